What follows belongs to an exercise in optimizing a design on an open flow for small area and a short achievable clock period; a production flow would make more cautious choices. Where RTL was checked, it was by simulation tests only, not by an equivalence proof against the original. Runs are listed by start time; runs that overlapped did not see each other's results, and the first one shown may already differ from the original design. Some runs may be left out. An edit can pass the tests and still lose a function that they never use. No functional check of the RTL was part of runs 2, 4, 6, 7, 10 to 13, 15 to 19, 24 to 26, 32, 42, 43, 47, 48 and 50 to 52. No activity file was given, so power comes from the tool's default toggle rates.

--- flow/run.sh ---
#!/bin/bash
# synth_recipe.tcl (not shown) runs the flow's synth.tcl, then flattens the netlist and writes it again
# the make line also repeats each setting of config.mk as NAME=value (left out here)
make -C /OpenROAD-flow-scripts/flow DESIGN_CONFIG=/design/flow/config.mk WORK_HOME=/design/flow/orfs CLKGATE_MAP_FILE= SYNTH_SCRIPT=/design/flow/synth_recipe.tcl finish
--- flow/config.mk ---
export PLATFORM = sky130hd
export DESIGN_NAME = mac_16bit
export DESIGN_NICKNAME = mac_16bit
export VERILOG_FILES = /design/flow/design.v
export SDC_FILE = /design/flow/constraint.sdc
export NUM_CORES = 4
export LEC_CHECK = 0
export CAP_MARGIN = 20
export CORE_MARGIN = 2
export CORE_UTILIZATION = 40
export SLEW_MARGIN = 20
--- flow/constraint.sdc ---
create_clock -name core_clock -period 6.9 [get_ports {clk}]
set_input_delay 1.3800 -clock core_clock [delete_from_list [all_inputs] [get_ports {clk}]]
set_output_delay 1.3800 -clock core_clock [all_outputs]
set_load 0.01 [all_outputs]
--- flow/design.v ---
module fullAdder(sum,cout,a,b,cin);
output sum,cout;
input a,b,cin;
wire m,n,o;
xor(m,a,b);
and(n,a,b);
xor(sum,m,cin);
and(o,m,cin);
or(cout,o,n);
endmodule 
module mux2to1(out, sel, in1 ,in2);
output out;
input sel,in1,in2;
wire a,b,c;
not(a,sel);
nand(b,in1,a);
nand(c,sel,in2);
nand(out,b,c);
endmodule
module carryLookAheadAdder4bit(sum, cout, a, b, c0);
output [3:0] sum;
output cout;
input [3:0] a,b;
input c0;
wire p0,p1,p2,p3,p0not,p1not,p2not,p3not;
wire g0,g1,g2,g3,g0not,g1not,g2not,g3not;
wire c1,c2,c3,c0not;
not(c0not,c0);
nand(g0not,a[0],b[0]);
not(g0,g0not);
xnor(p0not,a[0],b[0]);
not(p0,p0not);
nand(g1not,a[1],b[1]);
not(g1,g1not);
xnor(p1not,a[1],b[1]);
not(p1,p1not);
nand(g2not,a[2],b[2]);
not(g2,g2not);
xnor(p2not,a[2],b[2]);
not(p2,p2not);
nand(g3not,a[3],b[3]);
not(g3,g3not);
xnor(p3not,a[3],b[3]);
not(p3,p3not);
cy1 carry1(.c1(c1),.p0(p0),.c0(c0),.g0not(g0not));
cy2 carry2(.c2(c2),.p0(p0),.p1(p1),.c0not(c0not),.g0(g0),.g1not(g1not));
cy3 carry3(.c3(c3),.p1(p1),.p2(p2),.p0not(p0not),.c0(c0),.g0not(g0not),.g1(g1),.g2not(g2not));
cy4 carry4(.c4(cout),.p2(p2),.p3(p3),.p1(p1),.p0(p0),.c0not(c0not),.g0(g0),.g1(g1),.g2(g2),.g3(g3));
xor(sum[0],p0,c0);
xor(sum[1],p1,c1);
xor(sum[2],p2,c2);
xor(sum[3],p3,c3);
endmodule 
module cy1(c1,p0,c0,g0not);
output c1;
input p0,c0,g0not;
wire a;
nand(a,p0,c0);
nand(c1,a,g0not);
endmodule
module cy2(c2,p0,p1,c0not,g0,g1not);
output c2;
input p0,p1,c0not,g0,g1not;
wire a,b,c,d;
nand(a,p0,p1);
nor(c,a,c0not);
nand(b,p1,g0);
nand(d,b,g1not);
or(c2,c,d);
endmodule
module cy3(c3,p1,p2,p0not,c0,g0not,g1,g2not);
output c3;
input p1,p2,p0not,c0,g0not,g1,g2not;
wire a,b,c,e,f,g,h;
nand(a,p1,p2);
or(g,a,g0not);
nand(b,p2,g1);
nor(c,a,p0not);
nand(e,b,g2not);
nand(f,c,c0);
nand(h,f,g);
or(c3,h,e);
endmodule 
module cy4(c4,p2,p3,p1,p0,c0not,g0,g1,g2,g3);
output c4;
input p2,p3,p1,p0,c0not,g0,g1,g2,g3;
wire a,b,c,d,e,f,g,h,i,j,k,l,m;
and(a,p3,g2);
and(b,p3,p2);
nand(c,p3,p2);
nand(d,p1,g0);
nand(e,p3,p2);
nand(f,p1,p0);
nor(g,g3,a);
nand(h,b,g1);
or(i,c,d);
or(j,e,f);
and(k,h,i);
or(l,j,c0not);
and(m,k,l);
nand(c4,g,m);
endmodule 
module carrySlelectAdder4bit (sum, cout, a, b, cin);
output [3:0] sum;
output cout;
input [3:0] a,b;
input cin;
wire [3:0] sum_0, sum_1;
wire cout_0, cout_1;
carryLookAheadAdder4bit cla0(sum_0[3:0], cout_0, a, b, 1'b0);
carryLookAheadAdder4bit cla1(sum_1[3:0], cout_1, a, b, 1'b1);
mux2to1 m0(sum[0], cin, sum_0[0], sum_1[0]);
mux2to1 m1(sum[1], cin, sum_0[1], sum_1[1]);
mux2to1 m2(sum[2], cin, sum_0[2], sum_1[2]);
mux2to1 m3(sum[3], cin, sum_0[3], sum_1[3]);
mux2to1 m4(cout, cin, cout_0, cout_1);
endmodule
module carrySelectAdder28bit(sum, in1, in2);
output [27:0] sum;
input wire [26:0] in1; 
input wire [27:0] in2;
wire [27:0] in1_padded;
assign in1_padded[26:0] = in1;
assign in1_padded[27] = in1[26];
wire c0,c1,c2,c3,c4,c5,c6,cout;
carrySlelectAdder4bit cla0(sum[3:0], c0, in1_padded[3:0], in2[3:0], 1'b0);
carrySlelectAdder4bit cla1(sum[7:4], c1, in1_padded[7:4], in2[7:4], c0);
carrySlelectAdder4bit cla2(sum[11:8], c2, in1_padded[11:8], in2[11:8], c1);
carrySlelectAdder4bit cla3(sum[15:12], c3, in1_padded[15:12], in2[15:12], c2);
carrySlelectAdder4bit cla4(sum[19:16], c4, in1_padded[19:16], in2[19:16], c3);
carrySlelectAdder4bit cla5(sum[23:20], c5, in1_padded[23:20], in2[23:20], c4);
carrySlelectAdder4bit cla6(sum[27:24], c6, in1_padded[27:24], in2[27:24], c5);
endmodule
module carrySelectAdder32bit(sum, in1, in2);
output [31:0] sum;
input [31:0] in1, in2;
wire c0,c1,c2,c3,c4,c5,c6,cout;
carrySlelectAdder4bit cla0(sum[3:0], c0, in1[3:0], in2[3:0], 1'b0);
carrySlelectAdder4bit cla1(sum[7:4], c1, in1[7:4], in2[7:4], c0);
carrySlelectAdder4bit cla2(sum[11:8], c2, in1[11:8], in2[11:8], c1);
carrySlelectAdder4bit cla3(sum[15:12], c3, in1[15:12], in2[15:12], c2);
carrySlelectAdder4bit cla4(sum[19:16], c4, in1[19:16], in2[19:16], c3);
carrySlelectAdder4bit cla5(sum[23:20], c5, in1[23:20], in2[23:20], c4);
carrySlelectAdder4bit cla6(sum[27:24], c6, in1[27:24], in2[27:24], c5);
carrySlelectAdder4bit cla7(sum[31:28], cout, in1[31:28], in2[31:28], c6);
endmodule
module carrySelectAdder40bit(sum, in1, in2);
output [39:0] sum;
input [39:0] in1, in2;
wire c0,c1,c2,c3,c4,c5,c6,c7,c8,cout;
carrySlelectAdder4bit cla0(sum[3:0], c0, in1[3:0], in2[3:0], 1'b0);
carrySlelectAdder4bit cla1(sum[7:4], c1, in1[7:4], in2[7:4], c0);
carrySlelectAdder4bit cla2(sum[11:8], c2, in1[11:8], in2[11:8], c1);
carrySlelectAdder4bit cla3(sum[15:12], c3, in1[15:12], in2[15:12], c2);
carrySlelectAdder4bit cla4(sum[19:16], c4, in1[19:16], in2[19:16], c3);
carrySlelectAdder4bit cla5(sum[23:20], c5, in1[23:20], in2[23:20], c4);
carrySlelectAdder4bit cla6(sum[27:24], c6, in1[27:24], in2[27:24], c5);
carrySlelectAdder4bit cla7(sum[31:28], c7, in1[31:28], in2[31:28], c6);
carrySlelectAdder4bit cla8(sum[35:32], c8, in1[35:32], in2[35:32], c7);
carrySlelectAdder4bit cla9(sum[39:36], cout, in1[39:36], in2[39:36], c8);
endmodule
module carrySaveAdder32bit(sum,carry,in1,in2,in3);
output [31:0] sum, carry;
input [31:0] in1, in2, in3;
wire garbage;
assign carry[0] = 1'b0;
fullAdder f0(.sum(sum[0]),.cout(carry[1]),.a(in1[0]),.b(in2[0]),.cin(in3[0]));
fullAdder f1(.sum(sum[1]),.cout(carry[2]),.a(in1[1]),.b(in2[1]),.cin(in3[1]));
fullAdder f2(.sum(sum[2]),.cout(carry[3]),.a(in1[2]),.b(in2[2]),.cin(in3[2]));
fullAdder f3(.sum(sum[3]),.cout(carry[4]),.a(in1[3]),.b(in2[3]),.cin(in3[3]));
fullAdder f4(.sum(sum[4]),.cout(carry[5]),.a(in1[4]),.b(in2[4]),.cin(in3[4]));
fullAdder f5(.sum(sum[5]),.cout(carry[6]),.a(in1[5]),.b(in2[5]),.cin(in3[5]));
fullAdder f6(.sum(sum[6]),.cout(carry[7]),.a(in1[6]),.b(in2[6]),.cin(in3[6]));
fullAdder f7(.sum(sum[7]),.cout(carry[8]),.a(in1[7]),.b(in2[7]),.cin(in3[7]));
fullAdder f8(.sum(sum[8]),.cout(carry[9]),.a(in1[8]),.b(in2[8]),.cin(in3[8]));
fullAdder f9(.sum(sum[9]),.cout(carry[10]),.a(in1[9]),.b(in2[9]),.cin(in3[9]));
fullAdder f10(.sum(sum[10]),.cout(carry[11]),.a(in1[10]),.b(in2[10]),.cin(in3[10]));
fullAdder f11(.sum(sum[11]),.cout(carry[12]),.a(in1[11]),.b(in2[11]),.cin(in3[11]));
fullAdder f12(.sum(sum[12]),.cout(carry[13]),.a(in1[12]),.b(in2[12]),.cin(in3[12]));
fullAdder f13(.sum(sum[13]),.cout(carry[14]),.a(in1[13]),.b(in2[13]),.cin(in3[13]));
fullAdder f14(.sum(sum[14]),.cout(carry[15]),.a(in1[14]),.b(in2[14]),.cin(in3[14]));
fullAdder f15(.sum(sum[15]),.cout(carry[16]),.a(in1[15]),.b(in2[15]),.cin(in3[15]));
fullAdder f16(.sum(sum[16]),.cout(carry[17]),.a(in1[16]),.b(in2[16]),.cin(in3[16]));
fullAdder f17(.sum(sum[17]),.cout(carry[18]),.a(in1[17]),.b(in2[17]),.cin(in3[17]));
fullAdder f18(.sum(sum[18]),.cout(carry[19]),.a(in1[18]),.b(in2[18]),.cin(in3[18]));
fullAdder f19(.sum(sum[19]),.cout(carry[20]),.a(in1[19]),.b(in2[19]),.cin(in3[19]));
fullAdder f20(.sum(sum[20]),.cout(carry[21]),.a(in1[20]),.b(in2[20]),.cin(in3[20]));
fullAdder f21(.sum(sum[21]),.cout(carry[22]),.a(in1[21]),.b(in2[21]),.cin(in3[21]));
fullAdder f22(.sum(sum[22]),.cout(carry[23]),.a(in1[22]),.b(in2[22]),.cin(in3[22]));
fullAdder f23(.sum(sum[23]),.cout(carry[24]),.a(in1[23]),.b(in2[23]),.cin(in3[23]));
fullAdder f24(.sum(sum[24]),.cout(carry[25]),.a(in1[24]),.b(in2[24]),.cin(in3[24]));
fullAdder f25(.sum(sum[25]),.cout(carry[26]),.a(in1[25]),.b(in2[25]),.cin(in3[25]));
fullAdder f26(.sum(sum[26]),.cout(carry[27]),.a(in1[26]),.b(in2[26]),.cin(in3[26]));
fullAdder f27(.sum(sum[27]),.cout(carry[28]),.a(in1[27]),.b(in2[27]),.cin(in3[27]));
fullAdder f28(.sum(sum[28]),.cout(carry[29]),.a(in1[28]),.b(in2[28]),.cin(in3[28]));
fullAdder f29(.sum(sum[29]),.cout(carry[30]),.a(in1[29]),.b(in2[29]),.cin(in3[29]));
fullAdder f30(.sum(sum[30]),.cout(carry[31]),.a(in1[30]),.b(in2[30]),.cin(in3[30]));
fullAdder f31(.sum(sum[31]),.cout(garbage),.a(in1[31]),.b(in2[31]),.cin(in3[31]));
endmodule 
module boothEncoderDecoder(PPIJ, BIP1, BI, BIM1, AJ, AJM1);
output PPIJ;
input BIP1, BI, BIM1, AJ, AJM1;
wire a,b,c,d,e,f,g,h,i;
xor(a,BI,BIM1);
xor(b,BIP1,BI);
xor(c,BIP1,AJM1);
xor(d,BI,BIM1);
xor(e,BIP1,AJ);
nand(f,b,c);
nand(g,d,e);
nor(h,a,f);
not(i,h);
nand(PPIJ,i,g);
endmodule  
module partialProductGenerator(PP, neg, MD, MRIP1, MRI, MRIM1);
output [17:0] PP;
output neg;
input [15:0] MD;
input MRIP1, MRI, MRIM1;
boothEncoderDecoder PP0(PP[0], MRIP1, MRI, MRIM1, MD[0], 1'b0);
boothEncoderDecoder PP1(PP[1], MRIP1, MRI, MRIM1, MD[1], MD[0]);
boothEncoderDecoder PP2(PP[2], MRIP1, MRI, MRIM1, MD[2], MD[1]);
boothEncoderDecoder PP3(PP[3], MRIP1, MRI, MRIM1, MD[3], MD[2]);
boothEncoderDecoder PP4(PP[4], MRIP1, MRI, MRIM1, MD[4], MD[3]);
boothEncoderDecoder PP5(PP[5], MRIP1, MRI, MRIM1, MD[5], MD[4]);
boothEncoderDecoder PP6(PP[6], MRIP1, MRI, MRIM1, MD[6], MD[5]);
boothEncoderDecoder PP7(PP[7], MRIP1, MRI, MRIM1, MD[7], MD[6]);
boothEncoderDecoder PP8(PP[8], MRIP1, MRI, MRIM1, MD[8], MD[7]);
boothEncoderDecoder PP9(PP[9], MRIP1, MRI, MRIM1, MD[9], MD[8]);
boothEncoderDecoder PP10(PP[10], MRIP1, MRI, MRIM1, MD[10], MD[9]);
boothEncoderDecoder PP11(PP[11], MRIP1, MRI, MRIM1, MD[11], MD[10]);
boothEncoderDecoder PP12(PP[12], MRIP1, MRI, MRIM1, MD[12], MD[11]);
boothEncoderDecoder PP13(PP[13], MRIP1, MRI, MRIM1, MD[13], MD[12]);
boothEncoderDecoder PP14(PP[14], MRIP1, MRI, MRIM1, MD[14], MD[13]);
boothEncoderDecoder PP15(PP[15], MRIP1, MRI, MRIM1, MD[15], MD[14]);
boothEncoderDecoder PP16(PP[16], MRIP1, MRI, MRIM1, MD[15], MD[15]);
boothEncoderDecoder PP17(PP[17], MRIP1, MRI, MRIM1, MD[15], MD[15]);
getNegBit n0(neg,MD[15],PP[17],MRIP1, MRI, MRIM1);
endmodule
module getNegBit(neg,MD_MSB, PP_MSB,MRIP1, MRI, MRIM1);
output neg;
input MRIP1, MRI, MRIM1, MD_MSB, PP_MSB;
wire all_1, all_0, a,b,c,d,e,f;
nand(a,MRIP1,MRI);
not(b,MRIM1);
nor(all_1,a,b);
nor(c,MRIP1,MRI);
not(d,MRIM1);
and(all_0,c,d);
nor(e,all_0,all_1);
xor(f,PP_MSB,MD_MSB);
and(neg,e,f);
endmodule
module generatePartialProducts(PP0,PP1,PP2,PP3,PP4,PP5,PP6,PP7,PP8,neg,MD,MR);
output [17:0] PP0,PP1,PP2,PP3,PP4,PP5,PP6,PP7,PP8;
output [7:0] neg;
input [15:0] MD, MR;
wire not_used;
partialProductGenerator P0(PP0, neg[0], MD, MR[1], MR[0], 1'b0);
partialProductGenerator P1(PP1, neg[1], MD, MR[3], MR[2], MR[1]);
partialProductGenerator P2(PP2, neg[2], MD, MR[5], MR[4], MR[3]);
partialProductGenerator P3(PP3, neg[3], MD, MR[7], MR[6], MR[5]);
partialProductGenerator P4(PP4, neg[4], MD, MR[9], MR[8], MR[7]);
partialProductGenerator P5(PP5, neg[5], MD, MR[11], MR[10], MR[9]);
partialProductGenerator P6(PP6, neg[6], MD, MR[13], MR[12], MR[11]);
partialProductGenerator P7(PP7, neg[7], MD, MR[15], MR[14], MR[13]);
partialProductGenerator P8(PP8, not_used, MD, MR[15] ,MR[15], MR[15]);
endmodule
module mac_16bit(out_rounded,md,mr,clk,rst);
output reg [26:0] out_rounded;
input [15:0] md,mr;               
input clk,rst;
reg [15:0] MD,MR;
reg [39:0] acc;
wire [39:0] mult_out;
wire [17:0] PP0,PP1,PP2,PP3,PP4,PP5,PP6,PP7,PP8;
reg [31:0] PP0_reg,PP1_reg,PP2_reg,PP3_reg,PP4_reg,PP5_reg,PP6_reg,PP7_reg,PP8_reg;
wire [31:0] PP0_FULL,PP1_FULL,PP2_FULL,PP3_FULL,PP4_FULL,PP5_FULL,PP6_FULL,PP7_FULL,PP8_FULL;
wire [7:0] neg;
wire [31:0] sum0,carry0,sum1,carry1,sum2,carry2,sum3,carry3,sum4,carry4,sum5,carry5,sum6,carry6;
wire [39:0] new_acc;
reg [2:0] setup_count;
reg setup_completed;
reg [8:0] count;
generatePartialProducts PP(.PP0(PP0),.PP1(PP1),.PP2(PP2),.PP3(PP3),.PP4(PP4),.PP5(PP5),.PP6(PP6),.PP7(PP7),.PP8(PP8),.neg(neg),.MD(MD),.MR(MR));
genvar i;
assign PP0_FULL[16:0] = PP0;
for(i=31; i>16; i=i-1) begin
  assign PP0_FULL[i] = PP0_FULL[16];
end
assign PP1_FULL[18:2] = PP1;
for(i=31; i>18; i=i-1) begin
  assign PP1_FULL[i] = PP1_FULL[18];
end
assign PP1_FULL[1] = 1'b0;
assign PP1_FULL[0] = neg[0];
assign PP2_FULL[20:4] = PP2;
for(i=31; i>20; i=i-1) begin
  assign PP2_FULL[i] = PP2_FULL[20];
end
assign PP2_FULL[3] = 1'b0;
assign PP2_FULL[2] = neg[1];
for(i=0; i<2; i=i+1) begin
  assign PP2_FULL[i] = 1'b0;
end
assign PP3_FULL[22:6] = PP3;
for(i=31; i>22; i=i-1) begin
  assign PP3_FULL[i] = PP3_FULL[22];
end
assign PP3_FULL[5] = 1'b0;
assign PP3_FULL[4] = neg[2];
for(i=0; i<4; i=i+1) begin
  assign PP3_FULL[i] = 1'b0;
end
assign PP4_FULL[24:8] = PP4;
for(i=31; i>24; i=i-1) begin
  assign PP4_FULL[i] = PP4_FULL[24];
end
assign PP4_FULL[7] = 1'b0;
assign PP4_FULL[6] = neg[3];
for(i=0; i<6; i=i+1) begin
  assign PP4_FULL[i] = 1'b0;
end
assign PP5_FULL[26:10] = PP5;
for(i=31; i>26; i=i-1) begin
  assign PP5_FULL[i] = PP5_FULL[26];
end
assign PP5_FULL[9] = 1'b0;
assign PP5_FULL[8] = neg[4];
for(i=0; i<8; i=i+1) begin
  assign PP5_FULL[i] = 1'b0;
end
assign PP6_FULL[28:12] = PP6;
for(i=31; i>28; i=i-1) begin
  assign PP6_FULL[i] = PP6_FULL[28];
end
assign PP6_FULL[11] = 1'b0;
assign PP6_FULL[10] = neg[5];
for(i=0; i<10; i=i+1) begin
  assign PP6_FULL[i] = 1'b0;
end
assign PP7_FULL[30:14] = PP7;
assign PP7_FULL[31] = PP7_FULL[30];
assign PP7_FULL[13] = 1'b0;
assign PP7_FULL[12] = neg[6];
for(i=0; i<12; i=i+1) begin
  assign PP7_FULL[i] = 1'b0;
end
assign PP8_FULL[31:16] = PP8[15:0];
assign PP8_FULL[15] = 1'b0;
assign PP8_FULL[14] = neg[7];
for(i=0; i<14; i=i+1) begin
  assign PP8_FULL[i] = 1'b0;
end
carrySaveAdder32bit csa0(.sum(sum0),.carry(carry0),.in1(PP0_reg),.in2(PP1_reg),.in3(PP2_reg));
carrySaveAdder32bit csa1(.sum(sum1),.carry(carry1),.in1(PP3_reg),.in2(PP4_reg),.in3(PP5_reg));
carrySaveAdder32bit csa2(.sum(sum2),.carry(carry2),.in1(PP6_reg),.in2(PP7_reg),.in3(PP8_reg));
carrySaveAdder32bit csa3(.sum(sum3),.carry(carry3),.in1(sum0),.in2(carry0),.in3(sum1));
carrySaveAdder32bit csa4(.sum(sum4),.carry(carry4),.in1(carry1),.in2(sum2),.in3(carry2));
carrySaveAdder32bit csa5(.sum(sum5),.carry(carry5),.in1(sum3),.in2(carry3),.in3(sum4));
carrySaveAdder32bit csa6(.sum(sum6),.carry(carry6),.in1(sum5),.in2(carry5),.in3(carry4));
carrySelectAdder32bit cla0(.sum(mult_out[31:0]), .in1(sum6), .in2(carry6));
for(i=32; i<40; i=i+1) begin
  assign mult_out[i] = mult_out[31];
end
carrySelectAdder40bit cla1(.sum(new_acc), .in1(mult_out), .in2(acc));
wire a,b,c,d,e,f,g,h,j,k,l,m,OR;
wire up_down_select;
nor(a,acc[1],acc[0]);
nor(b,acc[3],acc[2]);
nor(c,acc[5],acc[4]);
nor(d,acc[7],acc[6]);
nor(e,acc[9],acc[8]);
nor(f,acc[11],acc[10]);
and(g,a,b);
and(h,c,d);
and(m,e,f);
and(j,h,m);
nand(OR,g,j);
nand(k,acc[12],acc[13]);
nand(l,acc[12],OR);
nand(up_down_select,k,l);
wire [27:0] out_up;
wire [26:0] out_rounded_wire;
carrySelectAdder28bit add0(out_up, acc[39:13], 28'b0000000000000000000000000001);
mux2to1 m0(out_rounded_wire[0], up_down_select, acc[13], out_up[0]);
mux2to1 m1(out_rounded_wire[1], up_down_select, acc[14], out_up[1]);
mux2to1 m2(out_rounded_wire[2], up_down_select, acc[15], out_up[2]);
mux2to1 m3(out_rounded_wire[3], up_down_select, acc[16], out_up[3]);
mux2to1 m4(out_rounded_wire[4], up_down_select, acc[17], out_up[4]);
mux2to1 m5(out_rounded_wire[5], up_down_select, acc[18], out_up[5]);
mux2to1 m6(out_rounded_wire[6], up_down_select, acc[19], out_up[6]);
mux2to1 m7(out_rounded_wire[7], up_down_select, acc[20], out_up[7]);
mux2to1 m8(out_rounded_wire[8], up_down_select, acc[21], out_up[8]);
mux2to1 m9(out_rounded_wire[9], up_down_select, acc[22], out_up[9]);
mux2to1 m10(out_rounded_wire[10], up_down_select, acc[23], out_up[10]);
mux2to1 m11(out_rounded_wire[11], up_down_select, acc[24], out_up[11]);
mux2to1 m12(out_rounded_wire[12], up_down_select, acc[25], out_up[12]);
mux2to1 m13(out_rounded_wire[13], up_down_select, acc[26], out_up[13]);
mux2to1 m14(out_rounded_wire[14], up_down_select, acc[27], out_up[14]);
mux2to1 m15(out_rounded_wire[15], up_down_select, acc[28], out_up[15]);
mux2to1 m16(out_rounded_wire[16], up_down_select, acc[29], out_up[16]);
mux2to1 m17(out_rounded_wire[17], up_down_select, acc[30], out_up[17]);
mux2to1 m18(out_rounded_wire[18], up_down_select, acc[31], out_up[18]);
mux2to1 m19(out_rounded_wire[19], up_down_select, acc[32], out_up[19]);
mux2to1 m20(out_rounded_wire[20], up_down_select, acc[33], out_up[20]);
mux2to1 m21(out_rounded_wire[21], up_down_select, acc[34], out_up[21]);
mux2to1 m22(out_rounded_wire[22], up_down_select, acc[35], out_up[22]);
mux2to1 m23(out_rounded_wire[23], up_down_select, acc[36], out_up[23]);
mux2to1 m24(out_rounded_wire[24], up_down_select, acc[37], out_up[24]);
mux2to1 m25(out_rounded_wire[25], up_down_select, acc[38], out_up[25]);
mux2to1 m26(out_rounded_wire[26], up_down_select, acc[39], out_up[26]);
always @ (posedge clk)
begin
if(setup_count == 3 && !setup_completed && rst)
begin
setup_completed <= 1;
MD <= md;
MR <= mr;
PP0_reg <= PP0_FULL;
PP1_reg <= PP1_FULL;
PP2_reg <= PP2_FULL;
PP3_reg <= PP3_FULL;
PP4_reg <= PP4_FULL;
PP5_reg <= PP5_FULL;
PP6_reg <= PP6_FULL;
PP7_reg <= PP7_FULL;
PP8_reg <= PP8_FULL;
acc <= new_acc;
out_rounded <= out_rounded_wire;
count <= 1;
end
else if(!setup_completed && rst)
begin
MD <= md;
MR <= mr;
PP0_reg <= PP0_FULL;
PP1_reg <= PP1_FULL;
PP2_reg <= PP2_FULL;
PP3_reg <= PP3_FULL;
PP4_reg <= PP4_FULL;
PP5_reg <= PP5_FULL;
PP6_reg <= PP6_FULL;
PP7_reg <= PP7_FULL;
PP8_reg <= PP8_FULL;
acc <= new_acc;
out_rounded <= out_rounded_wire;
setup_count <= setup_count + 1;
end
if(count != 0 && rst)
begin
MD <= md;
MR <= mr;
PP0_reg <= PP0_FULL;
PP1_reg <= PP1_FULL;
PP2_reg <= PP2_FULL;
PP3_reg <= PP3_FULL;
PP4_reg <= PP4_FULL;
PP5_reg <= PP5_FULL;
PP6_reg <= PP6_FULL;
PP7_reg <= PP7_FULL;
PP8_reg <= PP8_FULL;
acc <= new_acc;
count <= count + 1;
out_rounded <= out_rounded_wire;
end
if(!rst)
begin
acc <= 0;
MD <= 0;
MR <= 0;
out_rounded <= 0;
setup_count <= 0;
setup_completed <= 0;
count <= 0;
PP0_reg <= 0;
PP1_reg <= 0;
PP2_reg <= 0;
PP3_reg <= 0;
PP4_reg <= 0;
PP5_reg <= 0;
PP6_reg <= 0;
PP7_reg <= 0;
PP8_reg <= 0;
end
if(count == 256)
begin
acc <= 0;
out_rounded <= 0;
setup_count <= 1;
setup_completed <= 0;
count <= 0;
PP0_reg <= 0;
PP1_reg <= 0;
PP2_reg <= 0;
PP3_reg <= 0;
PP4_reg <= 0;
PP5_reg <= 0;
PP6_reg <= 0;
PP7_reg <= 0;
PP8_reg <= 0;
end
end
endmodule
==> impl_metrics.ini, run 1 <==
[run_status]
outcome = no timing/DRC/antenna violations

[synthesis]
async_flop_share = 0
synthesis.nets = 2785
ys_top_cells_by_count = nand2_1, inv_1, dfxtp_1
post_synthesis_instance_area_sq_um = 20400
ys_seq_area_frac = 0.252
postSynthCellCount = 2446
synth_enable_flop_cells = 0
synth_top_cells_by_area = dfxtp_1, fa_1, ha_1
yosys.cell_count.top_type = nand2_1
synth_largest_area_cell = dfxtp_1
netlist.area_leader.share = 0.252
post_synth_num_cell_types = 69
synth_flop_cell = dfxtp_1
synth.ff_latch_count = 256
yosys_warnings = 1
postSynthAreaPerCell_sq_um = 8.33

[place]
dpl.cell_count = 3034
place_hpwl_microns = 38000
placement.io_buffers = 60
place_congestion = 0.864

[critical_path]
critical_path.startpoint_type = register
path_delay_family = adder cells
critical_path_arrival_ns = 7.07
slowest_stage = fa_1
timing.setup.critical_path_class = reg -> reg
reg2reg_setup_slack_ns = 0.27
worstPathRequired_ns = 7.34
end_kind = register
r2r_cells = 28
rr_endpoint = acc[37]
worst_path_most_repeated_cell = fa_1
crit_path_max_fanout = 3
worstPathBufferInverterCount = 4
critPathMaxStageDelay_ns = 0.53
regToRegStartpoint = PP2_reg[13]

[floorplan]
num_rows = 82
coreArea_sq_um = 50200
ioPinCount = 61
die_y_microns = 230
initial_utilization = 0.406
die-area_sq_um = 52700
die_w_microns = 230

[global_routing]
first_global_vias = 16700
grt_usage = 0.203
antenna_found_initial = 0
grt_pass1_wl_microns = 88300
remaining_overflow_grt = 0
grt_max_degree = 124

[layout]
final_util = 0.460
finalNetCount = 2754
register_with_the_most_flip_flops = acc
antennaDiodeCount = 0
largest_register_ff_count = 40
synthToLayoutAreaGrowth_pct = 13.4
post_route_cells_drive_above_1_share = 0.0833
finalNonFillerCells = 3110
layout_top_registers = acc (40), out_rounded (27)

[clock_tree]
worst_skew_pair.late_latency_ns = 0.55
cts.hold.buffers_added = 0
cts-htree-levels = 2
cts_buffers = 34
tritoncts = done
clock_buffer_depth = 3
clk_pin_slew_ns = 0.06
clock_tree.root_cell = clkbuf_16
tritoncts_num_sinks = 256

[sta]
setup_viol_count_final = 0
worst_pin_slew_ns = 0.962
final_hold_viol_count = 0
maxSlewHeadroom = 0.358
slew_viol_final = 0
clock.fmax_mhz = 151
fin_worst_hold_slack_ns = 0.452
min_period_over_period = 0.960
timing.final.crit_period_ns = 6.63
skew_ns = 0.0176

[drt]
number_of_design_rule_violations_left_by_the_first_detailed_router_iteration = 1480
postRouteWirelength_microns = 54400
drc = 0
drt_first_pass_iters = 6
route.antenna.remaining_nets = 0
detail_route.vias_per_cell = 5.57
wl_per_cell_microns = 17.5
via_count = 17300

[power]
vdd_ir_drop_max_mv = 0.151
power.static_leakage_uw = 0.00910
power_density_nw_per_um2 = 272

[hold_path]
worstHoldEndpoint = PP5_reg[21]
worst_min_delay_path_startpoint = PP5_reg[21]
worst_hold_path.num_cells = 2
worstHoldPathType = reg -> reg

[run]
drv.max_cap_violation_count = 0
## per-layer routing
| metal | vias up | track usage | wire (microns) |
|---|---|---|---|
| met3 | 80 | 0.0264 | 2800 |
| li1 | 8449 | - | - |
| met4 | 0 | 0.0649 | 1330 |
| met1 | 8341 | 0.283 | 25200 |
| met5 | - | 0 | 0 |
| met2 | 462 | 0.326 | 25000 |
## kinds of logic after synthesis
group | after synthesis | share of synthesized area
simple gates | 633 | 0.137
compound gates | 630 | 0.221
flops | 256 | 0.252
xor+xnor | 119 | 0.0515
fa+ha+maj | 305 | 0.237
buf+inv | 475 | 0.0883
mux | 28 | 0.0139
## how the worst max path moves through the flow
stage                     start       to  slack, ns  cells past startpoint
finish              PP2_reg[13]  acc[37]       0.27                     28
floorplan           PP2_reg[13]  acc[37]       0.21                     27
global placement    PP2_reg[13]  acc[37]      -0.13                     28
CTS                 PP2_reg[13]  acc[35]      0.006                     29
detailed placement  PP2_reg[13]  acc[39]      -0.25                     28
global route        PP3_reg[14]  acc[37]      -0.08                     28
## worst register-to-register path: cells and delay by family, from the launching register on
family          cells  cell delay (ns)
mux                 2             0.44
compound gates     11             2.07
buf+inv             4             0.39
flops               1             0.33
simple gates        4             0.57
fa+ha+maj           7             2.72
## power breakdown
part / internal, uW / total, uW / switching (uW)
clock network: 1020 / 1750 / 727
registers: 1640 / 1810 / 172
logic: 1180 / 2720 / 1530
## cells in the final DEF (no fill, tap or decap), types with 9 or more instances in the layout
cell / netlist / routed
nand2_1: 291 / 288
inv_1: 263 / 260
dfxtp_1: 256 / 250
a21oi_1: 248 / 243
ha_1: 171 / 160
fa_1: 134 / 130
nor2_1: 129 / 128
nand3_1: 124 / 124
o221ai_1: 105 / 105
a221o_1: 105 / 105
buf_4: 2 / 77
xnor2_1: 74 / 72
clkdlybuf4s50_1: 0 / 60
a211oi_1: 58 / 58
xor2_1: 44 / 43
clkbuf_16: 0 / 35
o21ai_0: 32 / 27
mux2i_1: 25 / 23
or3_1: 15 / 15
nand4_1: 14 / 14
and3_1: 14 / 14
nor3_1: 15 / 14
o21a_1: 10 / 10
ha_4: 0 / 9
## through the flow
stage / power (uW) / worst slack (ns) / TNS (ns) / instance area (sq um)
floorplan: 3700 / 0.208 / 0 / 20400
global placement: 4310 / -0.128 / -0.323 / 21600
detailed placement: 4390 / -0.254 / -0.930 / 21600
CTS: 6210 / 0.00625 / 0 / 22800
global route: 6740 / -0.0751 / -0.183 / 23100
finish: 6280 / 0.274 / 0 / 23100
## area by class of cell
| class | count | area, sq um |
|---|---|---|
| multi-input cells | 1715 | 13700 |
| clock buffers | 43 | 956 |
| flip-flops and latches | 256 | 5130 |
| clock inverters | 16 | 143 |
| fillers | 4813 | 27100 |
| repair buffers | 144 | 1290 |
| inverters | 264 | 991 |
| well taps | 672 | 841 |
## what timing repair did
action,CTS,global route
resized for setup,7,51
setup endpoints to repair,5,11
pin swaps,7,41
setup buffers,8,9
--- run 2: outline of the changes from run 1 ---
flow/design.v: 504 -> 532 lines; modules unchanged: 0
  mac_16bit: edited, 236 -> 532 lines, not shown
  removed: fullAdder, mux2to1, carryLookAheadAdder4bit, cy1, cy2, cy3, cy4, carrySlelectAdder4bit, carrySelectAdder28bit, carrySelectAdder32bit, carrySelectAdder40bit, carrySaveAdder32bit, boothEncoderDecoder, partialProductGenerator, getNegBit, generatePartialProducts
==> run 2 against run 1 <==
Compared with the run above:
- still clean
- clock skew increased by 0.011 ns
- global-route usage fell by 3.0 points
- via count is 53% lower
- die area down 39%
- clock power shrank 28%
- power grew 9.0%
- first-iteration DRC count down 64%
- non-clock buffer count down 76
- flip-flop and latch count decreased by 51
- worst hold slack worse by 0.12 ns
- final cell count shrank 48%
- count of clock-buffer cells in the layout fell by 11
==> impl_metrics.ini, run 2 <==
[run_status]
outcome = no timing/DRC/antenna violations

[sta]
skew_ns = 0.0286
setup_viol_count_final = 0
timing.final.crit_period_ns = 3.70
maxSlewHeadroom = 0.239
setup_total_negative_slack_ns = 0
min_period_over_period = 0.536
fin_worst_hold_slack_ns = 0.331
slew_viol_final = 0
final_hold_viol_count = 0
rsz0062_at_grt = no
finalWorstSetupSlack_ns = 3.20
worst_pin_slew_ns = 1.14
clock.fmax_mhz = 271

[synthesis]
synth_largest_area_cell = dfxtp_1
synthesis.nets = 1409
async_flop_share = 0
synth_top_cells_by_area = dfxtp_1, fa_1, xnor2_1
post_synth_num_cell_types = 51
yosys.cell_count.top_type = dfxtp_1
synth_enable_flop_cells = 0
synth.ff_latch_count = 205
synth_flop_cell = dfxtp_1
postSynthCellCount = 1183
ys_seq_area_frac = 0.335
ys_top_cells_by_count = dfxtp_1, a22oi_1, fa_1
yosys_warnings = 1
postSynthAreaPerCell_sq_um = 10.4
post_synthesis_instance_area_sq_um = 12300
netlist.area_leader.share = 0.335

[drt]
drt_first_pass_iters = 5
wl_per_cell_microns = 16.5
drc = 0
number_of_design_rule_violations_left_by_the_first_detailed_router_iteration = 526
detail_route.vias_per_cell = 5.05
via_count = 8146
postRouteWirelength_microns = 26700
route.antenna.remaining_nets = 0

[clock_tree]
cts-htree-levels = 1
cts_setup_buffers = 0
tritoncts_num_sinks = 205
cts_repair_resize_count = 0
clock_tree.root_cell = clkbuf_16
cts_buffers = 25
clk_pin_slew_ns = 0.06
clock_buffer_depth = 3
cts.hold.buffers_added = 0
tritoncts = done
worst_skew_pair.late_latency_ns = 0.53

[hold_path]
worstHoldPathType = reg -> reg
worstHoldEndpoint = z2
worst_hold_path.num_cells = 0
worst_min_delay_path_startpoint = r1

[power]
vdd_ir_drop_max_mv = 0.212
total_power_uw = 6850
power_density_nw_per_um2 = 491
power.static_leakage_uw = 0.00571

[floorplan]
num_rows = 64
coreArea_sq_um = 30400
ioPinCount = 61
die_w_microns = 179
die-area_sq_um = 32100
initial_utilization = 0.403
die_y_microns = 179

[critical_path]
crit_path_max_fanout = 5
rr_endpoint = acc[33]
end_kind = register
timing.setup.critical_path_class = reg -> reg
critPathLaunch = P[23]
regToRegStartpoint = P[23]
worstPathRequired_ns = 7.28
reg2reg_setup_slack_ns = 3.20
critical_path.startpoint_type = register
r2r_cells = 13
critical_path_arrival_ns = 4.07

[layout]
synthToLayoutAreaGrowth_pct = 13.6
non_filler_cell_area_final_sq_um = 13900
post_route_cells_drive_above_1_share = 0.0551
layout.cells.most_common = dfxtp_1
final_util = 0.458
layout_top_registers = P (85), acc (40), out_rounded (27)
most-common-layout-cells = dfxtp_1, a22oi_1, fa_1, xnor2_1, inv_1
count_of_fill_cells_added_during_filler_insertion = 2900
finalNonFillerCells = 1613
largest_register_ff_count = 85
finalNetCount = 1425
register_with_the_most_flip_flops = P
antennaDiodeCount = 0

[run]
drv.max_cap_violation_count = 0

[global_routing]
grt_pass1_wl_microns = 44100
remaining_overflow_grt = 0
grt_max_degree = 40
grt_usage = 0.173
first_global_vias = 8525
antenna_found_initial = 0

[place]
dpl.cell_count = 1568
place_hpwl_microns = 19100
placement.io_buffers = 60
place_area_sq_um = 13100
pre_cts_ws_ns = 3.18
place_congestion = 0.845
-- run 2: cell count changes after synthesis, moves of 110 or more --
cell | before | now
inv_1 | 263 | 97
a21oi_1 | 248 | 24
a22oi_1 | 1 | 120
nand2_1 | 291 | 31
clkbuf_1 | 195 | 72
nand3_1 | 124 | 14
-- run 2: final cells by class --
type / count / area (sq um) / area share
inverters: 97 / 364 / 0.0261
clock buffers: 32 / 692 / 0.0497
flip-flops and latches: 205 / 4100 / 0.295
repair buffers: 68 / 658 / 0.0472
multi-input cells: 802 / 7500 / 0.539
clock inverters: 13 / 115 / 0.00826
well taps: 396 / 495 / 0.0356
-- run 2: report_power, final --
group / switching (uW) / internal (uW)
Combinational: 2120 / 1760
Clock: 511 / 748
Sequential: 244 / 1470
-- run 2: routing by layer --
metal | GRT usage | routed length, microns
met1 | 0.247 | 12900
met4 | 0.0457 | 615
met2 | 0.271 | 11500
met5 | 0 | 0
met3 | 0.0293 | 1610
-- run 2: cells by family (layout without fill, tap and decap cells) --
group                      count (synthesis)  count (layout)  share of synthesized area
muxes                                      4               4                    0.00347
xor gates and xnor gates                 190             190                      0.136
buffers and inverters                    176             210                     0.0539
AOI/OAI and AO/OA                        209             209                      0.120
DFF                                      205             205                      0.335
adders and majority gates                192             192                      0.269
and+or+nand+nor                          207             207                     0.0836
-- run 2: critical path, cell delays in order, from the launching register on --
cell and delay [ns]:
dfxtp_1 0.31, fa_1 0.55, fa_1 0.42, ha_1 0.39, a21oi_1 0.21, o21ai_0 0.13
a21oi_1 0.30, a21oi_2 0.11, nor2_1 0.20, nor2_1 0.09, a31o_2 0.26, fa_1 0.37
xnor2_1 0.16, nor2_1 0.05
-- run 2: worst max-delay path by stage --
stage / cells past startpoint / slack (ns) / to
2_1_floorplan: 15 / 3.45 / acc[33]
3_3_place_gp: 6 / 3.22 / acc[39]
3_5_place_dp: 6 / 3.18 / acc[39]
4_1_cts: 13 / 3.17 / acc[33]
5_1_grt: 14 / 2.92 / acc[37]
6_report: 13 / 3.20 / acc[33]
==> run 3: changes to the inputs <==
--- a/flow/design.v
+++ b/flow/design.v
@@ -6,3 +6,3 @@
 reg [7:0] ONE, TWO, NEG;         
-reg [84:0] P;                  
+reg [60:0] P;                  
 reg [39:0] acc;
@@ -121,3 +121,31 @@
 wire as165 = ~pp6[15];
-wire [84:0] pnext;
+wire as166, ac167; assign {ac167, as166} = {1'b0, pp0[2]} + {1'b0, pp1[0]};
+wire as168, ac169; assign {ac169, as168} = {1'b0, pp0[3]} + {1'b0, pp1[1]};
+wire as170, ac171; assign {ac171, as170} = {1'b0, as119} + {1'b0, pp2[0]} + {1'b0, NEG[2]};
+wire as172, ac173; assign {ac173, as172} = {1'b0, as121} + {1'b0, pp2[1]} + {1'b0, ac120};
+wire as174, ac175; assign {ac175, as174} = {1'b0, as123} + {1'b0, NEG[3]} + {1'b0, ac122};
+wire as176, ac177; assign {ac177, as176} = {1'b0, as125} + {1'b0, ac49} + {1'b0, ac124};
+wire as178, ac179; assign {ac179, as178} = {1'b0, as127} + {1'b0, ac51} + {1'b0, ac126};
+wire as180, ac181; assign {ac181, as180} = {1'b0, as129} + {1'b0, ac55} + {1'b0, ac128};
+wire as182, ac183; assign {ac183, as182} = {1'b0, as131} + {1'b0, ac59} + {1'b0, ac130};
+wire as184, ac185; assign {ac185, as184} = {1'b0, as133} + {1'b0, ac63} + {1'b0, ac132};
+wire as186, ac187; assign {ac187, as186} = {1'b0, as135} + {1'b0, ac67} + {1'b0, ac134};
+wire as188, ac189; assign {ac189, as188} = {1'b0, as137} + {1'b0, ac71} + {1'b0, ac136};
+wire as190, ac191; assign {ac191, as190} = {1'b0, as139} + {1'b0, ac75} + {1'b0, ac138};
+wire as192, ac193; assign {ac193, as192} = {1'b0, as141} + {1'b0, ac79} + {1'b0, ac140};
+wire as194, ac195; assign {ac195, as194} = {1'b0, as143} + {1'b0, ac83} + {1'b0, ac142};
+wire as196, ac197; assign {ac197, as196} = {1'b0, as145} + {1'b0, ac87} + {1'b0, ac144};
+wire as198, ac199; assign {ac199, as198} = {1'b0, as147} + {1'b0, ac91} + {1'b0, ac146};
+wire as200, ac201; assign {ac201, as200} = {1'b0, as149} + {1'b0, ac95} + {1'b0, ac148};
+wire as202, ac203; assign {ac203, as202} = {1'b0, as151} + {1'b0, ac99} + {1'b0, ac150};
+wire as204, ac205; assign {ac205, as204} = {1'b0, as153} + {1'b0, ac103} + {1'b0, ac152};
+wire as206, ac207; assign {ac207, as206} = {1'b0, as155} + {1'b0, ac107} + {1'b0, ac154};
+wire as208, ac209; assign {ac209, as208} = {1'b0, as157} + {1'b0, ac111} + {1'b0, ac156};
+wire as210, ac211; assign {ac211, as210} = {1'b0, as159} + {1'b0, ac115} + {1'b0, ac158};
+wire as212, ac213; assign {ac213, as212} = {1'b0, as161} + {1'b0, ac117} + {1'b0, ac160};
+wire as214, ac215; assign {ac215, as214} = {1'b0, as163} + {1'b0, pp5[15]} + {1'b0, ac162};
+wire as216, ac217; assign {ac217, as216} = {1'b0, as165} + {1'b0, pp7[13]} + {1'b0, ac164};
+wire as218, ac219; assign {ac219, as218} = {1'b0, ns6} + {1'b0, pp7[14]} + {1'b0, pp6[15]};
+wire as220 = ~pp7[15];
+wire [60:0] pnext;
 assign pnext[0] = pp0[0];
@@ -125,143 +153,91 @@
 assign pnext[2] = pp0[1];
-assign pnext[3] = pp0[2];
-assign pnext[4] = pp1[0];
-assign pnext[5] = NEG[1];
-assign pnext[6] = pp0[3];
-assign pnext[7] = pp1[1];
-assign pnext[8] = as119;
-assign pnext[9] = pp2[0];
-assign pnext[10] = NEG[2];
-assign pnext[11] = as121;
-assign pnext[12] = pp2[1];
-assign pnext[13] = ac120;
-assign pnext[14] = as123;
-assign pnext[15] = NEG[3];
-assign pnext[16] = ac122;
-assign pnext[17] = as125;
-assign pnext[18] = ac49;
-assign pnext[19] = ac124;
-assign pnext[20] = as127;
-assign pnext[21] = ac51;
-assign pnext[22] = ac126;
-assign pnext[23] = as129;
-assign pnext[24] = ac55;
-assign pnext[25] = ac128;
-assign pnext[26] = as131;
-assign pnext[27] = ac59;
-assign pnext[28] = ac130;
-assign pnext[29] = as133;
-assign pnext[30] = ac63;
-assign pnext[31] = ac132;
-assign pnext[32] = as135;
-assign pnext[33] = ac67;
-assign pnext[34] = ac134;
-assign pnext[35] = as137;
-assign pnext[36] = ac71;
-assign pnext[37] = ac136;
-assign pnext[38] = as139;
-assign pnext[39] = ac75;
-assign pnext[40] = ac138;
-assign pnext[41] = as141;
-assign pnext[42] = ac79;
-assign pnext[43] = ac140;
-assign pnext[44] = as143;
-assign pnext[45] = ac83;
-assign pnext[46] = ac142;
-assign pnext[47] = as145;
-assign pnext[48] = ac87;
-assign pnext[49] = ac144;
-assign pnext[50] = as147;
-assign pnext[51] = ac91;
-assign pnext[52] = ac146;
-assign pnext[53] = as149;
-assign pnext[54] = ac95;
-assign pnext[55] = ac148;
-assign pnext[56] = as151;
-assign pnext[57] = ac99;
-assign pnext[58] = ac150;
-assign pnext[59] = as153;
-assign pnext[60] = ac103;
-assign pnext[61] = ac152;
-assign pnext[62] = as155;
-assign pnext[63] = ac107;
-assign pnext[64] = ac154;
-assign pnext[65] = as157;
-assign pnext[66] = ac111;
-assign pnext[67] = ac156;
-assign pnext[68] = as159;
-assign pnext[69] = ac115;
-assign pnext[70] = ac158;
-assign pnext[71] = as161;
-assign pnext[72] = ac117;
-assign pnext[73] = ac160;
-assign pnext[74] = as163;
-assign pnext[75] = pp5[15];
-assign pnext[76] = ac162;
-assign pnext[77] = as165;
-assign pnext[78] = pp7[13];
-assign pnext[79] = ac164;
-assign pnext[80] = ns6;
-assign pnext[81] = pp7[14];
-assign pnext[82] = pp6[15];
-assign pnext[83] = pp7[15];
-assign pnext[84] = ns7;
-wire bs166, bc167; assign {bc167, bs166} = {1'b0, P[3]} + {1'b0, P[4]};
-wire bs168, bc169; assign {bc169, bs168} = {1'b0, P[6]} + {1'b0, P[7]};
-wire bs170, bc171; assign {bc171, bs170} = {1'b0, P[8]} + {1'b0, P[9]} + {1'b0, P[10]};
-wire bs172, bc173; assign {bc173, bs172} = {1'b0, P[11]} + {1'b0, P[12]} + {1'b0, P[13]};
-wire bs174, bc175; assign {bc175, bs174} = {1'b0, P[14]} + {1'b0, P[15]} + {1'b0, P[16]};
-wire bs176, bc177; assign {bc177, bs176} = {1'b0, P[17]} + {1'b0, P[18]} + {1'b0, P[19]};
-wire bs178, bc179; assign {bc179, bs178} = {1'b0, P[20]} + {1'b0, P[21]} + {1'b0, P[22]};
-wire bs180, bc181; assign {bc181, bs180} = {1'b0, P[23]} + {1'b0, P[24]} + {1'b0, P[25]};
-wire bs182, bc183; assign {bc183, bs182} = {1'b0, P[26]} + {1'b0, P[27]} + {1'b0, P[28]};
-wire bs184, bc185; assign {bc185, bs184} = {1'b0, P[29]} + {1'b0, P[30]} + {1'b0, P[31]};
-wire bs186, bc187; assign {bc187, bs186} = {1'b0, P[32]} + {1'b0, P[33]} + {1'b0, P[34]};
-wire bs188, bc189; assign {bc189, bs188} = {1'b0, P[35]} + {1'b0, P[36]} + {1'b0, P[37]};
-wire bs190, bc191; assign {bc191, bs190} = {1'b0, P[38]} + {1'b0, P[39]} + {1'b0, P[40]};
-wire bs192, bc193; assign {bc193, bs192} = {1'b0, P[41]} + {1'b0, P[42]} + {1'b0, P[43]};
-wire bs194, bc195; assign {bc195, bs194} = {1'b0, P[44]} + {1'b0, P[45]} + {1'b0, P[46]};
-wire bs196, bc197; assign {bc197, bs196} = {1'b0, P[47]} + {1'b0, P[48]} + {1'b0, P[49]};
-wire bs198, bc199; assign {bc199, bs198} = {1'b0, P[50]} + {1'b0, P[51]} + {1'b0, P[52]};
-wire bs200, bc201; assign {bc201, bs200} = {1'b0, P[53]} + {1'b0, P[54]} + {1'b0, P[55]};
-wire bs202, bc203; assign {bc203, bs202} = {1'b0, P[56]} + {1'b0, P[57]} + {1'b0, P[58]};
-wire bs204, bc205; assign {bc205, bs204} = {1'b0, P[59]} + {1'b0, P[60]} + {1'b0, P[61]};
-wire bs206, bc207; assign {bc207, bs206} = {1'b0, P[62]} + {1'b0, P[63]} + {1'b0, P[64]};
-wire bs208, bc209; assign {bc209, bs208} = {1'b0, P[65]} + {1'b0, P[66]} + {1'b0, P[67]};
-wire bs210, bc211; assign {bc211, bs210} = {1'b0, P[68]} + {1'b0, P[69]} + {1'b0, P[70]};
-wire bs212, bc213; assign {bc213, bs212} = {1'b0, P[71]} + {1'b0, P[72]} + {1'b0, P[73]};
-wire bs214, bc215; assign {bc215, bs214} = {1'b0, P[74]} + {1'b0, P[75]} + {1'b0, P[76]};
-wire bs216, bc217; assign {bc217, bs216} = {1'b0, P[77]} + {1'b0, P[78]} + {1'b0, P[79]};
-wire bs218, bc219; assign {bc219, bs218} = {1'b0, P[80]} + {1'b0, P[81]} + {1'b0, P[82]};
-wire bs220 = ~P[83];
+assign pnext[3] = as166;
+assign pnext[4] = NEG[1];
+assign pnext[5] = as168;
+assign pnext[6] = ac167;
+assign pnext[7] = as170;
+assign pnext[8] = ac169;
+assign pnext[9] = as172;
+assign pnext[10] = ac171;
+assign pnext[11] = as174;
+assign pnext[12] = ac173;
+assign pnext[13] = as176;
+assign pnext[14] = ac175;
+assign pnext[15] = as178;
+assign pnext[16] = ac177;
+assign pnext[17] = as180;
+assign pnext[18] = ac179;
+assign pnext[19] = as182;
+assign pnext[20] = ac181;
+assign pnext[21] = as184;
+assign pnext[22] = ac183;
+assign pnext[23] = as186;
+assign pnext[24] = ac185;
+assign pnext[25] = as188;
+assign pnext[26] = ac187;
+assign pnext[27] = as190;
+assign pnext[28] = ac189;
+assign pnext[29] = as192;
+assign pnext[30] = ac191;
+assign pnext[31] = as194;
+assign pnext[32] = ac193;
+assign pnext[33] = as196;
+assign pnext[34] = ac195;
+assign pnext[35] = as198;
+assign pnext[36] = ac197;
+assign pnext[37] = as200;
+assign pnext[38] = ac199;
+assign pnext[39] = as202;
+assign pnext[40] = ac201;
+assign pnext[41] = as204;
+assign pnext[42] = ac203;
+assign pnext[43] = as206;
+assign pnext[44] = ac205;
+assign pnext[45] = as208;
+assign pnext[46] = ac207;
+assign pnext[47] = as210;
+assign pnext[48] = ac209;
+assign pnext[49] = as212;
+assign pnext[50] = ac211;
+assign pnext[51] = as214;
+assign pnext[52] = ac213;
+assign pnext[53] = as216;
+assign pnext[54] = ac215;
+assign pnext[55] = as218;
+assign pnext[56] = ac217;
+assign pnext[57] = as220;
+assign pnext[58] = ac219;
+assign pnext[59] = ns7;
+assign pnext[60] = pp7[15];
 wire bs221, bc222; assign {bc222, bs221} = {1'b0, P[0]} + {1'b0, P[1]};
 wire bs223, bc224; assign {bc224, bs223} = {1'b0, P[2]} + {1'b0, acc[1]};
-wire bs225, bc226; assign {bc226, bs225} = {1'b0, bs166} + {1'b0, P[5]} + {1'b0, acc[2]};
-wire bs227, bc228; assign {bc228, bs227} = {1'b0, bs168} + {1'b0, acc[3]} + {1'b0, bc167};
-wire bs229, bc230; assign {bc230, bs229} = {1'b0, bs170} + {1'b0, acc[4]} + {1'b0, bc169};
-wire bs231, bc232; assign {bc232, bs231} = {1'b0, bs172} + {1'b0, acc[5]} + {1'b0, bc171};
-wire bs233, bc234; assign {bc234, bs233} = {1'b0, bs174} + {1'b0, acc[6]} + {1'b0, bc173};
-wire bs235, bc236; assign {bc236, bs235} = {1'b0, bs176} + {1'b0, acc[7]} + {1'b0, bc175};
-wire bs237, bc238; assign {bc238, bs237} = {1'b0, bs178} + {1'b0, acc[8]} + {1'b0, bc177};
-wire bs239, bc240; assign {bc240, bs239} = {1'b0, bs180} + {1'b0, acc[9]} + {1'b0, bc179};
-wire bs241, bc242; assign {bc242, bs241} = {1'b0, bs182} + {1'b0, acc[10]} + {1'b0, bc181};
-wire bs243, bc244; assign {bc244, bs243} = {1'b0, bs184} + {1'b0, acc[11]} + {1'b0, bc183};
-wire bs245, bc246; assign {bc246, bs245} = {1'b0, bs186} + {1'b0, acc[12]} + {1'b0, bc185};
-wire bs247, bc248; assign {bc248, bs247} = {1'b0, bs188} + {1'b0, acc[13]} + {1'b0, bc187};
-wire bs249, bc250; assign {bc250, bs249} = {1'b0, bs190} + {1'b0, acc[14]} + {1'b0, bc189};
-wire bs251, bc252; assign {bc252, bs251} = {1'b0, bs192} + {1'b0, acc[15]} + {1'b0, bc191};
-wire bs253, bc254; assign {bc254, bs253} = {1'b0, bs194} + {1'b0, acc[16]} + {1'b0, bc193};
-wire bs255, bc256; assign {bc256, bs255} = {1'b0, bs196} + {1'b0, acc[17]} + {1'b0, bc195};
-wire bs257, bc258; assign {bc258, bs257} = {1'b0, bs198} + {1'b0, acc[18]} + {1'b0, bc197};
-wire bs259, bc260; assign {bc260, bs259} = {1'b0, bs200} + {1'b0, acc[19]} + {1'b0, bc199};
-wire bs261, bc262; assign {bc262, bs261} = {1'b0, bs202} + {1'b0, acc[20]} + {1'b0, bc201};
-wire bs263, bc264; assign {bc264, bs263} = {1'b0, bs204} + {1'b0, acc[21]} + {1'b0, bc203};
-wire bs265, bc266; assign {bc266, bs265} = {1'b0, bs206} + {1'b0, acc[22]} + {1'b0, bc205};
-wire bs267, bc268; assign {bc268, bs267} = {1'b0, bs208} + {1'b0, acc[23]} + {1'b0, bc207};
-wire bs269, bc270; assign {bc270, bs269} = {1'b0, bs210} + {1'b0, acc[24]} + {1'b0, bc209};
-wire bs271, bc272; assign {bc272, bs271} = {1'b0, bs212} + {1'b0, acc[25]} + {1'b0, bc211};
-wire bs273, bc274; assign {bc274, bs273} = {1'b0, bs214} + {1'b0, acc[26]} + {1'b0, bc213};
-wire bs275, bc276; assign {bc276, bs275} = {1'b0, bs216} + {1'b0, acc[27]} + {1'b0, bc215};
-wire bs277, bc278; assign {bc278, bs277} = {1'b0, bs218} + {1'b0, acc[28]} + {1'b0, bc217};
-wire bs279, bc280; assign {bc280, bs279} = {1'b0, bs220} + {1'b0, acc[29]} + {1'b0, bc219};
-wire bs281, bc282; assign {bc282, bs281} = {1'b0, P[84]} + {1'b0, acc[30]} + {1'b0, P[83]};
+wire bs225, bc226; assign {bc226, bs225} = {1'b0, P[3]} + {1'b0, P[4]} + {1'b0, acc[2]};
+wire bs227, bc228; assign {bc228, bs227} = {1'b0, P[5]} + {1'b0, P[6]} + {1'b0, acc[3]};
+wire bs229, bc230; assign {bc230, bs229} = {1'b0, P[7]} + {1'b0, P[8]} + {1'b0, acc[4]};
+wire bs231, bc232; assign {bc232, bs231} = {1'b0, P[9]} + {1'b0, P[10]} + {1'b0, acc[5]};
+wire bs233, bc234; assign {bc234, bs233} = {1'b0, P[11]} + {1'b0, P[12]} + {1'b0, acc[6]};
+wire bs235, bc236; assign {bc236, bs235} = {1'b0, P[13]} + {1'b0, P[14]} + {1'b0, acc[7]};
+wire bs237, bc238; assign {bc238, bs237} = {1'b0, P[15]} + {1'b0, P[16]} + {1'b0, acc[8]};
+wire bs239, bc240; assign {bc240, bs239} = {1'b0, P[17]} + {1'b0, P[18]} + {1'b0, acc[9]};
+wire bs241, bc242; assign {bc242, bs241} = {1'b0, P[19]} + {1'b0, P[20]} + {1'b0, acc[10]};
+wire bs243, bc244; assign {bc244, bs243} = {1'b0, P[21]} + {1'b0, P[22]} + {1'b0, acc[11]};
+wire bs245, bc246; assign {bc246, bs245} = {1'b0, P[23]} + {1'b0, P[24]} + {1'b0, acc[12]};
+wire bs247, bc248; assign {bc248, bs247} = {1'b0, P[25]} + {1'b0, P[26]} + {1'b0, acc[13]};
+wire bs249, bc250; assign {bc250, bs249} = {1'b0, P[27]} + {1'b0, P[28]} + {1'b0, acc[14]};
+wire bs251, bc252; assign {bc252, bs251} = {1'b0, P[29]} + {1'b0, P[30]} + {1'b0, acc[15]};
+wire bs253, bc254; assign {bc254, bs253} = {1'b0, P[31]} + {1'b0, P[32]} + {1'b0, acc[16]};
+wire bs255, bc256; assign {bc256, bs255} = {1'b0, P[33]} + {1'b0, P[34]} + {1'b0, acc[17]};
+wire bs257, bc258; assign {bc258, bs257} = {1'b0, P[35]} + {1'b0, P[36]} + {1'b0, acc[18]};
+wire bs259, bc260; assign {bc260, bs259} = {1'b0, P[37]} + {1'b0, P[38]} + {1'b0, acc[19]};
+wire bs261, bc262; assign {bc262, bs261} = {1'b0, P[39]} + {1'b0, P[40]} + {1'b0, acc[20]};
+wire bs263, bc264; assign {bc264, bs263} = {1'b0, P[41]} + {1'b0, P[42]} + {1'b0, acc[21]};
+wire bs265, bc266; assign {bc266, bs265} = {1'b0, P[43]} + {1'b0, P[44]} + {1'b0, acc[22]};
+wire bs267, bc268; assign {bc268, bs267} = {1'b0, P[45]} + {1'b0, P[46]} + {1'b0, acc[23]};
+wire bs269, bc270; assign {bc270, bs269} = {1'b0, P[47]} + {1'b0, P[48]} + {1'b0, acc[24]};
+wire bs271, bc272; assign {bc272, bs271} = {1'b0, P[49]} + {1'b0, P[50]} + {1'b0, acc[25]};
+wire bs273, bc274; assign {bc274, bs273} = {1'b0, P[51]} + {1'b0, P[52]} + {1'b0, acc[26]};
+wire bs275, bc276; assign {bc276, bs275} = {1'b0, P[53]} + {1'b0, P[54]} + {1'b0, acc[27]};
+wire bs277, bc278; assign {bc278, bs277} = {1'b0, P[55]} + {1'b0, P[56]} + {1'b0, acc[28]};
+wire bs279, bc280; assign {bc280, bs279} = {1'b0, P[57]} + {1'b0, P[58]} + {1'b0, acc[29]};
+wire bs281, bc282; assign {bc282, bs281} = {1'b0, P[59]} + {1'b0, P[60]} + {1'b0, acc[30]};
 wire bs283 = ~acc[31];
--- a/flow/config.mk
+++ b/flow/config.mk
@@ -10,2 +10,4 @@
 export CORE_UTILIZATION = 40
+export SETUP_SLACK_MARGIN = 4.4
 export SLEW_MARGIN = 20
+export TNS_END_PERCENT = 100
==> run 3 against run 2 <==
Compared with the run above:
- flip-flop and latch count down 24
- utilization rose by 7.9 points
- non-clock buffer count grew 131
- sequential share of layout area fell by 5.6 points
- via count is 8.8% higher
- power grew 7.5%
- sequential power shrank 6%
- largest cell class unchanged
==> impl_metrics.ini, run 3 <==
[power]
power.static_leakage_uw = 0.00661
p_sw_frac = 0.421
proportion_of_power_drawn_by_flip_flops_and_latches = 0.219
total_power_uw = 7360
combPwrFrac = 0.651
power.internal_uw = 4260
vdd_ir_drop_max_mv = 0.221
netSwitchingPower_uw = 3100
power_density_nw_per_um2 = 464
power.clock.fraction = 0.130

[layout]
antennaDiodeCount = 0
synthToLayoutAreaGrowth_pct = 32.6
largest_register_ff_count = 61
layout.cells.most_common = dfxtp_1
post_route_cells_drive_above_1_share = 0.330
register_with_the_most_flip_flops = P
count_of_fill_cells_added_during_filler_insertion = 2572
most-common-layout-cells = dfxtp_1, inv_1, xnor2_1, buf_4, fa_1
layout_top_registers = P (61), acc (40), out_rounded (27)
finalNetCount = 1570
finalNonFillerCells = 1748

[critical_path]
cp_cell_sequence = inv_2 -> fa_1 -> inv_2 -> ha_4 -> o211ai_1 -> buf_4 -> a211oi_4 -> o2111ai_4 -> a211o_1 -> a21oi_4 -> or2_4 -> fa_2 -> and2_4
path_delay_family = adder cells
regToRegStartpoint = P[6]
rr_endpoint = acc[32]
worstPathRequired_ns = 7.24
worstPathBufferInverterCount = 3
end_kind = register
critical_path.startpoint_type = register
critPathLaunch = P[6]
slowest_stage = fa_1
critical_path_arrival_ns = 3.60
critPathMaxStageDelay_ns = 0.54
crit_path_max_fanout = 5
worst_path_most_repeated_cell = inv_2
r2r_cells = 13
reg2reg_setup_slack_ns = 3.64
timing.setup.critical_path_class = reg -> reg

[hold_path]
worst_min_delay_path_startpoint = r1
worst_hold_path.num_cells = 0
worstHoldPathType = reg -> reg
worstHoldEndpoint = z2

[drt]
detail_route.vias_per_cell = 5.07
drc = 0
drt_first_pass_iters = 6
number_of_design_rule_violations_left_by_the_first_detailed_router_iteration = 624
wl_per_cell_microns = 16.9
via_count = 8863
route.antenna.remaining_nets = 0
postRouteWirelength_microns = 29600

[synthesis]
synth_largest_area_cell = dfxtp_1
synth_flop_cell = dfxtp_1
post_synthesis_instance_area_sq_um = 12000
ys_top_cells_by_count = dfxtp_1, inv_1, a22oi_1
yosys.cell_count.top_type = dfxtp_1
postSynthCellCount = 1205
netlist.area_leader.share = 0.303
postSynthAreaPerCell_sq_um = 9.92
synth_enable_flop_cells = 0
async_flop_share = 0
post_synth_num_cell_types = 53
synth.ff_latch_count = 181
ys_seq_area_frac = 0.303
yosys_warnings = 1
synth_top_cells_by_area = dfxtp_1, fa_1, xnor2_1
synthesis.nets = 1430

[sta]
skew_ns = 0.0126
rsz0062_at_grt = yes
setup_total_negative_slack_ns = 0
min_period_over_period = 0.472
slew_viol_final = 0
timing.final.crit_period_ns = 3.26
clock.fmax_mhz = 307
worst_pin_slew_ns = 0.418
fin_worst_hold_slack_ns = 0.369
setup_viol_count_final = 0
maxSlewHeadroom = 0.720
final_hold_viol_count = 0

[floorplan]
ioPinCount = 61
initial_utilization = 0.405
die-area_sq_um = 31300
num_rows = 63
die_y_microns = 177
die_w_microns = 177
coreArea_sq_um = 29600

[run]
drv.max_cap_violation_count = 0

[global_routing]
grt_max_degree = 40
grt_pass1_wl_microns = 46900
first_global_vias = 8744
grt_usage = 0.193
antenna_found_initial = 0
remaining_overflow_grt = 0

[clock_tree]
clk_pin_slew_ns = 0.08
cts-htree-levels = 4
cts.hold.buffers_added = 0
clock_buffer_depth = 2
tritoncts = done
clock_tree.root_cell = clkbuf_16
tritoncts_num_sinks = 181
cts_setup_buffers = 103
cts_repair_resize_count = 232
worst_skew_pair.late_latency_ns = 0.44
cts_buffers = 17

[run_status]
outcome = no timing/DRC/antenna violations

[place]
place_hpwl_microns = 19200
placement.io_buffers = 60
dpl.cell_count = 1583
place_congestion = 0.831
==> run 3: changes by cell type after synthesis, sizes merged, moves of 5 or more <==
cell / before / now
clkbuf: 72 / 67
dfxtp: 205 / 181
inv: 97 / 136
nand3: 14 / 23
nand4: 14 / 7
nor2: 76 / 60
nor3: 9 / 15
or3: 8 / 14
xor2: 80 / 71
==> run 3: layout make-up <==
cell class                 count  area, sq um  share of cell area
multi-input combinational    809         8570               0.540
timing repair buffer         199         1910               0.121
inverter                     137          527              0.0332
tap                          390          488              0.0308
clock buffer                  17          425              0.0268
clock inverter                15          158             0.00994
sequential                   181         3780               0.238
==> run 3: power groups by stage <==
stage | logic, uW | clock network [uW] | registers (uW)
after floorplan | 2990 | 0 | 1550
after global placement | 3600 | 0 | 1670
after detailed placement | 3670 | 0 | 1670
after CTS | 4170 | 983 | 1610
after global routing | 5380 | 1020 | 1650
final | 4790 | 956 | 1610
==> run 3: worst max path at each step <==
stage	end	slack (ns)	cells after the start
final	acc[32]	3.64	13
after global routing	acc[32]	3.56	13
after CTS	acc[32]	3.61	12
after detailed placement	acc[38]	3.25	7
after global placement	acc[38]	3.18	6
after floorplan	acc[32]	3.77	12
==> run 3: layer usage <==
metal,up-vias,track usage,routed length [microns]
met2,277,0.311,13600
met3,52,0.0352,1720
met4,0,0.0661,748
met1,4266,0.259,13500
li1,4268,-,-
met5,-,0,0
==> run 3: through the flow <==
step,area [sq um],setup slack (ns),util
4_1_cts,15200,3.61,0.513
2_1_floorplan,12800,3.77,-
5_1_grt,15900,3.56,0.536
3_3_place_gp,13200,3.18,0.446
3_5_place_dp,13200,3.25,0.446
6_report,15900,3.64,0.536
==> run 3: kinds of logic (layout without fill, tap and decap cells) <==
family                     Yosys count  in the layout  synth area share
AOI/OAI and AO/OA                  222            222             0.129
buffers and inverters              215            368            0.0675
and+or+nand+nor                    211            211            0.0902
adders and majority gates          191            191             0.275
DFF                                181            181             0.303
xor gates and xnor gates           180            180             0.132
muxes                                5              5           0.00439
==> run 4: changes to the inputs <==
==> flow/design.v: back to that of run 2 <==
==> run 4 against run 3 <==
Compared with the run above:
- via count is 0.44% lower
- fmax is 5.1% lower
- non-clock buffer count is 28 lower
- global-route usage is 1.1 points lower
- synthesized cell count is 1.8% lower
- sequential power is 4% higher
- still clean on timing, DRC and antenna
- clock skew is 0.00097 ns lower
- first-iteration DRC count is 11% lower
- power is 10% higher
==> impl_metrics.ini, run 4 <==
[run_status]
outcome = no timing/DRC/antenna violations

[critical_path]
rr_endpoint = acc[32]
critical_path.startpoint_type = register
r2r_cells = 14
reg2reg_setup_slack_ns = 3.47
worstPathRequired_ns = 7.32
crit_path_max_fanout = 4
critical_path_arrival_ns = 3.84
regToRegStartpoint = P[17]
timing.setup.critical_path_class = reg -> reg
end_kind = register

[power]
vdd_ir_drop_max_mv = 0.300
power.clock.fraction = 0.147
power.internal_uw = 4760
clk-power_uw = 1200
sequentialPower_uw = 1680
netSwitchingPower_uw = 3370
power-top-group = combinational logic
power.static_leakage_uw = 0.00635
p_sw_frac = 0.415
proportion_of_power_drawn_by_flip_flops_and_latches = 0.206
power_density_nw_per_um2 = 525
combPwrFrac = 0.646
power.combinational.total_uw = 5250

[layout]
register_with_the_most_flip_flops = P
layout.cells.most_common = dfxtp_1
most-common-layout-cells = dfxtp_1, fa_1, xnor2_1, a22oi_1, buf_4
largest_register_ff_count = 85
antennaDiodeCount = 0
finalNonFillerCells = 1712
finalNetCount = 1527
post_route_cells_drive_above_1_share = 0.237
layout_top_registers = P (85), acc (40), out_rounded (27)
synthToLayoutAreaGrowth_pct = 26.1

[clock_tree]
tritoncts_num_sinks = 205
worst_skew_pair.late_latency_ns = 0.52
cts_setup_buffers = 38
clock_buffer_depth = 3
cts-htree-levels = 1
clock_tree.root_cell = clkbuf_16
cts_buffers = 24
tritoncts = done
clk_pin_slew_ns = 0.06
cts_repair_resize_count = 139
cts.hold.buffers_added = 0

[drt]
detail_route.vias_per_cell = 5.15
wl_per_cell_microns = 17.1
drc = 0
met2_routed_wirelength_microns = 13100
drt_first_pass_iters = 5
routedLengthMet1_microns = 13400
number_of_design_rule_violations_left_by_the_first_detailed_router_iteration = 554
uppermost_layer_routed = met4
postRouteWirelength_microns = 29300
route.antenna.remaining_nets = 0
wl_met3_microns = 2000
via_count = 8824

[floorplan]
die_y_microns = 179
initial_utilization = 0.403
ioPinCount = 61
die-area_sq_um = 32100
num_rows = 64
coreArea_sq_um = 30400
die_w_microns = 179

[global_routing]
grt_usage = 0.182
remaining_overflow_grt = 0
grt_max_degree = 40
antenna_found_initial = 0
first_global_vias = 8721
grt_pass1_wl_microns = 46100

[sta]
finalWorstSetupSlack_ns = 3.47
setup_total_negative_slack_ns = 0
rsz0062_at_grt = yes
worst_pin_slew_ns = 0.424
setup_viol_count_final = 0
clock.fmax_mhz = 292
min_period_over_period = 0.497
slew_viol_final = 0
fin_worst_hold_slack_ns = 0.329
final_hold_viol_count = 0
skew_ns = 0.0116
maxSlewHeadroom = 0.717
timing.final.crit_period_ns = 3.43

[synthesis]
synth_enable_flop_cells = 0
postSynthAreaPerCell_sq_um = 10.4
netlist.area_leader.share = 0.335
async_flop_share = 0
synth.ff_latch_count = 205
ys_top_cells_by_count = dfxtp_1, a22oi_1, fa_1
yosys_warnings = 1
yosys.cell_count.top_type = dfxtp_1
synth_top_cells_by_area = dfxtp_1, fa_1, xnor2_1
synth_largest_area_cell = dfxtp_1
synth_flop_cell = dfxtp_1
ys_seq_area_frac = 0.335
postSynthCellCount = 1183
synthesis.nets = 1409
post_synth_num_cell_types = 51
post_synthesis_instance_area_sq_um = 12300

[place]
pre_cts_ws_ns = 3.16
place_congestion = 0.828
placement.io_buffers = 60
dpl.cell_count = 1565
place_hpwl_microns = 19200

[hold_path]
worstHoldEndpoint = z2
worst_hold_path.num_cells = 0
worst_min_delay_path_startpoint = r1
worstHoldPathType = reg -> reg

[run]
drv.max_cap_violation_count = 0
[run 4: cell count changes in the layout (fill, tap and decap cells not counted), moves of 14 or more]
cell	before	now
a22oi_1	66	94
a22oi_2	54	26
buf_6	44	14
dfxtp_1	129	166
dlygate4sd2_1	27	9
fa_1	75	111
fa_2	44	9
inv_1	107	89
inv_2	29	8
xor2_1	64	78
[run 4: worst max path at each step]
stage,startpoint,endpoint,cells after the start
finish,P[17],acc[32],14
global route,P[41],acc[29],15
CTS,P[17],acc[32],14
detailed placement,rst,acc[39],6
global placement,rst,acc[39],6
floorplan,P[17],acc[32],14
[run 4: cell families after synthesis]
family | count (synthesis) | share of synthesized area
xor+xnor | 190 | 0.136
buf+inv | 176 | 0.0539
fa+ha+maj | 192 | 0.269
simple gates | 207 | 0.0836
flops | 205 | 0.335
mux | 4 | 0.00347
compound gates | 209 | 0.120
[run 4: area by class of cell]
cell class | count | area [sq um]
Timing Repair Buffer | 171 | 1480
Sequential cell | 205 | 4240
Tap cell | 396 | 495
Clock buffer | 32 | 672
Fill cell | 2745 | 15000
Clock inverter | 9 | 80.1
Inverter | 97 | 364
Multi-Input combinational cell | 802 | 8150
[run 4: per-stage QoR]
stage           util  total power, uW  cell area [sq um]
5_1_grt        0.509             8830              15500
3_3_place_gp   0.439             5910              13300
2_1_floorplan      -             5100              12700
3_5_place_dp   0.439             5990              13300
4_1_cts        0.482             7700              14700
6_report       0.509             8130              15500
[run 4: layer usage]
layer / vias up / global-route usage
met1: 4256 / 0.254
met4: 0 / 0.0561
li1: 4171 / -
met3: 66 / 0.0356
met2: 331 / 0.283
met5: - / 0
[run 4: worst max-delay path, stage by stage (launching register included)]
cell,delay (ns)
dfxtp_2,0.32
fa_1,0.54
inv_2,0.04
fa_2,0.52
inv_2,0.04
ha_4,0.28
and4_1,0.20
o311a_4,0.22
o21ai_4,0.08
a21oi_4,0.17
nor2_2,0.06
nor2_2,0.11
a31o_2,0.18
fa_2,0.42
and2_1,0.14
==> run 5: changes to the inputs <==
==> flow/design.v: back to that of run 3 <==
--- a/flow/config.mk
+++ b/flow/config.mk
@@ -10,4 +10,2 @@
 export CORE_UTILIZATION = 40
-export SETUP_SLACK_MARGIN = 4.4
 export SLEW_MARGIN = 20
-export TNS_END_PERCENT = 100
==> run 5 against run 4 <==
Compared with the run above:
- final cell count shrank 5.6%
- global-route usage shrank 0.42 points
- via count shrank 5.6%
- synthesized cell count grew 1.9%
- sequential power shrank 2%
- critical path type unchanged
==> impl_metrics.ini, run 5 <==
[sta]
clock.fmax_mhz = 267
fin_worst_hold_slack_ns = 0.364
worst_pin_slew_ns = 0.851
timing.final.crit_period_ns = 3.74
setup_total_negative_slack_ns = 0
skew_ns = 0.0116
setup_viol_count_final = 0
slew_viol_final = 0
maxSlewHeadroom = 0.432
final_hold_viol_count = 0
rsz0062_at_grt = no
min_period_over_period = 0.542

[synthesis]
synth_largest_area_cell = dfxtp_1
synth_flop_cell = dfxtp_1
postSynthCellCount = 1205
postSynthAreaPerCell_sq_um = 9.92
ys_seq_area_frac = 0.303
yosys_warnings = 1
synth_top_cells_by_area = dfxtp_1, fa_1, xnor2_1
async_flop_share = 0
post_synth_num_cell_types = 53
post_synthesis_instance_area_sq_um = 12000
synth_enable_flop_cells = 0
synth.ff_latch_count = 181
synthesis.nets = 1430
netlist.area_leader.share = 0.303
yosys.cell_count.top_type = dfxtp_1
ys_top_cells_by_count = dfxtp_1, inv_1, a22oi_1

[power]
clk-power_uw = 974
power.combinational.total_uw = 3440
p_sw_frac = 0.427
power.internal_uw = 3470
sequentialPower_uw = 1640
netSwitchingPower_uw = 2580
total_power_uw = 6050
proportion_of_power_drawn_by_flip_flops_and_latches = 0.270
power_density_nw_per_um2 = 451
combPwrFrac = 0.569
vdd_ir_drop_max_mv = 0.221
power.clock.fraction = 0.161
power-top-group = combinational logic
power.static_leakage_uw = 0.00561

[critical_path]
critical_path.startpoint_type = register
r2r_cells = 7
worstPathBufferInverterCount = 2
worst_path_most_repeated_cell = fa_1
regToRegStartpoint = NEG[3]
timing.setup.critical_path_class = reg -> reg
reg2reg_setup_slack_ns = 3.16
crit_path_max_fanout = 13
critPathMaxStageDelay_ns = 0.65
path_delay_family = adder cells
end_kind = register
rr_endpoint = P[39]
worstPathRequired_ns = 7.22
cp_cell_sequence = clkinv_1 -> xnor2_1 -> fa_1 -> fa_1 -> inv_1 -> fa_1 -> fa_1
slowest_stage = clkinv_1
critical_path_arrival_ns = 4.06

[layout]
layout_top_registers = P (61), acc (40), out_rounded (27)
register_with_the_most_flip_flops = P
finalNonFillerCells = 1616
finalNetCount = 1438
final_util = 0.454
layout.cells.most_common = dfxtp_1
count_of_fill_cells_added_during_filler_insertion = 2777
post_route_cells_drive_above_1_share = 0.0416
antennaDiodeCount = 0
most-common-layout-cells = dfxtp_1, inv_1, a22oi_1, fa_1, xnor2_1
largest_register_ff_count = 61
synthToLayoutAreaGrowth_pct = 12.2

[place]
dpl.cell_count = 1584
place_congestion = 0.834
place_hpwl_microns = 18900
placement.io_buffers = 60

[global_routing]
grt_pass1_wl_microns = 43400
remaining_overflow_grt = 0
antenna_found_initial = 0
grt_usage = 0.177
grt_max_degree = 40
first_global_vias = 8277

[clock_tree]
clock_buffer_depth = 2
cts_setup_buffers = 0
clock_tree.root_cell = clkbuf_16
cts-htree-levels = 4
tritoncts = done
cts_repair_resize_count = 0
worst_skew_pair.late_latency_ns = 0.44
cts.hold.buffers_added = 0
tritoncts_num_sinks = 181
clk_pin_slew_ns = 0.08
cts_buffers = 17

[run]
drv.max_cap_violation_count = 0

[floorplan]
ioPinCount = 61
num_rows = 63
die-area_sq_um = 31300
die_w_microns = 177
die_y_microns = 177
initial_utilization = 0.405
coreArea_sq_um = 29600

[hold_path]
worst_min_delay_path_startpoint = r1
worstHoldEndpoint = z2
worstHoldPathType = reg -> reg
worst_hold_path.num_cells = 0

[drt]
via_count = 8327
number_of_design_rule_violations_left_by_the_first_detailed_router_iteration = 591
postRouteWirelength_microns = 26700
detail_route.vias_per_cell = 5.15
drt_first_pass_iters = 5
route.antenna.remaining_nets = 0
drc = 0
wl_per_cell_microns = 16.5

[run_status]
outcome = no timing/DRC/antenna violations
## run 5: cell count changes in the layout (fill, tap and decap cells not counted), sizes merged, moves of 12 or more
cell / delta
inv: +46
clkbuf: -20
nor2: -16
buf: -103
clkdlybuf4s15: -12
dfxtp: -24
clkdlybuf4s50: +27
## run 5: final cells by class
class / count / area (sq um) / share of cell area
clock buffer: 19 / 453 / 0.0338
clock inverter: 13 / 154 / 0.0115
inverter: 137 / 514 / 0.0383
multi-input combinational: 809 / 7530 / 0.561
sequential: 181 / 3620 / 0.270
tap: 390 / 488 / 0.0364
timing repair buffer: 67 / 653 / 0.0487
## run 5: routing by layer
layer  global-route usage  wire, microns  vias up  part of all wire
li1                     -              -     4004                 -
met1                0.239          12500     3992              0.47
met2                0.277          11900      289              0.45
met3               0.0395           1710       42             0.064
met4               0.0685            631        0             0.024
met5                    0              0        -                 0
## run 5: cell families (layout without fill, tap and decap cells)
| group | count (synthesis) | in the layout | share of synthesized area |
|---|---|---|---|
| compound gates | 222 | 222 | 0.129 |
| simple gates | 211 | 211 | 0.0902 |
| xor+xnor | 180 | 180 | 0.132 |
| flops | 181 | 181 | 0.303 |
| fa+ha+maj | 191 | 191 | 0.275 |
| mux | 5 | 5 | 0.00439 |
| buf+inv | 215 | 236 | 0.0675 |
## run 5: how the worst max path moves through the flow
stage | slack [ns] | depth (start not counted) | startpoint | to
6_report | 3.16 | 7 | NEG[3] | P[39]
5_1_grt | 3.01 | 7 | NEG[3] | P[39]
4_1_cts | 3.10 | 7 | NEG[3] | P[39]
3_5_place_dp | 3.10 | 7 | NEG[3] | P[39]
3_3_place_gp | 3.17 | 6 | rst | acc[38]
2_1_floorplan | 3.39 | 9 | NEG[0] | P[27]
## run 5: through the flow
stage | worst slack, ns | instance area [sq um]
after floorplan | 3.39 | 12000
after global placement | 3.17 | 12800
after detailed placement | 3.10 | 12800
after CTS | 3.10 | 13400
after global routing | 3.01 | 13400
final | 3.16 | 13400
--- run 6: outline of the changes from run 5 ---
flow/design.v: 508 -> 532 lines; modules unchanged: 0
  mac_16bit: edited, 508 -> 532 lines, not shown
==> run 6 against run 5 <==
Compared with the run above:
- global-route usage fell by 0.70 points
- highest routed layer unchanged
- synthesized area rose by 9.3%
- worst setup slack improved by 0.23 ns
- clock skew increased by 0.00062 ns
- largest power group unchanged
==> impl_metrics.ini, run 6 <==
[clock_tree]
cts_buffers = 24
clock_tree.root_cell = clkbuf_16
clk_pin_slew_ns = 0.06
cts_setup_buffers = 0
tritoncts_num_sinks = 205
cts.hold.buffers_added = 0
tritoncts = done
cts_repair_resize_count = 0
cts-htree-levels = 1
worst_skew_pair.late_latency_ns = 0.53
clock_buffer_depth = 3

[layout]
register_with_the_most_flip_flops = P
post_route_cells_drive_above_1_share = 0.0506
finalNetCount = 1498
finalNonFillerCells = 1785
layout.cells.most_common = xnor2_1
antennaDiodeCount = 0
largest_register_ff_count = 85
most-common-layout-cells = xnor2_1, dfxtp_1, a22oi_1, xor2_1, nor2_1
synthToLayoutAreaGrowth_pct = 12.7
final_util = 0.455
layout_top_registers = P (85), acc (40), out_rounded (27)

[sta]
fin_worst_hold_slack_ns = 0.337
finalWorstSetupSlack_ns = 3.39
maxSlewHeadroom = 0.243
rsz0062_at_grt = no
setup_viol_count_final = 0
min_period_over_period = 0.508
worst_pin_slew_ns = 1.13
setup_total_negative_slack_ns = 0
slew_viol_final = 0
clock.fmax_mhz = 285
timing.final.crit_period_ns = 3.51
skew_ns = 0.0122
final_hold_viol_count = 0

[place]
placement.io_buffers = 60
place_congestion = 0.815
pre_cts_ws_ns = 2.97
place_hpwl_microns = 20200
dpl.cell_count = 1742

[critical_path]
end_kind = register
worstPathRequired_ns = 7.29
crit_path_max_fanout = 6
critPathMaxStageDelay_ns = 0.52
critical_path_arrival_ns = 3.90
timing.setup.critical_path_class = reg -> reg
slowest_stage = a2111o_1
cp_cell_sequence = maj3_1 -> maj3_1 -> ha_1 -> nand4_1 -> a211o_1 -> a2111o_1 -> a21oi_4 -> nor2_1 -> fa_1 -> xor2_1 -> nor2_1
critical_path.startpoint_type = register

[synthesis]
synth_compound_gate_area_share = 0.117
post_synthesis_instance_area_sq_um = 13100
synth_flop_cell = dfxtp_1
postSynthAreaPerCell_sq_um = 9.85
synth_enable_flop_cells = 0
synth_largest_area_cell = dfxtp_1
synth.area.mux_share = 0.0151
synth_xor_xnor_area_share = 0.202
synthAdderAreaFrac = 0.208
synth-simple-area-share = 0.0957
ys_top_cells_by_count = xnor2_1, dfxtp_1, a22oi_1
ys_seq_area_frac = 0.314
post_synth_num_cell_types = 64
synth.ff_latch_count = 205
synthesis.nets = 1499
main_combinational_cell_family_by_area_after_synthesis = adder cells
netlist.area_leader.share = 0.314
async_flop_share = 0
yosys_warnings = 1
postSynthCellCount = 1327
yosys.cell_count.top_type = xnor2_1
synth_top_cells_by_area = dfxtp_1, xnor2_1, fa_1

[drt]
wl_met3_microns = 1580
postRouteWirelength_microns = 28800
drt_first_pass_iters = 5
wl_per_cell_microns = 16.1
met2_routed_wirelength_microns = 12500
drc = 0
via_count = 9039
routedLengthMet1_microns = 14200
route.antenna.remaining_nets = 0
detail_route.vias_per_cell = 5.06
number_of_design_rule_violations_left_by_the_first_detailed_router_iteration = 431
uppermost_layer_routed = met4

[power]
p_sw_frac = 0.433
power_density_nw_per_um2 = 567
power.static_leakage_uw = 0.00568
power.internal_uw = 4740
netSwitchingPower_uw = 3620
proportion_of_power_drawn_by_flip_flops_and_latches = 0.211
vdd_ir_drop_max_mv = 0.257
power.clock.fraction = 0.159
combPwrFrac = 0.630

[floorplan]
die-area_sq_um = 34100
die_w_microns = 185
ioPinCount = 61
die_y_microns = 185
coreArea_sq_um = 32400
num_rows = 66
initial_utilization = 0.404

[global_routing]
grt_usage = 0.170
grt_pass1_wl_microns = 46700
remaining_overflow_grt = 0
first_global_vias = 8914
grt_max_degree = 40
antenna_found_initial = 0

[hold_path]
worstHoldPathType = reg -> reg

[run]
drv.max_cap_violation_count = 0

[run_status]
outcome = no timing/DRC/antenna violations
==> run 6: routing by layer <==
metal,vias to the layer above,GRT usage
met5,-,0
met4,0,0.0448
met2,261,0.265
met3,46,0.0277
li1,4476,-
met1,4256,0.244
==> run 6: cell type report <==
cell class                      count  area (sq um)
Inverter                           67           251
Fill cell                        3155         17600
Timing Repair Buffer               66           646
Tap cell                          442           553
Clock buffer                       32           702
Sequential cell                   205          4100
Multi-Input combinational cell    962          8330
Clock inverter                     11           143
==> run 6: path summary, 6_finish.rpt <==
| kind | to | from | slack (ns) | cells after the start |
|---|---|---|---|---|
| max reg2reg | acc[33] | P[10] | 3.39 | 11 |
| max | acc[33] | P[10] | 3.39 | 11 |
| min | z2 | r1 | 0.34 | 0 |
| min reg2reg | z2 | r1 | 0.34 | 0 |
==> run 6: through the flow <==
stage          total power (uW)  instance area (sq um)
6_report                   8360                  14700
3_3_place_gp               6950                  13900
4_1_cts                    8400                  14700
3_5_place_dp               7020                  13900
5_1_grt                    9140                  14700
2_1_floorplan              6140                  13100
==> run 6: logic make-up (layout without fill, tap and decap cells) <==
kind of cell    Yosys count  count (layout)
xor+xnor                301             301
simple gates            244             244
compound gates          211             211
flops                   205             205
fa+ha+maj               187             187
buf+inv                 160             176
mux                      19              19
==> run 6: worst max-delay path, delay by kind of cell (launching register included) <==
family | cells | cell delay [ns]
and+or+nand+nor | 3 | 0.27
adders and majority gates | 4 | 1.54
AOI/OAI and AO/OA | 3 | 1.10
DFF | 1 | 0.32
xor gates and xnor gates | 1 | 0.15
==> run 6: power groups by stage <==
stage	clock, uW	combinational, uW	sequential (uW)
floorplan	0	4480	1660
detailed placement	0	5230	1790
finish	1330	5260	1760
global placement	0	5170	1780
CTS	1360	5270	1760
global route	1410	5930	1800
==> run 7: too many edits to list; what changed since run 6 <==
flow/design.v: 532 -> 508 lines; modules unchanged: 0
  mac_16bit: edited, 532 -> 508 lines, shown in part
==> module mac_16bit, changes in run 7, first 25 of 759 lines <==
@@ -6,3 +6,3 @@
 reg [7:0] ONE, TWO, NEG;         
-reg [84:0] P;                  
+reg [60:0] P;                  
 reg [39:0] acc;
@@ -121,3 +121,31 @@
 wire as165 = ~pp6[15];
-wire [84:0] pnext;
+wire as166, ac167; assign {ac167, as166} = {1'b0, pp0[2]} + {1'b0, pp1[0]};
+wire as168, ac169; assign {ac169, as168} = {1'b0, pp0[3]} + {1'b0, pp1[1]};
+wire as170, ac171; assign {ac171, as170} = {1'b0, as119} + {1'b0, pp2[0]} + {1'b0, NEG[2]};
+wire as172, ac173; assign {ac173, as172} = {1'b0, as121} + {1'b0, pp2[1]} + {1'b0, ac120};
+wire as174, ac175; assign {ac175, as174} = {1'b0, as123} + {1'b0, NEG[3]} + {1'b0, ac122};
+wire as176, ac177; assign {ac177, as176} = {1'b0, as125} + {1'b0, ac49} + {1'b0, ac124};
+wire as178, ac179; assign {ac179, as178} = {1'b0, as127} + {1'b0, ac51} + {1'b0, ac126};
+wire as180, ac181; assign {ac181, as180} = {1'b0, as129} + {1'b0, ac55} + {1'b0, ac128};
+wire as182, ac183; assign {ac183, as182} = {1'b0, as131} + {1'b0, ac59} + {1'b0, ac130};
+wire as184, ac185; assign {ac185, as184} = {1'b0, as133} + {1'b0, ac63} + {1'b0, ac132};
+wire as186, ac187; assign {ac187, as186} = {1'b0, as135} + {1'b0, ac67} + {1'b0, ac134};
+wire as188, ac189; assign {ac189, as188} = {1'b0, as137} + {1'b0, ac71} + {1'b0, ac136};
+wire as190, ac191; assign {ac191, as190} = {1'b0, as139} + {1'b0, ac75} + {1'b0, ac138};
+wire as192, ac193; assign {ac193, as192} = {1'b0, as141} + {1'b0, ac79} + {1'b0, ac140};
+wire as194, ac195; assign {ac195, as194} = {1'b0, as143} + {1'b0, ac83} + {1'b0, ac142};
+wire as196, ac197; assign {ac197, as196} = {1'b0, as145} + {1'b0, ac87} + {1'b0, ac144};
+wire as198, ac199; assign {ac199, as198} = {1'b0, as147} + {1'b0, ac91} + {1'b0, ac146};
==> run 7 against run 6 <==
Compared with the run above:
- cell area decreased by 5.5%
- synthesized area decreased by 4.3%
- fmax decreased by 5.6%
- power decreased by 14%
- non-clock buffer count decreased by 1
- critical path depth decreased by 4
- die area decreased by 4.2%
- worst hold slack improved by 0.017 ns
- clock power decreased by 24%
- largest cell class unchanged
- largest power group unchanged
==> impl_metrics.ini, run 7 <==
[run_status]
outcome = no timing/DRC/antenna violations

[critical_path]
crit_path_max_fanout = 13
critPathMaxStageDelay_ns = 0.66
end_kind = register
critical_path_arrival_ns = 4.05
timing.setup.critical_path_class = reg -> reg
critical_path.startpoint_type = register
slowest_stage = clkinv_1
path_delay_family = adder cells
worst_path_most_repeated_cell = fa_1
cp_cell_sequence = clkinv_1 -> xnor2_1 -> fa_1 -> fa_1 -> inv_1 -> fa_1 -> fa_1
worstPathRequired_ns = 7.23
worstPathBufferInverterCount = 2

[synthesis]
postSynthAreaPerCell_sq_um = 9.68
synth_top_cells_by_area = dfxtp_1, fa_1, xnor2_1
netlist.area_leader.share = 0.290
async_flop_share = 0
postSynthCellCount = 1292
post_synthesis_instance_area_sq_um = 12500
synth_flop_cell = dfxtp_1
ys_seq_area_frac = 0.290
yosys.cell_count.top_type = dfxtp_1
post_synth_num_cell_types = 65
yosys_warnings = 1
synth_enable_flop_cells = 0
synth_largest_area_cell = dfxtp_1
ys_top_cells_by_count = dfxtp_1, xnor2_1, a22oi_1
synthesis.nets = 1488
synth.ff_latch_count = 181

[sta]
setup_total_negative_slack_ns = 0
worst_pin_slew_ns = 1.09
maxSlewHeadroom = 0.274
clock.fmax_mhz = 269
setup_viol_count_final = 0
timing.final.crit_period_ns = 3.72
rsz0062_at_grt = no
skew_ns = 0.0103
final_hold_viol_count = 0
slew_viol_final = 0
min_period_over_period = 0.539

[floorplan]
ioPinCount = 61
coreArea_sq_um = 30700
die_w_microns = 181
num_rows = 64
die-area_sq_um = 32700
initial_utilization = 0.408
die_y_microns = 181

[global_routing]
grt_usage = 0.174
grt_max_degree = 40
first_global_vias = 8807
antenna_found_initial = 0
remaining_overflow_grt = 0
grt_pass1_wl_microns = 45800

[power]
power.internal_uw = 4060
power.combinational.total_uw = 4510
power_density_nw_per_um2 = 519
clk-power_uw = 1010
power.static_leakage_uw = 0.00556
total_power_uw = 7230
proportion_of_power_drawn_by_flip_flops_and_latches = 0.237
sequentialPower_uw = 1710
power-top-group = combinational logic
power.clock.fraction = 0.140
p_sw_frac = 0.438
vdd_ir_drop_max_mv = 0.262
combPwrFrac = 0.623
netSwitchingPower_uw = 3170

[place]
placement.io_buffers = 60
place_congestion = 0.845
place_hpwl_microns = 20000

[layout]
register_with_the_most_flip_flops = P
layout.cells.most_common = dfxtp_1
most-common-layout-cells = dfxtp_1, xnor2_1, a22oi_1, inv_1, fa_1
synthToLayoutAreaGrowth_pct = 11.4
largest_register_ff_count = 61
layout_top_registers = P (61), acc (40), out_rounded (27)
finalNetCount = 1489
post_route_cells_drive_above_1_share = 0.0482
antennaDiodeCount = 0

[run]
drv.max_cap_violation_count = 0

[drt]
wl_per_cell_microns = 16.2
via_count = 8797
drt_first_pass_iters = 5
postRouteWirelength_microns = 27600
route.antenna.remaining_nets = 0
drc = 0
detail_route.vias_per_cell = 5.17
number_of_design_rule_violations_left_by_the_first_detailed_router_iteration = 646

[clock_tree]
clock_buffer_depth = 2
tritoncts = done
cts.hold.buffers_added = 0
clk_pin_slew_ns = 0.07
worst_skew_pair.late_latency_ns = 0.45
clock_tree.root_cell = clkbuf_16
cts-htree-levels = 4
tritoncts_num_sinks = 181
cts_setup_buffers = 0
cts_buffers = 17
cts_repair_resize_count = 0

[hold_path]
worstHoldPathType = reg -> reg
-- run 7: cell count changes in the layout (fill, tap and decap cells not counted), moves of 5 or more --
cell / delta
nor2_1: -12
xnor2_1: -51
or3_1: +8
xor2_1: -10
clkbuf_16: -8
a21oi_1: +8
inv_1: +43
o21ai_0: +11
dfxtp_1: -24
fa_1: +24
nand2b_1: +5
maj3_1: -20
-- run 7: area by class of cell --
class	count	area [sq um]
fill	2947	16700
multi-input combinational	914	8140
sequential	181	3620
timing repair buffer	65	638
tap	396	495
clock buffer	21	470
inverter	114	428
clock inverter	11	136
-- run 7: worst paths after layout --
check,start,endpoint,slack (ns),cells past startpoint
hold reg to reg,r1,z2,0.35,0
hold / removal,r1,z2,0.35,0
setup reg to reg,NEG[3],P[35],3.18,7
setup / recovery,NEG[3],P[35],3.18,7
-- run 7: cells by family (layout without fill, tap and decap cells) --
logic type | count (synthesis) | in the layout | synth area share
flip-flops | 181 | 181 | 0.290
XOR/XNOR | 240 | 240 | 0.168
adder cells (fa/ha/maj) | 191 | 191 | 0.239
AO/OA/AOI/OAI | 227 | 227 | 0.131
multiplexers | 17 | 17 | 0.0142
AND/OR/NAND/NOR | 239 | 239 | 0.0978
buffers and inverters | 197 | 211 | 0.0599
-- run 7: per-stage QoR --
step           setup slack (ns)  hold slack (ns)  cell area, sq um   util  cells
3_5_place_dp               3.17            0.316             13300  0.434   1670
4_1_cts                    3.17            0.350             13900  0.454   1702
5_1_grt                    3.03            0.354             13900  0.454   1702
2_1_floorplan              3.47            0.310             12500      -   1292
6_report                   3.18            0.354             13900  0.454   1702
3_3_place_gp               3.24            0.315             13300  0.434   1670
-- run 7: worst register-to-register path, delay by kind of cell, from the launching register on --
family | cells | cell delay, ns
xor gates and xnor gates | 1 | 0.47
adders and majority gates | 4 | 1.93
buffers and inverters | 2 | 0.71
DFF | 1 | 0.49
-- run 7: routing by layer --
layer	GRT usage	wire (microns)
met4	0.0574	462
met5	0	0
met2	0.268	12000
met1	0.244	13600
met3	0.0353	1560
==> run 8: changes to the inputs <==
==> flow/design.v: back to that of run 3 <==
--- a/flow/config.mk
+++ b/flow/config.mk
@@ -10,2 +10,3 @@
 export CORE_UTILIZATION = 40
+export SETUP_SLACK_MARGIN = 4.0
 export SLEW_MARGIN = 20
==> run 8 against run 7 <==
Compared with the run above:
- register-to-register slack improved by 0.43 ns
- worst hold slack improved by 0.023 ns
- clock skew up 0.0077 ns
- flip-flop and latch count did not move
- cell area increased by 7.6%
- non-clock buffer count increased by 89
- combinational power shrank 6.9%
- fmax rose by 13%
- largest power group unchanged
- highest routed layer unchanged
==> impl_metrics.ini, run 8 <==
[critical_path]
critical_path.startpoint_type = register
regToRegStartpoint = P[13]
end_kind = register
critPathLaunch = P[13]
r2r_cells = 12
crit_path_max_fanout = 4
critical_path_arrival_ns = 3.63
rr_endpoint = acc[32]
timing.setup.critical_path_class = reg -> reg
reg2reg_setup_slack_ns = 3.61
worstPathRequired_ns = 7.24

[layout]
largest_register_ff_count = 61
finalNonFillerCells = 1703
layout.cells.most_common = dfxtp_1
finalNetCount = 1525
post_route_cells_drive_above_1_share = 0.244
antennaDiodeCount = 0
multiInputGateArea_sq_um = 8180
most-common-layout-cells = dfxtp_1, inv_1, xnor2_1, fa_1, a22oi_1
final_util = 0.507
register_with_the_most_flip_flops = P
register_cell_area_after_layout_sq_um = 3780
layout_top_registers = P (61), acc (40), out_rounded (27)
count_of_fill_cells_added_during_filler_insertion = 2681
non_filler_cell_area_final_sq_um = 15000
synthToLayoutAreaGrowth_pct = 25.4

[clock_tree]
cts_buffers = 17
clk_pin_slew_ns = 0.08
worst_skew_pair.late_latency_ns = 0.44
cts.hold.buffers_added = 0
clock_tree.root_cell = clkbuf_16
tritoncts_num_sinks = 181
tritoncts = done
cts-htree-levels = 4
clock_buffer_depth = 2

[place]
dpl.cell_count = 1582
place_congestion = 0.819
placement.io_buffers = 60
place_hpwl_microns = 19100
pre_cts_ws_ns = 3.13
place_area_sq_um = 13000

[hold_path]
worst_min_delay_path_startpoint = r1
worst_hold_path.num_cells = 0
worstHoldPathType = reg -> reg
worstHoldEndpoint = z2

[global_routing]
remaining_overflow_grt = 0
grt_usage = 0.186
grt_max_degree = 40
first_global_vias = 8669
grt_pass1_wl_microns = 45900
antenna_found_initial = 0

[synthesis]
postSynthCellCount = 1205
synthesis.nets = 1430
synth_enable_flop_cells = 0
ys_top_cells_by_count = dfxtp_1, inv_1, a22oi_1
synth_top_cells_by_area = dfxtp_1, fa_1, xnor2_1
yosys.cell_count.top_type = dfxtp_1
ys_seq_area_frac = 0.303
yosys_warnings = 1
postSynthAreaPerCell_sq_um = 9.92
post_synthesis_instance_area_sq_um = 12000
synth_flop_cell = dfxtp_1
netlist.area_leader.share = 0.303
post_synth_num_cell_types = 53
synth_largest_area_cell = dfxtp_1
async_flop_share = 0
synth.ff_latch_count = 181

[floorplan]
initial_utilization = 0.405
num_rows = 63
die_y_microns = 177
coreArea_sq_um = 29600
die-area_sq_um = 31300
die_w_microns = 177
ioPinCount = 61

[power]
total_power_uw = 6810
vdd_ir_drop_max_mv = 0.226
power_density_nw_per_um2 = 455
power.static_leakage_uw = 0.00616

[drt]
drc = 0
number_of_design_rule_violations_left_by_the_first_detailed_router_iteration = 593
postRouteWirelength_microns = 28800
detail_route.vias_per_cell = 5.13
drt_first_pass_iters = 5
via_count = 8743
route.antenna.remaining_nets = 0
wl_per_cell_microns = 16.9

[sta]
fin_worst_hold_slack_ns = 0.376
rsz0062_at_grt = yes
maxSlewHeadroom = 0.566
setup_total_negative_slack_ns = 0
final_hold_viol_count = 0
skew_ns = 0.0179
timing.final.crit_period_ns = 3.29
worst_pin_slew_ns = 0.646
setup_viol_count_final = 0
min_period_over_period = 0.477
clock.fmax_mhz = 304
slew_viol_final = 0
finalWorstSetupSlack_ns = 3.61

[run_status]
outcome = no timing/DRC/antenna violations

[run]
drv.max_cap_violation_count = 0
-- run 8: area by class of cell --
cell class	count	share of cell area
multi-input cells	809	0.546
well taps	390	0.0325
clock buffers	17	0.0284
inverters	137	0.0351
flip-flops and latches	181	0.252
repair buffers	154	0.0930
clock inverters	15	0.0133
-- run 8: kinds of logic (layout without fill, tap and decap cells) --
family          Yosys count  in the layout  synth area share
xor+xnor                180            180             0.132
mux                       5              5           0.00439
buf+inv                 215            323            0.0675
simple gates            211            211            0.0902
flops                   181            181             0.303
compound gates          222            222             0.129
fa+ha+maj               191            191             0.275
-- run 8: critical path, cell delays in order, from the launching register on --
cell	delay (ns)
dfxtp_2	0.32
inv_1	0.05
fa_1	0.53
inv_1	0.07
ha_4	0.30
nand3_4	0.08
a211oi_4	0.37
o2111ai_4	0.17
a211o_4	0.38
a21oi_4	0.21
or2_4	0.15
fa_2	0.42
and2_4	0.14
-- run 8: power breakdown --
part	internal, uW	switching [uW]	total (uW)
clock network	498	489	987
logic	2020	2180	4200
registers	1370	255	1620
-- run 8: worst max path at each step --
stage | endpoint | slack (ns) | depth (start not counted)
after floorplan | acc[32] | 3.77 | 12
after global placement | acc[39] | 3.18 | 6
after detailed placement | acc[39] | 3.13 | 6
after CTS | acc[32] | 3.63 | 12
after global routing | acc[32] | 3.52 | 12
final | acc[32] | 3.61 | 12
-- run 8: per-layer routing --
metal	GRT usage	wire length [microns]	vias up
li1	-	-	4181
met1	0.256	13600	4266
met2	0.297	13300	258
met3	0.0273	1350	38
met4	0.0685	560	0
met5	0	0	-
-- run 8: timing repair --
| action | in CTS | in global routing |
|---|---|---|
| setup endpoints to repair | 72 | 49 |
| setup buffers | 69 | 20 |
| pin swaps | 33 | 55 |
| resized for setup | 132 | 99 |
==> run 9: changes to the inputs <==
--- a/flow/config.mk
+++ b/flow/config.mk
@@ -10,3 +10,3 @@
 export CORE_UTILIZATION = 40
-export SETUP_SLACK_MARGIN = 4.0
+export SETUP_SLACK_MARGIN = 3.6
 export SLEW_MARGIN = 20
==> run 9 against run 8 <==
Compared with the run above:
- sequential power is essentially flat
- still clean on timing, DRC and antenna
- cell area shrank 8.4%
- via count shrank 3.8%
- highest routed layer unchanged
- largest power group unchanged
- register-to-register slack lost 0.06 ns
==> impl_metrics.ini, run 9 <==
[run_status]
outcome = no timing/DRC/antenna violations

[power]
netSwitchingPower_uw = 2760
vdd_ir_drop_max_mv = 0.207
power.static_leakage_uw = 0.00566
combPwrFrac = 0.594
power_density_nw_per_um2 = 467
p_sw_frac = 0.430
power.clock.fraction = 0.150
total_power_uw = 6410
proportion_of_power_drawn_by_flip_flops_and_latches = 0.256
power.internal_uw = 3650

[global_routing]
grt_usage = 0.180
grt_pass1_wl_microns = 44100
groute.layer.met1.usage = 0.246
grtUsageMet3 = 0.0339
antenna_found_initial = 0
first_global_vias = 8358
grt_util_met2 = 0.288
busiest_layer = met2
grt_max_degree = 40
remaining_overflow_grt = 0

[sta]
slew_viol_final = 0
rsz0062_at_grt = yes
min_period_over_period = 0.485
maxSlewHeadroom = 0.549
clock.fmax_mhz = 299
final_hold_viol_count = 0
skew_ns = 0.0157
setup_viol_count_final = 0
timing.final.crit_period_ns = 3.35
setup_total_negative_slack_ns = 0
worst_pin_slew_ns = 0.672

[hold_path]
worst_hold_path.num_cells = 0
worstHoldPathType = reg -> reg
worstHoldEndpoint = z2
worst_min_delay_path_startpoint = r1

[synthesis]
synth-simple-area-share = 0.0902
synthesis.nets = 1430
yosys_warnings = 1
main_combinational_cell_family_by_area_after_synthesis = adder cells
postSynthAreaPerCell_sq_um = 9.92
synth_flop_cell = dfxtp_1
netlist.area_leader.share = 0.303
post_synthesis_instance_area_sq_um = 12000
synth.ff_latch_count = 181
synth_compound_gate_area_share = 0.129
async_flop_share = 0
synth.area.mux_share = 0.00439
synth_enable_flop_cells = 0
synth_largest_area_cell = dfxtp_1
synth_top_cells_by_area = dfxtp_1, fa_1, xnor2_1
yosys.cell_count.top_type = dfxtp_1
ys_top_cells_by_count = dfxtp_1, inv_1, a22oi_1
synth_xor_xnor_area_share = 0.132
ys_seq_area_frac = 0.303
postSynthCellCount = 1205
post_synth_num_cell_types = 53
synthAdderAreaFrac = 0.275

[drt]
drc = 0
uppermost_layer_routed = met4
route.antenna.remaining_nets = 0
wl_met3_microns = 1420
number_of_design_rule_violations_left_by_the_first_detailed_router_iteration = 521
postRouteWirelength_microns = 27400
drt_first_pass_iters = 7
routedLengthMet1_microns = 13000
wl_per_cell_microns = 16.9
met2_routed_wirelength_microns = 12500
via_count = 8412
detail_route.vias_per_cell = 5.18

[layout]
synthToLayoutAreaGrowth_pct = 14.8
count_of_fill_cells_added_during_filler_insertion = 2804
register_with_the_most_flip_flops = P
final_util = 0.465
layout.cells.most_common = dfxtp_1
finalNonFillerCells = 1625
multiInputGateArea_sq_um = 7720
largest_register_ff_count = 61
register_cell_area_after_layout_sq_um = 3690
post_route_cells_drive_above_1_share = 0.104
non_filler_cell_area_final_sq_um = 13700
finalNetCount = 1447
layout_top_registers = P (61), acc (40), out_rounded (27)
most-common-layout-cells = dfxtp_1, inv_1, a22oi_1, fa_1, xnor2_1
antennaDiodeCount = 0

[critical_path]
worstPathRequired_ns = 7.24
crit_path_max_fanout = 4
regToRegStartpoint = P[5]
r2r_cells = 13
reg2reg_setup_slack_ns = 3.55
timing.setup.critical_path_class = reg -> reg
end_kind = register
critical_path_arrival_ns = 3.69
rr_endpoint = acc[32]
critical_path.startpoint_type = register

[floorplan]
die-area_sq_um = 31300
die_w_microns = 177
coreArea_sq_um = 29600
num_rows = 63
die_y_microns = 177
ioPinCount = 61
initial_utilization = 0.405

[place]
dpl.cell_count = 1584
place_hpwl_microns = 19000
place_congestion = 0.853
place_area_sq_um = 12800
placement.io_buffers = 60

[clock_tree]
tritoncts_num_sinks = 181
cts_buffers = 17
clock_tree.root_cell = clkbuf_16
worst_skew_pair.late_latency_ns = 0.44
clock_buffer_depth = 2
tritoncts = done
cts-htree-levels = 4
clk_pin_slew_ns = 0.08

[run]
drv.max_cap_violation_count = 0
## run 9: cell types whose count changed in the layout (fill, tap and decap cells not counted), sizes merged
cell | previous run | this run
buf | 94 | 16
clkinvlp | 0 | 4
clkinv | 10 | 7
inv | 142 | 141
## run 9: cells by family (layout without fill, tap and decap cells)
family,Yosys count,after routing
xor+xnor,180,180
buf+inv,215,245
compound gates,222,222
flops,181,181
mux,5,5
fa+ha+maj,191,191
simple gates,211,211
## run 9: layout make-up
class	count	share of cell area
clock buffer	17	0.0310
clock inverter	15	0.0122
inverter	137	0.0378
multi-input combinational	809	0.562
sequential	181	0.269
tap	390	0.0355
timing repair buffer	76	0.0525
## run 9: stage by stage
stage,hold WS (ns),setup slack [ns]
finish,0.362,3.55
global route,0.367,3.45
CTS,0.364,3.58
detailed placement,0.335,3.16
global placement,0.362,3.16
floorplan,0.310,3.61
## run 9: how the worst max path moves through the flow
stage          startpoint  endpoint  slack [ns]  cells past startpoint
2_1_floorplan      NEG[0]     P[27]        3.61                      9
3_3_place_gp          rst   acc[38]        3.16                      6
3_5_place_dp       NEG[3]     P[35]        3.16                      7
4_1_cts             P[37]   acc[39]        3.58                     13
5_1_grt              P[5]   acc[32]        3.45                     13
6_report             P[5]   acc[32]        3.55                     13
## run 9: critical path, cell delays in order (launching register included)
cell and delay (ns):
dfxtp_2 0.32, inv_1 0.04, fa_1 0.54, inv_2 0.04, ha_4 0.27, o211ai_1 0.09
buf_4 0.15, a211oi_4 0.27, o2111ai_4 0.21, a211o_4 0.41, a21oi_4 0.20, or2_4 0.15
fa_2 0.41, and2_4 0.14
## run 9: power groups by stage
stage               Clock, uW  Combinational, uW  Sequential [uW]
CTS                       986               3640             1640
finish                    959               3810             1640
floorplan                   0               2740             1540
global route             1030               4370             1680
global placement            0               3360             1660
detailed placement          0               3450             1660
## run 9: repair_timing
item | 4_1_cts | 5_1_grt
gates resized for setup | 60 | 24
gates cloned | 0 | 0
pin swaps | 9 | 11
setup buffers | 5 | 4
hold buffers | 0 | 0
setup endpoints to repair | 36 | 20
==> run 10: changes to the inputs <==
==> flow/design.v: back to that of run 6 <==
==> run 10 against run 9 <==
Compared with the run above:
- synthesized cell count increased by 10%
- clock power grew 39%
- flip-flop and latch count rose by 24
- wire length up 6.1%
- critical endpoint is now acc[31]
- critical path type unchanged
- non-clock buffer count unchanged
==> impl_metrics.ini, run 10 <==
[layout]
multiInputGateArea_sq_um = 8600
post_route_cells_drive_above_1_share = 0.0872
register_with_the_most_flip_flops = P
non_filler_cell_area_final_sq_um = 15100
finalNetCount = 1508
most-common-layout-cells = dfxtp_1, xnor2_1, a22oi_1, xor2_1, nor2_1
count_of_fill_cells_added_during_filler_insertion = 3107
synthToLayoutAreaGrowth_pct = 15.6
largest_register_ff_count = 85
register_cell_area_after_layout_sq_um = 4110
antennaDiodeCount = 0
layout_top_registers = P (85), acc (40), out_rounded (27)

[drt]
wl_met3_microns = 1650
drt_first_pass_iters = 5
uppermost_layer_routed = met4
wl_per_cell_microns = 16.2
number_of_design_rule_violations_left_by_the_first_detailed_router_iteration = 444
route.antenna.remaining_nets = 0
drc = 0
detail_route.vias_per_cell = 5.07
postRouteWirelength_microns = 29100
met2_routed_wirelength_microns = 12800
via_count = 9108
routedLengthMet1_microns = 14200

[place]
place_hpwl_microns = 20200
place_congestion = 0.815
pre_cts_ws_ns = 2.97
placement.io_buffers = 60
place_area_sq_um = 13900

[sta]
worst_pin_slew_ns = 1.12
clock.fmax_mhz = 313
setup_viol_count_final = 0
maxSlewHeadroom = 0.250
rsz0062_at_grt = no
finalWorstSetupSlack_ns = 3.71
setup_total_negative_slack_ns = 0
timing.final.crit_period_ns = 3.19
min_period_over_period = 0.463
skew_ns = 0.0117
slew_viol_final = 0
fin_worst_hold_slack_ns = 0.337
final_hold_viol_count = 0

[power]
power_density_nw_per_um2 = 594
vdd_ir_drop_max_mv = 0.305
total_power_uw = 8980
power.static_leakage_uw = 0.00581

[synthesis]
post_synthesis_instance_area_sq_um = 13100
synth_flop_cell = dfxtp_1
post_synth_num_cell_types = 64
synth_enable_flop_cells = 0
yosys_warnings = 1
postSynthAreaPerCell_sq_um = 9.85
synth.ff_latch_count = 205
synth_largest_area_cell = dfxtp_1
netlist.area_leader.share = 0.314
postSynthCellCount = 1327
synthesis.nets = 1499
async_flop_share = 0
ys_top_cells_by_count = xnor2_1, dfxtp_1, a22oi_1
yosys.cell_count.top_type = xnor2_1
ys_seq_area_frac = 0.314
synth_top_cells_by_area = dfxtp_1, xnor2_1, fa_1

[clock_tree]
clock_buffer_depth = 3
tritoncts_num_sinks = 205
worst_skew_pair.late_latency_ns = 0.53
cts_buffers = 24
clock_tree.root_cell = clkbuf_16
cts-htree-levels = 1
cts.hold.buffers_added = 0
clk_pin_slew_ns = 0.06
tritoncts = done

[global_routing]
grt_max_degree = 40
groute.layer.met1.usage = 0.246
busiest_layer = met2
grt_util_met2 = 0.269
grt_usage = 0.172
first_global_vias = 8980
grtUsageMet3 = 0.0277
grt_pass1_wl_microns = 47100
remaining_overflow_grt = 0
antenna_found_initial = 0

[critical_path]
worstPathBufferInverterCount = 1
timing.setup.critical_path_class = reg -> reg
regToRegStartpoint = P[10]
reg2reg_setup_slack_ns = 3.71
critical_path_arrival_ns = 3.66
rr_endpoint = acc[31]
critical_path.startpoint_type = register
crit_path_max_fanout = 6
r2r_cells = 12
critPathMaxStageDelay_ns = 0.49
worst_path_most_repeated_cell = xnor2_1
slowest_stage = a2111o_1
worstPathRequired_ns = 7.37
path_delay_family = simple AND/OR/NAND/NOR gates
cp_cell_sequence = maj3_1 -> xnor2_1 -> xnor2_1 -> ha_4 -> nor3b_1 -> o211a_1 -> a2111o_1 -> buf_4 -> nand4_2 -> nor2_1 -> or4_1 -> nand2_1
end_kind = register

[floorplan]
num_rows = 66
die-area_sq_um = 34100
die_y_microns = 185
initial_utilization = 0.404
die_w_microns = 185
ioPinCount = 61
coreArea_sq_um = 32400

[run]
drv.max_cap_violation_count = 0

[run_status]
outcome = no timing/DRC/antenna violations

[hold_path]
worstHoldPathType = reg -> reg
worst_min_delay_path_startpoint = r1
worst_hold_path.num_cells = 0
worstHoldEndpoint = z2
run 10: cell count changes in the layout (fill, tap and decap cells not counted), sizes merged, moves of 14 or more:
cell	before	now
xor2	71	87
xnor2	109	214
maj3	0	49
nor2	60	86
fa	119	66
inv	141	67
a21oi	31	17
nand2	30	46
clkbuf	17	32
dfxtp	181	205
run 10: cells by family (layout without fill, tap and decap cells):
kind of cell | Yosys count | in the layout | synth area share
AO/OA/AOI/OAI | 211 | 211 | 0.117
multiplexers | 19 | 19 | 0.0151
buffers and inverters | 160 | 186 | 0.0483
XOR/XNOR | 301 | 301 | 0.202
AND/OR/NAND/NOR | 244 | 244 | 0.0957
flip-flops | 205 | 205 | 0.314
adder cells (fa/ha/maj) | 187 | 187 | 0.208
run 10: worst max path at each step:
stage	startpoint	to	slack (ns)	cells past startpoint
detailed placement	rst	acc[31]	2.97	5
floorplan	P[10]	acc[33]	3.68	12
finish	P[10]	acc[31]	3.71	12
CTS	P[10]	acc[33]	3.58	12
global placement	rst	acc[31]	2.99	5
global route	P[45]	acc[35]	3.56	12
run 10: power breakdown:
| group | total [uW] | switching, uW | leakage, uW | internal, uW |
|---|---|---|---|---|
| Sequential | 1770 | 298 | 0.00170 | 1480 |
| Combinational | 5870 | 3040 | 0.00369 | 2830 |
| Clock | 1330 | 503 | 0.000413 | 825 |
run 10: cell type report:
type                            instances  area share
Sequential cell                       205       0.272
Clock inverter                         11     0.00944
Inverter                               67      0.0167
Multi-Input combinational cell        962       0.570
Clock buffer                           32      0.0465
Timing Repair Buffer                   76      0.0494
Tap cell                              442      0.0366
run 10: what timing repair did:
action | 4_1_cts | 5_1_grt
hold endpoints to repair | 0 | 0
pin swaps | 7 | 13
gates resized for setup | 12 | 37
endpoints found under the setup margin | 13 | 18
setup buffers | 5 | 5
run 10: per-stage QoR:
step                 util  instances
finish              0.467       1795
global route        0.467       1795
CTS                 0.459       1790
detailed placement  0.429       1742
global placement    0.429       1742
floorplan               -       1327
==> run 11: changes to the inputs <==
==> flow/design.v: back to that of run 2 <==
==> run 11 against run 10 <==
Compared with the run above:
- still clean on timing, DRC and antenna
- flip-flop and latch count stayed put
- clock power is 3% higher
- via count is 7.9% lower
- highest routed layer unchanged
==> impl_metrics.ini, run 11 <==
[run_status]
outcome = no timing/DRC/antenna violations

[clock_tree]
clock_buffer_depth = 3
cts_buffers = 24
tritoncts_num_sinks = 205
tritoncts = done
clock_tree.root_cell = clkbuf_16
cts-htree-levels = 1
worst_skew_pair.late_latency_ns = 0.53
clk_pin_slew_ns = 0.06

[floorplan]
num_rows = 64
initial_utilization = 0.403
die-area_sq_um = 32100
ioPinCount = 61
die_y_microns = 179
die_w_microns = 179
coreArea_sq_um = 30400

[critical_path]
worst_path_most_repeated_cell = fa_1
critical_path_depth = 11
critical_path.startpoint_type = register
rr_endpoint = acc[36]
end_kind = register
cp_cell_sequence = fa_1 -> fa_1 -> ha_4 -> o21ai_1 -> o21bai_1 -> a221oi_2 -> o21ai_2 -> a21oi_2 -> a21oi_4 -> or4_1 -> and3_1
regToRegStartpoint = P[64]
critPathMaxStageDelay_ns = 0.58
timing.setup.critical_path_class = reg -> reg
r2r_cells = 11
slowest_stage = fa_1
path_delay_family = adder cells
reg2reg_setup_slack_ns = 3.44
crit_path_max_fanout = 5
worstPathBufferInverterCount = 0
worstPathRequired_ns = 7.30
critPathLaunch = P[64]
critical_path_arrival_ns = 3.86

[drt]
number_of_design_rule_violations_left_by_the_first_detailed_router_iteration = 540
drc = 0
route.antenna.remaining_nets = 0
detail_route.vias_per_cell = 5.14
wl_per_cell_microns = 17.0
via_count = 8386
postRouteWirelength_microns = 27700
drt_first_pass_iters = 5

[place]
pre_cts_ws_ns = 3.18
placement.io_buffers = 60
dpl.cell_count = 1567
place_hpwl_microns = 18900
place_area_sq_um = 13200
place_congestion = 0.824

[sta]
maxSlewHeadroom = 0.268
finalWorstSetupSlack_ns = 3.44
final_hold_viol_count = 0
worst_pin_slew_ns = 1.10
skew_ns = 0.0258
slew_viol_final = 0
setup_total_negative_slack_ns = 0
rsz0062_at_grt = yes
min_period_over_period = 0.501
fin_worst_hold_slack_ns = 0.325
timing.final.crit_period_ns = 3.46
clock.fmax_mhz = 289
setup_viol_count_final = 0

[synthesis]
netlist.area_leader.share = 0.335
synth_flop_cell = dfxtp_1
synth_top_cells_by_area = dfxtp_1, fa_1, xnor2_1
postSynthCellCount = 1183
post_synthesis_instance_area_sq_um = 12300
synth.ff_latch_count = 205
post_synth_num_cell_types = 51
async_flop_share = 0
yosys_warnings = 1
postSynthAreaPerCell_sq_um = 10.4
yosys.cell_count.top_type = dfxtp_1
ys_seq_area_frac = 0.335
synth_enable_flop_cells = 0
synth_largest_area_cell = dfxtp_1
synthesis.nets = 1409
ys_top_cells_by_count = dfxtp_1, a22oi_1, fa_1

[layout]
final_util = 0.480
finalNetCount = 1446
layout.cells.most_common = dfxtp_1
non_filler_cell_area_final_sq_um = 14600
most-common-layout-cells = dfxtp_1, a22oi_1, fa_1, xnor2_1, inv_1
register_cell_area_after_layout_sq_um = 4110
post_route_cells_drive_above_1_share = 0.119
multiInputGateArea_sq_um = 7930
finalNonFillerCells = 1633
largest_register_ff_count = 85
count_of_fill_cells_added_during_filler_insertion = 2788
register_with_the_most_flip_flops = P
layout_top_registers = P (85), acc (40), out_rounded (27)
antennaDiodeCount = 0
synthToLayoutAreaGrowth_pct = 19.0

[power]
vdd_ir_drop_max_mv = 0.315
power_density_nw_per_um2 = 565
power.static_leakage_uw = 0.00589
total_power_uw = 8250

[global_routing]
grt_usage = 0.176
antenna_found_initial = 0
remaining_overflow_grt = 0
first_global_vias = 8526
grt_pass1_wl_microns = 45000
grt_max_degree = 40

[hold_path]
worstHoldPathType = reg -> reg
worstHoldEndpoint = z2
worst_min_delay_path_startpoint = r1
worst_hold_path.num_cells = 0

[run]
drv.max_cap_violation_count = 0
run 11: cell count changes after synthesis, sizes merged, moves of 9 or more:
cell / change
fa: +54
nand2: -15
inv: +30
xnor2: -104
buf: -9
a21oi: +10
nor2: -10
maj3: -49
mux2i: -11
run 11: cell type report:
| type | count | area share |
|---|---|---|
| timing repair buffer | 90 | 0.0568 |
| sequential | 205 | 0.281 |
| tap | 396 | 0.0339 |
| inverter | 97 | 0.0249 |
| clock inverter | 12 | 0.0122 |
| multi-input combinational | 802 | 0.543 |
| clock buffer | 31 | 0.0478 |
run 11: worst max-delay path by stage:
stage / to / slack, ns
5_1_grt: acc[33] / 3.30
2_1_floorplan: acc[33] / 3.59
4_1_cts: acc[32] / 3.42
6_report: acc[36] / 3.44
3_5_place_dp: acc[39] / 3.18
3_3_place_gp: acc[39] / 3.18
run 11: layer usage:
layer / wire length, microns / part of all wire / global-route usage / vias to the layer above
met5: 0 / 0 / 0 / -
met4: 599 / 0.022 / 0.0430 / 0
met3: 1390 / 0.050 / 0.0297 / 43
met2: 12300 / 0.44 / 0.280 / 237
met1: 13400 / 0.48 / 0.250 / 4105
li1: - / - / - / 4001
run 11: worst reg2reg max path, delay by kind of cell (launching register included):
| family | cells | cell delay [ns] |
|---|---|---|
| flip-flops | 1 | 0.32 |
| AND/OR/NAND/NOR | 2 | 0.68 |
| adder cells (fa/ha/maj) | 3 | 1.36 |
| AO/OA/AOI/OAI | 6 | 0.98 |
run 11: timing repair:
action	CTS	global route
pin swaps	21	50
hold buffers	0	0
setup buffers	9	14
gates resized for setup	32	37
setup endpoints to repair	15	21
run 11: logic make-up after synthesis:
kind of cell / share of synthesized area
DFF: 0.335
adders and majority gates: 0.269
muxes: 0.00347
and+or+nand+nor: 0.0836
buffers and inverters: 0.0539
xor gates and xnor gates: 0.136
AOI/OAI and AO/OA: 0.120
run 11: where the power goes:
part	total (uW)	leakage [uW]	switching [uW]	internal [uW]
Clock	1370	0.000431	508	865
Sequential	1710	0.00170	243	1470
Combinational	5160	0.00376	2650	2520
==> run 12: too many edits to list; what changed since run 11 <==
flow/design.v: 532 -> 698 lines; modules unchanged: 0
  mac_16bit: edited, 532 -> 698 lines, not shown
==> run 12 against run 11 <==
Compared with the run above:
- largest power group unchanged
- highest routed layer unchanged
- cell area hardly changed
- still clean on timing, DRC and antenna
- clock skew is 0.0084 ns lower
- flip-flop and latch count is 4 higher
- critical endpoint is now A[28]
- worst hold slack better by 0.0095 ns
- largest cell class unchanged
==> impl_metrics.ini, run 12 <==
[run_status]
outcome = no timing/DRC/antenna violations

[place]
pre_cts_ws_ns = 3.01
place_congestion = 0.841
dpl.cell_count = 1639
placement.io_buffers = 60
place_hpwl_microns = 18800
place_area_sq_um = 13600

[layout]
layout.cells.most_common = dfxtp_1
multiInputGateArea_sq_um = 7520
most-common-layout-cells = dfxtp_1, inv_1, fa_1, a22oi_1, xnor2_1
register_with_the_most_flip_flops = P
layout_top_registers = P (85), A (40), out_rounded (27)
count_of_fill_cells_added_during_filler_insertion = 2907
non_filler_cell_area_final_sq_um = 14600
register_cell_area_after_layout_sq_um = 4180
largest_register_ff_count = 85
antennaDiodeCount = 0
synthToLayoutAreaGrowth_pct = 14.3
post_route_cells_drive_above_1_share = 0.0600
finalNonFillerCells = 1685
finalNetCount = 1501

[synthesis]
async_flop_share = 0
ys_seq_area_frac = 0.328
synth.ff_latch_count = 209
ys_top_cells_by_count = dfxtp_1, inv_1, fa_1
postSynthAreaPerCell_sq_um = 10.2
synth_enable_flop_cells = 0
postSynthCellCount = 1252
post_synth_num_cell_types = 49
post_synthesis_instance_area_sq_um = 12800
yosys.cell_count.top_type = dfxtp_1
synth_largest_area_cell = dfxtp_1
synthesis.nets = 1488
synth_top_cells_by_area = dfxtp_1, fa_1, xnor2_1
synth_flop_cell = dfxtp_1
netlist.area_leader.share = 0.328
yosys_warnings = 1

[critical_path]
critical_path_arrival_ns = 3.61
worstPathRequired_ns = 7.35
critical_path.startpoint_type = register
cp_cell_sequence = inv_1 -> fa_1 -> fa_1 -> inv_1 -> fa_1 -> fa_2 -> a21o_1 -> a21o_1 -> inv_1 -> fa_1 -> nor2_1
slowest_stage = fa_1
reg2reg_setup_slack_ns = 3.74
r2r_cells = 11
crit_path_max_fanout = 2
timing.setup.critical_path_class = reg -> reg
worst_path_most_repeated_cell = fa_1
regToRegStartpoint = P[68]
end_kind = register
rr_endpoint = A[28]
worstPathBufferInverterCount = 3
critPathMaxStageDelay_ns = 0.50
path_delay_family = adder cells

[sta]
setup_total_negative_slack_ns = 0
clock.fmax_mhz = 317
finalWorstSetupSlack_ns = 3.74
slew_viol_final = 0
setup_viol_count_final = 0
skew_ns = 0.0174
final_hold_viol_count = 0
timing.final.crit_period_ns = 3.16
min_period_over_period = 0.457
rsz0062_at_grt = no
worst_pin_slew_ns = 1.13
maxSlewHeadroom = 0.243
fin_worst_hold_slack_ns = 0.335

[floorplan]
num_rows = 65
die_w_microns = 183
initial_utilization = 0.406
die_y_microns = 183
ioPinCount = 61
die-area_sq_um = 33400
coreArea_sq_um = 31500

[hold_path]
worst_min_delay_path_startpoint = r1
worstHoldPathType = reg -> reg
worst_hold_path.num_cells = 0
worstHoldEndpoint = z2

[global_routing]
remaining_overflow_grt = 0
grt_max_degree = 39
grt_usage = 0.166
first_global_vias = 8474
grt_pass1_wl_microns = 44400
antenna_found_initial = 0

[clock_tree]
cts_buffers = 25
clock_buffer_depth = 3
tritoncts = done
worst_skew_pair.late_latency_ns = 0.53
tritoncts_num_sinks = 209
clk_pin_slew_ns = 0.06
clock_tree.root_cell = clkbuf_16
cts-htree-levels = 1

[drt]
wl_per_cell_microns = 15.9
via_count = 8282
detail_route.vias_per_cell = 4.92
route.antenna.remaining_nets = 0
number_of_design_rule_violations_left_by_the_first_detailed_router_iteration = 537
postRouteWirelength_microns = 26700
drc = 0
drt_first_pass_iters = 5

[power]
p_sw_frac = 0.376
power.clock.fraction = 0.234
combPwrFrac = 0.500
power.static_leakage_uw = 0.00630
vdd_ir_drop_max_mv = 0.198
power.internal_uw = 3960
power_density_nw_per_um2 = 436
netSwitchingPower_uw = 2390
proportion_of_power_drawn_by_flip_flops_and_latches = 0.266

[run]
drv.max_cap_violation_count = 0
==> run 12: worst max path at each step <==
stage                     startpoint  endpoint  slack (ns)  cells after the start
after floorplan                P[20]     CB[1]        3.80                     12
after global placement           rst     A[32]        3.10                      6
after detailed placement         rst      A[9]        3.01                      6
after CTS                        rst      A[6]        3.61                      7
after global routing           P[68]     A[28]        3.59                     11
final                          P[68]     A[28]        3.74                     11
==> run 12: kinds of logic after synthesis <==
family / count (synthesis) / share of synthesized area
buffers and inverters: 289 / 0.0858
flip-flops: 209 / 0.328
adder cells (fa/ha/maj): 202 / 0.277
AO/OA/AOI/OAI: 192 / 0.110
XOR/XNOR: 181 / 0.126
AND/OR/NAND/NOR: 176 / 0.0714
multiplexers: 3 / 0.00255
==> run 12: timing repair <==
item	CTS	global route
buffers inserted	0	1
endpoints found under the setup margin	11	11
hold buffers	0	0
resized for setup	2	7
pin swaps	0	3
hold endpoints to repair	0	0
==> run 12: stage by stage <==
stage,total power (uW),util
finish,6350,0.464
global route,7030,0.464
CTS,6380,0.463
detailed placement,4840,0.432
global placement,4770,0.432
floorplan,4090,-
==> run 12: layer usage <==
metal / track usage / part of all wire / vias up
met5: 0 / 0 / -
met2: 0.253 / 0.43 / 247
met3: 0.0359 / 0.069 / 35
met4: 0.0448 / 0.019 / 0
li1: - / - / 4016
met1: 0.238 / 0.49 / 3984
==> run 12: power by group through the flow <==
stage          sequential [uW]  clock, uW  combinational, uW
2_1_floorplan             1620          0               2470
3_3_place_gp              1710          0               3060
3_5_place_dp              1720          0               3130
4_1_cts                   1690       1530               3160
5_1_grt                   1730       1570               3740
6_report                  1690       1490               3180
==> run 12: final cells by class <==
| cell class | count | area share |
|---|---|---|
| multi-input combinational | 754 | 0.515 |
| inverter | 207 | 0.0532 |
| clock buffer | 32 | 0.0481 |
| timing repair buffer | 68 | 0.0453 |
| clock inverter | 13 | 0.0170 |
| tap | 402 | 0.0345 |
| sequential | 209 | 0.287 |
==> run 13: changes to the inputs <==
--- a/flow/config.mk
+++ b/flow/config.mk
@@ -10,3 +10,3 @@
 export CORE_UTILIZATION = 40
-export SETUP_SLACK_MARGIN = 3.6
+export SETUP_SLACK_MARGIN = 4.2
 export SLEW_MARGIN = 20
==> run 13 against run 12 <==
Compared with the run above:
- sequential share of layout area is 0.63 points higher
- combinational power is 4% higher
- power is 2.1% lower
- first-iteration DRC count is 25% lower
- critical path type unchanged
- clock skew is 0.014 ns higher
- flip-flop and latch count stayed put
- count of clock-buffer cells in the layout is 3 higher
- synthesized cell count stayed put
- wire length is 0.27% higher
- register-to-register slack better by 0.04 ns
- largest power group unchanged
==> impl_metrics.ini, run 13 <==
[run_status]
outcome = no timing/DRC/antenna violations

[floorplan]
coreArea_sq_um = 31500
die_y_microns = 183
die_w_microns = 183
ioPinCount = 61
die-area_sq_um = 33400
initial_utilization = 0.406
num_rows = 65

[critical_path]
r2r_cells = 12
critical_path_arrival_ns = 3.50
critPathMaxStageDelay_ns = 0.51
end_kind = register
cp_cell_sequence = inv_2 -> fa_1 -> fa_1 -> inv_1 -> fa_2 -> fa_2 -> a21o_1 -> a21oi_4 -> o21bai_1 -> a31o_2 -> a21oi_1 -> nor2_1
timing.setup.critical_path_class = reg -> reg
worstPathRequired_ns = 7.29
critical_path.startpoint_type = register
crit_path_max_fanout = 2
slowest_stage = fa_1

[synthesis]
postSynthAreaPerCell_sq_um = 10.2
yosys.cell_count.top_type = dfxtp_1
synthesis.nets = 1488
ys_seq_area_frac = 0.328
yosys_warnings = 1
post_synthesis_instance_area_sq_um = 12800
synth.ff_latch_count = 209
synth_top_cells_by_area = dfxtp_1, fa_1, xnor2_1
synth_largest_area_cell = dfxtp_1
post_synth_num_cell_types = 49
async_flop_share = 0
synth_flop_cell = dfxtp_1
ys_top_cells_by_count = dfxtp_1, inv_1, fa_1
netlist.area_leader.share = 0.328
synth_enable_flop_cells = 0
postSynthCellCount = 1252

[drt]
drc = 0
route.antenna.remaining_nets = 0
detail_route.vias_per_cell = 4.85
wl_per_cell_microns = 15.9
via_count = 8196
number_of_design_rule_violations_left_by_the_first_detailed_router_iteration = 401
postRouteWirelength_microns = 26800
drt_first_pass_iters = 6

[clock_tree]
cts-htree-levels = 1
cts_buffers = 24
tritoncts_num_sinks = 209
clock_buffer_depth = 3
clock_tree.root_cell = clkbuf_16
worst_skew_pair.late_latency_ns = 0.53
clk_pin_slew_ns = 0.06
cts.hold.buffers_added = 0
tritoncts = done

[hold_path]
worstHoldPathType = reg -> reg
worst_hold_path.num_cells = 0

[sta]
timing.final.crit_period_ns = 3.11
final_hold_viol_count = 0
rsz0062_at_grt = yes
worst_pin_slew_ns = 0.649
setup_viol_count_final = 0
setup_total_negative_slack_ns = 0
maxSlewHeadroom = 0.567
slew_viol_final = 0
skew_ns = 0.0319
clock.fmax_mhz = 321
min_period_over_period = 0.451

[place]
placement.io_buffers = 60
place_hpwl_microns = 18600
place_congestion = 0.838

[layout]
layout_top_registers = P (85), A (40), out_rounded (27)
count_of_fill_cells_added_during_filler_insertion = 2964
antennaDiodeCount = 0
layout.cells.most_common = inv_1
synthToLayoutAreaGrowth_pct = 14.7
register_cell_area_after_layout_sq_um = 4290
largest_register_ff_count = 85
multiInputGateArea_sq_um = 7600
finalNetCount = 1507
register_with_the_most_flip_flops = P
most-common-layout-cells = inv_1, dfxtp_1, fa_1, a22oi_1, xnor2_1
final_util = 0.465
post_route_cells_drive_above_1_share = 0.111

[global_routing]
antenna_found_initial = 0
grt_usage = 0.164
grt_pass1_wl_microns = 43900
remaining_overflow_grt = 0
grt_max_degree = 29
first_global_vias = 8372

[run]
drv.max_cap_violation_count = 0

[power]
power_density_nw_per_um2 = 425
vdd_ir_drop_max_mv = 0.238
power.static_leakage_uw = 0.00637
## run 13: area by class of cell
cell class | instances | share of cell area
Timing Repair inverter | 1 | 0.000513
Clock buffer | 35 | 0.0487
Sequential cell | 209 | 0.293
Inverter | 207 | 0.0533
Multi-Input combinational cell | 754 | 0.519
Timing Repair Buffer | 74 | 0.0464
Clock inverter | 7 | 0.00453
Tap cell | 402 | 0.0343
## run 13: worst paths after layout
kind                            startpoint  endpoint  slack, ns
worst max-delay path                 P[22]     CB[1]       3.79
worst min-delay path                    r1        z2       0.33
worst min register to register          r1        z2       0.33
worst max register to register       P[22]     CB[1]       3.79
## run 13: power breakdown
group,total [uW],internal (uW),leakage [uW],switching [uW]
sequential,1700,1490,0.00175,203
clock,1230,750,0.000384,479
combinational,3300,1560,0.00423,1740
total,6220,3810,0.00637,2420
## run 13: critical path, delay by kind of cell, from the launching register on
family | cells | cell delay [ns]
AOI/OAI and AO/OA | 5 | 0.86
and+or+nand+nor | 1 | 0.05
DFF | 1 | 0.32
adders and majority gates | 4 | 1.68
buffers and inverters | 2 | 0.08
## run 13: cell families after synthesis
family                     Yosys count  synth area share
adders and majority gates          202             0.277
DFF                                209             0.328
muxes                                3           0.00255
xor gates and xnor gates           181             0.126
buffers and inverters              289            0.0858
AOI/OAI and AO/OA                  192             0.110
and+or+nand+nor                    176            0.0714
## run 13: timing repair
item | in CTS | in global routing
pin swaps | 14 | 24
endpoints found under the setup margin | 96 | 54
buffers inserted | 4 | 4
resized for setup | 83 | 40
cloned | 1 | 0
## run 13: stage by stage
stage	hold WS (ns)	power (uW)	setup slack [ns]	cells	cell area, sq um
after floorplan	0.310	4130	3.95	1252	12800
after global placement	0.338	4800	3.05	1638	13600
after detailed placement	0.326	4870	2.94	1638	13600
after CTS	0.336	6180	3.77	1685	14500
after global routing	0.342	6900	3.62	1689	14600
final	0.330	6220	3.79	1689	14600
## run 13: per-layer routing
layer,wire length (microns),GRT usage
met5,0,0
met4,472,0.0410
met2,11400,0.250
met1,13300,0.243
met3,1630,0.0249
==> run 14: changes to the inputs <==
--- a/flow/design.v
+++ b/flow/design.v
@@ -6,3 +6,3 @@
 reg [7:0] ONE, TWO, NEG;         
-reg [84:0] P;                  
+reg [60:0] P;                  
 reg [39:0] A;                    
@@ -122,3 +122,31 @@
 wire as165 = ~pp6[15];
-wire [84:0] pnext;
+wire as166, ac167; assign {ac167, as166} = {1'b0, pp0[2]} + {1'b0, pp1[0]};
+wire as168, ac169; assign {ac169, as168} = {1'b0, pp0[3]} + {1'b0, pp1[1]};
+wire as170, ac171; assign {ac171, as170} = {1'b0, as119} + {1'b0, pp2[0]} + {1'b0, NEG[2]};
+wire as172, ac173; assign {ac173, as172} = {1'b0, as121} + {1'b0, pp2[1]} + {1'b0, ac120};
+wire as174, ac175; assign {ac175, as174} = {1'b0, as123} + {1'b0, NEG[3]} + {1'b0, ac122};
+wire as176, ac177; assign {ac177, as176} = {1'b0, as125} + {1'b0, ac49} + {1'b0, ac124};
+wire as178, ac179; assign {ac179, as178} = {1'b0, as127} + {1'b0, ac51} + {1'b0, ac126};
+wire as180, ac181; assign {ac181, as180} = {1'b0, as129} + {1'b0, ac55} + {1'b0, ac128};
+wire as182, ac183; assign {ac183, as182} = {1'b0, as131} + {1'b0, ac59} + {1'b0, ac130};
+wire as184, ac185; assign {ac185, as184} = {1'b0, as133} + {1'b0, ac63} + {1'b0, ac132};
+wire as186, ac187; assign {ac187, as186} = {1'b0, as135} + {1'b0, ac67} + {1'b0, ac134};
+wire as188, ac189; assign {ac189, as188} = {1'b0, as137} + {1'b0, ac71} + {1'b0, ac136};
+wire as190, ac191; assign {ac191, as190} = {1'b0, as139} + {1'b0, ac75} + {1'b0, ac138};
+wire as192, ac193; assign {ac193, as192} = {1'b0, as141} + {1'b0, ac79} + {1'b0, ac140};
+wire as194, ac195; assign {ac195, as194} = {1'b0, as143} + {1'b0, ac83} + {1'b0, ac142};
+wire as196, ac197; assign {ac197, as196} = {1'b0, as145} + {1'b0, ac87} + {1'b0, ac144};
+wire as198, ac199; assign {ac199, as198} = {1'b0, as147} + {1'b0, ac91} + {1'b0, ac146};
+wire as200, ac201; assign {ac201, as200} = {1'b0, as149} + {1'b0, ac95} + {1'b0, ac148};
+wire as202, ac203; assign {ac203, as202} = {1'b0, as151} + {1'b0, ac99} + {1'b0, ac150};
+wire as204, ac205; assign {ac205, as204} = {1'b0, as153} + {1'b0, ac103} + {1'b0, ac152};
+wire as206, ac207; assign {ac207, as206} = {1'b0, as155} + {1'b0, ac107} + {1'b0, ac154};
+wire as208, ac209; assign {ac209, as208} = {1'b0, as157} + {1'b0, ac111} + {1'b0, ac156};
+wire as210, ac211; assign {ac211, as210} = {1'b0, as159} + {1'b0, ac115} + {1'b0, ac158};
+wire as212, ac213; assign {ac213, as212} = {1'b0, as161} + {1'b0, ac117} + {1'b0, ac160};
+wire as214, ac215; assign {ac215, as214} = {1'b0, as163} + {1'b0, pp5[15]} + {1'b0, ac162};
+wire as216, ac217; assign {ac217, as216} = {1'b0, as165} + {1'b0, pp7[13]} + {1'b0, ac164};
+wire as218, ac219; assign {ac219, as218} = {1'b0, ns6} + {1'b0, pp7[14]} + {1'b0, pp6[15]};
+wire as220 = ~pp7[15];
+wire [60:0] pnext;
 assign pnext[0] = pp0[0];
@@ -126,143 +154,91 @@
 assign pnext[2] = pp0[1];
-assign pnext[3] = pp0[2];
-assign pnext[4] = pp1[0];
-assign pnext[5] = NEG[1];
-assign pnext[6] = pp0[3];
-assign pnext[7] = pp1[1];
-assign pnext[8] = as119;
-assign pnext[9] = pp2[0];
-assign pnext[10] = NEG[2];
-assign pnext[11] = as121;
-assign pnext[12] = pp2[1];
-assign pnext[13] = ac120;
-assign pnext[14] = as123;
-assign pnext[15] = NEG[3];
-assign pnext[16] = ac122;
-assign pnext[17] = as125;
-assign pnext[18] = ac49;
-assign pnext[19] = ac124;
-assign pnext[20] = as127;
-assign pnext[21] = ac51;
-assign pnext[22] = ac126;
-assign pnext[23] = as129;
-assign pnext[24] = ac55;
-assign pnext[25] = ac128;
-assign pnext[26] = as131;
-assign pnext[27] = ac59;
-assign pnext[28] = ac130;
-assign pnext[29] = as133;
-assign pnext[30] = ac63;
-assign pnext[31] = ac132;
-assign pnext[32] = as135;
-assign pnext[33] = ac67;
-assign pnext[34] = ac134;
-assign pnext[35] = as137;
-assign pnext[36] = ac71;
-assign pnext[37] = ac136;
-assign pnext[38] = as139;
-assign pnext[39] = ac75;
-assign pnext[40] = ac138;
-assign pnext[41] = as141;
-assign pnext[42] = ac79;
-assign pnext[43] = ac140;
-assign pnext[44] = as143;
-assign pnext[45] = ac83;
-assign pnext[46] = ac142;
-assign pnext[47] = as145;
-assign pnext[48] = ac87;
-assign pnext[49] = ac144;
-assign pnext[50] = as147;
-assign pnext[51] = ac91;
-assign pnext[52] = ac146;
-assign pnext[53] = as149;
-assign pnext[54] = ac95;
-assign pnext[55] = ac148;
-assign pnext[56] = as151;
-assign pnext[57] = ac99;
-assign pnext[58] = ac150;
-assign pnext[59] = as153;
-assign pnext[60] = ac103;
-assign pnext[61] = ac152;
-assign pnext[62] = as155;
-assign pnext[63] = ac107;
-assign pnext[64] = ac154;
-assign pnext[65] = as157;
-assign pnext[66] = ac111;
-assign pnext[67] = ac156;
-assign pnext[68] = as159;
-assign pnext[69] = ac115;
-assign pnext[70] = ac158;
-assign pnext[71] = as161;
-assign pnext[72] = ac117;
-assign pnext[73] = ac160;
-assign pnext[74] = as163;
-assign pnext[75] = pp5[15];
-assign pnext[76] = ac162;
-assign pnext[77] = as165;
-assign pnext[78] = pp7[13];
-assign pnext[79] = ac164;
-assign pnext[80] = ns6;
-assign pnext[81] = pp7[14];
-assign pnext[82] = pp6[15];
-assign pnext[83] = pp7[15];
-assign pnext[84] = ns7;
-wire bs166, bc167; assign {bc167, bs166} = {1'b0, P[3]} + {1'b0, P[4]};
-wire bs168, bc169; assign {bc169, bs168} = {1'b0, P[6]} + {1'b0, P[7]};
-wire bs170, bc171; assign {bc171, bs170} = {1'b0, P[8]} + {1'b0, P[9]} + {1'b0, P[10]};
-wire bs172, bc173; assign {bc173, bs172} = {1'b0, P[11]} + {1'b0, P[12]} + {1'b0, P[13]};
-wire bs174, bc175; assign {bc175, bs174} = {1'b0, P[14]} + {1'b0, P[15]} + {1'b0, P[16]};
-wire bs176, bc177; assign {bc177, bs176} = {1'b0, P[17]} + {1'b0, P[18]} + {1'b0, P[19]};
-wire bs178, bc179; assign {bc179, bs178} = {1'b0, P[20]} + {1'b0, P[21]} + {1'b0, P[22]};
-wire bs180, bc181; assign {bc181, bs180} = {1'b0, P[23]} + {1'b0, P[24]} + {1'b0, P[25]};
-wire bs182, bc183; assign {bc183, bs182} = {1'b0, P[26]} + {1'b0, P[27]} + {1'b0, P[28]};
-wire bs184, bc185; assign {bc185, bs184} = {1'b0, P[29]} + {1'b0, P[30]} + {1'b0, P[31]};
-wire bs186, bc187; assign {bc187, bs186} = {1'b0, P[32]} + {1'b0, P[33]} + {1'b0, P[34]};
-wire bs188, bc189; assign {bc189, bs188} = {1'b0, P[35]} + {1'b0, P[36]} + {1'b0, P[37]};
-wire bs190, bc191; assign {bc191, bs190} = {1'b0, P[38]} + {1'b0, P[39]} + {1'b0, P[40]};
-wire bs192, bc193; assign {bc193, bs192} = {1'b0, P[41]} + {1'b0, P[42]} + {1'b0, P[43]};
-wire bs194, bc195; assign {bc195, bs194} = {1'b0, P[44]} + {1'b0, P[45]} + {1'b0, P[46]};
-wire bs196, bc197; assign {bc197, bs196} = {1'b0, P[47]} + {1'b0, P[48]} + {1'b0, P[49]};
-wire bs198, bc199; assign {bc199, bs198} = {1'b0, P[50]} + {1'b0, P[51]} + {1'b0, P[52]};
-wire bs200, bc201; assign {bc201, bs200} = {1'b0, P[53]} + {1'b0, P[54]} + {1'b0, P[55]};
-wire bs202, bc203; assign {bc203, bs202} = {1'b0, P[56]} + {1'b0, P[57]} + {1'b0, P[58]};
-wire bs204, bc205; assign {bc205, bs204} = {1'b0, P[59]} + {1'b0, P[60]} + {1'b0, P[61]};
-wire bs206, bc207; assign {bc207, bs206} = {1'b0, P[62]} + {1'b0, P[63]} + {1'b0, P[64]};
-wire bs208, bc209; assign {bc209, bs208} = {1'b0, P[65]} + {1'b0, P[66]} + {1'b0, P[67]};
-wire bs210, bc211; assign {bc211, bs210} = {1'b0, P[68]} + {1'b0, P[69]} + {1'b0, P[70]};
-wire bs212, bc213; assign {bc213, bs212} = {1'b0, P[71]} + {1'b0, P[72]} + {1'b0, P[73]};
-wire bs214, bc215; assign {bc215, bs214} = {1'b0, P[74]} + {1'b0, P[75]} + {1'b0, P[76]};
-wire bs216, bc217; assign {bc217, bs216} = {1'b0, P[77]} + {1'b0, P[78]} + {1'b0, P[79]};
-wire bs218, bc219; assign {bc219, bs218} = {1'b0, P[80]} + {1'b0, P[81]} + {1'b0, P[82]};
-wire bs220 = ~P[83];
+assign pnext[3] = as166;
+assign pnext[4] = NEG[1];
+assign pnext[5] = as168;
+assign pnext[6] = ac167;
+assign pnext[7] = as170;
+assign pnext[8] = ac169;
+assign pnext[9] = as172;
+assign pnext[10] = ac171;
+assign pnext[11] = as174;
+assign pnext[12] = ac173;
+assign pnext[13] = as176;
+assign pnext[14] = ac175;
+assign pnext[15] = as178;
+assign pnext[16] = ac177;
+assign pnext[17] = as180;
+assign pnext[18] = ac179;
+assign pnext[19] = as182;
+assign pnext[20] = ac181;
+assign pnext[21] = as184;
+assign pnext[22] = ac183;
+assign pnext[23] = as186;
+assign pnext[24] = ac185;
+assign pnext[25] = as188;
+assign pnext[26] = ac187;
+assign pnext[27] = as190;
+assign pnext[28] = ac189;
+assign pnext[29] = as192;
+assign pnext[30] = ac191;
+assign pnext[31] = as194;
+assign pnext[32] = ac193;
+assign pnext[33] = as196;
+assign pnext[34] = ac195;
+assign pnext[35] = as198;
+assign pnext[36] = ac197;
+assign pnext[37] = as200;
+assign pnext[38] = ac199;
+assign pnext[39] = as202;
+assign pnext[40] = ac201;
+assign pnext[41] = as204;
+assign pnext[42] = ac203;
+assign pnext[43] = as206;
+assign pnext[44] = ac205;
+assign pnext[45] = as208;
+assign pnext[46] = ac207;
+assign pnext[47] = as210;
+assign pnext[48] = ac209;
+assign pnext[49] = as212;
+assign pnext[50] = ac211;
+assign pnext[51] = as214;
+assign pnext[52] = ac213;
+assign pnext[53] = as216;
+assign pnext[54] = ac215;
+assign pnext[55] = as218;
+assign pnext[56] = ac217;
+assign pnext[57] = as220;
+assign pnext[58] = ac219;
+assign pnext[59] = ns7;
+assign pnext[60] = pp7[15];
 wire bs221, bc222; assign {bc222, bs221} = {1'b0, P[0]} + {1'b0, P[1]};
 wire bs223, bc224; assign {bc224, bs223} = {1'b0, P[2]} + {1'b0, A[1]};
-wire bs225, bc226; assign {bc226, bs225} = {1'b0, bs166} + {1'b0, P[5]} + {1'b0, A[2]};
-wire bs227, bc228; assign {bc228, bs227} = {1'b0, bs168} + {1'b0, A[3]} + {1'b0, bc167};
-wire bs229, bc230; assign {bc230, bs229} = {1'b0, bs170} + {1'b0, A[4]} + {1'b0, bc169};
-wire bs231, bc232; assign {bc232, bs231} = {1'b0, bs172} + {1'b0, A[5]} + {1'b0, bc171};
-wire bs233, bc234; assign {bc234, bs233} = {1'b0, bs174} + {1'b0, A[6]} + {1'b0, bc173};
-wire bs235, bc236; assign {bc236, bs235} = {1'b0, bs176} + {1'b0, A[7]} + {1'b0, bc175};
-wire bs237, bc238; assign {bc238, bs237} = {1'b0, bs178} + {1'b0, A[8]} + {1'b0, bc177};
-wire bs239, bc240; assign {bc240, bs239} = {1'b0, bs180} + {1'b0, A[9]} + {1'b0, bc179};
-wire bs241, bc242; assign {bc242, bs241} = {1'b0, bs182} + {1'b0, A[10]} + {1'b0, bc181};
-wire bs243, bc244; assign {bc244, bs243} = {1'b0, bs184} + {1'b0, A[11]} + {1'b0, bc183};
-wire bs245, bc246; assign {bc246, bs245} = {1'b0, bs186} + {1'b0, A[12]} + {1'b0, bc185};
-wire bs247, bc248; assign {bc248, bs247} = {1'b0, bs188} + {1'b0, A[13]} + {1'b0, bc187};
-wire bs249, bc250; assign {bc250, bs249} = {1'b0, bs190} + {1'b0, A[14]} + {1'b0, bc189};
-wire bs251, bc252; assign {bc252, bs251} = {1'b0, bs192} + {1'b0, A[15]} + {1'b0, bc191};
-wire bs253, bc254; assign {bc254, bs253} = {1'b0, bs194} + {1'b0, A[16]} + {1'b0, bc193};
-wire bs255, bc256; assign {bc256, bs255} = {1'b0, bs196} + {1'b0, A[17]} + {1'b0, bc195};
-wire bs257, bc258; assign {bc258, bs257} = {1'b0, bs198} + {1'b0, A[18]} + {1'b0, bc197};
-wire bs259, bc260; assign {bc260, bs259} = {1'b0, bs200} + {1'b0, A[19]} + {1'b0, bc199};
-wire bs261, bc262; assign {bc262, bs261} = {1'b0, bs202} + {1'b0, A[20]} + {1'b0, bc201};
-wire bs263, bc264; assign {bc264, bs263} = {1'b0, bs204} + {1'b0, A[21]} + {1'b0, bc203};
-wire bs265, bc266; assign {bc266, bs265} = {1'b0, bs206} + {1'b0, A[22]} + {1'b0, bc205};
-wire bs267, bc268; assign {bc268, bs267} = {1'b0, bs208} + {1'b0, A[23]} + {1'b0, bc207};
-wire bs269, bc270; assign {bc270, bs269} = {1'b0, bs210} + {1'b0, A[24]} + {1'b0, bc209};
-wire bs271, bc272; assign {bc272, bs271} = {1'b0, bs212} + {1'b0, A[25]} + {1'b0, bc211};
-wire bs273, bc274; assign {bc274, bs273} = {1'b0, bs214} + {1'b0, A[26]} + {1'b0, bc213};
-wire bs275, bc276; assign {bc276, bs275} = {1'b0, bs216} + {1'b0, A[27]} + {1'b0, bc215};
-wire bs277, bc278; assign {bc278, bs277} = {1'b0, bs218} + {1'b0, A[28]} + {1'b0, bc217};
-wire bs279, bc280; assign {bc280, bs279} = {1'b0, bs220} + {1'b0, A[29]} + {1'b0, bc219};
-wire bs281, bc282; assign {bc282, bs281} = {1'b0, P[84]} + {1'b0, A[30]} + {1'b0, P[83]};
+wire bs225, bc226; assign {bc226, bs225} = {1'b0, P[3]} + {1'b0, P[4]} + {1'b0, A[2]};
+wire bs227, bc228; assign {bc228, bs227} = {1'b0, P[5]} + {1'b0, P[6]} + {1'b0, A[3]};
+wire bs229, bc230; assign {bc230, bs229} = {1'b0, P[7]} + {1'b0, P[8]} + {1'b0, A[4]};
+wire bs231, bc232; assign {bc232, bs231} = {1'b0, P[9]} + {1'b0, P[10]} + {1'b0, A[5]};
+wire bs233, bc234; assign {bc234, bs233} = {1'b0, P[11]} + {1'b0, P[12]} + {1'b0, A[6]};
+wire bs235, bc236; assign {bc236, bs235} = {1'b0, P[13]} + {1'b0, P[14]} + {1'b0, A[7]};
+wire bs237, bc238; assign {bc238, bs237} = {1'b0, P[15]} + {1'b0, P[16]} + {1'b0, A[8]};
+wire bs239, bc240; assign {bc240, bs239} = {1'b0, P[17]} + {1'b0, P[18]} + {1'b0, A[9]};
+wire bs241, bc242; assign {bc242, bs241} = {1'b0, P[19]} + {1'b0, P[20]} + {1'b0, A[10]};
+wire bs243, bc244; assign {bc244, bs243} = {1'b0, P[21]} + {1'b0, P[22]} + {1'b0, A[11]};
+wire bs245, bc246; assign {bc246, bs245} = {1'b0, P[23]} + {1'b0, P[24]} + {1'b0, A[12]};
+wire bs247, bc248; assign {bc248, bs247} = {1'b0, P[25]} + {1'b0, P[26]} + {1'b0, A[13]};
+wire bs249, bc250; assign {bc250, bs249} = {1'b0, P[27]} + {1'b0, P[28]} + {1'b0, A[14]};
+wire bs251, bc252; assign {bc252, bs251} = {1'b0, P[29]} + {1'b0, P[30]} + {1'b0, A[15]};
+wire bs253, bc254; assign {bc254, bs253} = {1'b0, P[31]} + {1'b0, P[32]} + {1'b0, A[16]};
+wire bs255, bc256; assign {bc256, bs255} = {1'b0, P[33]} + {1'b0, P[34]} + {1'b0, A[17]};
+wire bs257, bc258; assign {bc258, bs257} = {1'b0, P[35]} + {1'b0, P[36]} + {1'b0, A[18]};
+wire bs259, bc260; assign {bc260, bs259} = {1'b0, P[37]} + {1'b0, P[38]} + {1'b0, A[19]};
+wire bs261, bc262; assign {bc262, bs261} = {1'b0, P[39]} + {1'b0, P[40]} + {1'b0, A[20]};
+wire bs263, bc264; assign {bc264, bs263} = {1'b0, P[41]} + {1'b0, P[42]} + {1'b0, A[21]};
+wire bs265, bc266; assign {bc266, bs265} = {1'b0, P[43]} + {1'b0, P[44]} + {1'b0, A[22]};
+wire bs267, bc268; assign {bc268, bs267} = {1'b0, P[45]} + {1'b0, P[46]} + {1'b0, A[23]};
+wire bs269, bc270; assign {bc270, bs269} = {1'b0, P[47]} + {1'b0, P[48]} + {1'b0, A[24]};
+wire bs271, bc272; assign {bc272, bs271} = {1'b0, P[49]} + {1'b0, P[50]} + {1'b0, A[25]};
+wire bs273, bc274; assign {bc274, bs273} = {1'b0, P[51]} + {1'b0, P[52]} + {1'b0, A[26]};
+wire bs275, bc276; assign {bc276, bs275} = {1'b0, P[53]} + {1'b0, P[54]} + {1'b0, A[27]};
+wire bs277, bc278; assign {bc278, bs277} = {1'b0, P[55]} + {1'b0, P[56]} + {1'b0, A[28]};
+wire bs279, bc280; assign {bc280, bs279} = {1'b0, P[57]} + {1'b0, P[58]} + {1'b0, A[29]};
+wire bs281, bc282; assign {bc282, bs281} = {1'b0, P[59]} + {1'b0, P[60]} + {1'b0, A[30]};
 wire bs283 = ~A[31];
--- a/flow/config.mk
+++ b/flow/config.mk
@@ -10,3 +10,3 @@
 export CORE_UTILIZATION = 40
-export SETUP_SLACK_MARGIN = 4.2
+export SETUP_SLACK_MARGIN = 3.6
 export SLEW_MARGIN = 20
==> run 14 against run 13 <==
Compared with the run above:
- fmax fell by 4.1%
- clock power fell by 15%
- via count fell by 4.3%
- final cell count fell by 7.7%
- wire length fell by 1.8%
- combinational power fell by 16%
- clock skew fell by 0.016 ns
- still clean on timing, DRC and antenna
==> impl_metrics.ini, run 14 <==
[power]
power.internal_uw = 3220
vdd_ir_drop_max_mv = 0.211
p_sw_frac = 0.415
power.clock.fraction = 0.191
power_density_nw_per_um2 = 408
total_power_uw = 5500
power.static_leakage_uw = 0.00567
proportion_of_power_drawn_by_flip_flops_and_latches = 0.305
netSwitchingPower_uw = 2280
combPwrFrac = 0.503

[sta]
finalWorstSetupSlack_ns = 3.66
setup_viol_count_final = 0
skew_ns = 0.0158
worst_pin_slew_ns = 0.674
fin_worst_hold_slack_ns = 0.344
setup_total_negative_slack_ns = 0
clock.fmax_mhz = 308
slew_viol_final = 0
timing.final.crit_period_ns = 3.24
final_hold_viol_count = 0
rsz0062_at_grt = no
maxSlewHeadroom = 0.548
min_period_over_period = 0.470

[synthesis]
synth.area.mux_share = 0.00283
main_combinational_cell_family_by_area_after_synthesis = adder cells
ys_top_cells_by_count = dfxtp_1, inv_1, fa_1
synth_largest_area_cell = dfxtp_1
synthAdderAreaFrac = 0.294
synthesis.nets = 1389
synth_compound_gate_area_share = 0.119
postSynthAreaPerCell_sq_um = 10.4
synth_flop_cell = dfxtp_1
ys_seq_area_frac = 0.310
synth-simple-area-share = 0.0709
synth_enable_flop_cells = 0
post_synth_num_cell_types = 47
yosys_warnings = 1
synth.ff_latch_count = 185
async_flop_share = 0
netlist.area_leader.share = 0.310
synth_top_cells_by_area = dfxtp_1, fa_1, a22oi_1
post_synthesis_instance_area_sq_um = 12000
postSynthCellCount = 1154
yosys.cell_count.top_type = dfxtp_1
synth_xor_xnor_area_share = 0.133

[clock_tree]
cts_setup_buffers = 0
clock_tree.root_cell = clkbuf_16
cts_repair_resize_count = 38
cts_buffers = 17
clock_buffer_depth = 2
tritoncts_num_sinks = 185
cts.hold.buffers_added = 0
worst_skew_pair.late_latency_ns = 0.45
clk_pin_slew_ns = 0.09
cts-htree-levels = 4
tritoncts = done

[place]
pre_cts_ws_ns = 3.18
placement.io_buffers = 60
place_congestion = 0.824
place_hpwl_microns = 18800
dpl.cell_count = 1527
place_area_sq_um = 12800

[critical_path]
timing.setup.critical_path_class = reg -> reg
regToRegStartpoint = NEG[4]
r2r_cells = 7
end_kind = register
rr_endpoint = P[31]
critical_path.startpoint_type = register
reg2reg_setup_slack_ns = 3.66
worstPathRequired_ns = 7.22
critical_path_arrival_ns = 3.57
crit_path_max_fanout = 10
crit_path_end = P[31]
critPathLaunch = NEG[4]

[layout]
finalNetCount = 1391
final_util = 0.456
post_route_cells_drive_above_1_share = 0.0770
synthToLayoutAreaGrowth_pct = 12.8
non_filler_cell_area_final_sq_um = 13500
finalNonFillerCells = 1559
layout_top_registers = P (61), A (40), out_rounded (27)
most-common-layout-cells = dfxtp_1, inv_1, fa_1, a22oi_1, xnor2_1
layout.cells.most_common = dfxtp_1
antennaDiodeCount = 0
largest_register_ff_count = 61
register_with_the_most_flip_flops = P
count_of_fill_cells_added_during_filler_insertion = 2793

[drt]
route.antenna.remaining_nets = 0
wl_per_cell_microns = 16.9
detail_route.vias_per_cell = 5.03
via_count = 7845
drc = 0
number_of_design_rule_violations_left_by_the_first_detailed_router_iteration = 589
drt_first_pass_iters = 7
postRouteWirelength_microns = 26300

[run]
drv.max_cap_violation_count = 0

[global_routing]
grt_max_degree = 37
first_global_vias = 8051
remaining_overflow_grt = 0
grt_pass1_wl_microns = 43100
grt_usage = 0.178
antenna_found_initial = 1

[floorplan]
ioPinCount = 61
die-area_sq_um = 31300
die_y_microns = 177
coreArea_sq_um = 29600
initial_utilization = 0.404
die_w_microns = 177
num_rows = 63

[run_status]
outcome = no timing/DRC/antenna violations

[hold_path]
worstHoldPathType = reg -> reg
-- run 14: changes by cell type in the layout (fill, tap and decap cells not counted), moves of 10 or more --
cell | previous run | this run
inv_1 | 198 | 140
clkdlybuf4s50_1 | 33 | 60
dlygate4sd2_1 | 27 | 0
dfxtp_1 | 169 | 149
dfxtp_4 | 23 | 5
dfxtp_2 | 17 | 31
buf_4 | 12 | 2
fa_2 | 10 | 0
-- run 14: layout make-up --
cell class                      instances  area (sq um)  share of cell area
Timing Repair Buffer                   62           616              0.0457
Clock inverter                         15           223              0.0165
Multi-Input combinational cell        746          7430               0.551
Sequential cell                       185          3760               0.279
Clock buffer                           17           425              0.0315
Inverter                              144           546              0.0405
Tap cell                              390           488              0.0362
-- run 14: critical path, stage by stage, from the launching register on --
cell     delay (ns)
dfxtp_2        0.53
inv_2          0.25
xnor2_1        0.38
fa_1           0.49
fa_1           0.49
inv_1          0.05
fa_1           0.52
fa_1           0.41
-- run 14: worst min-delay path by stage --
stage	start	to	slack (ns)	cells after the start
2_1_floorplan	r1	z2	0.31	0
3_3_place_gp	r1	z2	0.31	0
3_5_place_dp	r1	z2	0.33	0
4_1_cts	r1	z2	0.35	0
5_1_grt	r1	z2	0.36	0
6_report	r1	z2	0.34	0
-- run 14: per-layer routing --
metal,global-route usage,part of all wire,routed length (microns),up-vias
li1,-,-,-,3755
met1,0.249,0.47,12500,3807
met2,0.279,0.45,11800,251
met3,0.0344,0.062,1630,32
met4,0.0554,0.014,378,0
met5,0,0,0,-
-- run 14: cells by family after synthesis --
family / after synthesis
flops: 185
mux: 3
compound gates: 198
xor+xnor: 180
simple gates: 164
fa+ha+maj: 201
buf+inv: 223
-- run 14: power by group through the flow --
| stage | sequential, uW | clock [uW] | combinational (uW) |
|---|---|---|---|
| floorplan | 1570 | 0 | 2160 |
| global placement | 1700 | 0 | 2680 |
| detailed placement | 1710 | 0 | 2790 |
| CTS | 1680 | 1080 | 2810 |
| global route | 1720 | 1120 | 3250 |
| finish | 1680 | 1050 | 2770 |
==> run 15: too many edits to list; what changed since run 14 <==
flow/design.v: 674 -> 748 lines; modules unchanged: 0
  mac_16bit: edited, 674 -> 748 lines, not shown
--- a/flow/config.mk
+++ b/flow/config.mk
@@ -10,3 +10,3 @@
 export CORE_UTILIZATION = 40
-export SETUP_SLACK_MARGIN = 3.6
+export SETUP_SLACK_MARGIN = 4.3
 export SLEW_MARGIN = 20
==> run 15 against run 14 <==
Compared with the run above:
- fmax rose by 9.6%
- critical endpoint is now CB[3]
- sequential share of layout area rose by 0.54 points
- highest routed layer unchanged
- worst hold slack got worse by 0.0084 ns
- register-to-register slack improved by 0.28 ns
- critical path depth rose by 6
- flip-flop and latch count rose by 24
==> impl_metrics.ini, run 15 <==
[run_status]
outcome = no timing/DRC/antenna violations

[synthesis]
ys_seq_area_frac = 0.327
synth_largest_area_cell = dfxtp_1
synthesis.nets = 1533
postSynthCellCount = 1302
netlist.area_leader.share = 0.327
synth.ff_latch_count = 209
synth_top_cells_by_area = dfxtp_1, fa_1, xnor2_1
synth_flop_cell = dfxtp_1
ys_top_cells_by_count = inv_1, dfxtp_1, xnor2_1
post_synth_num_cell_types = 43
synth_enable_flop_cells = 0
async_flop_share = 0
post_synthesis_instance_area_sq_um = 12800
postSynthAreaPerCell_sq_um = 9.83
yosys_warnings = 1
yosys.cell_count.top_type = inv_1

[clock_tree]
tritoncts = done
clock_tree.root_cell = clkbuf_16
worst_skew_pair.late_latency_ns = 0.53
cts_setup_buffers = 17
cts-htree-levels = 1
clock_buffer_depth = 3
cts_repair_resize_count = 122
tritoncts_num_sinks = 209
clk_pin_slew_ns = 0.06
cts_buffers = 24
cts.hold.buffers_added = 0

[layout]
layout.cells.most_common = inv_1
most-common-layout-cells = inv_1, dfxtp_1, xnor2_1, a22oi_1, fa_1
count_of_fill_cells_added_during_filler_insertion = 2928
final_util = 0.480
post_route_cells_drive_above_1_share = 0.148
register_with_the_most_flip_flops = P
finalNonFillerCells = 1763
finalNetCount = 1574
synthToLayoutAreaGrowth_pct = 18.4
layout_top_registers = P (85), A (40), out_rounded (27)
non_filler_cell_area_final_sq_um = 15200
antennaDiodeCount = 0
largest_register_ff_count = 85

[power]
combPwrFrac = 0.595
vdd_ir_drop_max_mv = 0.252
p_sw_frac = 0.391
proportion_of_power_drawn_by_flip_flops_and_latches = 0.225
netSwitchingPower_uw = 3010
power_density_nw_per_um2 = 508
power.static_leakage_uw = 0.00656
power.internal_uw = 4690
power.clock.fraction = 0.180

[critical_path]
critical_path.startpoint_type = register
critical_path_arrival_ns = 3.34
worstPathRequired_ns = 7.28
end_kind = register
timing.setup.critical_path_class = reg -> reg
crit_path_max_fanout = 2

[sta]
min_period_over_period = 0.429
slew_viol_final = 0
final_hold_viol_count = 0
timing.final.crit_period_ns = 2.96
clock.fmax_mhz = 338
setup_total_negative_slack_ns = 0
worst_pin_slew_ns = 0.791
skew_ns = 0.0167
setup_viol_count_final = 0
fin_worst_hold_slack_ns = 0.335
maxSlewHeadroom = 0.473
rsz0062_at_grt = yes

[place]
place_congestion = 0.803
dpl.cell_count = 1692
placement.io_buffers = 60
place_hpwl_microns = 19400
place_area_sq_um = 13700

[floorplan]
initial_utilization = 0.406
die_y_microns = 183
ioPinCount = 61
num_rows = 65
die_w_microns = 183
die-area_sq_um = 33500
coreArea_sq_um = 31600

[drt]
drt_first_pass_iters = 6
route.antenna.remaining_nets = 0
detail_route.vias_per_cell = 4.88
number_of_design_rule_violations_left_by_the_first_detailed_router_iteration = 573
postRouteWirelength_microns = 27800
wl_per_cell_microns = 15.8
via_count = 8600
drc = 0

[global_routing]
first_global_vias = 8810
grt_usage = 0.170
groute.layer.met1.usage = 0.239
remaining_overflow_grt = 0
grt_max_degree = 38
grtUsageMet3 = 0.0246
busiest_layer = met2
grt_pass1_wl_microns = 45700
antenna_found_initial = 0
grt_util_met2 = 0.273

[run]
drv.max_cap_violation_count = 0

[hold_path]
worstHoldPathType = reg -> reg
[run 15: final cells by class]
cell class                      instances  area [sq um]  area share
Multi-Input combinational cell        793          7780       0.513
Sequential cell                       209          4310       0.284
Inverter                              220           826      0.0545
Tap cell                              402           503      0.0332
Clock inverter                         11           170      0.0112
Timing Repair Buffer                   95           863      0.0570
Clock buffer                           33           706      0.0466
[run 15: path summary, 6_finish.rpt]
path	cells past startpoint	to	start	slack (ns)
max	13	CB[3]	P[68]	3.94
min	0	z2	r1	0.34
max reg2reg	13	CB[3]	P[68]	3.94
min reg2reg	0	z2	r1	0.34
[run 15: metal layers]
metal  part of all wire  vias up  routed length, microns
met3              0.055       43                    1530
li1                   -     4200                       -
met2               0.45      257                   12500
met5                  0        -                       0
met1               0.47     4100                   13200
met4              0.021        0                     596
[run 15: stage by stage]
step           power, uW  worst slack [ns]
3_5_place_dp        5520              3.79
5_1_grt             8450              3.83
4_1_cts             7510              3.92
2_1_floorplan       4720              4.09
3_3_place_gp        5420              3.88
6_report            7700              3.94
[run 15: worst max-delay path, stage by stage (launching register included)]
cell and delay (ns):
dfxtp_2 0.32, inv_2 0.03, fa_1 0.49, fa_1 0.52, fa_2 0.22, inv_2 0.04
fa_2 0.33, a21o_1 0.19, a21oi_2 0.15, o21bai_1 0.09, a21oi_2 0.16, o21bai_1 0.08
a21oi_1 0.13, nor2_1 0.05
[run 15: cells by family (layout without fill, tap and decap cells)]
group	count (synthesis)	after routing	share of synthesized area
AO/OA/AOI/OAI	199	199	0.108
XOR/XNOR	194	194	0.133
adder cells (fa/ha/maj)	197	197	0.265
buffers and inverters	300	359	0.0883
flip-flops	209	209	0.327
multiplexers	2	2	0.00176
AND/OR/NAND/NOR	201	201	0.0774
[run 15: power by group through the flow]
stage / Clock [uW] / Combinational (uW) / Sequential (uW)
after floorplan: 0 / 3080 / 1640
final: 1390 / 4590 / 1730
after CTS: 1420 / 4360 / 1720
after detailed placement: 0 / 3780 / 1740
after global routing: 1480 / 5200 / 1770
after global placement: 0 / 3680 / 1740
==> run 16: changes to the inputs <==
--- a/flow/config.mk
+++ b/flow/config.mk
@@ -10,3 +10,3 @@
 export CORE_UTILIZATION = 40
-export SETUP_SLACK_MARGIN = 4.3
+export SETUP_SLACK_MARGIN = 4.0
 export SLEW_MARGIN = 20
==> run 16 against run 15 <==
Compared with the run above:
- flip-flop and latch count unchanged
- count of clock-buffer cells in the layout fell by 1
- combinational power is 13% lower
- clock power down 6%
- worst hold slack got worse by 0.0083 ns
- clock skew decreased by 0.0020 ns
- non-clock buffer count down 23
- global-route usage down 0.16 points
- largest cell class unchanged
- highest routed layer unchanged
==> impl_metrics.ini, run 16 <==
[drt]
drc = 0
wl_per_cell_microns = 15.6
postRouteWirelength_microns = 27200
routedLengthMet1_microns = 13300
drt_first_pass_iters = 5
uppermost_layer_routed = met4
number_of_design_rule_violations_left_by_the_first_detailed_router_iteration = 436
detail_route.vias_per_cell = 4.86
wl_met3_microns = 1240
route.antenna.remaining_nets = 0
via_count = 8449
met2_routed_wirelength_microns = 11800

[global_routing]
grt_usage = 0.168
grt_max_degree = 38
grt_pass1_wl_microns = 45100
antenna_found_initial = 0
first_global_vias = 8666
remaining_overflow_grt = 0

[power]
power_density_nw_per_um2 = 479
power.static_leakage_uw = 0.00626
total_power_uw = 7020
vdd_ir_drop_max_mv = 0.202

[sta]
worst_pin_slew_ns = 0.771
maxSlewHeadroom = 0.484
slew_viol_final = 0
final_hold_viol_count = 0
rsz0062_at_grt = yes
setup_total_negative_slack_ns = 0
clock.fmax_mhz = 333
setup_viol_count_final = 0
finalWorstSetupSlack_ns = 3.90
timing.final.crit_period_ns = 3.00
fin_worst_hold_slack_ns = 0.327
skew_ns = 0.0147
min_period_over_period = 0.435

[floorplan]
coreArea_sq_um = 31600
num_rows = 65
die-area_sq_um = 33500
die_w_microns = 183
ioPinCount = 61
initial_utilization = 0.406
die_y_microns = 183

[critical_path]
cp_cell_sequence = inv_2 -> fa_1 -> fa_1 -> fa_2 -> inv_2 -> fa_2 -> a21o_1 -> a21oi_2 -> o21bai_1 -> a21oi_2 -> o21bai_1 -> a21oi_1 -> nor2_1
critical_path.startpoint_type = register
slowest_stage = fa_1
crit_path_max_fanout = 2
end_kind = register
path_delay_family = adder cells
critPathMaxStageDelay_ns = 0.54
worstPathBufferInverterCount = 2
critical_path_arrival_ns = 3.38
timing.setup.critical_path_class = reg -> reg
worstPathRequired_ns = 7.28

[synthesis]
synthesis.nets = 1533
postSynthAreaPerCell_sq_um = 9.83
synth_top_cells_by_area = dfxtp_1, fa_1, xnor2_1
yosys.cell_count.top_type = inv_1
netlist.area_leader.share = 0.327
synth_largest_area_cell = dfxtp_1
synth_enable_flop_cells = 0
ys_seq_area_frac = 0.327
ys_top_cells_by_count = inv_1, dfxtp_1, xnor2_1
synth.ff_latch_count = 209
post_synthesis_instance_area_sq_um = 12800
post_synth_num_cell_types = 43
postSynthCellCount = 1302
synth_flop_cell = dfxtp_1
yosys_warnings = 1
async_flop_share = 0

[layout]
finalNetCount = 1552
synthToLayoutAreaGrowth_pct = 14.4
multiInputGateArea_sq_um = 7580
most-common-layout-cells = inv_1, dfxtp_1, xnor2_1, a22oi_1, fa_1
layout_top_registers = P (85), A (40), out_rounded (27)
largest_register_ff_count = 85
count_of_fill_cells_added_during_filler_insertion = 2941
register_with_the_most_flip_flops = P
register_cell_area_after_layout_sq_um = 4230
layout.cells.most_common = inv_1
antennaDiodeCount = 0
post_route_cells_drive_above_1_share = 0.104

[clock_tree]
tritoncts = done
cts.hold.buffers_added = 0
cts_buffers = 25
worst_skew_pair.late_latency_ns = 0.53
clock_buffer_depth = 3
tritoncts_num_sinks = 209
clk_pin_slew_ns = 0.06
cts-htree-levels = 1
clock_tree.root_cell = clkbuf_16

[hold_path]
worstHoldPathType = reg -> reg

[place]
placement.io_buffers = 60
place_congestion = 0.835
place_hpwl_microns = 19200
pre_cts_ws_ns = 3.79

[run]
drv.max_cap_violation_count = 0

[run_status]
outcome = no timing/DRC/antenna violations
-- run 16: cell counts after synthesis --
No cell type changed its count.
-- run 16: path summary, 6_finish.rpt --
| kind | cells after the start | to | startpoint | slack (ns) |
|---|---|---|---|---|
| min reg2reg | 0 | z2 | r1 | 0.33 |
| max | 13 | CB[3] | P[70] | 3.90 |
| min | 0 | z2 | r1 | 0.33 |
| max reg2reg | 13 | CB[3] | P[70] | 3.90 |
-- run 16: metrics by stage --
stage / util / instances / instance area [sq um]
final: 0.464 / 1738 / 14600
after detailed placement: 0.433 / 1690 / 13700
after floorplan: - / 1302 / 12800
after global routing: 0.464 / 1738 / 14600
after CTS: 0.461 / 1736 / 14600
after global placement: 0.433 / 1690 / 13700
-- run 16: power by group --
group	internal [uW]	leakage (uW)	switching, uW
clock network	788	0.000403	509
logic	1940	0.00412	2040
registers	1520	0.00174	216
-- run 16: logic make-up (layout without fill, tap and decap cells) --
| logic type | Yosys count | after routing | synth area share |
|---|---|---|---|
| AO/OA/AOI/OAI | 199 | 199 | 0.108 |
| XOR/XNOR | 194 | 194 | 0.133 |
| adder cells (fa/ha/maj) | 197 | 197 | 0.265 |
| buffers and inverters | 300 | 334 | 0.0883 |
| flip-flops | 209 | 209 | 0.327 |
| multiplexers | 2 | 2 | 0.00176 |
| AND/OR/NAND/NOR | 201 | 201 | 0.0774 |
-- run 16: area by class of cell --
| cell class | count | area share |
|---|---|---|
| Inverter | 220 | 0.0564 |
| Sequential cell | 209 | 0.289 |
| Multi-Input combinational cell | 793 | 0.517 |
| Clock inverter | 10 | 0.00777 |
| Timing Repair Buffer | 72 | 0.0474 |
| Clock buffer | 32 | 0.0479 |
| Tap cell | 402 | 0.0343 |
-- run 16: repair_timing --
action	4_1_cts	5_1_grt
setup endpoints to repair	17	34
pin swaps	6	16
setup buffers	4	2
resized for setup	35	46
-- run 16: routing by layer --
metal  track usage  vias up
li1              -     4149
met1         0.236     4033
met2         0.271      210
met3        0.0236       57
met4        0.0515        0
met5             0        -
## Run 17: large edit since run 16, in outline
flow/design.v: 748 -> 724 lines; modules unchanged: 0
  mac_16bit: edited, 748 -> 724 lines, not shown
--- a/flow/config.mk
+++ b/flow/config.mk
@@ -10,3 +10,3 @@
 export CORE_UTILIZATION = 40
-export SETUP_SLACK_MARGIN = 4.0
+export SETUP_SLACK_MARGIN = 3.6
 export SLEW_MARGIN = 20
==> run 17 against run 16 <==
Compared with the run above:
- clock skew rose by 0.0010 ns
- combinational power down 26%
- power decreased by 20%
- synthesized area fell by 7.3%
- flip-flop and latch count down 24
- critical path type unchanged
- largest power group unchanged
- highest routed layer unchanged
==> impl_metrics.ini, run 17 <==
[clock_tree]
cts_buffers = 17
cts.hold.buffers_added = 0
clock_tree.root_cell = clkbuf_16
cts-htree-levels = 4
clock_buffer_depth = 2
tritoncts_num_sinks = 185
worst_skew_pair.late_latency_ns = 0.44
clk_pin_slew_ns = 0.08
tritoncts = done
cts_setup_buffers = 0

[sta]
slew_viol_final = 0
timing.final.crit_period_ns = 3.19
setup_viol_count_final = 0
setup_total_negative_slack_ns = 0
worst_pin_slew_ns = 0.805
min_period_over_period = 0.462
rsz0062_at_grt = no
clock.fmax_mhz = 313
skew_ns = 0.0157
final_hold_viol_count = 0
maxSlewHeadroom = 0.463

[drt]
route.antenna.remaining_nets = 0
number_of_design_rule_violations_left_by_the_first_detailed_router_iteration = 571
postRouteWirelength_microns = 25500
wl_per_cell_microns = 16.3
via_count = 7946
drc = 0
drt_first_pass_iters = 6
detail_route.vias_per_cell = 5.08

[layout]
layout_top_registers = P (61), A (40), out_rounded (27)
finalNetCount = 1390
post_route_cells_drive_above_1_share = 0.0725
layout.cells.most_common = dfxtp_1
antennaDiodeCount = 0
register_with_the_most_flip_flops = P
finalNonFillerCells = 1563
synthToLayoutAreaGrowth_pct = 12.4
most-common-layout-cells = dfxtp_1, xnor2_1, fa_1, a22oi_1, inv_1
largest_register_ff_count = 61

[floorplan]
initial_utilization = 0.404
coreArea_sq_um = 29400
die_w_microns = 176
die-area_sq_um = 31100
num_rows = 63
die_y_microns = 176
ioPinCount = 61

[run_status]
outcome = no timing/DRC/antenna violations

[power]
power.static_leakage_uw = 0.00532
total_power_uw = 5630
power_density_nw_per_um2 = 422
vdd_ir_drop_max_mv = 0.199

[global_routing]
grt_max_degree = 39
remaining_overflow_grt = 0
first_global_vias = 8123
grt_pass1_wl_microns = 42300
antenna_found_initial = 0
grt_usage = 0.173

[synthesis]
synth.ff_latch_count = 185
ys_seq_area_frac = 0.312
synth_top_cells_by_area = dfxtp_1, fa_1, xnor2_1
post_synthesis_instance_area_sq_um = 11900
synth_largest_area_cell = dfxtp_1
postSynthCellCount = 1159
yosys.cell_count.top_type = dfxtp_1
yosys_warnings = 1
synth_flop_cell = dfxtp_1
synth_enable_flop_cells = 0
post_synth_num_cell_types = 47
netlist.area_leader.share = 0.312
ys_top_cells_by_count = dfxtp_1, xnor2_1, fa_1
synthesis.nets = 1389
async_flop_share = 0
postSynthAreaPerCell_sq_um = 10.2

[run]
drv.max_cap_violation_count = 0

[critical_path]
reg2reg_setup_slack_ns = 3.71
end_kind = register
r2r_cells = 6
timing.setup.critical_path_class = reg -> reg
critPathMaxStageDelay_ns = 0.59
crit_path_max_fanout = 16
cp_cell_sequence = o21ai_0 -> xor2_1 -> fa_1 -> fa_1 -> fa_1 -> fa_1
slowest_stage = fa_1
worstPathRequired_ns = 7.21
critical_path.startpoint_type = register
critical_path_arrival_ns = 3.50
worst_path_most_repeated_cell = fa_1

[place]
place_hpwl_microns = 18700
dpl.cell_count = 1531
place_congestion = 0.833
placement.io_buffers = 60

[hold_path]
worst_hold_path.num_cells = 0
worstHoldPathType = reg -> reg
==> run 17: report_power, final <==
part	internal [uW]	switching [uW]
clock	504	521
sequential	1380	276
combinational	1460	1490
total	3340	2290
==> run 17: logic make-up (layout without fill, tap and decap cells) <==
group,after synthesis,in the layout,share of synthesized area
compound gates,209,209,0.124
flops,185,185,0.312
mux,3,3,0.00285
xor+xnor,184,184,0.136
fa+ha+maj,196,196,0.284
buf+inv,169,183,0.0540
simple gates,213,213,0.0867
==> run 17: path summary, 6_finish.rpt <==
check                           startpoint  endpoint
worst min register to register          r1        z2
worst max-delay path                TWO[2]     P[42]
worst max register to register      TWO[2]     P[42]
worst min-delay path                    r1        z2
==> run 17: critical path, delay by kind of cell (launching register included) <==
kind | cells | cell delay, ns
AOI/OAI and AO/OA | 1 | 0.20
xor gates and xnor gates | 1 | 0.30
adders and majority gates | 4 | 1.95
DFF | 1 | 0.58
==> run 17: metal layers <==
| metal | GRT usage | vias to the layer above | share of wire |
|---|---|---|---|
| li1 | - | 3836 | - |
| met1 | 0.241 | 3810 | 0.47 |
| met2 | 0.270 | 262 | 0.44 |
| met3 | 0.0388 | 38 | 0.063 |
| met4 | 0.0513 | 0 | 0.020 |
| met5 | 0 | - | 0 |
==> run 17: cell type report <==
cell class / count / area, sq um
Multi-Input combinational cell: 805 / 7520
Sequential cell: 185 / 3750
Tap cell: 390 / 488
Fill cell: 2730 / 16100
Clock buffer: 17 / 425
Timing Repair Buffer: 62 / 616
Clock inverter: 15 / 208
Inverter: 89 / 334
==> run 17: stage by stage <==
step	hold WS [ns]	setup slack [ns]	utilization	cell area (sq um)
3_5_place_dp	0.318	3.44	0.431	12700
2_1_floorplan	0.310	3.66	-	11900
5_1_grt	0.351	3.61	0.454	13300
4_1_cts	0.337	3.60	0.453	13300
3_3_place_gp	0.313	3.51	0.431	12700
6_report	0.333	3.71	0.454	13300
==> run 17: repair_timing <==
action | 4_1_cts | 5_1_grt
gates cloned | 0 | 0
endpoints found under the setup margin | 25 | 22
resized for setup | 19 | 18
## Run 18: large edit since run 17, in outline
flow/design.v: 724 -> 748 lines; modules unchanged: 0
  mac_16bit: edited, 724 -> 748 lines, not shown
--- a/flow/config.mk
+++ b/flow/config.mk
@@ -10,3 +10,3 @@
 export CORE_UTILIZATION = 40
-export SETUP_SLACK_MARGIN = 3.6
+export SETUP_SLACK_MARGIN = 4.3
 export SLEW_MARGIN = 20
==> run 18 against run 17 <==
Compared with the run above:
- largest power group unchanged
- flip-flop and latch count grew 24
- critical path depth grew 6
- clock skew grew 0.0047 ns
- via count grew 7.5%
- clock power grew 38%
- worst hold slack lost 0.0042 ns
- worst setup slack gained 0.26 ns
- critical endpoint is now A[22]
- register-to-register slack gained 0.26 ns
- synthesized cell count grew 4.4%
- global-route usage shrank 0.45 points
- final cell count grew 6.1%
==> impl_metrics.ini, run 18 <==
[clock_tree]
worst_skew_pair.late_latency_ns = 0.53
clk_pin_slew_ns = 0.06
tritoncts = done
tritoncts_num_sinks = 209
clock_tree.root_cell = clkbuf_16
clock_buffer_depth = 3
cts_buffers = 24
cts.hold.buffers_added = 0

[place]
placement.io_buffers = 60
place_congestion = 0.856
place_hpwl_microns = 19300

[critical_path]
timing.setup.critical_path_class = reg -> reg
crit_path_max_fanout = 2
critical_path_arrival_ns = 3.37
critical_path.startpoint_type = register
critical_path_depth = 12
cp_cell_sequence = fa_1 -> fa_1 -> inv_1 -> fa_2 -> inv_2 -> fa_2 -> a21o_1 -> a21oi_2 -> nor2b_2 -> o21a_1 -> o21ai_2 -> nor3b_2
critPathMaxStageDelay_ns = 0.56
path_delay_family = adder cells
worstPathBufferInverterCount = 2
worstPathRequired_ns = 7.34
slowest_stage = fa_1
end_kind = register

[global_routing]
first_global_vias = 8613
grt_usage = 0.169
grt_max_degree = 31
grt_pass1_wl_microns = 45200
remaining_overflow_grt = 0
antenna_found_initial = 0

[floorplan]
number_of_tapcells = 402
coreArea_sq_um = 31300
initial_utilization = 0.403
ioPinCount = 61
die_y_microns = 182
die-area_sq_um = 33000
num_rows = 65
die_w_microns = 182

[sta]
final_hold_viol_count = 0
setup_viol_count_final = 0
timing.final.crit_period_ns = 2.93
worst_pin_slew_ns = 1.02
slew_viol_final = 0
setup_total_negative_slack_ns = 0
min_period_over_period = 0.425
clock.fmax_mhz = 341
rsz0062_at_grt = yes
maxSlewHeadroom = 0.316
fin_worst_hold_slack_ns = 0.328
skew_ns = 0.0204

[drt]
detail_route.vias_per_cell = 5.15
number_of_design_rule_violations_left_by_the_first_detailed_router_iteration = 573
drt_first_pass_iters = 6
wl_per_cell_microns = 16.5
uppermost_layer_routed = met4
routedLengthMet1_microns = 13400
wl_met3_microns = 1330
postRouteWirelength_microns = 27400
drc = 0

[synthesis]
yosys.cell_count.top_type = dfxtp_1
netlist.area_leader.share = 0.332
postSynthCellCount = 1210
synth_largest_area_cell = dfxtp_1
yosys_warnings = 1
post_synthesis_instance_area_sq_um = 12600
synth.ff_latch_count = 209
synthesis.nets = 1441
postSynthAreaPerCell_sq_um = 10.4
ys_top_cells_by_count = dfxtp_1, fa_1, a22oi_1
synth_top_cells_by_area = dfxtp_1, fa_1, ha_1
ys_seq_area_frac = 0.332
synth_enable_flop_cells = 0
synth_flop_cell = dfxtp_1
post_synth_num_cell_types = 49
async_flop_share = 0

[layout]
seq_cell_count = 209
layout.clock.cell_area_share = 0.0601
count_of_fill_cells_added_during_filler_insertion = 2849
area.share.sequential = 0.289
register_with_the_most_flip_flops = P
layout_top_registers = P (85), A (40), out_rounded (27)
most-common-layout-cells = dfxtp_1, fa_1, a22oi_1, xnor2_1, inv_1
nClkBuffers = 29
multi_input_comb_cells = 821
multi_input_combinational_area_share = 0.539
num-nonclk-buffers = 93
synthToLayoutAreaGrowth_pct = 18.4
finalNetCount = 1469
post_route_cells_drive_above_1_share = 0.156
antennaDiodeCount = 0
register_cell_area_after_layout_sq_um = 4320
layout.cells.most_common = dfxtp_1
largest_register_ff_count = 85
multiInputGateArea_sq_um = 8050
area_dominant_class = multi-input gates

[hold_path]
worst_hold_path.num_cells = 0
worstHoldPathType = reg -> reg

[power]
total_power_uw = 7290
power_density_nw_per_um2 = 488
vdd_ir_drop_max_mv = 0.252
power.static_leakage_uw = 0.00613

[run_status]
outcome = no timing/DRC/antenna violations

[run]
drv.max_cap_violation_count = 0
run 18: cell count changes after synthesis, sizes merged, moves of 8 or more:
cell	change
xnor2	-45
nor2	-34
dfxtp	+24
xor2	+23
nor3	+13
mux2i	+12
clkbuf	+11
a21oi	+8
run 18: what timing repair did:
item / CTS / global route
resized for setup: 113 / 63
pin swaps: 21 / 24
buffers inserted: 14 / 13
endpoints found under the hold margin: 0 / 0
endpoints found under the setup margin: 84 / 44
run 18: per-layer routing:
metal  up-vias  GRT usage
li1       4135          -
met1      4136      0.240
met2       228      0.271
met3        46     0.0243
met4         0     0.0403
met5         -          0
run 18: worst register-to-register path, delay by kind of cell, from the launching register on:
| kind | cells | cell delay (ns) |
|---|---|---|
| AOI/OAI and AO/OA | 4 | 0.67 |
| adders and majority gates | 4 | 1.52 |
| buffers and inverters | 2 | 0.12 |
| DFF | 1 | 0.32 |
| and+or+nand+nor | 2 | 0.22 |
run 18: kinds of logic (layout without fill, tap and decap cells):
kind of cell | Yosys count | in the layout | synth area share
mux | 14 | 14 | 0.0116
flops | 209 | 209 | 0.332
xor+xnor | 162 | 162 | 0.112
fa+ha+maj | 197 | 197 | 0.269
buf+inv | 180 | 226 | 0.0552
compound gates | 238 | 238 | 0.134
simple gates | 210 | 210 | 0.0863
run 18: worst paths after layout:
kind                            startpoint  slack [ns]     to
worst min-delay path                    r1        0.33     z2
worst min register to register          r1        0.33     z2
worst max-delay path                 P[44]        3.97  A[22]
worst max register to register       P[44]        3.97  A[22]
run 18: per-stage QoR:
step | instance area [sq um] | cells | setup WS, ns | util
CTS | 14600 | 1645 | 3.94 | 0.467
global route | 14900 | 1658 | 3.80 | 0.477
global placement | 13500 | 1587 | 3.54 | 0.430
detailed placement | 13500 | 1587 | 3.48 | 0.430
finish | 14900 | 1658 | 3.97 | 0.477
floorplan | 12700 | 1210 | 4.13 | -
run 18: report_power, final:
| group | internal [uW] | switching [uW] |
|---|---|---|
| logic | 2080 | 2000 |
| registers | 1520 | 279 |
| clock network | 892 | 520 |
## Run 19: large edit since run 18, in outline
flow/design.v: 748 -> 722 lines; modules unchanged: 0
  mac_16bit: edited, 748 -> 722 lines, shown in part
==> module mac_16bit, changes in run 19, first 31 of 902 lines <==
@@ -8,3 +8,3 @@
 reg [39:0] A;                    
-reg [3:0] CB;                 
+reg [5:0] CB;                 
 reg [8:0] k;       
@@ -269,462 +269,436 @@
 wire [7:0] yhi = 8'd0 + {7'd0, A[31]} - 8'd1;
-wire k0_g338, k0_p346; assign {k0_g338, k0_p346} = {1'b0, bs246} + {1'b0, A[0]};
-wire k0_g339, k0_p347; assign {k0_g339, k0_p347} = {1'b0, bs248} + {1'b0, bc247};
-wire k0_g340, k0_p348; assign {k0_g340, k0_p348} = {1'b0, bs250} + {1'b0, bc249};
-wire k0_g341, k0_p349; assign {k0_g341, k0_p349} = {1'b0, bs253} + {1'b0, bc251};
-wire k0_g342, k0_p350; assign {k0_g342, k0_p350} = {1'b0, bs256} + {1'b0, bc254};
-wire k0_g343, k0_p351; assign {k0_g343, k0_p351} = {1'b0, bs259} + {1'b0, bc257};
-wire k0_g344, k0_p352; assign {k0_g344, k0_p352} = {1'b0, bs262} + {1'b0, bc260};
-wire k0_g345, k0_p353; assign {k0_g345, k0_p353} = {1'b0, bs265} + {1'b0, bc263};
-wire k0_G354 = k0_g339 | (k0_p347 & k0_g338);
+wire k0_g338, k0_p344; assign {k0_g338, k0_p344} = {1'b0, bs246} + {1'b0, A[0]};
+wire k0_g339, k0_p345; assign {k0_g339, k0_p345} = {1'b0, bs248} + {1'b0, bc247};
+wire k0_g340, k0_p346; assign {k0_g340, k0_p346} = {1'b0, bs250} + {1'b0, bc249};
+wire k0_g341, k0_p347; assign {k0_g341, k0_p347} = {1'b0, bs253} + {1'b0, bc251};
+wire k0_g342, k0_p348; assign {k0_g342, k0_p348} = {1'b0, bs256} + {1'b0, bc254};
+wire k0_g343, k0_p349; assign {k0_g343, k0_p349} = {1'b0, bs259} + {1'b0, bc257};
+wire k0_G350 = k0_g339 | (k0_p345 & k0_g338);
+wire k0_P351 = k0_p345 & k0_p344;
+wire k0_G352 = k0_g340 | (k0_p346 & k0_g339);
+wire k0_P353 = k0_p346 & k0_p345;
+wire k0_G354 = k0_g341 | (k0_p347 & k0_g340);
 wire k0_P355 = k0_p347 & k0_p346;
-wire k0_G356 = k0_g340 | (k0_p348 & k0_g339);
+wire k0_G356 = k0_g342 | (k0_p348 & k0_g341);
 wire k0_P357 = k0_p348 & k0_p347;
==> run 19 against run 18 <==
Compared with the run above:
- synthesized area is 1.1% higher
- critical path depth is 1 higher
- critical path type unchanged
- sequential power hardly changed
- worst hold slack hardly changed
- sequential share of layout area is 0.43 points higher
- clock skew is 0.0093 ns lower
- count of clock-buffer cells in the layout is 5 higher
- power is 3.3% lower
- flip-flop and latch count is 2 higher
- fmax is 3.6% higher
==> impl_metrics.ini, run 19 <==
[run_status]
outcome = no timing/DRC/antenna violations

[global_routing]
first_global_vias = 8870
antenna_found_initial = 0
grt_pass1_wl_microns = 45900
grt_usage = 0.170
grt_max_degree = 39
remaining_overflow_grt = 0

[sta]
fin_worst_hold_slack_ns = 0.329
slew_viol_final = 0
timing.final.crit_period_ns = 2.83
maxSlewHeadroom = 0.462
min_period_over_period = 0.410
rsz0062_at_grt = yes
worst_pin_slew_ns = 0.803
final_hold_viol_count = 0
skew_ns = 0.0111
setup_total_negative_slack_ns = 0
clock.fmax_mhz = 353
setup_viol_count_final = 0

[run]
drv.max_cap_violation_count = 0

[layout]
largest_register_ff_count = 85
layout.cells.most_common = dfxtp_1
synthToLayoutAreaGrowth_pct = 16.7
count_of_fill_cells_added_during_filler_insertion = 2880
multiInputGateArea_sq_um = 7840
most-common-layout-cells = dfxtp_1, inv_1, a22oi_1, fa_1, xnor2_1
post_route_cells_drive_above_1_share = 0.125
finalNetCount = 1503
register_with_the_most_flip_flops = P
register_cell_area_after_layout_sq_um = 4370
layout_top_registers = P (85), A (40), out_rounded (27)
antennaDiodeCount = 0

[clock_tree]
clk_pin_slew_ns = 0.06
clock_buffer_depth = 3
worst_skew_pair.late_latency_ns = 0.52
tritoncts = done
clock_tree.root_cell = clkbuf_16
cts-htree-levels = 1
tritoncts_num_sinks = 211
cts.hold.buffers_added = 0
cts_buffers = 24

[synthesis]
synth_largest_area_cell = dfxtp_1
post_synthesis_instance_area_sq_um = 12800
synth.ff_latch_count = 211
synthesis.nets = 1474
yosys.cell_count.top_type = dfxtp_1
post_synth_num_cell_types = 55
ys_top_cells_by_count = dfxtp_1, inv_1, fa_1
synth_flop_cell = dfxtp_1
postSynthCellCount = 1238
yosys_warnings = 1
postSynthAreaPerCell_sq_um = 10.3
netlist.area_leader.share = 0.331
synth_top_cells_by_area = dfxtp_1, fa_1, xnor2_1
async_flop_share = 0
ys_seq_area_frac = 0.331
synth_enable_flop_cells = 0

[floorplan]
initial_utilization = 0.405
die_w_microns = 183
num_rows = 65
die_y_microns = 183
die-area_sq_um = 33300
ioPinCount = 61
coreArea_sq_um = 31500

[critical_path]
cp_cell_sequence = fa_1 -> inv_1 -> fa_1 -> inv_1 -> fa_2 -> inv_2 -> fa_2 -> nor2b_2 -> o21ai_1 -> nand2b_1 -> a21o_1 -> a21oi_2 -> nor2_1
worstPathBufferInverterCount = 3
slowest_stage = fa_1
path_delay_family = adder cells
crit_path_max_fanout = 2
worstPathRequired_ns = 7.27
critical_path.startpoint_type = register
end_kind = register
timing.setup.critical_path_class = reg -> reg
critPathMaxStageDelay_ns = 0.57
critical_path_arrival_ns = 3.21

[drt]
postRouteWirelength_microns = 27500
via_count = 8455
drc = 0
route.antenna.remaining_nets = 0
detail_route.vias_per_cell = 5.01
wl_per_cell_microns = 16.3
number_of_design_rule_violations_left_by_the_first_detailed_router_iteration = 536
drt_first_pass_iters = 5

[place]
placement.io_buffers = 60
place_hpwl_microns = 19400
place_congestion = 0.851

[power]
power.clock.fraction = 0.193
netSwitchingPower_uw = 2680
proportion_of_power_drawn_by_flip_flops_and_latches = 0.256
power.static_leakage_uw = 0.00635
combPwrFrac = 0.550
power_density_nw_per_um2 = 473
power.internal_uw = 4370
vdd_ir_drop_max_mv = 0.193
p_sw_frac = 0.380

[hold_path]
worstHoldPathType = reg -> reg
==> run 19: logic make-up after synthesis <==
family / share of synthesized area
buf+inv: 0.0677
compound gates: 0.124
flops: 0.331
fa+ha+maj: 0.273
simple gates: 0.0778
xor+xnor: 0.124
mux: 0.00177
==> run 19: stage by stage <==
stage,setup slack (ns),util,std cells,power [uW],cell area [sq um]
floorplan,4.27,-,1238,4420,12800
global placement,3.79,0.432,1623,5060,13600
detailed placement,3.76,0.432,1623,5160,13600
CTS,4.07,0.465,1678,6870,14600
global route,3.91,0.473,1687,7800,14900
finish,4.07,0.473,1687,7040,14900
==> run 19: worst paths after layout <==
| kind | start | end | slack, ns | depth (start not counted) |
|---|---|---|---|---|
| max reg2reg | P[68] | CB[4] | 4.07 | 13 |
| min | r1 | z2 | 0.33 | 0 |
| min reg2reg | r1 | z2 | 0.33 | 0 |
| max | P[68] | CB[4] | 4.07 | 13 |
==> run 19: area by class of cell <==
class | count | share of cell area
Multi-Input combinational cell | 799 | 0.527
Sequential cell | 211 | 0.293
Timing Repair Buffer | 83 | 0.0504
Clock buffer | 34 | 0.0477
Inverter | 148 | 0.0373
Tap cell | 402 | 0.0338
Clock inverter | 10 | 0.0103
==> run 19: power groups by stage <==
stage | logic, uW | clock network (uW) | registers, uW
2_1_floorplan | 2710 | 0 | 1710
3_3_place_gp | 3230 | 0 | 1820
3_5_place_dp | 3330 | 0 | 1830
4_1_cts | 3660 | 1400 | 1810
5_1_grt | 4500 | 1450 | 1850
6_report | 3880 | 1360 | 1810
==> run 19: timing repair <==
action	CTS	global route
pin swaps	25	21
endpoints found under the setup margin	78	57
gates cloned	0	0
resized for setup	96	59
setup buffers	11	9
==> run 19: routing by layer <==
layer	part of all wire	wire length, microns	GRT usage
met1	0.47	12900	0.237
met2	0.44	12100	0.270
met3	0.064	1770	0.0309
met4	0.025	700	0.0523
met5	0	0	0
--- run 20: outline of the changes from run 19 ---
flow/design.v: 722 -> 751 lines; modules unchanged: 0
  mac_16bit: edited, 722 -> 751 lines, not shown
--- a/flow/config.mk
+++ b/flow/config.mk
@@ -10,3 +10,3 @@
 export CORE_UTILIZATION = 40
-export SETUP_SLACK_MARGIN = 4.3
+export SETUP_SLACK_MARGIN = 4.4
 export SLEW_MARGIN = 20
==> run 20 against run 19 <==
Compared with the run above:
- still clean on timing, DRC and antenna
- worst setup slack gained 0.22 ns
- via count increased by 1.3%
- utilization rose by 2.6 points
==> impl_metrics.ini, run 20 <==
[floorplan]
die_y_microns = 182
initial_utilization = 0.404
ioPinCount = 61
num_rows = 65
die-area_sq_um = 33000
coreArea_sq_um = 31300
die_w_microns = 182

[power]
power.internal_uw = 4490
combPwrFrac = 0.553
netSwitchingPower_uw = 2760
power_density_nw_per_um2 = 463
power.clock.fraction = 0.199
proportion_of_power_drawn_by_flip_flops_and_latches = 0.248
p_sw_frac = 0.381
vdd_ir_drop_max_mv = 0.246
power.static_leakage_uw = 0.00653

[layout]
finalNonFillerCells = 1720
count_of_fill_cells_added_during_filler_insertion = 2765
multiInputGateArea_sq_um = 8140
finalNetCount = 1536
antennaDiodeCount = 0
register_with_the_most_flip_flops = P
layout_top_registers = P (85), A (40), out_rounded (27)
register_cell_area_after_layout_sq_um = 4380
post_route_cells_drive_above_1_share = 0.215
synthToLayoutAreaGrowth_pct = 23.7
most-common-layout-cells = dfxtp_1, xnor2_1, fa_1, inv_1, a22oi_1
layout.cells.most_common = dfxtp_1
largest_register_ff_count = 85

[synthesis]
synth.ff_latch_count = 211
synthesis.nets = 1446
ys_top_cells_by_count = dfxtp_1, xnor2_1, fa_1
postSynthCellCount = 1210
postSynthAreaPerCell_sq_um = 10.4
ys_seq_area_frac = 0.334
synth_enable_flop_cells = 0
post_synth_num_cell_types = 58
post_synthesis_instance_area_sq_um = 12600
netlist.area_leader.share = 0.334
synth_largest_area_cell = dfxtp_1
synth_top_cells_by_area = dfxtp_1, fa_1, xnor2_1
yosys_warnings = 1
yosys.cell_count.top_type = dfxtp_1
async_flop_share = 0
synth_flop_cell = dfxtp_1

[place]
dpl.cell_count = 1595
place_hpwl_microns = 19000
placement.io_buffers = 60
place_congestion = 0.840

[global_routing]
grt_usage = 0.164
antenna_found_initial = 0
remaining_overflow_grt = 0
grt_max_degree = 43
grt_pass1_wl_microns = 44100
first_global_vias = 8338

[critical_path]
end_kind = register
critPathMaxStageDelay_ns = 0.56
critical_path.startpoint_type = register
crit_path_max_fanout = 3
path_delay_family = adder cells
worstPathBufferInverterCount = 0
cp_cell_sequence = fa_1 -> fa_1 -> ha_1 -> a21o_1 -> a21o_1 -> a21oi_2 -> o21ai_2 -> xnor2_1 -> nor2_1
timing.setup.critical_path_class = reg -> reg
critical_path_arrival_ns = 3.00
slowest_stage = fa_1
worstPathRequired_ns = 7.28

[run_status]
outcome = no timing/DRC/antenna violations

[sta]
maxSlewHeadroom = 0.464
clock.fmax_mhz = 383
fin_worst_hold_slack_ns = 0.335
setup_total_negative_slack_ns = 0
timing.final.crit_period_ns = 2.61
skew_ns = 0.0251
rsz0062_at_grt = yes
slew_viol_final = 0
min_period_over_period = 0.379
worst_pin_slew_ns = 0.805
final_hold_viol_count = 0
setup_viol_count_final = 0

[drt]
via_count = 8568
number_of_design_rule_violations_left_by_the_first_detailed_router_iteration = 590
detail_route.vias_per_cell = 4.98
wl_per_cell_microns = 16.0
drt_first_pass_iters = 6
route.antenna.remaining_nets = 0
drc = 0
postRouteWirelength_microns = 27600

[clock_tree]
clk_pin_slew_ns = 0.06
clock_buffer_depth = 3
cts.hold.buffers_added = 0
worst_skew_pair.late_latency_ns = 0.53
tritoncts_num_sinks = 211
tritoncts = done
cts-htree-levels = 1
cts_buffers = 25
clock_tree.root_cell = clkbuf_16

[hold_path]
worstHoldPathType = reg -> reg

[run]
drv.max_cap_violation_count = 0
run 20: cell type report:
class	count	area share
Clock inverter	12	0.0134
Tap cell	402	0.0322
Clock buffer	33	0.0451
Multi-Input combinational cell	804	0.521
Inverter	114	0.0275
Timing Repair Buffer	144	0.0808
Sequential cell	211	0.280
run 20: worst register-to-register path, stage by stage (launching register included):
cell and delay, ns:
dfxtp_2 0.32, fa_1 0.56, fa_1 0.44, ha_1 0.29
a21o_1 0.16, a21o_1 0.17, a21oi_2 0.20, o21ai_2 0.10
xnor2_1 0.17, nor2_1 0.06
run 20: routing by layer:
metal | vias up | part of all wire | global-route usage
li1 | 4182 | - | -
met1 | 4150 | 0.48 | 0.236
met2 | 205 | 0.46 | 0.260
met3 | 31 | 0.048 | 0.0227
met4 | 0 | 0.015 | 0.0390
met5 | - | 0 | 0
run 20: cell families after synthesis:
family          after synthesis  synth area share
compound gates              226             0.126
flops                       211             0.334
fa+ha+maj                   202             0.272
buf+inv                     196            0.0587
xor+xnor                    186             0.129
simple gates                184            0.0753
mux                           5           0.00455
run 20: power by group through the flow:
stage	Combinational, uW	Sequential, uW	Clock [uW]
2_1_floorplan	2780	1720	0
3_3_place_gp	3270	1820	0
3_5_place_dp	3380	1830	0
4_1_cts	3700	1800	1480
5_1_grt	4580	1830	1530
6_report	4010	1790	1440
run 20: through the flow:
step	utilization	total power [uW]	instance area (sq um)	setup slack, ns
floorplan	-	4500	12900	4.40
global placement	0.432	5090	13500	3.46
detailed placement	0.432	5210	13500	3.45
CTS	0.475	6980	14900	4.26
global route	0.499	7940	15600	4.14
finish	0.499	7240	15600	4.29
run 20: final timing paths:
path | from | cells past startpoint | end | slack, ns
min reg2reg | r1 | 0 | z2 | 0.34
min | r1 | 0 | z2 | 0.34
max | P[68] | 9 | A[29] | 4.29
max reg2reg | P[68] | 9 | A[29] | 4.29
run 20: repair_timing:
action                                  CTS  global route
pin swaps                                32            47
gates resized for setup                 148            94
gates cloned                              1             0
endpoints found under the setup margin   94            72
setup buffers                            22            57
==> run 21: changes to the inputs <==
--- a/flow/config.mk
+++ b/flow/config.mk
@@ -10,2 +10,3 @@
 export CORE_UTILIZATION = 40
+export CTS_BUF_LIST = sky130_fd_sc_hd__clkbuf_4 sky130_fd_sc_hd__clkbuf_8
 export SETUP_SLACK_MARGIN = 4.4
==> run 21 against run 20 <==
Compared with the run above:
- synthesized cell count is the same
- sequential power about the same
- clock skew is essentially flat
- global-route usage grew 0.21 points
==> impl_metrics.ini, run 21 <==
[synthesis]
postSynthAreaPerCell_sq_um = 10.4
synth_flop_cell = dfxtp_1
postSynthCellCount = 1210
synth_enable_flop_cells = 0
synth.ff_latch_count = 211
yosys.cell_count.top_type = dfxtp_1
ys_top_cells_by_count = dfxtp_1, xnor2_1, fa_1
async_flop_share = 0
post_synthesis_instance_area_sq_um = 12600
netlist.area_leader.share = 0.334
yosys_warnings = 1
ys_seq_area_frac = 0.334
synth_largest_area_cell = dfxtp_1
synth_top_cells_by_area = dfxtp_1, fa_1, xnor2_1
synthesis.nets = 1446
post_synth_num_cell_types = 58

[floorplan]
die_y_microns = 182
ioPinCount = 61
die-area_sq_um = 33000
die_w_microns = 182
initial_utilization = 0.404
num_rows = 65
coreArea_sq_um = 31300

[layout]
largest_register_ff_count = 85
layout_top_registers = P (85), A (40), out_rounded (27)
count_of_fill_cells_added_during_filler_insertion = 2777
finalNonFillerCells = 1779
most-common-layout-cells = dfxtp_1, xnor2_1, fa_1, inv_1, buf_4
synthToLayoutAreaGrowth_pct = 25.1
register_with_the_most_flip_flops = P
antennaDiodeCount = 0
register_cell_area_after_layout_sq_um = 4380
multiInputGateArea_sq_um = 8110
finalNetCount = 1587
layout.cells.most_common = dfxtp_1
post_route_cells_drive_above_1_share = 0.250

[sta]
setup_viol_count_final = 0
setup_total_negative_slack_ns = 0
worst_pin_slew_ns = 0.806
skew_ns = 0.0249
slew_viol_final = 0
timing.final.crit_period_ns = 2.61
min_period_over_period = 0.378
maxSlewHeadroom = 0.462
final_hold_viol_count = 0
clock.fmax_mhz = 383
rsz0062_at_grt = yes

[run]
drv.max_cap_violation_count = 0

[clock_tree]
worst_skew_pair.late_latency_ns = 0.54
tritoncts = done
cts_buffers = 38
clock_buffer_depth = 3
clock_tree.root_cell = clkbuf_8
cts-htree-levels = 2
clk_pin_slew_ns = 0.06
tritoncts_num_sinks = 211

[power]
power_density_nw_per_um2 = 448
proportion_of_power_drawn_by_flip_flops_and_latches = 0.251
power.combinational.total_uw = 3990
power.clock.fraction = 0.186
clk-power_uw = 1320
power.internal_uw = 4380
combPwrFrac = 0.563
power-top-group = combinational logic
sequentialPower_uw = 1780
power.static_leakage_uw = 0.00672
netSwitchingPower_uw = 2710
vdd_ir_drop_max_mv = 0.182
p_sw_frac = 0.382

[drt]
drt_first_pass_iters = 5
drc = 0
postRouteWirelength_microns = 28500
detail_route.vias_per_cell = 4.98
wl_per_cell_microns = 16.0
via_count = 8861
number_of_design_rule_violations_left_by_the_first_detailed_router_iteration = 579
route.antenna.remaining_nets = 0

[critical_path]
critical_path.startpoint_type = register
worstPathRequired_ns = 7.28
crit_path_max_fanout = 3
timing.setup.critical_path_class = reg -> reg
r2r_cells = 9
critical_path_arrival_ns = 2.99
end_kind = register

[place]
dpl.cell_count = 1595
place_congestion = 0.840
place_hpwl_microns = 19000
placement.io_buffers = 60

[hold_path]
worstHoldPathType = reg -> reg
worst_hold_path.num_cells = 0

[global_routing]
groute.layer.met1.usage = 0.234
grt_usage = 0.166
grtUsageMet3 = 0.0275
grt_util_met2 = 0.262
grt_max_degree = 43
first_global_vias = 8469
grt_pass1_wl_microns = 44300
antenna_found_initial = 0
busiest_layer = met2
remaining_overflow_grt = 0

[run_status]
outcome = no timing/DRC/antenna violations
## run 21: area by class of cell
type / count / share of cell area
multi-input cells: 804 / 0.513
well taps: 402 / 0.0318
clock inverters: 10 / 0.0103
repair buffers: 182 / 0.0963
flip-flops and latches: 211 / 0.277
clock buffers: 56 / 0.0444
inverters: 114 / 0.0272
## run 21: timing repair
action | CTS | global route
endpoints found under the setup margin | 94 | 67
buffers inserted | 23 | 94
pin swaps | 38 | 44
hold endpoints to repair | 0 | 0
cloned | 1 | 0
hold buffers | 0 | 0
gates resized for setup | 171 | 78
## run 21: worst paths after layout
| check | from | to | slack [ns] |
|---|---|---|---|
| max | P[33] | A[16] | 4.29 |
| min | r1 | z2 | 0.33 |
| max reg2reg | P[33] | A[16] | 4.29 |
| min reg2reg | r1 | z2 | 0.33 |
## run 21: cell families (layout without fill, tap and decap cells)
kind of cell	after synthesis	count (layout)	share of synthesized area
xor+xnor	186	186	0.129
buf+inv	196	362	0.0587
compound gates	226	226	0.126
fa+ha+maj	202	202	0.272
simple gates	184	185	0.0753
flops	211	211	0.334
mux	5	5	0.00455
## run 21: routing by layer
metal  routed length [microns]  share of wire
met1                     13400           0.47
met2                     13000           0.45
met3                      1430          0.050
met4                       727          0.025
met5                         0              0
## run 21: per-stage QoR
stage	worst slack, ns	instance area [sq um]	util	hold slack [ns]	power (uW)
final	4.29	15800	0.505	0.334	7090
after global routing	4.12	15800	0.505	0.354	7800
after CTS	4.25	14900	0.475	0.340	6900
after detailed placement	3.45	13500	0.432	0.317	5210
after global placement	3.46	13500	0.432	0.317	5090
after floorplan	4.40	12900	-	0.310	4500
## run 21: critical path, cell delays in order (launching register included)
cell	delay [ns]
dfxtp_2	0.32
fa_1	0.55
fa_1	0.44
ha_1	0.31
a21o_1	0.16
a21o_1	0.18
a21oi_2	0.19
o21bai_1	0.10
xnor2_1	0.15
nor2_1	0.05
==> run 22: too many edits to list; what changed since run 21 <==
flow/design.v: 751 -> 753 lines; modules unchanged: 0
  mac_16bit: edited, 751 -> 753 lines, not shown
--- a/flow/config.mk
+++ b/flow/config.mk
@@ -10,4 +10,3 @@
 export CORE_UTILIZATION = 40
-export CTS_BUF_LIST = sky130_fd_sc_hd__clkbuf_4 sky130_fd_sc_hd__clkbuf_8
-export SETUP_SLACK_MARGIN = 4.4
+export SETUP_SLACK_MARGIN = 3.8
 export SLEW_MARGIN = 20
==> run 22 against run 21 <==
Compared with the run above:
- still clean on timing, DRC and antenna
- worst hold slack better by 0.0076 ns
- non-clock buffer count down 119
- combinational power down 29%
- count of clock-buffer cells in the layout down 37
- global-route usage up 0.64 points
==> impl_metrics.ini, run 22 <==
[clock_tree]
cts.hold.buffers_added = 0
clock_buffer_depth = 2
cts_buffers = 17
tritoncts_num_sinks = 185
clock_tree.root_cell = clkbuf_16
cts-htree-levels = 4
worst_skew_pair.late_latency_ns = 0.44
clk_pin_slew_ns = 0.06
cts_setup_buffers = 0
tritoncts = done

[synthesis]
post_synthesis_instance_area_sq_um = 11900
postSynthAreaPerCell_sq_um = 10.3
postSynthCellCount = 1158
ys_top_cells_by_count = dfxtp_1, xnor2_1, a22oi_1
yosys.cell_count.top_type = dfxtp_1
synth_top_cells_by_area = dfxtp_1, fa_1, xnor2_1
async_flop_share = 0
synth_flop_cell = dfxtp_1
synth.ff_latch_count = 185
synthesis.nets = 1388
ys_seq_area_frac = 0.311
post_synth_num_cell_types = 50
netlist.area_leader.share = 0.311
synth_largest_area_cell = dfxtp_1
yosys_warnings = 1
synth_enable_flop_cells = 0

[power]
vdd_ir_drop_max_mv = 0.251
power-top-group = combinational logic
power.internal_uw = 3290
power.combinational.total_uw = 2840
p_sw_frac = 0.394
total_power_uw = 5430
sequentialPower_uw = 1650
power_density_nw_per_um2 = 405
netSwitchingPower_uw = 2140
power.static_leakage_uw = 0.00540
combPwrFrac = 0.522
proportion_of_power_drawn_by_flip_flops_and_latches = 0.304
power.clock.fraction = 0.174
clk-power_uw = 947

[layout]
post_route_cells_drive_above_1_share = 0.0753
register_with_the_most_flip_flops = P
layout_top_registers = P (61), A (40), out_rounded (27)
most-common-layout-cells = dfxtp_1, xnor2_1, a22oi_1, fa_1, inv_1
layout.cells.most_common = dfxtp_1
synthToLayoutAreaGrowth_pct = 12.7
finalNetCount = 1387
largest_register_ff_count = 61
antennaDiodeCount = 0

[critical_path]
timing.setup.critical_path_class = reg -> reg
worstPathBufferInverterCount = 0
end_kind = register
slowest_stage = dfxtp_2
worst_path_most_repeated_cell = fa_1
critical_path.startpoint_type = register
cp_cell_sequence = xor2_1 -> fa_1 -> fa_1 -> fa_1 -> fa_1
path_delay_family = adder cells
critical_path_arrival_ns = 3.33
crit_path_max_fanout = 17
critPathMaxStageDelay_ns = 0.66
worstPathRequired_ns = 7.22

[drt]
route.antenna.remaining_nets = 0
number_of_design_rule_violations_left_by_the_first_detailed_router_iteration = 514
wl_per_cell_microns = 16.3
postRouteWirelength_microns = 25300
drt_first_pass_iters = 7
detail_route.vias_per_cell = 5.13
via_count = 7986
drc = 0

[floorplan]
die-area_sq_um = 31100
die_y_microns = 176
die_w_microns = 176
ioPinCount = 61
num_rows = 63
initial_utilization = 0.404
coreArea_sq_um = 29500

[sta]
slew_viol_final = 0
timing.final.crit_period_ns = 3.01
maxSlewHeadroom = 0.428
final_hold_viol_count = 0
worst_pin_slew_ns = 0.858
clock.fmax_mhz = 332
setup_total_negative_slack_ns = 0
rsz0062_at_grt = yes
min_period_over_period = 0.437
setup_viol_count_final = 0
skew_ns = 0.0102

[place]
place_hpwl_microns = 18800
placement.io_buffers = 60
place_congestion = 0.868

[global_routing]
antenna_found_initial = 0
grt_usage = 0.172
grt_max_degree = 28
remaining_overflow_grt = 0
grt_pass1_wl_microns = 42000
first_global_vias = 8043

[hold_path]
worstHoldPathType = reg -> reg

[run_status]
outcome = no timing/DRC/antenna violations

[run]
drv.max_cap_violation_count = 0
[run 22: cell families after synthesis]
kind of cell,after synthesis,share of synthesized area
multiplexers,16,0.0138
AO/OA/AOI/OAI,223,0.129
AND/OR/NAND/NOR,197,0.0821
XOR/XNOR,177,0.130
adder cells (fa/ha/maj),196,0.281
buffers and inverters,164,0.0523
flip-flops,185,0.311
[run 22: path summary, 6_finish.rpt]
path,startpoint,end,cells after the start,slack [ns]
worst min-delay path,r1,z2,0,0.34
worst min register to register,r1,z2,0,0.34
worst max-delay path,NEG[2],P[39],5,3.89
worst max register to register,NEG[2],P[39],5,3.89
[run 22: metrics by stage]
step | utilization | area (sq um) | cells | hold WS [ns] | worst slack [ns]
final | 0.455 | 13400 | 1558 | 0.342 | 3.89
after global routing | 0.455 | 13400 | 1558 | 0.360 | 3.79
after CTS | 0.451 | 13300 | 1558 | 0.350 | 3.80
after detailed placement | 0.431 | 12700 | 1528 | 0.314 | 3.49
after global placement | 0.431 | 12700 | 1528 | 0.315 | 3.51
after floorplan | - | 11900 | 1158 | 0.310 | 3.80
[run 22: layout make-up]
| type | count | area [sq um] |
|---|---|---|
| clock buffers | 19 | 453 |
| well taps | 390 | 488 |
| multi-input cells | 809 | 7590 |
| fillers | 2759 | 16100 |
| flip-flops and latches | 185 | 3830 |
| clock inverters | 11 | 111 |
| repair buffers | 63 | 631 |
| inverters | 81 | 304 |
[run 22: what timing repair did]
item / 4_1_cts / 5_1_grt
setup endpoints to repair: 31 / 21
hold endpoints to repair: 0 / 0
resized for setup: 38 / 35
[run 22: worst reg2reg max path, stage by stage (launching register included)]
cell     delay, ns
dfxtp_2       0.66
xor2_1        0.30
fa_1          0.47
fa_1          0.58
fa_1          0.44
fa_1          0.45
[run 22: metal layers]
metal | global-route usage | wire length, microns | vias up
li1 | - | - | 3895
met5 | 0 | 0 | -
met2 | 0.263 | 11100 | 222
met3 | 0.0388 | 1610 | 26
met1 | 0.245 | 12300 | 3843
met4 | 0.0475 | 383 | 0
==> run 23: changes to the inputs <==
--- a/flow/config.mk
+++ b/flow/config.mk
@@ -10,3 +10,3 @@
 export CORE_UTILIZATION = 40
-export SETUP_SLACK_MARGIN = 3.8
+export SETUP_SLACK_MARGIN = 4.0
 export SLEW_MARGIN = 20
==> run 23 against run 22 <==
Compared with the run above:
- still clean on timing, DRC and antenna
- count of clock-buffer cells in the layout is 2 lower
- non-clock buffer count up 85
- combinational power is 4% higher
- largest cell class unchanged
==> impl_metrics.ini, run 23 <==
[run_status]
outcome = no timing/DRC/antenna violations

[layout]
synthToLayoutAreaGrowth_pct = 21.3
num-nonclk-buffers = 148
largest_register_ff_count = 61
multiInputGateArea_sq_um = 7860
post_route_cells_drive_above_1_share = 0.182
multi_input_combinational_area_share = 0.545
seq_cell_count = 185
area_dominant_class = multi-input gates
antennaDiodeCount = 0
finalNetCount = 1473
signal_buffer_area_fraction = 0.0897
area.share.sequential = 0.266
count_of_fill_cells_added_during_filler_insertion = 2676
layout_top_registers = P (61), A (40), out_rounded (27)
register_cell_area_after_layout_sq_um = 3840
layout.clock.cell_area_share = 0.0447
layout.cells.most_common = dfxtp_1
register_with_the_most_flip_flops = P
multi_input_comb_cells = 810
nClkBuffers = 17
num-nonclk-inverters = 81
most-common-layout-cells = dfxtp_1, xnor2_1, fa_1, a22oi_1

[drt]
drt_first_pass_iters = 7
via_count = 8450
number_of_design_rule_violations_left_by_the_first_detailed_router_iteration = 706
wl_per_cell_microns = 16.6
route.antenna.remaining_nets = 0
postRouteWirelength_microns = 27200
detail_route.vias_per_cell = 5.13
drc = 0

[sta]
min_period_over_period = 0.426
worst_pin_slew_ns = 0.567
skew_ns = 0.0166
slew_viol_final = 0
rsz0062_at_grt = yes
fin_worst_hold_slack_ns = 0.340
setup_viol_count_final = 0
setup_total_negative_slack_ns = 0
timing.final.crit_period_ns = 2.94
maxSlewHeadroom = 0.622
clock.fmax_mhz = 340
final_hold_viol_count = 0

[floorplan]
initial_utilization = 0.404
die_y_microns = 176
num_rows = 63
number_of_tapcells = 390
coreArea_sq_um = 29500
die-area_sq_um = 31100
die_w_microns = 176
ioPinCount = 61

[run]
drv.max_cap_violation_count = 0

[clock_tree]
tritoncts_num_sinks = 185
tritoncts = done
clk_pin_slew_ns = 0.09
clock_buffer_depth = 2
worst_skew_pair.late_latency_ns = 0.44
cts_buffers = 17
cts-htree-levels = 4
cts.hold.buffers_added = 0
clock_tree.root_cell = clkbuf_16

[critical_path]
worstPathRequired_ns = 7.22
timing.setup.critical_path_class = reg -> reg
regToRegStartpoint = TWO[2]
crit_path_max_fanout = 10
critical_path.startpoint_type = register
critPathLaunch = TWO[2]
critical_path_arrival_ns = 3.25
end_kind = register

[place]
place_congestion = 0.890
place_hpwl_microns = 18900
placement.io_buffers = 60

[power]
power.combinational.total_uw = 2950
power.internal_uw = 3350
p_sw_frac = 0.404
clk-power_uw = 1040
proportion_of_power_drawn_by_flip_flops_and_latches = 0.291
total_power_uw = 5620
power.static_leakage_uw = 0.00589
combPwrFrac = 0.525
power_density_nw_per_um2 = 389
power-top-group = combinational logic
power.clock.fraction = 0.185
sequentialPower_uw = 1630
vdd_ir_drop_max_mv = 0.212
netSwitchingPower_uw = 2270

[hold_path]
worstHoldPathType = reg -> reg
worst_min_delay_path_startpoint = r1

[synthesis]
synthesis.nets = 1388
synth_top_cells_by_area = dfxtp_1, fa_1, xnor2_1
synth_largest_area_cell = dfxtp_1
synth_flop_cell = dfxtp_1
postSynthAreaPerCell_sq_um = 10.3
async_flop_share = 0
synth.ff_latch_count = 185
post_synth_num_cell_types = 50
post_synthesis_instance_area_sq_um = 11900
netlist.area_leader.share = 0.311
synth_enable_flop_cells = 0
yosys.cell_count.top_type = dfxtp_1
postSynthCellCount = 1158
ys_top_cells_by_count = dfxtp_1, xnor2_1, a22oi_1
yosys_warnings = 1
ys_seq_area_frac = 0.311

[global_routing]
first_global_vias = 8408
remaining_overflow_grt = 0
grt_pass1_wl_microns = 44700
grt_usage = 0.181
grt_max_degree = 28
antenna_found_initial = 0
[run 23: cell count changes in the layout (fill, tap and decap cells not counted), moves of 4 or more]
cell      change
fa_2          +9
fa_1          -9
xnor2_2       +5
a22oi_1      -35
buf_4        +79
xnor2_1       -5
clkinv_8      +6
inv_12        +4
a22oi_2      +36
dfxtp_4       +4
[run 23: worst max-delay path, cell delays in order (launching register included)]
cell     delay, ns
dfxtp_4       0.42
a22oi_2       0.21
xnor2_1       0.12
fa_1          0.64
fa_2          0.48
fa_1          0.54
fa_1          0.41
[run 23: metal layers]
metal | part of all wire | wire [microns] | track usage
met4 | 0.028 | 758 | 0.0640
met1 | 0.47 | 12900 | 0.261
met5 | 0 | 0 | 0
met2 | 0.43 | 11800 | 0.269
met3 | 0.068 | 1840 | 0.0381
[run 23: stage by stage]
step	cell area [sq um]	worst slack, ns	utilization	cells
2_1_floorplan	12300	3.97	-	1158
3_3_place_gp	12800	3.43	0.435	1529
3_5_place_dp	12800	3.39	0.435	1529
4_1_cts	14000	3.97	0.475	1607
5_1_grt	14400	3.88	0.490	1646
6_report	14400	3.96	0.490	1646
[run 23: path summary, 6_finish.rpt]
| path | slack (ns) | cells after the start | to |
|---|---|---|---|
| max | 3.96 | 6 | P[35] |
| min | 0.34 | 0 | z2 |
| max reg2reg | 3.96 | 6 | P[35] |
| min reg2reg | 0.34 | 0 | z2 |
[run 23: repair_timing]
item / CTS / global route
setup endpoints to repair: 37 / 32
resized for setup: 79 / 33
cloned: 0 / 1
setup buffers: 46 / 38
pin swaps: 3 / 13
[run 23: kinds of logic (layout without fill, tap and decap cells)]
logic type	count (synthesis)	after routing	synth area share
flip-flops	185	185	0.311
buffers and inverters	164	261	0.0523
XOR/XNOR	177	177	0.130
AO/OA/AOI/OAI	223	224	0.129
multiplexers	16	16	0.0138
adder cells (fa/ha/maj)	196	196	0.281
AND/OR/NAND/NOR	197	197	0.0821
## Run 24: large edit since run 23, in outline
flow/design.v: 753 -> 770 lines; modules unchanged: 0
  mac_16bit: edited, 753 -> 770 lines, not shown
--- a/flow/config.mk
+++ b/flow/config.mk
@@ -10,3 +10,3 @@
 export CORE_UTILIZATION = 40
-export SETUP_SLACK_MARGIN = 4.0
+export SETUP_SLACK_MARGIN = 3.9
 export SLEW_MARGIN = 20
==> run 24 against run 23 <==
Compared with the run above:
- still clean on timing, DRC and antenna
- non-clock buffer count fell by 49
- critical path depth did not move
- clock power barely moved
- global-route usage fell by 1.8 points
- power rose by 3.0%
- clock skew fell by 0.0047 ns
- utilization fell by 1.9 points
- first-iteration DRC count fell by 13%
- sequential power rose by 4%
- critical endpoint is now P[27]
- largest power group unchanged
- highest routed layer unchanged
==> impl_metrics.ini, run 24 <==
[clock_tree]
tritoncts_num_sinks = 193
clock_buffer_depth = 2
tritoncts = done
cts_buffers = 17
worst_skew_pair.late_latency_ns = 0.43
cts-htree-levels = 4
clk_pin_slew_ns = 0.07
cts.hold.buffers_added = 0
clock_tree.root_cell = clkbuf_16

[sta]
maxSlewHeadroom = 0.527
rsz0062_at_grt = yes
min_period_over_period = 0.432
setup_viol_count_final = 0
clock.fmax_mhz = 335
slew_viol_final = 0
setup_total_negative_slack_ns = 0
skew_ns = 0.0120
timing.final.crit_period_ns = 2.98
final_hold_viol_count = 0
worst_pin_slew_ns = 0.709

[synthesis]
synth_enable_flop_cells = 0
yosys.cell_count.top_type = dfxtp_1
synth_top_cells_by_area = dfxtp_1, fa_1, xnor2_1
netlist.area_leader.share = 0.319
synth_flop_cell = dfxtp_1
synth_largest_area_cell = dfxtp_1
async_flop_share = 0
synth.ff_latch_count = 193
yosys_warnings = 1
synthesis.nets = 1407
post_synthesis_instance_area_sq_um = 12100
ys_seq_area_frac = 0.319
post_synth_num_cell_types = 51
postSynthAreaPerCell_sq_um = 10.3
postSynthCellCount = 1178
ys_top_cells_by_count = dfxtp_1, a22oi_1, fa_1

[critical_path]
critical_path_arrival_ns = 3.28
regToRegStartpoint = MD[10]
r2r_cells = 6
rr_endpoint = P[27]
crit_path_end = P[27]
end_kind = register
reg2reg_setup_slack_ns = 3.92
critical_path.startpoint_type = register
critPathLaunch = MD[10]
worstPathRequired_ns = 7.19
timing.setup.critical_path_class = reg -> reg
crit_path_max_fanout = 10

[drt]
via_count = 8102
route.antenna.remaining_nets = 0
detail_route.vias_per_cell = 5.03
drc = 0
postRouteWirelength_microns = 25000
drt_first_pass_iters = 8
number_of_design_rule_violations_left_by_the_first_detailed_router_iteration = 615
wl_per_cell_microns = 15.5

[floorplan]
num_rows = 63
die_y_microns = 178
initial_utilization = 0.407
die-area_sq_um = 31600
die_w_microns = 178
coreArea_sq_um = 29700
ioPinCount = 61

[hold_path]
worst_hold_path.num_cells = 0
worst_min_delay_path_startpoint = r1
worstHoldPathType = reg -> reg
worstHoldEndpoint = z2

[layout]
layout.cells.most_common = dfxtp_1
finalNetCount = 1441
post_route_cells_drive_above_1_share = 0.117
count_of_fill_cells_added_during_filler_insertion = 2748
largest_register_ff_count = 61
synthToLayoutAreaGrowth_pct = 15.7
most-common-layout-cells = dfxtp_1, fa_1, xnor2_1, a22oi_1, inv_1
register_with_the_most_flip_flops = P
finalNonFillerCells = 1612
antennaDiodeCount = 0
layout_top_registers = P (61), A (40), out_rounded (27)

[global_routing]
grt_max_degree = 33
grt_pass1_wl_microns = 40600
grt_usage = 0.163
antenna_found_initial = 0
first_global_vias = 7933
remaining_overflow_grt = 0

[power]
vdd_ir_drop_max_mv = 0.246
power.static_leakage_uw = 0.00577
power_density_nw_per_um2 = 413

[place]
dpl.cell_count = 1545
place_hpwl_microns = 18300
placement.io_buffers = 60
place_congestion = 0.870

[run_status]
outcome = no timing/DRC/antenna violations

[run]
drv.max_cap_violation_count = 0
## run 24: routing by layer
layer,track usage,vias up,wire (microns)
li1,-,3982,-
met2,0.252,247,11200
met4,0.0471,0,316
met3,0.0351,26,1480
met5,0,-,0
met1,0.228,3847,12000
## run 24: cell type report
class,instances,area (sq um),share of cell area
Clock inverter,10,150,0.0107
Clock buffer,19,453,0.0324
Timing Repair Buffer,99,901,0.0644
Sequential cell,193,4000,0.285
Tap cell,390,488,0.0349
Multi-Input combinational cell,809,7660,0.548
Inverter,92,345,0.0247
## run 24: metrics by stage
step / cell area [sq um] / total power [uW] / util / hold WS, ns / setup slack, ns
4_1_cts: 13600 / 5820 / 0.458 / 0.346 / 3.90
3_5_place_dp: 12900 / 4770 / 0.434 / 0.312 / 3.44
3_3_place_gp: 12900 / 4680 / 0.434 / 0.315 / 3.46
6_report: 14000 / 5780 / 0.471 / 0.347 / 3.92
2_1_floorplan: 12200 / 4090 / - / 0.310 / 3.89
5_1_grt: 14000 / 6420 / 0.471 / 0.364 / 3.86
## run 24: cell families (layout without fill, tap and decap cells)
logic type | after synthesis | count (layout) | synth area share
AOI/OAI and AO/OA | 216 | 216 | 0.127
xor gates and xnor gates | 190 | 190 | 0.138
adders and majority gates | 195 | 195 | 0.276
buffers and inverters | 176 | 220 | 0.0548
DFF | 193 | 193 | 0.319
muxes | 4 | 4 | 0.00362
and+or+nand+nor | 204 | 204 | 0.0824
## run 24: what timing repair did
action                     in CTS  in global routing
buffers inserted                0                 38
pin swaps                       0                  8
setup endpoints to repair      26                 20
gates resized for setup        60                 31
## run 24: power by group
group / switching, uW / internal, uW / total (uW)
Clock: 427 / 590 / 1020
Combinational: 1610 / 1470 / 3070
Sequential: 259 / 1430 / 1690
Total: 2290 / 3490 / 5780
## run 24: critical path, cell delays in order (launching register included)
cell and delay (ns):
dfxtp_4 0.40, a22oi_1 0.22, xor2_1 0.22, fa_1 0.51, fa_2 0.60, fa_1 0.44, fa_1 0.47
## Run 25: large edit since run 24, in outline
flow/design.v: 770 -> 784 lines; modules unchanged: 0
  mac_16bit: edited, 770 -> 784 lines, not shown
--- a/flow/config.mk
+++ b/flow/config.mk
@@ -10,3 +10,3 @@
 export CORE_UTILIZATION = 40
-export SETUP_SLACK_MARGIN = 3.9
+export SETUP_SLACK_MARGIN = 4.15
 export SLEW_MARGIN = 20
==> run 25 against run 24 <==
Compared with the run above:
- worst setup slack improved by 0.15 ns
- combinational power is about 30% higher
- sequential share of layout area up 1.3 points
- global-route usage is 0.060 points higher
- power up 21%
==> impl_metrics.ini, run 25 <==
[sta]
setup_total_negative_slack_ns = 0
min_period_over_period = 0.411
final_hold_viol_count = 0
rsz0062_at_grt = yes
maxSlewHeadroom = 0.436
clock.fmax_mhz = 353
timing.final.crit_period_ns = 2.83
finalWorstSetupSlack_ns = 4.07
setup_viol_count_final = 0
worst_pin_slew_ns = 0.846
slew_viol_final = 0
skew_ns = 0.00647

[global_routing]
grt_usage = 0.163
antenna_found_initial = 0
groute.layer.met1.usage = 0.237
grtUsageMet3 = 0.0261
first_global_vias = 8306
grt_pass1_wl_microns = 43600
remaining_overflow_grt = 0
busiest_layer = met2
grt_max_degree = 39
grt_util_met2 = 0.254

[synthesis]
ys_seq_area_frac = 0.338
postSynthCellCount = 1187
synth_enable_flop_cells = 0
yosys.cell_count.top_type = dfxtp_1
synth_flop_cell = dfxtp_1
synth_largest_area_cell = dfxtp_1
post_synth_num_cell_types = 49
async_flop_share = 0
postSynthAreaPerCell_sq_um = 10.4
ys_top_cells_by_count = dfxtp_1, a22oi_1, fa_1
post_synthesis_instance_area_sq_um = 12400
synthesis.nets = 1417
synth.ff_latch_count = 209
netlist.area_leader.share = 0.338
synth_top_cells_by_area = dfxtp_1, fa_1, xnor2_1
yosys_warnings = 1

[power]
power.clock.fraction = 0.172
vdd_ir_drop_max_mv = 0.303
power.internal_uw = 4120
combPwrFrac = 0.571
power_density_nw_per_um2 = 491
power.static_leakage_uw = 0.00591
netSwitchingPower_uw = 2860
proportion_of_power_drawn_by_flip_flops_and_latches = 0.256
p_sw_frac = 0.409

[place]
place_hpwl_microns = 18400
place_congestion = 0.834
placement.io_buffers = 60
pre_cts_ws_ns = 3.83

[floorplan]
die_w_microns = 180
die_y_microns = 180
ioPinCount = 61
die-area_sq_um = 32400
initial_utilization = 0.406
num_rows = 64
coreArea_sq_um = 30500

[critical_path]
worstPathBufferInverterCount = 0
r2r_cells = 9
critical_path.startpoint_type = register
timing.setup.critical_path_class = reg -> reg
cp_cell_sequence = fa_2 -> fa_1 -> ha_4 -> o21a_1 -> o31a_1 -> o211ai_1 -> a21o_1 -> a2111o_1 -> nand3_1
critical_path_arrival_ns = 3.29
end_kind = register
crit_path_max_fanout = 4
worstPathRequired_ns = 7.36
critical_path_depth = 9
critPathMaxStageDelay_ns = 0.60
path_delay_family = adder cells
slowest_stage = fa_2

[clock_tree]
cts-htree-levels = 1
clock_tree.root_cell = clkbuf_16
tritoncts = done
tritoncts_num_sinks = 209
worst_skew_pair.late_latency_ns = 0.52
clk_pin_slew_ns = 0.06
cts_buffers = 25
cts.hold.buffers_added = 0
cts_setup_buffers = 2
cts_repair_resize_count = 65
clock_buffer_depth = 3

[drt]
wl_per_cell_microns = 16.5
drc = 0
detail_route.vias_per_cell = 5.07
route.antenna.remaining_nets = 0
via_count = 8188
drt_first_pass_iters = 5
postRouteWirelength_microns = 26600
number_of_design_rule_violations_left_by_the_first_detailed_router_iteration = 541

[hold_path]
worstHoldPathType = reg -> reg
worst_hold_path.num_cells = 0

[layout]
largest_register_ff_count = 85
layout_top_registers = P (85), A (40), out_rounded (27)
count_of_fill_cells_added_during_filler_insertion = 2846
register_with_the_most_flip_flops = P
post_route_cells_drive_above_1_share = 0.0952
antennaDiodeCount = 0
finalNetCount = 1435
final_util = 0.466
most-common-layout-cells = dfxtp_1, a22oi_1, xnor2_1, fa_1, inv_1
layout.cells.most_common = dfxtp_1
synthToLayoutAreaGrowth_pct = 14.7

[run]
drv.max_cap_violation_count = 0

[run_status]
outcome = no timing/DRC/antenna violations
-- run 25: cell count changes after synthesis, moves of 4 or more --
cell,previous run,this run
dfxtp_1,193,209
xor2_1,79,68
nor2b_1,3,11
xnor2_1,111,119
nand2_1,36,29
nor2_1,79,72
nand2b_1,15,9
nand4_1,2,7
o21a_1,2,7
clkbuf_1,79,75
-- run 25: power by group through the flow --
stage | logic (uW) | clock network (uW) | registers, uW
after global placement | 3550 | 0 | 1810
after CTS | 3720 | 1250 | 1790
after detailed placement | 3660 | 0 | 1820
after global routing | 4560 | 1290 | 1830
after floorplan | 2970 | 0 | 1700
final | 3990 | 1200 | 1790
-- run 25: logic make-up (layout without fill, tap and decap cells) --
family          Yosys count  after routing  share of synthesized area
simple gates            200            200                     0.0799
buf+inv                 174            206                     0.0528
fa+ha+maj               196            196                      0.271
mux                       3              3                    0.00263
flops                   209            209                      0.338
compound gates          218            218                      0.124
xor+xnor                187            187                      0.132
-- run 25: path summary, 6_finish.rpt --
| kind | start | endpoint | slack [ns] |
|---|---|---|---|
| worst max register to register | P[8] | A[12] | 4.07 |
| worst min register to register | r1 | z2 | 0.35 |
| worst max-delay path | P[8] | A[12] | 4.07 |
| worst min-delay path | r1 | z2 | 0.35 |
-- run 25: through the flow --
step	power (uW)	cells	area (sq um)	hold slack (ns)
floorplan	4670	1187	12400	0.310
global placement	5360	1567	13200	0.314
detailed placement	5480	1567	13200	0.322
CTS	6760	1610	14000	0.345
global route	7680	1615	14200	0.351
finish	6980	1615	14200	0.350
-- run 25: layer usage --
metal  vias to the layer above  part of all wire
met5                         -                 0
met4                         0             0.021
met3                        37             0.059
met2                       250              0.43
met1                      3911              0.49
li1                       3990                 -
-- run 25: final cells by class --
cell class | count | area, sq um | area share
multi-input combinational | 804 | 7690 | 0.541
sequential | 209 | 4240 | 0.298
clock buffer | 36 | 717 | 0.0505
timing repair buffer | 73 | 679 | 0.0478
tap | 396 | 495 | 0.0349
inverter | 92 | 345 | 0.0243
clock inverter | 5 | 43.8 | 0.00308
==> run 26: changes to the inputs <==
--- a/flow/config.mk
+++ b/flow/config.mk
@@ -10,3 +10,3 @@
 export CORE_UTILIZATION = 40
-export SETUP_SLACK_MARGIN = 4.15
+export SETUP_SLACK_MARGIN = 4.3
 export SLEW_MARGIN = 20
==> run 26 against run 25 <==
Compared with the run above:
- fmax is 0.40% higher
- critical path type unchanged
- highest routed layer unchanged
- largest power group unchanged
- power is 5.4% higher
- still clean
- register-to-register slack hardly changed
- final cell count is 1.2% higher
- first-iteration DRC count is 8.9% lower
==> impl_metrics.ini, run 26 <==
[global_routing]
grt_max_degree = 39
remaining_overflow_grt = 0
first_global_vias = 8585
grt_pass1_wl_microns = 44600
antenna_found_initial = 0
grt_usage = 0.166

[floorplan]
coreArea_sq_um = 30500
die_w_microns = 180
initial_utilization = 0.406
num_rows = 64
die-area_sq_um = 32400
die_y_microns = 180
ioPinCount = 61

[critical_path]
timing.setup.critical_path_class = reg -> reg
end_kind = register
worstPathRequired_ns = 7.35
r2r_cells = 9
critPathLaunch = P[8]
crit_path_max_fanout = 4
critical_path_arrival_ns = 3.27
critical_path.startpoint_type = register
crit_path_end = A[12]
rr_endpoint = A[12]
regToRegStartpoint = P[8]
reg2reg_setup_slack_ns = 4.08

[layout]
count_of_fill_cells_added_during_filler_insertion = 2886
finalNetCount = 1454
antennaDiodeCount = 0
layout.cells.most_common = dfxtp_1
largest_register_ff_count = 85
layout_top_registers = P (85), A (40), out_rounded (27)
most-common-layout-cells = dfxtp_1, xnor2_1, fa_1, a22oi_1, inv_1
post_route_cells_drive_above_1_share = 0.126
register_with_the_most_flip_flops = P
register_cell_area_after_layout_sq_um = 4320
multiInputGateArea_sq_um = 7800
synthToLayoutAreaGrowth_pct = 17.1

[sta]
rsz0062_at_grt = yes
setup_total_negative_slack_ns = 0
setup_viol_count_final = 0
worst_pin_slew_ns = 0.837
skew_ns = 0.0202
min_period_over_period = 0.409
maxSlewHeadroom = 0.442
slew_viol_final = 0
timing.final.crit_period_ns = 2.82
clock.fmax_mhz = 354
final_hold_viol_count = 0

[drt]
postRouteWirelength_microns = 26300
detail_route.vias_per_cell = 5.07
drt_first_pass_iters = 5
wl_per_cell_microns = 16.1
route.antenna.remaining_nets = 0
via_count = 8288
number_of_design_rule_violations_left_by_the_first_detailed_router_iteration = 493
drc = 0

[run]
drv.max_cap_violation_count = 0

[power]
p_sw_frac = 0.413
proportion_of_power_drawn_by_flip_flops_and_latches = 0.241
netSwitchingPower_uw = 3040
power.combinational.total_uw = 4420
power.internal_uw = 4320
total_power_uw = 7360
power.clock.fraction = 0.158
power-top-group = combinational logic
combPwrFrac = 0.601
sequentialPower_uw = 1770
power_density_nw_per_um2 = 508
vdd_ir_drop_max_mv = 0.269
clk-power_uw = 1160
power.static_leakage_uw = 0.00595

[hold_path]
worstHoldEndpoint = z2
worst_min_delay_path_startpoint = r1
worst_hold_path.num_cells = 0
worstHoldPathType = reg -> reg

[synthesis]
synthesis.nets = 1417
yosys.cell_count.top_type = dfxtp_1
postSynthAreaPerCell_sq_um = 10.4
synth_flop_cell = dfxtp_1
synth_top_cells_by_area = dfxtp_1, fa_1, xnor2_1
synth_enable_flop_cells = 0
postSynthCellCount = 1187
post_synthesis_instance_area_sq_um = 12400
ys_top_cells_by_count = dfxtp_1, a22oi_1, fa_1
netlist.area_leader.share = 0.338
synth.ff_latch_count = 209
yosys_warnings = 1
synth_largest_area_cell = dfxtp_1
ys_seq_area_frac = 0.338
async_flop_share = 0
post_synth_num_cell_types = 49

[clock_tree]
tritoncts_num_sinks = 209
clock_tree.root_cell = clkbuf_16
tritoncts = done
worst_skew_pair.late_latency_ns = 0.52
clock_buffer_depth = 3
cts-htree-levels = 1
cts_buffers = 23
clk_pin_slew_ns = 0.06
cts.hold.buffers_added = 0

[place]
place_congestion = 0.819
placement.io_buffers = 60
place_hpwl_microns = 18800

[run_status]
outcome = no timing/DRC/antenna violations
==> run 26: cell counts after synthesis <==
No cell type changed its count.
==> run 26: repair_timing <==
| item | CTS | global route |
|---|---|---|
| resized for setup | 92 | 60 |
| buffers inserted | 6 | 20 |
| pin swaps | 23 | 24 |
| gates cloned | 0 | 0 |
| setup endpoints to repair | 69 | 41 |
==> run 26: cells by family after synthesis <==
kind of cell / count (synthesis) / synth area share
AO/OA/AOI/OAI: 218 / 0.124
flip-flops: 209 / 0.338
AND/OR/NAND/NOR: 200 / 0.0799
adder cells (fa/ha/maj): 196 / 0.271
XOR/XNOR: 187 / 0.132
buffers and inverters: 174 / 0.0528
multiplexers: 3 / 0.00263
==> run 26: routing by layer <==
metal | vias up | GRT usage | part of all wire
li1 | 4028 | - | -
met1 | 4019 | 0.239 | 0.48
met2 | 208 | 0.260 | 0.44
met3 | 33 | 0.0253 | 0.058
met4 | 0 | 0.0439 | 0.017
met5 | - | 0 | 0
==> run 26: per-stage QoR <==
step | instance area, sq um | worst slack, ns | hold WS (ns) | utilization | std cells
final | 14500 | 4.08 | 0.342 | 0.475 | 1635
after global routing | 14500 | 3.98 | 0.352 | 0.475 | 1635
after CTS | 14100 | 4.10 | 0.344 | 0.463 | 1615
after detailed placement | 13300 | 3.83 | 0.314 | 0.435 | 1569
after global placement | 13300 | 3.86 | 0.353 | 0.435 | 1569
after floorplan | 12500 | 4.24 | 0.310 | - | 1187
==> run 26: critical path, stage by stage (launching register included) <==
cell	delay (ns)
dfxtp_2	0.32
fa_2	0.60
fa_1	0.46
ha_4	0.31
o21a_1	0.12
o31a_1	0.14
o211ai_1	0.12
a21o_1	0.23
a2111o_1	0.38
nand3_1	0.08
==> run 26: area by class of cell <==
type                            count  area share
Clock inverter                      8     0.00535
Timing Repair Buffer               94      0.0572
Sequential cell                   209       0.298
Tap cell                          396      0.0342
Multi-Input combinational cell    804       0.538
Inverter                           92      0.0238
Clock buffer                       32      0.0434
==> run 27: changes to the inputs <==
==> flow/design.v: back to that of run 20 <==
==> flow/flow/run.sh (new file) <==
#!/bin/bash
# The standard layout (standard.sh), except that the port buffers are
# sky130_fd_sc_hd__buf_2 cells instead of the default delay buffers.
set -euo pipefail
export BUFFER_PORTS_ARGS="-buffer_cell sky130_fd_sc_hd__buf_2"
bash standard.sh > standard.log 2>&1
==> flow/standard.sh (new file) <==
#!/bin/bash
# synth_recipe.tcl (not shown) runs the flow's synth.tcl, then flattens the netlist and writes it again
# the make line also repeats each setting of config.mk as NAME=value (left out here)
make -C /OpenROAD-flow-scripts/flow DESIGN_CONFIG=/design/flow/config.mk WORK_HOME=/design/flow/orfs CLKGATE_MAP_FILE= SYNTH_SCRIPT=/design/flow/synth_recipe.tcl "${@:-finish}"
--- a/flow/config.mk
+++ b/flow/config.mk
@@ -10,3 +10,3 @@
 export CORE_UTILIZATION = 40
-export SETUP_SLACK_MARGIN = 4.3
+export SETUP_SLACK_MARGIN = 4.15
 export SLEW_MARGIN = 20
removed: flow/run.sh
==> run 27 against run 26 <==
Compared with the run above:
- final cell count increased by 0.86%
- critical path depth down 3
- flip-flop and latch count grew 2
- clock power is 17% higher
- global-route usage is 0.25 points lower
- combinational power fell by about 20%
- via count decreased by 0.80%
- worst setup slack improved by 0.079 ns
- synthesized area increased by 2.1%
==> impl_metrics.ini, run 27 <==
[drt]
via_count = 8222
detail_route.vias_per_cell = 4.99
drc = 0
met2_routed_wirelength_microns = 11200
route.antenna.remaining_nets = 0
routedLengthMet1_microns = 13200
wl_per_cell_microns = 16.1
number_of_design_rule_violations_left_by_the_first_detailed_router_iteration = 606
postRouteWirelength_microns = 26500
uppermost_layer_routed = met4
wl_met3_microns = 1400
drt_first_pass_iters = 5

[layout]
layout_top_registers = P (85), A (40), out_rounded (27)
most-common-layout-cells = dfxtp_1, xnor2_1, a22oi_1, fa_1, inv_1
largest_register_ff_count = 85
final_util = 0.456
layout.cells.most_common = dfxtp_1
multiInputGateArea_sq_um = 7810
synthToLayoutAreaGrowth_pct = 13.1
finalNetCount = 1465
register_cell_area_after_layout_sq_um = 4270
non_filler_cell_area_final_sq_um = 14300
antennaDiodeCount = 0
count_of_fill_cells_added_during_filler_insertion = 2899
finalNonFillerCells = 1649
post_route_cells_drive_above_1_share = 0.158
register_with_the_most_flip_flops = P

[synthesis]
async_flop_share = 0
post_synthesis_instance_area_sq_um = 12600
post_synth_num_cell_types = 58
postSynthAreaPerCell_sq_um = 10.4
synth_flop_cell = dfxtp_1
synth_largest_area_cell = dfxtp_1
yosys.cell_count.top_type = dfxtp_1
synth.ff_latch_count = 211
synthesis.nets = 1446
ys_top_cells_by_count = dfxtp_1, xnor2_1, fa_1
yosys_warnings = 1
netlist.area_leader.share = 0.334
ys_seq_area_frac = 0.334
synth_top_cells_by_area = dfxtp_1, fa_1, xnor2_1
postSynthCellCount = 1210
synth_enable_flop_cells = 0

[sta]
clock.fmax_mhz = 364
finalWorstSetupSlack_ns = 4.16
slew_viol_final = 0
min_period_over_period = 0.398
rsz0062_at_grt = yes
setup_total_negative_slack_ns = 0
skew_ns = 0.0230
worst_pin_slew_ns = 0.790
setup_viol_count_final = 0
maxSlewHeadroom = 0.474
final_hold_viol_count = 0
timing.final.crit_period_ns = 2.74
fin_worst_hold_slack_ns = 0.338

[critical_path]
crit_path_max_fanout = 16
end_kind = register
critical_path_arrival_ns = 3.13
timing.setup.critical_path_class = reg -> reg
worstPathRequired_ns = 7.29
critical_path.startpoint_type = register
reg2reg_setup_slack_ns = 4.16

[global_routing]
remaining_overflow_grt = 0
busiest_layer = met2
grt_pass1_wl_microns = 43900
antenna_found_initial = 0
grt_util_met2 = 0.248
first_global_vias = 8283
grt_max_degree = 43
grt_usage = 0.163
grtUsageMet3 = 0.0265
groute.layer.met1.usage = 0.241

[power]
power.static_leakage_uw = 0.00608
power_density_nw_per_um2 = 469
vdd_ir_drop_max_mv = 0.201
total_power_uw = 6700

[floorplan]
coreArea_sq_um = 31300
ioPinCount = 61
die_w_microns = 182
num_rows = 65
die_y_microns = 182
die-area_sq_um = 33000
initial_utilization = 0.404

[clock_tree]
tritoncts = done
clock_buffer_depth = 3
clk_pin_slew_ns = 0.06
tritoncts_num_sinks = 211
clock_tree.root_cell = clkbuf_16
cts_buffers = 25
worst_skew_pair.late_latency_ns = 0.53
cts-htree-levels = 1

[place]
dpl.cell_count = 1595
place_congestion = 0.824
pre_cts_ws_ns = 3.81
placement.io_buffers = 60
place_area_sq_um = 13200
place_hpwl_microns = 18900

[hold_path]
worstHoldPathType = reg -> reg

[run_status]
outcome = no timing/DRC/antenna violations

[run]
drv.max_cap_violation_count = 0
-- run 27: changes by cell type in the layout (fill, tap and decap cells not counted), sizes merged, moves of 4 or more --
| cell | change |
|---|---|
| xnor2 | +7 |
| xor2 | -8 |
| nand3 | -4 |
| a21oi | +7 |
| ha | +4 |
| or4b | +4 |
| dlygate4sd2 | -27 |
| clkdlybuf4s50 | -33 |
| o21ai | +5 |
| o21a | -4 |
| inv | +22 |
| nand4 | -5 |
| buf | +40 |
| a41oi | -4 |
-- run 27: critical path, cell delays in order (launching register included) --
cell	delay (ns)
dfxtp_2	0.58
a22oi_1	0.18
xor2_1	0.20
fa_1	0.62
inv_1	0.10
fa_1	0.51
fa_1	0.41
-- run 27: power breakdown --
part / internal (uW) / switching (uW)
clock network: 851 / 506
logic: 1740 / 1790
registers: 1540 / 271
total: 4130 / 2570
-- run 27: area by class of cell --
| type | count | share of cell area |
|---|---|---|
| flip-flops and latches | 211 | 0.299 |
| repair buffers | 74 | 0.0284 |
| clock buffers | 35 | 0.0513 |
| inverters | 114 | 0.0299 |
| well taps | 402 | 0.0352 |
| multi-input cells | 803 | 0.547 |
| clock inverters | 10 | 0.00954 |
-- run 27: logic make-up (layout without fill, tap and decap cells) --
logic type | Yosys count | after routing | synth area share
flip-flops | 211 | 211 | 0.334
AO/OA/AOI/OAI | 226 | 226 | 0.126
multiplexers | 5 | 5 | 0.00455
XOR/XNOR | 186 | 186 | 0.129
adder cells (fa/ha/maj) | 202 | 202 | 0.272
AND/OR/NAND/NOR | 184 | 184 | 0.0753
buffers and inverters | 196 | 233 | 0.0587
-- run 27: what timing repair did --
item | CTS | global route
endpoints found under the setup margin | 35 | 25
pin swaps | 0 | 22
hold buffers | 0 | 0
buffers inserted | 1 | 8
gates resized for setup | 45 | 27
-- run 27: worst paths after layout --
path | startpoint | to | cells after the start
setup reg to reg | MD[8] | P[38] | 6
hold reg to reg | r1 | z2 | 0
setup / recovery | MD[8] | P[38] | 6
hold / removal | r1 | z2 | 0
==> run 28: changes to the inputs <==
==> flow/run.sh (new file) <==
#!/bin/bash
# synth_recipe.tcl (not shown) runs the flow's synth.tcl, then flattens the netlist and writes it again
# the make line also repeats each setting of config.mk as NAME=value (left out here)
make -C /OpenROAD-flow-scripts/flow DESIGN_CONFIG=/design/flow/config.mk WORK_HOME=/design/flow/orfs CLKGATE_MAP_FILE= SYNTH_SCRIPT=/design/flow/synth_recipe.tcl finish
removed: flow/flow/run.sh
removed: flow/standard.sh
==> run 28 against run 27 <==
Compared with the run above:
- worst setup slack better by 0.043 ns
- global-route usage increased by 0.12 points
- die area did not move
- sequential share of layout area fell by 0.59 points
- cell area increased by 2.1%
- critical path depth unchanged
- synthesized cell count unchanged
- via count up 1.0%
- critical path type unchanged
- critical endpoint is now P[47]
- largest cell class unchanged
==> impl_metrics.ini, run 28 <==
[power]
vdd_ir_drop_max_mv = 0.204
power.internal_uw = 4150
total_power_uw = 6730
proportion_of_power_drawn_by_flip_flops_and_latches = 0.269
netSwitchingPower_uw = 2570
power.static_leakage_uw = 0.00630
power.clock.fraction = 0.211
power_density_nw_per_um2 = 461
combPwrFrac = 0.520
p_sw_frac = 0.383

[sta]
setup_viol_count_final = 0
skew_ns = 0.0344
clock.fmax_mhz = 370
final_hold_viol_count = 0
timing.final.crit_period_ns = 2.70
min_period_over_period = 0.391
slew_viol_final = 0
worst_pin_slew_ns = 0.820
setup_total_negative_slack_ns = 0
maxSlewHeadroom = 0.453
rsz0062_at_grt = no
fin_worst_hold_slack_ns = 0.334

[global_routing]
grtUsageMet3 = 0.0281
busiest_layer = met2
remaining_overflow_grt = 0
first_global_vias = 8429
grt_pass1_wl_microns = 44200
grt_util_met2 = 0.253
grt_usage = 0.165
antenna_found_initial = 1
groute.layer.met1.usage = 0.237
grt_max_degree = 43

[place]
placement.io_buffers = 60
place_area_sq_um = 13500
place_congestion = 0.802
place_hpwl_microns = 19000

[floorplan]
die-area_sq_um = 33000
ioPinCount = 61
num_rows = 65
coreArea_sq_um = 31300
initial_utilization = 0.404
die_w_microns = 182
die_y_microns = 182

[synthesis]
netlist.area_leader.share = 0.334
ys_seq_area_frac = 0.334
ys_top_cells_by_count = dfxtp_1, xnor2_1, fa_1
postSynthAreaPerCell_sq_um = 10.4
post_synth_num_cell_types = 58
post_synthesis_instance_area_sq_um = 12600
main_combinational_cell_family_by_area_after_synthesis = adder cells
synthesis.nets = 1446
postSynthCellCount = 1210
async_flop_share = 0
synth.area.mux_share = 0.00455
yosys.cell_count.top_type = dfxtp_1
synth_top_cells_by_area = dfxtp_1, fa_1, xnor2_1
synthAdderAreaFrac = 0.272
synth_flop_cell = dfxtp_1
synth_xor_xnor_area_share = 0.129
yosys_warnings = 1
synth-simple-area-share = 0.0753
synth.ff_latch_count = 211
synth_compound_gate_area_share = 0.126
synth_largest_area_cell = dfxtp_1
synth_enable_flop_cells = 0

[layout]
antennaDiodeCount = 0
largest_register_ff_count = 85
layout.cells.most_common = dfxtp_1
final_util = 0.466
synthToLayoutAreaGrowth_pct = 15.4
layout_top_registers = P (85), A (40), out_rounded (27)
register_with_the_most_flip_flops = P
finalNetCount = 1458
post_route_cells_drive_above_1_share = 0.102
non_filler_cell_area_final_sq_um = 14600
most-common-layout-cells = dfxtp_1, xnor2_1, a22oi_1, fa_1, inv_1

[drt]
postRouteWirelength_microns = 26600
detail_route.vias_per_cell = 5.06
drt_first_pass_iters = 6
wl_per_cell_microns = 16.2
drc = 0
number_of_design_rule_violations_left_by_the_first_detailed_router_iteration = 501
route.antenna.remaining_nets = 0
via_count = 8307

[critical_path]
crit_path_max_fanout = 17
critical_path.startpoint_type = register
worstPathRequired_ns = 7.28
end_kind = register
timing.setup.critical_path_class = reg -> reg
critical_path_arrival_ns = 3.08

[clock_tree]
tritoncts_num_sinks = 211
worst_skew_pair.late_latency_ns = 0.53
tritoncts = done
cts.hold.buffers_added = 0
clock_tree.root_cell = clkbuf_16
clk_pin_slew_ns = 0.07
cts_buffers = 24
cts-htree-levels = 1
clock_buffer_depth = 3

[hold_path]
worstHoldPathType = reg -> reg

[run_status]
outcome = no timing/DRC/antenna violations

[run]
drv.max_cap_violation_count = 0
==> run 28: timing repair <==
action / in CTS / in global routing
pin swaps: 2 / 11
endpoints found under the setup margin: 49 / 44
setup buffers: 3 / 1
gates resized for setup: 63 / 35
==> run 28: layer usage <==
metal	up-vias	routed length [microns]
met2	269	11500
met4	0	648
met3	43	1530
met1	3969	12900
met5	-	0
li1	4026	-
==> run 28: final timing paths <==
kind / startpoint / to / slack, ns / depth (start not counted)
max reg2reg: ONE[3] / P[47] / 4.20 / 6
min reg2reg: r1 / z2 / 0.33 / 0
max: ONE[3] / P[47] / 4.20 / 6
min: r1 / z2 / 0.33 / 0
==> run 28: worst max-delay path, cell delays in order (launching register included) <==
cell and delay [ns]:
dfxtp_2 0.58, a22oi_1 0.19, xor2_1 0.19, fa_1 0.54
fa_1 0.53, inv_1 0.06, fa_1 0.44
==> run 28: cell families (layout without fill, tap and decap cells) <==
| kind of cell | Yosys count | in the layout |
|---|---|---|
| adder cells (fa/ha/maj) | 202 | 202 |
| AO/OA/AOI/OAI | 226 | 226 |
| multiplexers | 5 | 5 |
| XOR/XNOR | 186 | 186 |
| AND/OR/NAND/NOR | 184 | 184 |
| flip-flops | 211 | 211 |
| buffers and inverters | 196 | 225 |
==> run 28: stage by stage <==
stage | setup WS [ns] | instances
2_1_floorplan | 4.17 | 1210
3_3_place_gp | 3.48 | 1594
3_5_place_dp | 3.47 | 1594
4_1_cts | 4.11 | 1640
5_1_grt | 4.15 | 1641
6_report | 4.20 | 1641
==> run 28: layout make-up <==
type / count / area [sq um]
clock buffer: 33 / 716
tap: 402 / 503
sequential: 211 / 4280
inverter: 114 / 428
multi-input combinational: 803 / 7800
timing repair buffer: 68 / 676
fill: 2912 / 16700
clock inverter: 10 / 186
==> run 28: power groups by stage <==
stage	clock network [uW]	registers, uW	logic (uW)
6_report	1420	1810	3500
5_1_grt	1500	1850	4020
4_1_cts	1460	1810	3400
3_5_place_dp	0	1830	3340
3_3_place_gp	0	1830	3210
2_1_floorplan	0	1720	2710
==> run 29: changes to the inputs <==
--- a/flow/config.mk
+++ b/flow/config.mk
@@ -9,3 +9,3 @@
 export CORE_MARGIN = 2
-export CORE_UTILIZATION = 40
+export CORE_UTILIZATION = 60
 export SETUP_SLACK_MARGIN = 4.15
==> run 29 against run 28 <==
Compared with the run above:
- worst hold slack gained 0.031 ns
- critical path depth shrank 5
- register-to-register slack improved by 0.05 ns
- global-route usage increased by 7.6 points
- via count rose by 0.70%
- final cell count decreased by 7.3%
- highest routed layer unchanged
- sequential share of layout area is 0.39 points higher
- clock power fell by 13%
==> impl_metrics.ini, run 29 <==
[critical_path]
path_delay_family = buffers and inverters
regToRegStartpoint = CB[1]
critical_path_arrival_ns = 1.33
r2r_cells = 9
worstPathRequired_ns = 5.52
worstPathBufferInverterCount = 1
slowest_stage = clkdlybuf4s50_1
timing.setup.critical_path_class = reg -> out
critPathLaunch = out_rounded[14]
critical_path.startpoint_type = register
crit_path_max_fanout = 1
end_kind = output port
crit_path_end = out_rounded[14]
critical_path_depth = 1
reg2reg_setup_slack_ns = 4.25
cp_cell_sequence = clkdlybuf4s50_1
critPathMaxStageDelay_ns = 0.52
rr_endpoint = out_rounded[10]

[sta]
min_period_over_period = 0.392
worst_pin_slew_ns = 0.788
rsz0062_at_grt = yes
final_hold_viol_count = 0
setup_total_negative_slack_ns = 0
skew_ns = 0.0183
maxSlewHeadroom = 0.475
timing.final.crit_period_ns = 2.71
fin_worst_hold_slack_ns = 0.366
finalWorstSetupSlack_ns = 4.19
clock.fmax_mhz = 369
setup_viol_count_final = 0
slew_viol_final = 0

[floorplan]
die-area_sq_um = 22200
die_w_microns = 149
num_rows = 53
coreArea_sq_um = 20800
die_y_microns = 149
initial_utilization = 0.607
ioPinCount = 61

[place]
place_congestion = 0.841
placement.io_buffers = 60
pre_cts_ws_ns = 3.47
place_hpwl_microns = 17900

[power]
power.clock.fraction = 0.186
combPwrFrac = 0.540
proportion_of_power_drawn_by_flip_flops_and_latches = 0.274
vdd_ir_drop_max_mv = 0.243
power.static_leakage_uw = 0.00629
power.internal_uw = 4010
netSwitchingPower_uw = 2580
power_density_nw_per_um2 = 458
p_sw_frac = 0.391

[run_status]
outcome = no timing/DRC/antenna violations

[drt]
drt_first_pass_iters = 6
via_count = 8365
drc = 0
wl_per_cell_microns = 17.0
number_of_design_rule_violations_left_by_the_first_detailed_router_iteration = 507
detail_route.vias_per_cell = 5.50
postRouteWirelength_microns = 25800
route.antenna.remaining_nets = 0

[layout]
layout.cells.most_common = dfxtp_1
most-common-layout-cells = dfxtp_1, xnor2_1, a22oi_1, fa_1, inv_1
final_util = 0.691
largest_register_ff_count = 85
antennaDiodeCount = 0
count_of_fill_cells_added_during_filler_insertion = 1623
finalNetCount = 1465
synthToLayoutAreaGrowth_pct = 13.9
layout_top_registers = P (85), A (40), out_rounded (27)
register_cell_area_after_layout_sq_um = 4280
post_route_cells_drive_above_1_share = 0.106
multiInputGateArea_sq_um = 7810
register_with_the_most_flip_flops = P

[global_routing]
grt_usage = 0.240
remaining_overflow_grt = 0
grt_pass1_wl_microns = 42600
antenna_found_initial = 0
first_global_vias = 8452
grt_max_degree = 43

[clock_tree]
cts.hold.buffers_added = 0
clock_buffer_depth = 3
cts-htree-levels = 1
tritoncts_num_sinks = 211
cts_buffers = 24
worst_skew_pair.late_latency_ns = 0.52
tritoncts = done
clock_tree.root_cell = clkbuf_16
clk_pin_slew_ns = 0.06

[synthesis]
synth_flop_cell = dfxtp_1
synth.ff_latch_count = 211
synth_largest_area_cell = dfxtp_1
ys_seq_area_frac = 0.334
synth_top_cells_by_area = dfxtp_1, fa_1, xnor2_1
postSynthCellCount = 1210
post_synthesis_instance_area_sq_um = 12600
netlist.area_leader.share = 0.334
yosys.cell_count.top_type = dfxtp_1
ys_top_cells_by_count = dfxtp_1, xnor2_1, fa_1
post_synth_num_cell_types = 58
yosys_warnings = 1
synth_enable_flop_cells = 0
synthesis.nets = 1446
postSynthAreaPerCell_sq_um = 10.4
async_flop_share = 0

[hold_path]
worstHoldPathType = reg -> reg
worst_hold_path.num_cells = 0

[run]
drv.max_cap_violation_count = 0
[run 29: cell counts after synthesis]
No cell type changed its count.
[run 29: area by class of cell]
cell class | instances | area share
timing repair buffer | 75 | 0.0525
inverter | 114 | 0.0297
clock buffer | 32 | 0.0473
multi-input combinational | 803 | 0.543
tap | 275 | 0.0239
sequential | 211 | 0.297
clock inverter | 11 | 0.00695
[run 29: cells by family (layout without fill, tap and decap cells)]
logic type      after synthesis  in the layout  share of synthesized area
fa+ha+maj                   202            202                      0.272
compound gates              226            226                      0.126
mux                           5              5                    0.00455
xor+xnor                    186            186                      0.129
buf+inv                     196            232                     0.0587
flops                       211            211                      0.334
simple gates                184            184                     0.0753
[run 29: stage by stage]
step	cells	total power, uW	instance area, sq um
after floorplan	1210	4430	12600
after global placement	1469	5010	13300
after detailed placement	1469	5130	13300
after CTS	1515	6440	14200
after global routing	1521	7260	14400
final	1521	6600	14400
[run 29: power groups by stage]
stage	combinational (uW)	clock, uW	sequential (uW)
detailed placement	3300	0	1830
floorplan	2710	0	1720
global placement	3190	0	1820
finish	3560	1230	1800
global route	4100	1310	1850
CTS	3380	1260	1810
[run 29: metal layers]
| layer | track usage | share of wire | wire, microns |
|---|---|---|---|
| met2 | 0.367 | 0.44 | 11300 |
| met1 | 0.344 | 0.47 | 12200 |
| met5 | 0 | 0 | 0 |
| met4 | 0.0867 | 0.022 | 577 |
| met3 | 0.0434 | 0.069 | 1790 |
[run 29: worst min-delay path by stage]
stage                     startpoint  to  slack, ns
after global routing              r1  z2       0.37
after floorplan                   r1  z2       0.31
after global placement            r1  z2       0.35
after CTS                         r1  z2       0.36
after detailed placement          r1  z2       0.34
final                             r1  z2       0.37
[run 29: timing repair]
action,in CTS,in global routing
setup endpoints to repair,42,43
resized for setup,48,44
buffers inserted,3,6
pin swaps,2,15
==> run 30: changes to the inputs <==
--- a/flow/config.mk
+++ b/flow/config.mk
@@ -7,5 +7,6 @@
 export LEC_CHECK = 0
+export ABC_AREA = 1
 export CAP_MARGIN = 20
 export CORE_MARGIN = 2
-export CORE_UTILIZATION = 60
+export CORE_UTILIZATION = 40
 export SETUP_SLACK_MARGIN = 4.15
==> run 30 against run 29 <==
Compared with the run above:
- power barely moved
- register-to-register slack got worse by 0.08 ns
- still clean
- clock power rose by 5%
- worst hold slack got worse by 0.033 ns
- critical path depth rose by 6
- utilization fell by 19 points
- non-clock buffer count rose by 99
- largest power group unchanged
- clock skew rose by 0.00091 ns
- via count rose by 24%
- synthesized area rose by 4.0%
- cell area rose by 12%
- die area rose by 54%
- critical path type is now reg -> reg
==> impl_metrics.ini, run 30 <==
[synthesis]
async_flop_share = 0
yosys_warnings = 1
synth_enable_flop_cells = 0
synth-simple-area-share = 0.123
post_synth_num_cell_types = 44
ys_top_cells_by_count = inv_1, dfxtp_1, xor2_1
postSynthAreaPerCell_sq_um = 9.01
ys_seq_area_frac = 0.321
post_synthesis_instance_area_sq_um = 13100
synthesis.nets = 1695
netlist.area_leader.share = 0.321
yosys.cell_count.top_type = inv_1
synth_flop_cell = dfxtp_1
synth_compound_gate_area_share = 0.111
synth.area.mux_share = 0
main_combinational_cell_family_by_area_after_synthesis = adder cells
synth_largest_area_cell = dfxtp_1
postSynthCellCount = 1459
synth.ff_latch_count = 211
synth_top_cells_by_area = dfxtp_1, fa_1, xor2_1
synthAdderAreaFrac = 0.262
synth_xor_xnor_area_share = 0.0972

[power]
power.static_leakage_uw = 0.00749
power.combinational.total_uw = 3550
power.clock.fraction = 0.195
total_power_uw = 6590
power.internal_uw = 3820
proportion_of_power_drawn_by_flip_flops_and_latches = 0.266
p_sw_frac = 0.420
sequentialPower_uw = 1760
power_density_nw_per_um2 = 408
combPwrFrac = 0.538
vdd_ir_drop_max_mv = 0.215
power-top-group = combinational logic
clk-power_uw = 1290
netSwitchingPower_uw = 2760

[clock_tree]
cts.hold.buffers_added = 0
tritoncts = done
clock_buffer_depth = 3
cts_setup_buffers = 49
worst_skew_pair.late_latency_ns = 0.52
cts_buffers = 24
tritoncts_num_sinks = 211
cts-htree-levels = 1
clock_tree.root_cell = clkbuf_16
cts_repair_resize_count = 61
clk_pin_slew_ns = 0.06

[floorplan]
initial_utilization = 0.405
die-area_sq_um = 34300
num_rows = 66
coreArea_sq_um = 32500
die_w_microns = 185
ioPinCount = 61
die_y_microns = 185

[critical_path]
critical_path_arrival_ns = 3.13
rr_endpoint = P[44]
worstPathRequired_ns = 7.29
end_kind = register
timing.setup.critical_path_class = reg -> reg
reg2reg_setup_slack_ns = 4.17
critical_path.startpoint_type = register
crit_path_max_fanout = 12
r2r_cells = 7
regToRegStartpoint = TWO[4]

[layout]
layout.cells.most_common = dfxtp_1
count_of_fill_cells_added_during_filler_insertion = 3014
finalNetCount = 1846
largest_register_ff_count = 85
finalNonFillerCells = 2070
layout_top_registers = P (85), A (40), out_rounded (27)
antennaDiodeCount = 0
post_route_cells_drive_above_1_share = 0.170
multiInputGateArea_sq_um = 7980
final_util = 0.497
most-common-layout-cells = dfxtp_1, inv_1, xor2_1, nand2_1, nor2_1
register_with_the_most_flip_flops = P
synthToLayoutAreaGrowth_pct = 22.7
register_cell_area_after_layout_sq_um = 4280

[global_routing]
grt_max_degree = 27
first_global_vias = 9908
antenna_found_initial = 0
remaining_overflow_grt = 0
grt_usage = 0.190
grt_pass1_wl_microns = 51500

[sta]
skew_ns = 0.0192
finalWorstSetupSlack_ns = 4.17
final_hold_viol_count = 0
slew_viol_final = 0
setup_total_negative_slack_ns = 0
min_period_over_period = 0.396
clock.fmax_mhz = 366
worst_pin_slew_ns = 0.867
maxSlewHeadroom = 0.421
timing.final.crit_period_ns = 2.73
setup_viol_count_final = 0
rsz0062_at_grt = yes

[drt]
via_count = 10400
detail_route.vias_per_cell = 5.03
drc = 0
number_of_design_rule_violations_left_by_the_first_detailed_router_iteration = 869
drt_first_pass_iters = 5
route.antenna.remaining_nets = 0
postRouteWirelength_microns = 33500
wl_per_cell_microns = 16.2

[hold_path]
worst_min_delay_path_startpoint = r1
worst_hold_path.num_cells = 0
worstHoldEndpoint = z2
worstHoldPathType = reg -> reg

[place]
pre_cts_ws_ns = 3.07
place_hpwl_microns = 22400
place_congestion = 0.939
dpl.cell_count = 1907
placement.io_buffers = 60

[run]
drv.max_cap_violation_count = 0

[run_status]
outcome = no timing/DRC/antenna violations
run 30: cell types whose count changed in the layout (fill, tap and decap cells not counted), moves of 34 or more:
cell,delta
o22ai_1,+109
xor2_1,+76
inv_1,+67
a21oi_1,+42
nand3_1,+52
clkinvlp_4,+34
xnor2_1,-122
nor2_1,+62
nand2_1,+106
a22oi_1,-117
buf_4,+93
run 30: worst max-delay path, cell delays in order (launching register included):
cell and delay (ns):
dfxtp_1 0.37, clkinvlp_4 0.28, o22ai_1 0.27, xor2_1 0.23, fa_1 0.47, fa_1 0.49
inv_1 0.05, fa_1 0.45
run 30: logic make-up after synthesis:
| kind of cell | count (synthesis) |
|---|---|
| DFF | 211 |
| AOI/OAI and AO/OA | 250 |
| xor gates and xnor gates | 145 |
| adders and majority gates | 202 |
| and+or+nand+nor | 368 |
| buffers and inverters | 283 |
run 30: metrics by stage:
stage	hold WS, ns	cell area (sq um)
floorplan	0.310	13100
global placement	0.328	14000
detailed placement	0.330	14000
CTS	0.342	15400
global route	0.352	16100
finish	0.333	16100
run 30: how the worst max path moves through the flow:
stage,startpoint,end,slack (ns),cells after the start
finish,TWO[4],P[44],4.17,7
global route,TWO[4],P[44],4.05,7
CTS,out_rounded[23],out_rounded[23],4.15,1
global placement,A[12],out_rounded[1],3.13,12
floorplan,NEG[2],P[56],4.20,7
detailed placement,A[12],out_rounded[1],3.07,12
run 30: final cells by class:
class | instances | share of cell area
Tap cell | 442 | 0.0343
Timing Repair inverter | 5 | 0.00202
Multi-Input combinational cell | 967 | 0.494
Inverter | 227 | 0.0602
Sequential cell | 211 | 0.265
Timing Repair Buffer | 174 | 0.0924
Clock inverter | 8 | 0.00458
Clock buffer | 36 | 0.0469
run 30: per-layer routing:
metal,global-route usage,wire length [microns],up-vias
li1,-,-,5021
met3,0.0348,2450,121
met2,0.304,15000,447
met1,0.254,14500,4821
met5,0,0,-
met4,0.0746,1550,0
==> run 31: changes to the inputs <==
--- a/flow/config.mk
+++ b/flow/config.mk
@@ -7,6 +7,6 @@
 export LEC_CHECK = 0
-export ABC_AREA = 1
 export CAP_MARGIN = 20
 export CORE_MARGIN = 2
-export CORE_UTILIZATION = 40
+export CORE_UTILIZATION = 60
+export PLACE_DENSITY = 0.8
 export SETUP_SLACK_MARGIN = 4.15
==> run 31 against run 30 <==
Compared with the run above:
- count of clock-buffer cells in the layout shrank 3
- worst hold slack lost 0.0022 ns
- fmax grew 0.28%
- worst setup slack gained 0.0075 ns
- sequential share of layout area grew 3.3 points
- wire length shrank 20%
- cell area shrank 11%
- clock skew shrank 0.00066 ns
- critical path type is now reg -> out
- critical endpoint is now out_rounded[18]
==> impl_metrics.ini, run 31 <==
[run_status]
outcome = no timing/DRC/antenna violations

[drt]
route.antenna.remaining_nets = 0
postRouteWirelength_microns = 26900
drc = 0
via_count = 8661
drt_first_pass_iters = 5
number_of_design_rule_violations_left_by_the_first_detailed_router_iteration = 625
wl_per_cell_microns = 17.7
detail_route.vias_per_cell = 5.71

[layout]
layout_top_registers = P (85), A (40), out_rounded (27)
synthToLayoutAreaGrowth_pct = 13.3
finalNonFillerCells = 1517
register_with_the_most_flip_flops = P
finalNetCount = 1463
layout.cells.most_common = dfxtp_1
final_util = 0.688
count_of_fill_cells_added_during_filler_insertion = 1544
largest_register_ff_count = 85
post_route_cells_drive_above_1_share = 0.101
non_filler_cell_area_final_sq_um = 14300
most-common-layout-cells = dfxtp_1, xnor2_1, a22oi_1, fa_1, inv_1
antennaDiodeCount = 0

[floorplan]
initial_utilization = 0.607
die_w_microns = 149
die_y_microns = 149
ioPinCount = 61
num_rows = 53
coreArea_sq_um = 20800
die-area_sq_um = 22200

[critical_path]
reg2reg_setup_slack_ns = 4.18
end_kind = output port
cp_cell_sequence = clkdlybuf4s50_1
slowest_stage = clkdlybuf4s50_1
critical_path.startpoint_type = register
r2r_cells = 9
worstPathRequired_ns = 5.52
path_delay_family = buffers and inverters
crit_path_max_fanout = 1
rr_endpoint = A[11]
worstPathBufferInverterCount = 1
critical_path_arrival_ns = 1.34
regToRegStartpoint = P[14]
timing.setup.critical_path_class = reg -> out
critPathMaxStageDelay_ns = 0.52

[clock_tree]
cts-htree-levels = 1
clock_buffer_depth = 3
cts_buffers = 23
clock_tree.root_cell = clkbuf_16
worst_skew_pair.late_latency_ns = 0.52
tritoncts = done
clk_pin_slew_ns = 0.06
tritoncts_num_sinks = 211
cts.hold.buffers_added = 0

[hold_path]
worstHoldEndpoint = z2
worst_min_delay_path_startpoint = r1
worstHoldPathType = reg -> reg
worst_hold_path.num_cells = 0

[sta]
setup_viol_count_final = 0
slew_viol_final = 0
worst_pin_slew_ns = 0.825
finalWorstSetupSlack_ns = 4.18
setup_total_negative_slack_ns = 0
fin_worst_hold_slack_ns = 0.331
maxSlewHeadroom = 0.450
timing.final.crit_period_ns = 2.72
final_hold_viol_count = 0
clock.fmax_mhz = 367
rsz0062_at_grt = yes
skew_ns = 0.0185
min_period_over_period = 0.395

[place]
placement.io_buffers = 60
place_hpwl_microns = 18400
dpl.cell_count = 1467
place_area_sq_um = 13300
pre_cts_ws_ns = 3.48
place_congestion = 0.892

[synthesis]
post_synthesis_instance_area_sq_um = 12600
post_synth_num_cell_types = 58
netlist.area_leader.share = 0.334
yosys.cell_count.top_type = dfxtp_1
postSynthCellCount = 1210
synth_top_cells_by_area = dfxtp_1, fa_1, xnor2_1
synth.ff_latch_count = 211
synthesis.nets = 1446
ys_top_cells_by_count = dfxtp_1, xnor2_1, fa_1
synth_flop_cell = dfxtp_1
async_flop_share = 0
ys_seq_area_frac = 0.334
synth_enable_flop_cells = 0
yosys_warnings = 1
postSynthAreaPerCell_sq_um = 10.4
synth_largest_area_cell = dfxtp_1

[global_routing]
grt_usage = 0.245
grt_pass1_wl_microns = 43400
antenna_found_initial = 0
first_global_vias = 8778
remaining_overflow_grt = 0
grt_max_degree = 43

[run]
drv.max_cap_violation_count = 0

[power]
vdd_ir_drop_max_mv = 0.266
power_density_nw_per_um2 = 470
total_power_uw = 6730
power.static_leakage_uw = 0.00619
run 31: cell types whose count changed after synthesis, moves of 36 or more:
cell / before / now
nor2_1: 133 / 69
inv_1: 213 / 114
o22ai_1: 120 / 0
xnor2_1: 4 / 126
nand3_1: 61 / 8
clkbuf_1: 26 / 73
a22oi_1: 3 / 120
a21oi_1: 65 / 29
nand2_1: 137 / 28
xor2_1: 140 / 60
run 31: routing by layer:
layer,track usage,vias up,wire (microns)
li1,-,4028,-
met4,0.0752,0,535
met1,0.327,4204,11300
met2,0.413,377,13000
met5,0,-,0
met3,0.0394,52,2040
run 31: worst max path at each step:
stage	slack (ns)	end	cells after the start	from
6_report	4.18	out_rounded[18]	1	out_rounded[18]
5_1_grt	4.09	A[16]	9	P[32]
4_1_cts	4.15	out_rounded[18]	1	out_rounded[18]
3_5_place_dp	3.48	out_rounded[19]	6	rst
3_3_place_gp	3.52	out_rounded[21]	5	rst
2_1_floorplan	4.17	P[56]	7	NEG[4]
run 31: power by group:
group	switching, uW	internal (uW)	leakage [uW]
combinational	1890	1760	0.00405
sequential	280	1540	0.00176
clock	488	777	0.000380
total	2660	4070	0.00619
run 31: timing repair:
item                                    CTS  global route
endpoints found under the setup margin   52            35
pin swaps                                 3            13
cloned                                    1             0
setup buffers                             2             7
resized for setup                        62            28
endpoints found under the hold margin     0             0
run 31: area by class of cell:
type,instances,area (sq um),share of cell area
Inverter,114,428,0.0299
Clock buffer,33,663,0.0463
Sequential cell,211,4270,0.298
Timing Repair Buffer,73,711,0.0496
Tap cell,275,344,0.0240
Multi-Input combinational cell,804,7790,0.544
Clock inverter,7,116,0.00812
run 31: cell families (layout without fill, tap and decap cells):
kind of cell / count (synthesis) / after routing / synth area share
xor+xnor: 186 / 186 / 0.129
mux: 5 / 5 / 0.00455
compound gates: 226 / 226 / 0.126
simple gates: 184 / 185 / 0.0753
flops: 211 / 211 / 0.334
fa+ha+maj: 202 / 202 / 0.272
buf+inv: 196 / 227 / 0.0587
==> run 32: changes to the inputs <==
--- a/flow/design.v
+++ b/flow/design.v
@@ -5,3 +5,4 @@
 reg [15:0] MD;
-reg [7:0] ONE, TWO, NEG;         
+reg [15:0] MR;
+wire [7:0] ONE, TWO, NEG;        
 reg [84:0] P;                  
@@ -14,3 +15,3 @@
 wire zero = !rst | clr;
-wire [16:0] mrx = {mr, 1'b0};
+wire [16:0] mrx = {MR, 1'b0};
 wire [7:0] one_n, two_n, neg_n;
@@ -22,2 +23,3 @@
 end endgenerate
+assign ONE = one_n; assign TWO = two_n; assign NEG = neg_n;
 wire [16:0] pp0 = (({17{ONE[0]}} & {MD[15], MD}) | ({17{TWO[0]}} & {MD, 1'b0})) ^ {17{NEG[0]}};
@@ -734,5 +736,3 @@
   MD <= md;
-  ONE <= one_n;
-  TWO <= two_n;
-  NEG <= neg_n;
+  MR <= mr;
   P <= pnext;
--- a/flow/config.mk
+++ b/flow/config.mk
@@ -10,3 +10,2 @@
 export CORE_UTILIZATION = 60
-export PLACE_DENSITY = 0.8
 export SETUP_SLACK_MARGIN = 4.15
==> run 32 against run 31 <==
Compared with the run above:
- still clean on timing, DRC and antenna
- cell area rose by 5.6%
- first-iteration DRC count is 22% higher
- critical path depth grew 10
- register-to-register slack worse by 0.12 ns
- flip-flop and latch count shrank 8
- clock power hardly changed
- global-route usage is 1.4 points higher
- power fell by 1.3%
- via count is 1.1% higher
- largest cell class unchanged
- highest routed layer unchanged
==> impl_metrics.ini, run 32 <==
[run_status]
outcome = no timing/DRC/antenna violations

[critical_path]
critPathLaunch = MR[3]
worstPathRequired_ns = 7.30
r2r_cells = 11
crit_path_end = P[26]
worst_path_most_repeated_cell = buf_4
regToRegStartpoint = MR[3]
critical_path_arrival_ns = 3.24
rr_endpoint = P[26]
critPathMaxStageDelay_ns = 0.51
critical_path.startpoint_type = register
end_kind = register
timing.setup.critical_path_class = reg -> reg
reg2reg_setup_slack_ns = 4.06
crit_path_max_fanout = 8
slowest_stage = fa_1
cp_cell_sequence = buf_6 -> nand3b_1 -> o21ai_4 -> buf_4 -> buf_4 -> buf_4 -> a22oi_1 -> xnor2_1 -> ha_1 -> fa_1 -> fa_1

[drt]
via_count = 8759
route.antenna.remaining_nets = 0
detail_route.vias_per_cell = 5.54
postRouteWirelength_microns = 27700
uppermost_layer_routed = met4
routedLengthMet1_microns = 12700
drc = 0
met2_routed_wirelength_microns = 12400
number_of_design_rule_violations_left_by_the_first_detailed_router_iteration = 763
wl_per_cell_microns = 17.5

[layout]
multi_input_combinational_area_share = 0.540
seq_cell_count = 203
antennaDiodeCount = 0
num-nonclk-buffers = 121
register_with_the_most_flip_flops = P
layout.cells.most_common = dfxtp_1
finalNetCount = 1531
num-nonclk-inverters = 120
final_util = 0.745
layout_top_registers = P (85), A (40), out_rounded (27)
most-common-layout-cells = dfxtp_1, inv_1, fa_1, xnor2_1, a22oi_1
post_route_cells_drive_above_1_share = 0.166
layout.clock.cell_area_share = 0.0528
count_of_fill_cells_added_during_filler_insertion = 1436
area_dominant_class = multi-input gates
register_cell_area_after_layout_sq_um = 4120
multi_input_comb_cells = 827

[synthesis]
ys_top_cells_by_count = dfxtp_1, fa_1, inv_1
synth.ff_latch_count = 203
postSynthCellCount = 1222
yosys.cell_count.top_type = dfxtp_1
synth_largest_area_cell = dfxtp_1
synth_flop_cell = dfxtp_1
post_synthesis_instance_area_sq_um = 12500
post_synth_num_cell_types = 51
synth_enable_flop_cells = 0
postSynthAreaPerCell_sq_um = 10.2
synthesis.nets = 1458
ys_seq_area_frac = 0.326
async_flop_share = 0
netlist.area_leader.share = 0.326

[clock_tree]
cts_buffers = 22
clock_buffer_depth = 3
clock_tree.root_cell = clkbuf_16
cts_repair_resize_count = 78
tritoncts = done
tritoncts_num_sinks = 203
cts_setup_buffers = 34
cts.hold.buffers_added = 0
clk_pin_slew_ns = 0.06

[place]
place_congestion = 0.884
place_hpwl_microns = 19000
placement.io_buffers = 60

[hold_path]
worstHoldPathType = reg -> reg

[power]
power_density_nw_per_um2 = 439
power.internal_uw = 4070
proportion_of_power_drawn_by_flip_flops_and_latches = 0.256
power.static_leakage_uw = 0.00674
p_sw_frac = 0.387
combPwrFrac = 0.552
vdd_ir_drop_max_mv = 0.236
power.clock.fraction = 0.193

[floorplan]
initial_utilization = 0.614
ioPinCount = 61
die-area_sq_um = 21900
die_w_microns = 148
coreArea_sq_um = 20300
num_rows = 52
number_of_tapcells = 270
die_y_microns = 148

[global_routing]
grt_util_met2 = 0.407
grt_pass1_wl_microns = 45300
grt_usage = 0.259
grtUsageMet3 = 0.0445
remaining_overflow_grt = 0
groute.layer.met1.usage = 0.362

[sta]
timing.final.crit_period_ns = 2.84
final_hold_viol_count = 0
skew_ns = 0.0137
min_period_over_period = 0.412
clock.fmax_mhz = 352
setup_viol_count_final = 0
slew_viol_final = 0
rsz0062_at_grt = yes

[run]
drv.max_cap_violation_count = 0
## run 32: how the worst min path moves through the flow
stage,slack (ns),endpoint,cells after the start,from
floorplan,0.31,z2,0,r1
global route,0.33,z2,0,r1
detailed placement,0.32,z2,0,r1
CTS,0.33,z2,0,r1
finish,0.32,z2,0,r1
global placement,0.32,z2,0,r1
## run 32: logic make-up (layout without fill, tap and decap cells)
kind of cell / after synthesis / after routing / share of synthesized area
AND/OR/NAND/NOR: 215 / 215 / 0.0846
buffers and inverters: 192 / 280 / 0.0581
AO/OA/AOI/OAI: 230 / 230 / 0.127
flip-flops: 203 / 203 / 0.326
multiplexers: 14 / 14 / 0.0112
adder cells (fa/ha/maj): 202 / 202 / 0.276
XOR/XNOR: 166 / 166 / 0.117
## run 32: worst max-delay path: cells and delay by family, from the launching register on
kind / cells / cell delay, ns
DFF: 1 / 0.37
and+or+nand+nor: 1 / 0.21
adders and majority gates: 3 / 1.23
buffers and inverters: 4 / 0.53
xor gates and xnor gates: 1 / 0.16
AOI/OAI and AO/OA: 2 / 0.24
## run 32: power by group through the flow
stage | clock, uW | combinational (uW) | sequential, uW
6_report | 1280 | 3670 | 1700
5_1_grt | 1350 | 4220 | 1740
4_1_cts | 1300 | 3470 | 1700
3_5_place_dp | 0 | 3330 | 1720
3_3_place_gp | 0 | 3190 | 1720
2_1_floorplan | 0 | 2680 | 1650
## run 32: per-stage QoR
| step | total power (uW) | std cells | hold WS (ns) | instance area, sq um | worst slack [ns] |
|---|---|---|---|---|---|
| 2_1_floorplan | 4330 | 1222 | 0.310 | 12800 | 4.14 |
| 3_3_place_gp | 4910 | 1487 | 0.315 | 13300 | 3.46 |
| 3_5_place_dp | 5050 | 1487 | 0.320 | 13300 | 3.43 |
| 4_1_cts | 6470 | 1561 | 0.326 | 14700 | 4.11 |
| 5_1_grt | 7310 | 1580 | 0.332 | 15100 | 4.00 |
| 6_report | 6640 | 1580 | 0.324 | 15100 | 4.06 |
==> run 33: changes to the inputs <==
--- a/flow/design.v
+++ b/flow/design.v
@@ -5,4 +5,3 @@
 reg [15:0] MD;
-reg [15:0] MR;
-wire [7:0] ONE, TWO, NEG;        
+reg [7:0] ONE, TWO, NEG;         
 reg [84:0] P;                  
@@ -15,3 +14,3 @@
 wire zero = !rst | clr;
-wire [16:0] mrx = {MR, 1'b0};
+wire [16:0] mrx = {mr, 1'b0};
 wire [7:0] one_n, two_n, neg_n;
@@ -23,3 +22,2 @@
 end endgenerate
-assign ONE = one_n; assign TWO = two_n; assign NEG = neg_n;
 wire [16:0] pp0 = (({17{ONE[0]}} & {MD[15], MD}) | ({17{TWO[0]}} & {MD, 1'b0})) ^ {17{NEG[0]}};
@@ -736,3 +734,5 @@
   MD <= md;
-  MR <= mr;
+  ONE <= one_n;
+  TWO <= two_n;
+  NEG <= neg_n;
   P <= pnext;
--- a/flow/config.mk
+++ b/flow/config.mk
@@ -10,3 +10,3 @@
 export CORE_UTILIZATION = 60
-export SETUP_SLACK_MARGIN = 4.15
+export SETUP_SLACK_MARGIN = 4.25
 export SLEW_MARGIN = 20
==> run 33 against run 32 <==
Compared with the run above:
- sequential power rose by 6%
- combinational power barely moved
- via count fell by 4.5%
- synthesized area rose by 1.4%
- first-iteration DRC count fell by 41%
- final cell count fell by 3.3%
- die area rose by 1.4%
- synthesized cell count fell by 0.98%
- cell area fell by 4.3%
- still clean on timing, DRC and antenna
- worst hold slack improved by 0.0022 ns
==> impl_metrics.ini, run 33 <==
[run_status]
outcome = no timing/DRC/antenna violations

[sta]
finalWorstSetupSlack_ns = 4.28
final_hold_viol_count = 0
rsz0062_at_grt = yes
setup_viol_count_final = 0
worst_pin_slew_ns = 0.786
slew_viol_final = 0
timing.final.crit_period_ns = 2.62
maxSlewHeadroom = 0.476
skew_ns = 0.0206
setup_total_negative_slack_ns = 0
min_period_over_period = 0.380
clock.fmax_mhz = 381

[floorplan]
die_y_microns = 149
initial_utilization = 0.607
ioPinCount = 61
die_w_microns = 149
coreArea_sq_um = 20800
die-area_sq_um = 22200
num_rows = 53

[critical_path]
regToRegStartpoint = P[32]
critPathMaxStageDelay_ns = 0.56
critical_path_arrival_ns = 3.00
timing.setup.critical_path_class = reg -> reg
crit_path_max_fanout = 3
cp_cell_sequence = fa_1 -> fa_1 -> ha_1 -> a21o_1 -> a21o_1 -> a21oi_2 -> o21bai_1 -> xnor2_1 -> nor2_1
worstPathBufferInverterCount = 0
path_delay_family = adder cells
r2r_cells = 9
worstPathRequired_ns = 7.27
reg2reg_setup_slack_ns = 4.28
end_kind = register
critical_path.startpoint_type = register
rr_endpoint = A[16]
slowest_stage = fa_1

[drt]
postRouteWirelength_microns = 26000
drt_first_pass_iters = 5
drc = 0
via_count = 8369
route.antenna.remaining_nets = 0
wl_per_cell_microns = 17.0
number_of_design_rule_violations_left_by_the_first_detailed_router_iteration = 450
detail_route.vias_per_cell = 5.48

[power]
power_density_nw_per_um2 = 462
vdd_ir_drop_max_mv = 0.238
power.static_leakage_uw = 0.00618
total_power_uw = 6700

[synthesis]
async_flop_share = 0
post_synthesis_instance_area_sq_um = 12600
synth_flop_cell = dfxtp_1
synth.ff_latch_count = 211
post_synth_num_cell_types = 58
synth_enable_flop_cells = 0
ys_top_cells_by_count = dfxtp_1, xnor2_1, fa_1
postSynthAreaPerCell_sq_um = 10.4
ys_seq_area_frac = 0.334
yosys_warnings = 1
synth_largest_area_cell = dfxtp_1
postSynthCellCount = 1210
yosys.cell_count.top_type = dfxtp_1
netlist.area_leader.share = 0.334
synthesis.nets = 1446
synth_top_cells_by_area = dfxtp_1, fa_1, xnor2_1

[hold_path]
worst_min_delay_path_startpoint = r1
worstHoldEndpoint = z2
worstHoldPathType = reg -> reg
worst_hold_path.num_cells = 0

[layout]
antennaDiodeCount = 0
finalNetCount = 1473
final_util = 0.696
layout_top_registers = P (85), A (40), out_rounded (27)
largest_register_ff_count = 85
register_with_the_most_flip_flops = P
layout.cells.most_common = dfxtp_1
most-common-layout-cells = dfxtp_1, xnor2_1, a22oi_1, fa_1, inv_1
synthToLayoutAreaGrowth_pct = 14.6
post_route_cells_drive_above_1_share = 0.118

[clock_tree]
worst_skew_pair.late_latency_ns = 0.52
cts-htree-levels = 1
cts_buffers = 24
clock_buffer_depth = 3
tritoncts = done
cts.hold.buffers_added = 0
clock_tree.root_cell = clkbuf_16
tritoncts_num_sinks = 211
clk_pin_slew_ns = 0.06

[global_routing]
grt_pass1_wl_microns = 41800
first_global_vias = 8273
grt_usage = 0.235
grt_max_degree = 43
antenna_found_initial = 0
remaining_overflow_grt = 0

[run]
drv.max_cap_violation_count = 0

[place]
place_congestion = 0.856
placement.io_buffers = 60
place_hpwl_microns = 18000
pre_cts_ws_ns = 3.46
## run 33: cells by family after synthesis
logic type / count (synthesis) / synth area share
adders and majority gates: 202 / 0.272
DFF: 211 / 0.334
buffers and inverters: 196 / 0.0587
xor gates and xnor gates: 186 / 0.129
muxes: 5 / 0.00455
and+or+nand+nor: 184 / 0.0753
AOI/OAI and AO/OA: 226 / 0.126
## run 33: timing repair
action                     4_1_cts  5_1_grt
setup endpoints to repair       75       45
gates resized for setup         84       50
pin swaps                        7       39
gates cloned                     0        1
setup buffers                    8        8
## run 33: worst max-delay path by stage
| stage | from | to | slack, ns | cells past startpoint |
|---|---|---|---|---|
| after global placement | rst | out_rounded[21] | 3.51 | 5 |
| after CTS | P[47] | CB[3] | 4.25 | 11 |
| final | P[32] | A[16] | 4.28 | 9 |
| after global routing | P[16] | A[11] | 4.13 | 9 |
| after floorplan | TWO[4] | P[56] | 4.25 | 8 |
| after detailed placement | rst | out_rounded[19] | 3.46 | 6 |
## run 33: final cells by class
class                           count  area, sq um
Clock inverter                      5         60.1
Clock buffer                       37          711
Timing Repair Buffer               82          736
Sequential cell                   211         4330
Multi-Input combinational cell    804         7880
Inverter                          114          428
Tap cell                          275          344
Fill cell                        1635         6340
## run 33: metal layers
| layer | track usage | wire length, microns | up-vias |
|---|---|---|---|
| li1 | - | - | 4069 |
| met1 | 0.342 | 12100 | 3969 |
| met2 | 0.362 | 11600 | 273 |
| met3 | 0.0367 | 1640 | 58 |
| met4 | 0.0757 | 724 | 0 |
| met5 | 0 | 0 | - |
## run 33: stage by stage
| stage | area (sq um) | instances | hold slack (ns) |
|---|---|---|---|
| global route | 14500 | 1528 | 0.344 |
| finish | 14500 | 1528 | 0.326 |
| global placement | 13300 | 1469 | 0.315 |
| floorplan | 12700 | 1210 | 0.310 |
| detailed placement | 13300 | 1469 | 0.315 |
| CTS | 14200 | 1519 | 0.328 |
## run 33: report_power, final
group	internal, uW	switching (uW)	leakage (uW)
combinational	1790	1870	0.00403
clock	744	486	0.000378
sequential	1540	268	0.00177
total	4080	2620	0.00618
==> run 34: changes to the inputs <==
==> flow/flow/run.sh (new file) <==
#!/bin/bash
# The standard layout (standard.sh), except that the port buffers are
# sky130_fd_sc_hd__buf_2 cells instead of the default delay buffers.
set -euo pipefail
export BUFFER_PORTS_ARGS="-buffer_cell sky130_fd_sc_hd__buf_2"
bash standard.sh > standard.log 2>&1
==> flow/standard.sh (new file) <==
#!/bin/bash
# synth_recipe.tcl (not shown) runs the flow's synth.tcl, then flattens the netlist and writes it again
# the make line also repeats each setting of config.mk as NAME=value (left out here)
make -C /OpenROAD-flow-scripts/flow DESIGN_CONFIG=/design/flow/config.mk WORK_HOME=/design/flow/orfs CLKGATE_MAP_FILE= SYNTH_SCRIPT=/design/flow/synth_recipe.tcl "${@:-finish}"
--- a/flow/config.mk
+++ b/flow/config.mk
@@ -10,3 +10,3 @@
 export CORE_UTILIZATION = 60
-export SETUP_SLACK_MARGIN = 4.25
+export SETUP_SLACK_MARGIN = 4.15
 export SLEW_MARGIN = 20
removed: flow/run.sh
==> run 34 against run 33 <==
Compared with the run above:
- non-clock buffer count is 16 lower
- sequential share of layout area is 0.67 points higher
- synthesized area stayed put
- critical endpoint is now CB[2]
- still clean on timing, DRC and antenna
- largest cell class unchanged
- count of clock-buffer cells in the layout is 6 lower
==> impl_metrics.ini, run 34 <==
[sta]
min_period_over_period = 0.384
slew_viol_final = 0
rsz0062_at_grt = yes
setup_total_negative_slack_ns = 0
setup_viol_count_final = 0
timing.final.crit_period_ns = 2.65
clock.fmax_mhz = 377
finalWorstSetupSlack_ns = 4.25
maxSlewHeadroom = 0.465
skew_ns = 0.0111

[global_routing]
grt_usage = 0.232
first_global_vias = 8011
antenna_found_initial = 0
grt_max_degree = 43
remaining_overflow_grt = 0

[power]
power.static_leakage_uw = 0.00602
power.combinational.total_uw = 3390
vdd_ir_drop_max_mv = 0.253
clk-power_uw = 1300
sequentialPower_uw = 1810
power_density_nw_per_um2 = 465
combPwrFrac = 0.522
proportion_of_power_drawn_by_flip_flops_and_latches = 0.278
p_sw_frac = 0.385
power.internal_uw = 4000
power.clock.fraction = 0.200

[clock_tree]
tritoncts_num_sinks = 211
tritoncts = done
worst_skew_pair.late_latency_ns = 0.52
cts-htree-levels = 1
clock_buffer_depth = 3
clk_pin_slew_ns = 0.06

[synthesis]
ys_top_cells_by_count = dfxtp_1, xnor2_1, fa_1
synth-simple-area-share = 0.0753
async_flop_share = 0
postSynthCellCount = 1210
synth_xor_xnor_area_share = 0.129
synth_flop_cell = dfxtp_1
synth.ff_latch_count = 211
synthAdderAreaFrac = 0.272
post_synthesis_instance_area_sq_um = 12600
synthesis.nets = 1446
yosys.cell_count.top_type = dfxtp_1
yosys_warnings = 1
ys_seq_area_frac = 0.334
main_combinational_cell_family_by_area_after_synthesis = adder cells
synth_largest_area_cell = dfxtp_1
netlist.area_leader.share = 0.334
synth.area.mux_share = 0.00455
postSynthAreaPerCell_sq_um = 10.4
synth_top_cells_by_area = dfxtp_1, fa_1, xnor2_1

[critical_path]
crit_path_max_fanout = 3
path_delay_family = adder cells
end_kind = register
critical_path_arrival_ns = 3.03
slowest_stage = fa_1
timing.setup.critical_path_class = reg -> reg
cp_cell_sequence = fa_1 -> fa_1 -> ha_1 -> a21o_1 -> a21o_1 -> a21oi_2 -> o21ai_1 -> a21oi_1 -> nor2_1
worstPathRequired_ns = 7.28
worstPathBufferInverterCount = 0

[layout]
num-nonclk-inverters = 114
post_route_cells_drive_above_1_share = 0.144
count_of_fill_cells_added_during_filler_insertion = 1687
multi_input_combinational_area_share = 0.555
area.share.sequential = 0.305
multiInputGateArea_sq_um = 7770
final_util = 0.672
layout.cells.most_common = dfxtp_1
num-nonclk-buffers = 66
nClkBuffers = 31
register_cell_area_after_layout_sq_um = 4280
synthToLayoutAreaGrowth_pct = 10.8
most-common-layout-cells = dfxtp_1, xnor2_1, a22oi_1, fa_1, inv_1
antennaDiodeCount = 0
multi_input_comb_cells = 803
area_dominant_class = multi-input gates
finalNetCount = 1455
seq_cell_count = 211
signal_buffer_area_fraction = 0.0256
layout.clock.cell_area_share = 0.0584
layout_top_registers = P (85), A (40), out_rounded (27)

[drt]
wl_per_cell_microns = 16.7
number_of_design_rule_violations_left_by_the_first_detailed_router_iteration = 464
drt_first_pass_iters = 5
route.antenna.remaining_nets = 0
postRouteWirelength_microns = 25300
via_count = 8181
drc = 0
detail_route.vias_per_cell = 5.41

[run_status]
outcome = no timing/DRC/antenna violations

[place]
pre_cts_ws_ns = 3.84
place_hpwl_microns = 18300
place_congestion = 0.849
placement.io_buffers = 60

[floorplan]
die-area_sq_um = 22200
die_w_microns = 149
ioPinCount = 61
die_y_microns = 149
number_of_tapcells = 275
initial_utilization = 0.607

[hold_path]
worstHoldPathType = reg -> reg

[run]
drv.max_cap_violation_count = 0
## run 34: cell types whose count changed in the layout (fill, tap and decap cells not counted), moves of 4 or more
cell,delta
buf_4,-16
a21oi_2,-4
clkbuf_1,-5
clkdlybuf4s50_1,-33
dlygate4sd2_1,-27
dfxtp_2,+16
buf_2,+60
dfxtp_4,-19
## run 34: worst paths after layout
| check | to | slack [ns] | from | cells past startpoint |
|---|---|---|---|---|
| setup / recovery | CB[2] | 4.25 | P[32] | 9 |
| hold / removal | z2 | 0.33 | r1 | 0 |
| setup reg to reg | CB[2] | 4.25 | P[32] | 9 |
| hold reg to reg | z2 | 0.33 | r1 | 0 |
## run 34: kinds of logic (layout without fill, tap and decap cells)
kind of cell             count (synthesis)  in the layout
AO/OA/AOI/OAI                          226            226
flip-flops                             211            211
buffers and inverters                  196            222
multiplexers                             5              5
AND/OR/NAND/NOR                        184            184
XOR/XNOR                               186            186
adder cells (fa/ha/maj)                202            202
## run 34: what timing repair did
| item | 4_1_cts | 5_1_grt |
|---|---|---|
| gates resized for setup | 43 | 20 |
| endpoints found under the setup margin | 35 | 27 |
| pin swaps | 1 | 12 |
| setup buffers | 0 | 3 |
| hold endpoints to repair | 0 | 0 |
## run 34: per-layer routing
| metal | GRT usage | up-vias | routed length, microns |
|---|---|---|---|
| met1 | 0.346 | 3900 | 12500 |
| met2 | 0.353 | 232 | 10800 |
| met5 | 0 | - | 0 |
| met3 | 0.0419 | 36 | 1480 |
| met4 | 0.0586 | 0 | 517 |
| li1 | - | 4013 | - |
## run 34: through the flow
| stage | hold slack, ns | std cells | total power, uW | instance area [sq um] |
|---|---|---|---|---|
| 2_1_floorplan | 0.310 | 1210 | 4430 | 12600 |
| 3_3_place_gp | 0.315 | 1466 | 4990 | 13000 |
| 3_5_place_dp | 0.315 | 1466 | 5110 | 13000 |
| 4_1_cts | 0.328 | 1508 | 6500 | 13900 |
| 5_1_grt | 0.335 | 1511 | 7150 | 14000 |
| 6_report | 0.327 | 1511 | 6500 | 14000 |
==> run 35: changes to the inputs <==
--- a/flow/config.mk
+++ b/flow/config.mk
@@ -12 +12,2 @@
 export SLEW_MARGIN = 20
+export TNS_END_PERCENT = 10
==> run 35 against run 34 <==
Compared with the run above:
- final cell count about the same
- die area unchanged
- critical path depth down 3
- non-clock buffer count up 1
- register-to-register slack worse by 0.09 ns
- clock power down 8%
- utilization down 0.22 points
- cell area down 0.33%
- synthesized area unchanged
- sequential share of layout area about the same
- sequential power about the same
- largest cell class unchanged
==> impl_metrics.ini, run 35 <==
[floorplan]
ioPinCount = 61
die_w_microns = 149
initial_utilization = 0.607
coreArea_sq_um = 20800
die-area_sq_um = 22200
num_rows = 53
die_y_microns = 149

[synthesis]
post_synthesis_instance_area_sq_um = 12600
synth.ff_latch_count = 211
ys_seq_area_frac = 0.334
postSynthAreaPerCell_sq_um = 10.4
postSynthCellCount = 1210
synth_top_cells_by_area = dfxtp_1, fa_1, xnor2_1
synth_largest_area_cell = dfxtp_1
yosys_warnings = 1
ys_top_cells_by_count = dfxtp_1, xnor2_1, fa_1
yosys.cell_count.top_type = dfxtp_1
synth_flop_cell = dfxtp_1
synth_enable_flop_cells = 0
async_flop_share = 0
netlist.area_leader.share = 0.334
synthesis.nets = 1446
post_synth_num_cell_types = 58

[layout]
non_filler_cell_area_final_sq_um = 14000
synthToLayoutAreaGrowth_pct = 10.4
layout_top_registers = P (85), A (40), out_rounded (27)
antennaDiodeCount = 0
layout.cells.most_common = dfxtp_1
finalNonFillerCells = 1512
register_cell_area_after_layout_sq_um = 4270
register_with_the_most_flip_flops = P
post_route_cells_drive_above_1_share = 0.140
finalNetCount = 1457
largest_register_ff_count = 85
count_of_fill_cells_added_during_filler_insertion = 1655
most-common-layout-cells = dfxtp_1, xnor2_1, fa_1, a22oi_1, inv_1
multiInputGateArea_sq_um = 7780

[power]
power_density_nw_per_um2 = 457
vdd_ir_drop_max_mv = 0.270
netSwitchingPower_uw = 2480
power.clock.fraction = 0.188
total_power_uw = 6370
combPwrFrac = 0.527
power.internal_uw = 3900
power.static_leakage_uw = 0.00599
proportion_of_power_drawn_by_flip_flops_and_latches = 0.284
p_sw_frac = 0.389

[sta]
setup_viol_count_final = 0
min_period_over_period = 0.397
maxSlewHeadroom = 0.455
timing.final.crit_period_ns = 2.74
worst_pin_slew_ns = 0.818
skew_ns = 0.00840
final_hold_viol_count = 0
slew_viol_final = 0
clock.fmax_mhz = 365
rsz0062_at_grt = yes
finalWorstSetupSlack_ns = 4.16
setup_total_negative_slack_ns = 0

[drt]
detail_route.vias_per_cell = 5.46
uppermost_layer_routed = met4
wl_per_cell_microns = 16.8
number_of_design_rule_violations_left_by_the_first_detailed_router_iteration = 430
met2_routed_wirelength_microns = 10900
drc = 0
routedLengthMet1_microns = 12500
route.antenna.remaining_nets = 0
via_count = 8257
postRouteWirelength_microns = 25400
drt_first_pass_iters = 5
wl_met3_microns = 1350

[global_routing]
grt_usage = 0.233
remaining_overflow_grt = 0
antenna_found_initial = 0
grt_pass1_wl_microns = 41300
first_global_vias = 7994
grt_max_degree = 43

[clock_tree]
cts-htree-levels = 1
cts.hold.buffers_added = 0
cts_buffers = 24
tritoncts_num_sinks = 211
worst_skew_pair.late_latency_ns = 0.51
tritoncts = done
clk_pin_slew_ns = 0.06
clock_buffer_depth = 3
clock_tree.root_cell = clkbuf_16

[place]
pre_cts_ws_ns = 3.82
dpl.cell_count = 1467
place_area_sq_um = 13000
place_congestion = 0.827
placement.io_buffers = 60
place_hpwl_microns = 18400

[run_status]
outcome = no timing/DRC/antenna violations

[critical_path]
worstPathRequired_ns = 7.28
timing.setup.critical_path_class = reg -> reg
critical_path.startpoint_type = register
crit_path_max_fanout = 16
end_kind = register
critical_path_arrival_ns = 3.13

[run]
drv.max_cap_violation_count = 0

[hold_path]
worstHoldPathType = reg -> reg
[run 35: cell counts after synthesis]
Identical to the previous run, type by type.
[run 35: worst paths after layout]
kind	startpoint	end	slack (ns)	depth (start not counted)
max	TWO[7]	P[44]	4.16	6
min	r1	z2	0.33	0
max reg2reg	TWO[7]	P[44]	4.16	6
min reg2reg	r1	z2	0.33	0
[run 35: power by group through the flow]
stage | registers (uW) | logic [uW] | clock network [uW]
floorplan | 1720 | 2710 | 0
global placement | 1830 | 3160 | 0
detailed placement | 1840 | 3270 | 0
CTS | 1810 | 3330 | 1230
global route | 1850 | 3890 | 1280
finish | 1810 | 3360 | 1200
[run 35: area by class of cell]
class	count	share of cell area
Clock inverter	6	0.00269
Tap cell	275	0.0247
Inverter	114	0.0307
Sequential cell	211	0.306
Clock buffer	36	0.0521
Timing Repair Buffer	67	0.0262
Multi-Input combinational cell	803	0.558
[run 35: stage by stage]
step	hold WS (ns)	utilization
after global placement	0.316	0.624
after floorplan	0.310	-
after detailed placement	0.315	0.624
after global routing	0.352	0.670
final	0.335	0.670
after CTS	0.339	0.664
[run 35: kinds of logic after synthesis]
kind of cell | Yosys count | synth area share
AO/OA/AOI/OAI | 226 | 0.126
flip-flops | 211 | 0.334
adder cells (fa/ha/maj) | 202 | 0.272
buffers and inverters | 196 | 0.0587
XOR/XNOR | 186 | 0.129
AND/OR/NAND/NOR | 184 | 0.0753
multiplexers | 5 | 0.00455
[run 35: timing repair]
item                       CTS  global route
gates resized for setup     37            21
setup endpoints to repair   35            42
pin swaps                    0             7
buffers inserted             0             3
[run 35: metal layers]
layer	global-route usage	vias to the layer above
met5	0	-
met4	0.0548	0
met3	0.0355	44
met2	0.355	239
met1	0.352	3955
li1	-	4019
[run 35: critical path, stage by stage (launching register included)]
cell     delay (ns)
dfxtp_1        0.71
a22oi_1        0.20
xor2_1         0.20
fa_1           0.49
fa_1           0.51
inv_1          0.05
fa_1           0.44
==> run 36: changes to the inputs <==
--- a/flow/config.mk
+++ b/flow/config.mk
@@ -7,3 +7,3 @@
 export LEC_CHECK = 0
-export CAP_MARGIN = 20
+export CAP_MARGIN = 10
 export CORE_MARGIN = 2
@@ -11,3 +11,2 @@
 export SETUP_SLACK_MARGIN = 4.15
-export SLEW_MARGIN = 20
-export TNS_END_PERCENT = 10
+export SLEW_MARGIN = 10
==> run 36 against run 35 <==
Compared with the run above:
- largest power group unchanged
- flip-flop and latch count unchanged
- power increased by 2.0%
- clock skew increased by 0.0026 ns
- worst hold slack got worse by 0.0077 ns
- critical endpoint is now CB[2]
- via count decreased by 0.92%
- first-iteration DRC count increased by 7.9%
- non-clock buffer count decreased by 1
==> impl_metrics.ini, run 36 <==
[sta]
clock.fmax_mhz = 377
setup_viol_count_final = 0
maxSlewHeadroom = 0.465
fin_worst_hold_slack_ns = 0.327
worst_pin_slew_ns = 0.802
timing.final.crit_period_ns = 2.65
rsz0062_at_grt = yes
slew_viol_final = 0
skew_ns = 0.0111
final_hold_viol_count = 0
setup_total_negative_slack_ns = 0
min_period_over_period = 0.384

[global_routing]
groute.layer.met1.usage = 0.346
grt_max_degree = 43
grt_usage = 0.232
grt_pass1_wl_microns = 41100
grtUsageMet3 = 0.0419
remaining_overflow_grt = 0
grt_util_met2 = 0.353
busiest_layer = met2
first_global_vias = 8011
antenna_found_initial = 0

[synthesis]
synth_xor_xnor_area_share = 0.129
synth_flop_cell = dfxtp_1
main_combinational_cell_family_by_area_after_synthesis = adder cells
synth.area.mux_share = 0.00455
ys_seq_area_frac = 0.334
synth_largest_area_cell = dfxtp_1
postSynthCellCount = 1210
ys_top_cells_by_count = dfxtp_1, xnor2_1, fa_1
netlist.area_leader.share = 0.334
synthesis.nets = 1446
yosys_warnings = 1
synthAdderAreaFrac = 0.272
async_flop_share = 0
synth.ff_latch_count = 211
synth_compound_gate_area_share = 0.126
yosys.cell_count.top_type = dfxtp_1
post_synth_num_cell_types = 58
synth-simple-area-share = 0.0753
synth_enable_flop_cells = 0
synth_top_cells_by_area = dfxtp_1, fa_1, xnor2_1
post_synthesis_instance_area_sq_um = 12600
postSynthAreaPerCell_sq_um = 10.4

[run]
drv.max_cap_violation_count = 0

[drt]
via_count = 8181
number_of_design_rule_violations_left_by_the_first_detailed_router_iteration = 464
wl_per_cell_microns = 16.7
drt_first_pass_iters = 5
drc = 0
postRouteWirelength_microns = 25300
route.antenna.remaining_nets = 0
detail_route.vias_per_cell = 5.41

[critical_path]
end_kind = register
cp_cell_sequence = fa_1 -> fa_1 -> ha_1 -> a21o_1 -> a21o_1 -> a21oi_2 -> o21ai_1 -> a21oi_1 -> nor2_1
critical_path_arrival_ns = 3.03
path_delay_family = adder cells
critPathMaxStageDelay_ns = 0.56
critPathLaunch = P[32]
worstPathRequired_ns = 7.28
regToRegStartpoint = P[32]
worstPathBufferInverterCount = 0
crit_path_max_fanout = 3
critical_path.startpoint_type = register
timing.setup.critical_path_class = reg -> reg
slowest_stage = fa_1

[layout]
finalNetCount = 1455
antennaDiodeCount = 0
non_filler_cell_area_final_sq_um = 14000
post_route_cells_drive_above_1_share = 0.144
layout.cells.most_common = dfxtp_1
finalNonFillerCells = 1511
most-common-layout-cells = dfxtp_1, xnor2_1, a22oi_1, fa_1, inv_1
register_with_the_most_flip_flops = P
count_of_fill_cells_added_during_filler_insertion = 1687
largest_register_ff_count = 85
layout_top_registers = P (85), A (40), out_rounded (27)
synthToLayoutAreaGrowth_pct = 10.8

[floorplan]
coreArea_sq_um = 20800
die_w_microns = 149
num_rows = 53
die-area_sq_um = 22200
die_y_microns = 149
initial_utilization = 0.607
ioPinCount = 61

[place]
place_hpwl_microns = 18300
dpl.cell_count = 1466
placement.io_buffers = 60
place_area_sq_um = 13000
place_congestion = 0.849

[power]
power.static_leakage_uw = 0.00602
vdd_ir_drop_max_mv = 0.253
total_power_uw = 6500
power_density_nw_per_um2 = 465

[hold_path]
worstHoldPathType = reg -> reg
worst_min_delay_path_startpoint = r1

[clock_tree]
cts.hold.buffers_added = 0
cts-htree-levels = 1
clock_buffer_depth = 3
tritoncts = done
clk_pin_slew_ns = 0.06
clock_tree.root_cell = clkbuf_16
cts_buffers = 23
tritoncts_num_sinks = 211
worst_skew_pair.late_latency_ns = 0.52

[run_status]
outcome = no timing/DRC/antenna violations
## run 36: repair_timing
| item | CTS | global route |
|---|---|---|
| setup endpoints to repair | 35 | 27 |
| pin swaps | 1 | 12 |
| gates resized for setup | 43 | 20 |
| setup buffers | 0 | 3 |
## run 36: final timing paths
check	endpoint	slack (ns)	cells after the start
max reg2reg	CB[2]	4.25	9
min	z2	0.33	0
min reg2reg	z2	0.33	0
max	CB[2]	4.25	9
## run 36: cell families after synthesis
| logic type | count (synthesis) |
|---|---|
| multiplexers | 5 |
| buffers and inverters | 196 |
| flip-flops | 211 |
| adder cells (fa/ha/maj) | 202 |
| AND/OR/NAND/NOR | 184 |
| AO/OA/AOI/OAI | 226 |
| XOR/XNOR | 186 |
## run 36: area by class of cell
class | count | area (sq um) | share of cell area
Inverter | 114 | 428 | 0.0306
Sequential cell | 211 | 4280 | 0.305
Tap cell | 275 | 344 | 0.0246
Multi-Input combinational cell | 803 | 7770 | 0.555
Clock inverter | 11 | 161 | 0.0115
Timing Repair Buffer | 66 | 358 | 0.0256
Clock buffer | 31 | 656 | 0.0468
## run 36: layer usage
metal	vias up	routed length (microns)
met3	36	1480
met2	232	10800
li1	4013	-
met4	0	517
met1	3900	12500
met5	-	0
## run 36: power by group
part           leakage (uW)  switching, uW  internal, uW  total, uW
sequential          0.00176            274          1540       1810
combinational       0.00385           1740          1650       3390
clock              0.000404            486           815       1300
## run 36: per-stage QoR
stage / setup slack [ns] / utilization
4_1_cts: 4.16 / 0.668
3_5_place_dp: 3.84 / 0.624
5_1_grt: 4.13 / 0.672
3_3_place_gp: 3.89 / 0.624
6_report: 4.25 / 0.672
2_1_floorplan: 4.17 / -
==> run 37: changes to the inputs <==
--- a/flow/config.mk
+++ b/flow/config.mk
@@ -7,6 +7,8 @@
 export LEC_CHECK = 0
-export CAP_MARGIN = 10
+export CAP_MARGIN = 20
 export CORE_MARGIN = 2
 export CORE_UTILIZATION = 60
+export CTS_CLUSTER_DIAMETER = 120
+export CTS_CLUSTER_SIZE = 30
 export SETUP_SLACK_MARGIN = 4.15
-export SLEW_MARGIN = 10
+export SLEW_MARGIN = 20
==> run 37 against run 36 <==
Compared with the run above:
- largest cell class unchanged
- synthesized cell count unchanged
- non-clock buffer count did not move
- critical path depth is 3 lower
- worst setup slack worse by 0.0046 ns
- still clean
- register-to-register slack is essentially flat
- flip-flop and latch count is the same
- cell area fell by 3.6%
- largest power group unchanged
- final cell count shrank 1.9%
- power decreased by 9.1%
==> impl_metrics.ini, run 37 <==
[layout]
antennaDiodeCount = 0
synthToLayoutAreaGrowth_pct = 6.78
register_with_the_most_flip_flops = P
layout.cells.most_common = dfxtp_1
finalNetCount = 1443
post_route_cells_drive_above_1_share = 0.124
largest_register_ff_count = 85
layout_top_registers = P (85), A (40), out_rounded (27)
most-common-layout-cells = dfxtp_1, xnor2_1, a22oi_1, fa_1, inv_1

[drt]
wl_per_cell_microns = 16.7
postRouteWirelength_microns = 24800
number_of_design_rule_violations_left_by_the_first_detailed_router_iteration = 415
drt_first_pass_iters = 5
via_count = 8114
detail_route.vias_per_cell = 5.48
route.antenna.remaining_nets = 0
drc = 0

[critical_path]
critPathMaxStageDelay_ns = 0.60
worst_path_most_repeated_cell = fa_1
crit_path_max_fanout = 17
timing.setup.critical_path_class = reg -> reg
cp_cell_sequence = o21ai_0 -> xnor2_1 -> fa_1 -> inv_1 -> fa_1 -> fa_1
slowest_stage = dfxtp_2
critical_path.startpoint_type = register
reg2reg_setup_slack_ns = 4.24
worstPathRequired_ns = 7.25
critical_path_arrival_ns = 3.01
end_kind = register

[power]
combPwrFrac = 0.579
power.static_leakage_uw = 0.00576
netSwitchingPower_uw = 2410
power.clock.fraction = 0.116
power_density_nw_per_um2 = 438
clk-power_uw = 684
p_sw_frac = 0.408
power-top-group = combinational logic
proportion_of_power_drawn_by_flip_flops_and_latches = 0.306
power.combinational.total_uw = 3420
sequentialPower_uw = 1810
vdd_ir_drop_max_mv = 0.249
power.internal_uw = 3500

[sta]
finalWorstSetupSlack_ns = 4.24
skew_ns = 0.0345
worst_pin_slew_ns = 0.800
rsz0062_at_grt = yes
clock.fmax_mhz = 376
min_period_over_period = 0.385
timing.final.crit_period_ns = 2.66
setup_viol_count_final = 0
maxSlewHeadroom = 0.466
final_hold_viol_count = 0
slew_viol_final = 0
setup_total_negative_slack_ns = 0

[run]
drv.max_cap_violation_count = 0

[global_routing]
first_global_vias = 7882
antenna_found_initial = 0
grt_max_degree = 43
grt_usage = 0.228
grt_pass1_wl_microns = 40400
remaining_overflow_grt = 0

[synthesis]
yosys.cell_count.top_type = dfxtp_1
yosys_warnings = 1
postSynthAreaPerCell_sq_um = 10.4
post_synthesis_instance_area_sq_um = 12600
synth_flop_cell = dfxtp_1
synth_largest_area_cell = dfxtp_1
ys_top_cells_by_count = dfxtp_1, xnor2_1, fa_1
ys_seq_area_frac = 0.334
synth_enable_flop_cells = 0
synthesis.nets = 1446
postSynthCellCount = 1210
post_synth_num_cell_types = 58
synth.ff_latch_count = 211
async_flop_share = 0
netlist.area_leader.share = 0.334
synth_top_cells_by_area = dfxtp_1, fa_1, xnor2_1

[run_status]
outcome = no timing/DRC/antenna violations

[clock_tree]
tritoncts = done
cts_buffers = 11
worst_skew_pair.late_latency_ns = 0.47
clk_pin_slew_ns = 0.11
clock_buffer_depth = 3
clock_tree.root_cell = clkbuf_16
cts-htree-levels = 1
tritoncts_num_sinks = 211
cts.hold.buffers_added = 0

[floorplan]
coreArea_sq_um = 20800
die_w_microns = 149
die_y_microns = 149
die-area_sq_um = 22200
ioPinCount = 61
initial_utilization = 0.607
num_rows = 53

[hold_path]
worstHoldPathType = reg -> reg

[place]
place_congestion = 0.849
pre_cts_ws_ns = 3.84
placement.io_buffers = 60
place_hpwl_microns = 18300
run 37: cell types whose count changed in the layout (fill, tap and decap cells not counted), moves of 2 or more:
cell,previous run,this run
clkinv_2,5,0
clkbuf_16,23,11
clkbuf_8,5,0
bufinv_16,4,0
dfxtp_2,38,34
dfxtp_4,1,4
clkbuf_1,3,1
run 37: cell type report:
type                       count  area, sq um
multi-input combinational    803         7770
fill                        1740         7330
sequential                   211         4280
inverter                     114          428
timing repair buffer          66          358
tap                          275          344
clock buffer                  12          279
clock inverter                 1         30.0
run 37: cell families after synthesis:
logic type / count (synthesis) / synth area share
buffers and inverters: 196 / 0.0587
adder cells (fa/ha/maj): 202 / 0.272
flip-flops: 211 / 0.334
multiplexers: 5 / 0.00455
XOR/XNOR: 186 / 0.129
AND/OR/NAND/NOR: 184 / 0.0753
AO/OA/AOI/OAI: 226 / 0.126
run 37: what timing repair did:
item,CTS,global route
setup buffers,0,3
setup endpoints to repair,35,33
resized for setup,42,23
pin swaps,2,11
run 37: per-layer routing:
layer	share of wire	track usage
met1	0.50	0.348
met2	0.42	0.345
met3	0.051	0.0306
met5	0	0
met4	0.021	0.0557
run 37: critical path, delay by kind of cell (launching register included):
kind            cells  cell delay (ns)
fa+ha+maj           3             1.51
buf+inv             1             0.05
compound gates      1             0.19
xor+xnor            1             0.18
flops               1             0.60
run 37: metrics by stage:
| stage | total power [uW] | utilization | area [sq um] | instances | hold WS, ns |
|---|---|---|---|---|---|
| global route | 6560 | 0.648 | 13500 | 1482 | 0.347 |
| CTS | 5870 | 0.644 | 13400 | 1479 | 0.335 |
| global placement | 4990 | 0.624 | 13000 | 1466 | 0.315 |
| floorplan | 4430 | - | 12600 | 1210 | 0.310 |
| detailed placement | 5110 | 0.624 | 13000 | 1466 | 0.315 |
| finish | 5910 | 0.648 | 13500 | 1482 | 0.337 |
run 37: worst paths after layout:
kind,cells past startpoint,end,from
setup / recovery,6,P[50],ONE[1]
hold / removal,0,z2,r1
setup reg to reg,6,P[50],ONE[1]
hold reg to reg,0,z2,r1
==> run 38: changes to the inputs <==
--- a/flow/config.mk
+++ b/flow/config.mk
@@ -10,4 +10,4 @@
 export CORE_UTILIZATION = 60
-export CTS_CLUSTER_DIAMETER = 120
-export CTS_CLUSTER_SIZE = 30
+export CTS_CLUSTER_DIAMETER = 100
+export CTS_CLUSTER_SIZE = 25
 export SETUP_SLACK_MARGIN = 4.15
==> run 38 against run 37 <==
Compared with the run above:
- combinational power about the same
- utilization up 0.13 points
- synthesized area unchanged
- fmax is 0.18% lower
- largest cell class unchanged
- sequential power barely moved
==> impl_metrics.ini, run 38 <==
[place]
placement.io_buffers = 60
place_hpwl_microns = 18300
pre_cts_ws_ns = 3.84
place_congestion = 0.849
place_area_sq_um = 13000
dpl.cell_count = 1466

[sta]
skew_ns = 0.0133
slew_viol_final = 0
rsz0062_at_grt = yes
timing.final.crit_period_ns = 2.66
maxSlewHeadroom = 0.458
finalWorstSetupSlack_ns = 4.24
fin_worst_hold_slack_ns = 0.339
min_period_over_period = 0.386
setup_viol_count_final = 0
final_hold_viol_count = 0
worst_pin_slew_ns = 0.814
clock.fmax_mhz = 376
setup_total_negative_slack_ns = 0

[global_routing]
grt_usage = 0.228
grt_pass1_wl_microns = 40300
grt_max_degree = 43
first_global_vias = 7852
antenna_found_initial = 0
remaining_overflow_grt = 0

[synthesis]
ys_top_cells_by_count = dfxtp_1, xnor2_1, fa_1
synth_top_cells_by_area = dfxtp_1, fa_1, xnor2_1
synth.ff_latch_count = 211
yosys.cell_count.top_type = dfxtp_1
netlist.area_leader.share = 0.334
synth_enable_flop_cells = 0
yosys_warnings = 1
async_flop_share = 0
post_synth_num_cell_types = 58
synth_flop_cell = dfxtp_1
synthesis.nets = 1446
postSynthCellCount = 1210
synth_largest_area_cell = dfxtp_1
post_synthesis_instance_area_sq_um = 12600
ys_seq_area_frac = 0.334
postSynthAreaPerCell_sq_um = 10.4

[power]
combPwrFrac = 0.576
power_density_nw_per_um2 = 442
p_sw_frac = 0.405
power.clock.fraction = 0.122
proportion_of_power_drawn_by_flip_flops_and_latches = 0.302
power.internal_uw = 3560
total_power_uw = 5970
power.static_leakage_uw = 0.00578
vdd_ir_drop_max_mv = 0.271
netSwitchingPower_uw = 2420

[layout]
layout_top_registers = P (85), A (40), out_rounded (27)
finalNonFillerCells = 1483
largest_register_ff_count = 85
most-common-layout-cells = dfxtp_1, xnor2_1, a22oi_1, fa_1, inv_1
layout.cells.most_common = dfxtp_1
final_util = 0.649
post_route_cells_drive_above_1_share = 0.127
antennaDiodeCount = 0
count_of_fill_cells_added_during_filler_insertion = 1741
register_with_the_most_flip_flops = P
finalNetCount = 1444
synthToLayoutAreaGrowth_pct = 7.00
non_filler_cell_area_final_sq_um = 13500

[floorplan]
initial_utilization = 0.607
ioPinCount = 61
die_w_microns = 149
coreArea_sq_um = 20800
die_y_microns = 149
num_rows = 53
die-area_sq_um = 22200

[drt]
via_count = 8127
postRouteWirelength_microns = 24900
wl_per_cell_microns = 16.8
number_of_design_rule_violations_left_by_the_first_detailed_router_iteration = 462
drc = 0
detail_route.vias_per_cell = 5.48
route.antenna.remaining_nets = 0
drt_first_pass_iters = 5

[clock_tree]
clock_buffer_depth = 3
cts.hold.buffers_added = 0
tritoncts = done
clock_tree.root_cell = clkbuf_16
cts_buffers = 12
clk_pin_slew_ns = 0.09
tritoncts_num_sinks = 211
cts-htree-levels = 1
worst_skew_pair.late_latency_ns = 0.47

[hold_path]
worstHoldPathType = reg -> reg

[critical_path]
worstPathRequired_ns = 7.25
reg2reg_setup_slack_ns = 4.24
timing.setup.critical_path_class = reg -> reg
critical_path.startpoint_type = register
critical_path_arrival_ns = 3.01
end_kind = register
crit_path_max_fanout = 16

[run_status]
outcome = no timing/DRC/antenna violations

[run]
drv.max_cap_violation_count = 0
[run 38: cell counts after synthesis]
Identical to the previous run, type by type.
[run 38: timing repair]
item                       in CTS  in global routing
pin swaps                       2                 11
gates resized for setup        43                 20
setup endpoints to repair      36                 30
setup buffers                   0                  3
[run 38: power by group through the flow]
stage	clock network [uW]	registers [uW]	logic [uW]
CTS	760	1810	3350
finish	729	1810	3440
floorplan	0	1720	2710
detailed placement	0	1830	3280
global route	795	1850	3980
global placement	0	1830	3160
[run 38: final timing paths]
| check | start | endpoint | depth (start not counted) |
|---|---|---|---|
| worst max-delay path | MD[9] | P[38] | 5 |
| worst min-delay path | r1 | z2 | 0 |
| worst max register to register | MD[9] | P[38] | 5 |
| worst min register to register | r1 | z2 | 0 |
[run 38: cell type report]
class                      instances  area, sq um  share of cell area
clock buffer                      13          325              0.0241
clock inverter                     1         16.3             0.00120
inverter                         114          428              0.0316
multi-input combinational        803         7780               0.575
sequential                       211         4270               0.316
tap                              275          344              0.0254
timing repair buffer              66          358              0.0265
[run 38: critical path, cell delays in order (launching register included)]
cell and delay (ns):
dfxtp_2 0.58, a22oi_1 0.18, xnor2_1 0.28, fa_1 0.50, fa_1 0.58, fa_1 0.42
[run 38: kinds of logic (layout without fill, tap and decap cells)]
| logic type | Yosys count | after routing | synth area share |
|---|---|---|---|
| multiplexers | 5 | 5 | 0.00455 |
| AND/OR/NAND/NOR | 184 | 184 | 0.0753 |
| adder cells (fa/ha/maj) | 202 | 202 | 0.272 |
| flip-flops | 211 | 211 | 0.334 |
| buffers and inverters | 196 | 194 | 0.0587 |
| XOR/XNOR | 186 | 186 | 0.129 |
| AO/OA/AOI/OAI | 226 | 226 | 0.126 |
[run 38: routing by layer]
metal / global-route usage / wire [microns] / vias up
li1: - / - / 3971
met3: 0.0358 / 1190 / 31
met2: 0.348 / 10700 / 214
met1: 0.345 / 12600 / 3911
met4: 0.0505 / 444 / 0
met5: 0 / 0 / -
==> run 39: changes to the inputs <==
--- a/flow/config.mk
+++ b/flow/config.mk
@@ -11,4 +11,4 @@
 export CTS_CLUSTER_DIAMETER = 100
-export CTS_CLUSTER_SIZE = 25
-export SETUP_SLACK_MARGIN = 4.15
+export CTS_CLUSTER_SIZE = 20
+export SETUP_SLACK_MARGIN = 4.3
 export SLEW_MARGIN = 20
==> run 39 against run 38 <==
Compared with the run above:
- still clean
- utilization grew 2.2 points
- flip-flop and latch count unchanged
- power up 5.6%
- wire length is 3.4% higher
- worst setup slack better by 0.043 ns
- sequential power about the same
- critical endpoint is now A[21]
- largest cell class unchanged
==> impl_metrics.ini, run 39 <==
[layout]
antennaDiodeCount = 0
count_of_fill_cells_added_during_filler_insertion = 1649
most-common-layout-cells = dfxtp_1, xnor2_1, a22oi_1, fa_1, inv_1
largest_register_ff_count = 85
layout_top_registers = P (85), A (40), out_rounded (27)
finalNetCount = 1479
synthToLayoutAreaGrowth_pct = 10.6
register_cell_area_after_layout_sq_um = 4360
finalNonFillerCells = 1518
layout.cells.most_common = dfxtp_1
post_route_cells_drive_above_1_share = 0.171
final_util = 0.671
non_filler_cell_area_final_sq_um = 14000
register_with_the_most_flip_flops = P
multiInputGateArea_sq_um = 7870

[clock_tree]
cts-htree-levels = 1
tritoncts_num_sinks = 211
cts_buffers = 14
clock_tree.root_cell = clkbuf_16
tritoncts = done
clock_buffer_depth = 3
worst_skew_pair.late_latency_ns = 0.47
clk_pin_slew_ns = 0.08

[floorplan]
initial_utilization = 0.607
die_w_microns = 149
die-area_sq_um = 22200
coreArea_sq_um = 20800
die_y_microns = 149
num_rows = 53
ioPinCount = 61

[synthesis]
synth_top_cells_by_area = dfxtp_1, fa_1, xnor2_1
synth_enable_flop_cells = 0
postSynthCellCount = 1210
yosys.cell_count.top_type = dfxtp_1
ys_top_cells_by_count = dfxtp_1, xnor2_1, fa_1
ys_seq_area_frac = 0.334
synth.ff_latch_count = 211
synth_flop_cell = dfxtp_1
post_synthesis_instance_area_sq_um = 12600
synth_largest_area_cell = dfxtp_1
synthesis.nets = 1446
yosys_warnings = 1
postSynthAreaPerCell_sq_um = 10.4
post_synth_num_cell_types = 58
async_flop_share = 0
netlist.area_leader.share = 0.334

[power]
vdd_ir_drop_max_mv = 0.264
power.static_leakage_uw = 0.00600
total_power_uw = 6310
power_density_nw_per_um2 = 451

[critical_path]
critical_path_depth = 9
r2r_cells = 9
critPathLaunch = P[51]
crit_path_end = A[21]
rr_endpoint = A[21]
end_kind = register
path_delay_family = adder cells
worstPathRequired_ns = 7.23
critPathMaxStageDelay_ns = 0.55
timing.setup.critical_path_class = reg -> reg
reg2reg_setup_slack_ns = 4.28
worstPathBufferInverterCount = 1
cp_cell_sequence = fa_1 -> fa_1 -> ha_1 -> a21o_1 -> a21o_1 -> a21oi_2 -> buf_4 -> xnor2_2 -> nor2_1
slowest_stage = fa_1
critical_path_arrival_ns = 2.95
crit_path_max_fanout = 3
regToRegStartpoint = P[51]
critical_path.startpoint_type = register

[sta]
setup_total_negative_slack_ns = 0
worst_pin_slew_ns = 0.801
setup_viol_count_final = 0
finalWorstSetupSlack_ns = 4.28
final_hold_viol_count = 0
clock.fmax_mhz = 382
rsz0062_at_grt = yes
maxSlewHeadroom = 0.466
slew_viol_final = 0
fin_worst_hold_slack_ns = 0.337
skew_ns = 0.0105
min_period_over_period = 0.380
timing.final.crit_period_ns = 2.62

[run]
drv.max_cap_violation_count = 0

[drt]
route.antenna.remaining_nets = 0
drc = 0
drt_first_pass_iters = 6
uppermost_layer_routed = met4
via_count = 8304
wl_per_cell_microns = 17.0
detail_route.vias_per_cell = 5.47
wl_met3_microns = 1360
routedLengthMet1_microns = 12600
number_of_design_rule_violations_left_by_the_first_detailed_router_iteration = 480
met2_routed_wirelength_microns = 11400
postRouteWirelength_microns = 25700

[place]
place_hpwl_microns = 18300
place_area_sq_um = 13000
dpl.cell_count = 1469
place_congestion = 0.851
pre_cts_ws_ns = 3.79
placement.io_buffers = 60

[global_routing]
antenna_found_initial = 0
grt_usage = 0.238
remaining_overflow_grt = 0
grt_max_degree = 43
grt_pass1_wl_microns = 42500
first_global_vias = 8264

[hold_path]
worst_min_delay_path_startpoint = r1
worstHoldPathType = reg -> reg
worst_hold_path.num_cells = 0

[run_status]
outcome = no timing/DRC/antenna violations
## run 39: cell counts after synthesis
Identical to the previous run, type by type.
## run 39: report_power, final
part | switching, uW | leakage, uW | internal [uW]
Combinational | 1850 | 0.00404 | 1870
Sequential | 270 | 0.00177 | 1530
Clock | 401 | 0.000191 | 391
## run 39: logic make-up after synthesis
| kind of cell | Yosys count | synth area share |
|---|---|---|
| fa+ha+maj | 202 | 0.272 |
| xor+xnor | 186 | 0.129 |
| flops | 211 | 0.334 |
| simple gates | 184 | 0.0753 |
| mux | 5 | 0.00455 |
| buf+inv | 196 | 0.0587 |
| compound gates | 226 | 0.126 |
## run 39: layout make-up
type | count | share of cell area
Clock buffer | 15 | 0.0269
Clock inverter | 1 | 0.000806
Inverter | 114 | 0.0306
Multi-Input combinational cell | 803 | 0.563
Sequential cell | 211 | 0.312
Tap cell | 275 | 0.0246
Timing Repair Buffer | 99 | 0.0424
## run 39: how the worst min path moves through the flow
stage               end  slack [ns]
floorplan            z2        0.31
global placement     z2        0.31
detailed placement   z2        0.32
CTS                  z2        0.34
global route         z2        0.35
finish               z2        0.34
## run 39: what timing repair did
action / in CTS / in global routing
buffers inserted: 23 / 10
hold buffers: 0 / 0
resized for setup: 71 / 50
endpoints found under the setup margin: 55 / 47
gates cloned: 0 / 0
pin swaps: 19 / 32
## run 39: layer usage
layer / vias to the layer above / GRT usage
met2: 228 / 0.367
li1: 4047 / -
met1: 3996 / 0.354
met5: - / 0
met4: 0 / 0.0638
met3: 33 / 0.0358
==> run 40: changes to the inputs <==
--- a/flow/config.mk
+++ b/flow/config.mk
@@ -9,6 +9,6 @@
 export CORE_MARGIN = 2
-export CORE_UTILIZATION = 60
+export CORE_UTILIZATION = 70
 export CTS_CLUSTER_DIAMETER = 100
 export CTS_CLUSTER_SIZE = 20
-export SETUP_SLACK_MARGIN = 4.3
+export SETUP_SLACK_MARGIN = 4.15
 export SLEW_MARGIN = 20
==> run 40 against run 39 <==
Compared with the run above:
- sequential share of layout area grew 0.41 points
- critical path depth shrank 3
- synthesized cell count is the same
- sequential power is essentially flat
- cell area shrank 3.1%
- wire length shrank 3.0%
- register-to-register slack lost 0.06 ns
- synthesized area is the same
- global-route usage grew 2.7 points
- highest routed layer unchanged
==> impl_metrics.ini, run 40 <==
[layout]
register_with_the_most_flip_flops = P
finalNonFillerCells = 1441
synthToLayoutAreaGrowth_pct = 7.17
non_filler_cell_area_final_sq_um = 13500
layout.cells.most_common = dfxtp_1
antennaDiodeCount = 0
layout_top_registers = P (85), A (40), out_rounded (27)
most-common-layout-cells = dfxtp_1, xnor2_1, a22oi_1, fa_1, inv_1
final_util = 0.759
count_of_fill_cells_added_during_filler_insertion = 1246
multiInputGateArea_sq_um = 7800
post_route_cells_drive_above_1_share = 0.138
register_cell_area_after_layout_sq_um = 4280
finalNetCount = 1448
largest_register_ff_count = 85

[power]
netSwitchingPower_uw = 2490
power.static_leakage_uw = 0.00581
power.clock.fraction = 0.129
vdd_ir_drop_max_mv = 0.263
power_density_nw_per_um2 = 453
combPwrFrac = 0.575
total_power_uw = 6140
power.internal_uw = 3650
proportion_of_power_drawn_by_flip_flops_and_latches = 0.296

[critical_path]
critical_path.startpoint_type = register
worstPathRequired_ns = 7.25
critical_path_depth = 6
crit_path_max_fanout = 17
slowest_stage = dfxtp_2
end_kind = register
crit_path_end = P[47]
timing.setup.critical_path_class = reg -> reg
worstPathBufferInverterCount = 1
rr_endpoint = P[47]
critPathMaxStageDelay_ns = 0.58
cp_cell_sequence = a22oi_1 -> xor2_1 -> fa_1 -> fa_1 -> inv_1 -> fa_1
critPathLaunch = ONE[5]
r2r_cells = 6
path_delay_family = adder cells
worst_path_most_repeated_cell = fa_1

[global_routing]
grt_max_degree = 43
antenna_found_initial = 0
grt_usage = 0.266
remaining_overflow_grt = 0
first_global_vias = 8363
grt_pass1_wl_microns = 42000

[place]
place_area_sq_um = 12900
pre_cts_ws_ns = 3.85
place_congestion = 0.886
placement.io_buffers = 60
dpl.cell_count = 1419
place_hpwl_microns = 18200

[drt]
detail_route.vias_per_cell = 5.81
number_of_design_rule_violations_left_by_the_first_detailed_router_iteration = 507
via_count = 8368
drc = 0
postRouteWirelength_microns = 25000
drt_first_pass_iters = 5
wl_per_cell_microns = 17.3

[sta]
finalWorstSetupSlack_ns = 4.22
worst_pin_slew_ns = 0.797
setup_viol_count_final = 0
final_hold_viol_count = 0
skew_ns = 0.0156
clock.fmax_mhz = 374
min_period_over_period = 0.388
rsz0062_at_grt = yes
setup_total_negative_slack_ns = 0
slew_viol_final = 0
fin_worst_hold_slack_ns = 0.335
maxSlewHeadroom = 0.469
timing.final.crit_period_ns = 2.68

[synthesis]
ys_seq_area_frac = 0.334
synth_largest_area_cell = dfxtp_1
yosys_warnings = 1
yosys.cell_count.top_type = dfxtp_1
synth_top_cells_by_area = dfxtp_1, fa_1, xnor2_1
post_synthesis_instance_area_sq_um = 12600
synthesis.nets = 1446
ys_top_cells_by_count = dfxtp_1, xnor2_1, fa_1
async_flop_share = 0
synth.ff_latch_count = 211
post_synth_num_cell_types = 58
postSynthCellCount = 1210
netlist.area_leader.share = 0.334

[run]
drv.max_cap_violation_count = 0

[floorplan]
die_y_microns = 138
die-area_sq_um = 19100
coreArea_sq_um = 17800
ioPinCount = 61
num_rows = 49

[hold_path]
worstHoldPathType = reg -> reg

[clock_tree]
cts_buffers = 14
worst_skew_pair.late_latency_ns = 0.48
clk_pin_slew_ns = 0.08
clock_buffer_depth = 3
cts-htree-levels = 1
tritoncts_num_sinks = 211
tritoncts = done
clock_tree.root_cell = clkbuf_16
cts.hold.buffers_added = 0

[run_status]
outcome = no timing/DRC/antenna violations
[run 40: cell count changes in the layout (fill, tap and decap cells not counted), moves of 2 or more]
cell and delta:
xnor2_2 -4, o211a_1 -2, fa_2 -3, a21oi_1 +4, fa_1 +3, dfxtp_4 -32
o21ai_2 -2, o211a_4 +2, a21oi_2 -6, xnor2_1 +4, buf_4 -31, a21oi_4 +2
dfxtp_2 +32
[run 40: power groups by stage]
stage                     logic [uW]  clock network, uW  registers [uW]
after global routing            4070                846            1860
after detailed placement        3310                  0            1840
after CTS                       3400                807            1810
after global placement          3110                  0            1820
final                           3530                790            1820
after floorplan                 2710                  0            1720
[run 40: cell families after synthesis]
group | count (synthesis) | share of synthesized area
AO/OA/AOI/OAI | 226 | 0.126
XOR/XNOR | 186 | 0.129
adder cells (fa/ha/maj) | 202 | 0.272
buffers and inverters | 196 | 0.0587
flip-flops | 211 | 0.334
multiplexers | 5 | 0.00455
AND/OR/NAND/NOR | 184 | 0.0753
[run 40: worst min-delay path by stage]
stage | end | from | slack, ns
5_1_grt | z2 | r1 | 0.35
3_5_place_dp | z2 | r1 | 0.32
2_1_floorplan | z2 | r1 | 0.31
4_1_cts | z2 | r1 | 0.34
6_report | z2 | r1 | 0.34
3_3_place_gp | z2 | r1 | 0.31
[run 40: layout make-up]
type / count / share of cell area
multi-input combinational: 803 / 0.576
clock inverter: 1 / 0.000831
clock buffer: 15 / 0.0277
timing repair buffer: 68 / 0.0266
inverter: 114 / 0.0316
tap: 229 / 0.0212
sequential: 211 / 0.316
[run 40: repair_timing]
| action | 4_1_cts | 5_1_grt |
|---|---|---|
| pin swaps | 1 | 18 |
| endpoints found under the setup margin | 36 | 34 |
| gates resized for setup | 44 | 29 |
| cloned | 0 | 0 |
| buffers inserted | 2 | 4 |
[run 40: layer usage]
metal  global-route usage  part of all wire  vias to the layer above
li1                     -                 -                     3977
met1                0.394              0.47                     4056
met2                0.417              0.45                      298
met3               0.0412             0.065                       37
met4               0.0618             0.020                        0
met5                    0                 0                        -
==> run 41: changes to the inputs <==
--- a/flow/config.mk
+++ b/flow/config.mk
@@ -9,3 +9,3 @@
 export CORE_MARGIN = 2
-export CORE_UTILIZATION = 70
+export CORE_UTILIZATION = 60
 export CTS_CLUSTER_DIAMETER = 100
==> run 41 against run 40 <==
Compared with the run above:
- highest routed layer unchanged
- utilization down 11 points
- still clean
- first-iteration DRC count down 15%
- count of clock-buffer cells in the layout unchanged
- sequential power about the same
- worst hold slack lost 0.0026 ns
- worst setup slack gained 0.014 ns
- sequential share of layout area down 0.083 points
==> impl_metrics.ini, run 41 <==
[power]
combPwrFrac = 0.570
power.combinational.total_uw = 3440
power-top-group = combinational logic
clk-power_uw = 787
power_density_nw_per_um2 = 445
power.clock.fraction = 0.130
vdd_ir_drop_max_mv = 0.250
power.internal_uw = 3600
netSwitchingPower_uw = 2430
p_sw_frac = 0.403
power.static_leakage_uw = 0.00580
sequentialPower_uw = 1810
total_power_uw = 6040
proportion_of_power_drawn_by_flip_flops_and_latches = 0.299

[hold_path]
worstHoldPathType = reg -> reg

[synthesis]
synth_enable_flop_cells = 0
yosys_warnings = 1
ys_seq_area_frac = 0.334
synth.ff_latch_count = 211
post_synth_num_cell_types = 58
post_synthesis_instance_area_sq_um = 12600
async_flop_share = 0
postSynthAreaPerCell_sq_um = 10.4
synth_flop_cell = dfxtp_1
postSynthCellCount = 1210
ys_top_cells_by_count = dfxtp_1, xnor2_1, fa_1
synthesis.nets = 1446
netlist.area_leader.share = 0.334
yosys.cell_count.top_type = dfxtp_1
synth_top_cells_by_area = dfxtp_1, fa_1, xnor2_1
synth_largest_area_cell = dfxtp_1

[floorplan]
ioPinCount = 61
die_y_microns = 149
num_rows = 53
die_w_microns = 149
coreArea_sq_um = 20800
initial_utilization = 0.607
die-area_sq_um = 22200

[critical_path]
crit_path_max_fanout = 16
worstPathRequired_ns = 7.25
critical_path.startpoint_type = register
worstPathBufferInverterCount = 0
path_delay_family = adder cells
worst_path_most_repeated_cell = fa_1
cp_cell_sequence = a22oi_1 -> xnor2_1 -> fa_1 -> fa_1 -> fa_1
timing.setup.critical_path_class = reg -> reg
critical_path_arrival_ns = 3.01
end_kind = register
slowest_stage = fa_1
critPathMaxStageDelay_ns = 0.58

[global_routing]
antenna_found_initial = 0
grt_max_degree = 43
grt_pass1_wl_microns = 40500
grt_usage = 0.229
remaining_overflow_grt = 0
first_global_vias = 7869

[run]
drv.max_cap_violation_count = 0

[sta]
min_period_over_period = 0.386
setup_viol_count_final = 0
worst_pin_slew_ns = 0.809
skew_ns = 0.0129
timing.final.crit_period_ns = 2.66
setup_total_negative_slack_ns = 0
final_hold_viol_count = 0
slew_viol_final = 0
maxSlewHeadroom = 0.460
rsz0062_at_grt = yes
clock.fmax_mhz = 376

[layout]
final_util = 0.652
register_cell_area_after_layout_sq_um = 4270
count_of_fill_cells_added_during_filler_insertion = 1735
register_with_the_most_flip_flops = P
largest_register_ff_count = 85
layout.cells.most_common = dfxtp_1
layout_top_registers = P (85), A (40), out_rounded (27)
most-common-layout-cells = dfxtp_1, xnor2_1, a22oi_1, fa_1, inv_1
multiInputGateArea_sq_um = 7780
antennaDiodeCount = 0
finalNetCount = 1446
post_route_cells_drive_above_1_share = 0.128
synthToLayoutAreaGrowth_pct = 7.36

[drt]
drc = 0
drt_first_pass_iters = 5
via_count = 8137
detail_route.vias_per_cell = 5.48
postRouteWirelength_microns = 25000
wl_per_cell_microns = 16.8
number_of_design_rule_violations_left_by_the_first_detailed_router_iteration = 432
route.antenna.remaining_nets = 0

[clock_tree]
tritoncts = done
cts_buffers = 14
clock_buffer_depth = 3
tritoncts_num_sinks = 211
cts-htree-levels = 1
cts.hold.buffers_added = 0
clk_pin_slew_ns = 0.08
clock_tree.root_cell = clkbuf_16
worst_skew_pair.late_latency_ns = 0.48

[place]
place_congestion = 0.849
placement.io_buffers = 60
place_hpwl_microns = 18300

[run_status]
outcome = no timing/DRC/antenna violations
==> run 41: cell counts after synthesis <==
Identical to the previous run, type by type.
==> run 41: stage by stage <==
stage / area (sq um) / hold WS (ns) / worst slack [ns] / cells
detailed placement: 13000 / 0.315 / 3.84 / 1466
floorplan: 12600 / 0.310 / 4.17 / 1210
global placement: 13000 / 0.315 / 3.89 / 1466
CTS: 13500 / 0.334 / 4.16 / 1482
global route: 13600 / 0.347 / 4.11 / 1485
finish: 13600 / 0.333 / 4.24 / 1485
==> run 41: worst paths after layout <==
path	from	end	slack, ns	cells after the start
worst max-delay path	MD[9]	P[38]	4.24	5
worst min register to register	r1	z2	0.33	0
worst max register to register	MD[9]	P[38]	4.24	5
worst min-delay path	r1	z2	0.33	0
==> run 41: layer usage <==
| metal | share of wire | routed length, microns | vias up | global-route usage |
|---|---|---|---|---|
| li1 | - | - | 3976 | - |
| met1 | 0.50 | 12600 | 3900 | 0.345 |
| met2 | 0.43 | 10700 | 226 | 0.346 |
| met3 | 0.051 | 1280 | 35 | 0.0398 |
| met4 | 0.019 | 463 | 0 | 0.0529 |
| met5 | 0 | 0 | - | 0 |
==> run 41: final cells by class <==
cell class                 instances  area share
multi-input combinational        803       0.573
sequential                       211       0.315
inverter                         114      0.0315
clock buffer                      15      0.0277
timing repair buffer              66      0.0264
tap                              275      0.0254
clock inverter                     1    0.000830
==> run 41: kinds of logic (layout without fill, tap and decap cells) <==
kind of cell / count (synthesis) / count (layout) / share of synthesized area
AO/OA/AOI/OAI: 226 / 226 / 0.126
flip-flops: 211 / 211 / 0.334
AND/OR/NAND/NOR: 184 / 184 / 0.0753
XOR/XNOR: 186 / 186 / 0.129
buffers and inverters: 196 / 196 / 0.0587
multiplexers: 5 / 5 / 0.00455
adder cells (fa/ha/maj): 202 / 202 / 0.272
==> run 41: timing repair <==
item	4_1_cts	5_1_grt
pin swaps	2	11
cloned	0	0
endpoints found under the setup margin	35	27
endpoints found under the hold margin	0	0
resized for setup	43	20
buffers inserted	0	3
## Run 42: large edit since run 41, in outline
flow/design.v: 751 -> 777 lines; modules unchanged: 0
  mac_16bit: edited, 751 -> 777 lines, shown in part
==> module mac_16bit, changes in run 42, first 31 of 960 lines <==
@@ -8,3 +8,3 @@
 reg [39:0] A;                    
-reg [5:0] CB;                 
+reg [3:0] CB;                 
 reg [8:0] k;       
@@ -269,465 +269,491 @@
 wire [7:0] yhi = 8'd0 + {7'd0, A[31]} - 8'd1;
-wire k0_g338, k0_p344; assign {k0_g338, k0_p344} = {1'b0, bs246} + {1'b0, A[0]};
-wire k0_g339, k0_p345; assign {k0_g339, k0_p345} = {1'b0, bs248} + {1'b0, bc247};
-wire k0_g340, k0_p346; assign {k0_g340, k0_p346} = {1'b0, bs250} + {1'b0, bc249};
-wire k0_g341, k0_p347; assign {k0_g341, k0_p347} = {1'b0, bs253} + {1'b0, bc251};
-wire k0_g342, k0_p348; assign {k0_g342, k0_p348} = {1'b0, bs256} + {1'b0, bc254};
-wire k0_g343, k0_p349; assign {k0_g343, k0_p349} = {1'b0, bs259} + {1'b0, bc257};
-wire k0_G350 = k0_g339 | (k0_p345 & k0_g338);
-wire k0_P351 = k0_p345 & k0_p344;
-wire k0_G352 = k0_g340 | (k0_p346 & k0_g339);
-wire k0_P353 = k0_p346 & k0_p345;
-wire k0_G354 = k0_g341 | (k0_p347 & k0_g340);
+wire k0_g338, k0_p346; assign {k0_g338, k0_p346} = {1'b0, bs246} + {1'b0, A[0]};
+wire k0_g339, k0_p347; assign {k0_g339, k0_p347} = {1'b0, bs248} + {1'b0, bc247};
+wire k0_g340, k0_p348; assign {k0_g340, k0_p348} = {1'b0, bs250} + {1'b0, bc249};
+wire k0_g341, k0_p349; assign {k0_g341, k0_p349} = {1'b0, bs253} + {1'b0, bc251};
+wire k0_g342, k0_p350; assign {k0_g342, k0_p350} = {1'b0, bs256} + {1'b0, bc254};
+wire k0_g343, k0_p351; assign {k0_g343, k0_p351} = {1'b0, bs259} + {1'b0, bc257};
+wire k0_g344, k0_p352; assign {k0_g344, k0_p352} = {1'b0, bs262} + {1'b0, bc260};
+wire k0_g345, k0_p353; assign {k0_g345, k0_p353} = {1'b0, bs265} + {1'b0, bc263};
+wire k0_G354 = k0_g339 | (k0_p347 & k0_g338);
 wire k0_P355 = k0_p347 & k0_p346;
-wire k0_G356 = k0_g342 | (k0_p348 & k0_g341);
+wire k0_G356 = k0_g340 | (k0_p348 & k0_g339);
 wire k0_P357 = k0_p348 & k0_p347;
==> run 42 against run 41 <==
Compared with the run above:
- first-iteration DRC count decreased by 6.7%
- utilization increased by 1.2 points
- clock skew increased by 0.0053 ns
- sequential power about the same
- cell area decreased by 1.4%
- power increased by 7.6%
- non-clock buffer count increased by 21
- worst setup slack got worse by 0.16 ns
- clock power increased by 1%
- count of clock-buffer cells in the layout unchanged
- final cell count decreased by 2.2%
- register-to-register slack got worse by 0.16 ns
- critical endpoint is now A[31]
==> impl_metrics.ini, run 42 <==
[run_status]
outcome = no timing/DRC/antenna violations

[synthesis]
netlist.area_leader.share = 0.341
async_flop_share = 0
synth_largest_area_cell = dfxtp_1
synth_flop_cell = dfxtp_1
yosys_warnings = 1
post_synthesis_instance_area_sq_um = 12300
synth.ff_latch_count = 209
postSynthAreaPerCell_sq_um = 10.6
synth_top_cells_by_area = dfxtp_1, fa_1, xnor2_1
synthesis.nets = 1389
ys_top_cells_by_count = dfxtp_1, xnor2_1, a22oi_1, fa_1, inv_1
ys_seq_area_frac = 0.341
postSynthCellCount = 1158
synth_enable_flop_cells = 0
post_synth_num_cell_types = 46
yosys.cell_count.top_type = dfxtp_1

[critical_path]
crit_path_max_fanout = 3
cp_cell_sequence = fa_1 -> fa_1 -> ha_1 -> a21o_1 -> a21o_1 -> a21oi_2 -> o21ai_2 -> a31o_1 -> xnor2_1 -> nor2_1
path_delay_family = adder cells
critical_path_depth = 10
timing.setup.critical_path_class = reg -> reg
worstPathRequired_ns = 7.23
worstPathBufferInverterCount = 0
critical_path.startpoint_type = register
r2r_cells = 10
critical_path_arrival_ns = 3.15
critPathMaxStageDelay_ns = 0.56
slowest_stage = fa_1
end_kind = register

[place]
place_area_sq_um = 12700
placement.io_buffers = 60
place_hpwl_microns = 18000
place_congestion = 0.828

[layout]
register_with_the_most_flip_flops = P
finalNetCount = 1413
layout.cells.most_common = dfxtp_1
most-common-layout-cells = dfxtp_1, a22oi_1, xnor2_1, fa_1, inv_1
antennaDiodeCount = 0
non_filler_cell_area_final_sq_um = 13400
largest_register_ff_count = 85
post_route_cells_drive_above_1_share = 0.153
layout_top_registers = P (85), A (40), out_rounded (27)
final_util = 0.663
synthToLayoutAreaGrowth_pct = 9.01

[floorplan]
die_y_microns = 147
initial_utilization = 0.609
coreArea_sq_um = 20200
die_w_microns = 147
ioPinCount = 61
num_rows = 52
die-area_sq_um = 21600

[power]
netSwitchingPower_uw = 2610
power_density_nw_per_um2 = 485
combPwrFrac = 0.602
power.clock.fraction = 0.122
proportion_of_power_drawn_by_flip_flops_and_latches = 0.275
power.internal_uw = 3880
vdd_ir_drop_max_mv = 0.281
p_sw_frac = 0.402
power.static_leakage_uw = 0.00579

[global_routing]
grt_max_degree = 39
remaining_overflow_grt = 0
grt_pass1_wl_microns = 41600
antenna_found_initial = 0
first_global_vias = 8041
grt_usage = 0.238

[sta]
setup_viol_count_final = 0
timing.final.crit_period_ns = 2.82
clock.fmax_mhz = 355
skew_ns = 0.0182
maxSlewHeadroom = 0.470
slew_viol_final = 0
rsz0062_at_grt = yes
final_hold_viol_count = 0
setup_total_negative_slack_ns = 0
min_period_over_period = 0.409
worst_pin_slew_ns = 0.795

[drt]
routedLengthMet1_microns = 12100
wl_met3_microns = 1250
number_of_design_rule_violations_left_by_the_first_detailed_router_iteration = 403
uppermost_layer_routed = met4
route.antenna.remaining_nets = 0
via_count = 7938
drt_first_pass_iters = 4
detail_route.vias_per_cell = 5.47
wl_per_cell_microns = 17.3
drc = 0
postRouteWirelength_microns = 25100
met2_routed_wirelength_microns = 11400

[clock_tree]
clk_pin_slew_ns = 0.08
cts.hold.buffers_added = 0
clock_buffer_depth = 3
cts-htree-levels = 1
tritoncts_num_sinks = 209
cts_buffers = 14
tritoncts = done
worst_skew_pair.late_latency_ns = 0.48
clock_tree.root_cell = clkbuf_16

[run]
drv.max_cap_violation_count = 0

[hold_path]
worstHoldPathType = reg -> reg
worst_hold_path.num_cells = 0
## run 42: cell types whose count changed after synthesis, sizes merged, moves of 4 or more
cell    change
and3        +5
buf         -6
inv        -22
nand2       -7
nand3       +4
nor2        +6
nor3       -12
o211ai      -4
o21ai      -11
or3         -6
or4b        -4
xnor2       -5
xor2       +18
## run 42: area by class of cell
type,count,area (sq um)
Multi-Input combinational cell,778,7550
Fill cell,1651,6790
Sequential cell,209,4240
Timing Repair Buffer,87,510
Clock buffer,15,375
Inverter,92,345
Tap cell,270,338
Clock inverter,1,16.3
## run 42: metal layers
| layer | track usage | vias to the layer above |
|---|---|---|
| met3 | 0.0326 | 23 |
| met1 | 0.346 | 3868 |
| li1 | - | 3849 |
| met4 | 0.0442 | 0 |
| met5 | 0 | - |
| met2 | 0.390 | 198 |
## run 42: cells by family (layout without fill, tap and decap cells)
family | Yosys count | after routing | share of synthesized area
AOI/OAI and AO/OA | 205 | 205 | 0.116
and+or+nand+nor | 174 | 174 | 0.0720
xor gates and xnor gates | 199 | 199 | 0.142
buffers and inverters | 171 | 195 | 0.0523
adders and majority gates | 197 | 197 | 0.274
muxes | 3 | 3 | 0.00296
DFF | 209 | 209 | 0.341
## run 42: path summary, 6_finish.rpt
path	end	start	slack, ns
min reg2reg	z2	r1	0.35
max	A[31]	P[68]	4.08
min	z2	r1	0.35
max reg2reg	A[31]	P[68]	4.08
## run 42: power groups by stage
stage,clock network [uW],registers (uW),logic (uW)
final,795,1790,3910
after global routing,857,1830,4440
after CTS,819,1790,3680
after detailed placement,0,1810,3430
after global placement,0,1800,3330
after floorplan,0,1690,2840
## run 42: stage by stage
step	setup WS, ns	hold slack [ns]	total power (uW)	std cells
after floorplan	4.11	0.310	4530	1158
after global placement	3.93	0.319	5130	1414
after detailed placement	3.90	0.335	5240	1414
after CTS	4.08	0.358	6280	1440
after global routing	3.96	0.358	7130	1452
final	4.08	0.352	6490	1452
## run 42: timing repair
action                                  CTS  global route
resized for setup                        45            22
buffers inserted                         10            12
pin swaps                                25            18
endpoints found under the setup margin   35            27
--- run 43: outline of the changes from run 42 ---
flow/design.v: 777 -> 753 lines; modules unchanged: 0
  mac_16bit: edited, 777 -> 753 lines, shown in part
==> module mac_16bit, changes in run 43, first 30 of 961 lines <==
@@ -8,3 +8,3 @@
 reg [39:0] A;                    
-reg [3:0] CB;                 
+reg [5:0] CB;                 
 reg [8:0] k;       
@@ -269,491 +269,467 @@
 wire [7:0] yhi = 8'd0 + {7'd0, A[31]} - 8'd1;
-wire k0_g338, k0_p346; assign {k0_g338, k0_p346} = {1'b0, bs246} + {1'b0, A[0]};
-wire k0_g339, k0_p347; assign {k0_g339, k0_p347} = {1'b0, bs248} + {1'b0, bc247};
-wire k0_g340, k0_p348; assign {k0_g340, k0_p348} = {1'b0, bs250} + {1'b0, bc249};
-wire k0_g341, k0_p349; assign {k0_g341, k0_p349} = {1'b0, bs253} + {1'b0, bc251};
-wire k0_g342, k0_p350; assign {k0_g342, k0_p350} = {1'b0, bs256} + {1'b0, bc254};
-wire k0_g343, k0_p351; assign {k0_g343, k0_p351} = {1'b0, bs259} + {1'b0, bc257};
-wire k0_g344, k0_p352; assign {k0_g344, k0_p352} = {1'b0, bs262} + {1'b0, bc260};
-wire k0_g345, k0_p353; assign {k0_g345, k0_p353} = {1'b0, bs265} + {1'b0, bc263};
-wire k0_G354 = k0_g339 | (k0_p347 & k0_g338);
+wire k0_g338, k0_p345; assign {k0_g338, k0_p345} = {1'b0, bs246} + {1'b0, A[0]};
+wire k0_g339, k0_p346; assign {k0_g339, k0_p346} = {1'b0, bs248} + {1'b0, bc247};
+wire k0_g340, k0_p347; assign {k0_g340, k0_p347} = {1'b0, bs250} + {1'b0, bc249};
+wire k0_g341, k0_p348; assign {k0_g341, k0_p348} = {1'b0, bs253} + {1'b0, bc251};
+wire k0_g342, k0_p349; assign {k0_g342, k0_p349} = {1'b0, bs256} + {1'b0, bc254};
+wire k0_g343, k0_p350; assign {k0_g343, k0_p350} = {1'b0, bs259} + {1'b0, bc257};
+wire k0_g344, k0_p351; assign {k0_g344, k0_p351} = {1'b0, bs262} + {1'b0, bc260};
+wire k0_G352 = k0_g339 | (k0_p346 & k0_g338);
+wire k0_P353 = k0_p346 & k0_p345;
+wire k0_G354 = k0_g340 | (k0_p347 & k0_g339);
 wire k0_P355 = k0_p347 & k0_p346;
-wire k0_G356 = k0_g340 | (k0_p348 & k0_g339);
+wire k0_G356 = k0_g341 | (k0_p348 & k0_g340);
 wire k0_P357 = k0_p348 & k0_p347;
==> run 43 against run 42 <==
Compared with the run above:
- critical endpoint is now A[30]
- still clean on timing, DRC and antenna
- sequential power is essentially flat
- highest routed layer unchanged
- combinational power shrank 5%
- largest power group unchanged
- first-iteration DRC count grew 15%
- clock skew grew 0.0015 ns
- cell area grew 3.4%
==> impl_metrics.ini, run 43 <==
[run_status]
outcome = no timing/DRC/antenna violations

[sta]
worst_pin_slew_ns = 0.873
rsz0062_at_grt = yes
slew_viol_final = 0
timing.final.crit_period_ns = 2.84
finalWorstSetupSlack_ns = 4.06
skew_ns = 0.0196
clock.fmax_mhz = 352
min_period_over_period = 0.411
setup_total_negative_slack_ns = 0
fin_worst_hold_slack_ns = 0.340
setup_viol_count_final = 0
maxSlewHeadroom = 0.416
final_hold_viol_count = 0

[synthesis]
yosys.cell_count.top_type = dfxtp_1
post_synth_num_cell_types = 52
ys_seq_area_frac = 0.333
synthesis.nets = 1450
netlist.area_leader.share = 0.333
async_flop_share = 0
yosys_warnings = 1
post_synthesis_instance_area_sq_um = 12700
synth.ff_latch_count = 211
postSynthAreaPerCell_sq_um = 10.4
ys_top_cells_by_count = dfxtp_1, xnor2_1, fa_1
synth_flop_cell = dfxtp_1
synth_enable_flop_cells = 0
synth_largest_area_cell = dfxtp_1
postSynthCellCount = 1214
synth_top_cells_by_area = dfxtp_1, fa_1, xnor2_1

[global_routing]
antenna_found_initial = 0
grt_usage = 0.247
first_global_vias = 8550
grt_max_degree = 38
remaining_overflow_grt = 0
grt_pass1_wl_microns = 43800

[floorplan]
die_y_microns = 149
initial_utilization = 0.607
die_w_microns = 149
coreArea_sq_um = 20900
num_rows = 53
ioPinCount = 61
die-area_sq_um = 22300

[clock_tree]
cts-htree-levels = 1
cts_buffers = 14
clock_tree.root_cell = clkbuf_16
clock_buffer_depth = 3
cts.hold.buffers_added = 0
worst_skew_pair.late_latency_ns = 0.49
tritoncts = done
clk_pin_slew_ns = 0.08
tritoncts_num_sinks = 211

[drt]
wl_per_cell_microns = 17.8
via_count = 8354
route.antenna.remaining_nets = 0
postRouteWirelength_microns = 26800
detail_route.vias_per_cell = 5.54
drc = 0
drt_first_pass_iters = 5
number_of_design_rule_violations_left_by_the_first_detailed_router_iteration = 465

[power]
netSwitchingPower_uw = 2510
power_density_nw_per_um2 = 457
power.combinational.total_uw = 3730
sequentialPower_uw = 1800
p_sw_frac = 0.397
power.clock.fraction = 0.126
power.static_leakage_uw = 0.00595
combPwrFrac = 0.590
total_power_uw = 6320
power.internal_uw = 3810
clk-power_uw = 796
proportion_of_power_drawn_by_flip_flops_and_latches = 0.285
power-top-group = combinational logic
vdd_ir_drop_max_mv = 0.222

[hold_path]
worstHoldPathType = reg -> reg

[critical_path]
end_kind = register
worstPathRequired_ns = 7.23
timing.setup.critical_path_class = reg -> reg
reg2reg_setup_slack_ns = 4.06
critical_path.startpoint_type = register
crit_path_max_fanout = 2
critical_path_arrival_ns = 3.17

[place]
place_hpwl_microns = 19000
placement.io_buffers = 60
pre_cts_ws_ns = 3.90
place_congestion = 0.865

[layout]
multiInputGateArea_sq_um = 7870
finalNetCount = 1469
most-common-layout-cells = dfxtp_1, xnor2_1, inv_1, a22oi_1, fa_1
antennaDiodeCount = 0
largest_register_ff_count = 85
register_cell_area_after_layout_sq_um = 4270
count_of_fill_cells_added_during_filler_insertion = 1686
register_with_the_most_flip_flops = P
layout_top_registers = P (85), A (40), out_rounded (27)
layout.cells.most_common = dfxtp_1
synthToLayoutAreaGrowth_pct = 9.19
post_route_cells_drive_above_1_share = 0.151

[run]
drv.max_cap_violation_count = 0
run 43: cell count changes in the layout (fill, tap and decap cells not counted), moves of 8 or more:
| cell | delta |
|---|---|
| a21oi_1 | -8 |
| xor2_1 | -18 |
| inv_1 | +35 |
| nor2_1 | -14 |
| o21a_1 | +10 |
| nor3_1 | +9 |
run 43: repair_timing:
item	4_1_cts	5_1_grt
gates cloned	0	0
endpoints found under the setup margin	45	31
pin swaps	30	32
buffers inserted	9	10
resized for setup	52	26
run 43: worst max-delay path, stage by stage (launching register included):
cell,delay (ns)
dfxtp_2,0.33
fa_1,0.57
fa_1,0.45
ha_1,0.29
a21o_1,0.16
a21o_1,0.18
a21oi_2,0.19
o21bai_2,0.10
a21oi_2,0.18
nor2b_2,0.17
nor3_1,0.06
run 43: metrics by stage:
step                      cell area [sq um]   util  instances
after floorplan                       12700      -       1214
after global placement                13100  0.625       1473
after detailed placement              13100  0.625       1473
after CTS                             13600  0.653       1498
after global routing                  13800  0.662       1508
final                                 13800  0.662       1508
run 43: path summary, 6_finish.rpt:
path,startpoint,to,cells past startpoint
max,P[72],A[30],10
min,r1,z2,0
max reg2reg,P[72],A[30],10
min reg2reg,r1,z2,0
run 43: metal layers:
metal	part of all wire	global-route usage	vias to the layer above
li1	-	-	4015
met1	0.48	0.358	4030
met2	0.45	0.386	274
met3	0.057	0.0382	35
met4	0.017	0.0705	0
met5	0	0	-
run 43: final cells by class:
class / instances / area share
well taps: 275 / 0.0249
clock buffers: 15 / 0.0271
flip-flops and latches: 211 / 0.309
inverters: 121 / 0.0328
repair buffers: 87 / 0.0364
multi-input cells: 798 / 0.569
clock inverters: 1 / 0.000814
run 43: kinds of logic after synthesis:
family                     after synthesis  share of synthesized area
DFF                                    211                      0.333
and+or+nand+nor                        185                     0.0749
muxes                                    9                    0.00751
AOI/OAI and AO/OA                      219                      0.125
buffers and inverters                  205                     0.0607
adders and majority gates              202                      0.272
xor gates and xnor gates               183                      0.127
==> run 44: changes to the inputs <==
==> flow/design.v: back to that of run 20 <==
--- a/flow/config.mk
+++ b/flow/config.mk
@@ -11,4 +11,4 @@
 export CTS_CLUSTER_DIAMETER = 100
-export CTS_CLUSTER_SIZE = 20
-export SETUP_SLACK_MARGIN = 4.15
+export CTS_CLUSTER_SIZE = 25
+export SETUP_SLACK_MARGIN = 4.2
 export SLEW_MARGIN = 20
==> run 44 against run 43 <==
Compared with the run above:
- wire length is 6.4% lower
- first-iteration DRC count is 12% higher
- non-clock buffer count is 12 lower
- synthesized cell count is 0.33% lower
- sequential share of layout area is 0.50 points higher
- via count is 2.7% lower
- critical path type unchanged
- still clean
- worst setup slack better by 0.20 ns
- synthesized area is 0.25% lower
- clock power is 7.0% lower
- die area is 0.24% lower
- highest routed layer unchanged
- count of clock-buffer cells in the layout is 2 lower
- largest power group unchanged
==> impl_metrics.ini, run 44 <==
[critical_path]
reg2reg_setup_slack_ns = 4.26
end_kind = register
rr_endpoint = P[41]
critPathLaunch = MD[8]
crit_path_max_fanout = 16
r2r_cells = 6
worstPathRequired_ns = 7.26
regToRegStartpoint = MD[8]
timing.setup.critical_path_class = reg -> reg
critical_path.startpoint_type = register
critical_path_arrival_ns = 3.00

[clock_tree]
clk_pin_slew_ns = 0.10
cts_setup_buffers = 5
clock_buffer_depth = 3
tritoncts_num_sinks = 211
tritoncts = done
cts_repair_resize_count = 48
cts-htree-levels = 1
cts_buffers = 12
worst_skew_pair.late_latency_ns = 0.48
cts.hold.buffers_added = 0
clock_tree.root_cell = clkbuf_16

[layout]
post_route_cells_drive_above_1_share = 0.143
antennaDiodeCount = 0
largest_register_ff_count = 85
layout.cells.most_common = dfxtp_1
synthToLayoutAreaGrowth_pct = 8.07
register_with_the_most_flip_flops = P
most-common-layout-cells = dfxtp_1, xnor2_1, a22oi_1, fa_1, inv_1
finalNetCount = 1453
layout_top_registers = P (85), A (40), out_rounded (27)
count_of_fill_cells_added_during_filler_insertion = 1735

[power]
sequentialPower_uw = 1810
power.clock.fraction = 0.123
clk-power_uw = 740
power.static_leakage_uw = 0.00583
power_density_nw_per_um2 = 442
power-top-group = combinational logic
combPwrFrac = 0.578
p_sw_frac = 0.407
power.combinational.total_uw = 3490
vdd_ir_drop_max_mv = 0.212
proportion_of_power_drawn_by_flip_flops_and_latches = 0.300
netSwitchingPower_uw = 2450
power.internal_uw = 3580

[drt]
drc = 0
wl_per_cell_microns = 16.8
number_of_design_rule_violations_left_by_the_first_detailed_router_iteration = 521
via_count = 8126
detail_route.vias_per_cell = 5.44
drt_first_pass_iters = 5
route.antenna.remaining_nets = 0
postRouteWirelength_microns = 25100

[sta]
rsz0062_at_grt = yes
clock.fmax_mhz = 378
fin_worst_hold_slack_ns = 0.334
final_hold_viol_count = 0
timing.final.crit_period_ns = 2.64
maxSlewHeadroom = 0.458
slew_viol_final = 0
setup_viol_count_final = 0
skew_ns = 0.00982
min_period_over_period = 0.383
worst_pin_slew_ns = 0.813
setup_total_negative_slack_ns = 0

[hold_path]
worst_min_delay_path_startpoint = r1
worstHoldEndpoint = z2
worstHoldPathType = reg -> reg
worst_hold_path.num_cells = 0

[floorplan]
ioPinCount = 61
die_y_microns = 149
initial_utilization = 0.607
num_rows = 53
die-area_sq_um = 22200
coreArea_sq_um = 20800
die_w_microns = 149

[place]
placement.io_buffers = 60
place_congestion = 0.833
place_hpwl_microns = 18200

[global_routing]
grt_usage = 0.228
antenna_found_initial = 0
remaining_overflow_grt = 0
first_global_vias = 7778
grt_max_degree = 43
grt_pass1_wl_microns = 40400

[synthesis]
ys_top_cells_by_count = dfxtp_1, xnor2_1, fa_1
synth_flop_cell = dfxtp_1
synth_largest_area_cell = dfxtp_1
yosys_warnings = 1
async_flop_share = 0
synth.ff_latch_count = 211
ys_seq_area_frac = 0.334
post_synth_num_cell_types = 58
netlist.area_leader.share = 0.334
postSynthCellCount = 1210
postSynthAreaPerCell_sq_um = 10.4
post_synthesis_instance_area_sq_um = 12600
yosys.cell_count.top_type = dfxtp_1
synth_top_cells_by_area = dfxtp_1, fa_1, xnor2_1
synth_enable_flop_cells = 0
synthesis.nets = 1446

[run_status]
outcome = no timing/DRC/antenna violations

[run]
drv.max_cap_violation_count = 0
## run 44: cell count changes in the layout (fill, tap and decap cells not counted), sizes merged, moves of 6 or more
cell	delta
buf	-12
o21ai	+11
a21oi	+9
nor2b	-9
o21a	-9
inv	-8
nor2	+7
nand2	+6
## run 44: how the worst max path moves through the flow
stage,to,slack (ns),cells past startpoint
floorplan,P[50],4.19,8
global placement,out_rounded[19],3.88,6
detailed placement,out_rounded[19],3.84,6
CTS,CB[4],4.20,9
global route,A[22],4.14,9
finish,P[41],4.26,6
## run 44: cell type report
class | instances | area (sq um) | share of cell area
Clock inverter | 2 | 21.3 | 0.00156
Tap cell | 275 | 344 | 0.0252
Timing Repair Buffer | 75 | 420 | 0.0308
Clock buffer | 13 | 325 | 0.0238
Inverter | 114 | 428 | 0.0313
Sequential cell | 211 | 4290 | 0.314
Multi-Input combinational cell | 803 | 7830 | 0.573
## run 44: kinds of logic after synthesis
kind of cell | share of synthesized area
compound gates | 0.126
flops | 0.334
fa+ha+maj | 0.272
buf+inv | 0.0587
xor+xnor | 0.129
simple gates | 0.0753
mux | 0.00455
## run 44: stage by stage
| step | area, sq um | power, uW | instances | utilization | setup WS (ns) |
|---|---|---|---|---|---|
| after floorplan | 12700 | 4430 | 1210 | - | 4.19 |
| after global placement | 13000 | 4990 | 1467 | 0.624 | 3.88 |
| after detailed placement | 13000 | 5110 | 1467 | 0.624 | 3.84 |
| after CTS | 13500 | 5930 | 1487 | 0.647 | 4.20 |
| after global routing | 13700 | 6700 | 1493 | 0.656 | 4.14 |
| final | 13700 | 6030 | 1493 | 0.656 | 4.26 |
## run 44: metal layers
metal	wire length [microns]	up-vias	part of all wire	track usage
met1	12300	3899	0.49	0.342
met4	374	0	0.015	0.0443
li1	-	3995	-	-
met2	11000	206	0.44	0.349
met3	1480	26	0.059	0.0443
met5	0	-	0	0
## run 44: critical path: stages (launching register included)
cell	delay (ns)
dfxtp_2	0.60
a22oi_1	0.14
xor2_1	0.18
fa_1	0.58
inv_1	0.08
fa_1	0.52
fa_1	0.41
==> run 45: changes to the inputs <==
--- a/flow/config.mk
+++ b/flow/config.mk
@@ -11,4 +11,5 @@
 export CTS_CLUSTER_DIAMETER = 100
-export CTS_CLUSTER_SIZE = 25
-export SETUP_SLACK_MARGIN = 4.2
+export CTS_CLUSTER_SIZE = 20
+export PLACE_DENSITY = 0.72
+export SETUP_SLACK_MARGIN = 4.15
 export SLEW_MARGIN = 20
==> run 45 against run 44 <==
Compared with the run above:
- global-route usage up 0.31 points
- worst setup slack worse by 0.025 ns
- power up 0.17%
- utilization down 0.16 points
- wire length up 0.27%
- first-iteration DRC count up 9.2%
- sequential share of layout area about the same
- synthesized cell count unchanged
- combinational power down 1%
- sequential power about the same
- critical path depth unchanged
- final cell count about the same
- critical path type unchanged
==> impl_metrics.ini, run 45 <==
[synthesis]
netlist.area_leader.share = 0.334
synth_top_cells_by_area = dfxtp_1, fa_1, xnor2_1
post_synthesis_instance_area_sq_um = 12600
synth_enable_flop_cells = 0
synth_xor_xnor_area_share = 0.129
synth-simple-area-share = 0.0753
ys_seq_area_frac = 0.334
postSynthCellCount = 1210
yosys.cell_count.top_type = dfxtp_1
async_flop_share = 0
synth_compound_gate_area_share = 0.126
synth.area.mux_share = 0.00455
synthAdderAreaFrac = 0.272
synth_largest_area_cell = dfxtp_1
synth_flop_cell = dfxtp_1
synthesis.nets = 1446
post_synth_num_cell_types = 58
yosys_warnings = 1
postSynthAreaPerCell_sq_um = 10.4
main_combinational_cell_family_by_area_after_synthesis = adder cells
ys_top_cells_by_count = dfxtp_1, xnor2_1, fa_1
synth.ff_latch_count = 211

[hold_path]
worstHoldPathType = reg -> reg

[sta]
maxSlewHeadroom = 0.451
fin_worst_hold_slack_ns = 0.339
setup_total_negative_slack_ns = 0
skew_ns = 0.0353
slew_viol_final = 0
clock.fmax_mhz = 375
min_period_over_period = 0.387
setup_viol_count_final = 0
rsz0062_at_grt = yes
timing.final.crit_period_ns = 2.67
worst_pin_slew_ns = 0.823
final_hold_viol_count = 0

[critical_path]
end_kind = register
timing.setup.critical_path_class = reg -> reg
worstPathRequired_ns = 7.24
crit_path_max_fanout = 16
critical_path.startpoint_type = register
reg2reg_setup_slack_ns = 4.23
critical_path_arrival_ns = 3.00

[power]
power.clock.fraction = 0.130
power.static_leakage_uw = 0.00583
power_density_nw_per_um2 = 443
combPwrFrac = 0.571
power.internal_uw = 3600
p_sw_frac = 0.404
vdd_ir_drop_max_mv = 0.235
proportion_of_power_drawn_by_flip_flops_and_latches = 0.299
netSwitchingPower_uw = 2440

[layout]
largest_register_ff_count = 85
register_with_the_most_flip_flops = P
synthToLayoutAreaGrowth_pct = 7.81
layout_top_registers = P (85), A (40), out_rounded (27)
most-common-layout-cells = dfxtp_1, xnor2_1, a22oi_1, fa_1, inv_1
antennaDiodeCount = 0
layout.cells.most_common = dfxtp_1
post_route_cells_drive_above_1_share = 0.139
finalNetCount = 1452

[drt]
drc = 0
wl_per_cell_microns = 16.9
detail_route.vias_per_cell = 5.52
drt_first_pass_iters = 6
via_count = 8234
route.antenna.remaining_nets = 0
number_of_design_rule_violations_left_by_the_first_detailed_router_iteration = 569
postRouteWirelength_microns = 25200

[global_routing]
grt_usage = 0.231
grt_max_degree = 43
grtUsageMet3 = 0.0379
first_global_vias = 8302
antenna_found_initial = 0
grt_pass1_wl_microns = 41800
remaining_overflow_grt = 0
grt_util_met2 = 0.362
busiest_layer = met2
groute.layer.met1.usage = 0.342

[run_status]
outcome = no timing/DRC/antenna violations

[floorplan]
die_y_microns = 149
num_rows = 53
ioPinCount = 61
die-area_sq_um = 22200
die_w_microns = 149
initial_utilization = 0.607
coreArea_sq_um = 20800

[clock_tree]
clock_buffer_depth = 3
cts.hold.buffers_added = 0
tritoncts = done
cts-htree-levels = 1
cts_buffers = 14
clock_tree.root_cell = clkbuf_16
clk_pin_slew_ns = 0.09
worst_skew_pair.late_latency_ns = 0.48
tritoncts_num_sinks = 211

[run]
drv.max_cap_violation_count = 0

[place]
place_congestion = 0.862
place_hpwl_microns = 18000
placement.io_buffers = 60
-- run 45: layer usage --
layer	up-vias	part of all wire
li1	3997	-
met5	-	0
met4	0	0.010
met2	254	0.46
met3	28	0.068
met1	3955	0.46
-- run 45: path summary, 6_finish.rpt --
path              cells after the start  startpoint  endpoint
setup / recovery                      6       MD[8]     P[38]
hold / removal                        0          r1        z2
hold reg to reg                       0          r1        z2
setup reg to reg                      6       MD[8]     P[38]
-- run 45: power groups by stage --
| stage | logic [uW] | clock network (uW) | registers [uW] |
|---|---|---|---|
| after floorplan | 2710 | 0 | 1720 |
| after global placement | 3130 | 0 | 1820 |
| after detailed placement | 3280 | 0 | 1830 |
| after CTS | 3350 | 814 | 1810 |
| after global routing | 3990 | 859 | 1850 |
| final | 3450 | 788 | 1810 |
-- run 45: cell type report --
class | count | area [sq um]
fillers | 1672 | 7200
clock inverters | 1 | 8.76
flip-flops and latches | 211 | 4270
inverters | 114 | 428
clock buffers | 16 | 379
repair buffers | 72 | 390
well taps | 275 | 344
multi-input cells | 803 | 7800
-- run 45: timing repair --
action,CTS,global route
endpoints found under the setup margin,35,47
gates resized for setup,42,29
pin swaps,3,11
setup buffers,2,6
cloned,0,0
-- run 45: per-stage QoR --
step / power (uW) / util / instances / setup slack (ns) / instance area [sq um]
2_1_floorplan: 4430 / - / 1210 / 4.17 / 12600
6_report: 6040 / 0.654 / 1492 / 4.23 / 13600
4_1_cts: 5970 / 0.648 / 1486 / 4.12 / 13500
3_5_place_dp: 5110 / 0.624 / 1467 / 3.82 / 13000
5_1_grt: 6690 / 0.654 / 1492 / 4.12 / 13600
3_3_place_gp: 4950 / 0.624 / 1467 / 3.85 / 13000
-- run 45: critical path, stage by stage (launching register included) --
cell and delay, ns:
dfxtp_2 0.58, a22oi_1 0.18, xor2_1 0.19, fa_1 0.57, inv_1 0.07, fa_1 0.51, fa_1 0.42
==> run 46: changes to the inputs <==
--- a/flow/config.mk
+++ b/flow/config.mk
@@ -12,3 +12,3 @@
 export CTS_CLUSTER_SIZE = 20
-export PLACE_DENSITY = 0.72
+export GPL_ROUTABILITY_DRIVEN = 0
 export SETUP_SLACK_MARGIN = 4.15
==> run 46 against run 45 <==
Compared with the run above:
- largest cell class unchanged
- register-to-register slack barely moved
- flip-flop and latch count did not move
- synthesized area did not move
- critical path depth fell by 1
- worst hold slack got worse by 0.0064 ns
- combinational power barely moved
- power barely moved
- first-iteration DRC count fell by 24%
- clock power barely moved
- sequential power barely moved
- largest power group unchanged
- worst setup slack improved by 0.0044 ns
==> impl_metrics.ini, run 46 <==
[critical_path]
slowest_stage = fa_1
end_kind = register
critical_path.startpoint_type = register
cp_cell_sequence = a22oi_1 -> xnor2_1 -> fa_1 -> fa_1 -> fa_1
timing.setup.critical_path_class = reg -> reg
critical_path_arrival_ns = 3.01
critPathMaxStageDelay_ns = 0.58
crit_path_max_fanout = 16
worstPathRequired_ns = 7.25
worst_path_most_repeated_cell = fa_1

[synthesis]
synth_enable_flop_cells = 0
postSynthAreaPerCell_sq_um = 10.4
yosys.cell_count.top_type = dfxtp_1
netlist.area_leader.share = 0.334
synthesis.nets = 1446
postSynthCellCount = 1210
synth_largest_area_cell = dfxtp_1
synth_top_cells_by_area = dfxtp_1, fa_1, xnor2_1
ys_seq_area_frac = 0.334
synth_flop_cell = dfxtp_1
post_synth_num_cell_types = 58
async_flop_share = 0
ys_top_cells_by_count = dfxtp_1, xnor2_1, fa_1
yosys_warnings = 1
synth.ff_latch_count = 211
post_synthesis_instance_area_sq_um = 12600

[layout]
post_route_cells_drive_above_1_share = 0.128
synthToLayoutAreaGrowth_pct = 7.36
antennaDiodeCount = 0
seq_cell_count = 211
most-common-layout-cells = dfxtp_1, xnor2_1, a22oi_1, fa_1, inv_1
num-nonclk-inverters = 114
area.share.sequential = 0.315
multi_input_comb_cells = 803
count_of_fill_cells_added_during_filler_insertion = 1735
layout.clock.cell_area_share = 0.0285
layout.cells.most_common = dfxtp_1
register_cell_area_after_layout_sq_um = 4270
nClkBuffers = 15
area_dominant_class = multi-input gates
largest_register_ff_count = 85
num-nonclk-buffers = 66
multi_input_combinational_area_share = 0.573
finalNetCount = 1446
register_with_the_most_flip_flops = P
final_util = 0.652
signal_buffer_area_fraction = 0.0264
multiInputGateArea_sq_um = 7780
layout_top_registers = P (85), A (40), out_rounded (27)

[drt]
via_count = 8137
postRouteWirelength_microns = 25000
route.antenna.remaining_nets = 0
detail_route.vias_per_cell = 5.48
drt_first_pass_iters = 5
drc = 0
number_of_design_rule_violations_left_by_the_first_detailed_router_iteration = 432
wl_per_cell_microns = 16.8

[sta]
maxSlewHeadroom = 0.460
min_period_over_period = 0.386
setup_total_negative_slack_ns = 0
timing.final.crit_period_ns = 2.66
final_hold_viol_count = 0
rsz0062_at_grt = yes
worst_pin_slew_ns = 0.809
clock.fmax_mhz = 376
slew_viol_final = 0
skew_ns = 0.0129
setup_viol_count_final = 0

[global_routing]
first_global_vias = 7869
antenna_found_initial = 0
grt_usage = 0.229
remaining_overflow_grt = 0
grt_max_degree = 43
grt_pass1_wl_microns = 40500

[power]
power.static_leakage_uw = 0.00580
power_density_nw_per_um2 = 445
vdd_ir_drop_max_mv = 0.250

[floorplan]
die-area_sq_um = 22200
coreArea_sq_um = 20800
initial_utilization = 0.607
number_of_tapcells = 275
ioPinCount = 61
die_w_microns = 149
die_y_microns = 149
num_rows = 53

[clock_tree]
clock_tree.root_cell = clkbuf_16
clk_pin_slew_ns = 0.08
clock_buffer_depth = 3
cts-htree-levels = 1
tritoncts_num_sinks = 211
worst_skew_pair.late_latency_ns = 0.48
cts_buffers = 14
tritoncts = done

[run_status]
outcome = no timing/DRC/antenna violations

[place]
place_hpwl_microns = 18300
placement.io_buffers = 60

[hold_path]
worstHoldPathType = reg -> reg

[run]
drv.max_cap_violation_count = 0
==> run 46: cell counts after synthesis <==
No cell type changed its count.
==> run 46: cell families (layout without fill, tap and decap cells) <==
logic type	count (synthesis)	after routing	share of synthesized area
fa+ha+maj	202	202	0.272
xor+xnor	186	186	0.129
flops	211	211	0.334
simple gates	184	184	0.0753
mux	5	5	0.00455
compound gates	226	226	0.126
buf+inv	196	196	0.0587
==> run 46: layer usage <==
layer  share of wire  GRT usage  vias up
li1                -          -     3976
met1            0.50      0.345     3900
met2            0.43      0.346      226
met3           0.051     0.0398       35
met4           0.019     0.0529        0
met5               0          0        -
==> run 46: worst paths after layout <==
path	from	to	slack [ns]	depth (start not counted)
setup / recovery	MD[9]	P[38]	4.24	5
hold / removal	r1	z2	0.33	0
setup reg to reg	MD[9]	P[38]	4.24	5
hold reg to reg	r1	z2	0.33	0
==> run 46: power breakdown <==
group          switching, uW  total (uW)  internal (uW)  leakage [uW]
clock                    397         787            391      0.000191
sequential               274        1810           1530       0.00176
combinational           1760        3440           1680       0.00385
total                   2430        6040           3600       0.00580
==> run 46: timing repair <==
action,4_1_cts,5_1_grt
setup endpoints to repair,35,27
setup buffers,0,3
hold buffers,0,0
resized for setup,43,20
pin swaps,2,11
==> run 46: metrics by stage <==
step	instance area (sq um)	instances	setup slack, ns	hold WS (ns)	total power [uW]
floorplan	12600	1210	4.17	0.310	4430
global placement	13000	1466	3.89	0.315	4990
detailed placement	13000	1466	3.84	0.315	5110
CTS	13500	1482	4.16	0.334	5970
global route	13600	1485	4.11	0.347	6680
finish	13600	1485	4.24	0.333	6040
==> run 46: worst max-delay path, delay by kind of cell, from the launching register on <==
kind	cells	cell delay, ns
adder cells (fa/ha/maj)	3	1.50
XOR/XNOR	1	0.28
flip-flops	1	0.57
AO/OA/AOI/OAI	1	0.18
==> run 47: too many edits to list; what changed since run 46 <==
flow/design.v: 751 -> 745 lines; modules unchanged: 0
  mac_16bit: edited, 751 -> 745 lines, shown in part
==> module mac_16bit, changes in run 47, first 45 of 1202 lines <==
@@ -6,3 +6,3 @@
 reg [7:0] ONE, TWO, NEG;         
-reg [84:0] P;                  
+reg [78:0] P;                  
 reg [39:0] A;                    
@@ -122,3 +122,10 @@
 wire as165 = ~pp6[15];
-wire [84:0] pnext;
+wire as7226, ac7227; assign {ac7227, as7226} = {1'b0, pp0[2]} + {1'b0, pp1[0]} + {1'b0, NEG[1]};
+wire as7228, ac7229; assign {ac7229, as7228} = {1'b0, ac115} + {1'b0, as159} + {1'b0, ac158};
+wire as7230, ac7231; assign {ac7231, as7230} = {1'b0, ac117} + {1'b0, as161} + {1'b0, ac160};
+wire as7232, ac7233; assign {ac7233, as7232} = {1'b0, pp5[15]} + {1'b0, as163} + {1'b0, ac162};
+wire as7234, ac7235; assign {ac7235, as7234} = {1'b0, pp7[13]} + {1'b0, as165} + {1'b0, ac164};
+wire as7236, ac7237; assign {ac7237, as7236} = {1'b0, ns6} + {1'b0, pp7[14]} + {1'b0, pp6[15]};
+wire as7238 = ~(pp7[15] ^ ac7237); wire ac7239 = pp7[15] | ac7237;
+wire [78:0] pnext;
 assign pnext[0] = pp0[0];
@@ -126,403 +133,390 @@
 assign pnext[2] = pp0[1];
-assign pnext[3] = pp0[2];
-assign pnext[4] = pp1[0];
-assign pnext[5] = NEG[1];
-assign pnext[6] = pp0[3];
-assign pnext[7] = pp1[1];
-assign pnext[8] = as119;
-assign pnext[9] = pp2[0];
-assign pnext[10] = NEG[2];
-assign pnext[11] = as121;
-assign pnext[12] = pp2[1];
-assign pnext[13] = ac120;
-assign pnext[14] = as123;
-assign pnext[15] = NEG[3];
-assign pnext[16] = ac122;
-assign pnext[17] = as125;
-assign pnext[18] = ac49;
-assign pnext[19] = ac124;
-assign pnext[20] = as127;
-assign pnext[21] = ac51;
-assign pnext[22] = ac126;
-assign pnext[23] = as129;
-assign pnext[24] = ac55;
-assign pnext[25] = ac128;
-assign pnext[26] = as131;
-assign pnext[27] = ac59;
-assign pnext[28] = ac130;
--- a/flow/config.mk
+++ b/flow/config.mk
@@ -12,3 +12,2 @@
 export CTS_CLUSTER_SIZE = 20
-export GPL_ROUTABILITY_DRIVEN = 0
 export SETUP_SLACK_MARGIN = 4.15
==> run 47 against run 46 <==
Compared with the run above:
- still clean on timing, DRC and antenna
- synthesized cell count decreased by 1.2%
- first-iteration DRC count increased by 13%
- fmax decreased by 4.2%
- power about the same
==> impl_metrics.ini, run 47 <==
[run_status]
outcome = no timing/DRC/antenna violations

[sta]
setup_viol_count_final = 0
maxSlewHeadroom = 0.456
rsz0062_at_grt = yes
min_period_over_period = 0.403
clock.fmax_mhz = 360
final_hold_viol_count = 0
slew_viol_final = 0
fin_worst_hold_slack_ns = 0.346
worst_pin_slew_ns = 0.813
skew_ns = 0.0218
finalWorstSetupSlack_ns = 4.12
timing.final.crit_period_ns = 2.78
setup_total_negative_slack_ns = 0

[floorplan]
ioPinCount = 61
initial_utilization = 0.613
num_rows = 52
die_y_microns = 148
die-area_sq_um = 21800
coreArea_sq_um = 20200
die_w_microns = 148

[drt]
route.antenna.remaining_nets = 0
drt_first_pass_iters = 5
detail_route.vias_per_cell = 5.43
drc = 0
wl_per_cell_microns = 16.8
via_count = 8119
number_of_design_rule_violations_left_by_the_first_detailed_router_iteration = 488
postRouteWirelength_microns = 25100

[layout]
layout.cells.most_common = dfxtp_1
synthToLayoutAreaGrowth_pct = 9.72
register_with_the_most_flip_flops = P
most-common-layout-cells = dfxtp_1, inv_1, a22oi_1, fa_1, xnor2_1
layout_top_registers = P (79), A (40), out_rounded (27)
finalNetCount = 1459
finalNonFillerCells = 1495
final_util = 0.672
count_of_fill_cells_added_during_filler_insertion = 1604
post_route_cells_drive_above_1_share = 0.158
antennaDiodeCount = 0
largest_register_ff_count = 79

[synthesis]
yosys.cell_count.top_type = dfxtp_1
ys_top_cells_by_count = dfxtp_1, inv_1, a22oi_1, fa_1, xnor2_1
yosys_warnings = 1
synth_flop_cell = dfxtp_1
async_flop_share = 0
netlist.area_leader.share = 0.331
post_synth_num_cell_types = 48
postSynthAreaPerCell_sq_um = 10.4
synthesis.nets = 1432
post_synthesis_instance_area_sq_um = 12400
synth.ff_latch_count = 205
ys_seq_area_frac = 0.331
postSynthCellCount = 1196
synth_enable_flop_cells = 0
synth_largest_area_cell = dfxtp_1
synth_top_cells_by_area = dfxtp_1, fa_1, ha_1

[global_routing]
remaining_overflow_grt = 0
grt_pass1_wl_microns = 41200
antenna_found_initial = 0
grt_usage = 0.234
grt_max_degree = 39
first_global_vias = 7982

[power]
vdd_ir_drop_max_mv = 0.231
power.static_leakage_uw = 0.00598
power_density_nw_per_um2 = 443

[clock_tree]
worst_skew_pair.late_latency_ns = 0.48
clk_pin_slew_ns = 0.09
clock_buffer_depth = 3
cts-htree-levels = 1
cts_buffers = 14
tritoncts_num_sinks = 205
clock_tree.root_cell = clkbuf_16
tritoncts = done
cts.hold.buffers_added = 0

[critical_path]
regToRegStartpoint = P[14]
critical_path_arrival_ns = 3.14
critical_path.startpoint_type = register
crit_path_max_fanout = 2
slowest_stage = fa_1
timing.setup.critical_path_class = reg -> reg
worstPathRequired_ns = 7.26
r2r_cells = 10
worstPathBufferInverterCount = 0
reg2reg_setup_slack_ns = 4.12
cp_cell_sequence = fa_1 -> fa_1 -> ha_1 -> a21o_1 -> a21o_1 -> a21oi_2 -> o21bai_2 -> a21oi_2 -> nor2b_1 -> o21a_1
critPathMaxStageDelay_ns = 0.57
end_kind = register
rr_endpoint = CB[1]
path_delay_family = adder cells

[place]
pre_cts_ws_ns = 3.82
place_hpwl_microns = 17500
dpl.cell_count = 1455
place_congestion = 0.826
placement.io_buffers = 60

[hold_path]
worst_min_delay_path_startpoint = r1
worstHoldEndpoint = z2
worstHoldPathType = reg -> reg
worst_hold_path.num_cells = 0

[run]
drv.max_cap_violation_count = 0
## run 47: changes by cell type after synthesis, moves of 5 or more
cell	delta
a21oi_1	-6
buf_2	-5
dfxtp_1	-6
inv_1	+24
nand2_1	-7
nor2_1	-5
nor2b_1	+9
o21ai_0	-7
xnor2_1	-11
xor2_1	+11
## run 47: how the worst max path moves through the flow
stage               startpoint  cells past startpoint         endpoint  slack (ns)
global placement           rst                      5  out_rounded[26]        3.85
CTS                      CB[0]                     12  out_rounded[26]        4.07
floorplan                P[64]                     12            CB[4]        4.16
finish                   P[14]                     10            CB[1]        4.12
detailed placement         rst                      5  out_rounded[26]        3.82
global route             P[14]                     10            CB[1]        4.02
## run 47: power by group
group,total [uW],internal [uW],switching [uW]
Sequential,1750,1500,246
Clock,799,395,404
Combinational,3480,1760,1730
## run 47: cell families (layout without fill, tap and decap cells)
logic type      after synthesis  in the layout  synth area share
fa+ha+maj                   202            202             0.277
compound gates              210            210             0.122
mux                           4              4           0.00353
xor+xnor                    186            186             0.131
simple gates                172            172            0.0694
flops                       205            205             0.331
buf+inv                     217            246            0.0657
## run 47: metal layers
layer | wire length, microns | vias to the layer above | GRT usage
li1 | - | 3933 | -
met1 | 12300 | 3908 | 0.348
met2 | 11100 | 237 | 0.370
met3 | 1300 | 41 | 0.0293
met4 | 447 | 0 | 0.0524
met5 | 0 | - | 0
## run 47: final cells by class
type / instances / area, sq um / share of cell area
Timing Repair Buffer: 90 / 537 / 0.0395
Multi-Input combinational cell: 774 / 7640 / 0.562
Clock buffer: 16 / 379 / 0.0279
Inverter: 138 / 518 / 0.0381
Clock inverter: 2 / 18.8 / 0.00138
Tap cell: 270 / 338 / 0.0248
Sequential cell: 205 / 4170 / 0.306
## run 47: through the flow
stage	power [uW]	cell area, sq um
CTS	5840	13500
global placement	4700	12800
floorplan	4170	12400
detailed placement	4810	12800
global route	6690	13600
finish	6030	13600
## run 47: what timing repair did
item                       CTS  global route
pin swaps                   25            22
buffers inserted            19             3
setup endpoints to repair   36            36
resized for setup           56            28
==> run 48: changes to the inputs <==
--- a/flow/config.mk
+++ b/flow/config.mk
@@ -12,3 +12,3 @@
 export CTS_CLUSTER_SIZE = 20
-export SETUP_SLACK_MARGIN = 4.15
+export SETUP_SLACK_MARGIN = 4.25
 export SLEW_MARGIN = 20
==> run 48 against run 47 <==
Compared with the run above:
- clock skew decreased by 0.0036 ns
- register-to-register slack got worse by 0.04 ns
- die area did not move
- fmax decreased by 1.4%
- global-route usage increased by 0.18 points
- worst setup slack worse by 0.039 ns
- non-clock buffer count rose by 8
- sequential power about the same
- power grew 4.3%
- wire length rose by 0.48%
- first-iteration DRC count grew 12%
- synthesized area is the same
- critical path type unchanged
- critical endpoint unchanged
==> impl_metrics.ini, run 48 <==
[run_status]
outcome = no timing/DRC/antenna violations

[synthesis]
ys_top_cells_by_count = dfxtp_1, inv_1, a22oi_1, fa_1, xnor2_1
yosys_warnings = 1
main_combinational_cell_family_by_area_after_synthesis = adder cells
synth-simple-area-share = 0.0694
synth_flop_cell = dfxtp_1
synthesis.nets = 1432
synth_compound_gate_area_share = 0.122
synth.area.mux_share = 0.00353
synth_top_cells_by_area = dfxtp_1, fa_1, ha_1
post_synthesis_instance_area_sq_um = 12400
netlist.area_leader.share = 0.331
post_synth_num_cell_types = 48
postSynthCellCount = 1196
synthAdderAreaFrac = 0.277
yosys.cell_count.top_type = dfxtp_1
synth_largest_area_cell = dfxtp_1
postSynthAreaPerCell_sq_um = 10.4
synth_xor_xnor_area_share = 0.131
synth_enable_flop_cells = 0
async_flop_share = 0
synth.ff_latch_count = 205
ys_seq_area_frac = 0.331

[layout]
largest_register_ff_count = 79
register_with_the_most_flip_flops = P
synthToLayoutAreaGrowth_pct = 11.8
antennaDiodeCount = 0
layout.cells.most_common = dfxtp_1
most-common-layout-cells = dfxtp_1, inv_1, a22oi_1, fa_1, xnor2_1
layout_top_registers = P (79), A (40), out_rounded (27)
finalNetCount = 1467
post_route_cells_drive_above_1_share = 0.182
final_util = 0.685
count_of_fill_cells_added_during_filler_insertion = 1551

[sta]
min_period_over_period = 0.408
worst_pin_slew_ns = 0.865
maxSlewHeadroom = 0.421
final_hold_viol_count = 0
setup_viol_count_final = 0
setup_total_negative_slack_ns = 0
clock.fmax_mhz = 355
skew_ns = 0.0182
timing.final.crit_period_ns = 2.82
rsz0062_at_grt = yes
slew_viol_final = 0

[global_routing]
grt_usage = 0.236
first_global_vias = 8215
grt_pass1_wl_microns = 41400
grt_max_degree = 39
antenna_found_initial = 0
remaining_overflow_grt = 0

[floorplan]
coreArea_sq_um = 20200
die_y_microns = 148
ioPinCount = 61
die_w_microns = 148
num_rows = 52
initial_utilization = 0.613
die-area_sq_um = 21800

[drt]
route.antenna.remaining_nets = 0
wl_per_cell_microns = 16.8
drt_first_pass_iters = 5
detail_route.vias_per_cell = 5.45
via_count = 8187
number_of_design_rule_violations_left_by_the_first_detailed_router_iteration = 545
postRouteWirelength_microns = 25300
drc = 0

[critical_path]
worstPathRequired_ns = 7.27
timing.setup.critical_path_class = reg -> reg
critical_path_arrival_ns = 3.19
critPathMaxStageDelay_ns = 0.56
critical_path_depth = 10
critical_path.startpoint_type = register
cp_cell_sequence = fa_1 -> fa_1 -> ha_1 -> a21o_1 -> a21o_1 -> a21oi_2 -> o21bai_2 -> a21oi_2 -> nor2b_1 -> o21a_1
path_delay_family = adder cells
r2r_cells = 10
crit_path_end = CB[1]
reg2reg_setup_slack_ns = 4.08
crit_path_max_fanout = 2
critPathLaunch = P[13]
slowest_stage = fa_1
worstPathBufferInverterCount = 0
rr_endpoint = CB[1]
end_kind = register
regToRegStartpoint = P[13]

[place]
placement.io_buffers = 60
place_congestion = 0.838
place_hpwl_microns = 17800

[power]
power.static_leakage_uw = 0.00608
power_density_nw_per_um2 = 454
total_power_uw = 6290
vdd_ir_drop_max_mv = 0.253

[clock_tree]
worst_skew_pair.late_latency_ns = 0.48
cts.hold.buffers_added = 0
tritoncts = done
cts_buffers = 14
clock_tree.root_cell = clkbuf_16
tritoncts_num_sinks = 205
cts-htree-levels = 1
clk_pin_slew_ns = 0.08
clock_buffer_depth = 3

[hold_path]
worstHoldPathType = reg -> reg

[run]
drv.max_cap_violation_count = 0
-- run 48: worst min-delay path by stage --
stage,from,end,slack [ns],cells past startpoint
detailed placement,r1,z2,0.32,0
finish,r1,z2,0.33,0
global route,r1,z2,0.34,0
floorplan,r1,z2,0.31,0
CTS,r1,z2,0.34,0
global placement,r1,z2,0.32,0
-- run 48: what timing repair did --
item / in CTS / in global routing
gates resized for setup: 63 / 69
hold endpoints to repair: 0 / 0
setup buffers: 27 / 6
endpoints found under the setup margin: 46 / 50
pin swaps: 41 / 39
-- run 48: per-stage QoR --
step / std cells / hold WS [ns] / worst slack (ns) / area [sq um]
after floorplan: 1196 / 0.310 / 4.25 / 12500
after global placement: 1452 / 0.318 / 3.88 / 12800
after detailed placement: 1452 / 0.322 / 3.84 / 12800
after CTS: 1496 / 0.336 / 4.02 / 13600
after global routing: 1502 / 0.342 / 4.01 / 13900
final: 1502 / 0.335 / 4.08 / 13900
-- run 48: report_power, final --
group | internal, uW | leakage (uW) | switching (uW)
Combinational | 1930 | 0.00416 | 1800
Sequential | 1500 | 0.00172 | 256
Clock | 403 | 0.000199 | 401
Total | 3840 | 0.00608 | 2450
-- run 48: cell families after synthesis --
logic type / count (synthesis)
buffers and inverters: 217
AO/OA/AOI/OAI: 210
flip-flops: 205
adder cells (fa/ha/maj): 202
XOR/XNOR: 186
AND/OR/NAND/NOR: 172
multiplexers: 4
-- run 48: metal layers --
layer  part of all wire  vias up  track usage
met5                  0        -            0
met4              0.023        0       0.0692
met3              0.054       50       0.0346
met2               0.44      229        0.361
met1               0.49     3958        0.351
li1                   -     3950            -
-- run 48: final cells by class --
type                       instances  area (sq um)  area share
tap                              270           338      0.0244
timing repair buffer              98           623      0.0450
clock inverter                     1          16.3     0.00117
multi-input combinational        774          7760       0.560
clock buffer                      16           389      0.0281
sequential                       205          4220       0.304
inverter                         138           518      0.0374
==> run 49: changes to the inputs <==
==> flow/design.v: back to that of run 22 <==
--- a/flow/config.mk
+++ b/flow/config.mk
@@ -12,3 +12,3 @@
 export CTS_CLUSTER_SIZE = 20
-export SETUP_SLACK_MARGIN = 4.25
+export SETUP_SLACK_MARGIN = 3.9
 export SLEW_MARGIN = 20
==> run 49 against run 48 <==
Compared with the run above:
- still clean
- combinational power shrank 23%
- worst setup slack lost 0.16 ns
- power shrank 12%
- register-to-register slack lost 0.16 ns
- largest cell class unchanged
==> impl_metrics.ini, run 49 <==
[critical_path]
regToRegStartpoint = MD[8]
crit_path_max_fanout = 12
reg2reg_setup_slack_ns = 3.92
critical_path.startpoint_type = register
rr_endpoint = P[25]
worstPathRequired_ns = 7.20
timing.setup.critical_path_class = reg -> reg
r2r_cells = 6
critical_path_arrival_ns = 3.28
end_kind = register

[synthesis]
synth_enable_flop_cells = 0
async_flop_share = 0
post_synth_num_cell_types = 50
postSynthAreaPerCell_sq_um = 10.3
netlist.area_leader.share = 0.311
postSynthCellCount = 1158
yosys_warnings = 1
synth.ff_latch_count = 185
ys_top_cells_by_count = dfxtp_1, xnor2_1, a22oi_1
post_synthesis_instance_area_sq_um = 11900
synth_largest_area_cell = dfxtp_1
yosys.cell_count.top_type = dfxtp_1
synth_top_cells_by_area = dfxtp_1, fa_1, xnor2_1
ys_seq_area_frac = 0.311
synthesis.nets = 1388
synth_flop_cell = dfxtp_1

[sta]
setup_viol_count_final = 0
finalWorstSetupSlack_ns = 3.92
clock.fmax_mhz = 336
timing.final.crit_period_ns = 2.98
rsz0062_at_grt = yes
final_hold_viol_count = 0
setup_total_negative_slack_ns = 0
min_period_over_period = 0.431
skew_ns = 0.0139
slew_viol_final = 0
fin_worst_hold_slack_ns = 0.337
worst_pin_slew_ns = 0.632
maxSlewHeadroom = 0.579

[clock_tree]
cts-htree-levels = 4
cts_buffers = 17
clk_pin_slew_ns = 0.08
clock_buffer_depth = 2
tritoncts_num_sinks = 185
tritoncts = done
cts.hold.buffers_added = 0
worst_skew_pair.late_latency_ns = 0.44
clock_tree.root_cell = clkbuf_16

[global_routing]
groute.layer.met1.usage = 0.373
grt_max_degree = 28
busiest_layer = met1
grt_pass1_wl_microns = 40500
grtUsageMet3 = 0.0536
first_global_vias = 7855
antenna_found_initial = 1
grt_util_met2 = 0.373
remaining_overflow_grt = 0
grt_usage = 0.251

[drt]
drt_first_pass_iters = 5
uppermost_layer_routed = met4
via_count = 8258
drc = 0
routedLengthMet1_microns = 12400
postRouteWirelength_microns = 26000
detail_route.vias_per_cell = 5.58
met2_routed_wirelength_microns = 11300
wl_per_cell_microns = 17.6
route.antenna.remaining_nets = 0
number_of_design_rule_violations_left_by_the_first_detailed_router_iteration = 727
wl_met3_microns = 1920

[place]
place_area_sq_um = 12200
dpl.cell_count = 1403
place_congestion = 0.900
place_hpwl_microns = 18000
pre_cts_ws_ns = 3.49
placement.io_buffers = 60

[run_status]
outcome = no timing/DRC/antenna violations

[layout]
post_route_cells_drive_above_1_share = 0.166
count_of_fill_cells_added_during_filler_insertion = 1506
largest_register_ff_count = 61
finalNetCount = 1432
final_util = 0.688
antennaDiodeCount = 0
synthToLayoutAreaGrowth_pct = 12.5
finalNonFillerCells = 1480
register_with_the_most_flip_flops = P
multiInputGateArea_sq_um = 7630
register_cell_area_after_layout_sq_um = 3840
non_filler_cell_area_final_sq_um = 13400
most-common-layout-cells = xnor2_1, dfxtp_1, fa_1, a22oi_1, inv_1
layout.cells.most_common = xnor2_1
layout_top_registers = P (61), A (40), out_rounded (27)

[power]
vdd_ir_drop_max_mv = 0.225
total_power_uw = 5520
power.static_leakage_uw = 0.00568
power_density_nw_per_um2 = 412

[floorplan]
num_rows = 51
die-area_sq_um = 21000
initial_utilization = 0.611
coreArea_sq_um = 19500
die_w_microns = 145
die_y_microns = 145
ioPinCount = 61

[hold_path]
worstHoldEndpoint = z2
worst_min_delay_path_startpoint = r1
worst_hold_path.num_cells = 0
worstHoldPathType = reg -> reg

[run]
drv.max_cap_violation_count = 0
run 49: cell count changes in the layout (fill, tap and decap cells not counted), moves of 14 or more:
cell     delta
xnor2_1    +40
nand2_1    +33
dfxtp_4    +16
dfxtp_2    -26
inv_1      -55
xor2_1     -41
a21oi_1    +16
buf_4      +14
run 49: worst max path at each step:
stage | end | slack, ns | startpoint
CTS | P[35] | 3.89 | TWO[3]
detailed placement | P[35] | 3.49 | NEG[1]
floorplan | P[25] | 3.89 | MD[8]
finish | P[25] | 3.92 | MD[8]
global route | P[29] | 3.88 | ONE[1]
global placement | P[35] | 3.53 | NEG[1]
run 49: timing repair:
| action | CTS | global route |
|---|---|---|
| pin swaps | 0 | 5 |
| buffers inserted | 0 | 45 |
| gates cloned | 0 | 0 |
| endpoints found under the setup margin | 31 | 24 |
| gates resized for setup | 67 | 23 |
run 49: cells by family (layout without fill, tap and decap cells):
family | count (synthesis) | in the layout | synth area share
AO/OA/AOI/OAI | 223 | 223 | 0.129
AND/OR/NAND/NOR | 197 | 197 | 0.0821
adder cells (fa/ha/maj) | 196 | 196 | 0.281
flip-flops | 185 | 185 | 0.311
XOR/XNOR | 177 | 177 | 0.130
buffers and inverters | 164 | 221 | 0.0523
multiplexers | 16 | 16 | 0.0138
run 49: worst max-delay path, stage by stage, from the launching register on:
cell and delay [ns]:
dfxtp_4 0.46, a22oi_2 0.12, xnor2_1 0.30, fa_1 0.47, fa_1 0.48, fa_1 0.58, fa_1 0.42
run 49: power by group:
| group | switching [uW] | total, uW | internal (uW) |
|---|---|---|---|
| Sequential | 263 | 1640 | 1370 |
| Combinational | 1460 | 2860 | 1400 |
| Clock | 473 | 1020 | 551 |
| Total | 2200 | 5520 | 3320 |
run 49: cell type report:
| cell class | instances | share of cell area |
|---|---|---|
| clock inverter | 14 | 0.0135 |
| tap | 265 | 0.0248 |
| multi-input combinational | 809 | 0.570 |
| sequential | 185 | 0.287 |
| timing repair buffer | 108 | 0.0497 |
| inverter | 81 | 0.0227 |
| clock buffer | 18 | 0.0321 |
## Run 50: large edit since run 49, in outline
flow/design.v: 753 -> 761 lines; modules unchanged: 0
  mac_16bit: edited, 753 -> 761 lines, not shown
--- a/flow/config.mk
+++ b/flow/config.mk
@@ -12,3 +12,3 @@
 export CTS_CLUSTER_SIZE = 20
-export SETUP_SLACK_MARGIN = 3.9
+export SETUP_SLACK_MARGIN = 4.25
 export SLEW_MARGIN = 20
==> run 50 against run 49 <==
Compared with the run above:
- still clean on timing, DRC and antenna
- sequential share of layout area is 2.5 points higher
- register-to-register slack better by 0.14 ns
- critical path depth is 2 higher
- cell area is 7.1% higher
- clock skew is 0.0056 ns lower
- combinational power is 31% higher
- wire length is 5.2% higher
- synthesized area is 10% higher
- global-route usage is 1.1 points lower
- count of clock-buffer cells in the layout is 3 lower
- worst hold slack better by 0.010 ns
- worst setup slack better by 0.14 ns
- largest power group unchanged
- highest routed layer unchanged
==> impl_metrics.ini, run 50 <==
[run_status]
outcome = no timing/DRC/antenna violations

[drt]
postRouteWirelength_microns = 27400
route.antenna.remaining_nets = 0
wl_per_cell_microns = 17.4
drt_first_pass_iters = 5
via_count = 8758
detail_route.vias_per_cell = 5.57
number_of_design_rule_violations_left_by_the_first_detailed_router_iteration = 533

[floorplan]
num_rows = 54
die-area_sq_um = 23100
initial_utilization = 0.607
die_y_microns = 152
coreArea_sq_um = 21600
die_w_microns = 152
ioPinCount = 61

[sta]
maxSlewHeadroom = 0.549
setup_total_negative_slack_ns = 0
rsz0062_at_grt = yes
final_hold_viol_count = 0
setup_viol_count_final = 0
timing.final.crit_period_ns = 2.83
worst_pin_slew_ns = 0.677
fin_worst_hold_slack_ns = 0.347
min_period_over_period = 0.411
slew_viol_final = 0
skew_ns = 0.00832
clock.fmax_mhz = 353

[hold_path]
worst_hold_path.num_cells = 0
worst_min_delay_path_startpoint = r1
worstHoldEndpoint = z2
worstHoldPathType = reg -> reg

[critical_path]
critPathMaxStageDelay_ns = 0.58
crit_path_max_fanout = 2
worstPathRequired_ns = 7.28
worstPathBufferInverterCount = 0
reg2reg_setup_slack_ns = 4.07
critical_path.startpoint_type = register
end_kind = register
slowest_stage = fa_1
timing.setup.critical_path_class = reg -> reg
path_delay_family = adder cells
r2r_cells = 8
cp_cell_sequence = fa_1 -> fa_1 -> ha_1 -> a21o_1 -> a21o_1 -> a2111o_1 -> and3_4 -> o21a_1
critical_path_arrival_ns = 3.21
regToRegStartpoint = P[15]
rr_endpoint = CB[1]

[place]
dpl.cell_count = 1538
place_hpwl_microns = 20900
place_congestion = 0.883
placement.io_buffers = 60
place_area_sq_um = 13500

[power]
p_sw_frac = 0.410
vdd_ir_drop_max_mv = 0.230
power_density_nw_per_um2 = 452
power.internal_uw = 3820
power.clock.fraction = 0.128
netSwitchingPower_uw = 2660
proportion_of_power_drawn_by_flip_flops_and_latches = 0.292
power.static_leakage_uw = 0.00616
combPwrFrac = 0.580

[global_routing]
grt_usage = 0.240
antenna_found_initial = 0
grt_max_degree = 32
first_global_vias = 8820
grt_pass1_wl_microns = 46100
remaining_overflow_grt = 0

[clock_tree]
clock_buffer_depth = 3
clock_tree.root_cell = clkbuf_16
cts-htree-levels = 1
cts_buffers = 15
tritoncts = done
tritoncts_num_sinks = 219
clk_pin_slew_ns = 0.08

[synthesis]
yosys_warnings = 1
netlist.area_leader.share = 0.334
ys_top_cells_by_count = dfxtp_1, inv_1, fa_1
postSynthCellCount = 1280
ys_seq_area_frac = 0.334
synth_top_cells_by_area = dfxtp_1, fa_1, ha_1
synth_enable_flop_cells = 0
post_synthesis_instance_area_sq_um = 13100
postSynthAreaPerCell_sq_um = 10.3
synth.ff_latch_count = 219
post_synth_num_cell_types = 51
async_flop_share = 0
synth_largest_area_cell = dfxtp_1
yosys.cell_count.top_type = dfxtp_1
synthesis.nets = 1516

[layout]
register_cell_area_after_layout_sq_um = 4470
count_of_fill_cells_added_during_filler_insertion = 1753
antennaDiodeCount = 0
multiInputGateArea_sq_um = 8160
layout.cells.most_common = dfxtp_1
synthToLayoutAreaGrowth_pct = 9.16
non_filler_cell_area_final_sq_um = 14300
post_route_cells_drive_above_1_share = 0.152
largest_register_ff_count = 85
layout_top_registers = P (85), A (40), out_rounded (27)
finalNetCount = 1528
finalNonFillerCells = 1572
most-common-layout-cells = dfxtp_1, inv_1, a22oi_1, fa_1, xnor2_1

[run]
drv.max_cap_violation_count = 0
-- run 50: how the worst max path moves through the flow --
| stage | endpoint | depth (start not counted) | from | slack (ns) |
|---|---|---|---|---|
| floorplan | CB[1] | 8 | P[15] | 4.21 |
| global placement | out_rounded[22] | 8 | A[12] | 4.03 |
| detailed placement | out_rounded[22] | 8 | A[12] | 4.01 |
| CTS | CB[1] | 8 | P[14] | 4.09 |
| global route | CB[1] | 8 | P[15] | 3.96 |
| finish | CB[1] | 8 | P[15] | 4.07 |
-- run 50: stage by stage --
stage / util / worst slack (ns) / power (uW)
after floorplan: - / 4.21 / 4540
after global placement: 0.624 / 4.03 / 5180
after detailed placement: 0.624 / 4.01 / 5280
after CTS: 0.651 / 4.09 / 6340
after global routing: 0.663 / 3.96 / 7210
final: 0.663 / 4.07 / 6480
-- run 50: logic make-up after synthesis --
group                      count (synthesis)  synth area share
xor gates and xnor gates                 168             0.112
buffers and inverters                    215            0.0620
and+or+nand+nor                          223            0.0843
DFF                                      219             0.334
AOI/OAI and AO/OA                        233             0.129
adders and majority gates                202             0.262
muxes                                     20            0.0165
-- run 50: metal layers --
layer / global-route usage / share of wire / routed length (microns)
met2: 0.367 / 0.44 / 12000
met4: 0.0454 / 0.0086 / 236
met3: 0.0288 / 0.054 / 1490
met5: 0 / 0 / 0
met1: 0.372 / 0.50 / 13600
-- run 50: area by class of cell --
| type | instances | area share |
|---|---|---|
| multi-input cells | 846 | 0.569 |
| flip-flops and latches | 219 | 0.312 |
| inverters | 131 | 0.0343 |
| repair buffers | 79 | 0.0322 |
| clock buffers | 15 | 0.0262 |
| well taps | 280 | 0.0244 |
| clock inverters | 2 | 0.00192 |
-- run 50: what timing repair did --
action	CTS	global route
buffers inserted	8	9
resized for setup	51	51
pin swaps	14	22
hold buffers	0	0
endpoints found under the setup margin	44	48
-- run 50: power by group through the flow --
stage,registers [uW],clock network (uW),logic (uW)
floorplan,1780,0,2760
global placement,1910,0,3270
detailed placement,1920,0,3360
CTS,1890,859,3590
global route,1930,904,4370
finish,1890,830,3760
==> run 51: too many edits to list; what changed since run 50 <==
flow/design.v: 761 -> 757 lines; modules unchanged: 0
  mac_16bit: edited, 761 -> 751 lines, not shown
  fa_cell: new, 3 lines
  ha_cell: new, 3 lines
==> module fa_cell as of run 51 <==
module fa_cell(input a, input b, input c, output s, output co);
assign {co, s} = {1'b0, a} + {1'b0, b} + {1'b0, c};
endmodule
==> module ha_cell as of run 51 <==
module ha_cell(input a, input b, output s, output co);
assign {co, s} = {1'b0, a} + {1'b0, b};
endmodule
--- a/flow/config.mk
+++ b/flow/config.mk
@@ -12,3 +12,5 @@
 export CTS_CLUSTER_SIZE = 20
-export SETUP_SLACK_MARGIN = 4.25
+export SETUP_SLACK_MARGIN = 4.15
 export SLEW_MARGIN = 20
+export SYNTH_HIERARCHICAL = 1
+export SYNTH_MINIMUM_KEEP_SIZE = 0
==> run 51 against run 50 <==
Compared with the run above:
- wire length fell by 5.5%
- power fell by 5.7%
- critical path depth increased by 1
- sequential power shrank 4%
- cell area decreased by 6.8%
- largest cell class unchanged
- largest power group unchanged
==> impl_metrics.ini, run 51 <==
[synthesis]
synth.area.mux_share = 0.00485
ys_top_cells_by_count = dfxtp_1, xnor2_1, a22oi_1
async_flop_share = 0
yosys_warnings = 7
synth_enable_flop_cells = 0
synth-simple-area-share = 0.0807
netlist.area_leader.share = 0.341
synth_largest_area_cell = dfxtp_1
post_synthesis_instance_area_sq_um = 12400
yosys.cell_count.top_type = dfxtp_1
post_synth_num_cell_types = 51
postSynthAreaPerCell_sq_um = 10.7
synth.ff_latch_count = 211
synth_xor_xnor_area_share = 0.119
synth_compound_gate_area_share = 0.140
synth_top_cells_by_area = dfxtp_1, fa_1, xnor2_1
ys_seq_area_frac = 0.341
synth_flop_cell = dfxtp_1
main_combinational_cell_family_by_area_after_synthesis = adder cells
synthAdderAreaFrac = 0.277
postSynthCellCount = 1153
synthesis.nets = 1391

[critical_path]
cp_cell_sequence = fa_2 -> fa_1 -> ha_4 -> a21o_1 -> a21oi_2 -> o21ba_4 -> o21ba_4 -> o21ba_4 -> mux2i_1
critPathLaunch = P[70]
regToRegStartpoint = P[70]
slowest_stage = fa_2
crit_path_max_fanout = 2
end_kind = register
worst_path_most_repeated_cell = o21ba_4
critical_path_arrival_ns = 3.08
timing.setup.critical_path_class = reg -> reg
reg2reg_setup_slack_ns = 4.19
critical_path.startpoint_type = register
worstPathRequired_ns = 7.27
critPathMaxStageDelay_ns = 0.61

[place]
place_hpwl_microns = 18500
placement.io_buffers = 60
place_congestion = 0.848

[power]
total_power_uw = 6110
power_density_nw_per_um2 = 457
power.static_leakage_uw = 0.00542
vdd_ir_drop_max_mv = 0.272

[sta]
timing.final.crit_period_ns = 2.71
setup_total_negative_slack_ns = 0
final_hold_viol_count = 0
clock.fmax_mhz = 369
skew_ns = 0.0174
min_period_over_period = 0.393
rsz0062_at_grt = yes
setup_viol_count_final = 0
maxSlewHeadroom = 0.544
slew_viol_final = 0
worst_pin_slew_ns = 0.683

[drt]
route.antenna.remaining_nets = 0
detail_route.vias_per_cell = 5.72
uppermost_layer_routed = met4
routedLengthMet1_microns = 12600
drc = 0
number_of_design_rule_violations_left_by_the_first_detailed_router_iteration = 587
drt_first_pass_iters = 5
via_count = 8163
postRouteWirelength_microns = 25900
wl_per_cell_microns = 18.1
wl_met3_microns = 1410
met2_routed_wirelength_microns = 11300

[floorplan]
initial_utilization = 0.612
coreArea_sq_um = 20200
die_y_microns = 148
ioPinCount = 61
die-area_sq_um = 21800
die_w_microns = 148
num_rows = 52

[layout]
register_with_the_most_flip_flops = P
finalNetCount = 1395
layout_top_registers = P (85), A (40), out_rounded (27)
most-common-layout-cells = dfxtp_1, xnor2_1, a22oi_1, fa_1, ha_1
post_route_cells_drive_above_1_share = 0.139
synthToLayoutAreaGrowth_pct = 7.98
layout.cells.most_common = dfxtp_1
count_of_fill_cells_added_during_filler_insertion = 1565
antennaDiodeCount = 0
largest_register_ff_count = 85

[clock_tree]
clock_buffer_depth = 3
tritoncts_num_sinks = 211
clock_tree.root_cell = clkbuf_16
cts-htree-levels = 1
tritoncts = done
clk_pin_slew_ns = 0.08
worst_skew_pair.late_latency_ns = 0.48
cts_buffers = 14

[run_status]
outcome = no timing/DRC/antenna violations

[global_routing]
grtUsageMet3 = 0.0340
busiest_layer = met2
grt_usage = 0.244
first_global_vias = 8094
groute.layer.met1.usage = 0.365
antenna_found_initial = 0
grt_util_met2 = 0.374
remaining_overflow_grt = 0
grt_pass1_wl_microns = 42500
grt_max_degree = 29

[hold_path]
worst_min_delay_path_startpoint = r1
worstHoldPathType = reg -> reg

[run]
drv.max_cap_violation_count = 0
-- run 51: cell types whose count changed after synthesis, sizes merged, moves of 13 or more --
cell	change
xor2	-29
o21ba	+15
xnor2	+29
inv	-89
o21ai	+14
nor3	-13
-- run 51: worst paths after layout --
kind                            endpoint  cells past startpoint
worst max register to register     A[29]                      9
worst max-delay path               A[29]                      9
worst min register to register        z2                      0
worst min-delay path                  z2                      0
-- run 51: timing repair --
action / CTS / global route
resized for setup: 32 / 32
buffers inserted: 0 / 3
endpoints found under the hold margin: 0 / 0
pin swaps: 1 / 20
setup endpoints to repair: 30 / 39
hold buffers: 0 / 0
-- run 51: cell type report --
cell class                      instances  area, sq um  area share
Clock buffer                           15          375      0.0281
Clock inverter                          1         11.3    0.000843
Multi-Input combinational cell        818         7840       0.587
Timing Repair Buffer                   70          375      0.0281
Sequential cell                       211         4270       0.319
Inverter                               42          158      0.0118
Tap cell                              270          338      0.0253
-- run 51: critical path, delay by kind of cell, from the launching register on --
kind | cells | cell delay (ns)
multiplexers | 1 | 0.11
flip-flops | 1 | 0.33
AO/OA/AOI/OAI | 5 | 0.80
adder cells (fa/ha/maj) | 3 | 1.36
-- run 51: report_power, final --
part           total, uW  switching, uW  internal (uW)
clock                786            396            391
sequential          1810            276           1540
combinational       3510           1710           1800
-- run 51: modules after synthesis, one instance, submodules excluded --
module,cells,cell area (sq um)
fa_cell,1,20.0
ha_cell,1,12.5
mac_16bit,973,9250
-- run 51: cells by family (layout without fill, tap and decap cells) --
logic type,after synthesis,after routing
compound gates,243,243
xor+xnor,168,168
fa+ha+maj,204,204
buf+inv,124,128
flops,211,211
mux,6,6
simple gates,197,197
-- run 51: through the flow --
step           std cells  area [sq um]  utilization  hold WS (ns)  setup WS [ns]
6_report            1427         13400        0.660         0.346           4.19
2_1_floorplan       1153         12400            -         0.310           4.17
3_3_place_gp        1408         12800        0.630         0.321           3.98
5_1_grt             1427         13400        0.660         0.363           3.97
4_1_cts             1424         13200        0.653         0.356           4.11
3_5_place_dp        1408         12800        0.630         0.323           3.96
==> run 52: changes to the inputs <==
--- a/flow/design.v
+++ b/flow/design.v
@@ -6,2 +6,3 @@
 reg [7:0] ONE, TWO, NEG;         
+reg [7:0] NEGN;                 
 reg [84:0] P;                  
@@ -22,17 +23,25 @@
 end endgenerate
-wire [16:0] pp0 = (({17{ONE[0]}} & {MD[15], MD}) | ({17{TWO[0]}} & {MD, 1'b0})) ^ {17{NEG[0]}};
+wire [16:0] sel0 = ({17{ONE[0]}} & {MD[15], MD}) | ({17{TWO[0]}} & {MD, 1'b0});
+wire [16:0] pp0 = {~(sel0[16:9] ^ {8{NEGN[0]}}), sel0[8:0] ^ {9{NEG[0]}}};
 wire ns0 = ~pp0[16];
-wire [16:0] pp1 = (({17{ONE[1]}} & {MD[15], MD}) | ({17{TWO[1]}} & {MD, 1'b0})) ^ {17{NEG[1]}};
+wire [16:0] sel1 = ({17{ONE[1]}} & {MD[15], MD}) | ({17{TWO[1]}} & {MD, 1'b0});
+wire [16:0] pp1 = {~(sel1[16:9] ^ {8{NEGN[1]}}), sel1[8:0] ^ {9{NEG[1]}}};
 wire ns1 = ~pp1[16];
-wire [16:0] pp2 = (({17{ONE[2]}} & {MD[15], MD}) | ({17{TWO[2]}} & {MD, 1'b0})) ^ {17{NEG[2]}};
+wire [16:0] sel2 = ({17{ONE[2]}} & {MD[15], MD}) | ({17{TWO[2]}} & {MD, 1'b0});
+wire [16:0] pp2 = {~(sel2[16:9] ^ {8{NEGN[2]}}), sel2[8:0] ^ {9{NEG[2]}}};
 wire ns2 = ~pp2[16];
-wire [16:0] pp3 = (({17{ONE[3]}} & {MD[15], MD}) | ({17{TWO[3]}} & {MD, 1'b0})) ^ {17{NEG[3]}};
+wire [16:0] sel3 = ({17{ONE[3]}} & {MD[15], MD}) | ({17{TWO[3]}} & {MD, 1'b0});
+wire [16:0] pp3 = {~(sel3[16:9] ^ {8{NEGN[3]}}), sel3[8:0] ^ {9{NEG[3]}}};
 wire ns3 = ~pp3[16];
-wire [16:0] pp4 = (({17{ONE[4]}} & {MD[15], MD}) | ({17{TWO[4]}} & {MD, 1'b0})) ^ {17{NEG[4]}};
+wire [16:0] sel4 = ({17{ONE[4]}} & {MD[15], MD}) | ({17{TWO[4]}} & {MD, 1'b0});
+wire [16:0] pp4 = {~(sel4[16:9] ^ {8{NEGN[4]}}), sel4[8:0] ^ {9{NEG[4]}}};
 wire ns4 = ~pp4[16];
-wire [16:0] pp5 = (({17{ONE[5]}} & {MD[15], MD}) | ({17{TWO[5]}} & {MD, 1'b0})) ^ {17{NEG[5]}};
+wire [16:0] sel5 = ({17{ONE[5]}} & {MD[15], MD}) | ({17{TWO[5]}} & {MD, 1'b0});
+wire [16:0] pp5 = {~(sel5[16:9] ^ {8{NEGN[5]}}), sel5[8:0] ^ {9{NEG[5]}}};
 wire ns5 = ~pp5[16];
-wire [16:0] pp6 = (({17{ONE[6]}} & {MD[15], MD}) | ({17{TWO[6]}} & {MD, 1'b0})) ^ {17{NEG[6]}};
+wire [16:0] sel6 = ({17{ONE[6]}} & {MD[15], MD}) | ({17{TWO[6]}} & {MD, 1'b0});
+wire [16:0] pp6 = {~(sel6[16:9] ^ {8{NEGN[6]}}), sel6[8:0] ^ {9{NEG[6]}}};
 wire ns6 = ~pp6[16];
-wire [16:0] pp7 = (({17{ONE[7]}} & {MD[15], MD}) | ({17{TWO[7]}} & {MD, 1'b0})) ^ {17{NEG[7]}};
+wire [16:0] sel7 = ({17{ONE[7]}} & {MD[15], MD}) | ({17{TWO[7]}} & {MD, 1'b0});
+wire [16:0] pp7 = {~(sel7[16:9] ^ {8{NEGN[7]}}), sel7[8:0] ^ {9{NEG[7]}}};
 wire ns7 = ~pp7[16];
@@ -737,2 +746,3 @@
   NEG <= neg_n;
+  NEGN <= ~neg_n;
   P <= pnext;
==> run 52 against run 51 <==
Compared with the run above:
- still clean on timing, DRC and antenna
- clock power is 0.8% higher
- count of clock-buffer cells in the layout is 1 higher
- worst hold slack worse by 0.0077 ns
- power is 4.4% higher
- fmax is 0.93% lower
- worst setup slack worse by 0.026 ns
- synthesized area is 0.11% lower
- wire length is 3.2% lower
- global-route usage is 1.3 points lower
- critical path type unchanged
- critical endpoint is now A[11]
- largest cell class unchanged
- largest power group unchanged
==> impl_metrics.ini, run 52 <==
[run_status]
outcome = no timing/DRC/antenna violations

[floorplan]
coreArea_sq_um = 20200
die_y_microns = 148
initial_utilization = 0.611
die-area_sq_um = 21800
die_w_microns = 148
num_rows = 52
ioPinCount = 61

[place]
place_congestion = 0.867
placement.io_buffers = 60
pre_cts_ws_ns = 3.94
place_hpwl_microns = 18200
dpl.cell_count = 1386

[layout]
finalNonFillerCells = 1427
register_with_the_most_flip_flops = P
final_util = 0.668
post_route_cells_drive_above_1_share = 0.160
multiInputGateArea_sq_um = 7740
largest_register_ff_count = 85
most-common-layout-cells = dfxtp_1, a22oi_1, fa_1, xnor2_1, ha_1
count_of_fill_cells_added_during_filler_insertion = 1642
register_cell_area_after_layout_sq_um = 4440
finalNetCount = 1395
layout_top_registers = P (85), A (40), out_rounded (27)
layout.cells.most_common = dfxtp_1
antennaDiodeCount = 0
synthToLayoutAreaGrowth_pct = 9.40

[critical_path]
crit_path_max_fanout = 2
critical_path_arrival_ns = 3.07
worstPathRequired_ns = 7.23
cp_cell_sequence = fa_1 -> fa_1 -> ha_4 -> a21o_1 -> a21o_1 -> a21oi_2 -> o21bai_1 -> a21oi_2 -> nor2b_2 -> nor3_1
reg2reg_setup_slack_ns = 4.16
rr_endpoint = A[11]
slowest_stage = fa_1
regToRegStartpoint = P[16]
end_kind = register
timing.setup.critical_path_class = reg -> reg
critical_path.startpoint_type = register
r2r_cells = 10
critPathMaxStageDelay_ns = 0.58

[sta]
maxSlewHeadroom = 0.528
min_period_over_period = 0.397
final_hold_viol_count = 0
timing.final.crit_period_ns = 2.74
setup_total_negative_slack_ns = 0
clock.fmax_mhz = 365
slew_viol_final = 0
skew_ns = 0.0111
rsz0062_at_grt = yes
worst_pin_slew_ns = 0.708
finalWorstSetupSlack_ns = 4.16
setup_viol_count_final = 0

[drt]
via_count = 7937
postRouteWirelength_microns = 25100
route.antenna.remaining_nets = 0
number_of_design_rule_violations_left_by_the_first_detailed_router_iteration = 582
drt_first_pass_iters = 5
wl_per_cell_microns = 17.6
drc = 0
detail_route.vias_per_cell = 5.56

[synthesis]
yosys_warnings = 7
synth_top_cells_by_area = dfxtp_1, fa_1, ha_1
netlist.area_leader.share = 0.355
synth_flop_cell = dfxtp_1
postSynthAreaPerCell_sq_um = 10.9
synth_enable_flop_cells = 0
postSynthCellCount = 1135
post_synthesis_instance_area_sq_um = 12400
synth.ff_latch_count = 219
synth_largest_area_cell = dfxtp_1
async_flop_share = 0
ys_top_cells_by_count = dfxtp_1, a22oi_1, fa_1
ys_seq_area_frac = 0.355
post_synth_num_cell_types = 46
synthesis.nets = 1373
yosys.cell_count.top_type = dfxtp_1

[global_routing]
grt_usage = 0.230
grt_pass1_wl_microns = 40300
groute.layer.met1.usage = 0.355
first_global_vias = 7600
grt_util_met2 = 0.348
antenna_found_initial = 0
grt_max_degree = 34
grtUsageMet3 = 0.0330
busiest_layer = met1
remaining_overflow_grt = 0

[clock_tree]
cts.hold.buffers_added = 0
tritoncts_num_sinks = 219
cts-htree-levels = 1
worst_skew_pair.late_latency_ns = 0.48
tritoncts = done
clk_pin_slew_ns = 0.08
clock_tree.root_cell = clkbuf_16
cts_buffers = 14
cts_repair_resize_count = 43
clock_buffer_depth = 3
cts_setup_buffers = 20

[hold_path]
worstHoldEndpoint = z2
worst_min_delay_path_startpoint = r1
worst_hold_path.num_cells = 0
worstHoldPathType = reg -> reg

[run]
drv.max_cap_violation_count = 0

[power]
power.static_leakage_uw = 0.00558
power_density_nw_per_um2 = 472
total_power_uw = 6380
vdd_ir_drop_max_mv = 0.228
-- run 52: worst max-delay path by stage --
stage	startpoint	to	slack, ns	depth (start not counted)
floorplan	P[14]	CB[1]	4.16	10
detailed placement	A[6]	out_rounded[25]	3.94	11
CTS	P[16]	A[11]	4.12	10
finish	P[16]	A[11]	4.16	10
global route	P[16]	A[11]	4.02	10
global placement	A[6]	out_rounded[25]	4.00	11
-- run 52: worst max-delay path, delay by kind of cell (launching register included) --
family | cells | cell delay, ns
AND/OR/NAND/NOR | 2 | 0.20
flip-flops | 1 | 0.33
AO/OA/AOI/OAI | 5 | 0.78
adder cells (fa/ha/maj) | 3 | 1.30
-- run 52: per-layer routing --
metal,up-vias,share of wire
li1,3887,-
met1,3760,0.49
met2,255,0.43
met3,35,0.061
met4,0,0.019
met5,-,0
-- run 52: where the power goes --
| group | leakage (uW) | internal [uW] | total, uW | switching [uW] |
|---|---|---|---|---|
| clock network | 0.000186 | 389 | 792 | 403 |
| registers | 0.00183 | 1590 | 1890 | 297 |
| logic | 0.00356 | 1990 | 3700 | 1710 |
| total | 0.00558 | 3970 | 6380 | 2410 |
-- run 52: cell type report --
cell class              count  area share
inverters                  34     0.00944
well taps                 270      0.0250
repair buffers             86      0.0372
multi-input cells         802       0.572
flip-flops and latches    219       0.328
clock buffers              16      0.0280
-- run 52: cells by family after synthesis --
| kind of cell | share of synthesized area |
|---|---|
| AOI/OAI and AO/OA | 0.127 |
| DFF | 0.355 |
| adders and majority gates | 0.277 |
| and+or+nand+nor | 0.0793 |
| xor gates and xnor gates | 0.127 |
| buffers and inverters | 0.0346 |
| muxes | 0.000810 |
-- run 52: per-module statistics from Yosys, one instance, submodules excluded --
module     copies in the design  flip-flops and latches  area [sq um]
fa_cell                     116                       0          20.0
ha_cell                      64                       0          12.5
mac_16bit                     1                     219          9240
-- run 52: stage by stage --
step | cell area [sq um] | hold slack, ns
floorplan | 12400 | 0.310
CTS | 13300 | 0.347
detailed placement | 12700 | 0.321
finish | 13500 | 0.338
global placement | 12700 | 0.316
global route | 13500 | 0.355
## Run 53: large edit since run 52, in outline
flow/design.v: 767 -> 753 lines; modules unchanged: 2
  mac_16bit: edited, 761 -> 747 lines, not shown
--- a/flow/config.mk
+++ b/flow/config.mk
@@ -12,3 +12,3 @@
 export CTS_CLUSTER_SIZE = 20
-export SETUP_SLACK_MARGIN = 4.15
+export SETUP_SLACK_MARGIN = 4.3
 export SLEW_MARGIN = 20
==> run 53 against run 52 <==
Compared with the run above:
- via count fell by 1.6%
- wire length rose by 0.79%
- synthesized area fell by 3.4%
- largest cell class unchanged
- global-route usage rose by 0.85 points
- flip-flop and latch count fell by 14
- critical path depth did not move
- cell area fell by 2.1%
- register-to-register slack improved by 0.05 ns
- first-iteration DRC count fell by 10%
- count of clock-buffer cells in the layout fell by 1
- clock skew rose by 0.0023 ns
==> impl_metrics.ini, run 53 <==
[layout]
count_of_fill_cells_added_during_filler_insertion = 1569
layout_top_registers = P (79), A (40), out_rounded (27)
area.share.sequential = 0.321
seq_cell_count = 205
layout.clock.cell_area_share = 0.0296
finalNetCount = 1362
area_dominant_class = multi-input gates
antennaDiodeCount = 0
largest_register_ff_count = 79
register_cell_area_after_layout_sq_um = 4250
finalNonFillerCells = 1390
multi_input_comb_cells = 787
post_route_cells_drive_above_1_share = 0.173
signal_buffer_area_fraction = 0.0403
synthToLayoutAreaGrowth_pct = 10.8
multiInputGateArea_sq_um = 7630
nClkBuffers = 15
register_with_the_most_flip_flops = P
num-nonclk-inverters = 27
num-nonclk-buffers = 90
layout.cells.most_common = dfxtp_1
most-common-layout-cells = dfxtp_1, xnor2_1, a22oi_1, fa_1, ha_1
multi_input_combinational_area_share = 0.576

[synthesis]
yosys.cell_count.top_type = dfxtp_1
synth_enable_flop_cells = 0
synthesis.nets = 1336
postSynthAreaPerCell_sq_um = 10.9
yosys_warnings = 7
async_flop_share = 0
post_synthesis_instance_area_sq_um = 11900
synth_largest_area_cell = dfxtp_1
ys_seq_area_frac = 0.344
netlist.area_leader.share = 0.344
ys_top_cells_by_count = dfxtp_1, xnor2_1, a22oi_1
synth.ff_latch_count = 205
synth_top_cells_by_area = dfxtp_1, fa_1, xnor2_1
postSynthCellCount = 1099
synth_flop_cell = dfxtp_1
post_synth_num_cell_types = 42

[clock_tree]
clock_buffer_depth = 3
tritoncts = done
worst_skew_pair.late_latency_ns = 0.47
cts_buffers = 14
cts-htree-levels = 1
clock_tree.root_cell = clkbuf_16
cts.hold.buffers_added = 0
clk_pin_slew_ns = 0.08
tritoncts_num_sinks = 205

[critical_path]
regToRegStartpoint = P[30]
critical_path.startpoint_type = register
worstPathRequired_ns = 7.24
crit_path_max_fanout = 2
end_kind = register
critical_path_arrival_ns = 3.02
critPathLaunch = P[30]
timing.setup.critical_path_class = reg -> reg

[floorplan]
die_w_microns = 145
die_y_microns = 145
ioPinCount = 61
initial_utilization = 0.612
num_rows = 51
die-area_sq_um = 21100
coreArea_sq_um = 19500
number_of_tapcells = 265

[sta]
timing.final.crit_period_ns = 2.69
worst_pin_slew_ns = 0.703
setup_total_negative_slack_ns = 0
slew_viol_final = 0
clock.fmax_mhz = 372
maxSlewHeadroom = 0.531
skew_ns = 0.0133
setup_viol_count_final = 0
rsz0062_at_grt = yes
min_period_over_period = 0.389
final_hold_viol_count = 0
fin_worst_hold_slack_ns = 0.341

[global_routing]
remaining_overflow_grt = 0
first_global_vias = 7846
grt_pass1_wl_microns = 40900
grt_max_degree = 34
antenna_found_initial = 0
grt_usage = 0.239

[power]
vdd_ir_drop_max_mv = 0.244
power.static_leakage_uw = 0.00536
total_power_uw = 6130
power_density_nw_per_um2 = 463

[place]
place_hpwl_microns = 17500
dpl.cell_count = 1347
placement.io_buffers = 60
place_congestion = 0.885

[drt]
number_of_design_rule_violations_left_by_the_first_detailed_router_iteration = 521
wl_per_cell_microns = 18.2
detail_route.vias_per_cell = 5.62
route.antenna.remaining_nets = 0
drt_first_pass_iters = 5
via_count = 7807
postRouteWirelength_microns = 25300
drc = 0

[run]
drv.max_cap_violation_count = 0

[hold_path]
worst_min_delay_path_startpoint = r1
worstHoldPathType = reg -> reg

[run_status]
outcome = no timing/DRC/antenna violations
[run 53: power breakdown]
group / switching (uW) / internal (uW)
Combinational: 1690 / 1870
Sequential: 279 / 1500
Clock: 392 / 393
Total: 2360 / 3760
[run 53: worst paths after layout]
path,end,slack [ns],depth (start not counted)
min,z2,0.34,0
max reg2reg,A[17],4.21,10
min reg2reg,z2,0.34,0
max,A[17],4.21,10
[run 53: what timing repair did]
item / in CTS / in global routing
gates resized for setup: 62 / 56
pin swaps: 25 / 22
gates cloned: 0 / 0
buffers inserted: 14 / 13
setup endpoints to repair: 49 / 49
[run 53: metrics by stage]
stage	util	worst slack, ns	instance area, sq um
2_1_floorplan	-	4.28	12000
3_3_place_gp	0.631	3.91	12300
3_5_place_dp	0.631	3.87	12300
4_1_cts	0.663	4.14	12900
5_1_grt	0.678	4.06	13200
6_report	0.678	4.21	13200
[run 53: cell families (layout without fill, tap and decap cells)]
| family | Yosys count | in the layout | synth area share |
|---|---|---|---|
| and+or+nand+nor | 190 | 190 | 0.0800 |
| buffers and inverters | 107 | 133 | 0.0336 |
| AOI/OAI and AO/OA | 204 | 204 | 0.118 |
| xor gates and xnor gates | 190 | 190 | 0.139 |
| adders and majority gates | 203 | 203 | 0.286 |
| DFF | 205 | 205 | 0.344 |
[run 53: per-module statistics from Yosys, one instance, submodules excluded]
| module | flip-flops and latches | times used |
|---|---|---|
| mac_16bit | 205 | 1 |
| ha_cell | 0 | 65 |
| fa_cell | 0 | 115 |
[run 53: worst max-delay path, stage by stage (launching register included)]
cell and delay, ns:
dfxtp_1 0.32, fa_1 0.50, fa_1 0.48, ha_4 0.26, a21o_1 0.16, a21o_1 0.18
a21oi_2 0.16, o21bai_2 0.09, a21oi_2 0.17, xor2_1 0.17, nor2_1 0.05
[run 53: routing by layer]
metal  up-vias  GRT usage  wire, microns
met2       264      0.374          11200
met5         -          0              0
met1      3752      0.346          11800
met4         0     0.0603            573
met3        50     0.0443           1630
li1       3741          -              -
==> run 54: changes to the inputs <==
--- a/flow/config.mk
+++ b/flow/config.mk
@@ -12,3 +12,3 @@
 export CTS_CLUSTER_SIZE = 20
-export SETUP_SLACK_MARGIN = 4.3
+export SETUP_SLACK_MARGIN = 4.05
 export SLEW_MARGIN = 20
==> run 54 against run 53 <==
Compared with the run above:
- critical path type unchanged
- sequential share of layout area is 0.080 points lower
- critical endpoint is now A[11]
- register-to-register slack got worse by 0.07 ns
- still clean on timing, DRC and antenna
- clock skew rose by 0.0028 ns
==> impl_metrics.ini, run 54 <==
[run_status]
outcome = no timing/DRC/antenna violations

[layout]
finalNetCount = 1345
register_with_the_most_flip_flops = P
synthToLayoutAreaGrowth_pct = 8.33
largest_register_ff_count = 79
multiInputGateArea_sq_um = 7570
layout_top_registers = P (79), A (40), out_rounded (27)
count_of_fill_cells_added_during_filler_insertion = 1593
register_cell_area_after_layout_sq_um = 4140
most-common-layout-cells = dfxtp_1, xnor2_1, a22oi_1, fa_1, ha_1
layout.cells.most_common = dfxtp_1
post_route_cells_drive_above_1_share = 0.138
antennaDiodeCount = 0

[floorplan]
initial_utilization = 0.612
coreArea_sq_um = 19500
num_rows = 51
die_w_microns = 145
die_y_microns = 145
die-area_sq_um = 21100
ioPinCount = 61

[critical_path]
crit_path_max_fanout = 2
worstPathRequired_ns = 7.23
timing.setup.critical_path_class = reg -> reg
end_kind = register
critical_path.startpoint_type = register
critical_path_arrival_ns = 3.08
r2r_cells = 10

[synthesis]
synthAdderAreaFrac = 0.286
synth.area.mux_share = 0
synth_compound_gate_area_share = 0.118
synth_xor_xnor_area_share = 0.139
netlist.area_leader.share = 0.344
post_synth_num_cell_types = 42
synth.ff_latch_count = 205
synth_flop_cell = dfxtp_1
synthesis.nets = 1336
yosys.cell_count.top_type = dfxtp_1
main_combinational_cell_family_by_area_after_synthesis = adder cells
postSynthAreaPerCell_sq_um = 10.9
synth_top_cells_by_area = dfxtp_1, fa_1, xnor2_1
synth-simple-area-share = 0.0800
synth_largest_area_cell = dfxtp_1
synth_enable_flop_cells = 0
async_flop_share = 0
yosys_warnings = 7
postSynthCellCount = 1099
post_synthesis_instance_area_sq_um = 11900
ys_seq_area_frac = 0.344
ys_top_cells_by_count = dfxtp_1, xnor2_1, a22oi_1

[drt]
number_of_design_rule_violations_left_by_the_first_detailed_router_iteration = 472
drt_first_pass_iters = 5
drc = 0
route.antenna.remaining_nets = 0
via_count = 7695
wl_per_cell_microns = 18.1
postRouteWirelength_microns = 24800
detail_route.vias_per_cell = 5.60

[sta]
maxSlewHeadroom = 0.519
final_hold_viol_count = 0
rsz0062_at_grt = yes
setup_viol_count_final = 0
min_period_over_period = 0.399
slew_viol_final = 0
clock.fmax_mhz = 363
setup_total_negative_slack_ns = 0
skew_ns = 0.0162
timing.final.crit_period_ns = 2.76
worst_pin_slew_ns = 0.722
fin_worst_hold_slack_ns = 0.335

[power]
vdd_ir_drop_max_mv = 0.283
power.static_leakage_uw = 0.00524
power_density_nw_per_um2 = 450

[place]
place_congestion = 0.837
placement.io_buffers = 60
place_hpwl_microns = 17600

[clock_tree]
clk_pin_slew_ns = 0.08
tritoncts = done
cts_buffers = 14
clock_buffer_depth = 3
cts-htree-levels = 1
worst_skew_pair.late_latency_ns = 0.48
clock_tree.root_cell = clkbuf_16
cts.hold.buffers_added = 0
tritoncts_num_sinks = 205

[global_routing]
first_global_vias = 7732
grt_usage = 0.241
grt_max_degree = 34
remaining_overflow_grt = 0
grt_pass1_wl_microns = 41000
antenna_found_initial = 0

[hold_path]
worst_hold_path.num_cells = 0
worstHoldPathType = reg -> reg

[run]
drv.max_cap_violation_count = 0
[run 54: worst paths after layout]
path / start / endpoint / slack, ns
min reg2reg: r1 / z2 / 0.33
min: r1 / z2 / 0.33
max: P[12] / A[11] / 4.14
max reg2reg: P[12] / A[11] / 4.14
[run 54: what timing repair did]
| item | 4_1_cts | 5_1_grt |
|---|---|---|
| resized for setup | 26 | 33 |
| buffers inserted | 0 | 6 |
| setup endpoints to repair | 28 | 36 |
| pin swaps | 3 | 24 |
| hold endpoints to repair | 0 | 0 |
[run 54: critical path, cell delays in order (launching register included)]
cell and delay (ns):
dfxtp_1 0.36, fa_2 0.47, fa_1 0.48, ha_4 0.26, a21o_1 0.15, a21o_1 0.20
a21oi_2 0.20, o21bai_2 0.11, a21oi_2 0.18, xor2_1 0.16, nor2_1 0.05
[run 54: routing by layer]
layer  track usage  share of wire
met1         0.360           0.49
met2         0.371           0.44
met3        0.0418          0.055
met4        0.0485          0.015
met5             0              0
[run 54: area by class of cell]
type	count	share of cell area
repair buffers	73	0.0308
multi-input cells	787	0.585
clock buffers	15	0.0290
clock inverters	2	0.00135
flip-flops and latches	205	0.320
well taps	265	0.0256
inverters	27	0.00783
[run 54: per-module statistics from Yosys, one instance, submodules excluded]
module,cells,times used
ha_cell,1,65
mac_16bit,919,1
fa_cell,1,115
[run 54: stage by stage]
step	worst slack (ns)	cell area [sq um]	total power, uW	std cells	utilization
floorplan	4.15	12000	4110	1099	-
global placement	3.94	12300	4650	1351	0.631
detailed placement	3.88	12300	4760	1351	0.631
CTS	4.05	12800	5660	1368	0.655
global route	4.02	12900	6420	1374	0.663
finish	4.14	12900	5820	1374	0.663
[run 54: kinds of logic after synthesis]
| logic type | Yosys count |
|---|---|
| AOI/OAI and AO/OA | 204 |
| xor gates and xnor gates | 190 |
| adders and majority gates | 203 |
| buffers and inverters | 107 |
| DFF | 205 |
| and+or+nand+nor | 190 |
[run 54: where the power goes]
part	switching, uW	total (uW)	internal, uW
sequential	274	1780	1500
clock	392	784	393
combinational	1610	3260	1660
==> run 55: changes to the inputs <==
--- a/flow/config.mk
+++ b/flow/config.mk
@@ -12,3 +12,3 @@
 export CTS_CLUSTER_SIZE = 20
-export SETUP_SLACK_MARGIN = 4.05
+export SETUP_SLACK_MARGIN = 4.15
 export SLEW_MARGIN = 20
==> run 55 against run 54 <==
Compared with the run above:
- synthesized cell count unchanged
- highest routed layer unchanged
- wire length down 1.2%
- final cell count up 0.29%
- utilization up 0.46 points
==> impl_metrics.ini, run 55 <==
[run]
drv.max_cap_violation_count = 0

[power]
combPwrFrac = 0.569
power_density_nw_per_um2 = 456
power.clock.fraction = 0.133
power.internal_uw = 3630
vdd_ir_drop_max_mv = 0.226
power.static_leakage_uw = 0.00527
proportion_of_power_drawn_by_flip_flops_and_latches = 0.298
netSwitchingPower_uw = 2310
p_sw_frac = 0.389

[synthesis]
yosys_warnings = 7
postSynthAreaPerCell_sq_um = 10.9
netlist.area_leader.share = 0.344
post_synth_num_cell_types = 42
synth_enable_flop_cells = 0
ys_top_cells_by_count = dfxtp_1, xnor2_1, a22oi_1
synth_flop_cell = dfxtp_1
yosys.cell_count.top_type = dfxtp_1
synth_top_cells_by_area = dfxtp_1, fa_1, xnor2_1
ys_seq_area_frac = 0.344
post_synthesis_instance_area_sq_um = 11900
synthesis.nets = 1336
postSynthCellCount = 1099
synth_largest_area_cell = dfxtp_1
synth.ff_latch_count = 205
async_flop_share = 0

[clock_tree]
tritoncts_num_sinks = 205
clock_tree.root_cell = clkbuf_16
cts.hold.buffers_added = 0
cts_buffers = 14
worst_skew_pair.late_latency_ns = 0.48
clk_pin_slew_ns = 0.08
clock_buffer_depth = 3
tritoncts = done
cts-htree-levels = 1

[sta]
min_period_over_period = 0.392
maxSlewHeadroom = 0.538
final_hold_viol_count = 0
setup_total_negative_slack_ns = 0
skew_ns = 0.0159
worst_pin_slew_ns = 0.693
setup_viol_count_final = 0
fin_worst_hold_slack_ns = 0.332
timing.final.crit_period_ns = 2.70
rsz0062_at_grt = yes
slew_viol_final = 0
clock.fmax_mhz = 370

[global_routing]
grt_max_degree = 34
remaining_overflow_grt = 0
grt_usage = 0.236
antenna_found_initial = 0
grt_pass1_wl_microns = 40200
first_global_vias = 7652

[floorplan]
num_rows = 51
initial_utilization = 0.612
die_y_microns = 145
coreArea_sq_um = 19500
die_w_microns = 145
die-area_sq_um = 21100
ioPinCount = 61

[layout]
antennaDiodeCount = 0
finalNonFillerCells = 1378
synthToLayoutAreaGrowth_pct = 9.08
multiInputGateArea_sq_um = 7620
largest_register_ff_count = 79
finalNetCount = 1349
count_of_fill_cells_added_during_filler_insertion = 1568
register_with_the_most_flip_flops = P
layout.cells.most_common = dfxtp_1
layout_top_registers = P (79), A (40), out_rounded (27)
most-common-layout-cells = dfxtp_1, xnor2_1, a22oi_1, fa_1, ha_1
post_route_cells_drive_above_1_share = 0.155
register_cell_area_after_layout_sq_um = 4160

[drt]
drc = 0
drt_first_pass_iters = 5
detail_route.vias_per_cell = 5.60
wl_per_cell_microns = 17.8
route.antenna.remaining_nets = 0
number_of_design_rule_violations_left_by_the_first_detailed_router_iteration = 360
postRouteWirelength_microns = 24500
via_count = 7719

[critical_path]
critical_path.startpoint_type = register
cp_cell_sequence = fa_1 -> fa_1 -> ha_4 -> a21o_1 -> a21o_1 -> a21oi_2 -> o21bai_2 -> a21oi_2 -> xor2_1 -> nor2_1
crit_path_max_fanout = 2
end_kind = register
critical_path_arrival_ns = 3.04
slowest_stage = fa_1
critPathMaxStageDelay_ns = 0.55
path_delay_family = adder cells
worstPathBufferInverterCount = 0
timing.setup.critical_path_class = reg -> reg
worstPathRequired_ns = 7.24

[run_status]
outcome = no timing/DRC/antenna violations

[place]
placement.io_buffers = 60
dpl.cell_count = 1352
place_congestion = 0.845
place_hpwl_microns = 17400

[hold_path]
worstHoldPathType = reg -> reg
-- run 55: cell counts after synthesis --
No cell type changed its count.
-- run 55: cell families after synthesis --
kind of cell,synth area share
flops,0.344
compound gates,0.118
fa+ha+maj,0.286
xor+xnor,0.139
simple gates,0.0800
buf+inv,0.0336
-- run 55: repair_timing --
item / in CTS / in global routing
setup buffers: 4 / 5
gates resized for setup: 41 / 36
endpoints found under the setup margin: 35 / 37
pin swaps: 16 / 33
hold endpoints to repair: 0 / 0
-- run 55: layout make-up --
| class | count | share of cell area |
|---|---|---|
| Inverter | 27 | 0.00778 |
| Clock inverter | 1 | 0.00125 |
| Clock buffer | 16 | 0.0291 |
| Multi-Input combinational cell | 787 | 0.585 |
| Timing Repair Buffer | 77 | 0.0328 |
| Tap cell | 265 | 0.0254 |
| Sequential cell | 205 | 0.319 |
-- run 55: worst paths after layout --
check,to,slack [ns],depth (start not counted),from
worst max-delay path,A[17],4.20,10,P[31]
worst min-delay path,z2,0.33,0,r1
worst max register to register,A[17],4.20,10,P[31]
worst min register to register,z2,0.33,0,r1
-- run 55: routing by layer --
layer	up-vias	wire (microns)	global-route usage
li1	3723	-	-
met1	3742	12000	0.346
met2	214	10600	0.360
met3	40	1280	0.0377
met4	0	659	0.0745
met5	-	0	0
-- run 55: stage by stage --
step	cell area, sq um	power, uW	setup slack [ns]	util
after floorplan	12000	4140	4.16	-
after global placement	12300	4680	3.97	0.632
after detailed placement	12300	4770	3.96	0.632
after CTS	12900	5730	4.15	0.658
after global routing	13000	6560	4.06	0.667
final	13000	5940	4.20	0.667
-- run 55: power by group through the flow --
| stage | Sequential (uW) | Clock (uW) | Combinational, uW |
|---|---|---|---|
| final | 1770 | 788 | 3390 |
| after global routing | 1820 | 859 | 3890 |
| after CTS | 1770 | 816 | 3150 |
| after floorplan | 1680 | 0 | 2460 |
| after detailed placement | 1790 | 0 | 2980 |
| after global placement | 1790 | 0 | 2890 |
==> run 56: changes to the inputs <==
--- a/flow/config.mk
+++ b/flow/config.mk
@@ -12,3 +12,3 @@
 export CTS_CLUSTER_SIZE = 20
-export SETUP_SLACK_MARGIN = 4.15
+export SETUP_SLACK_MARGIN = 4.2
 export SLEW_MARGIN = 20
==> run 56 against run 55 <==
Compared with the run above:
- still clean
- count of clock-buffer cells in the layout did not move
- sequential power barely moved
- flip-flop and latch count did not move
- sequential share of layout area barely moved
- global-route usage fell by 0.17 points
- clock power rose by 0.5%
- critical path type unchanged
- largest cell class unchanged
- largest power group unchanged
- highest routed layer unchanged
==> impl_metrics.ini, run 56 <==
[run_status]
outcome = no timing/DRC/antenna violations

[global_routing]
grt_pass1_wl_microns = 40200
remaining_overflow_grt = 0
grt_max_degree = 34
grt_usage = 0.234
antenna_found_initial = 0
first_global_vias = 7682

[clock_tree]
cts_setup_buffers = 10
cts_repair_resize_count = 56
tritoncts_num_sinks = 205
cts.hold.buffers_added = 0
tritoncts = done
clock_tree.root_cell = clkbuf_16
worst_skew_pair.late_latency_ns = 0.48
clk_pin_slew_ns = 0.08
cts-htree-levels = 1
cts_buffers = 14
clock_buffer_depth = 3

[power]
p_sw_frac = 0.384
proportion_of_power_drawn_by_flip_flops_and_latches = 0.291
netSwitchingPower_uw = 2340
total_power_uw = 6090
power.static_leakage_uw = 0.00531
power.internal_uw = 3750
power_density_nw_per_um2 = 464
power.clock.fraction = 0.130
vdd_ir_drop_max_mv = 0.264
combPwrFrac = 0.579

[floorplan]
die_y_microns = 145
coreArea_sq_um = 19500
ioPinCount = 61
die-area_sq_um = 21100
initial_utilization = 0.612
die_w_microns = 145
num_rows = 51

[layout]
non_filler_cell_area_final_sq_um = 13100
finalNonFillerCells = 1384
largest_register_ff_count = 79
count_of_fill_cells_added_during_filler_insertion = 1547
finalNetCount = 1355
post_route_cells_drive_above_1_share = 0.165
layout_top_registers = P (79), A (40), out_rounded (27)
antennaDiodeCount = 0
layout.cells.most_common = dfxtp_1
register_with_the_most_flip_flops = P
most-common-layout-cells = dfxtp_1, xnor2_1, a22oi_1, fa_1, ha_1
synthToLayoutAreaGrowth_pct = 9.72
final_util = 0.671

[synthesis]
ys_top_cells_by_count = dfxtp_1, xnor2_1, a22oi_1
synth.ff_latch_count = 205
yosys_warnings = 7
post_synth_num_cell_types = 42
ys_seq_area_frac = 0.344
synth_largest_area_cell = dfxtp_1
post_synthesis_instance_area_sq_um = 11900
postSynthCellCount = 1099
yosys.cell_count.top_type = dfxtp_1
netlist.area_leader.share = 0.344
synth_flop_cell = dfxtp_1
synthesis.nets = 1336
synth_top_cells_by_area = dfxtp_1, fa_1, xnor2_1
postSynthAreaPerCell_sq_um = 10.9
synth_enable_flop_cells = 0
async_flop_share = 0

[critical_path]
end_kind = register
critPathMaxStageDelay_ns = 0.60
critical_path_arrival_ns = 3.03
critical_path.startpoint_type = register
slowest_stage = fa_1
timing.setup.critical_path_class = reg -> reg
crit_path_max_fanout = 2
cp_cell_sequence = fa_1 -> fa_1 -> ha_4 -> a21o_1 -> a21o_1 -> a21oi_2 -> o21bai_2 -> a21oi_2 -> xor2_1 -> nor2_1
worstPathRequired_ns = 7.24

[run]
drv.max_cap_violation_count = 0

[drt]
route.antenna.remaining_nets = 0
postRouteWirelength_microns = 24300
drt_first_pass_iters = 5
via_count = 7613
drc = 0
number_of_design_rule_violations_left_by_the_first_detailed_router_iteration = 443
detail_route.vias_per_cell = 5.50
wl_per_cell_microns = 17.6

[place]
place_hpwl_microns = 17400
placement.io_buffers = 60
place_congestion = 0.828
place_area_sq_um = 12300
dpl.cell_count = 1352

[hold_path]
worstHoldPathType = reg -> reg

[sta]
worst_pin_slew_ns = 0.717
setup_total_negative_slack_ns = 0
slew_viol_final = 0
clock.fmax_mhz = 372
rsz0062_at_grt = yes
maxSlewHeadroom = 0.522
final_hold_viol_count = 0
timing.final.crit_period_ns = 2.69
setup_viol_count_final = 0
min_period_over_period = 0.390
skew_ns = 0.0147
run 56: kinds of logic (layout without fill, tap and decap cells):
kind of cell             after synthesis  count (layout)  share of synthesized area
buffers and inverters                107             127                     0.0336
flip-flops                           205             205                      0.344
AO/OA/AOI/OAI                        204             204                      0.118
AND/OR/NAND/NOR                      190             190                     0.0800
XOR/XNOR                             190             190                      0.139
adder cells (fa/ha/maj)              203             203                      0.286
run 56: final cells by class:
type                    instances  area [sq um]  share of cell area
multi-input cells             787          7610               0.581
clock inverters                 1          16.3             0.00124
clock buffers                  16           389              0.0297
inverters                      27           101             0.00773
well taps                     265           332              0.0253
flip-flops and latches        205          4180               0.319
repair buffers                 83           473              0.0361
run 56: through the flow:
| step | setup slack (ns) | hold slack [ns] |
|---|---|---|
| finish | 4.21 | 0.340 |
| global route | 4.07 | 0.354 |
| CTS | 4.18 | 0.346 |
| detailed placement | 3.92 | 0.320 |
| global placement | 3.97 | 0.318 |
| floorplan | 4.20 | 0.310 |
run 56: worst max-delay path, delay by kind of cell (launching register included):
family	cells	cell delay (ns)
xor+xnor	1	0.15
simple gates	1	0.05
fa+ha+maj	3	1.26
compound gates	5	0.79
flops	1	0.33
run 56: metal layers:
| layer | share of wire | GRT usage |
|---|---|---|
| met3 | 0.053 | 0.0421 |
| met5 | 0 | 0 |
| met2 | 0.44 | 0.357 |
| met1 | 0.49 | 0.343 |
| met4 | 0.024 | 0.0706 |
run 56: path summary, 6_finish.rpt:
kind	cells past startpoint	slack, ns	startpoint	to
setup / recovery	10	4.21	P[30]	A[17]
hold / removal	0	0.34	r1	z2
setup reg to reg	10	4.21	P[30]	A[17]
hold reg to reg	0	0.34	r1	z2
run 56: power by group through the flow:
| stage | Sequential, uW | Combinational [uW] | Clock (uW) |
|---|---|---|---|
| detailed placement | 1790 | 2990 | 0 |
| finish | 1770 | 3530 | 792 |
| global placement | 1790 | 2900 | 0 |
| CTS | 1770 | 3290 | 816 |
| global route | 1810 | 4030 | 855 |
| floorplan | 1680 | 2460 | 0 |
==> run 57: changes to the inputs <==
--- a/flow/config.mk
+++ b/flow/config.mk
@@ -9,6 +9,6 @@
 export CORE_MARGIN = 2
-export CORE_UTILIZATION = 60
+export CORE_UTILIZATION = 65
 export CTS_CLUSTER_DIAMETER = 100
 export CTS_CLUSTER_SIZE = 20
-export SETUP_SLACK_MARGIN = 4.2
+export SETUP_SLACK_MARGIN = 4.15
 export SLEW_MARGIN = 20
==> run 57 against run 56 <==
Compared with the run above:
- sequential power about the same
- worst hold slack worse by 0.0045 ns
- synthesized cell count unchanged
- cell area down 0.73%
- final cell count down 2.7%
- sequential share of layout area up 0.060 points
- combinational power about the same
- clock power down 1%
- synthesized area unchanged
- global-route usage up 2.1 points
==> impl_metrics.ini, run 57 <==
[critical_path]
slowest_stage = fa_1
critPathMaxStageDelay_ns = 0.59
critical_path.startpoint_type = register
worstPathRequired_ns = 7.24
timing.setup.critical_path_class = reg -> reg
cp_cell_sequence = fa_1 -> fa_1 -> ha_4 -> a21o_1 -> a21o_1 -> a21oi_2 -> o21bai_2 -> a21oi_2 -> xor2_1 -> nor2_1
crit_path_max_fanout = 2
critical_path_arrival_ns = 3.09
end_kind = register

[global_routing]
first_global_vias = 7699
grt_usage = 0.255
grtUsageMet3 = 0.0368
remaining_overflow_grt = 0
grt_pass1_wl_microns = 40100
grt_max_degree = 34
groute.layer.met1.usage = 0.381
busiest_layer = met2
antenna_found_initial = 0
grt_util_met2 = 0.401

[synthesis]
yosys_warnings = 7
synthAdderAreaFrac = 0.286
synth.ff_latch_count = 205
main_combinational_cell_family_by_area_after_synthesis = adder cells
synth_flop_cell = dfxtp_1
synth_compound_gate_area_share = 0.118
async_flop_share = 0
netlist.area_leader.share = 0.344
postSynthCellCount = 1099
yosys.cell_count.top_type = dfxtp_1
synth-simple-area-share = 0.0800
synth_largest_area_cell = dfxtp_1
synth_enable_flop_cells = 0
synth_xor_xnor_area_share = 0.139
synth_top_cells_by_area = dfxtp_1, fa_1, xnor2_1
synthesis.nets = 1336
post_synthesis_instance_area_sq_um = 11900
post_synth_num_cell_types = 42
postSynthAreaPerCell_sq_um = 10.9
ys_top_cells_by_count = dfxtp_1, xnor2_1, a22oi_1
synth.area.mux_share = 0
ys_seq_area_frac = 0.344

[power]
power-top-group = combinational logic
power_density_nw_per_um2 = 470
p_sw_frac = 0.390
total_power_uw = 6120
power.static_leakage_uw = 0.00529
vdd_ir_drop_max_mv = 0.266
power.clock.fraction = 0.128
sequentialPower_uw = 1780
power.combinational.total_uw = 3560
power.internal_uw = 3730
combPwrFrac = 0.582
netSwitchingPower_uw = 2390
proportion_of_power_drawn_by_flip_flops_and_latches = 0.290
clk-power_uw = 781

[clock_tree]
cts-htree-levels = 1
worst_skew_pair.late_latency_ns = 0.47
cts_buffers = 14
tritoncts = done
clock_buffer_depth = 3
tritoncts_num_sinks = 205
cts.hold.buffers_added = 0
clk_pin_slew_ns = 0.08
clock_tree.root_cell = clkbuf_16

[layout]
layout_top_registers = P (79), A (40), out_rounded (27)
register_with_the_most_flip_flops = P
antennaDiodeCount = 0
post_route_cells_drive_above_1_share = 0.160
count_of_fill_cells_added_during_filler_insertion = 1326
synthToLayoutAreaGrowth_pct = 8.93
largest_register_ff_count = 79
most-common-layout-cells = dfxtp_1, xnor2_1, a22oi_1, fa_1, ha_1
layout.cells.most_common = dfxtp_1
finalNetCount = 1354

[sta]
clock.fmax_mhz = 363
worst_pin_slew_ns = 0.714
rsz0062_at_grt = yes
maxSlewHeadroom = 0.524
setup_total_negative_slack_ns = 0
skew_ns = 0.0162
final_hold_viol_count = 0
setup_viol_count_final = 0
min_period_over_period = 0.399
slew_viol_final = 0
timing.final.crit_period_ns = 2.75

[floorplan]
initial_utilization = 0.663
num_rows = 49
die_y_microns = 140
ioPinCount = 61
coreArea_sq_um = 18000
die-area_sq_um = 19500
die_w_microns = 140

[drt]
postRouteWirelength_microns = 24400
via_count = 7829
wl_met3_microns = 1490
met2_routed_wirelength_microns = 11000
route.antenna.remaining_nets = 0
drc = 0
uppermost_layer_routed = met4
detail_route.vias_per_cell = 5.82
drt_first_pass_iters = 5
number_of_design_rule_violations_left_by_the_first_detailed_router_iteration = 577
routedLengthMet1_microns = 11500
wl_per_cell_microns = 18.1

[hold_path]
worstHoldPathType = reg -> reg

[place]
place_congestion = 0.877
placement.io_buffers = 60
place_hpwl_microns = 17100

[run_status]
outcome = no timing/DRC/antenna violations

[run]
drv.max_cap_violation_count = 0
==> run 57: critical path: cells and delay by family (launching register included) <==
family / cells / cell delay (ns)
XOR/XNOR: 1 / 0.15
adder cells (fa/ha/maj): 3 / 1.30
AO/OA/AOI/OAI: 5 / 0.80
flip-flops: 1 / 0.32
AND/OR/NAND/NOR: 1 / 0.05
==> run 57: worst paths after layout <==
kind / startpoint / endpoint / slack, ns / cells after the start
setup reg to reg: P[33] / A[17] / 4.15 / 10
setup / recovery: P[33] / A[17] / 4.15 / 10
hold reg to reg: r1 / z2 / 0.34 / 0
hold / removal: r1 / z2 / 0.34 / 0
==> run 57: Yosys stat by module (local to each module, per instance) <==
module     cell area (sq um)  times used  cells  flops+latches
fa_cell                 20.0         115      1              0
ha_cell                 12.5          65      1              0
mac_16bit               8830           1    919            205
==> run 57: area by class of cell <==
cell class / count / area, sq um / share of cell area
multi-input cells: 787 / 7600 / 0.584
clock buffers: 15 / 375 / 0.0289
well taps: 229 / 287 / 0.0220
flip-flops and latches: 205 / 4160 / 0.320
clock inverters: 1 / 16.3 / 0.00125
inverters: 27 / 101 / 0.00779
repair buffers: 82 / 469 / 0.0361
==> run 57: per-stage QoR <==
step / setup slack (ns) / hold slack, ns / instances / area [sq um] / utilization
after detailed placement: 3.93 / 0.315 / 1316 / 12300 / 0.682
after global placement: 3.93 / 0.319 / 1316 / 12300 / 0.682
after floorplan: 4.16 / 0.310 / 1099 / 12000 / -
final: 4.15 / 0.335 / 1346 / 13000 / 0.722
after global routing: 4.01 / 0.352 / 1346 / 13000 / 0.722
after CTS: 4.16 / 0.341 / 1341 / 12900 / 0.715
==> run 57: logic make-up (layout without fill, tap and decap cells) <==
kind of cell / Yosys count / in the layout
xor+xnor: 190 / 190
simple gates: 190 / 190
buf+inv: 107 / 125
fa+ha+maj: 203 / 203
flops: 205 / 205
compound gates: 204 / 204
==> run 57: what timing repair did <==
action / CTS / global route
pin swaps: 22 / 15
resized for setup: 51 / 25
buffers inserted: 9 / 5
endpoints found under the setup margin: 38 / 25
==> run 58: changes to the inputs <==
--- a/flow/config.mk
+++ b/flow/config.mk
@@ -9,6 +9,6 @@
 export CORE_MARGIN = 2
-export CORE_UTILIZATION = 65
+export CORE_UTILIZATION = 60
 export CTS_CLUSTER_DIAMETER = 100
-export CTS_CLUSTER_SIZE = 20
-export SETUP_SLACK_MARGIN = 4.15
+export CTS_CLUSTER_SIZE = 25
+export SETUP_SLACK_MARGIN = 4.2
 export SLEW_MARGIN = 20
==> run 58 against run 57 <==
Compared with the run above:
- still clean
- non-clock buffer count increased by 2
- worst setup slack improved by 0.062 ns
- count of clock-buffer cells in the layout decreased by 2
- clock power decreased by 7.2%
- sequential share of layout area about the same
- fmax increased by 2.3%
- largest cell class unchanged
- largest power group unchanged
==> impl_metrics.ini, run 58 <==
[power]
power.combinational.total_uw = 3540
power.internal_uw = 3700
sequentialPower_uw = 1770
proportion_of_power_drawn_by_flip_flops_and_latches = 0.293
vdd_ir_drop_max_mv = 0.260
power.static_leakage_uw = 0.00528
clk-power_uw = 725
combPwrFrac = 0.586
power_density_nw_per_um2 = 462
power.clock.fraction = 0.120
total_power_uw = 6030
p_sw_frac = 0.386
netSwitchingPower_uw = 2330
power-top-group = combinational logic

[clock_tree]
cts-htree-levels = 1
clk_pin_slew_ns = 0.09
worst_skew_pair.late_latency_ns = 0.47
tritoncts = done
clock_buffer_depth = 3
cts.hold.buffers_added = 0
clock_tree.root_cell = clkbuf_16
tritoncts_num_sinks = 205
cts_buffers = 12

[critical_path]
critPathMaxStageDelay_ns = 0.60
worstPathRequired_ns = 7.24
reg2reg_setup_slack_ns = 4.21
critPathLaunch = P[30]
timing.setup.critical_path_class = reg -> reg
regToRegStartpoint = P[30]
rr_endpoint = A[17]
critical_path_depth = 10
slowest_stage = fa_1
worstPathBufferInverterCount = 0
critical_path.startpoint_type = register
crit_path_end = A[17]
end_kind = register
crit_path_max_fanout = 2
path_delay_family = adder cells
r2r_cells = 10
cp_cell_sequence = fa_1 -> fa_1 -> ha_4 -> a21o_1 -> a21o_1 -> a21oi_2 -> o21bai_2 -> a21oi_2 -> xor2_1 -> nor2_1
critical_path_arrival_ns = 3.04

[sta]
timing.final.crit_period_ns = 2.69
fin_worst_hold_slack_ns = 0.342
final_hold_viol_count = 0
min_period_over_period = 0.390
worst_pin_slew_ns = 0.715
skew_ns = 0.0224
clock.fmax_mhz = 372
setup_viol_count_final = 0
setup_total_negative_slack_ns = 0
maxSlewHeadroom = 0.524
finalWorstSetupSlack_ns = 4.21
slew_viol_final = 0
rsz0062_at_grt = yes

[layout]
layout_top_registers = P (79), A (40), out_rounded (27)
post_route_cells_drive_above_1_share = 0.165
final_util = 0.669
synthToLayoutAreaGrowth_pct = 9.31
largest_register_ff_count = 79
layout.cells.most_common = dfxtp_1
count_of_fill_cells_added_during_filler_insertion = 1543
non_filler_cell_area_final_sq_um = 13100
multiInputGateArea_sq_um = 7610
finalNetCount = 1354
register_with_the_most_flip_flops = P
antennaDiodeCount = 0
most-common-layout-cells = dfxtp_1, xnor2_1, a22oi_1, fa_1, ha_1
register_cell_area_after_layout_sq_um = 4180
finalNonFillerCells = 1383

[synthesis]
postSynthAreaPerCell_sq_um = 10.9
synth_largest_area_cell = dfxtp_1
async_flop_share = 0
post_synth_num_cell_types = 42
ys_seq_area_frac = 0.344
netlist.area_leader.share = 0.344
synth_flop_cell = dfxtp_1
synthesis.nets = 1336
synth_top_cells_by_area = dfxtp_1, fa_1, xnor2_1
ys_top_cells_by_count = dfxtp_1, xnor2_1, a22oi_1
synth.ff_latch_count = 205
synth_enable_flop_cells = 0
postSynthCellCount = 1099
yosys_warnings = 7
post_synthesis_instance_area_sq_um = 11900
yosys.cell_count.top_type = dfxtp_1

[global_routing]
antenna_found_initial = 0
grt_max_degree = 34
grt_usage = 0.234
grt_pass1_wl_microns = 40200
first_global_vias = 7682
remaining_overflow_grt = 0

[drt]
drt_first_pass_iters = 5
drc = 0
route.antenna.remaining_nets = 0
detail_route.vias_per_cell = 5.50
number_of_design_rule_violations_left_by_the_first_detailed_router_iteration = 423
wl_per_cell_microns = 17.5
postRouteWirelength_microns = 24200
via_count = 7601

[floorplan]
num_rows = 51
die_y_microns = 145
ioPinCount = 61
die_w_microns = 145
die-area_sq_um = 21100
coreArea_sq_um = 19500
initial_utilization = 0.612

[place]
dpl.cell_count = 1352
place_congestion = 0.828
pre_cts_ws_ns = 3.92
place_hpwl_microns = 17400
placement.io_buffers = 60
place_area_sq_um = 12300

[run]
drv.max_cap_violation_count = 0

[run_status]
outcome = no timing/DRC/antenna violations

[hold_path]
worstHoldPathType = reg -> reg
run 58: cell counts after synthesis:
No cell type changed its count.
run 58: area by class of cell:
class | instances | share of cell area
multi-input combinational | 787 | 0.583
clock inverter | 2 | 0.00182
sequential | 205 | 0.320
clock buffer | 13 | 0.0249
tap | 265 | 0.0254
inverter | 27 | 0.00776
timing repair buffer | 84 | 0.0371
run 58: repair_timing:
item	in CTS	in global routing
gates resized for setup	55	32
setup buffers	11	5
setup endpoints to repair	40	27
pin swaps	33	18
run 58: worst reg2reg max path, cell delays in order (launching register included):
cell and delay, ns:
dfxtp_2 0.33, fa_1 0.45, fa_1 0.60, ha_4 0.21
a21o_1 0.16, a21o_1 0.17, a21oi_2 0.19, o21bai_2 0.10
a21oi_2 0.16, xor2_1 0.15, nor2_1 0.05
run 58: logic make-up after synthesis:
kind of cell,count (synthesis),share of synthesized area
adders and majority gates,203,0.286
buffers and inverters,107,0.0336
xor gates and xnor gates,190,0.139
and+or+nand+nor,190,0.0800
DFF,205,0.344
AOI/OAI and AO/OA,204,0.118
run 58: modules after synthesis (local to each module, per instance):
module | copies in the design | flip-flops and latches | cell area, sq um
fa_cell | 115 | 0 | 20.0
ha_cell | 65 | 0 | 12.5
mac_16bit | 1 | 205 | 8830
run 58: metal layers:
| layer | track usage | part of all wire |
|---|---|---|
| met1 | 0.343 | 0.49 |
| met3 | 0.0396 | 0.054 |
| met4 | 0.0676 | 0.025 |
| met2 | 0.358 | 0.43 |
| met5 | 0 | 0 |
run 58: how the worst min path moves through the flow:
| stage | from | endpoint | slack [ns] | cells past startpoint |
|---|---|---|---|---|
| after floorplan | r1 | z2 | 0.31 | 0 |
| after global placement | r1 | z2 | 0.32 | 0 |
| after detailed placement | r1 | z2 | 0.32 | 0 |
| after CTS | r1 | z2 | 0.35 | 0 |
| after global routing | r1 | z2 | 0.36 | 0 |
| final | r1 | z2 | 0.34 | 0 |
==> run 59: changes to the inputs <==
==> flow/flow/run.sh (replaced) <==
#!/bin/bash
# The standard layout (standard.sh), except that the port buffers are
# sky130_fd_sc_hd__buf_1 cells instead of the default delay buffers.
set -euo pipefail
export BUFFER_PORTS_ARGS="-buffer_cell sky130_fd_sc_hd__buf_1"
bash standard.sh > standard.log 2>&1
--- a/flow/config.mk
+++ b/flow/config.mk
@@ -11,4 +11,4 @@
 export CTS_CLUSTER_DIAMETER = 100
-export CTS_CLUSTER_SIZE = 25
-export SETUP_SLACK_MARGIN = 4.2
+export CTS_CLUSTER_SIZE = 20
+export SETUP_SLACK_MARGIN = 4.15
 export SLEW_MARGIN = 20
==> run 59 against run 58 <==
Compared with the run above:
- cell area shrank 1.1%
- still clean on timing, DRC and antenna
- critical path depth is the same
- worst setup slack lost 0.11 ns
- largest power group unchanged
==> impl_metrics.ini, run 59 <==
[sta]
min_period_over_period = 0.406
setup_total_negative_slack_ns = 0
timing.final.crit_period_ns = 2.80
maxSlewHeadroom = 0.532
clock.fmax_mhz = 357
worst_pin_slew_ns = 0.702
slew_viol_final = 0
setup_viol_count_final = 0
rsz0062_at_grt = yes
final_hold_viol_count = 0
skew_ns = 0.0175

[synthesis]
netlist.area_leader.share = 0.344
synth_largest_area_cell = dfxtp_1
postSynthCellCount = 1099
postSynthAreaPerCell_sq_um = 10.9
post_synthesis_instance_area_sq_um = 11900
ys_top_cells_by_count = dfxtp_1, xnor2_1, a22oi_1
async_flop_share = 0
synth.ff_latch_count = 205
ys_seq_area_frac = 0.344
yosys.cell_count.top_type = dfxtp_1
synth_top_cells_by_area = dfxtp_1, fa_1, xnor2_1
post_synth_num_cell_types = 42
synthesis.nets = 1336
synth_enable_flop_cells = 0
yosys_warnings = 7
synth_flop_cell = dfxtp_1

[floorplan]
num_rows = 51
die-area_sq_um = 21100
coreArea_sq_um = 19500
initial_utilization = 0.612
ioPinCount = 61
die_w_microns = 145
die_y_microns = 145

[critical_path]
worstPathRequired_ns = 7.23
critical_path_arrival_ns = 3.13
end_kind = register
crit_path_max_fanout = 2
timing.setup.critical_path_class = reg -> reg
rr_endpoint = A[11]
regToRegStartpoint = P[13]
r2r_cells = 10
critPathLaunch = P[13]
reg2reg_setup_slack_ns = 4.10
critical_path.startpoint_type = register
crit_path_end = A[11]

[layout]
final_util = 0.662
multiInputGateArea_sq_um = 7580
synthToLayoutAreaGrowth_pct = 8.15
finalNonFillerCells = 1378
count_of_fill_cells_added_during_filler_insertion = 1546
layout.cells.most_common = dfxtp_1
post_route_cells_drive_above_1_share = 0.0961
finalNetCount = 1350
register_with_the_most_flip_flops = P
antennaDiodeCount = 0
layout_top_registers = P (79), A (40), out_rounded (27)
register_cell_area_after_layout_sq_um = 4150
largest_register_ff_count = 79
most-common-layout-cells = dfxtp_1, xnor2_1, a22oi_1, fa_1, ha_1

[clock_tree]
clock_buffer_depth = 3
tritoncts_num_sinks = 205
cts.hold.buffers_added = 0
tritoncts = done
clock_tree.root_cell = clkbuf_16
clk_pin_slew_ns = 0.08
cts-htree-levels = 1
cts_buffers = 14
worst_skew_pair.late_latency_ns = 0.48

[run_status]
outcome = no timing/DRC/antenna violations

[place]
place_congestion = 0.852
place_hpwl_microns = 17300
placement.io_buffers = 60
dpl.cell_count = 1351

[drt]
via_count = 7758
drt_first_pass_iters = 5
drc = 0
number_of_design_rule_violations_left_by_the_first_detailed_router_iteration = 517
postRouteWirelength_microns = 24600
wl_per_cell_microns = 17.8
route.antenna.remaining_nets = 0
detail_route.vias_per_cell = 5.63

[global_routing]
busiest_layer = met2
first_global_vias = 7685
grt_util_met2 = 0.371
grtUsageMet3 = 0.0308
groute.layer.met1.usage = 0.353
grt_max_degree = 34
remaining_overflow_grt = 0
grt_usage = 0.237
grt_pass1_wl_microns = 40600
antenna_found_initial = 0

[power]
power.static_leakage_uw = 0.00505
power_density_nw_per_um2 = 458
total_power_uw = 5920
vdd_ir_drop_max_mv = 0.221

[hold_path]
worstHoldPathType = reg -> reg

[run]
drv.max_cap_violation_count = 0
[run 59: cell counts after synthesis]
Identical to the previous run, type by type.
[run 59: worst min path at each step]
stage,to,slack [ns],start,depth (start not counted)
6_report,z2,0.35,r1,0
5_1_grt,z2,0.36,r1,0
4_1_cts,z2,0.35,r1,0
3_5_place_dp,z2,0.32,r1,0
3_3_place_gp,z2,0.32,r1,0
2_1_floorplan,z2,0.31,r1,0
[run 59: cell type report]
type                    instances  share of cell area
multi-input cells             787               0.587
flip-flops and latches        205               0.321
clock buffers                  15              0.0291
repair buffers                 78              0.0279
well taps                     265              0.0257
inverters                      27             0.00785
clock inverters                 1             0.00126
[run 59: cells by family after synthesis]
kind of cell / count (synthesis) / synth area share
DFF: 205 / 0.344
AOI/OAI and AO/OA: 204 / 0.118
adders and majority gates: 203 / 0.286
xor gates and xnor gates: 190 / 0.139
and+or+nand+nor: 190 / 0.0800
buffers and inverters: 107 / 0.0336
[run 59: critical path: stages (launching register included)]
cell and delay (ns):
dfxtp_2 0.33, fa_1 0.49, fa_1 0.60, ha_4 0.21
a21o_1 0.16, a21o_1 0.18, a21oi_2 0.19, o21bai_2 0.12
a21oi_2 0.18, xor2_1 0.15, nor2_1 0.05
[run 59: routing by layer]
metal | wire length (microns) | vias up | part of all wire
met5 | 0 | - | 0
li1 | - | 3726 | -
met4 | 325 | 0 | 0.013
met1 | 12100 | 3749 | 0.49
met2 | 10600 | 264 | 0.43
met3 | 1500 | 19 | 0.061
[run 59: per-stage QoR]
step                hold slack, ns  cell area (sq um)  worst slack (ns)
finish                       0.346              12900              4.10
global route                 0.357              12900              4.00
CTS                          0.347              12800              4.15
detailed placement           0.315              12300              3.88
global placement             0.316              12300              3.89
floorplan                    0.310              12000              4.16
[run 59: power breakdown]
part	switching, uW	leakage (uW)	internal, uW
Clock	396	0.000192	393
Combinational	1620	0.00315	1730
Sequential	275	0.00171	1500
[run 59: repair_timing]
action,4_1_cts,5_1_grt
gates cloned,0,0
setup buffers,6,5
pin swaps,21,28
setup endpoints to repair,39,19
resized for setup,44,23

## separate check: timing with driven ports
Ports are ideal in the flow. The routed layouts listed here were re-timed in OpenROAD. Step 1, drivers: a clkbuf_16 drives clk and a buf_2 each remaining input, both assumed. Step 2 adds t to the input delays and takes it off the output delays; t is the mean of the earliest and latest rising clock arrival at the registers after step 1. Input paths then give back, and output paths get back, about the clock's delay inside the block. Three values: no drivers, after step 1, after step 2; two values: the first two.
| run | t (ns) | setup slack, ns | hold slack, ns |
|---|---|---|---|
| run 1 | 0.597 | 0.274 / 0.274 / 0.274 | 0.452 / 0.452 / 0.452 |
| run 2 | 0.558 | 3.205 / 3.205 / 3.205 | 0.331 / 0.331 / 0.331 |
| run 3 | 0.482 | 3.645 / 3.645 / 3.645 | 0.369 / 0.369 / 0.369 |
| run 4 | 0.557 | 3.471 / 3.471 / 3.471 | 0.329 / 0.329 / 0.329 |
| run 5 | 0.484 | 3.161 / 3.161 / 3.161 | 0.364 / 0.364 / 0.364 |
| run 6 | 0.572 | 3.392 / 3.392 / 2.979 | 0.337 / 0.337 / 0.337 |
| run 7 | 0.490 | 3.183 / 3.183 / 3.183 | 0.354 / 0.354 / 0.354 |
| run 8 | 0.477 | 3.612 / 3.612 / 3.571 | 0.376 / 0.376 / 0.376 |
| run 9 | 0.478 | 3.551 / 3.551 / 3.286 | 0.362 / 0.362 / 0.362 |
| run 10 | 0.573 | 3.708 / 3.708 / 3.235 | 0.337 / 0.337 / 0.337 |
| run 11 | 0.562 | 3.442 / 3.442 / 3.315 | 0.325 / 0.325 / 0.325 |
| run 12 | 0.565 | 3.745 / 3.745 / 3.370 | 0.335 / 0.335 / 0.335 |
| run 13 | 0.558 | 3.788 / 3.788 / 3.770 | 0.330 / 0.330 / 0.330 |
| run 14 | 0.489 | 3.656 / 3.656 / 3.526 | 0.344 / 0.344 / 0.344 |
| run 15 | 0.568 | 3.940 / 3.940 / 3.790 | 0.335 / 0.335 / 0.335 |
| run 16 | 0.565 | 3.900 / 3.900 / 3.804 | 0.327 / 0.327 / 0.327 |
| run 17 | 0.477 | 3.710 / 3.710 / 3.710 | 0.333 / 0.333 / 0.333 |
| run 18 | 0.567 | 3.966 / 3.966 / 3.919 | 0.328 / 0.328 / 0.328 |
| run 19 | 0.565 | 4.069 / 4.069 / 3.810 | 0.329 / 0.329 / 0.329 |
| run 20 | 0.560 | 4.286 / 4.286 / 4.192 | 0.335 / 0.335 / 0.335 |
| run 21 | 0.567 | 4.292 / 4.292 / 4.192 | 0.334 / 0.334 / 0.334 |
| run 22 | 0.482 | 3.886 / 3.886 / 3.641 | 0.342 / 0.342 / 0.342 |
| run 23 | 0.482 | 3.962 / 3.962 / 3.702 | 0.340 / 0.340 / 0.340 |
| run 24 | 0.465 | 3.918 / 3.918 / 3.612 | 0.347 / 0.347 / 0.347 |
| run 25 | 0.566 | 4.065 / 4.065 / 3.840 | 0.350 / 0.350 / 0.350 |
| run 26 | 0.559 | 4.077 / 4.077 / 3.917 | 0.342 / 0.342 / 0.342 |
| run 27 | 0.562 | 4.156 / 4.156 / 3.791 | 0.338 / 0.338 / 0.338 |
| run 28 | 0.559 | 4.199 / 4.199 / 3.739 | 0.334 / 0.334 / 0.334 |
| run 29 | 0.559 | 4.192 / 4.145 / 3.751 | 0.366 / 0.366 / 0.366 |
| run 30 | 0.564 | 4.169 / 4.169 / 3.780 | 0.333 / 0.333 / 0.333 |
| run 31 | 0.559 | 4.176 / 4.132 / 3.740 | 0.331 / 0.331 / 0.331 |
| run 32 | 0.563 | 4.060 / 4.060 / 3.780 | 0.324 / 0.324 / 0.324 |
| run 33 | 0.553 | 4.275 / 4.275 / 3.799 | 0.326 / 0.326 / 0.326 |
| run 34 | 0.559 | 4.247 / 4.247 / 3.849 | 0.327 / 0.327 / 0.327 |
| run 35 | 0.556 | 4.159 / 4.159 / 3.814 | 0.335 / 0.335 / 0.335 |
| run 36 | 0.559 | 4.247 / 4.247 / 3.849 | 0.327 / 0.327 / 0.327 |
| run 37 | 0.499 | 4.242 / 4.242 / 3.868 | 0.337 / 0.337 / 0.337 |
| run 38 | 0.508 | 4.238 / 4.238 / 3.851 | 0.339 / 0.339 / 0.339 |
| run 39 | 0.514 | 4.281 / 4.281 / 3.931 | 0.337 / 0.337 / 0.337 |
| run 40 | 0.517 | 4.223 / 4.223 / 3.837 | 0.335 / 0.335 / 0.335 |
| run 41 | 0.514 | 4.237 / 4.237 / 3.843 | 0.333 / 0.333 / 0.333 |
| run 42 | 0.518 | 4.080 / 4.080 / 4.080 | 0.352 / 0.352 / 0.352 |
| run 43 | 0.522 | 4.061 / 4.061 / 3.934 | 0.340 / 0.340 / 0.340 |
| run 44 | 0.517 | 4.257 / 4.257 / 3.837 | 0.334 / 0.334 / 0.334 |
| run 45 | 0.516 | 4.233 / 4.233 / 3.816 | 0.339 / 0.339 / 0.339 |
| run 46 | 0.514 | 4.237 / 4.237 / 3.843 | 0.333 / 0.333 / 0.333 |
| run 47 | 0.520 | 4.121 / 4.121 / 3.838 | 0.346 / 0.346 / 0.346 |
| run 48 | 0.524 | 4.082 / 4.082 / 3.853 | 0.335 / 0.335 / 0.335 |
| run 49 | 0.476 | 3.924 / 3.924 / 3.924 | 0.337 / 0.337 / 0.337 |
| run 50 | 0.522 | 4.066 / 4.066 / 4.008 | 0.347 / 0.347 / 0.347 |
| run 51 | 0.520 | 4.186 / 4.186 / 3.967 | 0.346 / 0.346 / 0.346 |
| run 52 | 0.520 | 4.161 / 4.161 / 4.022 | 0.338 / 0.338 / 0.338 |
| run 53 | 0.512 | 4.213 / 4.213 / 4.213 | 0.341 / 0.341 / 0.341 |
| run 54 | 0.516 | 4.145 / 4.145 / 4.145 | 0.335 / 0.335 / 0.335 |
| run 55 | 0.520 | 4.198 / 4.198 / 4.198 | 0.332 / 0.332 / 0.332 |
| run 56 | 0.514 | 4.210 / 4.210 / 4.210 | 0.340 / 0.340 / 0.340 |
| run 57 | 0.510 | 4.147 / 4.147 / 4.147 | 0.335 / 0.335 / 0.335 |
| run 58 | 0.511 | 4.209 / 4.209 / 4.209 | 0.342 / 0.342 / 0.342 |
| run 59 | 0.514 | 4.101 / 4.101 / 4.101 | 0.346 / 0.346 / 0.346 |
After both steps every run listed still meets setup and hold. For run 33, which loses most, drivers alone change the setup slack by 0.000 ns; drivers and shift together by -0.476 ns.
